What follows belongs to an exercise in optimizing a design on an open flow for small area; a production flow would make more cautious choices.
Where RTL was checked, it was by simulation tests only, not by an equivalence proof against the original.
Order is by start time. A run may have started before the one above it ended, and the first run may already hold edits.
Not every run is shown, and edits may drop behaviour that the tests do not exercise.
Only the layout flow was run in runs 3, 19 to 22 and 27; the RTL was not checked for function there.
In runs 11 to 15 and 17 to 31 the design's own scripts or RTL, not TritonCTS, make the clock network.
The clock input has no modelled driver; a real chip could not lean on it and would need a root buffer or a full tree.
No activity file was given, so power comes from the tool's default toggle rates.

--- design/flow/config.mk ---
export PLATFORM = sky130hd
export DESIGN_NAME = MISR_golden_sign
export DESIGN_NICKNAME = MISR_golden_sign
export VERILOG_FILES = /design/flow/design.v
export SDC_FILE = /design/flow/constraint.sdc
export NUM_CORES = 4
export LEC_CHECK = 0
export CAP_MARGIN = 20
export CORE_MARGIN = 2
export CORE_UTILIZATION = 40
export SLEW_MARGIN = 20
--- design/flow/constraint.sdc ---
create_clock -name core_clock -period 5.5 [get_ports {clk}]
set_input_delay 1.1000 -clock core_clock [delete_from_list [all_inputs] [get_ports {clk}]]
set_output_delay 1.1000 -clock core_clock [all_outputs]
set_load 0.01 [all_outputs]
--- design/flow/design.v ---
`timescale 1ns / 1ps
module LFSR_input(
    input wire clk,
	 input wire reset,
	 output reg [7:0] q
	 );
	 always@(posedge clk)begin
	 if(reset)
	    q<=8'd1;
	 else begin
	 q[0]<=q[7];
	 q[1]<=q[0]^q[7];
	 q[2]<=q[1];
	 q[3]<=q[2];
	 q[4]<=q[3]^q[7];
	 q[5]<=q[4]^q[7];
	 q[6]<=q[5];
	 q[7]<=q[6];
	 end
	 end
endmodule
`timescale 1ns / 1ps
module CUT_ALU(
    input wire clk,
	 input wire reset,
	 output reg [7:0]sum,
	 output reg cout,
	 output reg [7:0]sub,
	 output reg borrow,
	 output reg [15:0] mul,
	 output reg [7:0] out_xor,
	 output reg [7:0] out_xnor,
	 output reg [7:0] out_NAND,
	 output reg [7:0] out_LL,
	 output reg [7:0] out_LR
    );
	  wire [7:0] w;
	 LFSR_input a0(.clk(clk),.reset(reset),.q(w));
	 reg [7:0] q,q_past;
	 always@(posedge clk)begin
	      if(reset)begin
	         sum<=8'd0;
				cout<=1'd0;
				sub<=8'd0;
				borrow<=1'd0;
				mul<=16'd0;
				out_xor<=8'd0;
				out_xnor<=8'd0;
				out_NAND<=8'd0;
				out_LL<=8'd0;
				out_LR<=8'd0;
				q<=8'd0;
				q_past<=8'd0;
			end
			else begin
			     q<=w;
			    {cout,sum}<=q+q_past;
				 {borrow,sub}<=q-q_past;
				 mul<=q*q_past;
				 out_xor<=q^q_past;
				 out_xnor<=~(q^q_past);
				 out_NAND<=~(q&q_past);
				 out_LL<=q<<2;
				 out_LR<=q>>2;
				 q_past<=q;
			end
	end
endmodule
`timescale 1ns / 1ps
module MISR_golden_sign(
    input clk,
	 input reset,
	 output reg[73:0] MISR
    );
	wire [7:0]sum;
   wire cout;
	wire [7:0]sub;
	wire borrow;
	wire [15:0] mul;
	wire [7:0] out_xor;
	wire [7:0] out_xnor;
	wire [7:0] out_NAND;
	wire [7:0] out_LL;
	wire [7:0] out_LR;
	CUT_ALU misr_in(.clk(clk),.reset(reset),
	         .sum(sum),
				.cout(cout),
				.sub(sub),
				.borrow(borrow),				
				.mul(mul),
				.out_xor(out_xor),
				.out_xnor(out_xnor),
				.out_NAND(out_NAND),
				.out_LL(out_LL),
				.out_LR(out_LR)
				);
				wire [73:0] MISR_in;
				assign MISR_in={sum,cout,sub,borrow,mul,out_xor,out_xnor,out_NAND,out_LL,out_LR};
	  wire [73:0] w1;
	  shifter_2 s0(.a(MISR_in[0]),.b(w1[73]),.c(w1[0]),.clk(clk),.reset(reset));
	  genvar i;
	  generate
	  for(i=1;i<=73;i=i+1) begin: gen_loop
	          if(i==69||i==70||i==73) begin:fb_loop
				 shifter_3 s3(.a(MISR_in[i]),.b(w1[i-1]),.fb(w1[73]),.c(w1[i]),.clk(clk),.reset(reset));
				 end
	         else begin:norm_loop
	           shifter_2 s1(.a(MISR_in[i]),.b(w1[i-1]),.c(w1[i]),.clk(clk),.reset(reset));
				  end
	  end
	  endgenerate
	  always@(posedge clk)begin
			  if(reset)
			  MISR<=74'd0;
			  else 
			  MISR<=w1;
			end
endmodule
module shifter_2(
    input a,
	 input b,
	 input clk,
	 input reset,
	 output reg c
	 );
	 always@(posedge clk)begin
	 if(reset)
	    c<=1'b0;
		 else
	 c<=a^b;
	 end
endmodule
module shifter_3(
    input a,
	 input b,
	 input fb,
	 input reset,
	 input clk,
	 output reg c
	 );
	 always@(posedge clk)begin
	 if(reset)
	    c<=1'b0;
		 else
	 c<=a^b^fb;
	 end
endmodule
--- design/flow/run.sh ---
#!/bin/bash
# synth_recipe.tcl (not shown) runs the flow's synth.tcl, then flattens the netlist and writes it again
# the make line also repeats each setting of config.mk as NAME=value (left out here)
make -C /OpenROAD-flow-scripts/flow DESIGN_CONFIG=/design/flow/config.mk WORK_HOME=/design/flow/orfs CLKGATE_MAP_FILE= SYNTH_SCRIPT=/design/flow/synth_recipe.tcl finish
==> results of run 1 <==
## final cells by class
class	instances	area [um^2]
Timing Repair Buffer	80	790
Inverter	73	274
Tap cell	280	350
Multi-Input combinational cell	538	4110
Sequential cell	216	4320
Clock inverter	5	41.3
Clock buffer	34	697
Fill cell	2069	11200
## sequential cells by signal (all words and copies together), names as in the netlist
signal                   cells
s0.c                         1
misr_in.sub                  7
misr_in.q                    2
misr_in.a0.q                 7
gen_loop.norm_loop.s1.c     66
misr_in.sum                  7
MISR                        74
misr_in.cout                 1
misr_in.out_LL               1
misr_in.out_LR               6
misr_in.out_NAND             8
misr_in.borrow               1
gen_loop.fb_loop.s3.c        3
misr_in.out_xnor             8
misr_in.mul                 16
misr_in.out_xor              8
## kinds of logic after synthesis
| logic type | after synthesis | share of synthesized area (%) |
|---|---|---|
| multiplexers | 7 | 0.944 |
| buffers and inverters | 107 | 4.97 |
| adder cells (fa/ha/maj) | 90 | 15.8 |
| AND/OR/NAND/NOR | 297 | 16.6 |
| flip-flops | 216 | 48.7 |
| XOR/XNOR | 82 | 8.09 |
| AO/OA/AOI/OAI | 62 | 4.88 |
## per-layer routing
| metal | track usage [%] | wire, um | vias up |
|---|---|---|---|
| li1 | - | - | 2812 |
| met1 | 19.4 | 7570 | 2587 |
| met2 | 23.0 | 7590 | 95 |
| met3 | 2.15 | 632 | 34 |
| met4 | 4.41 | 397 | 0 |
| met5 | 0 | 0 | - |
## worst max-delay path, cell delays in order, from the launching register on
cell      delay (ps)
dfxtp_1          630
inv_1            270
nor2_1           300
fa_1             490
fa_1             550
inv_1             50
fa_1             510
fa_1             540
inv_1             40
ha_1             370
a211oi_2          90
nor2_1           290
nor3_1            80
a21boi_1         140
mux2_1           320
## path summary, 6_finish.rpt
kind	startpoint	endpoint	slack, ps	cells past startpoint
max	misr_in.out_LR[0]	misr_in.mul[13]	680	14
min	misr_in.a0.q[1]	misr_in.a0.q[2]	440	1
max reg2reg	misr_in.out_LR[0]	misr_in.mul[13]	680	14
min reg2reg	misr_in.a0.q[1]	misr_in.a0.q[2]	440	1
## cell usage in the layout, fill, tap and decap left out, drive strengths merged, types with 2 or more instances in the layout
master	n
dfxtp	216
nor2	141
nor2b	98
xnor2	76
clkdlybuf4s50	74
inv	74
ha	53
fa	37
clkbuf	34
and2	19
o21ai	18
nand2	17
a21oi	14
nor3	9
o21a	6
xor2	6
nor4	6
buf	6
a211oi	6
mux2	5
o21bai	4
o31a	3
clkinv	2
nand2b	2
or2	2
nand4	2
mux2i	2
o31ai	2
clkinvlp	2
a21o	2
## power breakdown
part	leakage [nW]	switching, mW	internal, mW
Clock	0.358	0.594	0.877
Sequential	1.76	0.0340	1.63
Combinational	2.25	0.0819	0.0886
==> reports/summary.txt, run 1 <==
Max Fclk = 0.208 GHz
Vias in the first global route = 5444
Core Util, Final = 48.5%
FF+latch count, synth = 216
Post-synth EDFFs = 0
Clk buf depth = 3
P_leak = 4.37 nW
Endpoint class of the critical path = flop
Die Footprint = 23400 um^2
Max cap viols = 0
Primary FF master, synth = dfxtp_1
Wire per inst = 13.2 um
Peak supply drop = 131 uV
Overall Power = 3.30 mW
Worst-path clk slew = 60 ps
Tcrit/Tclk final = 87.5%
Core area = 21800 um^2
Least-Margin Pin Slew = 749 ps
Routed WL = 16200 um
Most instantiated cells after synthesis = dfxtp_1, nor2_1, nor2b_1, xnor2_1, inv_1
Ys Warns = 5
TritonCTS clock tree = done
Grt ovf = 0
Final setup fails = 0
Setup Buffers After CTS = 0
Area delta synth->final = 19.3%
CTS H-tree depth = 1
Post-DRT Antenna Nets = 0
CP required = 5880 ps
Non-filler instance count after layout = 1226
Initial cell density of the core = 40.7%
Clock sinks = 216
Die Span X = 153 um
Sequential element share of the synthesized area = 48.7%
TritonRoute pass-1 iters = 5
Most numerous cell in the Yosys netlist = dfxtp_1
Minimum clock period = 4820 ps
Detailed-route via count = 5528
I/O Buffers = 75
N_diodes = 0
Post-CTS Resized = 0
Count of different cell masters after synthesis = 49
Worst Path Max Fanout = 11
Synth area leader = dfxtp_1
Crit Path Category = reg -> reg
Row count = 54
Final hold violations = 0
Status = no timing/DRC/antenna violations
First-pass GRT wire length = 27300 um
Placed inst area = 9850 um^2
CTS root buffer = clkbuf_16
Final instance area = 10600 um^2
Post-Syn Area = 8880 um^2
Synth Area per Inst = 10.3 um^2
Largest cells by area after synthesis = dfxtp_1, fa_1, xnor2_1
RSZ-0062 raised after global routing = no
Via-to-Cell Ratio = 4.51
Max-slew violations = 0
Max-slew headroom = 50.1%
Clock latency on the worst-skew pair = 500 ps
Share of flip-flops with an asynchronous set or reset = 0%
CTS Buf Count = 23
DRC = 0
Hold WS = 436 ps
Pre-CTS setup slack = 738 ps
Share of cells above drive strength 1 = 6.03%
Detailed Place HPWL = 11500 um
Power Dens Cells = 312 nW/um^2
Crit path launch type = flop
Initial DRC count = 293
Inst Count DP = 1187
Fin worst setup slack = 685 ps
CP arrival = 5190 ps
Largest net degree at the start of global routing = 79
Final nets = 1024
Die Y-Extent = 153 um
Fin Clk Skew = 21.1 ps
GRT Resource Usage Total = 14.1%
Initial antenna violation count = 0
Cells after Synth = 861
Hold-fix buffers at CTS = 0
Yosys top cell area share = 48.7%
GP Congestion = 0.836
Fin Setup TNS = 0 ps
I/O Pins = 76
Worst hold path class = reg -> reg
==> inputs of run 2 (changes only) <==
==> design/flow/design.v (replaced) <==
module MISR_golden_sign(
    input clk,
    input reset,
    output reg [73:0] MISR
    );
    reg [7:0] x;
    reg [4:1] t;
    wire inj = t[2] & ~t[3];
    wire m = x[0] & t[4];
    wire [7:0] a = x;
    wire [7:0] b = {m, x[7], x[6], x[5] ^ m, x[4] ^ m, x[3], x[2], x[1] ^ m};
    wire [8:0] s = {1'b0, a} + {1'b0, b};    
    wire [8:0] d = {1'b0, a} - {1'b0, b};    
    wire [15:0] p = a * b;
    wire [7:0] xr = a ^ b;
    wire [7:0] xn = ~xr & {8{t[2]}};
    wire [7:0] nd = ~(a & b) & {8{t[2]}};
    wire [7:0] ll = a << 2;
    wire [7:0] lr = a >> 2;
    wire [73:0] r = {s[7:0], s[8], d[7:0], d[8], p, xr, xn, nd, ll, lr};
    wire fb = MISR[73];
    wire [73:0] nxt = {MISR[72:0], fb} ^ r ^ {fb, 2'b00, fb, fb, 69'd0};
    always @(posedge clk) begin
        if (reset) begin
            MISR <= 74'd0;
            x <= 8'd0;
            t <= 4'd0;
        end else begin
            MISR <= nxt;
            x <= {x[6], x[5], x[4] ^ x[7], x[3] ^ x[7], x[2], x[1], x[0] ^ x[7], x[7] | inj};
            t <= {t[3:1], 1'b1};
        end
    end
endmodule
==> run 2 against run 1 <==
  * Cell count fell by 28%
  * Routed wire length fell by 16%
  * Sequential power fell by 59%
  * Count of clock-buffer cells in the layout fell by 25
  * Largest cell class is now multi-input gates
  * Core utilization rose by 1.5 points
==> reports/summary.txt, run 2 <==
Status = no timing/DRC/antenna violations (unchanged)
Synth area leader = dfxtp_1 (unchanged)
Initial antenna violation count = 0 (unchanged)
Share of flip-flops with an asynchronous set or reset = 0% (unchanged)
Synth Area per Inst = 9.05 um^2 (was 10.3 um^2)
Crit path launch type = flop (unchanged)
Final nets = 800 (was 1024)
R2r endpoint = MISR[55] (was misr_in.mul[13])
FF+latch count, synth = 86 (was 216)
Max Fclk = 0.198 GHz (was 0.208 GHz)
Initial cell density of the core = 41.0% (was 40.7%)
Most numerous cell in the Yosys netlist = nor2_1 (was dfxtp_1)
Number of flip-flops in the largest register = 74 (unchanged)
Detailed Place HPWL = 10500 um (was 11500 um)
Worst-path clk slew = 70 ps (was 60 ps)
Largest net degree at the start of global routing = 68 (was 79)
Internal power = 1.10 mW (was 2.59 mW)
Most frequent cells in the layout = nor2_1, dfxtp_1, inv_1, clkdlybuf4s50_1, xnor2_1 (was dfxtp_1, nor2_1, nor2b_1, xnor2_1, clkdlybuf4s50_1)
Fin Setup TNS = 0 ps (unchanged)
Post-synth EDFFs = 0 (unchanged)
GP Congestion = 0.875 (was 0.836)
CTS Buf Count = 9 (was 23)
Crit Path Category = reg -> reg (unchanged)
RSZ-0062 raised after global routing = no (unchanged)
N_diodes = 0 (unchanged)
Core area = 13900 um^2 (was 21800 um^2)
Most common library cell in the layout ignoring fill and taps = nor2_1 (was dfxtp_1)
Grt ovf = 0 (unchanged)
Worst hold path class = reg -> reg (unchanged)
Fin Clk Skew = 6.61 ps (was 21.1 ps)
Tcrit/Tclk final = 92.0% (was 87.5%)
Inst Count DP = 870 (was 1187)
Hold-fix buffers at CTS = 0 (unchanged)
Non-filler instance count after layout = 886 (was 1226)
RR Startpoint = t[4] (was misr_in.out_LR[0])
Most instantiated cells after synthesis = nor2_1, dfxtp_1, inv_1, xnor2_1, ha_1 (was dfxtp_1, nor2_1, nor2b_1, xnor2_1, inv_1)
Minimum clock period = 5060 ps (was 4820 ps)
I/O Pins = 76 (unchanged)
Clock latency on the worst-skew pair = 350 ps (was 500 ps)
Ys Warns = 1 (was 5)
Clock network fraction of design power = 43.1% (was 44.5%)
Hold path endpoint = t[4] (was misr_in.a0.q[2])
TritonRoute pass-1 iters = 4 (was 5)
First-pass GRT wire length = 22300 um (was 27300 um)
P_leak = 3.10 nW (was 4.37 nW)
Max cap viols = 0 (unchanged)
Peak supply drop = 152 uV (was 131 uV)
CP required = 5790 ps (was 5880 ps)
Sequential element share of the synthesized area = 30.2% (was 48.7%)
Clk buf depth = 2 (was 3)
Power Dens Cells = 213 nW/um^2 (was 312 nW/um^2)
Worst hold start = t[3] (was misr_in.a0.q[1])
Post-Syn Area = 5690 um^2 (was 8880 um^2)
Worst Path Max Fanout = 6 (was 11)
Hold Path Depth = 2 (was 1)
CTS H-tree depth = 3 (was 1)
Max-slew headroom = 53.9% (was 50.1%)
Largest regs = MISR x74, x x8, t x4 (was MISR x74, gen_loop.norm_loop.s1.c x66, misr_in.mul x16)
Largest cells by area after synthesis = dfxtp_1, ha_1, fa_1 (was dfxtp_1, fa_1, xnor2_1)
Initial DRC count = 201 (was 293)
Endpoint class of the critical path = flop (unchanged)
Least-Margin Pin Slew = 691 ps (was 749 ps)
I/O Buffers = 75 (unchanged)
Final hold violations = 0 (unchanged)
Vias in the first global route = 4323 (was 5444)
CTS root buffer = clkbuf_16 (unchanged)
Share of cells above drive strength 1 = 4.67% (was 6.03%)
R2r setup slk = 440 ps (was 680 ps)
Row count = 43 (was 54)
CP arrival = 5350 ps (was 5190 ps)
Primary FF master, synth = dfxtp_1 (unchanged)
Area delta synth->final = 21.9% (was 19.3%)
Setup Buffers After CTS = 0 (unchanged)
Reg with most FFs = MISR (unchanged)
Final setup fails = 0 (unchanged)
Sw Pwr = 0.381 mW (was 0.710 mW)
Die Y-Extent = 123 um (was 153 um)
Post-CTS Resized = 0 (unchanged)
Wire per inst = 15.3 um (was 13.2 um)
Routed WL = 13600 um (was 16200 um)
DRC = 0 (unchanged)
Reg2Reg Depth = 16 (was 14)
Detailed-route via count = 4305 (was 5528)
Clock sinks = 86 (was 216)
Comb pwr share = 11.2% (was 5.2%)
Yosys top cell area share = 30.2% (was 48.7%)
GRT Resource Usage Total = 19.3% (was 14.1%)
Cells after Synth = 629 (was 861)
Die Footprint = 15200 um^2 (was 23400 um^2)
Max-slew violations = 0 (unchanged)
Switching share of power = 25.8% (was 21.5%)
Via-to-Cell Ratio = 4.86 (was 4.51)
Count of different cell masters after synthesis = 46 (was 49)
Die Span X = 123 um (was 153 um)
TritonCTS clock tree = done (unchanged)
Post-DRT Antenna Nets = 0 (unchanged)
Sequential share of power = 45.7% (was 50.3%)
[run 2: cell types whose count changed after synthesis, sizes merged, moves of 6 or more]
| cell | delta |
|---|---|
| buf | -10 |
| and2 | -11 |
| xnor2 | -11 |
| nor3 | -6 |
| nor2 | -45 |
| nor2b | -66 |
| inv | +6 |
| nand2 | +13 |
| ha | +7 |
| dfxtp | -130 |
| xor2 | +17 |
[run 2: layout make-up]
| cell class | count | area, um^2 |
|---|---|---|
| fill | 1320 | 6940 |
| sequential | 86 | 1720 |
| clock buffer | 9 | 225 |
| tap | 180 | 225 |
| clock inverter | 7 | 78.8 |
| timing repair buffer | 88 | 843 |
| multi-input combinational | 439 | 3560 |
| inverter | 77 | 289 |
[run 2: how the worst max path moves through the flow]
stage               from        to  slack [ps]  depth (start not counted)
floorplan           x[0]  MISR[55]         420                         19
global placement    t[4]  MISR[55]         620                         16
detailed placement  t[4]  MISR[55]         470                         16
CTS                 t[4]  MISR[55]         460                         16
global route        t[4]  MISR[55]         180                         16
finish              t[4]  MISR[55]         440                         16
[run 2: power groups by stage]
stage	Combinational [mW]	Sequential, mW	Clock (mW)
global route	0.182	0.679	0.680
floorplan	0.0835	0.697	0
global placement	0.166	0.689	0
detailed placement	0.166	0.690	0
CTS	0.167	0.676	0.651
finish	0.165	0.676	0.638
[run 2: kinds of logic (layout without fill, tap and decap cells)]
| kind of cell | count (synthesis) | count (layout) | synth area share [%] |
|---|---|---|---|
| AO/OA/AOI/OAI | 66 | 66 | 7.56 |
| XOR/XNOR | 88 | 88 | 13.5 |
| adder cells (fa/ha/maj) | 97 | 97 | 26.2 |
| buffers and inverters | 104 | 181 | 7.25 |
| flip-flops | 86 | 86 | 30.2 |
| multiplexers | 1 | 1 | 0.198 |
| AND/OR/NAND/NOR | 187 | 187 | 15.0 |
[run 2: layer usage]
metal  up-vias  GRT usage (%)  part of all wire [%]
met3        11           2.68                   3.4
met2        78           29.7                    46
met5         -              0                     0
li1       2121              -                     -
met4         0           6.82                   1.6
met1      2095           27.8                    48
[run 2: critical path: stages, from the launching register on]
cell      delay, ps
dfxtp_1         350
nand2_1         130
ha_1            430
inv_1           110
ha_1            280
fa_1            520
fa_1            450
fa_1            540
inv_1            50
fa_1            530
inv_1            40
ha_1            380
and3_4          220
a211oi_2        250
a21oi_1         130
or4_1           510
o21ai_1          80
[run 2: through the flow]
stage / setup WS (ps) / total power [mW] / hold WS, ps / utilization, % / instance area, um^2
4_1_cts: 462 / 1.49 / 439 / 50.0 / 6940
5_1_grt: 179 / 1.54 / 454 / 50.0 / 6940
6_report: 441 / 1.48 / 438 / 50.0 / 6940
3_5_place_dp: 466 / 0.856 / 427 / 47.8 / 6640
3_3_place_gp: 619 / 0.855 / 421 / 47.8 / 6640
2_1_floorplan: 425 / 0.780 / 414 / - / 5690
==> inputs of run 3 (changes only) <==
==> design/flow/design.v (replaced) <==
module bist_fa(input x, input y, input z, output s, output c);
    assign {c, s} = {1'b0, x} + {1'b0, y} + {1'b0, z};
endmodule
module bist_ha(input x, input y, output s, output c);
    assign {c, s} = {1'b0, x} + {1'b0, y};
endmodule
module MISR_golden_sign(
    input clk,
    input reset,
    output reg [73:0] MISR
    );
    reg [7:0] x;
    reg [4:1] t;
    wire inj = t[2] & ~t[3];
    wire m = x[0] & t[4];
    wire [7:0] a = x;
    wire [7:0] b = {m, x[7], x[6], x[5] ^ m, x[4] ^ m, x[3], x[2], x[1] ^ m};
    wire [8:0] cs;
    wire [7:0] s;
    assign cs[0] = 1'b0;
    wire [8:0] cd;
    wire [7:0] d;
    assign cd[0] = 1'b1;
    genvar i;
    generate
        for (i = 0; i < 8; i = i + 1) begin : rc
            assign s[i] = a[i] ^ b[i] ^ cs[i];
            assign cs[i+1] = (a[i] & b[i]) | (a[i] & cs[i]) | (b[i] & cs[i]);
            assign d[i] = a[i] ^ ~b[i] ^ cd[i];
            assign cd[i+1] = (a[i] & ~b[i]) | (a[i] & cd[i]) | (~b[i] & cd[i]);
        end
    endgenerate
    wire pp1 = a[0] & b[0];
    wire pp2 = a[0] & b[3];
    wire pp3 = a[0] & b[4];
    wire pp4 = a[0] & b[7];
    wire pp5 = a[1] & b[0];
    wire pp6 = a[1] & b[3];
    wire pp7 = a[1] & b[4];
    wire pp8 = a[1] & b[7];
    wire pp9 = a[2] & b[0];
    wire pp10 = a[2] & b[3];
    wire pp11 = a[2] & b[4];
    wire pp12 = a[2] & b[7];
    wire pp13 = a[3] & b[0];
    wire pp14 = a[3] & b[3];
    wire pp15 = a[3] & b[4];
    wire pp16 = a[3] & b[7];
    wire pp17 = a[4] & b[0];
    wire pp18 = a[4] & b[3];
    wire pp19 = a[4] & b[4];
    wire pp20 = a[4] & b[7];
    wire pp21 = a[5] & b[0];
    wire pp22 = a[5] & b[3];
    wire pp23 = a[5] & b[4];
    wire pp24 = a[5] & b[7];
    wire pp25 = a[6] & b[0];
    wire pp26 = a[6] & b[3];
    wire pp27 = a[6] & b[4];
    wire pp28 = a[6] & b[7];
    wire pp29 = a[7] & b[0];
    wire pp30 = a[7] & b[3];
    wire pp31 = a[7] & b[4];
    wire pp32 = a[7] & b[7];
    wire pp33 = a[0] & a[2];
    wire pp34 = a[0] & a[3];
    wire pp35 = a[0] & a[6];
    wire pp36 = a[0] & a[7];
    wire pp37 = a[1] & a[2];
    wire pp38 = a[1] & a[3];
    wire pp39 = a[1] & a[6];
    wire pp40 = a[1] & a[7];
    wire pp41 = a[2];
    wire pp42 = a[2] & a[3];
    wire pp43 = a[2] & a[6];
    wire pp44 = a[2] & a[7];
    wire pp45 = a[3];
    wire pp46 = a[3] & a[6];
    wire pp47 = a[3] & a[7];
    wire pp48 = a[2] & a[4];
    wire pp49 = a[3] & a[4];
    wire pp50 = a[4] & a[6];
    wire pp51 = a[4] & a[7];
    wire pp52 = a[2] & a[5];
    wire pp53 = a[3] & a[5];
    wire pp54 = a[5] & a[6];
    wire pp55 = a[5] & a[7];
    wire pp56 = a[6];
    wire pp57 = a[6] & a[7];
    wire pp58 = a[7];
    wire s59, c60;
    bist_ha us59 (.x(pp33), .y(pp5), .s(s59), .c(c60));
    wire s61, c62;
    bist_fa us61 (.x(pp34), .y(pp37), .z(pp9), .s(s61), .c(c62));
    wire s63, c64;
    bist_ha us63 (.x(c60), .y(s61), .s(s63), .c(c64));
    wire s65, c66;
    bist_fa us65 (.x(pp41), .y(pp38), .z(pp13), .s(s65), .c(c66));
    wire s67, c68;
    bist_fa us67 (.x(pp2), .y(c62), .z(s65), .s(s67), .c(c68));
    wire s69, c70;
    bist_ha us69 (.x(c64), .y(s67), .s(s69), .c(c70));
    wire s71, c72;
    bist_fa us71 (.x(pp17), .y(pp3), .z(pp6), .s(s71), .c(c72));
    wire s73, c74;
    bist_fa us73 (.x(c66), .y(s71), .z(c68), .s(s73), .c(c74));
    wire s75, c76;
    bist_ha us75 (.x(c70), .y(s73), .s(s75), .c(c76));
    wire s77, c78;
    bist_fa us77 (.x(pp45), .y(pp35), .z(pp42), .s(s77), .c(c78));
    wire s79, c80;
    bist_fa us79 (.x(pp48), .y(pp10), .z(pp21), .s(s79), .c(c80));
    wire s81, c82;
    bist_fa us81 (.x(pp7), .y(s77), .z(c72), .s(s81), .c(c82));
    wire s83, c84;
    bist_fa us83 (.x(s79), .y(s81), .z(c74), .s(s83), .c(c84));
    wire s85, c86;
    bist_ha us85 (.x(c76), .y(s83), .s(s85), .c(c86));
    wire s87, c88;
    bist_fa us87 (.x(pp36), .y(pp39), .z(pp49), .s(s87), .c(c88));
    wire s89, c90;
    bist_fa us89 (.x(pp52), .y(pp11), .z(pp14), .s(s89), .c(c90));
    wire s91, c92;
    bist_fa us91 (.x(pp25), .y(c78), .z(s87), .s(s91), .c(c92));
    wire s93, c94;
    bist_fa us93 (.x(c80), .y(s89), .z(s91), .s(s93), .c(c94));
    wire s95, c96;
    bist_fa us95 (.x(c82), .y(s93), .z(c84), .s(s95), .c(c96));
    wire s97, c98;
    bist_ha us97 (.x(c86), .y(s95), .s(s97), .c(c98));
    wire s99, c100;
    bist_fa us99 (.x(pp40), .y(pp53), .z(pp15), .s(s99), .c(c100));
    wire s101, c102;
    bist_fa us101 (.x(pp18), .y(pp29), .z(pp4), .s(s101), .c(c102));
    wire s103, c104;
    bist_fa us103 (.x(c88), .y(c90), .z(s101), .s(s103), .c(c104));
    wire s105, c106;
    bist_fa us105 (.x(s99), .y(c92), .z(s103), .s(s105), .c(c106));
    wire s107, c108;
    bist_fa us107 (.x(c94), .y(s105), .z(c96), .s(s107), .c(c108));
    wire s109, c110;
    bist_ha us109 (.x(c98), .y(s107), .s(s109), .c(c110));
    wire s111, c112;
    bist_fa us111 (.x(pp43), .y(pp19), .z(pp22), .s(s111), .c(c112));
    wire s113, c114;
    bist_fa us113 (.x(pp8), .y(c100), .z(c102), .s(s113), .c(c114));
    wire s115, c116;
    bist_fa us115 (.x(s111), .y(c104), .z(s113), .s(s115), .c(c116));
    wire s117, c118;
    bist_fa us117 (.x(c106), .y(s115), .z(c108), .s(s117), .c(c118));
    wire s119, c120;
    bist_ha us119 (.x(c110), .y(s117), .s(s119), .c(c120));
    wire s121, c122;
    bist_fa us121 (.x(pp44), .y(pp46), .z(pp50), .s(s121), .c(c122));
    wire s123, c124;
    bist_fa us123 (.x(pp12), .y(pp23), .z(pp26), .s(s123), .c(c124));
    wire s125, c126;
    bist_fa us125 (.x(s121), .y(c112), .z(s123), .s(s125), .c(c126));
    wire s127, c128;
    bist_fa us127 (.x(c114), .y(s125), .z(c116), .s(s127), .c(c128));
    wire s129, c130;
    bist_fa us129 (.x(s127), .y(c118), .z(c120), .s(s129), .c(c130));
    wire s131, c132;
    bist_fa us131 (.x(pp47), .y(pp51), .z(pp54), .s(s131), .c(c132));
    wire s133, c134;
    bist_fa us133 (.x(pp16), .y(pp27), .z(pp30), .s(s133), .c(c134));
    wire s135, c136;
    bist_fa us135 (.x(c122), .y(s131), .z(c124), .s(s135), .c(c136));
    wire s137, c138;
    bist_fa us137 (.x(s133), .y(c126), .z(s135), .s(s137), .c(c138));
    wire s139, c140;
    bist_fa us139 (.x(s137), .y(c128), .z(c130), .s(s139), .c(c140));
    wire s141, c142;
    bist_fa us141 (.x(pp56), .y(pp55), .z(pp20), .s(s141), .c(c142));
    wire s143, c144;
    bist_fa us143 (.x(pp31), .y(c132), .z(c134), .s(s143), .c(c144));
    wire s145, c146;
    bist_fa us145 (.x(s141), .y(c136), .z(s143), .s(s145), .c(c146));
    wire s147, c148;
    bist_fa us147 (.x(c138), .y(s145), .z(c140), .s(s147), .c(c148));
    wire s149, c150;
    bist_fa us149 (.x(pp24), .y(c142), .z(c144), .s(s149), .c(c150));
    wire s151, c152;
    bist_fa us151 (.x(c146), .y(s149), .z(c148), .s(s151), .c(c152));
    wire s153, c154;
    bist_fa us153 (.x(pp58), .y(pp57), .z(pp28), .s(s153), .c(c154));
    wire s155, c156;
    bist_fa us155 (.x(s153), .y(c150), .z(c152), .s(s155), .c(c156));
    wire s157, c158;
    bist_fa us157 (.x(pp32), .y(c154), .z(c156), .s(s157), .c(c158));
    wire [15:0] p = {c158, s157, s155, s151, s147, s139, s129, s119, s109, s97, s85, s75, s69, s63, s59, pp1};
    wire [7:0] xr = a ^ b;
    wire [7:0] xn = ~xr & {8{t[2]}};
    wire [7:0] nd = ~(a & b) & {8{t[2]}};
    wire [7:0] ll = a << 2;
    wire [7:0] lr = a >> 2;
    wire [73:0] r = {s, cs[8], d, ~cd[8], p, xr, xn, nd, ll, lr};
    wire fb = MISR[73];
    wire [73:0] nxt = {MISR[72:0], fb} ^ r ^ {fb, 2'b00, fb, fb, 69'd0};
    always @(posedge clk) begin
        if (reset) begin
            MISR <= 74'd0;
            x <= 8'd0;
            t <= 4'd0;
        end else begin
            MISR <= nxt;
            x <= {x[6], x[5], x[4] ^ x[7], x[3] ^ x[7], x[2], x[1], x[0] ^ x[7], x[7] | inj};
            t <= {t[3:1], 1'b1};
        end
    end
endmodule
--- a/design/flow/config.mk
+++ b/design/flow/config.mk
@@ -9,3 +9,4 @@
 export CORE_MARGIN = 2
 export CORE_UTILIZATION = 40
 export SLEW_MARGIN = 20
+export SYNTH_HIERARCHICAL = 1
==> run 3 against run 2 <==
  * Now fails the layout checks on negative setup slack
  * Cell count decreased by 25%
  * Sequential share of layout area increased by 3.6 points
  * Synthesized area decreased by 19%
  * Sequential power about the same
  * Design area decreased by 12%
  * Critical path depth increased by 3
  * Largest power group unchanged
==> reports/summary.txt, run 3 <==
Sequential element share of the synthesized area = 37.2% (was 30.2%)
Worst Path Max Fanout = 3 (was 6)
Share of flip-flops with an asynchronous set or reset = 0% (unchanged)
Most instantiated cells after synthesis = nor2_1, dfxtp_1, xnor2_1, fa_1, ha_1 (was nor2_1, dfxtp_1, inv_1, xnor2_1, ha_1)
Vias in the first global route = 3290 (was 4323)
Max incr delay on CP = 510 ps (was 540 ps)
GRT Resource Usage Total = 17.8% (was 19.3%)
First-pass GRT wire length = 17100 um (was 22300 um)
Grt ovf = 0 (unchanged)
Hold path endpoint = t[2] (was t[4])
Tcrit/Tclk final = 112% (was 92.0%)
Count of different cell masters after synthesis = 18 (was 46)
Post-synth EDFFs = 0 (unchanged)
Least-Margin Pin Slew = 870 ps (was 691 ps)
DRC = 0 (unchanged)
Detailed Place HPWL = 7640 um (was 10500 um)
Setup Buffers After CTS = 0 (unchanged)
Layout Check Fails = negative setup slack
Worst hold path class = reg -> reg (unchanged)
Most numerous cell in the Yosys netlist = nor2_1 (unchanged)
N_diodes = 0 (unchanged)
Final nets = 607 (was 800)
Ys Warns = 7 (was 1)
Cells after Synth = 416 (was 629)
Max cap viols = 0 (unchanged)
Fin Clk Skew = 3.76 ps (was 6.61 ps)
Worst-path clk slew = 60 ps (was 70 ps)
Clock sinks = 86 (unchanged)
CTS Buf Count = 9 (unchanged)
Wire per inst = 15.3 um (about the same)
Share of cells above drive strength 1 = 13.4% (was 4.67%)
RSZ-0062 raised after global routing = yes (was no)
Largest net degree at the start of global routing = 87 (was 68)
I/O Buffers = 75 (unchanged)
Worst hold start = t[1] (was t[3])
Largest cells by area after synthesis = dfxtp_1, fa_1, xnor2_1 (was dfxtp_1, ha_1, fa_1)
Status = finished with violations (was no timing/DRC/antenna violations)
TritonRoute pass-1 iters = 4 (unchanged)
Slowest cell on the critical path = fa_1 (unchanged)
Row count = 39 (was 43)
Hold Path Depth = 1 (was 2)
Most frequent CP cell = fa_2 (was fa_1)
CP arrival = 6330 ps (was 5350 ps)
Endpoint class of the critical path = flop (unchanged)
Crit path launch type = flop (unchanged)
Die Span X = 112 um (was 123 um)
Die Footprint = 12500 um^2 (was 15200 um^2)
P_leak = 2.67 nW (was 3.10 nW)
CTS root buffer = clkbuf_16 (unchanged)
Most frequent cells in the layout = nor2_1, dfxtp_1, clkdlybuf4s50_1, xnor2_1, fa_1 (was nor2_1, dfxtp_1, inv_1, clkdlybuf4s50_1, xnor2_1)
FF+latch count, synth = 86 (unchanged)
Routed WL = 10200 um (was 13600 um)
Post-Syn Area = 4630 um^2 (was 5690 um^2)
Max-slew headroom = 42.0% (was 53.9%)
CTS H-tree depth = 3 (unchanged)
Max Fclk = 0.163 GHz (was 0.198 GHz)
Final setup fails = 3 (was 0)
Final hold violations = 0 (unchanged)
Detailed-route via count = 2969 (was 4305)
Synth Area per Inst = 11.1 um^2 (was 9.05 um^2)
CP required = 5700 ps (was 5790 ps)
Max-slew violations = 0 (unchanged)
Primary FF master, synth = dfxtp_1 (unchanged)
CP Cell Sequence = nand2_4, ha_4, nor2_4, fa_1, fa_2, fa_2, fa_2, fa_2, fa_2, fa_1, ha_2, fa_2, fa_2, fa_2, fa_2, fa_2, fa_1, xnor2_1, nor2_1 (was nand2_1, ha_1, inv_1, ha_1, fa_1, fa_1, fa_1, inv_1, fa_1, inv_1, ha_1, and3_4, a211oi_2, a21oi_1, or4_1, o21ai_1)
Hold WS = 437 ps (was 438 ps)
R2r endpoint = MISR[54] (was MISR[55])
Crit Path Category = reg -> reg (unchanged)
Yosys top cell area share = 37.2% (was 30.2%)
Peak supply drop = 190 uV (was 152 uV)
Initial cell density of the core = 40.7% (was 41.0%)
R2r setup slk = -630 ps (was 440 ps)
Clock latency on the worst-skew pair = 340 ps (was 350 ps)
Reg with most FFs = MISR (unchanged)
Initial DRC count = 132 (was 201)
Inst Count DP = 652 (was 870)
Power Dens Cells = 241 nW/um^2 (was 213 nW/um^2)
Hold-fix buffers at CTS = 0 (unchanged)
I/O Pins = 76 (unchanged)
Number of flip-flops in the largest register = 74 (unchanged)
GP Congestion = 0.851 (was 0.875)
Non-filler instance count after layout = 667 (was 886)
Clk buf depth = 2 (unchanged)
TritonCTS clock tree = done (unchanged)
Reg2Reg Depth = 19 (was 16)
FILL cells = 1033 (was 1320)
Minimum clock period = 6130 ps (was 5060 ps)
Core area = 11400 um^2 (was 13900 um^2)
Synth area leader = dfxtp_1 (unchanged)
Fin worst setup slack = -635 ps (was 441 ps)
Initial antenna violation count = 0 (unchanged)
Most common library cell in the layout ignoring fill and taps = nor2_1 (unchanged)
Largest regs = MISR x74, x x8, t x4 (unchanged)
Post-DRT Antenna Nets = 0 (unchanged)
Area delta synth->final = 31.5% (was 21.9%)
RR Startpoint = x[0] (was t[4])
Die Y-Extent = 112 um (was 123 um)
Via-to-Cell Ratio = 4.45 (was 4.86)
run 3: cell count changes in the layout (fill, tap and decap cells not counted), moves of 9 or more:
cell / before / now
inv_1: 76 / 11
o21ai_1: 10 / 0
buf_4: 13 / 34
nand2_1: 30 / 5
fa_2: 0 / 12
a21oi_1: 17 / 2
ha_1: 60 / 28
nor2b_1: 32 / 22
xnor2_1: 65 / 56
run 3: how the worst max path moves through the flow:
stage / depth (start not counted) / end / from / slack [ps]
after floorplan: 19 / MISR[54] / x[0] / -620
after global placement: 19 / MISR[54] / t[4] / -650
after detailed placement: 19 / MISR[54] / t[4] / -720
after CTS: 19 / MISR[54] / x[0] / -690
after global routing: 18 / MISR[54] / x[0] / -830
final: 19 / MISR[54] / x[0] / -630
run 3: through the flow:
step	util, %	TNS, ps	instance area, um^2	power (mW)	worst slack, ps
finish	53.6	-1470	6090	1.47	-635
global route	53.6	-2220	6090	1.53	-834
CTS	53.6	-1620	6090	1.49	-687
detailed placement	50.7	-1810	5760	0.834	-716
global placement	50.7	-1560	5760	0.833	-654
floorplan	-	-1460	4690	0.765	-621
run 3: layout make-up:
class                           count  area [um^2]  share of cell area, %
Clock buffer                       12          268                   4.40
Multi-Input combinational cell    301         2820                   46.3
Sequential cell                    86         1730                   28.4
Tap cell                          143          179                   2.94
Timing Repair Buffer              109         1000                   16.4
Inverter                           13         48.8                  0.801
Clock inverter                      3         47.5                  0.780
run 3: routing by layer:
| metal | track usage, % | vias up | wire (um) | share of wire (%) |
|---|---|---|---|---|
| met3 | 4.63 | 13 | 636 | 6.2 |
| met1 | 23.2 | 1419 | 4520 | 44 |
| met2 | 28.7 | 75 | 4880 | 48 |
| met4 | 6.42 | 0 | 160 | 1.6 |
| li1 | - | 1462 | - | - |
| met5 | 0 | - | 0 | 0 |
run 3: report_power, final:
group | total, mW | switching [mW] | internal, mW
combinational | 0.146 | 0.0652 | 0.0812
clock | 0.646 | 0.253 | 0.393
sequential | 0.673 | 0.0232 | 0.650
run 3: worst max-delay path, delay by kind of cell (launching register included):
| family | cells | cell delay [ps] |
|---|---|---|
| AND/OR/NAND/NOR | 3 | 150 |
| XOR/XNOR | 1 | 120 |
| adder cells (fa/ha/maj) | 15 | 5370 |
| flip-flops | 1 | 350 |
run 3: logic make-up (layout without fill, tap and decap cells):
kind of cell | after synthesis | in the layout | share of synthesized area (%)
adder cells (fa/ha/maj) | 85 | 85 | 31.9
buffers and inverters | 29 | 137 | 3.32
flip-flops | 86 | 86 | 37.2
AO/OA/AOI/OAI | 2 | 2 | 0.216
AND/OR/NAND/NOR | 140 | 140 | 13.4
XOR/XNOR | 74 | 74 | 14.0
run 3: repair_timing:
| action | CTS | global route |
|---|---|---|
| resized for setup | 5 | 0 |
| setup endpoints to repair | 4 | 4 |
| pin swaps | 4 | 1 |
run 3: modules after synthesis (local to each module, per instance):
module / flip-flops and latches / cell area (um^2)
MISR_golden_sign: 86 / 3690
bist_fa: 0 / 20.0
bist_ha: 0 / 12.5
==> inputs of run 4 (changes only) <==
==> design/flow/design.v (replaced) <==
module MISR_golden_sign(
    input clk,
    input reset,
    output reg [73:0] MISR
    );
    reg [7:0] x;
    reg [4:1] t;
    wire inj = t[2] & ~t[3];
    wire m = x[0] & t[4];
    wire [7:0] a = x;
    wire [7:0] b = {m, x[7], x[6], x[5] ^ m, x[4] ^ m, x[3], x[2], x[1] ^ m};
    wire [8:0] s = {1'b0, a} + {1'b0, b};    
    wire [8:0] d = {1'b0, a} - {1'b0, b};    
    wire [15:0] p = a * b;
    wire [7:0] xr = a ^ b;
    wire [7:0] xn = ~xr & {8{t[2]}};
    wire [7:0] nd = ~(a & b) & {8{t[2]}};
    wire [7:0] ll = a << 2;
    wire [7:0] lr = a >> 2;
    wire [73:0] r = {s[7:0], s[8], d[7:0], d[8], p, xr, xn, nd, ll, lr};
    wire fb = MISR[73];
    wire [73:0] nxt = {MISR[72:0], fb} ^ r ^ {fb, 2'b00, fb, fb, 69'd0};
    always @(posedge clk) begin
        if (reset) begin
            MISR <= 74'd0;
            x <= 8'd0;
            t <= 4'd0;
        end else begin
            MISR <= nxt;
            x <= {x[6], x[5], x[4] ^ x[7], x[3] ^ x[7], x[2], x[1], x[0] ^ x[7], x[7] | inj};
            t <= {t[3:1], 1'b1};
        end
    end
endmodule
==> design/flow/flow/run.sh (new file) <==
#!/bin/bash
# Standard ORFS layout with smaller port buffers and no CTS dummy loads.
set -uo pipefail
bash standard.sh \
  "BUFFER_PORTS_ARGS=-buffer_cell sky130_fd_sc_hd__buf_1" \
  "CTS_ARGS=-sink_clustering_enable -repair_clock_nets -dont_use_dummy_load" \
  finish > standard.log 2>&1
==> design/flow/standard.sh (new file) <==
#!/bin/bash
# synth_recipe.tcl (not shown) runs the flow's synth.tcl, then flattens the netlist and writes it again
# the make line also repeats each setting of config.mk as NAME=value (left out here)
make -C /OpenROAD-flow-scripts/flow DESIGN_CONFIG=/design/flow/config.mk WORK_HOME=/design/flow/orfs CLKGATE_MAP_FILE= SYNTH_SCRIPT=/design/flow/synth_recipe.tcl "${@:-finish}"
--- a/design/flow/config.mk
+++ b/design/flow/config.mk
@@ -9,4 +9,3 @@
 export CORE_MARGIN = 2
 export CORE_UTILIZATION = 40
 export SLEW_MARGIN = 20
-export SYNTH_HIERARCHICAL = 1
removed: design/flow/run.sh
==> run 4 against run 3 <==
  * Now clean on timing, DRC and antenna
  * Fmax grew 19%
  * Sequential share of layout area shrank 1.3 points
  * Routed wire length grew 33%
  * Count of clock-buffer cells in the layout shrank 3
  * Highest routed layer unchanged
==> reports/summary.txt, run 4 <==
Row count = 43 (was 39)
Via-to-Cell Ratio = 4.92 (was 4.45)
Most instantiated cells after synthesis = nor2_1, dfxtp_1, inv_1, xnor2_1, ha_1 (was nor2_1, dfxtp_1, xnor2_1, fa_1, ha_1)
Setup Buffers After CTS = 0 (unchanged)
I/O Buffers = 75 (unchanged)
Final setup fails = 0 (was 3)
Detailed-route via count = 4296 (was 2969)
Count of different cell masters after synthesis = 46 (was 18)
Clock sinks = 86 (unchanged)
Max cap viols = 0 (unchanged)
Worst-path clk slew = 60 ps (about the same)
Post-synth EDFFs = 0 (unchanged)
Fin Setup TNS = 0 ps (was -1470 ps)
Max Fclk = 0.194 GHz (was 0.163 GHz)
CP Cell Sequence = nand2_1, ha_1, inv_1, ha_1, inv_1, fa_1, fa_1, inv_1, fa_1, inv_1, fa_1, inv_1, ha_1, and3_4, a211oi_2, a21oi_1, or4_1, o21ai_1 (was nand2_4, ha_4, nor2_4, fa_1, fa_2, fa_2, fa_2, fa_2, fa_2, fa_1, ha_2, fa_2, fa_2, fa_2, fa_2, fa_2, fa_1, xnor2_1, nor2_1)
Share of cells above drive strength 1 = 3.03% (was 13.4%)
Most frequent cells in the layout = nor2_1, dfxtp_1, inv_1, buf_1, xnor2_1 (was nor2_1, dfxtp_1, clkdlybuf4s50_1, xnor2_1, fa_1)
DRC = 0 (unchanged)
Least-Margin Pin Slew = 686 ps (was 870 ps)
Number of flip-flops in the largest register = 74 (unchanged)
Reg with most FFs = MISR (unchanged)
Die Span X = 123 um (was 112 um)
FILL cells = 1380 (was 1033)
Post-Syn Area = 5690 um^2 (was 4630 um^2)
Fin Clk Skew = 12.9 ps (was 3.76 ps)
Endpoint class of the critical path = flop (unchanged)
FF/Latch Area = 1720 um^2 (was 1730 um^2)
Tcrit/Tclk final = 93.6% (was 112%)
CP arrival = 5420 ps (was 6330 ps)
Yosys top cell area share = 30.2% (was 37.2%)
CTS root buffer = clkbuf_16 (unchanged)
Max-slew violations = 0 (unchanged)
Post-DRT Antenna Nets = 0 (unchanged)
RSZ-0062 raised after global routing = no (was yes)
Sequential element share of the synthesized area = 30.2% (was 37.2%)
Area delta synth->final = 11.8% (was 31.5%)
Crit Path Category = reg -> reg (unchanged)
Core area = 13900 um^2 (was 11400 um^2)
Initial DRC count = 204 (was 132)
N_diodes = 0 (unchanged)
Die Y-Extent = 123 um (was 112 um)
R2r setup slk = 350 ps (was -630 ps)
Cells after Synth = 629 (was 416)
Ys Warns = 1 (was 7)
Clk buf depth = 2 (unchanged)
Synth Area per Inst = 9.05 um^2 (was 11.1 um^2)
FF+latch count, synth = 86 (unchanged)
P_leak = 2.87 nW (was 2.67 nW)
Share of flip-flops with an asynchronous set or reset = 0% (unchanged)
Initial antenna violation count = 0 (unchanged)
Most frequent CP cell = inv_1 (was fa_2)
Primary FF master, synth = dfxtp_1 (unchanged)
Detailed Place HPWL = 10400 um (was 7640 um)
Hold-fix buffers at CTS = 0 (unchanged)
Multi-input logic area = 3560 um^2 (was 2820 um^2)
Largest regs = MISR x74, x x8, t x4 (unchanged)
Clock latency on the worst-skew pair = 350 ps (was 340 ps)
Final instance area = 6360 um^2 (was 6090 um^2)
Die Footprint = 15200 um^2 (was 12500 um^2)
Grt ovf = 0 (unchanged)
Initial cell density of the core = 41.0% (was 40.7%)
Post-CTS Resized = 0 (was 5)
CTS H-tree depth = 3 (unchanged)
TritonCTS clock tree = done (unchanged)
GP Congestion = 0.901 (was 0.851)
I/O Pins = 76 (unchanged)
Synth area leader = dfxtp_1 (unchanged)
CP required = 5770 ps (was 5700 ps)
Routed WL = 13600 um (was 10200 um)
Wire per inst = 15.5 um (was 15.3 um)
TritonRoute pass-1 iters = 4 (unchanged)
Crit path launch type = flop (unchanged)
Most numerous cell in the Yosys netlist = nor2_1 (unchanged)
Vias in the first global route = 4266 (was 3290)
Final hold violations = 0 (unchanged)
CTS Buf Count = 9 (unchanged)
Status = no timing/DRC/antenna violations (was finished with violations)
Largest cells by area after synthesis = dfxtp_1, ha_1, fa_1 (was dfxtp_1, fa_1, xnor2_1)
Slowest cell on the critical path = fa_1 (unchanged)
Power Dens Cells = 209 nW/um^2 (was 241 nW/um^2)
GRT Resource Usage Total = 18.8% (was 17.8%)
Largest net degree at the start of global routing = 67 (was 87)
Placed inst area = 6140 um^2 (was 5760 um^2)
Peak supply drop = 138 uV (was 190 uV)
Worst Path Max Fanout = 8 (was 3)
Max incr delay on CP = 530 ps (was 510 ps)
Most common library cell in the layout ignoring fill and taps = nor2_1 (unchanged)
Max-slew headroom = 54.2% (was 42.0%)
Minimum clock period = 5150 ps (was 6130 ps)
Final nets = 795 (was 607)
Worst hold path class = reg -> reg (unchanged)
First-pass GRT wire length = 21600 um (was 17100 um)
==> run 4: metrics by stage <==
stage | hold WS [ps] | worst slack, ps | instances | power [mW] | util, %
floorplan | 414 | 425 | 629 | 0.780 | -
finish | 435 | 352 | 874 | 1.33 | 45.8
CTS | 435 | 335 | 874 | 1.35 | 45.8
detailed placement | 420 | 370 | 865 | 0.823 | 44.2
global route | 470 | 29.4 | 874 | 1.39 | 45.8
global placement | 417 | 526 | 865 | 0.822 | 44.2
==> run 4: path summary, 6_finish.rpt <==
kind,start,end,cells past startpoint
hold reg to reg,t[1],t[2],1
setup / recovery,x[0],MISR[55],18
setup reg to reg,x[0],MISR[55],18
hold / removal,t[1],t[2],1
==> run 4: layer usage <==
metal	track usage, %	up-vias	wire length, um
met5	0	-	0
met2	30.4	86	6510
met4	5.54	0	81
met3	3.14	6	509
met1	26.0	2098	6490
li1	-	2106	-
==> run 4: power by group <==
group	leakage, nW	switching (mW)	internal (mW)
Sequential	0.700	0.0239	0.652
Combinational	2.06	0.0770	0.0561
Clock	0.111	0.230	0.288
Total	2.87	0.331	0.996
==> run 4: layout make-up <==
class,instances,area share (%)
flip-flops and latches,86,27.1
repair buffers,83,5.39
multi-input cells,439,55.9
clock buffers,9,3.54
inverters,77,4.54
well taps,180,3.54
==> run 4: cells by family after synthesis <==
| logic type | share of synthesized area, % |
|---|---|
| DFF | 30.2 |
| xor gates and xnor gates | 13.5 |
| AOI/OAI and AO/OA | 7.56 |
| muxes | 0.198 |
| and+or+nand+nor | 15.0 |
| buffers and inverters | 7.25 |
| adders and majority gates | 26.2 |
==> run 4: worst max-delay path: cells and delay by family, from the launching register on <==
family | cells | cell delay (ps)
buf+inv | 5 | 340
fa+ha+maj | 7 | 3020
simple gates | 3 | 890
compound gates | 3 | 480
flops | 1 | 320
==> inputs of run 5 (changes only) <==
==> design/flow/flow/run.sh (replaced) <==
#!/bin/bash
# Standard ORFS layout with smaller port buffers, a lighter clock tree and no CTS dummy loads.
set -uo pipefail
bash standard.sh \
  "BUFFER_PORTS_ARGS=-buffer_cell sky130_fd_sc_hd__buf_1" \
  "CTS_ARGS=-sink_clustering_enable -repair_clock_nets -dont_use_dummy_load -buf_list sky130_fd_sc_hd__clkbuf_8 -root_buf sky130_fd_sc_hd__clkbuf_8" \
  finish > standard.log 2>&1
--- a/design/flow/config.mk
+++ b/design/flow/config.mk
@@ -7,5 +7,5 @@
 export LEC_CHECK = 0
 export CAP_MARGIN = 20
 export CORE_MARGIN = 2
-export CORE_UTILIZATION = 40
+export CORE_UTILIZATION = 70
 export SLEW_MARGIN = 20
==> run 5 against run 4 <==
  * Critical path depth stayed put
  * First-iteration DRC count grew 7.4%
  * Core utilization up 33 points
  * Global-route usage is 11 points higher
  * Total power down 13%
  * Synthesized cell count stayed put
  * Non-clock buffer count is 2 higher
  * Combinational power is essentially flat
  * Critical endpoint unchanged
  * Worst hold slack gained 2.6 ps
  * Clock power down 32%
  * Fmax is 0.46% higher
  * Via count up 2.5%
==> reports/summary.txt, run 5 <==
Reg2Reg Depth = 18 (unchanged)
Status = no timing/DRC/antenna violations (unchanged)
First-pass GRT wire length = 20700 um (was 21600 um)
Worst-path clk slew = 80 ps (was 60 ps)
XOR/XNOR share of the synthesized area = 13.5% (unchanged)
P_leak = 2.84 nW (was 2.87 nW)
Minimum clock period = 5120 ps (was 5150 ps)
Initial DRC count = 219 (was 204)
GP Congestion = 0.989 (was 0.901)
Ys Warns = 1 (unchanged)
Power Dens Cells = 187 nW/um^2 (was 209 nW/um^2)
Least-Margin Pin Slew = 653 ps (was 686 ps)
Routed WL = 12600 um (was 13600 um)
Die Span X = 94.2 um (was 123 um)
Largest regs = MISR x74, x x8, t x4 (unchanged)
Post-Syn Area = 5690 um^2 (unchanged)
FF+latch count, synth = 86 (unchanged)
Setup Buffers After CTS = 0 (unchanged)
Yosys top cell area share = 30.2% (unchanged)
Peak supply drop = 149 uV (was 138 uV)
Synth area leader = dfxtp_1 (unchanged)
Area delta synth->final = 8.53% (was 11.8%)
Crit path launch type = flop (unchanged)
Detailed Place HPWL = 9590 um (was 10400 um)
R2r endpoint = MISR[55] (unchanged)
Hold path endpoint = t[2] (unchanged)
Clock latency on the worst-skew pair = 360 ps (was 350 ps)
I/O Pins = 76 (unchanged)
Cells after Synth = 629 (unchanged)
Clock sinks = 86 (unchanged)
DRC = 0 (unchanged)
Wire per inst = 15.7 um (was 15.5 um)
Max Fclk = 0.195 GHz (was 0.194 GHz)
Hold-fix buffers at CTS = 0 (unchanged)
Synth Area in Simple Gates = 15.0% (unchanged)
Pre-CTS setup slack = 427 ps (was 370 ps)
Overall Power = 1.16 mW (was 1.33 mW)
Final setup fails = 0 (unchanged)
Grt ovf = 0 (unchanged)
Row count = 32 (was 43)
CTS root buffer = clkbuf_8 (was clkbuf_16)
Initial cell density of the core = 72.9% (was 41.0%)
CTS H-tree depth = 3 (unchanged)
Fin Clk Skew = 29.2 ps (was 12.9 ps)
Most instantiated cells after synthesis = nor2_1, dfxtp_1, inv_1, xnor2_1, ha_1 (unchanged)
Hold Path Depth = 1 (unchanged)
R2r setup slk = 380 ps (was 350 ps)
Die Y-Extent = 94.2 um (was 123 um)
Die Footprint = 8870 um^2 (was 15200 um^2)
Max-slew violations = 0 (unchanged)
Final hold violations = 0 (unchanged)
CP required = 5770 ps (about the same)
CTS Buf Count = 9 (unchanged)
Share of cells above drive strength 1 = 3.30% (was 3.03%)
Reg with most FFs = MISR (unchanged)
Count of different cell masters after synthesis = 46 (unchanged)
Synth Area in Compound Gates = 7.56% (unchanged)
Clk buf depth = 2 (unchanged)
Final instance area = 6180 um^2 (was 6360 um^2)
Max-slew headroom = 56.4% (was 54.2%)
Number of flip-flops in the largest register = 74 (unchanged)
Main combinational cell family by area after synthesis = adder cells (unchanged)
Most numerous cell in the Yosys netlist = nor2_1 (unchanged)
TritonCTS clock tree = done (unchanged)
Largest net degree at the start of global routing = 66 (was 67)
Post-DRT Antenna Nets = 0 (unchanged)
Worst hold start = t[1] (unchanged)
Synth Area per Inst = 9.05 um^2 (unchanged)
Most frequent cells in the layout = nor2_1, dfxtp_1, inv_1, buf_1, xnor2_1 (unchanged)
Adder-cell area share of the yosys netlist = 26.2% (unchanged)
GRT Resource Usage Total = 30.3% (was 18.8%)
Fin worst setup slack = 375 ps (was 352 ps)
Initial antenna violation count = 0 (unchanged)
Fin Setup TNS = 0 ps (unchanged)
Post-synth EDFFs = 0 (unchanged)
Crit Path Category = reg -> reg (unchanged)
RSZ-0062 raised after global routing = no (unchanged)
RR Startpoint = t[4] (was x[0])
Max cap viols = 0 (unchanged)
Share of flip-flops with an asynchronous set or reset = 0% (unchanged)
Tcrit/Tclk final = 93.2% (was 93.6%)
Primary FF master, synth = dfxtp_1 (unchanged)
CP arrival = 5400 ps (was 5420 ps)
Placed inst area = 6060 um^2 (was 6140 um^2)
Vias in the first global route = 4363 (was 4266)
Sequential element share of the synthesized area = 30.2% (unchanged)
TritonRoute pass-1 iters = 5 (was 4)
Post-CTS Resized = 0 (unchanged)
Mux contribution to synthesized area = 0.198% (unchanged)
Largest cells by area after synthesis = dfxtp_1, ha_1, fa_1 (unchanged)
Core area = 7810 um^2 (was 13900 um^2)
Endpoint class of the critical path = flop (unchanged)
Worst Path Max Fanout = 8 (unchanged)
Detailed-route via count = 4404 (was 4296)
Most common library cell in the layout ignoring fill and taps = nor2_1 (unchanged)
Final nets = 797 (was 795)
I/O Buffers = 75 (unchanged)
N_diodes = 0 (unchanged)
Worst hold path class = reg -> reg (unchanged)
Via-to-Cell Ratio = 5.52 (was 4.92)
==> run 5: cell counts after synthesis <==
Identical to the previous run, type by type.
==> run 5: layout make-up <==
cell class / count / area, um^2
repair buffers: 85 / 358
fillers: 560 / 1630
well taps: 102 / 128
inverters: 77 / 289
clock buffers: 9 / 124
multi-input cells: 439 / 3560
flip-flops and latches: 86 / 1720
==> run 5: critical path: stages (launching register included) <==
cell      delay, ps
dfxtp_1         350
nand2_1         130
ha_1            420
inv_1           110
ha_1            230
inv_1           110
fa_1            450
fa_1            510
inv_1            50
fa_1            480
inv_1            60
fa_1            520
inv_1            40
ha_1            350
and3_4          210
a211oi_2        300
a21oi_1         140
or4_1           520
o21ai_1          80
==> run 5: layer usage <==
metal | GRT usage, % | wire length, um | vias to the layer above
met1 | 41.1 | 5590 | 2094
met5 | 0 | 0 | -
met2 | 49.4 | 5920 | 188
met4 | 7.61 | 150 | 0
met3 | 6.42 | 896 | 19
li1 | - | - | 2103
==> run 5: through the flow <==
stage / hold slack [ps] / cells / utilization [%]
after detailed placement: 433 / 789 / 77.6
after global routing: 453 / 798 / 79.2
after floorplan: 414 / 629 / -
after CTS: 445 / 798 / 79.2
after global placement: 423 / 789 / 77.6
final: 438 / 798 / 79.2
==> run 5: worst max path at each step <==
stage / to / start / cells after the start
after floorplan: MISR[55] / x[0] / 19
after global placement: MISR[55] / t[4] / 18
after detailed placement: MISR[55] / t[4] / 18
after CTS: MISR[55] / t[4] / 16
after global routing: MISR[55] / t[4] / 18
final: MISR[55] / t[4] / 18
==> run 5: power breakdown <==
part / switching, mW / internal [mW]
Sequential: 0.0237 / 0.651
Combinational: 0.0763 / 0.0564
Clock: 0.204 / 0.147
==> run 5: cells by family after synthesis <==
group,after synthesis
AND/OR/NAND/NOR,187
buffers and inverters,104
adder cells (fa/ha/maj),97
XOR/XNOR,88
flip-flops,86
AO/OA/AOI/OAI,66
multiplexers,1
==> inputs of run 6 (changes only) <==
==> design/flow/design.v (replaced) <==
module bist_fa(input x, input y, input z, output s, output c);
    assign {c, s} = {1'b0, x} + {1'b0, y} + {1'b0, z};
endmodule
module bist_ha(input x, input y, output s, output c);
    assign {c, s} = {1'b0, x} + {1'b0, y};
endmodule
module MISR_golden_sign(
    input clk,
    input reset,
    output reg [73:0] MISR
    );
    reg [7:0] x;
    reg [4:1] t;
    wire inj = t[2] & ~t[3];
    wire m = x[0] & t[4];
    wire [7:0] a = x;
    wire [7:0] b = {m, x[7], x[6], x[5] ^ m, x[4] ^ m, x[3], x[2], x[1] ^ m};
    wire [8:0] cs, cd;
    wire [7:0] s, d;
    bist_ha u_add0 (.x(a[0]), .y(b[0]), .s(s[0]), .c(cs[1]));
    assign d[0] = a[0] ^ b[0];
    assign cd[1] = a[0] | ~b[0];
    genvar i;
    generate
        for (i = 1; i < 8; i = i + 1) begin : rc
            bist_fa u_add (.x(a[i]), .y(b[i]), .z(cs[i]), .s(s[i]), .c(cs[i+1]));
            bist_fa u_sub (.x(a[i]), .y(~b[i]), .z(cd[i]), .s(d[i]), .c(cd[i+1]));
        end
    endgenerate
    wire pp1 = a[0] & b[0];
    wire pp2 = a[0] & b[3];
    wire pp3 = a[0] & b[4];
    wire pp4 = a[0] & b[7];
    wire pp5 = a[1] & b[0];
    wire pp6 = a[1] & b[3];
    wire pp7 = a[1] & b[4];
    wire pp8 = a[1] & b[7];
    wire pp9 = a[2] & b[0];
    wire pp10 = a[2] & b[3];
    wire pp11 = a[2] & b[4];
    wire pp12 = a[2] & b[7];
    wire pp13 = a[3] & b[0];
    wire pp14 = a[3] & b[3];
    wire pp15 = a[3] & b[4];
    wire pp16 = a[3] & b[7];
    wire pp17 = a[4] & b[0];
    wire pp18 = a[4] & b[3];
    wire pp19 = a[4] & b[4];
    wire pp20 = a[4] & b[7];
    wire pp21 = a[5] & b[0];
    wire pp22 = a[5] & b[3];
    wire pp23 = a[5] & b[4];
    wire pp24 = a[5] & b[7];
    wire pp25 = a[6] & b[0];
    wire pp26 = a[6] & b[3];
    wire pp27 = a[6] & b[4];
    wire pp28 = a[6] & b[7];
    wire pp29 = a[7] & b[0];
    wire pp30 = a[7] & b[3];
    wire pp31 = a[7] & b[4];
    wire pp32 = a[7] & b[7];
    wire pp33 = a[0] & a[2];
    wire pp34 = a[0] & a[3];
    wire pp35 = a[1] & a[2];
    wire pp36 = a[1] & a[3];
    wire pp37 = a[2];
    wire pp38 = a[2] & a[3];
    wire pp39 = a[0] & a[6];
    wire pp40 = a[2] & a[4];
    wire pp41 = a[3];
    wire pp42 = a[0] & a[7];
    wire pp43 = a[1] & a[6];
    wire pp44 = a[2] & a[5];
    wire pp45 = a[3] & a[4];
    wire pp46 = a[1] & a[7];
    wire pp47 = a[2] & a[6];
    wire pp48 = a[3] & a[5];
    wire pp49 = a[2] & a[7];
    wire pp50 = a[3] & a[6];
    wire pp51 = a[3] & a[7];
    wire pp52 = a[4] & a[6];
    wire pp53 = a[4] & a[7];
    wire pp54 = a[5] & a[6];
    wire pp55 = a[5] & a[7];
    wire pp56 = a[6];
    wire pp57 = a[6] & a[7];
    wire pp58 = a[7];
    wire s59, c60;
    bist_fa u_s59 (.x(pp34), .y(pp35), .z(pp9), .s(s59), .c(c60));
    wire s61, c62;
    bist_fa u_s61 (.x(pp37), .y(pp36), .z(pp13), .s(s61), .c(c62));
    wire s63, c64;
    bist_fa u_s63 (.x(pp2), .y(c60), .z(s61), .s(s63), .c(c64));
    wire s65, c66;
    bist_fa u_s65 (.x(pp17), .y(pp3), .z(pp6), .s(s65), .c(c66));
    wire s67, c68;
    bist_fa u_s67 (.x(c62), .y(s65), .z(c64), .s(s67), .c(c68));
    wire s69, c70;
    bist_fa u_s69 (.x(pp41), .y(pp38), .z(pp39), .s(s69), .c(c70));
    wire s71, c72;
    bist_fa u_s71 (.x(pp40), .y(pp10), .z(pp21), .s(s71), .c(c72));
    wire s73, c74;
    bist_fa u_s73 (.x(pp7), .y(s69), .z(c66), .s(s73), .c(c74));
    wire s75, c76;
    bist_fa u_s75 (.x(s71), .y(s73), .z(c68), .s(s75), .c(c76));
    wire s77, c78;
    bist_fa u_s77 (.x(pp42), .y(pp43), .z(pp44), .s(s77), .c(c78));
    wire s79, c80;
    bist_fa u_s79 (.x(pp45), .y(pp11), .z(pp14), .s(s79), .c(c80));
    wire s81, c82;
    bist_fa u_s81 (.x(pp25), .y(c70), .z(s77), .s(s81), .c(c82));
    wire s83, c84;
    bist_fa u_s83 (.x(c72), .y(s79), .z(s81), .s(s83), .c(c84));
    wire s85, c86;
    bist_fa u_s85 (.x(c74), .y(s83), .z(c76), .s(s85), .c(c86));
    wire s87, c88;
    bist_fa u_s87 (.x(pp46), .y(pp48), .z(pp15), .s(s87), .c(c88));
    wire s89, c90;
    bist_fa u_s89 (.x(pp18), .y(pp29), .z(pp4), .s(s89), .c(c90));
    wire s91, c92;
    bist_fa u_s91 (.x(c78), .y(c80), .z(s87), .s(s91), .c(c92));
    wire s93, c94;
    bist_fa u_s93 (.x(s89), .y(c82), .z(s91), .s(s93), .c(c94));
    wire s95, c96;
    bist_fa u_s95 (.x(c84), .y(s93), .z(c86), .s(s95), .c(c96));
    wire s97, c98;
    bist_fa u_s97 (.x(pp47), .y(pp19), .z(pp22), .s(s97), .c(c98));
    wire s99, c100;
    bist_fa u_s99 (.x(pp8), .y(c88), .z(c90), .s(s99), .c(c100));
    wire s101, c102;
    bist_fa u_s101 (.x(s97), .y(c92), .z(s99), .s(s101), .c(c102));
    wire s103, c104;
    bist_fa u_s103 (.x(c94), .y(s101), .z(c96), .s(s103), .c(c104));
    wire s105, c106;
    bist_fa u_s105 (.x(pp49), .y(pp50), .z(pp52), .s(s105), .c(c106));
    wire s107, c108;
    bist_fa u_s107 (.x(pp12), .y(pp23), .z(pp26), .s(s107), .c(c108));
    wire s109, c110;
    bist_fa u_s109 (.x(s105), .y(c98), .z(s107), .s(s109), .c(c110));
    wire s111, c112;
    bist_fa u_s111 (.x(c100), .y(s109), .z(c102), .s(s111), .c(c112));
    wire s113, c114;
    bist_fa u_s113 (.x(pp51), .y(pp53), .z(pp54), .s(s113), .c(c114));
    wire s115, c116;
    bist_fa u_s115 (.x(pp16), .y(pp27), .z(pp30), .s(s115), .c(c116));
    wire s117, c118;
    bist_fa u_s117 (.x(c106), .y(s113), .z(c108), .s(s117), .c(c118));
    wire s119, c120;
    bist_fa u_s119 (.x(s115), .y(s117), .z(c110), .s(s119), .c(c120));
    wire s121, c122;
    bist_fa u_s121 (.x(pp56), .y(pp55), .z(pp20), .s(s121), .c(c122));
    wire s123, c124;
    bist_fa u_s123 (.x(pp31), .y(c114), .z(c116), .s(s123), .c(c124));
    wire s125, c126;
    bist_fa u_s125 (.x(s121), .y(c118), .z(s123), .s(s125), .c(c126));
    wire s127, c128;
    bist_fa u_s127 (.x(pp24), .y(c122), .z(c124), .s(s127), .c(c128));
    wire s129, c130;
    bist_fa u_s129 (.x(pp58), .y(pp57), .z(pp28), .s(s129), .c(c130));
    wire s131, c132;
    bist_ha u_s131 (.x(pp33), .y(pp5), .s(s131), .c(c132));
    wire s133, c134;
    bist_ha u_s133 (.x(c132), .y(s59), .s(s133), .c(c134));
    wire s135, c136;
    bist_ha u_s135 (.x(c134), .y(s63), .s(s135), .c(c136));
    wire s137, c138;
    bist_ha u_s137 (.x(c136), .y(s67), .s(s137), .c(c138));
    wire s139, c140;
    bist_ha u_s139 (.x(c138), .y(s75), .s(s139), .c(c140));
    wire s141, c142;
    bist_ha u_s141 (.x(c140), .y(s85), .s(s141), .c(c142));
    wire s143, c144;
    bist_ha u_s143 (.x(c142), .y(s95), .s(s143), .c(c144));
    wire s145, c146;
    bist_ha u_s145 (.x(c144), .y(s103), .s(s145), .c(c146));
    wire s147, c148;
    bist_fa u_s147 (.x(s111), .y(c104), .z(c146), .s(s147), .c(c148));
    wire s149, c150;
    bist_ha u_s149 (.x(s119), .y(c112), .s(s149), .c(c150));
    wire s151 = s149 ^ c148;
    wire s152, c153;
    bist_ha u_s152 (.x(c120), .y(s125), .s(s152), .c(c153));
    wire cy154 = c150 | (s149 & c148);
    wire s155 = s152 ^ cy154;
    wire G156 = c153 | (s152 & c150);
    wire P157 = s152 & s149;
    wire s158, c159;
    bist_ha u_s158 (.x(c126), .y(s127), .s(s158), .c(c159));
    wire cy160 = G156 | (P157 & c148);
    wire s161 = s158 ^ cy160;
    wire G162 = c159 | (s158 & G156);
    wire P163 = s158 & P157;
    wire s164, c165;
    bist_ha u_s164 (.x(s129), .y(c128), .s(s164), .c(c165));
    wire cy166 = G162 | (P163 & c148);
    wire s167 = s164 ^ cy166;
    wire G168 = c165 | (s164 & G162);
    wire P169 = s164 & P163;
    wire s170, c171;
    bist_ha u_s170 (.x(pp32), .y(c130), .s(s170), .c(c171));
    wire cy172 = G168 | (P169 & c148);
    wire s173 = s170 ^ cy172;
    wire G174 = c171 | (s170 & G168);
    wire P175 = s170 & P169;
    wire cy176 = G174 | (P175 & c148);
    wire s177 = cy176;
    wire [15:0] p = {s177, s173, s167, s161, s155, s151, s147, s145, s143, s141, s139, s137, s135, s133, s131, pp1};
    wire [7:0] xr = a ^ b;
    wire [7:0] xn = ~xr & {8{t[2]}};
    wire [7:0] nd = ~(a & b) & {8{t[2]}};
    wire [7:0] ll = a << 2;
    wire [7:0] lr = a >> 2;
    wire [73:0] r = {s, cs[8], d, ~cd[8], p, xr, xn, nd, ll, lr};
    wire fb = MISR[73];
    wire [73:0] nxt = {MISR[72:0], fb} ^ r ^ {fb, 2'b00, fb, fb, 69'd0};
    always @(posedge clk) begin
        if (reset) begin
            MISR <= 74'd0;
            x <= 8'd0;
            t <= 4'd0;
        end else begin
            MISR <= nxt;
            x <= {x[6], x[5], x[4] ^ x[7], x[3] ^ x[7], x[2], x[1], x[0] ^ x[7], x[7] | inj};
            t <= {t[3:1], 1'b1};
        end
    end
endmodule
==> design/flow/flow/run.sh (replaced) <==
#!/bin/bash
# Standard ORFS layout with smaller port buffers and no CTS dummy loads.
set -uo pipefail
bash standard.sh \
  "BUFFER_PORTS_ARGS=-buffer_cell sky130_fd_sc_hd__buf_1" \
  "CTS_ARGS=-sink_clustering_enable -repair_clock_nets -dont_use_dummy_load" \
  finish > standard.log 2>&1
--- a/design/flow/config.mk
+++ b/design/flow/config.mk
@@ -7,5 +7,6 @@
 export LEC_CHECK = 0
 export CAP_MARGIN = 20
 export CORE_MARGIN = 2
-export CORE_UTILIZATION = 70
+export CORE_UTILIZATION = 40
 export SLEW_MARGIN = 20
+export SYNTH_HIERARCHICAL = 1
==> run 6 against run 5 <==
  * Cell count down 18%
  * Critical path depth shrank 2
  * Critical path type unchanged
  * Largest cell class unchanged
  * Count of clock-buffer cells in the layout unchanged
==> reports/summary.txt, run 6 <==
Status = no timing/DRC/antenna violations (unchanged)
Worst Path Max Fanout = 7 (was 8)
Crit path launch type = flop (unchanged)
Die Footprint = 12700 um^2 (was 8870 um^2)
Most instantiated cells after synthesis = nor2_1, dfxtp_1, xnor2_1, fa_1, ha_1 (was nor2_1, dfxtp_1, inv_1, xnor2_1, ha_1)
Fin Clk Skew = 12.7 ps (was 29.2 ps)
Core Util, Final = 47.9% (was 79.2%)
Ys Warns = 7 (was 1)
I/O Buffers = 75 (unchanged)
CTS root buffer = clkbuf_16 (was clkbuf_8)
Grt ovf = 0 (unchanged)
Max cap viols = 0 (unchanged)
Final setup fails = 0 (unchanged)
CP arrival = 5430 ps (was 5400 ps)
Final hold violations = 0 (unchanged)
Max Fclk = 0.192 GHz (was 0.195 GHz)
Hold Path Depth = 1 (unchanged)
Synth area leader = dfxtp_1 (unchanged)
Clock latency on the worst-skew pair = 350 ps (was 360 ps)
Primary FF master, synth = dfxtp_1 (unchanged)
GP Congestion = 0.856 (was 0.989)
Clock sinks = 86 (unchanged)
TritonRoute pass-1 iters = 4 (was 5)
Yosys top cell area share = 36.5% (was 30.2%)
Post-CTS Resized = 0 (unchanged)
Clk buf depth = 2 (unchanged)
Detailed Place HPWL = 7750 um (was 9590 um)
Tcrit/Tclk final = 94.6% (was 93.2%)
Vias in the first global route = 3274 (was 4363)
Setup Buffers After CTS = 0 (unchanged)
Post-synth EDFFs = 0 (unchanged)
Initial DRC count = 106 (was 219)
Area delta synth->final = 16.6% (was 8.53%)
N_diodes = 0 (unchanged)
I/O Pins = 76 (unchanged)
Hold-fix buffers at CTS = 0 (unchanged)
TritonCTS clock tree = done (unchanged)
Post-Syn Area = 4710 um^2 (was 5690 um^2)
Worst hold start = t[1] (unchanged)
Reg2Reg Depth = 16 (was 18)
Worst-path clk slew = 60 ps (was 80 ps)
Hold WS = 449 ps (was 438 ps)
Overall Power = 1.30 mW (was 1.16 mW)
Initial antenna violation count = 0 (unchanged)
Die Y-Extent = 113 um (was 94.2 um)
First-pass GRT wire length = 16800 um (was 20700 um)
RSZ-0062 raised after global routing = no (unchanged)
Share of cells above drive strength 1 = 9.02% (was 3.30%)
Largest net degree at the start of global routing = 70 (was 66)
Wire per inst = 15.6 um (was 15.7 um)
Cells after Synth = 426 (was 629)
Hold path endpoint = t[2] (unchanged)
Endpoint class of the critical path = flop (unchanged)
Detailed-route via count = 3080 (was 4404)
FILL cells = 1098 (was 560)
R2r setup slk = 300 ps (was 380 ps)
Largest cells by area after synthesis = dfxtp_1, fa_1, xnor2_1 (was dfxtp_1, ha_1, fa_1)
Power Dens Cells = 237 nW/um^2 (was 187 nW/um^2)
Initial cell density of the core = 41.1% (was 72.9%)
Via-to-Cell Ratio = 4.72 (was 5.52)
Most numerous cell in the Yosys netlist = nor2_1 (unchanged)
Sequential element share of the synthesized area = 36.5% (was 30.2%)
CP required = 5730 ps (was 5770 ps)
RR Startpoint = x[0] (was t[4])
Share of flip-flops with an asynchronous set or reset = 0% (unchanged)
Most common library cell in the layout ignoring fill and taps = nor2_1 (unchanged)
Least-Margin Pin Slew = 682 ps (was 653 ps)
Max-slew headroom = 54.5% (was 56.4%)
Worst hold path class = reg -> reg (unchanged)
Max-slew violations = 0 (unchanged)
Die Span X = 113 um (was 94.2 um)
Number of flip-flops in the largest register = 74 (unchanged)
CTS H-tree depth = 3 (unchanged)
Peak supply drop = 174 uV (was 149 uV)
Row count = 39 (was 32)
R2r endpoint = MISR[55] (unchanged)
Final nets = 597 (was 797)
P_leak = 2.41 nW (was 2.84 nW)
Largest regs = MISR x74, x x8, t x4 (unchanged)
Most frequent cells in the layout = nor2_1, dfxtp_1, buf_1, xnor2_1, fa_1 (was nor2_1, dfxtp_1, inv_1, buf_1, xnor2_1)
FF+latch count, synth = 86 (unchanged)
GRT Resource Usage Total = 17.4% (was 30.3%)
Core area = 11500 um^2 (was 7810 um^2)
CTS Buf Count = 9 (unchanged)
Post-DRT Antenna Nets = 0 (unchanged)
Minimum clock period = 5200 ps (was 5120 ps)
Reg with most FFs = MISR (unchanged)
Fin Setup TNS = 0 ps (unchanged)
Count of different cell masters after synthesis = 30 (was 46)
Crit Path Category = reg -> reg (unchanged)
Routed WL = 10200 um (was 12600 um)
Synth Area per Inst = 11.1 um^2 (was 9.05 um^2)
DRC = 0 (unchanged)
## run 6: changes by cell type after synthesis, moves of 5 or more
cell,before,now
a21oi_1,17,2
and2b_1,0,8
clkbuf_1,19,5
fa_1,37,51
ha_1,60,32
inv_1,76,7
nand2_1,30,2
nor2_1,96,88
o211ai_1,6,1
o21ai_1,10,0
xor2_1,23,5
## run 6: report_power, final
group,leakage [nW],switching (mW),internal [mW]
sequential,0.701,0.0224,0.651
clock,0.111,0.225,0.288
combinational,1.60,0.0640,0.0533
## run 6: layout make-up
class | instances | area, um^2 | share of cell area (%)
clock buffers | 9 | 225 | 4.10
inverters | 9 | 33.8 | 0.615
multi-input cells | 314 | 2920 | 53.2
flip-flops and latches | 86 | 1720 | 31.4
well taps | 143 | 179 | 3.26
repair buffers | 92 | 410 | 7.47
## run 6: metrics by stage
stage | setup slack (ps) | instances | cell area, um^2
3_3_place_gp | 112 | 644 | 5230
2_1_floorplan | 45.2 | 426 | 4730
6_report | 299 | 653 | 5490
4_1_cts | 31.7 | 653 | 5450
3_5_place_dp | 56.2 | 644 | 5230
5_1_grt | 34.9 | 653 | 5490
## run 6: how the worst max path moves through the flow
stage                to  start  slack, ps
6_report       MISR[55]   x[0]        300
5_1_grt        MISR[55]   t[4]         30
4_1_cts        MISR[55]   x[0]         30
3_5_place_dp   MISR[55]   x[0]         60
3_3_place_gp   MISR[55]   t[4]        110
2_1_floorplan  MISR[55]   x[1]         50
## run 6: kinds of logic (layout without fill, tap and decap cells)
family | Yosys count | count (layout) | share of synthesized area (%)
xor gates and xnor gates | 74 | 74 | 13.8
and+or+nand+nor | 147 | 147 | 15.0
muxes | 1 | 1 | 0.319
DFF | 86 | 86 | 36.5
adders and majority gates | 83 | 83 | 30.2
buffers and inverters | 26 | 110 | 2.66
AOI/OAI and AO/OA | 9 | 9 | 1.54
## run 6: routing by layer
metal	up-vias	track usage, %	wire length [um]
met2	68	27.5	4750
met1	1511	22.7	4720
li1	1488	-	-
met4	0	4.96	142
met5	-	0	0
met3	13	6.16	567
## run 6: worst max-delay path, stage by stage (launching register included)
cell and delay (ps):
dfxtp_2 330, nand2_2 70, ha_4 310, nor2_2 50, fa_1 480, fa_2 380, fa_2 370, fa_2 370
fa_1 420, fa_1 420, fa_1 470, ha_2 210, fa_2 370, nand3_2 100, a21boi_2 90, o41ai_2 330
mux2_4 330
## run 6: modules after synthesis, one instance, submodules excluded
module / area (um^2) / flops+latches / cells
bist_fa: 20.0 / 0 / 1
MISR_golden_sign: 3510 / 86 / 361
bist_ha: 12.5 / 0 / 1
==> inputs of run 7 (changes only) <==
==> design/flow/flow/run.sh (replaced) <==
#!/bin/bash
set -uo pipefail
bash standard.sh \
  "BUFFER_PORTS_ARGS=-buffer_cell sky130_fd_sc_hd__buf_1" \
  "CTS_ARGS=-sink_clustering_enable -repair_clock_nets -dont_use_dummy_load -buf_list sky130_fd_sc_hd__clkbuf_8 -root_buf sky130_fd_sc_hd__clkbuf_8 -sink_clustering_size 30 -sink_clustering_max_diameter 200" \
  finish > standard.log 2>&1
--- a/design/flow/config.mk
+++ b/design/flow/config.mk
@@ -7,6 +7,6 @@
 export LEC_CHECK = 0
 export CAP_MARGIN = 20
 export CORE_MARGIN = 2
-export CORE_UTILIZATION = 40
+export CORE_UTILIZATION = 70
 export SLEW_MARGIN = 20
 export SYNTH_HIERARCHICAL = 1
==> run 7 against run 6 <==
  * Total power shrank 14%
  * Sequential share of layout area grew 1.2 points
  * Routed wire length shrank 6.4%
  * Combinational power is essentially flat
  * Via count grew 0.81%
  * Largest power group unchanged
==> reports/summary.txt, run 7 <==
Detailed-route via count = 3105 (was 3080)
Number of flip-flops in the largest register = 74 (unchanged)
Most common library cell in the layout ignoring fill and taps = nor2_1 (unchanged)
FILL cells = 402 (was 1098)
Largest cells by area after synthesis = dfxtp_1, fa_1, xnor2_1 (unchanged)
Clock sinks = 86 (unchanged)
Most instantiated cells after synthesis = nor2_1, dfxtp_1, xnor2_1, fa_1, ha_1 (unchanged)
Max Fclk = 0.189 GHz (was 0.192 GHz)
N_diodes = 0 (unchanged)
Endpoint class of the critical path = flop (unchanged)
Worst-path clk slew = 80 ps (was 60 ps)
Switching share of power = 24.6% (was 23.9%)
Setup Buffers After CTS = 0 (unchanged)
Non-filler instance count after layout = 587 (was 653)
Vias in the first global route = 3301 (was 3274)
Worst Setup SP = x[0] (unchanged)
Detailed Place HPWL = 7240 um (was 7750 um)
CP required = 5740 ps (was 5730 ps)
Via-to-Cell Ratio = 5.29 (was 4.72)
Most numerous cell in the Yosys netlist = nor2_1 (unchanged)
Status = no timing/DRC/antenna violations (unchanged)
CP arrival = 5540 ps (was 5430 ps)
Share of flip-flops with an asynchronous set or reset = 0% (unchanged)
Area delta synth->final = 12.4% (was 16.6%)
Largest regs = MISR x74, x x8, t x4 (unchanged)
TritonRoute pass-1 iters = 4 (unchanged)
I/O Buffers = 75 (unchanged)
Post-DRT Antenna Nets = 0 (unchanged)
Wire per inst = 16.2 um (was 15.6 um)
Yosys top cell area share = 36.5% (unchanged)
RSZ-0062 raised after global routing = no (unchanged)
Die Y-Extent = 86.0 um (was 113 um)
Worst hold start = t[1] (unchanged)
CTS H-tree depth = 3 (unchanged)
Largest net degree at the start of global routing = 72 (was 70)
Minimum clock period = 5300 ps (was 5200 ps)
Post-Syn Area = 4710 um^2 (unchanged)
Initial cell density of the core = 73.3% (was 41.1%)
Reg2Reg Depth = 16 (unchanged)
Cells after Synth = 426 (unchanged)
GP Congestion = 0.859 (was 0.856)
Tcrit/Tclk final = 96.4% (was 94.6%)
Primary FF master, synth = dfxtp_1 (unchanged)
FF/Latch Area = 1720 um^2 (unchanged)
Die Footprint = 7400 um^2 (was 12700 um^2)
Mux contribution to synthesized area = 0.319% (unchanged)
First-pass GRT wire length = 16500 um (was 16800 um)
Synth area leader = dfxtp_1 (unchanged)
TritonCTS clock tree = done (unchanged)
P_leak = 2.37 nW (was 2.41 nW)
Ys Warns = 7 (unchanged)
Share of cells above drive strength 1 = 8.04% (was 9.02%)
Sw Pwr = 0.276 mW (was 0.311 mW)
Clock network fraction of design power = 29.9% (was 39.3%)
Adder-cell area share of the yosys netlist = 30.2% (unchanged)
Die Span X = 86.0 um (was 113 um)
DRC = 0 (unchanged)
Synth Area in Compound Gates = 1.54% (unchanged)
Synth Area in Simple Gates = 15.0% (unchanged)
Worst hold path class = reg -> reg (unchanged)
Initial DRC count = 136 (was 106)
I/O Pins = 76 (unchanged)
Hold WS = 453 ps (was 449 ps)
CTS Buf Count = 9 (unchanged)
Crit path launch type = flop (unchanged)
XOR/XNOR share of the synthesized area = 13.8% (unchanged)
Main combinational cell family by area after synthesis = adder cells (unchanged)
Multi-input logic area = 2900 um^2 (was 2920 um^2)
CTS root buffer = clkbuf_8 (was clkbuf_16)
Most frequent cells in the layout = nor2_1, dfxtp_1, buf_1, xnor2_1, fa_1 (unchanged)
Clock latency on the worst-skew pair = 360 ps (was 350 ps)
Least-Margin Pin Slew = 680 ps (was 682 ps)
Comb pwr share = 10.4% (was 9.0%)
Reg with most FFs = MISR (unchanged)
Internal power = 0.850 mW (was 0.991 mW)
Fin Clk Skew = 35.8 ps (was 12.7 ps)
Peak supply drop = 221 uV (was 174 uV)
Worst Path Max Fanout = 5 (was 7)
Pre-CTS setup slack = -25.9 ps (was 56.2 ps)
Count of different cell masters after synthesis = 30 (unchanged)
Crit Path Category = reg -> reg (unchanged)
Initial antenna violation count = 0 (unchanged)
Synth Area per Inst = 11.1 um^2 (unchanged)
Fin worst setup slack = 198 ps (was 299 ps)
Post-synth EDFFs = 0 (unchanged)
Final nets = 597 (unchanged)
Routed WL = 9530 um (was 10200 um)
Max cap viols = 0 (unchanged)
Sequential share of power = 59.7% (was 51.7%)
Grt ovf = 0 (unchanged)
Sequential element share of the synthesized area = 36.5% (unchanged)
FF+latch count, synth = 86 (unchanged)
RR Startpoint = x[0] (unchanged)
GRT Resource Usage Total = 29.5% (was 17.4%)
Final hold violations = 0 (unchanged)
Max-slew headroom = 54.6% (was 54.5%)
Max-slew violations = 0 (unchanged)
Power Dens Cells = 213 nW/um^2 (was 237 nW/um^2)
Clk buf depth = 2 (unchanged)
Hold Path Depth = 1 (unchanged)
Final setup fails = 0 (unchanged)
Core area = 6420 um^2 (was 11500 um^2)
Inst Count DP = 578 (was 644)
Overall Power = 1.13 mW (was 1.30 mW)
Row count = 29 (was 39)
[run 7: cells by family (layout without fill, tap and decap cells)]
group | Yosys count | count (layout)
mux | 1 | 1
buf+inv | 26 | 110
flops | 86 | 86
simple gates | 147 | 147
compound gates | 9 | 9
fa+ha+maj | 83 | 83
xor+xnor | 74 | 74
[run 7: worst paths after layout]
check	end	slack, ps
min reg2reg	t[2]	450
max	MISR[55]	200
max reg2reg	MISR[55]	200
min	t[2]	450
[run 7: what timing repair did]
item | 4_1_cts | 5_1_grt
endpoints found under the hold margin | 0 | 0
gates resized for setup | 1 | 7
hold buffers | 0 | 0
setup endpoints to repair | 1 | 2
pin swaps | 0 | 2
[run 7: layout make-up]
class	count	area share, %
repair buffers	92	7.75
inverters	9	0.638
multi-input cells	314	54.9
flip-flops and latches	86	32.6
well taps	77	1.82
clock buffers	9	2.34
[run 7: worst max-delay path, cell delays in order, from the launching register on]
cell	delay, ps
dfxtp_2	330
nand2_2	80
ha_4	290
nor2_1	50
fa_1	510
fa_2	390
fa_1	420
fa_1	430
fa_2	380
fa_2	370
fa_1	470
ha_1	250
fa_2	380
nand3_1	120
a21boi_2	100
o41ai_2	320
mux2_4	330
[run 7: stage by stage]
stage	utilization [%]	setup TNS (ps)	cell area, um^2
after CTS	82.0	0	5270
final	82.4	0	5290
after global placement	80.1	0	5140
after detailed placement	80.1	-25.9	5140
after global routing	82.4	0	5290
after floorplan	-	0	4730
[run 7: layer usage]
metal | wire (um) | GRT usage, % | up-vias
li1 | - | - | 1480
met1 | 4220 | 40.2 | 1509
met2 | 4660 | 47.5 | 102
met3 | 522 | 8.18 | 14
met4 | 136 | 6.49 | 0
met5 | 0 | 0 | -
[run 7: power groups by stage]
stage | Combinational (mW) | Clock, mW | Sequential, mW
floorplan | 0.0710 | 0 | 0.694
global placement | 0.114 | 0 | 0.685
detailed placement | 0.116 | 0 | 0.686
CTS | 0.118 | 0.345 | 0.672
global route | 0.131 | 0.371 | 0.675
finish | 0.117 | 0.337 | 0.672
[run 7: Yosys stat by module, one instance, submodules excluded]
module / flops+latches / cells / copies in the design
MISR_golden_sign: 86 / 361 / 1
bist_fa: 0 / 1 / 51
bist_ha: 0 / 1 / 14
==> inputs of run 8 (changes only) <==
==> design/flow/flow/run.sh (replaced) <==
#!/bin/bash
set -uo pipefail
bash standard.sh \
  "BUFFER_PORTS_ARGS=-buffer_cell sky130_fd_sc_hd__buf_1" \
  "CTS_ARGS=-repair_clock_nets -dont_use_dummy_load -buf_list sky130_fd_sc_hd__clkbuf_16 -root_buf sky130_fd_sc_hd__clkbuf_16" \
  finish > standard.log 2>&1
==> run 8 against run 7 <==
  * Core utilization is 1.5 points higher
  * Flip-flop and latch count stayed put
  * Die area stayed put
  * Worst setup slack better by 2.6 ps
  * Register-to-register slack hardly changed
  * Fmax hardly changed
  * Via count is 0.58% higher
  * Clock skew is 11 ps lower
  * Design area is 1.8% higher
  * Synthesized cell count stayed put
==> reports/summary.txt, run 8 <==
Status = no timing/DRC/antenna violations (unchanged)
Count of different cell masters after synthesis = 30 (unchanged)
Synth Area per Inst = 11.1 um^2 (unchanged)
TritonRoute pass-1 iters = 4 (unchanged)
Share of cells above drive strength 1 = 7.65% (was 8.04%)
Crit Path Category = reg -> reg (unchanged)
Hold path endpoint = t[2] (unchanged)
Core area = 6420 um^2 (unchanged)
Wire per inst = 16.8 um (was 16.2 um)
Die Y-Extent = 86.0 um (unchanged)
First-pass GRT wire length = 16800 um (was 16500 um)
R2r setup slk = 200 ps (about the same)
Ys Warns = 7 (unchanged)
GP Congestion = 0.859 (unchanged)
P_leak = 2.42 nW (was 2.37 nW)
Pre-CTS setup slack = -25.9 ps (unchanged)
CTS Buf Count = 9 (unchanged)
Minimum clock period = 5300 ps (about the same)
TritonCTS clock tree = done (unchanged)
Number of flip-flops in the largest register = 74 (unchanged)
Worst hold start = t[1] (unchanged)
Detailed-route via count = 3123 (was 3105)
Detailed Place HPWL = 7240 um (unchanged)
Reg with most FFs = MISR (unchanged)
Initial antenna violation count = 0 (unchanged)
Area delta synth->final = 14.4% (was 12.4%)
Peak supply drop = 224 uV (was 221 uV)
CP arrival = 5520 ps (was 5540 ps)
Endpoint class of the critical path = flop (unchanged)
CTS H-tree depth = 3 (unchanged)
Worst-path clk slew = 60 ps (was 80 ps)
Post-DRT Antenna Nets = 0 (unchanged)
Hold Path Depth = 1 (unchanged)
Grt ovf = 0 (unchanged)
Reg2Reg Depth = 16 (unchanged)
Setup Buffers After CTS = 0 (unchanged)
Most frequent cells in the layout = nor2_1, dfxtp_1, buf_1, xnor2_1, fa_1 (unchanged)
Primary FF master, synth = dfxtp_1 (unchanged)
R2r endpoint = MISR[55] (unchanged)
Crit path launch type = flop (unchanged)
Routed WL = 9840 um (was 9530 um)
GRT Resource Usage Total = 30.0% (was 29.5%)
Fin Setup TNS = 0 ps (unchanged)
Via-to-Cell Ratio = 5.32 (was 5.29)
Worst hold path class = reg -> reg (unchanged)
Die Footprint = 7400 um^2 (unchanged)
Share of flip-flops with an asynchronous set or reset = 0% (unchanged)
Hold WS = 449 ps (was 453 ps)
Fin worst setup slack = 201 ps (was 198 ps)
Most common library cell in the layout ignoring fill and taps = nor2_1 (unchanged)
Initial cell density of the core = 73.3% (unchanged)
Fin Clk Skew = 24.6 ps (was 35.8 ps)
Post-synth EDFFs = 0 (unchanged)
Least-Margin Pin Slew = 684 ps (was 680 ps)
Vias in the first global route = 3352 (was 3301)
Largest net degree at the start of global routing = 72 (unchanged)
Tcrit/Tclk final = 96.3% (was 96.4%)
Initial DRC count = 128 (was 136)
RR Startpoint = t[4] (was x[0])
Max Fclk = 0.189 GHz (about the same)
FF+latch count, synth = 86 (unchanged)
Overall Power = 1.29 mW (was 1.13 mW)
Most numerous cell in the Yosys netlist = nor2_1 (unchanged)
Yosys top cell area share = 36.5% (unchanged)
Core Util, Final = 83.9% (was 82.4%)
Most instantiated cells after synthesis = nor2_1, dfxtp_1, xnor2_1, fa_1, ha_1 (unchanged)
Max cap viols = 0 (unchanged)
Clock sinks = 86 (unchanged)
Die Span X = 86.0 um (unchanged)
CP required = 5720 ps (was 5740 ps)
Synth area leader = dfxtp_1 (unchanged)
I/O Buffers = 75 (unchanged)
Max-slew headroom = 54.4% (was 54.6%)
Final nets = 597 (unchanged)
I/O Pins = 76 (unchanged)
DRC = 0 (unchanged)
Clk buf depth = 2 (unchanged)
Worst Path Max Fanout = 5 (unchanged)
Post-Syn Area = 4710 um^2 (unchanged)
Cells after Synth = 426 (unchanged)
N_diodes = 0 (unchanged)
CTS root buffer = clkbuf_16 (was clkbuf_8)
Sequential element share of the synthesized area = 36.5% (unchanged)
Power Dens Cells = 239 nW/um^2 (was 213 nW/um^2)
Largest cells by area after synthesis = dfxtp_1, fa_1, xnor2_1 (unchanged)
Final setup fails = 0 (unchanged)
Final hold violations = 0 (unchanged)
Row count = 29 (unchanged)
Clock latency on the worst-skew pair = 340 ps (was 360 ps)
Max-slew violations = 0 (unchanged)
RSZ-0062 raised after global routing = no (unchanged)
Largest regs = MISR x74, x x8, t x4 (unchanged)
==> run 8: cell counts after synthesis <==
No cell type changed its count.
==> run 8: through the flow <==
step,std cells,instance area [um^2]
after floorplan,426,4730
after global placement,578,5140
after detailed placement,578,5140
after CTS,587,5380
after global routing,587,5390
final,587,5390
==> run 8: area by class of cell <==
cell class                      instances  area [um^2]
Fill cell                             368         1030
Tap cell                               77         96.3
Inverter                                9         33.8
Clock buffer                            9          225
Timing Repair Buffer                   92          410
Multi-Input combinational cell        314         2900
Sequential cell                        86         1720
==> run 8: where the power goes <==
part / internal [mW] / switching, mW / leakage, nW / total (mW)
clock: 0.287 / 0.209 / 0.111 / 0.496
sequential: 0.651 / 0.0229 / 0.701 / 0.674
combinational: 0.0533 / 0.0646 / 1.61 / 0.118
==> run 8: worst max-delay path by stage <==
stage | slack, ps | startpoint | endpoint
CTS | 50 | t[4] | MISR[55]
floorplan | 50 | x[1] | MISR[55]
detailed placement | -30 | x[1] | MISR[55]
finish | 200 | t[4] | MISR[55]
global route | 9 | t[4] | MISR[55]
global placement | 100 | x[1] | MISR[55]
==> run 8: cells by family (layout without fill, tap and decap cells) <==
logic type | count (synthesis) | count (layout) | share of synthesized area [%]
fa+ha+maj | 83 | 83 | 30.2
buf+inv | 26 | 110 | 2.66
flops | 86 | 86 | 36.5
mux | 1 | 1 | 0.319
xor+xnor | 74 | 74 | 13.8
compound gates | 9 | 9 | 1.54
simple gates | 147 | 147 | 15.0
==> run 8: worst max-delay path: stages (launching register included) <==
cell and delay (ps):
dfxtp_1 330, nand2_2 100, ha_4 290, nor2_1 50, fa_1 500, fa_2 390
fa_1 420, fa_1 430, fa_1 430, fa_2 380, fa_1 460, ha_1 250
fa_2 380, nand3_1 120, a21boi_2 100, o41ai_2 250, mux2_4 330
==> run 8: per-layer routing <==
metal | share of wire, % | wire length (um) | vias up | global-route usage, %
met3 | 6.4 | 632 | 15 | 8.47
met1 | 43 | 4270 | 1516 | 40.4
met2 | 48 | 4750 | 108 | 48.0
met5 | 0 | 0 | - | 0
met4 | 1.8 | 179 | 0 | 8.51
li1 | - | - | 1484 | -
==> run 8: what timing repair did <==
| item | in CTS | in global routing |
|---|---|---|
| endpoints found under the setup margin | 1 | 1 |
| hold buffers | 0 | 0 |
| gates resized for setup | 4 | 2 |
| pin swaps | 1 | 2 |
==> run 8: Yosys stat by module (local to each module, per instance) <==
module            cells inside  copies in the design
bist_ha                      1                    14
bist_fa                      1                    51
MISR_golden_sign           361                     1
==> inputs of run 9 (changes only) <==
==> design/flow/flow/run.sh (replaced) <==
#!/bin/bash
# Standard ORFS layout with buf_1 port buffers and a one-buffer clock tree
# (flow/cts_manual.tcl). Logs: standard.log.
set -uo pipefail
bash standard.sh \
  "BUFFER_PORTS_ARGS=-buffer_cell sky130_fd_sc_hd__buf_1" \
  "PRE_CTS_TCL=$PWD/flow/cts_manual.tcl" \
  "MANUAL_CTS_BUF=sky130_fd_sc_hd__clkbuf_16" \
  finish > standard.log 2>&1
==> design/flow/flow/cts_manual.tcl (new file) <==
# Sourced by ORFS's cts.tcl before its clock tree synthesis (PRE_CTS_TCL).
# Replaces clock_tree_synthesis with a one-level clock tree: a single clock
# buffer, placed at the centroid of the flip-flops, drives every clock pin.
# The clock port then drives only that buffer.
rename clock_tree_synthesis orfs_clock_tree_synthesis
proc clock_tree_synthesis {args} {
  set block [ord::get_db_block]
  set net [$block findNet clk]
  set sx 0.0
  set sy 0.0
  set n 0
  foreach it [$net getITerms] {
    set box [[$it getInst] getBBox]
    set sx [expr {$sx + ([$box xMin] + [$box xMax]) / 2.0}]
    set sy [expr {$sy + ([$box yMin] + [$box yMax]) / 2.0}]
    incr n
  }
  set dbu [$block getDbUnitsPerMicron]
  set cx [expr {$sx / $n / $dbu}]
  set cy [expr {$sy / $n / $dbu}]
  puts "manual CTS: $n clock pins, buffer at ($cx, $cy)"
  insert_buffer -net clk -buffer_cell $::env(MANUAL_CTS_BUF) \
    -location [list $cx $cy] -buffer_name clkbuf_root -net_name clknet_root
  [$block findNet clknet_root] setSigType CLOCK
  set_propagated_clock [all_clocks]
}
==> run 9 against run 8 <==
  * The flow now stops in 4_1_cts
  * Synthesized cell count is the same
  * Synthesized area is the same
==> reports/summary.txt, run 9 <==
Ys Warns = 7 (unchanged)
Inst Count DP = 578 (unchanged)
Synth Area per Inst = 11.1 um^2 (unchanged)
GP Congestion = 0.859 (unchanged)
Pre-CTS setup slack = -25.9 ps (unchanged)
Count of different cell masters after synthesis = 30 (unchanged)
Row count = 29 (unchanged)
Tool Error = Error: cts.tcl, 36 invalid command name "NULL"
Status = aborted with a tool error (was no timing/DRC/antenna violations)
Most instantiated cells after synthesis = nor2_1, dfxtp_1, xnor2_1, fa_1, ha_1 (unchanged)
I/O Buffers = 75 (unchanged)
Stop stage = 4_1_cts
Post-synth EDFFs = 0 (unchanged)
Yosys top cell area share = 36.5% (unchanged)
Detailed Place HPWL = 7240 um (unchanged)
Sequential element share of the synthesized area = 36.5% (unchanged)
Post-Syn Area = 4710 um^2 (unchanged)
Die Y-Extent = 86.0 um (unchanged)
Cells after Synth = 426 (unchanged)
I/O Pins = 76 (unchanged)
Largest cells by area after synthesis = dfxtp_1, fa_1, xnor2_1 (unchanged)
FF+latch count, synth = 86 (unchanged)
Die Span X = 86.0 um (unchanged)
Share of flip-flops with an asynchronous set or reset = 0% (unchanged)
Primary FF master, synth = dfxtp_1 (unchanged)
Most numerous cell in the Yosys netlist = nor2_1 (unchanged)
Synth area leader = dfxtp_1 (unchanged)
Initial cell density of the core = 73.3% (unchanged)
run 9: cells by family after synthesis:
group / Yosys count / synth area share (%)
simple gates: 147 / 15.0
flops: 86 / 36.5
fa+ha+maj: 83 / 30.2
xor+xnor: 74 / 13.8
buf+inv: 26 / 2.66
compound gates: 9 / 1.54
mux: 1 / 0.319
run 9: how the worst min path moves through the flow:
stage                       to  slack (ps)
after detailed placement  t[2]         440
after global placement    t[2]         430
after floorplan           t[2]         410
run 9: power by group through the flow:
stage               clock [mW]  combinational [mW]  sequential [mW]
global placement             0               0.114            0.685
floorplan                    0              0.0710            0.694
detailed placement           0               0.116            0.686
run 9: per-stage QoR:
step / hold slack, ps / instance area (um^2)
after global placement: 425 / 5140
after detailed placement: 435 / 5140
after floorplan: 414 / 4730
run 9: Yosys stat by module, one instance, submodules excluded:
module,copies in the design,flip-flops and latches,cells inside,cell area [um^2]
bist_ha,14,0,1,12.5
bist_fa,51,0,1,20.0
MISR_golden_sign,1,86,361,3510
==> inputs of run 10 (changes only) <==
==> design/flow/flow/run.sh (replaced) <==
#!/bin/bash
set -uo pipefail
bash standard.sh \
  "BUFFER_PORTS_ARGS=-buffer_cell sky130_fd_sc_hd__buf_1" \
  "CTS_ARGS=-sink_clustering_enable -repair_clock_nets -dont_use_dummy_load -buf_list sky130_fd_sc_hd__clkbuf_8 -root_buf sky130_fd_sc_hd__clkbuf_8 -sink_clustering_size 30 -sink_clustering_max_diameter 200" \
  finish > standard.log 2>&1
--- a/design/flow/config.mk
+++ b/design/flow/config.mk
@@ -8,5 +8,6 @@
 export CAP_MARGIN = 20
 export CORE_MARGIN = 2
 export CORE_UTILIZATION = 70
+export GPL_TIMING_DRIVEN = 0
 export SLEW_MARGIN = 20
 export SYNTH_HIERARCHICAL = 1
removed: design/flow/flow/cts_manual.tcl
==> run 10 against run 9 <==
  * The run now finishes clean
  * Synthesized cell count unchanged
  * Synthesized area stayed put
==> reports/summary.txt, run 10 <==
Status = no timing/DRC/antenna violations (was aborted with a tool error)
TritonCTS clock tree = done
CP arrival = 5520 ps
Synth Area per Inst = 11.1 um^2 (unchanged)
Vias in the first global route = 3469
Crit path launch type = flop
I/O Buffers = 75 (unchanged)
Synth area leader = dfxtp_1 (unchanged)
Peak supply drop = 238 uV
Detailed-route via count = 3257
Internal power = 0.849 mW
Grt ovf = 0
Worst-path clk slew = 80 ps
Sw Pwr = 0.288 mW
Comb pwr share = 10.5%
CTS Buf Count = 9
Minimum clock period = 5270 ps
Core area = 6420 um^2
Clk buf depth = 2
Ys Warns = 7 (unchanged)
Initial DRC count = 150
Met2 Usage GRT = 51.0%
FILL cells = 415
Primary FF master, synth = dfxtp_1 (unchanged)
Max-slew violations = 0
Largest cells by area after synthesis = dfxtp_1, fa_1, xnor2_1 (unchanged)
Fin Setup TNS = 0 ps
Hold-fix buffers at CTS = 0
Row count = 29 (unchanged)
Fin Clk Skew = 27.9 ps
Via-to-Cell Ratio = 5.54
Worst hold path class = reg -> reg
Clock sinks = 86
CTS root buffer = clkbuf_8
Post-DRT Antenna Nets = 0
Final setup fails = 0
P_leak = 2.36 nW
Sequential element share of the synthesized area = 36.5% (unchanged)
Initial cell density of the core = 73.3% (unchanged)
Least-Margin Pin Slew = 641 ps
Most frequent cells in the layout = nor2_1, dfxtp_1, buf_1, xnor2_1, fa_1
Clock network fraction of design power = 30.4%
Most numerous cell in the Yosys netlist = nor2_1 (unchanged)
Detailed Place HPWL = 7510 um (was 7240 um)
Post-Syn Area = 4710 um^2 (unchanged)
Endpoint class of the critical path = flop
Met3 Use GR = 7.70%
Most Crowded Layer GR = met2
Number of flip-flops in the largest register = 74
First-pass GRT wire length = 16800 um
DRC = 0
Die Footprint = 7400 um^2
TritonRoute pass-1 iters = 4
Reg with most FFs = MISR
Max cap viols = 0
Final hold violations = 0
Yosys top cell area share = 36.5% (unchanged)
Initial antenna violation count = 0
Power Dens Cells = 215 nW/um^2
GRT met1 Usage = 38.2%
Area delta synth->final = 12.0%
Max-slew headroom = 57.2%
RSZ-0062 raised after global routing = no
Cells after Synth = 426 (unchanged)
GP Congestion = 0.820 (was 0.859)
Share of cells above drive strength 1 = 8.22%
Max Fclk = 0.190 GHz
Core Util, Final = 82.2%
Routed WL = 10200 um
CTS H-tree depth = 3
Final nets = 598
Tcrit/Tclk final = 95.9%
Count of different cell masters after synthesis = 30 (unchanged)
Wire per inst = 17.3 um
Clock latency on the worst-skew pair = 370 ps
Largest net degree at the start of global routing = 17
Most common library cell in the layout ignoring fill and taps = nor2_1
GRT Resource Usage Total = 30.2%
Share of flip-flops with an asynchronous set or reset = 0% (unchanged)
CP required = 5750 ps
N_diodes = 0
Sequential share of power = 59.1%
Largest regs = MISR x74, x x8, t x4
Die Y-Extent = 86.0 um (unchanged)
Crit Path Category = reg -> reg
FF+latch count, synth = 86 (unchanged)
Die Span X = 86.0 um (unchanged)
Post-synth EDFFs = 0 (unchanged)
Most instantiated cells after synthesis = nor2_1, dfxtp_1, xnor2_1, fa_1, ha_1 (unchanged)
Switching share of power = 25.4%
I/O Pins = 76 (unchanged)
Worst Path Max Fanout = 8
==> run 10: worst paths after layout <==
path,start,endpoint,slack [ps],cells past startpoint
setup / recovery,t[4],MISR[55],230,16
hold / removal,t[1],t[2],440,1
setup reg to reg,t[4],MISR[55],230,16
hold reg to reg,t[1],t[2],440,1
==> run 10: power by group through the flow <==
stage	logic (mW)	registers (mW)	clock network, mW
after detailed placement	0.116	0.687	0
after global routing	0.132	0.674	0.371
after CTS	0.119	0.671	0.354
after global placement	0.113	0.686	0
after floorplan	0.0710	0.694	0
final	0.119	0.672	0.346
==> run 10: stage by stage <==
stage | setup slack [ps] | cells | cell area [um^2] | hold slack (ps) | power (mW)
3_5_place_dp | -587 | 578 | 5100 | 427 | 0.803
3_3_place_gp | -411 | 578 | 5100 | 425 | 0.799
2_1_floorplan | 45.2 | 426 | 4730 | 414 | 0.765
4_1_cts | 53.9 | 588 | 5270 | 447 | 1.14
5_1_grt | 7.52 | 588 | 5280 | 460 | 1.18
6_report | 225 | 588 | 5280 | 441 | 1.14
==> run 10: metal layers <==
layer	vias up	share of wire, %	wire (um)
met1	1622	40	4100
met3	22	7.2	738
li1	1489	-	-
met4	0	2.2	225
met5	-	0	0
met2	124	50	5130
==> run 10: worst max-delay path, stage by stage, from the launching register on <==
cell and delay, ps:
dfxtp_1 360, nand2_4 120, ha_4 320, nor2_1 60, fa_1 530, fa_2 400, fa_2 380, fa_2 370
fa_2 380, fa_2 380, fa_1 470, ha_1 240, fa_2 390, nand3_2 110, a21boi_2 90, o41ai_2 260
mux2_4 330
==> run 10: cells by family (layout without fill, tap and decap cells) <==
group	Yosys count	after routing	share of synthesized area (%)
simple gates	147	147	15.0
fa+ha+maj	83	83	30.2
compound gates	9	9	1.54
buf+inv	26	111	2.66
xor+xnor	74	74	13.8
flops	86	86	36.5
mux	1	1	0.319
==> run 10: modules after synthesis, one instance, submodules excluded <==
module,times used,flip-flops and latches,area (um^2)
bist_ha,14,0,12.5
bist_fa,51,0,20.0
MISR_golden_sign,1,86,3510
==> run 10: layout make-up <==
class / instances / area [um^2] / area share [%]
sequential: 86 / 1740 / 32.9
multi-input combinational: 314 / 2900 / 55.0
clock buffer: 9 / 124 / 2.35
timing repair buffer: 76 / 289 / 5.48
inverter: 9 / 33.8 / 0.640
buffer: 17 / 92.6 / 1.75
tap: 77 / 96.3 / 1.83
==> run 10: what timing repair did <==
action,4_1_cts,5_1_grt
endpoints found under the setup margin,7,1
gates resized for setup,14,3
setup buffers,1,0
pin swaps,1,2
==> inputs of run 11 (changes only) <==
--- a/design/flow/design.v
+++ b/design/flow/design.v
@@ -206,20 +206,24 @@
     wire s177 = cy176;
     wire [15:0] p = {s177, s173, s167, s161, s155, s151, s147, s145, s143, s141, s139, s137, s135, s133, s131, pp1};
     wire [7:0] xr = a ^ b;
-    wire [7:0] xn = ~xr & {8{t[2]}};
-    wire [7:0] nd = ~(a & b) & {8{t[2]}};
+    wire [7:0] xn = ~xr;
+    wire [7:0] nd = ~(a & b);
     wire [7:0] ll = a << 2;
     wire [7:0] lr = a >> 2;
     wire [73:0] r = {s, cs[8], d, ~cd[8], p, xr, xn, nd, ll, lr};
     wire fb = MISR[73];
     wire [73:0] nxt = {MISR[72:0], fb} ^ r ^ {fb, 2'b00, fb, fb, 69'd0};
     always @(posedge clk) begin
+        if (reset | ~t[2])
+            MISR <= 74'd0;
+        else
+            MISR <= nxt;
+    end
+    always @(posedge clk) begin
         if (reset) begin
-            MISR <= 74'd0;
             x <= 8'd0;
             t <= 4'd0;
         end else begin
-            MISR <= nxt;
             x <= {x[6], x[5], x[4] ^ x[7], x[3] ^ x[7], x[2], x[1], x[0] ^ x[7], x[7] | inj};
             t <= {t[3:1], 1'b1};
         end
==> design/flow/flow/run.sh (replaced) <==
#!/bin/bash
# Standard ORFS layout with buf_1 port buffers and a one-buffer clock tree
# (flow/cts_manual.tcl). Logs: standard.log.
set -uo pipefail
bash standard.sh \
  "BUFFER_PORTS_ARGS=-buffer_cell sky130_fd_sc_hd__buf_1" \
  "PRE_CTS_TCL=$PWD/flow/cts_manual.tcl" \
  "MANUAL_CTS_BUF=sky130_fd_sc_hd__clkbuf_16" "MANUAL_CTS_N=4" \
  finish > standard.log 2>&1
==> design/flow/flow/cts_manual.tcl (new file) <==
# Sourced by ORFS's cts.tcl before its clock tree synthesis (PRE_CTS_TCL).
# Replaces clock_tree_synthesis with a one-level clock tree: the flip-flops
# are split into MANUAL_CTS_N balanced groups by position (halves by x, then
# halves by y), and one clock buffer at each group's centroid drives that
# group's clock pins. The clock port drives only these buffers.
rename clock_tree_synthesis orfs_clock_tree_synthesis

proc cts_split {pins axis} {
  set keyed {}
  foreach p $pins {
    lappend keyed [list [lindex $p $axis] $p]
  }
  set sorted [lsort -real -index 0 $keyed]
  set half [expr {[llength $sorted] / 2}]
  set a {}
  set b {}
  set i 0
  foreach kp $sorted {
    if {$i < $half} { lappend a [lindex $kp 1] } else { lappend b [lindex $kp 1] }
    incr i
  }
  return [list $a $b]
}

proc clock_tree_synthesis {args} {
  set block [ord::get_db_block]
  set dbu [$block getDbUnitsPerMicron]
  set net [$block findNet clk]
  # each pin: {x y iterm}
  set pins {}
  foreach it [$net getITerms] {
    set box [[$it getInst] getBBox]
    lappend pins [list [expr {([$box xMin] + [$box xMax]) / 2.0 / $dbu}] \
                      [expr {([$box yMin] + [$box yMax]) / 2.0 / $dbu}] $it]
  }
  set groups [list $pins]
  set axis 0
  while {[llength $groups] < $::env(MANUAL_CTS_N)} {
    set next {}
    foreach g $groups {
      foreach h [cts_split $g $axis] { lappend next $h }
    }
    set groups $next
    set axis [expr {1 - $axis}]
  }
  set k 0
  foreach g $groups {
    set sx 0.0
    set sy 0.0
    set loads {}
    foreach p $g {
      set sx [expr {$sx + [lindex $p 0]}]
      set sy [expr {$sy + [lindex $p 1]}]
      set it [lindex $p 2]
      lappend loads [get_pins "[[$it getInst] getName]/[[$it getMTerm] getName]"]
    }
    set n [llength $g]
    set cx [expr {$sx / $n}]
    set cy [expr {$sy / $n}]
    puts "manual CTS: group $k, $n clock pins, buffer at ($cx, $cy)"
    insert_buffer -net clk -load_pins $loads -buffer_cell $::env(MANUAL_CTS_BUF) \
      -location [list $cx $cy] -buffer_name clkbuf_m$k -net_name clknet_m$k
    incr k
  }
  foreach it [[$block findNet clk] getITerms] {
    set buf [$it getInst]
    set out [[$buf findITerm X] getNet]
    $out setSigType CLOCK
    puts "manual CTS: [$buf getName] drives [$out getName] ([llength [$out getITerms]] pins)"
  }
  set_propagated_clock [all_clocks]
}
--- a/design/flow/config.mk
+++ b/design/flow/config.mk
@@ -8,6 +8,5 @@
 export CAP_MARGIN = 20
 export CORE_MARGIN = 2
 export CORE_UTILIZATION = 70
-export GPL_TIMING_DRIVEN = 0
 export SLEW_MARGIN = 20
 export SYNTH_HIERARCHICAL = 1
==> run 11 against run 10 <==
  * Combinational power shrank about 50%
  * Still clean
  * Cell count shrank 3.6%
  * Clock skew shrank 17 ps
  * Fmax grew 0.77%
  * Largest cell class unchanged
==> reports/summary.txt, run 11 <==
Detailed Place HPWL = 7090 um (was 7510 um)
Endpoint class of the critical path = flop (unchanged)
Number of flip-flops in the largest register = 74 (unchanged)
Via-to-Cell Ratio = 5.23 (was 5.54)
I/O Pins = 76 (unchanged)
Fin worst setup slack = 265 ps (was 225 ps)
Sequential element share of the synthesized area = 37.4% (was 36.5%)
Core Util, Final = 81.1% (was 82.2%)
Slowest cell on the critical path = fa_1 (unchanged)
RSZ-0062 raised after global routing = no (unchanged)
Detailed-route via count = 2967 (was 3257)
Die Span X = 85.1 um (was 86.0 um)
Final setup fails = 0 (unchanged)
Max incr delay on CP = 580 ps (was 530 ps)
Power Dens Cells = 191 nW/um^2 (was 215 nW/um^2)
Post-synth EDFFs = 0 (unchanged)
First-pass GRT wire length = 15300 um (was 16800 um)
Worst-path clk slew = 90 ps (was 80 ps)
Crit path launch type = flop (unchanged)
Share of cells above drive strength 1 = 6.94% (was 8.22%)
Max Fclk = 0.191 GHz (was 0.190 GHz)
Least-Margin Pin Slew = 731 ps (was 641 ps)
Area delta synth->final = 11.9% (was 12.0%)
Peak supply drop = 247 uV (was 238 uV)
Final instance area = 5150 um^2 (was 5280 um^2)
Synth Area in Compound Gates = 0.979% (was 1.54%)
CP arrival = 5310 ps (was 5520 ps)
Initial antenna violation count = 0 (unchanged)
Routed WL = 9250 um (was 10200 um)
Grt ovf = 0 (unchanged)
Ys Warns = 7 (unchanged)
CP required = 5570 ps (was 5750 ps)
N_diodes = 0 (unchanged)
Final nets = 577 (was 598)
Placed inst area = 5010 um^2 (was 5100 um^2)
CP Cell Sequence = nand2_2, buf_4, ha_2, inv_1, ha_1, fa_1, fa_1, fa_1, fa_1, fa_1, ha_1, fa_1, nand3_1, a21boi_1, or3_1, a21oi_1 (was nand2_4, ha_4, nor2_1, fa_1, fa_2, fa_2, fa_2, fa_2, fa_2, fa_1, ha_1, fa_2, nand3_2, a21boi_2, o41ai_2, mux2_4)
Initial DRC count = 156 (was 150)
Clock latency on the worst-skew pair = 150 ps (was 370 ps)
Most common library cell in the layout ignoring fill and taps = nor2_1 (unchanged)
Worst hold path class = reg -> reg (unchanged)
Most numerous cell in the Yosys netlist = nor2_1 (unchanged)
Post-DRT Antenna Nets = 0 (unchanged)
FILL cells = 405 (was 415)
Core area = 6350 um^2 (was 6420 um^2)
Hold-fix buffers at CTS = 0 (unchanged)
Post-Syn Area = 4600 um^2 (was 4710 um^2)
Synth Area per Inst = 11.2 um^2 (was 11.1 um^2)
GRT Resource Usage Total = 26.6% (was 30.2%)
TritonRoute pass-1 iters = 4 (unchanged)
Max-slew violations = 0 (unchanged)
Crit Path Category = reg -> reg (unchanged)
Tcrit/Tclk final = 95.2% (was 95.9%)
Die Y-Extent = 85.1 um (was 86.0 um)
FF/Latch Area = 1720 um^2 (was 1740 um^2)
Mux contribution to synthesized area = 0.435% (was 0.319%)
Die Footprint = 7240 um^2 (was 7400 um^2)
Largest net degree at the start of global routing = 72 (was 17)
CP Buf/Inv Count = 2 (was 0)
Most instantiated cells after synthesis = nor2_1, dfxtp_1, xnor2_1, fa_1, ha_1 (unchanged)
Pre-CTS setup slack = 7.87 ps (was -587 ps)
P_leak = 2.33 nW (was 2.36 nW)
Minimum clock period = 5230 ps (was 5270 ps)
Max cap viols = 0 (unchanged)
Primary FF master, synth = dfxtp_1 (unchanged)
Main combinational cell family by area after synthesis = adder cells (unchanged)
Largest regs = MISR x74, x x8, t x4 (unchanged)
Max-slew headroom = 51.2% (was 57.2%)
Worst Path Max Fanout = 7 (was 8)
Final hold violations = 0 (unchanged)
Largest cells by area after synthesis = dfxtp_1, fa_1, xnor2_1 (unchanged)
R2r setup slk = 270 ps (was 230 ps)
Adder-cell area share of the yosys netlist = 30.9% (was 30.2%)
Most frequent cells in the layout = nor2_1, dfxtp_1, buf_1, xnor2_1, fa_1 (unchanged)
CP top delay family = adder cells (unchanged)
Most frequent CP cell = fa_1 (was fa_2)
GP Congestion = 0.851 (was 0.820)
Synth area leader = dfxtp_1 (unchanged)
Synth Area in Simple Gates = 13.4% (was 15.0%)
Share of flip-flops with an asynchronous set or reset = 0% (unchanged)
Wire per inst = 16.3 um (was 17.3 um)
Fin Clk Skew = 10.7 ps (was 27.9 ps)
Fin Setup TNS = 0 ps (unchanged)
FF+latch count, synth = 86 (unchanged)
I/O Buffers = 75 (unchanged)
Initial cell density of the core = 72.4% (was 73.3%)
Multi-input logic area = 2790 um^2 (was 2900 um^2)
Count of different cell masters after synthesis = 31 (was 30)
Yosys top cell area share = 37.4% (was 36.5%)
Cells after Synth = 411 (was 426)
Row count = 29 (unchanged)
Reg with most FFs = MISR (unchanged)
Setup Buffers After CTS = 0 (was 1)
Status = no timing/DRC/antenna violations (unchanged)
Vias in the first global route = 3076 (was 3469)
XOR/XNOR share of the synthesized area = 14.1% (was 13.8%)
DRC = 0 (unchanged)
run 11: timing repair:
action / CTS / global route
pin swaps: 0 / 0
endpoints found under the setup margin: 1 / 5
cloned: 0 / 0
resized for setup: 2 / 8
run 11: layout make-up, clock buffers not listed:
| type | count | share of cell area [%] |
|---|---|---|
| Inverter | 10 | 0.729 |
| Multi-Input combinational cell | 299 | 54.2 |
| Sequential cell | 86 | 33.5 |
| Tap cell | 77 | 1.87 |
| Timing Repair Buffer | 91 | 7.80 |
run 11: worst paths after layout:
path,cells after the start,from,endpoint
setup / recovery,16,t[4],MISR[53]
hold / removal,1,t[1],t[2]
setup reg to reg,16,t[4],MISR[53]
hold reg to reg,1,t[1],t[2]
run 11: modules after synthesis, one instance, submodules excluded:
module | times used | cells | cell area, um^2
bist_ha | 14 | 1 | 12.5
MISR_golden_sign | 1 | 346 | 3400
bist_fa | 51 | 1 | 20.0
run 11: worst register-to-register path, stage by stage, from the launching register on:
cell and delay [ps]:
dfxtp_1 340, nand2_2 80, buf_4 170, ha_2 400, inv_1 120, ha_1 270, fa_1 440, fa_1 580
fa_1 450, fa_1 450, fa_1 460, ha_1 230, fa_1 420, nand3_1 120, a21boi_1 120, or3_1 360
a21oi_1 130
run 11: cell families after synthesis:
kind of cell,count (synthesis)
compound gates,7
xor+xnor,74
fa+ha+maj,83
buf+inv,26
flops,86
mux,2
simple gates,133
run 11: where the power goes:
group / switching (mW) / internal [mW]
Combinational: 0.0343 / 0.0253
Sequential: 0.00669 / 0.632
Clock: 0.155 / 0.133
run 11: routing by layer:
layer,track usage [%],part of all wire [%]
met3,2.04,5.2
met1,37.2,43
met2,47.4,51
met4,2.89,1.3
met5,0,0
run 11: through the flow:
step	total power, mW	hold WS, ps	instances
5_1_grt	1.01	467	567
4_1_cts	0.990	451	567
3_5_place_dp	0.712	431	563
2_1_floorplan	0.695	414	411
3_3_place_gp	0.710	419	563
6_report	0.986	451	567
==> inputs of run 12 (changes only) <==
==> design/flow/flow/run.sh (replaced) <==
#!/bin/bash
# The standard ORFS layout (standard.sh) with two changes:
#  - port buffers are buf_1 cells (BUFFER_PORTS_ARGS); every port is still buffered;
#  - the clock tree is one level of MANUAL_CTS_N clock buffers, each driving a
#    balanced group of flip-flops (flow/cts_manual.tcl, sourced as PRE_CTS_TCL).
# ORFS's own logs stay under orfs/logs/; make's output goes to standard.log.
set -uo pipefail
bash standard.sh \
  "BUFFER_PORTS_ARGS=-buffer_cell sky130_fd_sc_hd__buf_1" \
  "PRE_CTS_TCL=$PWD/flow/cts_manual.tcl" \
  "MANUAL_CTS_BUF=sky130_fd_sc_hd__clkbuf_16" \
  "MANUAL_CTS_N=4" \
  finish > standard.log 2>&1
==> run 12 against run 11 <==
  * Register-to-register slack barely moved
  * Combinational power barely moved
  * Worst setup slack did not move
  * Sequential power barely moved
  * Critical endpoint unchanged
  * Largest cell class unchanged
==> reports/summary.txt, run 12 <==
GP Congestion = 0.851 (unchanged)
Initial DRC count = 156 (unchanged)
Power Dens Cells = 191 nW/um^2 (unchanged)
Crit Path Category = reg -> reg (unchanged)
Hold-fix buffers at CTS = 0 (unchanged)
Count of different cell masters after synthesis = 31 (unchanged)
Fin Setup TNS = 0 ps (unchanged)
Non-filler instance count after layout = 567 (unchanged)
Number of flip-flops in the largest register = 74 (unchanged)
Via-to-Cell Ratio = 5.23 (unchanged)
N_diodes = 0 (unchanged)
I/O Pins = 76 (unchanged)
Crit path launch type = flop (unchanged)
Core area = 6350 um^2 (unchanged)
Inst Count DP = 563 (unchanged)
Die Footprint = 7240 um^2 (unchanged)
Post-DRT Antenna Nets = 0 (unchanged)
R2r setup slk = 270 ps (about the same)
Post-synth EDFFs = 0 (unchanged)
Synth Area per Inst = 11.2 um^2 (unchanged)
Synth area leader = dfxtp_1 (unchanged)
R2r endpoint = MISR[53] (unchanged)
Sequential element share of the synthesized area = 37.4% (unchanged)
GRT Resource Usage Total = 26.6% (unchanged)
Share of cells above drive strength 1 = 6.94% (unchanged)
Final setup fails = 0 (unchanged)
Vias in the first global route = 3076 (unchanged)
Share of flip-flops with an asynchronous set or reset = 0% (unchanged)
Most common library cell in the layout ignoring fill and taps = nor2_1 (unchanged)
Status = no timing/DRC/antenna violations (unchanged)
Worst Setup SP = t[4] (unchanged)
Cells after Synth = 411 (unchanged)
Largest net degree at the start of global routing = 72 (unchanged)
Reg2Reg Depth = 16 (unchanged)
CP required = 5570 ps (about the same)
Largest cells by area after synthesis = dfxtp_1, fa_1, xnor2_1 (unchanged)
I/O Buffers = 75 (unchanged)
DRC = 0 (unchanged)
Largest regs = MISR x74, x x8, t x4 (unchanged)
Worst Path Max Fanout = 7 (unchanged)
Least-Margin Pin Slew = 731 ps (unchanged)
Final nets = 577 (unchanged)
Final hold violations = 0 (unchanged)
Row count = 29 (unchanged)
Primary FF master, synth = dfxtp_1 (unchanged)
Max Fclk = 0.191 GHz (unchanged)
Worst setup path endpoint = MISR[53] (unchanged)
Overall Power = 0.986 mW (unchanged)
Reg with most FFs = MISR (unchanged)
First-pass GRT wire length = 15300 um (unchanged)
RSZ-0062 raised after global routing = no (unchanged)
Minimum clock period = 5230 ps (unchanged)
RR Startpoint = t[4] (unchanged)
Wire per inst = 16.3 um (unchanged)
Detailed-route via count = 2967 (unchanged)
Worst-path clk slew = 90 ps (about the same)
Grt ovf = 0 (unchanged)
TritonRoute pass-1 iters = 4 (unchanged)
Worst hold path class = reg -> reg (unchanged)
Detailed Place HPWL = 7090 um (unchanged)
Placed inst area = 5010 um^2 (unchanged)
Peak supply drop = 247 uV (unchanged)
Yosys top cell area share = 37.4% (unchanged)
Initial cell density of the core = 72.4% (unchanged)
Max-slew violations = 0 (unchanged)
Fin Clk Skew = 10.7 ps (unchanged)
Die Span X = 85.1 um (unchanged)
Initial antenna violation count = 0 (unchanged)
Die Y-Extent = 85.1 um (unchanged)
Tcrit/Tclk final = 95.2% (unchanged)
P_leak = 2.33 nW (unchanged)
Post-Syn Area = 4600 um^2 (unchanged)
Max-slew headroom = 51.2% (unchanged)
Most instantiated cells after synthesis = nor2_1, dfxtp_1, xnor2_1, fa_1, ha_1 (unchanged)
Most frequent cells in the layout = nor2_1, dfxtp_1, buf_1, xnor2_1, fa_1 (unchanged)
Clock latency on the worst-skew pair = 150 ps (about the same)
Routed WL = 9250 um (unchanged)
Max cap viols = 0 (unchanged)
Area delta synth->final = 11.9% (unchanged)
Final instance area = 5150 um^2 (unchanged)
Endpoint class of the critical path = flop (unchanged)
Most numerous cell in the Yosys netlist = nor2_1 (unchanged)
Ys Warns = 7 (unchanged)
FF+latch count, synth = 86 (unchanged)
CP arrival = 5310 ps (about the same)
## run 12: cell counts after synthesis
Identical to the previous run, type by type.
## run 12: worst max-delay path: stages, from the launching register on
cell	delay, ps
dfxtp_1	340
nand2_2	80
buf_4	170
ha_2	400
inv_1	120
ha_1	270
fa_1	440
fa_1	580
fa_1	450
fa_1	450
fa_1	460
ha_1	230
fa_1	420
nand3_1	120
a21boi_1	120
or3_1	360
a21oi_1	130
## run 12: modules after synthesis, one instance, submodules excluded
module	area (um^2)	times used	flip-flops and latches
bist_fa	20.0	51	0
bist_ha	12.5	14	0
MISR_golden_sign	3400	1	86
## run 12: metrics by stage
stage / setup WS, ps / util, % / hold WS (ps)
after floorplan: 56.5 / - / 414
after global placement: 106 / 78.9 / 419
after detailed placement: 7.87 / 78.9 / 431
after CTS: 34.0 / 80.7 / 451
after global routing: 21.4 / 81.1 / 467
final: 265 / 81.1 / 451
## run 12: layout make-up, clock buffers not listed
| class | instances | area, um^2 |
|---|---|---|
| fillers | 405 | 1200 |
| inverters | 10 | 37.5 |
| multi-input cells | 299 | 2790 |
| flip-flops and latches | 86 | 1720 |
| well taps | 77 | 96.3 |
| repair buffers | 91 | 402 |
## run 12: report_power, final
group / leakage, nW / switching, mW / internal [mW] / total [mW]
clock: 0.0493 / 0.155 / 0.133 / 0.288
combinational: 1.58 / 0.0343 / 0.0253 / 0.0596
sequential: 0.697 / 0.00669 / 0.632 / 0.638
## run 12: worst min path at each step
| stage | startpoint | to | slack [ps] | depth (start not counted) |
|---|---|---|---|---|
| floorplan | t[1] | t[2] | 410 | 1 |
| global placement | t[1] | t[2] | 420 | 1 |
| detailed placement | t[1] | t[2] | 430 | 1 |
| CTS | t[1] | t[2] | 450 | 1 |
| global route | t[1] | t[2] | 470 | 1 |
| finish | t[1] | t[2] | 450 | 1 |
## run 12: kinds of logic after synthesis
| family | synth area share [%] |
|---|---|
| adders and majority gates | 30.9 |
| xor gates and xnor gates | 14.1 |
| AOI/OAI and AO/OA | 0.979 |
| DFF | 37.4 |
| muxes | 0.435 |
| and+or+nand+nor | 13.4 |
| buffers and inverters | 2.77 |
## run 12: per-layer routing
| metal | track usage (%) | wire [um] | vias to the layer above |
|---|---|---|---|
| met5 | 0 | 0 | - |
| met4 | 2.89 | 123 | 0 |
| met3 | 2.04 | 482 | 13 |
| met2 | 47.4 | 4710 | 77 |
| met1 | 37.2 | 3930 | 1445 |
| li1 | - | - | 1432 |
## run 12: repair_timing
| action | in CTS | in global routing |
|---|---|---|
| endpoints found under the hold margin | 0 | 0 |
| endpoints found under the setup margin | 1 | 5 |
| setup buffers | 0 | 0 |
| resized for setup | 2 | 8 |
==> inputs of run 13 (changes only) <==
--- a/design/flow/flow/run.sh
+++ b/design/flow/flow/run.sh
@@ -9,5 +9,5 @@
   "BUFFER_PORTS_ARGS=-buffer_cell sky130_fd_sc_hd__buf_1" \
   "PRE_CTS_TCL=$PWD/flow/cts_manual.tcl" \
   "MANUAL_CTS_BUF=sky130_fd_sc_hd__clkbuf_16" \
-  "MANUAL_CTS_N=4" \
+  "MANUAL_CTS_N=4" "REMOVE_ABC_BUFFERS=1" \
   finish > standard.log 2>&1
--- a/design/flow/config.mk
+++ b/design/flow/config.mk
@@ -8,5 +8,6 @@
 export CAP_MARGIN = 20
 export CORE_MARGIN = 2
 export CORE_UTILIZATION = 70
+export GPL_TIMING_DRIVEN = 0
 export SLEW_MARGIN = 20
 export SYNTH_HIERARCHICAL = 1
==> run 13 against run 12 <==
  * First-iteration DRC count shrank 47%
  * Fmax fell by 0.29%
  * Via count is 1.5% lower
  * Critical path depth did not move
  * Still clean
  * Design area is 1.1% lower
  * Synthesized cell count did not move
  * Largest cell class unchanged
  * Sequential power about the same
  * Clock power is essentially flat
  * Highest routed layer unchanged
==> reports/summary.txt, run 13 <==
Yosys top cell area share = 37.4% (unchanged)
Max-slew violations = 0 (unchanged)
Final instance area = 5090 um^2 (was 5150 um^2)
Core Util, Final = 80.2% (was 81.1%)
Final setup fails = 0 (unchanged)
Clock network fraction of design power = 29.1% (was 29.2%)
Power Dens Cells = 193 nW/um^2 (was 191 nW/um^2)
I/O Pins = 76 (unchanged)
Least-Margin Pin Slew = 746 ps (was 731 ps)
Worst Path Max Fanout = 8 (was 7)
Non-filler instance count after layout = 556 (was 567)
Max-slew headroom = 50.3% (was 51.2%)
Met2 WL = 4350 um (was 4710 um)
GP Congestion = 0.825 (was 0.851)
FF+latch count, synth = 86 (unchanged)
Clock latency on the worst-skew pair = 150 ps (about the same)
Tcrit/Tclk final = 95.4% (was 95.2%)
Sw Pwr = 0.193 mW (was 0.196 mW)
Die Footprint = 7240 um^2 (unchanged)
Wire per inst = 15.3 um (was 16.3 um)
Reg with most FFs = MISR (unchanged)
Placed inst area = 4890 um^2 (was 5010 um^2)
Crit path launch type = flop (unchanged)
Die Y-Extent = 85.1 um (unchanged)
Area delta synth->final = 10.7% (was 11.9%)
Post-Syn Area = 4600 um^2 (unchanged)
Max incr delay on CP = 520 ps (was 580 ps)
Largest net degree at the start of global routing = 72 (unchanged)
Row count = 29 (unchanged)
Post-synth EDFFs = 0 (unchanged)
Max Fclk = 0.190 GHz (was 0.191 GHz)
Slowest cell on the critical path = fa_1 (unchanged)
Internal power = 0.787 mW (was 0.789 mW)
GRT Resource Usage Total = 24.7% (was 26.6%)
First-pass GRT wire length = 14400 um (was 15300 um)
Switching share of power = 19.7% (was 19.9%)
Hold path endpoint = t[2] (unchanged)
Synth Area per Inst = 11.2 um^2 (unchanged)
CP arrival = 5330 ps (was 5310 ps)
N_diodes = 0 (unchanged)
Inst Count DP = 547 (was 563)
Hold-fix buffers at CTS = 0 (unchanged)
Reg2Reg Depth = 16 (unchanged)
Count of different cell masters after synthesis = 31 (unchanged)
CP Cell Sequence = nand2_4, ha_4, nor2_1, fa_1, fa_1, fa_2, fa_1, fa_2, fa_2, fa_1, ha_1, fa_2, nand3_2, a21boi_2, o41ai_2, mux2i_1 (was nand2_2, buf_4, ha_2, inv_1, ha_1, fa_1, fa_1, fa_1, fa_1, fa_1, ha_1, fa_1, nand3_1, a21boi_1, or3_1, a21oi_1)
P_leak = 2.29 nW (was 2.33 nW)
Cells after Synth = 411 (unchanged)
Most common library cell in the layout ignoring fill and taps = nor2_1 (unchanged)
Most instantiated cells after synthesis = nor2_1, dfxtp_1, xnor2_1, fa_1, ha_1 (unchanged)
Detailed Place HPWL = 6390 um (was 7090 um)
Sequential element share of the synthesized area = 37.4% (unchanged)
Max cap viols = 0 (unchanged)
Most frequent cells in the layout = nor2_1, dfxtp_1, buf_1, xnor2_1, fa_1 (unchanged)
Initial antenna violation count = 0 (unchanged)
Core area = 6350 um^2 (unchanged)
RR Startpoint = x[0] (was t[4])
Hold Path Depth = 1 (unchanged)
M1 WL = 3640 um (was 3930 um)
Worst-path clk slew = 80 ps (was 90 ps)
Routed wl met3 = 372 um (was 482 um)
Primary FF master, synth = dfxtp_1 (unchanged)
Ys Warns = 7 (unchanged)
Via-to-Cell Ratio = 5.26 (was 5.23)
Endpoint class of the critical path = flop (unchanged)
Share of flip-flops with an asynchronous set or reset = 0% (unchanged)
Comb pwr share = 5.7% (was 6.0%)
R2r endpoint = MISR[55] (was MISR[53])
Share of cells above drive strength 1 = 6.05% (was 6.94%)
Detailed-route via count = 2922 (was 2967)
Sequential share of power = 65.2% (was 64.7%)
R2r setup slk = 250 ps (was 270 ps)
Routed WL = 8510 um (was 9250 um)
Grt ovf = 0 (unchanged)
Worst hold path class = reg -> reg (unchanged)
Number of flip-flops in the largest register = 74 (unchanged)
Worst hold start = t[1] (unchanged)
Post-DRT Antenna Nets = 0 (unchanged)
Vias in the first global route = 2961 (was 3076)
Final hold violations = 0 (unchanged)
Minimum clock period = 5250 ps (was 5230 ps)
Peak supply drop = 197 uV (was 247 uV)
I/O Buffers = 75 (unchanged)
CP required = 5580 ps (was 5570 ps)
Die Span X = 85.1 um (unchanged)
Synth area leader = dfxtp_1 (unchanged)
Initial DRC count = 82 (was 156)
Most numerous cell in the Yosys netlist = nor2_1 (unchanged)
Largest cells by area after synthesis = dfxtp_1, fa_1, xnor2_1 (unchanged)
Largest regs = MISR x74, x x8, t x4 (unchanged)
Fin Clk Skew = 7.69 ps (was 10.7 ps)
Final nets = 566 (was 577)
DRC = 0 (unchanged)
TritonRoute pass-1 iters = 4 (unchanged)
Status = no timing/DRC/antenna violations (unchanged)
Top layer in use = met4 (unchanged)
Crit Path Category = reg -> reg (unchanged)
Initial cell density of the core = 72.4% (unchanged)
## run 13: power by group through the flow
stage	registers [mW]	logic, mW	clock network, mW
2_1_floorplan	0.657	0.0351	0
3_3_place_gp	0.655	0.0518	0
3_5_place_dp	0.655	0.0531	0
4_1_cts	0.639	0.0556	0.293
5_1_grt	0.641	0.0630	0.316
6_report	0.639	0.0561	0.285
## run 13: worst max-delay path by stage
stage | depth (start not counted) | start | end | slack, ps
CTS | 16 | t[4] | MISR[53] | 60
detailed placement | 16 | x[0] | MISR[55] | -760
global placement | 16 | x[0] | MISR[55] | -660
finish | 16 | x[0] | MISR[55] | 250
floorplan | 16 | x[0] | MISR[55] | -120
global route | 16 | x[0] | MISR[55] | -1
## run 13: per-layer routing
metal  track usage [%]  vias up
met5                 0        -
met4              3.90        0
met3              2.04       13
met2              43.0       72
met1              34.8     1432
li1                  -     1405
## run 13: critical path: cells and delay by family, from the launching register on
| kind | cells | cell delay (ps) |
|---|---|---|
| AOI/OAI and AO/OA | 2 | 410 |
| adders and majority gates | 10 | 3920 |
| and+or+nand+nor | 3 | 270 |
| muxes | 1 | 220 |
| DFF | 1 | 360 |
## run 13: timing repair
item	CTS	global route
pin swaps	0	3
buffers inserted	1	4
endpoints found under the setup margin	7	4
resized for setup	14	8
## run 13: metrics by stage
step | setup slack (ps) | power (mW) | setup TNS [ps] | hold WS [ps]
after floorplan | -120 | 0.692 | -209 | 414
after global placement | -665 | 0.707 | -3070 | 418
after detailed placement | -759 | 0.709 | -3630 | 440
after CTS | 56.1 | 0.988 | 0 | 462
after global routing | -1.27 | 1.02 | -1.27 | 481
final | 250 | 0.981 | 0 | 457
## run 13: area by class of cell, clock buffers not listed
type | count | area (um^2)
timing repair buffer | 80 | 319
sequential | 86 | 1740
tap | 77 | 96.3
fill | 423 | 1260
inverter | 10 | 41.3
multi-input combinational | 299 | 2800
## run 13: kinds of logic (layout without fill, tap and decap cells)
logic type	count (synthesis)	after routing	share of synthesized area (%)
AO/OA/AOI/OAI	7	7	0.979
XOR/XNOR	74	74	14.1
AND/OR/NAND/NOR	133	133	13.4
flip-flops	86	86	37.4
adder cells (fa/ha/maj)	83	83	30.9
buffers and inverters	26	94	2.77
multiplexers	2	2	0.435
## run 13: Yosys stat by module, one instance, submodules excluded
module | flops+latches | times used
MISR_golden_sign | 86 | 1
bist_fa | 0 | 51
bist_ha | 0 | 14
==> inputs of run 14 (changes only) <==
--- a/design/flow/flow/run.sh
+++ b/design/flow/flow/run.sh
@@ -9,5 +9,5 @@
   "BUFFER_PORTS_ARGS=-buffer_cell sky130_fd_sc_hd__buf_1" \
   "PRE_CTS_TCL=$PWD/flow/cts_manual.tcl" \
   "MANUAL_CTS_BUF=sky130_fd_sc_hd__clkbuf_16" \
-  "MANUAL_CTS_N=4" "REMOVE_ABC_BUFFERS=1" \
+  "MANUAL_CTS_N=4" \
   finish > standard.log 2>&1
==> run 14 against run 13 <==
  * Still clean
  * Sequential share of layout area decreased by 0.61 points
  * First-iteration DRC count rose by 140%
  * Core utilization rose by 1.4 points
  * Combinational power rose by 9.3%
  * Die area unchanged
  * Synthesized area is the same
  * Routed wire length rose by 9.1%
  * Worst setup slack lost 48 ps
  * Total power is 0.49% higher
  * Synthesized cell count unchanged
  * Clock skew is essentially flat
  * Register-to-register slack worse by 50 ps
  * Critical endpoint is now MISR[53]
  * Largest power group unchanged
==> reports/summary.txt, run 14 <==
Slowest cell on the critical path = fa_1 (unchanged)
Row count = 29 (unchanged)
Crit Path Category = reg -> reg (unchanged)
P_leak = 2.35 nW (was 2.29 nW)
Grt ovf = 0 (unchanged)
Wire per inst = 16.2 um (was 15.3 um)
Detailed-route via count = 3066 (was 2922)
Vias in the first global route = 3142 (was 2961)
Most Crowded Layer GR = met2 (unchanged)
Crit path launch type = flop (unchanged)
FF+latch count, synth = 86 (unchanged)
RSZ-0062 raised after global routing = no
CP arrival = 5380 ps (was 5330 ps)
Max-slew violations = 0 (unchanged)
Core Util, Final = 81.6% (was 80.2%)
I/O Pins = 76 (unchanged)
Fin Setup TNS = 0 ps (unchanged)
Most numerous cell in the Yosys netlist = nor2_1 (unchanged)
Final nets = 583 (was 566)
Core area = 6350 um^2 (unchanged)
Least-Margin Pin Slew = 588 ps (was 746 ps)
Pre-CTS setup slack = -472 ps (was -759 ps)
Hold-fix buffers at CTS = 0 (unchanged)
Area delta synth->final = 12.6% (was 10.7%)
Initial cell density of the core = 72.4% (unchanged)
Max incr delay on CP = 510 ps (was 520 ps)
CP top delay family = adder cells (unchanged)
Die Footprint = 7240 um^2 (unchanged)
N_diodes = 0 (unchanged)
Worst Path Max Fanout = 8 (unchanged)
Count of different cell masters after synthesis = 31 (unchanged)
GP Congestion = 0.852 (was 0.825)
Most instantiated cells after synthesis = nor2_1, dfxtp_1, xnor2_1, fa_1, ha_1 (unchanged)
Final hold violations = 0 (unchanged)
Worst hold path class = reg -> reg (unchanged)
Share of cells above drive strength 1 = 7.46% (was 6.05%)
Primary FF master, synth = dfxtp_1 (unchanged)
Minimum clock period = 5300 ps (was 5250 ps)
GRT Resource Usage Total = 26.3% (was 24.7%)
Reg with most FFs = MISR (unchanged)
DRC = 0 (unchanged)
I/O Buffers = 75 (unchanged)
Die Span X = 85.1 um (unchanged)
Most common library cell in the layout ignoring fill and taps = nor2_1 (unchanged)
Post-DRT Antenna Nets = 0 (unchanged)
Synth area leader = dfxtp_1 (unchanged)
Sequential element share of the synthesized area = 37.4% (unchanged)
Peak supply drop = 238 uV (was 197 uV)
Max-slew headroom = 60.8% (was 50.3%)
Most frequent cells in the layout = nor2_1, dfxtp_1, buf_1, xnor2_1, fa_1 (unchanged)
Clock latency on the worst-skew pair = 150 ps (about the same)
Synth Area per Inst = 11.2 um^2 (unchanged)
Met2 Usage GRT = 45.2% (was 43.0%)
Endpoint class of the critical path = flop (unchanged)
First-pass GRT wire length = 15300 um (was 14400 um)
Die Y-Extent = 85.1 um (unchanged)
Via-to-Cell Ratio = 5.35 (was 5.26)
Fin Clk Skew = 7.37 ps (was 7.69 ps)
Share of flip-flops with an asynchronous set or reset = 0% (unchanged)
Ys Warns = 7 (unchanged)
Post-Syn Area = 4600 um^2 (unchanged)
Status = no timing/DRC/antenna violations (unchanged)
Max Fclk = 0.189 GHz (was 0.190 GHz)
Yosys top cell area share = 37.4% (unchanged)
Largest cells by area after synthesis = dfxtp_1, fa_1, xnor2_1 (unchanged)
Initial DRC count = 199 (was 82)
Tcrit/Tclk final = 96.3% (was 95.4%)
Final instance area = 5180 um^2 (was 5090 um^2)
CP required = 5580 ps (about the same)
Most frequent CP cell = fa_1
FILL cells = 431 (was 423)
Worst-path clk slew = 80 ps (about the same)
Fin worst setup slack = 202 ps (was 250 ps)
Initial antenna violation count = 0 (unchanged)
CP Cell Sequence = nand2_4, ha_4, nor2_2, fa_1, fa_2, fa_1, fa_1, fa_2, fa_2, fa_1, ha_1, fa_1, nand3_1, a21boi_1, or3_1, a21oi_2 (was nand2_4, ha_4, nor2_1, fa_1, fa_1, fa_2, fa_1, fa_2, fa_2, fa_1, ha_1, fa_2, nand3_2, a21boi_2, o41ai_2, mux2i_1)
GRT met1 Usage = 37.3% (was 34.8%)
Placed inst area = 4980 um^2 (was 4890 um^2)
Cells after Synth = 411 (unchanged)
Largest regs = MISR x74, x x8, t x4 (unchanged)
CP Buf/Inv Count = 0 (unchanged)
Post-synth EDFFs = 0 (unchanged)
Met3 Use GR = 2.92% (was 2.04%)
Detailed Place HPWL = 7020 um (was 6390 um)
Max cap viols = 0 (unchanged)
Power Dens Cells = 190 nW/um^2 (was 193 nW/um^2)
Routed WL = 9280 um (was 8510 um)
Number of flip-flops in the largest register = 74 (unchanged)
Final setup fails = 0 (unchanged)
Largest net degree at the start of global routing = 23 (was 72)
TritonRoute pass-1 iters = 4 (unchanged)
-- run 14: cell counts after synthesis --
Identical to the previous run, type by type.
-- run 14: area by class of cell, clock buffers not listed --
class,instances,area (um^2),area share [%]
buffer,16,91.3,1.76
inverter,10,37.5,0.725
multi-input combinational,299,2790,53.9
sequential,86,1740,33.5
tap,77,96.3,1.86
timing repair buffer,81,327,6.30
-- run 14: worst paths after layout --
kind | from | end | slack, ps | depth (start not counted)
worst max register to register | t[4] | MISR[53] | 200 | 16
worst max-delay path | t[4] | MISR[53] | 200 | 16
worst min register to register | t[1] | t[2] | 440 | 1
worst min-delay path | t[1] | t[2] | 440 | 1
-- run 14: stage by stage --
step	total power [mW]	instances	hold WS, ps
final	0.986	573	444
after global routing	1.02	573	456
after CTS	0.990	568	450
after detailed placement	0.712	563	430
after global placement	0.710	563	418
after floorplan	0.695	411	414
-- run 14: timing repair --
item,4_1_cts,5_1_grt
pin swaps,0,2
hold endpoints to repair,0,0
setup buffers,1,5
gates resized for setup,11,8
endpoints found under the setup margin,6,3
-- run 14: modules after synthesis (local to each module, per instance) --
module            flip-flops and latches  cells  times used
MISR_golden_sign                      86    346           1
bist_fa                                0      1          51
bist_ha                                0      1          14
-- run 14: layer usage --
metal / part of all wire [%] / vias to the layer above
met4: 1.4 / 0
met1: 43 / 1516
li1: - / 1443
met2: 49 / 94
met5: 0 / -
met3: 5.8 / 13
-- run 14: worst reg2reg max path, cell delays in order, from the launching register on --
cell	delay, ps
dfxtp_1	370
nand2_4	120
ha_4	330
nor2_2	60
fa_1	510
fa_2	380
fa_1	420
fa_1	430
fa_2	380
fa_2	370
fa_1	480
ha_1	230
fa_1	420
nand3_1	110
a21boi_1	120
or3_1	380
a21oi_2	150
-- run 14: cells by family after synthesis --
group / after synthesis / synth area share, %
adder cells (fa/ha/maj): 83 / 30.9
multiplexers: 2 / 0.435
AO/OA/AOI/OAI: 7 / 0.979
flip-flops: 86 / 37.4
buffers and inverters: 26 / 2.77
XOR/XNOR: 74 / 14.1
AND/OR/NAND/NOR: 133 / 13.4
-- run 14: where the power goes --
group	switching, mW	internal [mW]
Combinational	0.0346	0.0267
Sequential	0.00809	0.630
Clock	0.153	0.133
Total	0.196	0.790
==> inputs of run 15 (changes only) <==
==> design/flow/flow/run.sh (replaced) <==
#!/bin/bash
# The standard ORFS layout (standard.sh) with these changes:
#  - port buffers are buf_1 cells (BUFFER_PORTS_ARGS); every port is still buffered;
#  - the clock tree is one level of MANUAL_CTS_N clock buffers, each driving a
#    balanced group of flip-flops (flow/cts_manual.tcl, sourced as PRE_CTS_TCL).
# ORFS's own logs stay under orfs/logs/; make's output goes to standard.log.
set -uo pipefail
bash standard.sh \
  "BUFFER_PORTS_ARGS=-buffer_cell sky130_fd_sc_hd__buf_1" \
  "REMOVE_ABC_BUFFERS=1" \
  "PRE_CTS_TCL=$PWD/flow/cts_manual.tcl" \
  "MANUAL_CTS_BUF=sky130_fd_sc_hd__clkbuf_16" \
  "MANUAL_CTS_N=4" \
  finish > standard.log 2>&1
==> run 15 against run 14 <==
  * Still clean
  * Global-route usage down 1.6 points
  * Total power down 0.49%
  * Design area is 1.7% lower
  * Flip-flop and latch count did not move
  * Core utilization is 1.4 points lower
  * Sequential power about the same
  * Clock power about the same
  * Fmax increased by 0.92%
  * Die area unchanged
  * Critical endpoint is now MISR[55]
  * Largest cell class unchanged
  * Largest power group unchanged
  * Highest routed layer unchanged
==> reports/summary.txt, run 15 <==
Final nets = 566 (was 583)
Synth Area per Inst = 11.2 um^2 (unchanged)
Initial antenna violation count = 0 (unchanged)
Status = no timing/DRC/antenna violations (unchanged)
Die Footprint = 7240 um^2 (unchanged)
Number of flip-flops in the largest register = 74 (unchanged)
Most frequent cells in the layout = nor2_1, dfxtp_1, buf_1, xnor2_1, fa_1 (unchanged)
Via-to-Cell Ratio = 5.26 (was 5.35)
Grt ovf = 0 (unchanged)
Most common library cell in the layout ignoring fill and taps = nor2_1 (unchanged)
Max-slew violations = 0 (unchanged)
Largest net degree at the start of global routing = 72 (was 23)
Core area = 6350 um^2 (unchanged)
Max Fclk = 0.190 GHz (was 0.189 GHz)
GP Congestion = 0.825 (was 0.852)
TritonRoute pass-1 iters = 4 (unchanged)
Count of different cell masters after synthesis = 31 (unchanged)
Reg2Reg Depth = 16 (unchanged)
P_leak = 2.29 nW (was 2.35 nW)
FF+latch count, synth = 86 (unchanged)
Share of cells above drive strength 1 = 6.05% (was 7.46%)
Die Span X = 85.1 um (unchanged)
Hold WS = 457 ps (was 444 ps)
Row count = 29 (unchanged)
Fin Clk Skew = 7.69 ps (was 7.37 ps)
Die Y-Extent = 85.1 um (unchanged)
CP arrival = 5330 ps (was 5380 ps)
Most instantiated cells after synthesis = nor2_1, dfxtp_1, xnor2_1, fa_1, ha_1 (unchanged)
Yosys top cell area share = 37.4% (unchanged)
Hold path endpoint = t[2] (unchanged)
Tcrit/Tclk final = 95.4% (was 96.3%)
Hold-fix buffers at CTS = 0 (unchanged)
Final setup fails = 0 (unchanged)
Power Dens Cells = 193 nW/um^2 (was 190 nW/um^2)
Clock latency on the worst-skew pair = 150 ps (about the same)
Wire per inst = 15.3 um (was 16.2 um)
Minimum clock period = 5250 ps (was 5300 ps)
Least-Margin Pin Slew = 746 ps (was 588 ps)
Worst Path Max Fanout = 8 (unchanged)
Peak supply drop = 197 uV (was 238 uV)
I/O Buffers = 75 (unchanged)
Final hold violations = 0 (unchanged)
Worst hold start = t[1] (unchanged)
R2r endpoint = MISR[55] (was MISR[53])
Worst-path clk slew = 80 ps (about the same)
Initial DRC count = 82 (was 199)
Detailed-route via count = 2922 (was 3066)
Post-synth EDFFs = 0 (unchanged)
DRC = 0 (unchanged)
N_diodes = 0 (unchanged)
First-pass GRT wire length = 14400 um (was 15300 um)
CP required = 5580 ps (about the same)
Ys Warns = 7 (unchanged)
Area delta synth->final = 10.7% (was 12.6%)
Share of flip-flops with an asynchronous set or reset = 0% (unchanged)
I/O Pins = 76 (unchanged)
RR Startpoint = x[0] (was t[4])
Crit path launch type = flop (unchanged)
Hold Path Depth = 1 (unchanged)
Largest cells by area after synthesis = dfxtp_1, fa_1, xnor2_1 (unchanged)
Post-Syn Area = 4600 um^2 (unchanged)
Detailed Place HPWL = 6390 um (was 7020 um)
R2r setup slk = 250 ps (was 200 ps)
Primary FF master, synth = dfxtp_1 (unchanged)
Endpoint class of the critical path = flop (unchanged)
Cells after Synth = 411 (unchanged)
Overall Power = 0.981 mW (was 0.986 mW)
Initial cell density of the core = 72.4% (unchanged)
GRT Resource Usage Total = 24.7% (was 26.3%)
Reg with most FFs = MISR (unchanged)
Largest regs = MISR x74, x x8, t x4 (unchanged)
Max cap viols = 0 (unchanged)
Sequential element share of the synthesized area = 37.4% (unchanged)
Post-DRT Antenna Nets = 0 (unchanged)
Vias in the first global route = 2961 (was 3142)
Crit Path Category = reg -> reg (unchanged)
Synth area leader = dfxtp_1 (unchanged)
Routed WL = 8510 um (was 9280 um)
Worst hold path class = reg -> reg (unchanged)
Most numerous cell in the Yosys netlist = nor2_1 (unchanged)
Max-slew headroom = 50.3% (was 60.8%)
==> run 15: cell types whose count changed in the layout (fill, tap and decap cells not counted), sizes merged <==
cell,delta
buf,-11
clkinv,-1
clkbuf,-6
clkinvlp,+1
==> run 15: worst max-delay path by stage <==
stage	from	slack, ps	to
2_1_floorplan	x[0]	-120	MISR[55]
3_3_place_gp	x[0]	-660	MISR[55]
3_5_place_dp	x[0]	-760	MISR[55]
4_1_cts	t[4]	60	MISR[53]
5_1_grt	x[0]	-1	MISR[55]
6_report	x[0]	250	MISR[55]
==> run 15: kinds of logic (layout without fill, tap and decap cells) <==
logic type / Yosys count / after routing / synth area share [%]
buf+inv: 26 / 94 / 2.77
flops: 86 / 86 / 37.4
mux: 2 / 2 / 0.435
simple gates: 133 / 133 / 13.4
xor+xnor: 74 / 74 / 14.1
compound gates: 7 / 7 / 0.979
fa+ha+maj: 83 / 83 / 30.9
==> run 15: timing repair <==
| action | in CTS | in global routing |
|---|---|---|
| pin swaps | 0 | 3 |
| endpoints found under the setup margin | 7 | 4 |
| cloned | 0 | 0 |
| hold endpoints to repair | 0 | 0 |
| setup buffers | 1 | 4 |
| gates resized for setup | 14 | 8 |
==> run 15: report_power, final <==
| group | leakage (nW) | internal, mW | switching [mW] |
|---|---|---|---|
| sequential | 0.701 | 0.630 | 0.00879 |
| combinational | 1.54 | 0.0243 | 0.0319 |
| clock | 0.0493 | 0.133 | 0.153 |
| total | 2.29 | 0.787 | 0.193 |
==> run 15: final cells by class, clock buffers not listed <==
cell class,instances,area [um^2]
fill,423,1260
timing repair buffer,80,319
inverter,10,41.3
multi-input combinational,299,2800
sequential,86,1740
tap,77,96.3
==> run 15: through the flow <==
step           instances  util, %  area (um^2)  setup slack (ps)  setup TNS [ps]
2_1_floorplan        395        -         4510              -120            -209
3_3_place_gp         547     77.0         4890              -665           -3070
3_5_place_dp         547     77.0         4890              -759           -3630
4_1_cts              552     79.3         5040              56.1               0
5_1_grt              556     80.2         5090             -1.27           -1.27
6_report             556     80.2         5090               250               0
==> run 15: per-module statistics from Yosys, one instance, submodules excluded <==
module            flops+latches  copies in the design  cell area (um^2)
MISR_golden_sign             86                     1              3400
bist_fa                       0                    51              20.0
bist_ha                       0                    14              12.5
==> run 15: per-layer routing <==
metal / vias up / track usage (%) / part of all wire (%)
li1: 1405 / - / -
met1: 1432 / 34.8 / 43
met2: 72 / 43.0 / 51
met3: 13 / 2.04 / 4.4
met4: 0 / 3.90 / 1.7
met5: - / 0 / 0
==> run 15: critical path: stages (launching register included) <==
cell and delay (ps):
dfxtp_4 360, nand2_4 100, ha_4 320, nor2_1 70, fa_1 520, fa_1 430, fa_2 390, fa_1 430
fa_2 380, fa_2 370, fa_1 460, ha_1 240, fa_2 380, nand3_2 100, a21boi_2 80, o41ai_2 330
mux2i_1 220
==> inputs of run 16 (changes only) <==
--- a/design/flow/config.mk
+++ b/design/flow/config.mk
@@ -7,7 +7,7 @@
 export LEC_CHECK = 0
 export CAP_MARGIN = 20
 export CORE_MARGIN = 2
-export CORE_UTILIZATION = 70
+export CORE_UTILIZATION = 85
 export GPL_TIMING_DRIVEN = 0
 export SLEW_MARGIN = 20
 export SYNTH_HIERARCHICAL = 1
==> run 16 against run 15 <==
  * The flow now stops in 4_1_cts
  * Synthesized area unchanged
  * Synthesized cell count unchanged
==> reports/summary.txt, run 16 <==
Status = aborted with a tool error (was no timing/DRC/antenna violations)
Stop stage = 4_1_cts
Tool Error = [ERROR DPL-0033] detailed placement checks failed during check placement.
Primary FF master, synth = dfxtp_1 (unchanged)
Post-synth EDFFs = 0 (unchanged)
Setup Buffers After CTS = 1 (unchanged)
Hold-fix buffers at CTS = 0 (unchanged)
Share of flip-flops with an asynchronous set or reset = 0% (unchanged)
Synth Area per Inst = 11.2 um^2 (unchanged)
Post-Syn Area = 4600 um^2 (unchanged)
Sequential element share of the synthesized area = 37.4% (unchanged)
Mux contribution to synthesized area = 0.435% (unchanged)
Placed inst area = 4880 um^2 (was 4890 um^2)
Die Span X = 77.6 um (was 85.1 um)
I/O Buffers = 75 (unchanged)
Initial cell density of the core = 88.9% (was 72.4%)
Adder-cell area share of the yosys netlist = 30.9% (unchanged)
Detailed Place HPWL = 8610 um (was 6390 um)
Most numerous cell in the Yosys netlist = nor2_1 (unchanged)
I/O Pins = 76 (unchanged)
Die Y-Extent = 77.6 um (was 85.1 um)
Ys Warns = 7 (unchanged)
Pre-CTS setup slack = -966 ps (was -759 ps)
Post-CTS Resized = 22 (was 14)
FF+latch count, synth = 86 (unchanged)
Cells after Synth = 411 (unchanged)
GP Congestion = 0.891 (was 0.825)
Synth Area in Compound Gates = 0.979% (unchanged)
Yosys top cell area share = 37.4% (unchanged)
Largest cells by area after synthesis = dfxtp_1, fa_1, xnor2_1 (unchanged)
Inst Count DP = 540 (was 547)
Most instantiated cells after synthesis = nor2_1, dfxtp_1, xnor2_1, fa_1, ha_1 (unchanged)
XOR/XNOR share of the synthesized area = 14.1% (unchanged)
Synth Area in Simple Gates = 13.4% (unchanged)
Row count = 26 (was 29)
Main combinational cell family by area after synthesis = adder cells (unchanged)
Synth area leader = dfxtp_1 (unchanged)
Count of different cell masters after synthesis = 31 (unchanged)
## run 16: per-stage QoR
stage | hold WS, ps | util, %
2_1_floorplan | 414 | -
3_3_place_gp | 419 | 94.3
3_5_place_dp | 456 | 94.3
## run 16: cells by family after synthesis
family          count (synthesis)
simple gates                  133
mux                             2
buf+inv                        26
flops                          86
fa+ha+maj                      83
xor+xnor                       74
compound gates                  7
## run 16: Yosys stat by module, one instance, submodules excluded
| module | cells inside | flip-flops and latches |
|---|---|---|
| bist_ha | 1 | 0 |
| MISR_golden_sign | 346 | 86 |
| bist_fa | 1 | 0 |
## run 16: worst min path at each step
stage             from      end  depth (start not counted)
3_5_place_dp   MISR[6]  MISR[7]                          1
3_3_place_gp      t[1]     t[2]                          1
2_1_floorplan     t[1]     t[2]                          1
## run 16: power groups by stage
stage | clock, mW | combinational, mW | sequential, mW
after floorplan | 0 | 0.0351 | 0.657
after global placement | 0 | 0.0509 | 0.655
after detailed placement | 0 | 0.0564 | 0.656
==> inputs of run 17 (changes only) <==
--- a/design/flow/flow/run.sh
+++ b/design/flow/flow/run.sh
@@ -7,7 +7,7 @@
 set -uo pipefail
 bash standard.sh \
   "BUFFER_PORTS_ARGS=-buffer_cell sky130_fd_sc_hd__buf_1" \
-  "REMOVE_ABC_BUFFERS=1" \
+  "REMOVE_ABC_BUFFERS=1" "RECOVER_POWER=100" \
   "PRE_CTS_TCL=$PWD/flow/cts_manual.tcl" \
   "MANUAL_CTS_BUF=sky130_fd_sc_hd__clkbuf_16" \
   "MANUAL_CTS_N=4" \
--- a/design/flow/config.mk
+++ b/design/flow/config.mk
@@ -7,7 +7,7 @@
 export LEC_CHECK = 0
 export CAP_MARGIN = 20
 export CORE_MARGIN = 2
-export CORE_UTILIZATION = 85
+export CORE_UTILIZATION = 70
 export GPL_TIMING_DRIVEN = 0
 export SLEW_MARGIN = 20
 export SYNTH_HIERARCHICAL = 1
==> run 17 against run 16 <==
  * Now fails the layout checks on max-capacitance violations, max-slew violations
  * Synthesized cell count unchanged
  * Synthesized area stayed put
==> reports/summary.txt, run 17 <==
Clock latency on the worst-skew pair = 150 ps
Max cap viols = 1
Hold-fix buffers at CTS = 0 (unchanged)
Placed inst area = 4890 um^2 (was 4880 um^2)
Minimum clock period = 5250 ps
GRT Resource Usage Total = 24.7%
Vias in the first global route = 2961
Area delta synth->final = 10.4%
FILL cells = 428
TritonRoute pass-1 iters = 4
FF+latch count, synth = 86 (unchanged)
Post-synth EDFFs = 0 (unchanged)
P_leak = 2.28 nW
Initial DRC count = 82
Core Util, Final = 80.0%
Most instantiated cells after synthesis = nor2_1, dfxtp_1, xnor2_1, fa_1, ha_1 (unchanged)
Largest net degree at the start of global routing = 72
Layout Check Fails = max-capacitance violations, max-slew violations
Tcrit/Tclk final = 95.5%
CP required = 5580 ps
I/O Pins = 76 (unchanged)
Wire per inst = 15.2 um
Die Y-Extent = 85.1 um (was 77.6 um)
Endpoint class of the critical path = flop
Initial antenna violation count = 0
Share of flip-flops with an asynchronous set or reset = 0% (unchanged)
Overall Power = 0.979 mW
Status = finished with violations (was aborted with a tool error)
Synth area leader = dfxtp_1 (unchanged)
Max Fclk = 0.190 GHz
DRC = 0
Final setup fails = 0
Die Span X = 85.1 um (was 77.6 um)
Sequential element share of the synthesized area = 37.4% (unchanged)
Initial cell density of the core = 72.4% (was 88.9%)
Most numerous cell in the Yosys netlist = nor2_1 (unchanged)
Largest cells by area after synthesis = dfxtp_1, fa_1, xnor2_1 (unchanged)
Share of cells above drive strength 1 = 5.43%
Synth Area per Inst = 11.2 um^2 (unchanged)
Row count = 29 (was 26)
I/O Buffers = 75 (unchanged)
Most common library cell in the layout ignoring fill and taps = nor2_1
Via-to-Cell Ratio = 5.24
Ys Warns = 7 (unchanged)
Worst-path clk slew = 80 ps
Met2 WL = 4340 um
Number of flip-flops in the largest register = 74
Largest regs = MISR x74, x x8, t x4
M1 WL = 3630 um
Power Dens Cells = 193 nW/um^2
Worst hold path class = reg -> reg
Yosys top cell area share = 37.4% (unchanged)
Grt ovf = 0
Worst Path Max Fanout = 8
First-pass GRT wire length = 14400 um
Post-Syn Area = 4600 um^2 (unchanged)
Max-slew headroom = -70.4%
Final instance area = 5080 um^2
Fin worst setup slack = 249 ps
Routed WL = 8470 um
Routed wl met3 = 359 um
Reg with most FFs = MISR
Crit path launch type = flop
Least-Margin Pin Slew = 2560 ps
Most frequent cells in the layout = nor2_1, dfxtp_1, buf_1, xnor2_1, fa_1
Detailed Place HPWL = 6390 um (was 8610 um)
Top layer in use = met4
Fin Setup TNS = 0 ps
Max-slew violations = 72
Count of different cell masters after synthesis = 31 (unchanged)
Primary FF master, synth = dfxtp_1 (unchanged)
Final hold violations = 0
Core area = 6350 um^2
Pre-CTS setup slack = -759 ps (was -966 ps)
N_diodes = 0
Final nets = 566
Crit Path Category = reg -> reg
CP arrival = 5330 ps
Peak supply drop = 197 uV
GP Congestion = 0.825 (was 0.891)
Detailed-route via count = 2913
Post-DRT Antenna Nets = 0
Die Footprint = 7240 um^2
Fin Clk Skew = 7.73 ps
Cells after Synth = 411 (unchanged)
run 17: cell counts after synthesis:
No cell type changed its count.
run 17: cell families (layout without fill, tap and decap cells):
family	after synthesis	after routing	synth area share, %
buf+inv	26	94	2.77
flops	86	86	37.4
mux	2	2	0.435
simple gates	133	133	13.4
xor+xnor	74	74	14.1
fa+ha+maj	83	83	30.9
compound gates	7	7	0.979
run 17: cell type report, clock buffers not listed:
class,instances,area [um^2],area share (%)
sequential,86,1740,34.2
inverter,10,38.8,0.764
tap,77,96.3,1.90
timing repair buffer,80,315,6.21
multi-input combinational,299,2790,54.9
run 17: report_power, final:
group	internal, mW	total [mW]	switching [mW]
Combinational	0.0243	0.0560	0.0317
Clock	0.132	0.284	0.151
Sequential	0.630	0.639	0.00851
run 17: layer usage:
layer,up-vias,track usage [%]
li1,1407,-
met5,-,0
met3,13,2.04
met1,1425,34.8
met2,68,43.0
met4,0,3.90
run 17: path summary, 6_finish.rpt:
kind | start | end | cells after the start | slack [ps]
min | t[1] | t[2] | 1 | 460
max reg2reg | x[0] | MISR[55] | 16 | 250
min reg2reg | t[1] | t[2] | 1 | 460
max | x[0] | MISR[55] | 16 | 250
run 17: Yosys stat by module, one instance, submodules excluded:
module,cells inside,flip-flops and latches,copies in the design,cell area [um^2]
MISR_golden_sign,346,86,1,3400
bist_fa,1,0,51,20.0
bist_ha,1,0,14,12.5
run 17: through the flow:
step	std cells	hold slack (ps)
after floorplan	395	414
after CTS	552	462
after global routing	556	481
after detailed placement	547	440
final	556	457
after global placement	547	418
run 17: what timing repair did:
item,in CTS,in global routing
setup buffers,1,4
setup endpoints to repair,7,4
pin swaps,0,3
gates resized for setup,14,8
run 17: critical path: stages (launching register included):
cell and delay (ps):
dfxtp_4 360, nand2_4 100, ha_4 320, nor2_1 70, fa_1 520, fa_1 430, fa_2 390, fa_1 430
fa_2 380, fa_2 370, fa_1 460, ha_1 240, fa_2 380, nand3_2 100, a21boi_2 80, o41ai_2 330
mux2i_1 220
==> inputs of run 18 (changes only) <==
--- a/design/flow/design.v
+++ b/design/flow/design.v
@@ -9,24 +9,31 @@
     input reset,
     output reg [73:0] MISR
     );
-    reg [7:0] x;
+    reg [7:0] xn;
     reg [4:1] t;
+    wire [7:0] x = ~xn;
     wire inj = t[2] & ~t[3];
     wire m = x[0] & t[4];
     wire [7:0] a = x;
     wire [7:0] b = {m, x[7], x[6], x[5] ^ m, x[4] ^ m, x[3], x[2], x[1] ^ m};
-    wire [8:0] cs, cd;
+    wire [8:1] csn, cdn;
+    wire [7:1] sn, dn;
     wire [7:0] s, d;
-    bist_ha u_add0 (.x(a[0]), .y(b[0]), .s(s[0]), .c(cs[1]));
+    assign s[0] = a[0] ^ b[0];
+    assign csn[1] = ~(a[0] & b[0]);
     assign d[0] = a[0] ^ b[0];
-    assign cd[1] = a[0] | ~b[0];
+    assign cdn[1] = ~a[0] & b[0];
     genvar i;
     generate
         for (i = 1; i < 8; i = i + 1) begin : rc
-            bist_fa u_add (.x(a[i]), .y(b[i]), .z(cs[i]), .s(s[i]), .c(cs[i+1]));
-            bist_fa u_sub (.x(a[i]), .y(~b[i]), .z(cd[i]), .s(d[i]), .c(cd[i+1]));
+            bist_fa u_add (.x(xn[i]), .y(~b[i]), .z(csn[i]), .s(sn[i]), .c(csn[i+1]));
+            bist_fa u_sub (.x(xn[i]), .y(b[i]), .z(cdn[i]), .s(dn[i]), .c(cdn[i+1]));
         end
     endgenerate
+    assign s[7:1] = ~sn;
+    assign d[7:1] = ~dn;
+    wire [8:0] cs = {~csn[8], 8'd0};
+    wire [8:0] cd = {~cdn[8], 8'd0};
     wire pp1 = a[0] & b[0];
     wire pp2 = a[0] & b[3];
     wire pp3 = a[0] & b[4];
@@ -206,11 +213,11 @@
     wire s177 = cy176;
     wire [15:0] p = {s177, s173, s167, s161, s155, s151, s147, s145, s143, s141, s139, s137, s135, s133, s131, pp1};
     wire [7:0] xr = a ^ b;
-    wire [7:0] xn = ~xr;
+    wire [7:0] xnr = ~xr;
     wire [7:0] nd = ~(a & b);
     wire [7:0] ll = a << 2;
     wire [7:0] lr = a >> 2;
-    wire [73:0] r = {s, cs[8], d, ~cd[8], p, xr, xn, nd, ll, lr};
+    wire [73:0] r = {s, cs[8], d, ~cd[8], p, xr, xnr, nd, ll, lr};
     wire fb = MISR[73];
     wire [73:0] nxt = {MISR[72:0], fb} ^ r ^ {fb, 2'b00, fb, fb, 69'd0};
     always @(posedge clk) begin
@@ -221,10 +228,10 @@
     end
     always @(posedge clk) begin
         if (reset) begin
-            x <= 8'd0;
+            xn <= 8'hff;
             t <= 4'd0;
         end else begin
-            x <= {x[6], x[5], x[4] ^ x[7], x[3] ^ x[7], x[2], x[1], x[0] ^ x[7], x[7] | inj};
+            xn <= ~{x[6], x[5], x[4] ^ x[7], x[3] ^ x[7], x[2], x[1], x[0] ^ x[7], x[7] | inj};
             t <= {t[3:1], 1'b1};
         end
     end
--- a/design/flow/flow/run.sh
+++ b/design/flow/flow/run.sh
@@ -7,7 +7,7 @@
 set -uo pipefail
 bash standard.sh \
   "BUFFER_PORTS_ARGS=-buffer_cell sky130_fd_sc_hd__buf_1" \
-  "REMOVE_ABC_BUFFERS=1" "RECOVER_POWER=100" \
+  "REMOVE_ABC_BUFFERS=1" \
   "PRE_CTS_TCL=$PWD/flow/cts_manual.tcl" \
   "MANUAL_CTS_BUF=sky130_fd_sc_hd__clkbuf_16" \
   "MANUAL_CTS_N=4" \
==> run 18 against run 17 <==
  * The run now finishes clean
  * Synthesized area down 0.79%
  * Cell count rose by 0.54%
  * Global-route usage up 0.88 points
  * Combinational power shrank 3.7%
  * Core utilization rose by 0.063 points
  * Largest cell class unchanged
  * Flip-flop and latch count did not move
  * Critical path depth rose by 1
  * Worst setup slack worse by 75 ps
  * Register-to-register slack got worse by 70 ps
  * Design area down 0.49%
  * Largest power group unchanged
  * Clock skew down 1.0 ps
  * Critical endpoint is now MISR[53]
==> reports/summary.txt, run 18 <==
Core area = 6310 um^2 (was 6350 um^2)
Ys Warns = 7 (unchanged)
Largest regs = MISR x74, xn x8, t x4 (was MISR x74, x x8, t x4)
Hold-fix buffers at CTS = 0 (unchanged)
Initial cell density of the core = 72.3% (was 72.4%)
FF+latch count, synth = 86 (unchanged)
CP arrival = 5400 ps (was 5330 ps)
First-pass GRT wire length = 14800 um (was 14400 um)
Sw Pwr = 0.200 mW (was 0.192 mW)
Post-synth EDFFs = 0 (unchanged)
Largest cells by area after synthesis = dfxtp_1, fa_1, nor2_1 (was dfxtp_1, fa_1, xnor2_1)
Final hold violations = 0 (unchanged)
Comb pwr share = 5.5% (was 5.7%)
Routed WL = 8960 um (was 8470 um)
Placed inst area = 4830 um^2 (was 4890 um^2)
Sequential element share of the synthesized area = 37.7% (was 37.4%)
GRT Resource Usage Total = 25.6% (was 24.7%)
Post-DRT Antenna Nets = 0 (unchanged)
Number of flip-flops in the largest register = 74 (unchanged)
Final setup fails = 0 (unchanged)
Slowest cell on the critical path = fa_1 (unchanged)
Worst hold path class = reg -> reg (unchanged)
Tcrit/Tclk final = 96.8% (was 95.5%)
Area delta synth->final = 10.7% (was 10.4%)
Cells after Synth = 421 (was 411)
Primary FF master, synth = dfxtp_1 (unchanged)
Most instantiated cells after synthesis = nor2_1, dfxtp_1, fa_1, xor2_1, xnor2_1 (was nor2_1, dfxtp_1, xnor2_1, fa_1, ha_1)
Most common library cell in the layout ignoring fill and taps = nor2_1 (unchanged)
Max cap viols = 0 (was 1)
Most frequent cells in the layout = nor2_1, dfxtp_1, buf_1, fa_1, xor2_1 (was nor2_1, dfxtp_1, buf_1, xnor2_1, fa_1)
CP Cell Sequence = inv_6, nand2_8, ha_4, nor2_2, fa_1, fa_2, fa_2, fa_2, fa_1, fa_1, fa_1, ha_1, fa_2, nand3_1, a21boi_2, or3_1, a21oi_1 (was nand2_4, ha_4, nor2_1, fa_1, fa_1, fa_2, fa_1, fa_2, fa_2, fa_1, ha_1, fa_2, nand3_2, a21boi_2, o41ai_2, mux2i_1)
Wire per inst = 16.0 um (was 15.2 um)
Non-filler instance count after layout = 559 (was 556)
Max-slew violations = 0 (was 72)
Count of different cell masters after synthesis = 31 (unchanged)
Max-slew headroom = 50.6% (was -70.4%)
Peak supply drop = 252 uV (was 197 uV)
Worst-path clk slew = 90 ps (was 80 ps)
Share of cells above drive strength 1 = 6.02% (was 5.43%)
Pre-CTS setup slack = -683 ps (was -759 ps)
Vias in the first global route = 3040 (was 2961)
Grt ovf = 0 (unchanged)
Fin Clk Skew = 6.68 ps (was 7.73 ps)
Initial antenna violation count = 0 (unchanged)
CP Buf/Inv Count = 1 (was 0)
Minimum clock period = 5330 ps (was 5250 ps)
Endpoint class of the critical path = flop (unchanged)
GP Congestion = 0.826 (was 0.825)
Fin worst setup slack = 174 ps (was 249 ps)
Switching share of power = 20.3% (was 19.6%)
Sequential share of power = 64.9% (was 65.3%)
Final nets = 568 (was 566)
FILL cells = 410 (was 428)
Detailed-route via count = 2994 (was 2913)
Worst Path Max Fanout = 8 (unchanged)
DRC = 0 (unchanged)
Most numerous cell in the Yosys netlist = nor2_1 (unchanged)
Reg with most FFs = MISR (unchanged)
P_leak = 2.25 nW (was 2.28 nW)
Synth Area per Inst = 10.8 um^2 (was 11.2 um^2)
Multi-input logic area = 2740 um^2 (was 2790 um^2)
Share of flip-flops with an asynchronous set or reset = 0% (unchanged)
Least-Margin Pin Slew = 742 ps (was 2560 ps)
Status = no timing/DRC/antenna violations (was finished with violations)
TritonRoute pass-1 iters = 5 (was 4)
Detailed Place HPWL = 6550 um (was 6390 um)
I/O Buffers = 75 (unchanged)
Crit path launch type = flop (unchanged)
Clock network fraction of design power = 29.6% (was 29.0%)
Clock latency on the worst-skew pair = 150 ps (about the same)
Max Fclk = 0.188 GHz (was 0.190 GHz)
Synth area leader = dfxtp_1 (unchanged)
I/O Pins = 76 (unchanged)
Post-Syn Area = 4560 um^2 (was 4600 um^2)
Internal power = 0.784 mW (was 0.787 mW)
Die Footprint = 7180 um^2 (was 7240 um^2)
Crit Path Category = reg -> reg (unchanged)
Row count = 29 (unchanged)
Final instance area = 5050 um^2 (was 5080 um^2)
Power Dens Cells = 195 nW/um^2 (was 193 nW/um^2)
N_diodes = 0 (unchanged)
Die Span X = 84.7 um (was 85.1 um)
Inst Count DP = 551 (was 547)
Initial DRC count = 153 (was 82)
Die Y-Extent = 84.7 um (was 85.1 um)
Largest net degree at the start of global routing = 72 (unchanged)
Overall Power = 0.984 mW (was 0.979 mW)
FF/Latch Area = 1740 um^2 (about the same)
CP top delay family = adder cells (unchanged)
CP required = 5570 ps (was 5580 ps)
Max incr delay on CP = 510 ps (was 520 ps)
Yosys top cell area share = 37.7% (was 37.4%)
Via-to-Cell Ratio = 5.36 (was 5.24)
[run 18: power groups by stage]
| stage | Combinational, mW | Sequential, mW | Clock [mW] |
|---|---|---|---|
| 2_1_floorplan | 0.0331 | 0.656 | 0 |
| 3_3_place_gp | 0.0495 | 0.654 | 0 |
| 3_5_place_dp | 0.0510 | 0.654 | 0 |
| 4_1_cts | 0.0524 | 0.639 | 0.293 |
| 5_1_grt | 0.0606 | 0.639 | 0.313 |
| 6_report | 0.0539 | 0.638 | 0.292 |
[run 18: kinds of logic after synthesis]
| logic type | count (synthesis) | synth area share, % |
|---|---|---|
| and+or+nand+nor | 133 | 12.1 |
| DFF | 86 | 37.7 |
| muxes | 2 | 0.439 |
| buffers and inverters | 37 | 3.70 |
| AOI/OAI and AO/OA | 7 | 0.905 |
| xor gates and xnor gates | 74 | 14.2 |
| adders and majority gates | 82 | 30.9 |
[run 18: metal layers]
layer / global-route usage [%] / share of wire, % / vias up
li1: - / - / 1415
met1: 35.6 / 43 / 1486
met3: 1.47 / 3.2 / 14
met5: 0 / 0 / -
met2: 44.6 / 52 / 79
met4: 5.63 / 1.9 / 0
[run 18: worst paths after layout]
path / to / startpoint / slack, ps / depth (start not counted)
setup reg to reg: MISR[53] / xn[0] / 170 / 17
setup / recovery: MISR[53] / xn[0] / 170 / 17
hold / removal: t[2] / t[1] / 440 / 1
hold reg to reg: t[2] / t[1] / 440 / 1
[run 18: area by class of cell, clock buffers not listed]
class | instances | area share, %
multi-input cells | 298 | 54.2
well taps | 77 | 1.91
flip-flops and latches | 86 | 34.5
repair buffers | 79 | 6.17
inverters | 15 | 1.21
[run 18: metrics by stage]
step,setup TNS [ps],hold WS [ps],utilization (%)
final,0,443,80.0
after global placement,-3020,414,76.5
after detailed placement,-3300,430,76.5
after CTS,0,448,79.1
after floorplan,-208,411,-
after global routing,-1.64,473,80.0
[run 18: per-module statistics from Yosys (local to each module, per instance)]
module	times used	flops+latches
bist_fa	51	0
MISR_golden_sign	1	86
bist_ha	13	0
[run 18: what timing repair did]
item                                    4_1_cts  5_1_grt
cloned                                        0        0
hold endpoints to repair                      0        0
buffers inserted                              1        3
pin swaps                                     1        1
resized for setup                            22        8
endpoints found under the setup margin        7        6
[run 18: worst register-to-register path, stage by stage, from the launching register on]
cell	delay, ps
dfxtp_4	400
inv_6	100
nand2_8	100
ha_4	310
nor2_2	50
fa_1	510
fa_2	380
fa_2	370
fa_2	370
fa_1	420
fa_1	430
fa_1	470
ha_1	250
fa_2	380
nand3_1	120
a21boi_2	90
or3_1	360
a21oi_1	140
==> inputs of run 19 (changes only) <==
--- a/design/flow/design.v
+++ b/design/flow/design.v
@@ -3,6 +3,9 @@
 endmodule
 module bist_ha(input x, input y, output s, output c);
     assign {c, s} = {1'b0, x} + {1'b0, y};
+endmodule
+module bist_xor(input p, input q, output y);
+    assign y = p ^ q;
 endmodule
 module MISR_golden_sign(
     input clk,
@@ -15,7 +18,14 @@
     wire inj = t[2] & ~t[3];
     wire m = x[0] & t[4];
     wire [7:0] a = x;
-    wire [7:0] b = {m, x[7], x[6], x[5] ^ m, x[4] ^ m, x[3], x[2], x[1] ^ m};
+    wire [7:0] bn;
+    assign bn[7] = ~m;
+    assign bn[6:5] = xn[7:6];
+    assign bn[2:1] = xn[3:2];
+    bist_xor u_b0 (.p(xn[1]), .q(m), .y(bn[0]));
+    bist_xor u_b3 (.p(xn[4]), .q(m), .y(bn[3]));
+    bist_xor u_b4 (.p(xn[5]), .q(m), .y(bn[4]));
+    wire [7:0] b = ~bn;
     wire [8:1] csn, cdn;
     wire [7:1] sn, dn;
     wire [7:0] s, d;
@@ -212,7 +222,8 @@
     wire cy176 = G174 | (P175 & c148);
     wire s177 = cy176;
     wire [15:0] p = {s177, s173, s167, s161, s155, s151, s147, s145, s143, s141, s139, s137, s135, s133, s131, pp1};
-    wire [7:0] xr = a ^ b;
+    wire [7:0] xr;
+    bist_xor u_xr [7:0] (.p(xn), .q(bn), .y(xr));
     wire [7:0] xnr = ~xr;
     wire [7:0] nd = ~(a & b);
     wire [7:0] ll = a << 2;
==> run 19 against run 18 <==
  * Sequential power barely moved
  * Synthesized cell count increased by 2.9%
  * Critical path depth rose by 1
  * Still clean
  * First-iteration DRC count fell by 8.5%
  * Register-to-register slack improved by 30 ps
  * Sequential share of layout area decreased by 0.67 points
  * Global-route usage up 0.48 points
  * Flip-flop and latch count unchanged
  * Fmax up 0.52%
==> reports/summary.txt, run 19 <==
Detailed Place HPWL = 6150 um (was 6550 um)
Peak supply drop = 268 uV (was 252 uV)
CP arrival = 5360 ps (was 5400 ps)
Core Util, Final = 81.4% (was 80.0%)
Max cap viols = 0 (unchanged)
Minimum clock period = 5300 ps (was 5330 ps)
Initial DRC count = 140 (was 153)
Synth Area per Inst = 10.5 um^2 (was 10.8 um^2)
CP Buf/Inv Count = 3 (was 1)
Synth area leader = dfxtp_1 (unchanged)
Post-Syn Area = 4570 um^2 (was 4560 um^2)
FF+latch count, synth = 86 (unchanged)
Endpoint class of the critical path = flop (unchanged)
Top layer in use = met4 (unchanged)
Row count = 29 (unchanged)
Primary FF master, synth = dfxtp_1 (unchanged)
Fin Setup TNS = 0 ps (unchanged)
Tcrit/Tclk final = 96.3% (was 96.8%)
Yosys top cell area share = 37.7% (about the same)
Hold-fix buffers at CTS = 0 (unchanged)
Detailed-route via count = 3072 (was 2994)
Vias in the first global route = 3232 (was 3040)
I/O Buffers = 75 (unchanged)
Number of flip-flops in the largest register = 74 (unchanged)
Final setup fails = 0 (unchanged)
Routed WL = 9150 um (was 8960 um)
CP Cell Sequence = nand2b_4, clkinvlp_4, buf_4, buf_4, xor2_4, nor2_2, fa_1, fa_1, fa_1, fa_2, fa_2, fa_1, ha_1, fa_1, nand3_1, a21boi_2, or3_1, a21oi_1 (was inv_6, nand2_8, ha_4, nor2_2, fa_1, fa_2, fa_2, fa_2, fa_1, fa_1, fa_1, ha_1, fa_2, nand3_1, a21boi_2, or3_1, a21oi_1)
Post-synth EDFFs = 0 (unchanged)
Clock latency on the worst-skew pair = 150 ps (about the same)
Worst Path Max Fanout = 4 (was 8)
Hold WS = 438 ps (was 443 ps)
Most instantiated cells after synthesis = nor2_1, dfxtp_1, fa_1, xor2_1, xnor2_1 (unchanged)
Max-slew headroom = 42.5% (was 50.6%)
Area delta synth->final = 12.5% (was 10.7%)
N_diodes = 0 (unchanged)
Status = no timing/DRC/antenna violations (unchanged)
Crit path launch type = flop (unchanged)
Ys Warns = 7 (unchanged)
Wire per inst = 15.9 um (was 16.0 um)
Share of flip-flops with an asynchronous set or reset = 0% (unchanged)
CP top delay family = adder cells (unchanged)
Grt ovf = 0 (unchanged)
Routed wl met3 = 561 um (was 291 um)
Initial antenna violation count = 0 (unchanged)
CP required = 5560 ps (was 5570 ps)
I/O Pins = 76 (unchanged)
Fin Clk Skew = 12.2 ps (was 6.68 ps)
Die Y-Extent = 84.8 um (was 84.7 um)
Most frequent cells in the layout = nor2_1, dfxtp_1, buf_1, xor2_1, fa_1 (was nor2_1, dfxtp_1, buf_1, fa_1, xor2_1)
P_leak = 2.18 nW (was 2.25 nW)
Final nets = 573 (was 568)
Worst-path clk slew = 80 ps (was 90 ps)
Crit Path Category = reg -> reg (unchanged)
Count of different cell masters after synthesis = 30 (was 31)
Max Fclk = 0.189 GHz (was 0.188 GHz)
Initial cell density of the core = 72.4% (was 72.3%)
Overall Power = 0.987 mW (was 0.984 mW)
Cells after Synth = 433 (was 421)
M1 WL = 3730 um (was 3860 um)
Die Span X = 84.8 um (was 84.7 um)
Largest regs = MISR x74, xn x8, t x4 (unchanged)
DRC = 0 (unchanged)
Most common library cell in the layout ignoring fill and taps = nor2_1 (unchanged)
GP Congestion = 0.779 (was 0.826)
Sequential element share of the synthesized area = 37.7% (about the same)
First-pass GRT wire length = 15200 um (was 14800 um)
Max-slew violations = 0 (unchanged)
Share of cells above drive strength 1 = 8.42% (was 6.02%)
GRT Resource Usage Total = 26.0% (was 25.6%)
Final hold violations = 0 (unchanged)
Most frequent CP cell = fa_1
Inst Count DP = 560 (was 551)
TritonRoute pass-1 iters = 4 (was 5)
Via-to-Cell Ratio = 5.33 (was 5.36)
Die Footprint = 7190 um^2 (was 7180 um^2)
Largest cells by area after synthesis = dfxtp_1, fa_1, xor2_1 (was dfxtp_1, fa_1, nor2_1)
Slowest cell on the critical path = fa_1 (unchanged)
Core area = 6310 um^2 (unchanged)
Reg with most FFs = MISR (unchanged)
Least-Margin Pin Slew = 861 ps (was 742 ps)
Largest net degree at the start of global routing = 72 (unchanged)
Met2 WL = 4700 um (was 4630 um)
Max incr delay on CP = 500 ps (was 510 ps)
Power Dens Cells = 192 nW/um^2 (was 195 nW/um^2)
Worst hold path class = reg -> reg (unchanged)
Post-DRT Antenna Nets = 0 (unchanged)
Non-filler instance count after layout = 576 (was 559)
Most numerous cell in the Yosys netlist = nor2_1 (unchanged)
-- run 19: cell types whose count changed after synthesis, moves of 2 or more --
cell and change:
nand2_1 -3, xor2_1 +11, nor2_1 +12, clkbuf_1 +2
buf_2 +2, ha_1 -12, or2_2 +2
-- run 19: cells by family (layout without fill, tap and decap cells) --
logic type,after synthesis,count (layout),share of synthesized area [%]
AND/OR/NAND/NOR,145,145,13.3
flip-flops,86,86,37.7
XOR/XNOR,85,85,16.3
adder cells (fa/ha/maj),70,70,27.6
buffers and inverters,38,104,3.83
AO/OA/AOI/OAI,7,7,0.904
multiplexers,2,2,0.438
-- run 19: power breakdown --
| group | internal (mW) | switching [mW] | total, mW |
|---|---|---|---|
| sequential | 0.630 | 0.00952 | 0.640 |
| combinational | 0.0229 | 0.0331 | 0.0559 |
| clock | 0.133 | 0.158 | 0.291 |
| total | 0.786 | 0.201 | 0.987 |
-- run 19: timing repair --
action	CTS	global route
gates resized for setup	21	7
setup endpoints to repair	14	4
hold endpoints to repair	0	0
pin swaps	1	1
buffers inserted	12	0
-- run 19: Yosys stat by module (local to each module, per instance) --
| module | flops+latches | cells inside | copies in the design |
|---|---|---|---|
| MISR_golden_sign | 86 | 358 | 1 |
| bist_fa | 0 | 1 | 51 |
| bist_ha | 0 | 1 | 13 |
| bist_xor | 0 | 1 | 11 |
-- run 19: path summary, 6_finish.rpt --
path / cells after the start / endpoint / start / slack (ps)
worst max-delay path: 18 / MISR[53] / xn[0] / 200
worst min-delay path: 1 / t[2] / t[1] / 440
worst max register to register: 18 / MISR[53] / xn[0] / 200
worst min register to register: 1 / t[2] / t[1] / 440
-- run 19: layer usage --
layer | vias up | global-route usage (%)
met2 | 99 | 46.5
met1 | 1510 | 35.1
met4 | 0 | 3.75
li1 | 1447 | -
met3 | 16 | 3.24
met5 | - | 0
-- run 19: cell type report, clock buffers not listed --
type | instances | area (um^2)
fill | 407 | 1180
sequential | 86 | 1740
multi-input combinational | 309 | 2770
timing repair buffer | 87 | 384
tap | 77 | 96.3
inverter | 13 | 52.6
-- run 19: per-stage QoR --
step,area [um^2],setup WS [ps]
final,5140,202
after global routing,5140,-11.1
after CTS,5120,30.5
after detailed placement,4830,-1570
after global placement,4820,-1540
after floorplan,4440,-576
-- run 19: worst reg2reg max path, delay by kind of cell (launching register included) --
family	cells	cell delay, ps
DFF	1	350
AOI/OAI and AO/OA	2	250
buffers and inverters	3	450
xor gates and xnor gates	1	210
adders and majority gates	8	3270
and+or+nand+nor	4	690
==> inputs of run 20 (changes only) <==
--- a/design/flow/design.v
+++ b/design/flow/design.v
@@ -3,9 +3,6 @@
 endmodule
 module bist_ha(input x, input y, output s, output c);
     assign {c, s} = {1'b0, x} + {1'b0, y};
-endmodule
-module bist_xor(input p, input q, output y);
-    assign y = p ^ q;
 endmodule
 module MISR_golden_sign(
     input clk,
@@ -13,19 +10,12 @@
     output reg [73:0] MISR
     );
     reg [7:0] xn;
-    reg [4:1] t;
+    reg [3:1] t;
+    reg m;
     wire [7:0] x = ~xn;
     wire inj = t[2] & ~t[3];
-    wire m = x[0] & t[4];
     wire [7:0] a = x;
-    wire [7:0] bn;
-    assign bn[7] = ~m;
-    assign bn[6:5] = xn[7:6];
-    assign bn[2:1] = xn[3:2];
-    bist_xor u_b0 (.p(xn[1]), .q(m), .y(bn[0]));
-    bist_xor u_b3 (.p(xn[4]), .q(m), .y(bn[3]));
-    bist_xor u_b4 (.p(xn[5]), .q(m), .y(bn[4]));
-    wire [7:0] b = ~bn;
+    wire [7:0] b = {m, x[7], x[6], x[5] ^ m, x[4] ^ m, x[3], x[2], x[1] ^ m};
     wire [8:1] csn, cdn;
     wire [7:1] sn, dn;
     wire [7:0] s, d;
@@ -222,8 +212,7 @@
     wire cy176 = G174 | (P175 & c148);
     wire s177 = cy176;
     wire [15:0] p = {s177, s173, s167, s161, s155, s151, s147, s145, s143, s141, s139, s137, s135, s133, s131, pp1};
-    wire [7:0] xr;
-    bist_xor u_xr [7:0] (.p(xn), .q(bn), .y(xr));
+    wire [7:0] xr = a ^ b;
     wire [7:0] xnr = ~xr;
     wire [7:0] nd = ~(a & b);
     wire [7:0] ll = a << 2;
@@ -240,10 +229,12 @@
     always @(posedge clk) begin
         if (reset) begin
             xn <= 8'hff;
-            t <= 4'd0;
+            t <= 3'd0;
+            m <= 1'b0;
         end else begin
             xn <= ~{x[6], x[5], x[4] ^ x[7], x[3] ^ x[7], x[2], x[1], x[0] ^ x[7], x[7] | inj};
-            t <= {t[3:1], 1'b1};
+            t <= {t[2:1], 1'b1};
+            m <= x[7] & t[3];
         end
     end
 endmodule
==> run 20 against run 19 <==
  * Cell count shrank 2.4%
  * Combinational power shrank about 10%
  * Largest cell class unchanged
  * Critical endpoint unchanged
  * Worst setup slack gained 66 ps
  * Sequential power shrank 0.6%
  * Sequential share of layout area grew 0.49 points
  * Clock skew is essentially flat
  * Via count shrank 4.4%
  * Synthesized cell count shrank 2.8%
  * Die area grew 0.13%
  * Routed wire length shrank 1.6%
  * Global-route usage grew 0.12 points
  * Core utilization shrank 1.4 points
==> reports/summary.txt, run 20 <==
Worst-path clk slew = 80 ps (about the same)
Non-filler instance count after layout = 562 (was 576)
Primary FF master, synth = dfxtp_1 (unchanged)
Minimum clock period = 5230 ps (was 5300 ps)
Row count = 29 (unchanged)
Hold WS = 461 ps (was 438 ps)
DRC = 0 (unchanged)
Initial DRC count = 129 (was 140)
Die Y-Extent = 84.8 um (about the same)
Power Dens Cells = 192 nW/um^2 (about the same)
Synth area leader = dfxtp_1 (unchanged)
Initial cell density of the core = 72.0% (was 72.4%)
Most numerous cell in the Yosys netlist = nor2_1 (unchanged)
CP arrival = 5300 ps (was 5360 ps)
Final hold violations = 0 (unchanged)
Detailed-route via count = 2936 (was 3072)
Largest regs = MISR x74, xn x8, t x3 (was MISR x74, xn x8, t x4)
Inst Count DP = 551 (was 560)
Vias in the first global route = 3203 (was 3232)
Number of flip-flops in the largest register = 74 (unchanged)
Final nets = 572 (was 573)
Max cap viols = 0 (unchanged)
Routed WL = 9000 um (was 9150 um)
Pre-CTS setup slack = -626 ps (was -1570 ps)
Synth Area per Inst = 10.9 um^2 (was 10.5 um^2)
Yosys top cell area share = 37.6% (was 37.7%)
Max Fclk = 0.191 GHz (was 0.189 GHz)
Share of flip-flops with an asynchronous set or reset = 0% (unchanged)
Die Footprint = 7200 um^2 (was 7190 um^2)
I/O Pins = 76 (unchanged)
Wire per inst = 16.0 um (was 15.9 um)
Status = no timing/DRC/antenna violations (unchanged)
Post-Syn Area = 4570 um^2 (about the same)
RSZ-0062 raised after global routing = no
Most common library cell in the layout ignoring fill and taps = nor2_1 (unchanged)
Most frequent cells in the layout = nor2_1, dfxtp_1, buf_1, fa_1, xor2_1 (was nor2_1, dfxtp_1, buf_1, xor2_1, fa_1)
Reg with most FFs = MISR (unchanged)
Fin worst setup slack = 268 ps (was 202 ps)
Clock latency on the worst-skew pair = 150 ps (about the same)
Largest cells by area after synthesis = dfxtp_1, fa_1, ha_1 (was dfxtp_1, fa_1, xor2_1)
Final setup fails = 0 (unchanged)
TritonRoute pass-1 iters = 4 (unchanged)
Cells after Synth = 421 (was 433)
FILL cells = 423 (was 407)
Fin Clk Skew = 12.2 ps (about the same)
Most instantiated cells after synthesis = nor2_1, dfxtp_1, fa_1, xor2_1, xnor2_1 (unchanged)
Tcrit/Tclk final = 95.1% (was 96.3%)
N_diodes = 0 (unchanged)
Largest net degree at the start of global routing = 72 (unchanged)
First-pass GRT wire length = 15200 um (about the same)
Crit Path Category = reg -> reg (unchanged)
Peak supply drop = 255 uV (was 268 uV)
GRT Resource Usage Total = 26.1% (was 26.0%)
CP required = 5570 ps (was 5560 ps)
P_leak = 2.26 nW (was 2.18 nW)
Worst hold path class = reg -> reg (unchanged)
Crit path launch type = flop (unchanged)
Count of different cell masters after synthesis = 31 (was 30)
Sequential element share of the synthesized area = 37.6% (was 37.7%)
Die Span X = 84.8 um (about the same)
Share of cells above drive strength 1 = 6.60% (was 8.42%)
Core area = 6350 um^2 (was 6310 um^2)
Least-Margin Pin Slew = 747 ps (was 861 ps)
Worst Path Max Fanout = 4 (unchanged)
Endpoint class of the critical path = flop (unchanged)
Ys Warns = 7 (unchanged)
Detailed Place HPWL = 6360 um (was 6150 um)
Fin Setup TNS = 0 ps (unchanged)
Via-to-Cell Ratio = 5.22 (was 5.33)
Initial antenna violation count = 0 (unchanged)
Grt ovf = 0 (unchanged)
FF+latch count, synth = 86 (unchanged)
Max-slew headroom = 50.2% (was 42.5%)
GP Congestion = 0.780 (was 0.779)
Overall Power = 0.976 mW (was 0.987 mW)
I/O Buffers = 75 (unchanged)
Post-synth EDFFs = 0 (unchanged)
Max-slew violations = 0 (unchanged)
Post-DRT Antenna Nets = 0 (unchanged)
Area delta synth->final = 11.0% (was 12.5%)
run 20: changes by cell type in the layout (fill, tap and decap cells not counted), moves of 3 or more:
cell / delta
xor2_4: -3
nor2_1: -10
xor2_1: -8
ha_1: +10
buf_4: -4
ha_4: +3
run 20: path summary, 6_finish.rpt:
kind                            depth (start not counted)       end  slack, ps     from
worst max-delay path                                   16  MISR[53]        270        m
worst min-delay path                                    1   MISR[8]        460  MISR[7]
worst min register to register                          1   MISR[8]        460  MISR[7]
worst max register to register                         16  MISR[53]        270        m
run 20: cells by family after synthesis:
group / synth area share (%)
fa+ha+maj: 31.1
mux: 0.438
simple gates: 12.0
buf+inv: 3.69
flops: 37.6
xor+xnor: 14.2
compound gates: 0.985
run 20: where the power goes:
part | total (mW) | switching [mW] | internal [mW]
sequential | 0.636 | 0.00748 | 0.629
combinational | 0.0501 | 0.0306 | 0.0195
clock | 0.290 | 0.157 | 0.133
total | 0.976 | 0.196 | 0.781
run 20: worst max-delay path, cell delays in order, from the launching register on:
cell and delay (ps):
dfxtp_4 370, clkinvlp_4 150, ha_4 320, nor2_1 60, fa_1 440, fa_2 410
fa_1 420, fa_1 440, fa_2 380, fa_2 370, fa_1 460, ha_1 230
fa_2 380, nand3_1 120, a21boi_2 110, or3_1 350, a21oi_1 140
run 20: modules after synthesis (local to each module, per instance):
module	copies in the design	cell area (um^2)	cells	flip-flops and latches
MISR_golden_sign	1	3390	357	86
bist_fa	51	20.0	1	0
bist_ha	13	12.5	1	0
run 20: area by class of cell, clock buffers not listed:
| cell class | count | area, um^2 | area share (%) |
|---|---|---|---|
| well taps | 77 | 96.3 | 1.90 |
| repair buffers | 82 | 334 | 6.58 |
| multi-input cells | 298 | 2750 | 54.1 |
| flip-flops and latches | 86 | 1740 | 34.3 |
| inverters | 15 | 60.1 | 1.18 |
run 20: what timing repair did:
action                                  4_1_cts  5_1_grt
buffers inserted                              6        1
endpoints found under the setup margin        7        3
hold endpoints to repair                      0        0
pin swaps                                     2        2
gates resized for setup                      22        4
gates cloned                                  0        0
hold buffers                                  0        0
run 20: stage by stage:
step           area, um^2  util, %
6_report             5080     80.0
5_1_grt              5080     80.0
4_1_cts              5060     79.7
3_5_place_dp         4840     76.2
3_3_place_gp         4840     76.2
2_1_floorplan        4460        -
run 20: per-layer routing:
metal / track usage [%] / part of all wire, % / vias to the layer above
met5: 0 / 0 / -
met4: 4.62 / 1.3 / 0
met3: 1.65 / 5.2 / 9
met2: 48.1 / 53 / 88
met1: 34.8 / 41 / 1428
li1: - / - / 1411
==> inputs of run 21 (changes only) <==
--- a/design/flow/design.v
+++ b/design/flow/design.v
@@ -183,35 +183,31 @@
     wire s147, c148;
     bist_fa u_s147 (.x(s111), .y(c104), .z(c146), .s(s147), .c(c148));
     wire s149, c150;
-    bist_ha u_s149 (.x(s119), .y(c112), .s(s149), .c(c150));
-    wire s151 = s149 ^ c148;
-    wire s152, c153;
-    bist_ha u_s152 (.x(c120), .y(s125), .s(s152), .c(c153));
-    wire cy154 = c150 | (s149 & c148);
-    wire s155 = s152 ^ cy154;
-    wire G156 = c153 | (s152 & c150);
-    wire P157 = s152 & s149;
-    wire s158, c159;
-    bist_ha u_s158 (.x(c126), .y(s127), .s(s158), .c(c159));
-    wire cy160 = G156 | (P157 & c148);
-    wire s161 = s158 ^ cy160;
-    wire G162 = c159 | (s158 & G156);
-    wire P163 = s158 & P157;
-    wire s164, c165;
-    bist_ha u_s164 (.x(s129), .y(c128), .s(s164), .c(c165));
-    wire cy166 = G162 | (P163 & c148);
-    wire s167 = s164 ^ cy166;
-    wire G168 = c165 | (s164 & G162);
-    wire P169 = s164 & P163;
-    wire s170, c171;
-    bist_ha u_s170 (.x(pp32), .y(c130), .s(s170), .c(c171));
-    wire cy172 = G168 | (P169 & c148);
-    wire s173 = s170 ^ cy172;
-    wire G174 = c171 | (s170 & G168);
-    wire P175 = s170 & P169;
-    wire cy176 = G174 | (P175 & c148);
-    wire s177 = cy176;
-    wire [15:0] p = {s177, s173, s167, s161, s155, s151, s147, s145, s143, s141, s139, s137, s135, s133, s131, pp1};
+    bist_fa u_s149 (.x(s119), .y(c112), .z(c148), .s(s149), .c(c150));
+    wire s151, c152;
+    bist_ha u_s151 (.x(c120), .y(s125), .s(s151), .c(c152));
+    wire s153 = s151 ^ c150;
+    wire s154, c155;
+    bist_ha u_s154 (.x(c126), .y(s127), .s(s154), .c(c155));
+    wire cy156 = c152 | (s151 & c150);
+    wire s157 = s154 ^ cy156;
+    wire G158 = c155 | (s154 & c152);
+    wire P159 = s154 & s151;
+    wire s160, c161;
+    bist_ha u_s160 (.x(s129), .y(c128), .s(s160), .c(c161));
+    wire cy162 = G158 | (P159 & c150);
+    wire s163 = s160 ^ cy162;
+    wire G164 = c161 | (s160 & G158);
+    wire P165 = s160 & P159;
+    wire s166, c167;
+    bist_ha u_s166 (.x(pp32), .y(c130), .s(s166), .c(c167));
+    wire cy168 = G164 | (P165 & c150);
+    wire s169 = s166 ^ cy168;
+    wire G170 = c167 | (s166 & G164);
+    wire P171 = s166 & P165;
+    wire cy172 = G170 | (P171 & c150);
+    wire s173 = cy172;
+    wire [15:0] p = {s173, s169, s163, s157, s153, s149, s147, s145, s143, s141, s139, s137, s135, s133, s131, pp1};
     wire [7:0] xr = a ^ b;
     wire [7:0] xnr = ~xr;
     wire [7:0] nd = ~(a & b);
==> run 21 against run 20 <==
  * Via count rose by 0.92%
  * Sequential share of layout area fell by 0.33 points
  * Global-route usage decreased by 0.50 points
  * Cell count grew 1.1%
  * Clock skew fell by 6.9 ps
  * Routed wire length is 1.9% lower
  * Sequential power hardly changed
  * Flip-flop and latch count did not move
  * Critical endpoint is now MISR[54]
  * Largest cell class unchanged
  * Largest power group unchanged
  * Highest routed layer unchanged
==> reports/summary.txt, run 21 <==
Detailed-route via count = 2963 (was 2936)
CP Buf/Inv Count = 1 (unchanged)
Largest net degree at the start of global routing = 74 (was 72)
Worst-path clk slew = 80 ps (about the same)
Slowest cell on the critical path = fa_1 (unchanged)
Die Footprint = 7170 um^2 (was 7200 um^2)
Worst Path Max Fanout = 8 (was 4)
Endpoint class of the critical path = flop (unchanged)
Fin Setup TNS = 0 ps (unchanged)
Number of flip-flops in the largest register = 74 (unchanged)
Routed wl met3 = 419 um (was 464 um)
Max incr delay on CP = 510 ps (was 460 ps)
Clock latency on the worst-skew pair = 150 ps (about the same)
Via-to-Cell Ratio = 5.22 (about the same)
Switching share of power = 19.7% (was 20.0%)
Initial DRC count = 84 (was 129)
Least-Margin Pin Slew = 775 ps (was 747 ps)
Routed WL = 8830 um (was 9000 um)
Inst Count DP = 549 (was 551)
Most common library cell in the layout ignoring fill and taps = nor2_1 (unchanged)
Worst setup path endpoint = MISR[54] (was MISR[53])
RR Startpoint = m (unchanged)
Largest regs = MISR x74, xn x8, t x3 (unchanged)
Grt ovf = 0 (unchanged)
Ys Warns = 7 (unchanged)
CP top delay family = adder cells (unchanged)
Synth Area per Inst = 10.9 um^2 (about the same)
Sequential element share of the synthesized area = 37.8% (was 37.6%)
Detailed Place HPWL = 6270 um (was 6360 um)
Most frequent CP cell = fa_2
Final nets = 578 (was 572)
Worst Setup SP = m (unchanged)
R2r endpoint = MISR[54] (was MISR[53])
Max Fclk = 0.188 GHz (was 0.191 GHz)
Vias in the first global route = 3185 (was 3203)
Reg2Reg Depth = 17 (was 16)
R2r setup slk = 170 ps (was 270 ps)
Sequential share of power = 65.3% (was 65.2%)
Primary FF master, synth = dfxtp_1 (unchanged)
Share of cells above drive strength 1 = 10.4% (was 6.60%)
Row count = 29 (unchanged)
Most instantiated cells after synthesis = nor2_1, dfxtp_1, fa_1, xor2_1, xnor2_1 (unchanged)
CP Cell Sequence = inv_8, ha_4, nor2_2, fa_1, fa_2, fa_2, fa_2, fa_2, fa_2, fa_1, ha_2, fa_2, fa_2, a211oi_2, nor2_2, or3_1, a21oi_2 (was clkinvlp_4, ha_4, nor2_1, fa_1, fa_2, fa_1, fa_1, fa_2, fa_2, fa_1, ha_1, fa_2, nand3_1, a21boi_2, or3_1, a21oi_1)
Final hold violations = 0 (unchanged)
Power Dens Cells = 189 nW/um^2 (was 192 nW/um^2)
Yosys top cell area share = 37.8% (was 37.6%)
Initial cell density of the core = 72.2% (was 72.0%)
Max-slew violations = 0 (unchanged)
FILL cells = 414 (was 423)
Peak supply drop = 251 uV (was 255 uV)
RSZ-0062 raised after global routing = no (unchanged)
Die Y-Extent = 84.7 um (was 84.8 um)
CP arrival = 5400 ps (was 5300 ps)
Crit path launch type = flop (unchanged)
Cells after Synth = 419 (was 421)
CP required = 5570 ps (about the same)
P_leak = 2.25 nW (was 2.26 nW)
Multi-input logic area = 2740 um^2 (was 2750 um^2)
Wire per inst = 15.5 um (was 16.0 um)
Initial antenna violation count = 0 (unchanged)
Largest cells by area after synthesis = dfxtp_1, fa_1, nor2_1 (was dfxtp_1, fa_1, ha_1)
Crit Path Category = reg -> reg (unchanged)
Clock network fraction of design power = 29.4% (was 29.7%)
I/O Buffers = 75 (unchanged)
Reg with most FFs = MISR (unchanged)
Minimum clock period = 5330 ps (was 5230 ps)
Max-slew headroom = 48.3% (was 50.2%)
Core area = 6310 um^2 (was 6350 um^2)
TritonRoute pass-1 iters = 4 (unchanged)
GRT Resource Usage Total = 25.6% (was 26.1%)
Post-Syn Area = 4560 um^2 (was 4570 um^2)
Max cap viols = 0 (unchanged)
Internal power = 0.781 mW (about the same)
M1 WL = 3840 um (was 3660 um)
Post-DRT Antenna Nets = 0 (unchanged)
Post-synth EDFFs = 0 (unchanged)
N_diodes = 0 (unchanged)
Final setup fails = 0 (unchanged)
Synth area leader = dfxtp_1 (unchanged)
Top layer in use = met4 (unchanged)
Non-filler instance count after layout = 568 (was 562)
Hold WS = 452 ps (was 461 ps)
Status = no timing/DRC/antenna violations (unchanged)
FF+latch count, synth = 86 (unchanged)
Stages on worst setup path = 17 (was 16)
FF/Latch Area = 1750 um^2 (was 1740 um^2)
Sw Pwr = 0.192 mW (was 0.196 mW)
Tcrit/Tclk final = 96.8% (was 95.1%)
I/O Pins = 76 (unchanged)
GP Congestion = 0.815 (was 0.780)
Worst hold path class = reg -> reg (unchanged)
Most frequent cells in the layout = nor2_1, dfxtp_1, buf_1, fa_1, xor2_1 (unchanged)
Share of flip-flops with an asynchronous set or reset = 0% (unchanged)
Die Span X = 84.7 um (was 84.8 um)
Overall Power = 0.972 mW (was 0.976 mW)
Met2 WL = 4410 um (was 4750 um)
Comb pwr share = 5.3% (was 5.1%)
Count of different cell masters after synthesis = 31 (unchanged)
DRC = 0 (unchanged)
Final instance area = 5150 um^2 (was 5080 um^2)
Most numerous cell in the Yosys netlist = nor2_1 (unchanged)
First-pass GRT wire length = 15000 um (was 15200 um)
Fin Clk Skew = 5.30 ps (was 12.2 ps)
Area delta synth->final = 13.0% (was 11.0%)
Placed inst area = 4830 um^2 (was 4840 um^2)
-- run 21: area by class of cell, clock buffers not listed --
type                       count  area share (%)
inverter                      15            1.31
multi-input combinational    296            53.2
sequential                    86            34.0
tap                           77            1.87
timing repair buffer          90            7.65
-- run 21: cells by family (layout without fill, tap and decap cells) --
family          after synthesis  after routing  synth area share, %
xor+xnor                     74             74                 14.2
buf+inv                      37            109                 3.73
flops                        86             86                 37.8
fa+ha+maj                    83             83                 31.4
compound gates                9              9                 1.43
simple gates                130            130                 11.5
-- run 21: power groups by stage --
| stage | clock (mW) | combinational (mW) | sequential (mW) |
|---|---|---|---|
| floorplan | 0 | 0.0303 | 0.655 |
| global placement | 0 | 0.0458 | 0.654 |
| detailed placement | 0 | 0.0469 | 0.654 |
| CTS | 0.290 | 0.0511 | 0.635 |
| global route | 0.309 | 0.0575 | 0.636 |
| finish | 0.286 | 0.0513 | 0.635 |
-- run 21: how the worst min path moves through the flow --
stage | startpoint | to | slack, ps | depth (start not counted)
2_1_floorplan | t[1] | t[2] | 410 | 1
3_3_place_gp | t[1] | t[2] | 420 | 1
3_5_place_dp | t[1] | t[2] | 430 | 1
4_1_cts | t[1] | t[2] | 450 | 1
5_1_grt | MISR[7] | MISR[8] | 480 | 1
6_report | t[1] | t[2] | 450 | 1
-- run 21: per-stage QoR --
| step | util (%) | setup slack [ps] |
|---|---|---|
| 2_1_floorplan | - | -573 |
| 3_3_place_gp | 76.4 | -1120 |
| 3_5_place_dp | 76.5 | -1090 |
| 5_1_grt | 81.6 | 28.7 |
| 6_report | 81.6 | 175 |
| 4_1_cts | 81.2 | 3.26 |
-- run 21: metal layers --
metal	GRT usage (%)	up-vias
met5	0	-
met3	2.46	16
li1	-	1429
met4	4.76	0
met2	45.4	86
met1	34.9	1432
-- run 21: repair_timing --
action,4_1_cts,5_1_grt
gates cloned,0,0
buffers inserted,13,2
setup endpoints to repair,7,4
gates resized for setup,37,3
hold buffers,0,0
pin swaps,5,14
-- run 21: modules after synthesis (local to each module, per instance) --
module	cells	copies in the design
bist_ha	1	12
bist_fa	1	52
MISR_golden_sign	355	1
==> inputs of run 22 (changes only) <==
--- a/design/flow/design.v
+++ b/design/flow/design.v
@@ -185,29 +185,25 @@
     wire s149, c150;
     bist_fa u_s149 (.x(s119), .y(c112), .z(c148), .s(s149), .c(c150));
     wire s151, c152;
-    bist_ha u_s151 (.x(c120), .y(s125), .s(s151), .c(c152));
-    wire s153 = s151 ^ c150;
-    wire s154, c155;
-    bist_ha u_s154 (.x(c126), .y(s127), .s(s154), .c(c155));
-    wire cy156 = c152 | (s151 & c150);
-    wire s157 = s154 ^ cy156;
-    wire G158 = c155 | (s154 & c152);
-    wire P159 = s154 & s151;
-    wire s160, c161;
-    bist_ha u_s160 (.x(s129), .y(c128), .s(s160), .c(c161));
-    wire cy162 = G158 | (P159 & c150);
-    wire s163 = s160 ^ cy162;
-    wire G164 = c161 | (s160 & G158);
-    wire P165 = s160 & P159;
-    wire s166, c167;
-    bist_ha u_s166 (.x(pp32), .y(c130), .s(s166), .c(c167));
-    wire cy168 = G164 | (P165 & c150);
-    wire s169 = s166 ^ cy168;
-    wire G170 = c167 | (s166 & G164);
-    wire P171 = s166 & P165;
-    wire cy172 = G170 | (P171 & c150);
-    wire s173 = cy172;
-    wire [15:0] p = {s173, s169, s163, s157, s153, s149, s147, s145, s143, s141, s139, s137, s135, s133, s131, pp1};
+    bist_fa u_s151 (.x(c120), .y(s125), .z(c150), .s(s151), .c(c152));
+    wire s153, c154;
+    bist_ha u_s153 (.x(c126), .y(s127), .s(s153), .c(c154));
+    wire s155 = s153 ^ c152;
+    wire s156, c157;
+    bist_ha u_s156 (.x(s129), .y(c128), .s(s156), .c(c157));
+    wire cy158 = c154 | (s153 & c152);
+    wire s159 = s156 ^ cy158;
+    wire G160 = c157 | (s156 & c154);
+    wire P161 = s156 & s153;
+    wire s162, c163;
+    bist_ha u_s162 (.x(pp32), .y(c130), .s(s162), .c(c163));
+    wire cy164 = G160 | (P161 & c152);
+    wire s165 = s162 ^ cy164;
+    wire G166 = c163 | (s162 & G160);
+    wire P167 = s162 & P161;
+    wire cy168 = G166 | (P167 & c152);
+    wire s169 = cy168;
+    wire [15:0] p = {s169, s165, s159, s155, s151, s149, s147, s145, s143, s141, s139, s137, s135, s133, s131, pp1};
     wire [7:0] xr = a ^ b;
     wire [7:0] xnr = ~xr;
     wire [7:0] nd = ~(a & b);
==> run 22 against run 21 <==
  * The layout now fails its checks (negative setup slack)
  * Via count shrank 3.5%
  * Routed wire length shrank 1.4%
  * Die area shrank 0.27%
  * Synthesized cell count shrank 1.9%
  * Cell count shrank 2.1%
  * Design area shrank 0.95%
  * Sequential power is essentially flat
  * Flip-flop and latch count is the same
  * Core utilization shrank 0.77 points
  * Worst setup slack lost 200 ps
  * Largest cell class unchanged
  * Largest power group unchanged
==> reports/summary.txt, run 22 <==
Fin worst setup slack = -25.5 ps (was 175 ps)
Non-filler instance count after layout = 556 (was 568)
Overall Power = 0.975 mW (was 0.972 mW)
Area delta synth->final = 12.3% (was 13.0%)
Post-DRT Antenna Nets = 0 (unchanged)
Endpoint class of the critical path = flop (unchanged)
Max-slew violations = 0 (unchanged)
Detailed Place HPWL = 6110 um (was 6270 um)
Primary FF master, synth = dfxtp_1 (unchanged)
Cells after Synth = 411 (was 419)
Fin Setup TNS = -25.5 ps (was 0 ps)
Reg with most FFs = MISR (unchanged)
Detailed-route via count = 2858 (was 2963)
Post-synth EDFFs = 0 (unchanged)
Routed WL = 8700 um (was 8830 um)
Most numerous cell in the Yosys netlist = nor2_1 (unchanged)
FF+latch count, synth = 86 (unchanged)
Vias in the first global route = 2976 (was 3185)
Crit Path Category = reg -> reg (unchanged)
Worst hold path class = reg -> reg (unchanged)
Fin Clk Skew = 9.12 ps (was 5.30 ps)
I/O Pins = 76 (unchanged)
Die Y-Extent = 84.6 um (was 84.7 um)
Clock latency on the worst-skew pair = 150 ps (about the same)
Largest cells by area after synthesis = dfxtp_1, fa_1, nor2_1 (unchanged)
Largest net degree at the start of global routing = 71 (was 74)
Worst Path Max Fanout = 4 (was 8)
Least-Margin Pin Slew = 733 ps (was 775 ps)
Core Util, Final = 80.8% (was 81.6%)
DRC = 0 (unchanged)
Minimum clock period = 5530 ps (was 5330 ps)
R2r setup slk = -30 ps (was 170 ps)
Layout Check Fails = negative setup slack
Number of flip-flops in the largest register = 74 (unchanged)
CP required = 5590 ps (was 5570 ps)
Status = finished with violations (was no timing/DRC/antenna violations)
GP Congestion = 0.809 (was 0.815)
Grt ovf = 0 (unchanged)
Max cap viols = 0 (unchanged)
Most common library cell in the layout ignoring fill and taps = nor2_1 (unchanged)
GRT Resource Usage Total = 25.1% (was 25.6%)
Multi-input logic area = 2720 um^2 (was 2740 um^2)
N_diodes = 0 (unchanged)
Yosys top cell area share = 37.9% (was 37.8%)
Tcrit/Tclk final = 100% (was 96.8%)
First-pass GRT wire length = 14500 um (was 15000 um)
Core area = 6310 um^2 (unchanged)
Synth area leader = dfxtp_1 (unchanged)
Peak supply drop = 232 uV (was 251 uV)
Final setup fails = 1 (was 0)
Max Fclk = 0.181 GHz (was 0.188 GHz)
Sequential element share of the synthesized area = 37.9% (was 37.8%)
Row count = 29 (unchanged)
CP arrival = 5610 ps (was 5400 ps)
Initial antenna violation count = 0 (unchanged)
Pre-CTS setup slack = -1350 ps (was -1090 ps)
Max-slew headroom = 51.1% (was 48.3%)
FILL cells = 393 (was 414)
Ys Warns = 7 (unchanged)
Largest regs = MISR x74, xn x8, t x3 (unchanged)
Most frequent cells in the layout = nor2_1, dfxtp_1, buf_1, fa_1, xor2_1 (unchanged)
Post-Syn Area = 4540 um^2 (was 4560 um^2)
Initial cell density of the core = 72.0% (was 72.2%)
Final hold violations = 0 (unchanged)
Power Dens Cells = 191 nW/um^2 (was 189 nW/um^2)
Via-to-Cell Ratio = 5.14 (was 5.22)
P_leak = 2.23 nW (was 2.25 nW)
TritonRoute pass-1 iters = 4 (unchanged)
Final nets = 566 (was 578)
Crit path launch type = flop (unchanged)
Inst Count DP = 541 (was 549)
Share of cells above drive strength 1 = 10.2% (was 10.4%)
Wire per inst = 15.6 um (was 15.5 um)
Die Footprint = 7150 um^2 (was 7170 um^2)
Share of flip-flops with an asynchronous set or reset = 0% (unchanged)
I/O Buffers = 75 (unchanged)
Worst-path clk slew = 80 ps (about the same)
RSZ-0062 raised after global routing = yes (was no)
Count of different cell masters after synthesis = 26 (was 31)
Synth Area per Inst = 11.1 um^2 (was 10.9 um^2)
Most instantiated cells after synthesis = nor2_1, dfxtp_1, fa_1, xor2_1, xnor2_1 (unchanged)
Initial DRC count = 138 (was 84)
Die Span X = 84.6 um (was 84.7 um)
FF/Latch Area = 1750 um^2 (unchanged)
-- run 22: worst max-delay path, stage by stage, from the launching register on --
cell and delay, ps:
dfxtp_4 370, clkinvlp_4 120, ha_4 320, nor2_4 40, fa_1 480, fa_2 380
fa_2 350, fa_2 360, fa_2 350, fa_2 340, fa_1 460, ha_2 210
fa_2 340, fa_2 350, fa_2 370, a21o_1 190, a2111o_1 380, o21ai_2 60
-- run 22: area by class of cell, clock buffers not listed --
class                           instances  area share (%)
Inverter                               15            1.32
Multi-Input combinational cell        288            53.3
Sequential cell                        86            34.3
Tap cell                               77            1.89
Timing Repair Buffer                   86            7.21
-- run 22: metrics by stage --
stage	cell area, um^2	hold WS, ps
2_1_floorplan	4400	414
3_3_place_gp	4780	425
3_5_place_dp	4790	445
4_1_cts	5080	464
5_1_grt	5100	475
6_report	5100	464
-- run 22: Yosys stat by module, one instance, submodules excluded --
module / times used / area [um^2]
MISR_golden_sign: 1 / 3350
bist_fa: 53 / 20.0
bist_ha: 11 / 12.5
-- run 22: where the power goes --
part	internal (mW)	switching, mW	total [mW]
combinational	0.0197	0.0304	0.0501
clock	0.133	0.157	0.290
sequential	0.628	0.00723	0.635
-- run 22: path summary, 6_finish.rpt --
check                           startpoint        to  cells after the start
worst min register to register        t[1]      t[2]                      1
worst max-delay path                     m  MISR[54]                     17
worst max register to register           m  MISR[54]                     17
worst min-delay path                  t[1]      t[2]                      1
-- run 22: cell families after synthesis --
kind of cell | after synthesis | synth area share, %
muxes | 1 | 0.220
xor gates and xnor gates | 73 | 14.1
adders and majority gates | 83 | 31.6
and+or+nand+nor | 124 | 10.7
AOI/OAI and AO/OA | 7 | 1.16
buffers and inverters | 37 | 4.32
DFF | 86 | 37.9
-- run 22: timing repair --
| item | CTS | global route |
|---|---|---|
| hold buffers | 0 | 0 |
| gates resized for setup | 39 | 4 |
| setup endpoints to repair | 7 | 5 |
| setup buffers | 11 | 0 |
| pin swaps | 18 | 5 |
-- run 22: metal layers --
| layer | routed length (um) | global-route usage, % | part of all wire (%) |
|---|---|---|---|
| met1 | 3760 | 35.9 | 43 |
| met2 | 4400 | 43.5 | 51 |
| met3 | 373 | 1.67 | 4.3 |
| met4 | 166 | 4.18 | 1.9 |
| met5 | 0 | 0 | 0 |
==> inputs of run 23 (changes only) <==
==> design/flow/design.v: back to that of run 18 <==
--- a/design/flow/flow/run.sh
+++ b/design/flow/flow/run.sh
@@ -10,5 +10,5 @@
   "REMOVE_ABC_BUFFERS=1" \
   "PRE_CTS_TCL=$PWD/flow/cts_manual.tcl" \
   "MANUAL_CTS_BUF=sky130_fd_sc_hd__clkbuf_16" \
-  "MANUAL_CTS_N=4" \
+  "MANUAL_CTS_N=3" \
   finish > standard.log 2>&1
--- a/design/flow/flow/cts_manual.tcl
+++ b/design/flow/flow/cts_manual.tcl
@@ -1,25 +1,29 @@
 # Sourced by ORFS's cts.tcl before its clock tree synthesis (PRE_CTS_TCL).
 # Replaces clock_tree_synthesis with a one-level clock tree: the flip-flops
-# are split into MANUAL_CTS_N balanced groups by position (halves by x, then
-# halves by y), and one clock buffer at each group's centroid drives that
+# are split into MANUAL_CTS_N balanced groups by position (cut recursively
+# across the longer side), and one clock buffer at each group's centroid drives that
 # group's clock pins. The clock port drives only these buffers.
 rename clock_tree_synthesis orfs_clock_tree_synthesis
 
-proc cts_split {pins axis} {
-  set keyed {}
+# Split pins ({x y iterm} each) into n groups of near-equal size: cut across
+# the longer side of the group's bounding box, in proportion, and recurse.
+proc cts_split {pins n} {
+  if {$n <= 1} { return [list $pins] }
+  set xs {}
+  set ys {}
   foreach p $pins {
-    lappend keyed [list [lindex $p $axis] $p]
+    lappend xs [lindex $p 0]
+    lappend ys [lindex $p 1]
   }
-  set sorted [lsort -real -index 0 $keyed]
-  set half [expr {[llength $sorted] / 2}]
-  set a {}
-  set b {}
-  set i 0
-  foreach kp $sorted {
-    if {$i < $half} { lappend a [lindex $kp 1] } else { lappend b [lindex $kp 1] }
-    incr i
-  }
-  return [list $a $b]
+  set xs [lsort -real $xs]
+  set ys [lsort -real $ys]
+  set axis [expr {([lindex $xs end] - [lindex $xs 0]) >= ([lindex $ys end] - [lindex $ys 0]) ? 0 : 1}]
+  set sorted [lsort -real -index $axis $pins]
+  set n1 [expr {$n / 2}]
+  set cut [expr {([llength $sorted] * $n1 + $n / 2) / $n}]
+  set a [lrange $sorted 0 [expr {$cut - 1}]]
+  set b [lrange $sorted $cut end]
+  return [concat [cts_split $a $n1] [cts_split $b [expr {$n - $n1}]]]
 }
 
 proc clock_tree_synthesis {args} {
@@ -33,16 +37,7 @@
     lappend pins [list [expr {([$box xMin] + [$box xMax]) / 2.0 / $dbu}] \
                       [expr {([$box yMin] + [$box yMax]) / 2.0 / $dbu}] $it]
   }
-  set groups [list $pins]
-  set axis 0
-  while {[llength $groups] < $::env(MANUAL_CTS_N)} {
-    set next {}
-    foreach g $groups {
-      foreach h [cts_split $g $axis] { lappend next $h }
-    }
-    set groups $next
-    set axis [expr {1 - $axis}]
-  }
+  set groups [cts_split $pins $::env(MANUAL_CTS_N)]
   set k 0
   foreach g $groups {
     set sx 0.0
==> run 23 against run 22 <==
  * Synthesized area rose by 0.41%
  * Core utilization is 1.5 points lower
  * Worst setup slack better by 200 ps
  * Largest power group unchanged
  * Fmax rose by 3.8%
  * Total power decreased by 3.2%
  * Highest routed layer unchanged
  * Routed wire length is 0.80% higher
  * Cell count increased by 0.36%
  * Worst hold slack got worse by 10 ps
  * Now clean on timing, DRC and antenna
  * Critical path depth down 3
  * Die area increased by 0.40%
==> reports/summary.txt, run 23 <==
Die Footprint = 7180 um^2 (was 7150 um^2)
CP Cell Sequence = inv_1, ha_1, fa_1, fa_1, fa_1, fa_1, fa_1, fa_1, ha_1, fa_2, nand3_1, a21boi_2, or3_1, a21oi_1 (was clkinvlp_4, ha_4, nor2_4, fa_1, fa_2, fa_2, fa_2, fa_2, fa_2, fa_1, ha_2, fa_2, fa_2, fa_2, a21o_1, a2111o_1, o21ai_2)
Grt ovf = 0 (unchanged)
Clock latency on the worst-skew pair = 160 ps (was 150 ps)
Row count = 29 (unchanged)
FF/Latch Area = 1740 um^2 (was 1750 um^2)
N_diodes = 0 (unchanged)
Vias in the first global route = 2987 (was 2976)
Most frequent cells in the layout = nor2_1, dfxtp_1, buf_1, fa_1, xor2_1 (unchanged)
Max incr delay on CP = 540 ps (was 480 ps)
Final setup fails = 0 (was 1)
Wire per inst = 15.7 um (was 15.6 um)
Max Fclk = 0.188 GHz (was 0.181 GHz)
FF+latch count, synth = 86 (unchanged)
Crit path launch type = flop (unchanged)
Most frequent CP cell = fa_1 (was fa_2)
Reg with most FFs = MISR (unchanged)
GP Congestion = 0.826 (was 0.809)
Overall Power = 0.944 mW (was 0.975 mW)
Largest cells by area after synthesis = dfxtp_1, fa_1, nor2_1 (unchanged)
Slowest cell on the critical path = dfxtp_2 (was fa_1)
Post-synth EDFFs = 0 (unchanged)
Multi-input logic area = 2720 um^2 (about the same)
CP Buf/Inv Count = 1 (unchanged)
Yosys top cell area share = 37.7% (was 37.9%)
Core area = 6310 um^2 (unchanged)
Detailed Place HPWL = 6550 um (was 6110 um)
Pre-CTS setup slack = -683 ps (was -1350 ps)
CP top delay family = adder cells (unchanged)
Hold-fix buffers at CTS = 0 (unchanged)
Sequential share of power = 67.6% (was 65.2%)
Ys Warns = 7 (unchanged)
Power Dens Cells = 189 nW/um^2 (was 191 nW/um^2)
Internal power = 0.753 mW (was 0.780 mW)
Most common library cell in the layout ignoring fill and taps = nor2_1 (unchanged)
Via-to-Cell Ratio = 5.37 (was 5.14)
Primary FF master, synth = dfxtp_1 (unchanged)
Most numerous cell in the Yosys netlist = nor2_1 (unchanged)
Clock network fraction of design power = 26.7% (was 29.7%)
Initial DRC count = 100 (was 138)
Worst Path Max Fanout = 11 (was 4)
Final nets = 567 (was 566)
Fin Setup TNS = 0 ps (was -25.5 ps)
Tcrit/Tclk final = 96.8% (was 100%)
Cells after Synth = 421 (was 411)
Sequential element share of the synthesized area = 37.7% (was 37.9%)
Max cap viols = 0 (unchanged)
Share of cells above drive strength 1 = 5.82% (was 10.2%)
Max-slew violations = 0 (unchanged)
Endpoint class of the critical path = flop (unchanged)
Post-DRT Antenna Nets = 0 (unchanged)
CP arrival = 5420 ps (was 5610 ps)
GRT Resource Usage Total = 25.0% (was 25.1%)
Max-slew headroom = 51.1% (about the same)
Post-Syn Area = 4560 um^2 (was 4540 um^2)
Fin Clk Skew = 6.18 ps (was 9.12 ps)
Die Span X = 84.7 um (was 84.6 um)
RSZ-0062 raised after global routing = no (was yes)
Hold WS = 453 ps (was 464 ps)
P_leak = 2.25 nW (was 2.23 nW)
CP required = 5590 ps (about the same)
Largest net degree at the start of global routing = 72 (was 71)
Worst-path clk slew = 100 ps (was 80 ps)
FILL cells = 412 (was 393)
Largest regs = MISR x74, xn x8, t x4 (was MISR x74, xn x8, t x3)
I/O Buffers = 75 (unchanged)
TritonRoute pass-1 iters = 4 (unchanged)
Switching share of power = 20.3% (was 20.0%)
Share of flip-flops with an asynchronous set or reset = 0% (unchanged)
Minimum clock period = 5330 ps (was 5530 ps)
Count of different cell masters after synthesis = 31 (was 26)
Crit Path Category = reg -> reg (unchanged)
Most instantiated cells after synthesis = nor2_1, dfxtp_1, fa_1, xor2_1, xnor2_1 (unchanged)
Fin worst setup slack = 174 ps (was -25.5 ps)
Detailed-route via count = 2994 (was 2858)
First-pass GRT wire length = 14600 um (was 14500 um)
I/O Pins = 76 (unchanged)
Least-Margin Pin Slew = 734 ps (was 733 ps)
Initial antenna violation count = 0 (unchanged)
Sw Pwr = 0.191 mW (was 0.194 mW)
Status = no timing/DRC/antenna violations (was finished with violations)
Final hold violations = 0 (unchanged)
Area delta synth->final = 9.71% (was 12.3%)
Peak supply drop = 280 uV (was 232 uV)
Die Y-Extent = 84.7 um (was 84.6 um)
Worst hold path class = reg -> reg (unchanged)
Comb pwr share = 5.7% (was 5.1%)
Synth Area per Inst = 10.8 um^2 (was 11.1 um^2)
Number of flip-flops in the largest register = 74 (unchanged)
DRC = 0 (unchanged)
Synth area leader = dfxtp_1 (unchanged)
Initial cell density of the core = 72.3% (was 72.0%)
Routed WL = 8770 um (was 8700 um)
==> run 23: modules after synthesis (local to each module, per instance) <==
module / times used / flip-flops and latches / cell area (um^2) / cells
MISR_golden_sign: 1 / 86 / 3380 / 357
bist_fa: 51 / 0 / 20.0 / 1
bist_ha: 13 / 0 / 12.5 / 1
==> run 23: cells by family (layout without fill, tap and decap cells) <==
family | count (synthesis) | after routing | synth area share [%]
flops | 86 | 86 | 37.7
xor+xnor | 74 | 74 | 14.2
buf+inv | 37 | 97 | 3.70
compound gates | 7 | 7 | 0.905
fa+ha+maj | 82 | 82 | 30.9
mux | 2 | 2 | 0.439
simple gates | 133 | 133 | 12.1
==> run 23: cell type report, clock buffers not listed <==
type                       count  area share (%)
sequential                    86            34.8
tap                           77            1.92
multi-input combinational    298            54.4
inverter                      15            1.17
timing repair buffer          79            6.22
==> run 23: final timing paths <==
| check | startpoint | endpoint | slack (ps) | cells after the start |
|---|---|---|---|---|
| max | xn[7] | MISR[53] | 170 | 14 |
| min | t[1] | t[2] | 450 | 1 |
| max reg2reg | xn[7] | MISR[53] | 170 | 14 |
| min reg2reg | t[1] | t[2] | 450 | 1 |
==> run 23: power by group through the flow <==
stage          logic [mW]  registers, mW  clock network, mW
2_1_floorplan      0.0331          0.656                  0
3_3_place_gp       0.0495          0.654                  0
3_5_place_dp       0.0510          0.654                  0
4_1_cts            0.0526          0.640              0.260
5_1_grt            0.0604          0.640              0.275
6_report           0.0537          0.638              0.252
==> run 23: repair_timing <==
| item | CTS | global route |
|---|---|---|
| setup buffers | 1 | 3 |
| resized for setup | 22 | 5 |
| pin swaps | 1 | 1 |
| endpoints found under the setup margin | 7 | 6 |
==> run 23: metal layers <==
metal  share of wire [%]  vias to the layer above  global-route usage, %
met5                   0                        -                      0
met1                  41                     1472                   34.6
met2                  52                       87                   44.2
met3                 5.1                       20                   1.38
li1                    -                     1415                      -
met4                 2.5                        0                   5.48
==> run 23: metrics by stage <==
stage,cells,utilization [%],area [um^2]
floorplan,399,-,4450
global placement,551,76.5,4830
detailed placement,551,76.5,4830
CTS,555,78.7,4970
global route,558,79.3,5010
finish,558,79.3,5010
==> inputs of run 24 (changes only) <==
--- a/design/flow/flow/run.sh
+++ b/design/flow/flow/run.sh
@@ -9,6 +9,6 @@
   "BUFFER_PORTS_ARGS=-buffer_cell sky130_fd_sc_hd__buf_1" \
   "REMOVE_ABC_BUFFERS=1" \
   "PRE_CTS_TCL=$PWD/flow/cts_manual.tcl" \
-  "MANUAL_CTS_BUF=sky130_fd_sc_hd__clkbuf_16" \
-  "MANUAL_CTS_N=3" \
+  "MANUAL_CTS_BUF=sky130_fd_sc_hd__buf_12" \
+  "MANUAL_CTS_N=4" \
   finish > standard.log 2>&1
==> run 24 against run 23 <==
  * Total power rose by 2.0%
  * Critical endpoint unchanged
  * Design area rose by 0.52%
  * Fmax fell by 0.48%
  * Worst setup slack got worse by 25 ps
  * Largest power group unchanged
==> reports/summary.txt, run 24 <==
GRT Resource Usage Total = 25.3% (was 25.0%)
CP arrival = 5400 ps (was 5420 ps)
Pre-CTS setup slack = -683 ps (unchanged)
Most common library cell in the layout ignoring fill and taps = nor2_1 (unchanged)
I/O Buffers = 75 (unchanged)
Detailed Place HPWL = 6550 um (unchanged)
GP Congestion = 0.826 (unchanged)
Endpoint class of the critical path = flop (unchanged)
Core area = 6310 um^2 (unchanged)
Max incr delay on CP = 520 ps (was 540 ps)
Largest regs = MISR x74, xn x8, t x4 (unchanged)
Sw Pwr = 0.192 mW (was 0.191 mW)
Number of flip-flops in the largest register = 74 (unchanged)
Final instance area = 5030 um^2 (was 5010 um^2)
TritonRoute pass-1 iters = 4 (unchanged)
Primary FF master, synth = dfxtp_1 (unchanged)
I/O Pins = 76 (unchanged)
Clock latency on the worst-skew pair = 130 ps (was 160 ps)
Die Span X = 84.7 um (unchanged)
DRC = 0 (unchanged)
Vias in the first global route = 2995 (was 2987)
Crit Path Category = reg -> reg (unchanged)
Count of different cell masters after synthesis = 31 (unchanged)
Final setup fails = 0 (unchanged)
CP required = 5550 ps (was 5590 ps)
Post-Syn Area = 4560 um^2 (unchanged)
Clock network fraction of design power = 28.0% (was 26.7%)
Sequential share of power = 66.4% (was 67.6%)
Grt ovf = 0 (unchanged)
Yosys top cell area share = 37.7% (unchanged)
Final nets = 568 (was 567)
Most numerous cell in the Yosys netlist = nor2_1 (unchanged)
Fin worst setup slack = 149 ps (was 174 ps)
Crit path launch type = flop (unchanged)
Switching share of power = 20.0% (was 20.3%)
Worst hold path class = reg -> reg (unchanged)
Most instantiated cells after synthesis = nor2_1, dfxtp_1, fa_1, xor2_1, xnor2_1 (unchanged)
Sequential element share of the synthesized area = 37.7% (unchanged)
CP top delay family = adder cells (unchanged)
Hold-fix buffers at CTS = 0 (unchanged)
Die Footprint = 7180 um^2 (unchanged)
Cells after Synth = 421 (unchanged)
Share of cells above drive strength 1 = 6.02% (was 5.82%)
Max Fclk = 0.187 GHz (was 0.188 GHz)
Final hold violations = 0 (unchanged)
Initial antenna violation count = 0 (unchanged)
P_leak = 2.24 nW (was 2.25 nW)
Synth Area per Inst = 10.8 um^2 (unchanged)
Comb pwr share = 5.6% (was 5.7%)
Max cap viols = 0 (unchanged)
Detailed-route via count = 2969 (was 2994)
Initial DRC count = 154 (was 100)
N_diodes = 0 (unchanged)
Synth area leader = dfxtp_1 (unchanged)
Worst Path Max Fanout = 8 (was 11)
Tcrit/Tclk final = 97.3% (was 96.8%)
Slowest cell on the critical path = fa_1 (was dfxtp_2)
Largest cells by area after synthesis = dfxtp_1, fa_1, nor2_1 (unchanged)
Most frequent cells in the layout = nor2_1, dfxtp_1, buf_1, fa_1, xor2_1 (unchanged)
Post-synth EDFFs = 0 (unchanged)
Worst-path clk slew = 90 ps (was 100 ps)
Power Dens Cells = 191 nW/um^2 (was 189 nW/um^2)
FILL cells = 411 (was 412)
Share of flip-flops with an asynchronous set or reset = 0% (unchanged)
FF/Latch Area = 1740 um^2 (unchanged)
Largest net degree at the start of global routing = 72 (unchanged)
Fin Setup TNS = 0 ps (unchanged)
Least-Margin Pin Slew = 733 ps (was 734 ps)
Via-to-Cell Ratio = 5.31 (was 5.37)
Max-slew violations = 0 (unchanged)
Wire per inst = 15.8 um (was 15.7 um)
Overall Power = 0.963 mW (was 0.944 mW)
FF+latch count, synth = 86 (unchanged)
Die Y-Extent = 84.7 um (unchanged)
CP Buf/Inv Count = 1 (unchanged)
Post-DRT Antenna Nets = 0 (unchanged)
First-pass GRT wire length = 14700 um (was 14600 um)
Area delta synth->final = 10.3% (was 9.71%)
Minimum clock period = 5350 ps (was 5330 ps)
Placed inst area = 4830 um^2 (unchanged)
Peak supply drop = 262 uV (was 280 uV)
Max-slew headroom = 51.1% (about the same)
Initial cell density of the core = 72.3% (unchanged)
Ys Warns = 7 (unchanged)
Reg with most FFs = MISR (unchanged)
Row count = 29 (unchanged)
Fin Clk Skew = 7.26 ps (was 6.18 ps)
Internal power = 0.770 mW (was 0.753 mW)
CP Cell Sequence = inv_6, nand2_8, ha_4, nor2_2, fa_1, fa_2, fa_2, fa_2, fa_1, fa_1, fa_1, ha_1, fa_2, nand3_1, a21boi_2, or3_1, a21oi_1 (was inv_1, ha_1, fa_1, fa_1, fa_1, fa_1, fa_1, fa_1, ha_1, fa_2, nand3_1, a21boi_2, or3_1, a21oi_1)
Routed WL = 8860 um (was 8770 um)
Status = no timing/DRC/antenna violations (unchanged)
Multi-input logic area = 2740 um^2 (was 2720 um^2)
run 24: cell counts after synthesis:
No cell type changed its count.
run 24: per-module statistics from Yosys (local to each module, per instance):
module / flip-flops and latches / cells / cell area, um^2
MISR_golden_sign: 86 / 357 / 3380
bist_fa: 0 / 1 / 20.0
bist_ha: 0 / 1 / 12.5
run 24: final timing paths:
check	startpoint	end	slack, ps	cells past startpoint
setup / recovery	xn[0]	MISR[53]	150	17
hold / removal	t[1]	t[2]	450	1
setup reg to reg	xn[0]	MISR[53]	150	17
hold reg to reg	t[1]	t[2]	450	1
run 24: cell families (layout without fill, tap and decap cells):
logic type	after synthesis	after routing	share of synthesized area [%]
flops	86	86	37.7
compound gates	7	7	0.905
buf+inv	37	98	3.70
xor+xnor	74	74	14.2
simple gates	133	133	12.1
mux	2	2	0.439
fa+ha+maj	82	82	30.9
run 24: metrics by stage:
| step | util [%] | instances | hold WS [ps] |
|---|---|---|---|
| 2_1_floorplan | - | 399 | 411 |
| 3_3_place_gp | 76.5 | 551 | 414 |
| 3_5_place_dp | 76.5 | 551 | 430 |
| 4_1_cts | 78.8 | 556 | 451 |
| 5_1_grt | 79.7 | 559 | 478 |
| 6_report | 79.7 | 559 | 446 |
run 24: power by group through the flow:
stage          clock network (mW)  registers [mW]  logic (mW)
2_1_floorplan                   0           0.656      0.0331
3_3_place_gp                    0           0.654      0.0495
3_5_place_dp                    0           0.654      0.0510
4_1_cts                     0.278           0.640      0.0524
5_1_grt                     0.297           0.639      0.0605
6_report                    0.270           0.639      0.0539
run 24: per-layer routing:
layer,global-route usage [%],part of all wire (%)
met1,35.6,42
met2,43.8,51
met3,1.87,5.1
met4,4.76,1.7
met5,0,0
run 24: final cells by class, clock buffers not listed:
type	count	share of cell area, %
Inverter	15	1.22
Tap cell	77	1.91
Multi-Input combinational cell	298	54.5
Timing Repair Buffer	79	6.19
Sequential cell	86	34.6
run 24: repair_timing:
action | in CTS | in global routing
pin swaps | 1 | 1
resized for setup | 22 | 8
endpoints found under the setup margin | 7 | 6
setup buffers | 1 | 3
==> inputs of run 25 (changes only) <==
--- a/design/flow/flow/run.sh
+++ b/design/flow/flow/run.sh
@@ -10,5 +10,5 @@
   "REMOVE_ABC_BUFFERS=1" \
   "PRE_CTS_TCL=$PWD/flow/cts_manual.tcl" \
   "MANUAL_CTS_BUF=sky130_fd_sc_hd__buf_12" \
-  "MANUAL_CTS_N=4" \
+  "MANUAL_CTS_N=3" \
   finish > standard.log 2>&1
==> run 25 against run 24 <==
  * Total power down 3.2%
  * Flip-flop and latch count unchanged
  * Sequential power barely moved
  * Fmax grew 0.56%
  * Combinational power is essentially flat
  * Global-route usage down 0.27 points
  * Clock power down 11%
  * Routed wire length is 1.1% lower
  * Synthesized area unchanged
  * Worst setup slack better by 30 ps
  * Cell count down 0.18%
  * Critical path depth is 3 lower
  * Largest cell class unchanged
  * Highest routed layer unchanged
==> reports/summary.txt, run 25 <==
Tcrit/Tclk final = 96.7% (was 97.3%)
Ys Warns = 7 (unchanged)
Overall Power = 0.932 mW (was 0.963 mW)
Most frequent cells in the layout = nor2_1, dfxtp_1, buf_1, fa_1, xor2_1 (unchanged)
Grt ovf = 0 (unchanged)
Synth area leader = dfxtp_1 (unchanged)
Non-filler instance count after layout = 558 (was 559)
Post-synth EDFFs = 0 (unchanged)
Max-slew violations = 0 (unchanged)
Peak supply drop = 261 uV (was 262 uV)
Share of flip-flops with an asynchronous set or reset = 0% (unchanged)
Wire per inst = 15.7 um (was 15.8 um)
Initial DRC count = 137 (was 154)
DRC = 0 (unchanged)
Final setup fails = 0 (unchanged)
Placed inst area = 4830 um^2 (unchanged)
Share of cells above drive strength 1 = 5.82% (was 6.02%)
Stages on worst setup path = 14 (was 17)
I/O Buffers = 75 (unchanged)
Largest cells by area after synthesis = dfxtp_1, fa_1, nor2_1 (unchanged)
Routed WL = 8760 um (was 8860 um)
Initial antenna violation count = 0 (unchanged)
P_leak = 2.24 nW (about the same)
Reg with most FFs = MISR (unchanged)
Worst-path clk slew = 110 ps (was 90 ps)
Most numerous cell in the Yosys netlist = nor2_1 (unchanged)
CP Buf/Inv Count = 1 (unchanged)
GRT Resource Usage Total = 25.0% (was 25.3%)
Detailed-route via count = 2978 (was 2969)
Primary FF master, synth = dfxtp_1 (unchanged)
Max incr delay on CP = 540 ps (was 520 ps)
CP required = 5570 ps (was 5550 ps)
Worst Path Max Fanout = 11 (was 8)
First-pass GRT wire length = 14600 um (was 14700 um)
Yosys top cell area share = 37.7% (unchanged)
Area delta synth->final = 9.38% (was 10.3%)
Final instance area = 4990 um^2 (was 5030 um^2)
Count of different cell masters after synthesis = 31 (unchanged)
TritonRoute pass-1 iters = 4 (unchanged)
Largest regs = MISR x74, xn x8, t x4 (unchanged)
Clock latency on the worst-skew pair = 140 ps (was 130 ps)
Via-to-Cell Ratio = 5.34 (was 5.31)
Worst Setup SP = xn[7] (was xn[0])
Detailed Place HPWL = 6550 um (unchanged)
Worst hold start = t[1] (unchanged)
Row count = 29 (unchanged)
Die Y-Extent = 84.7 um (unchanged)
Largest net degree at the start of global routing = 72 (unchanged)
I/O Pins = 76 (unchanged)
Power Dens Cells = 187 nW/um^2 (was 191 nW/um^2)
Inst Count DP = 551 (unchanged)
Slowest cell on the critical path = dfxtp_2 (was fa_1)
Max Fclk = 0.188 GHz (was 0.187 GHz)
GP Congestion = 0.826 (unchanged)
N_diodes = 0 (unchanged)
Worst hold path class = reg -> reg (unchanged)
CP top delay family = adder cells (unchanged)
Reg2Reg Depth = 14 (was 17)
Hold Path Depth = 1 (unchanged)
Fin worst setup slack = 179 ps (was 149 ps)
Fin Clk Skew = 4.12 ps (was 7.26 ps)
Max cap viols = 0 (unchanged)
Die Span X = 84.7 um (unchanged)
Most common library cell in the layout ignoring fill and taps = nor2_1 (unchanged)
Status = no timing/DRC/antenna violations (unchanged)
Max-slew headroom = 51.0% (was 51.1%)
Top layer in use = met4 (unchanged)
CP Cell Sequence = inv_1, ha_1, fa_1, fa_1, fa_1, fa_1, fa_1, fa_1, ha_1, fa_2, nand3_1, a21boi_2, or3_1, a21oi_1 (was inv_6, nand2_8, ha_4, nor2_2, fa_1, fa_2, fa_2, fa_2, fa_1, fa_1, fa_1, ha_1, fa_2, nand3_1, a21boi_2, or3_1, a21oi_1)
M1 WL = 3560 um (was 3700 um)
Crit Path Category = reg -> reg (unchanged)
Vias in the first global route = 2988 (was 2995)
Synth Area per Inst = 10.8 um^2 (unchanged)
RR Startpoint = xn[7] (was xn[0])
FF+latch count, synth = 86 (unchanged)
Final nets = 567 (was 568)
Least-Margin Pin Slew = 736 ps (was 733 ps)
Core Util, Final = 79.1% (was 79.7%)
Final hold violations = 0 (unchanged)
Number of flip-flops in the largest register = 74 (unchanged)
Minimum clock period = 5320 ps (was 5350 ps)
Die Footprint = 7180 um^2 (unchanged)
Endpoint class of the critical path = flop (unchanged)
Initial cell density of the core = 72.3% (unchanged)
Most instantiated cells after synthesis = nor2_1, dfxtp_1, fa_1, xor2_1, xnor2_1 (unchanged)
Sequential element share of the synthesized area = 37.7% (unchanged)
Routed wl met3 = 482 um (was 456 um)
Hold-fix buffers at CTS = 0 (unchanged)
Core area = 6310 um^2 (unchanged)
Pre-CTS setup slack = -683 ps (unchanged)
Most frequent CP cell = fa_1
Crit path launch type = flop (unchanged)
Post-DRT Antenna Nets = 0 (unchanged)
CP arrival = 5390 ps (was 5400 ps)
Met2 WL = 4500 um (was 4550 um)
Post-Syn Area = 4560 um^2 (unchanged)
Cells after Synth = 421 (unchanged)
==> run 25: cell counts after synthesis <==
Identical to the previous run, type by type.
==> run 25: Yosys stat by module, one instance, submodules excluded <==
module	flip-flops and latches	cell area [um^2]
bist_fa	0	20.0
bist_ha	0	12.5
MISR_golden_sign	86	3380
==> run 25: cell type report, clock buffers not listed <==
cell class	count	area, um^2
well taps	77	96.3
fillers	416	1320
inverters	15	58.8
multi-input cells	298	2720
repair buffers	79	312
flip-flops and latches	86	1740
==> run 25: cells by family after synthesis <==
family                     count (synthesis)  share of synthesized area, %
muxes                                      2                         0.439
adders and majority gates                 82                          30.9
and+or+nand+nor                          133                          12.1
AOI/OAI and AO/OA                          7                         0.905
buffers and inverters                     37                          3.70
xor gates and xnor gates                  74                          14.2
DFF                                       86                          37.7
==> run 25: where the power goes <==
part	total, mW	internal, mW	switching, mW
Clock	0.240	0.0891	0.151
Combinational	0.0538	0.0219	0.0319
Sequential	0.638	0.629	0.00870
Total	0.932	0.741	0.191
==> run 25: timing repair <==
item                       4_1_cts  5_1_grt
buffers inserted                 1        3
gates resized for setup         22        5
hold endpoints to repair         0        0
setup endpoints to repair        7        6
pin swaps                        1        1
==> run 25: final timing paths <==
path,to,slack [ps]
setup / recovery,MISR[53],180
hold / removal,t[2],450
setup reg to reg,MISR[53],180
hold reg to reg,t[2],450
==> run 25: metrics by stage <==
stage	hold WS [ps]	TNS [ps]
CTS	457	0
global placement	414	-3020
finish	453	0
floorplan	411	-208
global route	485	-2.41
detailed placement	430	-3300
==> run 25: routing by layer <==
metal | global-route usage, % | up-vias
met1 | 34.4 | 1457
met4 | 4.91 | 0
met3 | 2.06 | 19
li1 | - | 1412
met2 | 44.0 | 90
met5 | 0 | -
==> inputs of run 26 (changes only) <==
--- a/design/flow/flow/run.sh
+++ b/design/flow/flow/run.sh
@@ -1,7 +1,7 @@
 #!/bin/bash
 # The standard ORFS layout (standard.sh) with these changes:
 #  - port buffers are buf_1 cells (BUFFER_PORTS_ARGS); every port is still buffered;
-#  - the clock tree is one level of MANUAL_CTS_N clock buffers, each driving a
+#  - the clock tree is one level of MANUAL_CTS_N buffers (MANUAL_CTS_BUF), each driving a
 #    balanced group of flip-flops (flow/cts_manual.tcl, sourced as PRE_CTS_TCL).
 # ORFS's own logs stay under orfs/logs/; make's output goes to standard.log.
 set -uo pipefail
==> run 26 against run 25 <==
  * First-iteration DRC count unchanged
  * Cell count did not move
  * Synthesized area unchanged
  * Combinational power about the same
  * Sequential power is essentially flat
  * Routed wire length unchanged
  * Clock skew stayed put
  * Register-to-register slack about the same
  * Highest routed layer unchanged
==> reports/summary.txt, run 26 <==
Status = no timing/DRC/antenna violations (unchanged)
Yosys top cell area share = 37.7% (unchanged)
Post-Syn Area = 4560 um^2 (unchanged)
Final setup fails = 0 (unchanged)
Worst hold path class = reg -> reg (unchanged)
Most frequent cells in the layout = nor2_1, dfxtp_1, buf_1, fa_1, xor2_1 (unchanged)
TritonRoute pass-1 iters = 4 (unchanged)
Detailed-route via count = 2978 (unchanged)
Synth area leader = dfxtp_1 (unchanged)
Max-slew violations = 0 (unchanged)
Most numerous cell in the Yosys netlist = nor2_1 (unchanged)
Reg with most FFs = MISR (unchanged)
I/O Buffers = 75 (unchanged)
DRC = 0 (unchanged)
Number of flip-flops in the largest register = 74 (unchanged)
Most instantiated cells after synthesis = nor2_1, dfxtp_1, fa_1, xor2_1, xnor2_1 (unchanged)
Largest regs = MISR x74, xn x8, t x4 (unchanged)
Synth Area per Inst = 10.8 um^2 (unchanged)
Grt ovf = 0 (unchanged)
Most common library cell in the layout ignoring fill and taps = nor2_1 (unchanged)
Max cap viols = 0 (unchanged)
Hold-fix buffers at CTS = 0 (unchanged)
Non-filler instance count after layout = 558 (unchanged)
Max Fclk = 0.188 GHz (unchanged)
FF+latch count, synth = 86 (unchanged)
RR Startpoint = xn[7] (unchanged)
CP Buf/Inv Count = 1 (unchanged)
Final hold violations = 0 (unchanged)
Post-synth EDFFs = 0 (unchanged)
Multi-input logic area = 2720 um^2 (unchanged)
P_leak = 2.24 nW (unchanged)
Minimum clock period = 5320 ps (unchanged)
Initial cell density of the core = 72.3% (unchanged)
I/O Pins = 76 (unchanged)
Clock network fraction of design power = 25.8% (about the same)
Most frequent CP cell = fa_1 (unchanged)
Overall Power = 0.932 mW (unchanged)
Fin Setup TNS = 0 ps (unchanged)
Max-slew headroom = 51.0% (unchanged)
Pre-CTS setup slack = -683 ps (unchanged)
CP arrival = 5390 ps (about the same)
Share of flip-flops with an asynchronous set or reset = 0% (unchanged)
Worst-path clk slew = 110 ps (about the same)
Hold Path Depth = 1 (unchanged)
Die Footprint = 7180 um^2 (unchanged)
Hold path endpoint = t[2] (unchanged)
Row count = 29 (unchanged)
First-pass GRT wire length = 14600 um (unchanged)
Least-Margin Pin Slew = 736 ps (unchanged)
Worst Path Max Fanout = 11 (unchanged)
R2r endpoint = MISR[53] (unchanged)
Fin worst setup slack = 179 ps (unchanged)
Worst hold start = t[1] (unchanged)
Largest cells by area after synthesis = dfxtp_1, fa_1, nor2_1 (unchanged)
Final nets = 567 (unchanged)
Switching share of power = 20.5% (unchanged)
Internal power = 0.741 mW (unchanged)
Tcrit/Tclk final = 96.7% (unchanged)
Sequential share of power = 68.5% (about the same)
Clock latency on the worst-skew pair = 140 ps (about the same)
CP Cell Sequence = inv_1, ha_1, fa_1, fa_1, fa_1, fa_1, fa_1, fa_1, ha_1, fa_2, nand3_1, a21boi_2, or3_1, a21oi_1 (unchanged)
Crit path launch type = flop (unchanged)
Power Dens Cells = 187 nW/um^2 (unchanged)
Inst Count DP = 551 (unchanged)
Fin Clk Skew = 4.12 ps (unchanged)
Routed WL = 8760 um (unchanged)
CP top delay family = adder cells (unchanged)
Slowest cell on the critical path = dfxtp_2 (unchanged)
Via-to-Cell Ratio = 5.34 (unchanged)
Hold WS = 453 ps (unchanged)
Wire per inst = 15.7 um (unchanged)
Reg2Reg Depth = 14 (unchanged)
Detailed Place HPWL = 6550 um (unchanged)
Initial antenna violation count = 0 (unchanged)
Cells after Synth = 421 (unchanged)
Share of cells above drive strength 1 = 5.82% (unchanged)
Count of different cell masters after synthesis = 31 (unchanged)
Vias in the first global route = 2988 (unchanged)
R2r setup slk = 180 ps (about the same)
Max incr delay on CP = 540 ps (about the same)
GRT Resource Usage Total = 25.0% (unchanged)
Core area = 6310 um^2 (unchanged)
Sw Pwr = 0.191 mW (unchanged)
CP required = 5570 ps (about the same)
Die Y-Extent = 84.7 um (unchanged)
Endpoint class of the critical path = flop (unchanged)
Crit Path Category = reg -> reg (unchanged)
GP Congestion = 0.826 (unchanged)
Area delta synth->final = 9.38% (unchanged)
FF/Latch Area = 1740 um^2 (unchanged)
Die Span X = 84.7 um (unchanged)
Peak supply drop = 261 uV (unchanged)
Comb pwr share = 5.8% (about the same)
Post-DRT Antenna Nets = 0 (unchanged)
FILL cells = 416 (unchanged)
Primary FF master, synth = dfxtp_1 (unchanged)
N_diodes = 0 (unchanged)
Initial DRC count = 137 (unchanged)
Ys Warns = 7 (unchanged)
Sequential element share of the synthesized area = 37.7% (unchanged)
Largest net degree at the start of global routing = 72 (unchanged)
[run 26: metrics by stage]
stage / cell area [um^2] / util, %
2_1_floorplan: 4450 / -
3_3_place_gp: 4830 / 76.5
3_5_place_dp: 4830 / 76.5
4_1_cts: 4960 / 78.5
5_1_grt: 4990 / 79.1
6_report: 4990 / 79.1
[run 26: area by class of cell, clock buffers not listed]
cell class                 instances  area share (%)
sequential                        86            34.9
multi-input combinational        298            54.5
timing repair buffer              79            6.24
tap                               77            1.93
inverter                          15            1.18
[run 26: worst reg2reg max path: stages, from the launching register on]
cell	delay, ps
dfxtp_2	540
inv_1	280
ha_1	280
fa_1	460
fa_1	500
fa_1	510
fa_1	460
fa_1	430
fa_1	470
ha_1	240
fa_2	370
nand3_1	120
a21boi_2	100
or3_1	360
a21oi_1	140
[run 26: repair_timing]
action                     in CTS  in global routing
buffers inserted                1                  3
setup endpoints to repair       7                  6
pin swaps                       1                  1
resized for setup              22                  5
[run 26: cells by family (layout without fill, tap and decap cells)]
| group | Yosys count | count (layout) | synth area share [%] |
|---|---|---|---|
| AO/OA/AOI/OAI | 7 | 7 | 0.905 |
| multiplexers | 2 | 2 | 0.439 |
| adder cells (fa/ha/maj) | 82 | 82 | 30.9 |
| buffers and inverters | 37 | 97 | 3.70 |
| AND/OR/NAND/NOR | 133 | 133 | 12.1 |
| flip-flops | 86 | 86 | 37.7 |
| XOR/XNOR | 74 | 74 | 14.2 |
[run 26: how the worst max path moves through the flow]
stage | from | end | depth (start not counted)
after floorplan | xn[0] | MISR[55] | 17
after global placement | xn[0] | MISR[55] | 17
after detailed placement | xn[0] | MISR[55] | 17
after CTS | xn[0] | MISR[53] | 17
after global routing | xn[4] | MISR[53] | 15
final | xn[7] | MISR[53] | 14
[run 26: power by group through the flow]
stage                     combinational, mW  sequential, mW  clock, mW
after CTS                            0.0526           0.639      0.248
after floorplan                      0.0331           0.656          0
final                                0.0538           0.638      0.240
after detailed placement             0.0510           0.654          0
after global routing                 0.0603           0.639      0.264
after global placement               0.0495           0.654          0
[run 26: layer usage]
layer | GRT usage, % | wire, um | vias to the layer above
met3 | 2.06 | 482 | 19
met4 | 4.91 | 212 | 0
met1 | 34.4 | 3560 | 1457
met2 | 44.0 | 4500 | 90
li1 | - | - | 1412
met5 | 0 | 0 | -
[run 26: per-module statistics from Yosys, one instance, submodules excluded]
| module | area (um^2) | cells inside | flops+latches |
|---|---|---|---|
| bist_ha | 12.5 | 1 | 0 |
| MISR_golden_sign | 3380 | 357 | 86 |
| bist_fa | 20.0 | 1 | 0 |
==> inputs of run 27 (changes only) <==
--- a/design/flow/design.v
+++ b/design/flow/design.v
@@ -3,6 +3,14 @@
 endmodule
 module bist_ha(input x, input y, output s, output c);
     assign {c, s} = {1'b0, x} + {1'b0, y};
+endmodule
+module bist_cy(input p, input x, input y, output s, output on);
+    assign s = p ^ x;
+    assign on = ~(p ? x : y);
+endmodule
+module bist_bw(input p, input w, input bb, output d, output on);
+    assign d = p ^ w;
+    assign on = ~(p ? bb : w);
 endmodule
 module MISR_golden_sign(
     input clk,
@@ -10,30 +18,34 @@
     output reg [73:0] MISR
     );
     reg [7:0] xn;
-    reg [4:1] t;
+    reg [3:1] t;
+    reg m;
     wire [7:0] x = ~xn;
     wire inj = t[2] & ~t[3];
-    wire m = x[0] & t[4];
     wire [7:0] a = x;
     wire [7:0] b = {m, x[7], x[6], x[5] ^ m, x[4] ^ m, x[3], x[2], x[1] ^ m};
-    wire [8:1] csn, cdn;
-    wire [7:1] sn, dn;
-    wire [7:0] s, d;
-    assign s[0] = a[0] ^ b[0];
-    assign csn[1] = ~(a[0] & b[0]);
-    assign d[0] = a[0] ^ b[0];
-    assign cdn[1] = ~a[0] & b[0];
+    wire [7:0] bn = ~b;
+    wire [7:0] xr = a ^ b;
+    wire [8:1] cy, bw;
+    wire [7:1] sv, dv;
+    assign cy[1] = a[0] & b[0];
+    assign bw[1] = ~a[0] & b[0];
     genvar i;
     generate
         for (i = 1; i < 8; i = i + 1) begin : rc
-            bist_fa u_add (.x(xn[i]), .y(~b[i]), .z(csn[i]), .s(sn[i]), .c(csn[i+1]));
-            bist_fa u_sub (.x(xn[i]), .y(b[i]), .z(cdn[i]), .s(dn[i]), .c(cdn[i+1]));
+            if (i % 2) begin : odd
+                bist_cy u_add (.p(xr[i]), .x(cy[i]), .y(a[i]), .s(sv[i]), .on(cy[i+1]));
+                bist_bw u_sub (.p(xr[i]), .w(bw[i]), .bb(b[i]), .d(dv[i]), .on(bw[i+1]));
+            end else begin : even
+                bist_cy u_add (.p(xr[i]), .x(cy[i]), .y(xn[i]), .s(sv[i]), .on(cy[i+1]));
+                bist_bw u_sub (.p(xr[i]), .w(bw[i]), .bb(bn[i]), .d(dv[i]), .on(bw[i+1]));
+            end
         end
     endgenerate
-    assign s[7:1] = ~sn;
-    assign d[7:1] = ~dn;
-    wire [8:0] cs = {~csn[8], 8'd0};
-    wire [8:0] cd = {~cdn[8], 8'd0};
+    wire [7:0] s = {sv[7], ~sv[6], sv[5], ~sv[4], sv[3], ~sv[2], sv[1], xr[0]};
+    wire [7:0] d = {dv[7], ~dv[6], dv[5], ~dv[4], dv[3], ~dv[2], dv[1], xr[0]};
+    wire cout = ~cy[8];
+    wire borrow = ~bw[8];
     wire pp1 = a[0] & b[0];
     wire pp2 = a[0] & b[3];
     wire pp3 = a[0] & b[4];
@@ -212,12 +224,11 @@
     wire cy176 = G174 | (P175 & c148);
     wire s177 = cy176;
     wire [15:0] p = {s177, s173, s167, s161, s155, s151, s147, s145, s143, s141, s139, s137, s135, s133, s131, pp1};
-    wire [7:0] xr = a ^ b;
     wire [7:0] xnr = ~xr;
     wire [7:0] nd = ~(a & b);
     wire [7:0] ll = a << 2;
     wire [7:0] lr = a >> 2;
-    wire [73:0] r = {s, cs[8], d, ~cd[8], p, xr, xnr, nd, ll, lr};
+    wire [73:0] r = {s, cout, d, borrow, p, xr, xnr, nd, ll, lr};
     wire fb = MISR[73];
     wire [73:0] nxt = {MISR[72:0], fb} ^ r ^ {fb, 2'b00, fb, fb, 69'd0};
     always @(posedge clk) begin
@@ -229,10 +240,12 @@
     always @(posedge clk) begin
         if (reset) begin
             xn <= 8'hff;
-            t <= 4'd0;
+            t <= 3'd0;
+            m <= 1'b0;
         end else begin
             xn <= ~{x[6], x[5], x[4] ^ x[7], x[3] ^ x[7], x[2], x[1], x[0] ^ x[7], x[7] | inj};
-            t <= {t[3:1], 1'b1};
+            t <= {t[2:1], 1'b1};
+            m <= x[7];
         end
     end
 endmodule
==> run 27 against run 26 <==
  * Clock power rose by 2%
  * Critical path depth rose by 2
  * Worst setup slack improved by 83 ps
  * Design area rose by 0.43%
  * Register-to-register slack improved by 80 ps
  * Fmax rose by 1.6%
  * Via count rose by 1.6%
  * Sequential power barely moved
  * Routed wire length rose by 0.21%
  * Cell count rose by 3.0%
  * Combinational power fell by 7.4%
  * First-iteration DRC count fell by 40%
  * Critical path type unchanged
  * Largest cell class unchanged
  * Largest power group unchanged
  * Highest routed layer unchanged
==> reports/summary.txt, run 27 <==
Fin Setup TNS = 0 ps (unchanged)
Share of flip-flops with an asynchronous set or reset = 0% (unchanged)
Routed WL = 8780 um (was 8760 um)
Overall Power = 0.930 mW (was 0.932 mW)
Non-filler instance count after layout = 575 (was 558)
Reg with most FFs = MISR (unchanged)
Most instantiated cells after synthesis = nor2_1, dfxtp_1, xor2_1, fa_1, xnor2_1 (was nor2_1, dfxtp_1, fa_1, xor2_1, xnor2_1)
Via-to-Cell Ratio = 5.26 (was 5.34)
Minimum clock period = 5240 ps (was 5320 ps)
Most Crowded Layer GR = met2 (unchanged)
Worst hold path class = reg -> reg (unchanged)
Vias in the first global route = 2951 (was 2988)
Yosys top cell area share = 37.9% (was 37.7%)
First-pass GRT wire length = 14400 um (was 14600 um)
Worst-path clk slew = 110 ps (about the same)
FF+latch count, synth = 86 (unchanged)
Inst Count DP = 564 (was 551)
Post-DRT Antenna Nets = 0 (unchanged)
Count of different cell masters after synthesis = 29 (was 31)
Die Span X = 84.5 um (was 84.7 um)
Detailed-route via count = 3025 (was 2978)
Share of cells above drive strength 1 = 6.63% (was 5.82%)
Final hold violations = 0 (unchanged)
Met2 Usage GRT = 41.9% (was 44.0%)
Max cap viols = 0 (unchanged)
Most numerous cell in the Yosys netlist = nor2_1 (unchanged)
Peak supply drop = 300 uV (was 261 uV)
Wire per inst = 15.3 um (was 15.7 um)
Largest net degree at the start of global routing = 73 (was 72)
Initial cell density of the core = 71.9% (was 72.3%)
CP Cell Sequence = inv_4, ha_4, nor2_2, fa_1, fa_2, fa_2, fa_2, fa_1, fa_1, fa_1, ha_1, fa_2, nand3_1, a21boi_2, o41ai_2, mux2i_1 (was inv_1, ha_1, fa_1, fa_1, fa_1, fa_1, fa_1, fa_1, ha_1, fa_2, nand3_1, a21boi_2, or3_1, a21oi_1)
CP arrival = 5320 ps (was 5390 ps)
Internal power = 0.737 mW (was 0.741 mW)
Most frequent cells in the layout = nor2_1, dfxtp_1, buf_1, xor2_1, xnor2_1 (was nor2_1, dfxtp_1, buf_1, fa_1, xor2_1)
Synth area leader = dfxtp_1 (unchanged)
Initial DRC count = 82 (was 137)
GP Congestion = 0.783 (was 0.826)
Fin Clk Skew = 14.1 ps (was 4.12 ps)
Power Dens Cells = 186 nW/um^2 (was 187 nW/um^2)
I/O Buffers = 75 (unchanged)
Core area = 6310 um^2 (unchanged)
Met3 Use GR = 1.18% (was 2.06%)
Slowest cell on the critical path = fa_1 (was dfxtp_2)
Least-Margin Pin Slew = 734 ps (was 736 ps)
Cells after Synth = 433 (was 421)
Final nets = 571 (was 567)
Initial antenna violation count = 0 (unchanged)
Max incr delay on CP = 490 ps (was 540 ps)
Clock network fraction of design power = 26.4% (was 25.8%)
Area delta synth->final = 10.4% (was 9.38%)
Endpoint class of the critical path = flop (unchanged)
Max-slew violations = 0 (unchanged)
Largest regs = MISR x74, xn x8, t x3 (was MISR x74, xn x8, t x4)
Crit Path Category = reg -> reg (unchanged)
Primary FF master, synth = dfxtp_1 (unchanged)
Switching share of power = 20.8% (was 20.5%)
Synth Area per Inst = 10.5 um^2 (was 10.8 um^2)
N_diodes = 0 (unchanged)
DRC = 0 (unchanged)
Max Fclk = 0.191 GHz (was 0.188 GHz)
I/O Pins = 76 (unchanged)
Crit path launch type = flop (unchanged)
Tcrit/Tclk final = 95.2% (was 96.7%)
Sequential element share of the synthesized area = 37.9% (was 37.7%)
Clock latency on the worst-skew pair = 150 ps (was 140 ps)
Grt ovf = 0 (unchanged)
Pre-CTS setup slack = -400 ps (was -683 ps)
Die Footprint = 7140 um^2 (was 7180 um^2)
RSZ-0062 raised after global routing = no
Most common library cell in the layout ignoring fill and taps = nor2_1 (unchanged)
Die Y-Extent = 84.5 um (was 84.7 um)
Status = no timing/DRC/antenna violations (unchanged)
Post-Syn Area = 4540 um^2 (was 4560 um^2)
Largest cells by area after synthesis = dfxtp_1, fa_1, xor2_1 (was dfxtp_1, fa_1, nor2_1)
Sw Pwr = 0.194 mW (was 0.191 mW)
Number of flip-flops in the largest register = 74 (unchanged)
Worst Path Max Fanout = 7 (was 11)
Row count = 29 (unchanged)
Fin worst setup slack = 262 ps (was 179 ps)
Detailed Place HPWL = 6510 um (was 6550 um)
GRT met1 Usage = 35.8% (was 34.4%)
Sequential share of power = 68.3% (was 68.5%)
Final setup fails = 0 (unchanged)
GRT Resource Usage Total = 24.4% (was 25.0%)
CP required = 5580 ps (was 5570 ps)
Comb pwr share = 5.4% (was 5.8%)
Ys Warns = 7 (unchanged)
P_leak = 2.27 nW (was 2.24 nW)
Hold Path Depth = 1 (unchanged)
Max-slew headroom = 51.0% (about the same)
Reg2Reg Depth = 16 (was 14)
Post-synth EDFFs = 0 (unchanged)
TritonRoute pass-1 iters = 4 (unchanged)
[run 27: through the flow]
step | hold WS (ps) | area [um^2] | util (%)
floorplan | 414 | 4430 | -
global placement | 422 | 4810 | 76.2
detailed placement | 432 | 4810 | 76.2
CTS | 466 | 4910 | 77.7
global route | 481 | 5010 | 79.4
finish | 465 | 5010 | 79.4
[run 27: logic make-up (layout without fill, tap and decap cells)]
| kind of cell | count (synthesis) | count (layout) | synth area share [%] |
|---|---|---|---|
| adders and majority gates | 69 | 69 | 25.1 |
| muxes | 16 | 16 | 3.53 |
| DFF | 86 | 86 | 37.9 |
| xor gates and xnor gates | 88 | 88 | 17.0 |
| buffers and inverters | 35 | 100 | 3.53 |
| AOI/OAI and AO/OA | 6 | 6 | 0.800 |
| and+or+nand+nor | 133 | 133 | 12.1 |
[run 27: path summary, 6_finish.rpt]
check          start  endpoint  slack [ps]
max                m  MISR[55]         260
min          MISR[7]   MISR[8]         470
max reg2reg        m  MISR[55]         260
min reg2reg  MISR[7]   MISR[8]         470
[run 27: modules after synthesis, one instance, submodules excluded]
| module | times used | cells | flip-flops and latches | cell area, um^2 |
|---|---|---|---|---|
| bist_ha | 13 | 1 | 0 | 12.5 |
| bist_bw | 7 | 2 | 0 | 18.8 |
| bist_cy | 7 | 2 | 0 | 18.8 |
| bist_fa | 37 | 1 | 0 | 20.0 |
| MISR_golden_sign | 1 | 355 | 86 | 3370 |
[run 27: critical path: cells and delay by family, from the launching register on]
family / cells / cell delay [ps]
flops: 1 / 400
buf+inv: 1 / 70
simple gates: 2 / 170
compound gates: 2 / 450
fa+ha+maj: 10 / 3890
mux: 1 / 210
[run 27: final cells by class, clock buffers not listed]
type / count / area (um^2)
fill: 425 / 1300
inverter: 14 / 57.6
multi-input combinational: 312 / 2710
sequential: 86 / 1750
tap: 77 / 96.3
timing repair buffer: 83 / 342
[run 27: per-layer routing]
layer / vias to the layer above / share of wire (%)
met5: - / 0
met4: 0 / 0.93
met3: 8 / 3.3
met2: 59 / 51
met1: 1483 / 45
li1: 1475 / -
[run 27: timing repair]
item | in CTS | in global routing
pin swaps | 0 | 1
endpoints found under the hold margin | 0 | 0
hold buffers | 0 | 0
setup endpoints to repair | 6 | 4
resized for setup | 16 | 15
setup buffers | 0 | 8
[run 27: power groups by stage]
stage | registers (mW) | clock network, mW | logic (mW)
detailed placement | 0.654 | 0 | 0.0471
global route | 0.636 | 0.270 | 0.0554
CTS | 0.638 | 0.254 | 0.0478
floorplan | 0.655 | 0 | 0.0313
finish | 0.635 | 0.245 | 0.0498
global placement | 0.653 | 0 | 0.0461
==> inputs of run 28 (changes only) <==
--- a/design/flow/design.v
+++ b/design/flow/design.v
@@ -20,10 +20,11 @@
     reg [7:0] xn;
     reg [3:1] t;
     reg m;
+    reg [2:0] bq;
     wire [7:0] x = ~xn;
     wire inj = t[2] & ~t[3];
     wire [7:0] a = x;
-    wire [7:0] b = {m, x[7], x[6], x[5] ^ m, x[4] ^ m, x[3], x[2], x[1] ^ m};
+    wire [7:0] b = {m, x[7], x[6], bq[2], bq[1], x[3], x[2], bq[0]};
     wire [7:0] bn = ~b;
     wire [7:0] xr = a ^ b;
     wire [8:1] cy, bw;
@@ -107,35 +108,35 @@
     wire s59, c60;
     bist_fa u_s59 (.x(pp34), .y(pp35), .z(pp9), .s(s59), .c(c60));
     wire s61, c62;
-    bist_fa u_s61 (.x(pp37), .y(pp36), .z(pp13), .s(s61), .c(c62));
+    bist_fa u_s61 (.x(pp37), .y(pp13), .z(pp2), .s(s61), .c(c62));
     wire s63, c64;
-    bist_fa u_s63 (.x(pp2), .y(c60), .z(s61), .s(s63), .c(c64));
+    bist_fa u_s63 (.x(pp36), .y(c60), .z(s61), .s(s63), .c(c64));
     wire s65, c66;
     bist_fa u_s65 (.x(pp17), .y(pp3), .z(pp6), .s(s65), .c(c66));
     wire s67, c68;
     bist_fa u_s67 (.x(c62), .y(s65), .z(c64), .s(s67), .c(c68));
     wire s69, c70;
-    bist_fa u_s69 (.x(pp41), .y(pp38), .z(pp39), .s(s69), .c(c70));
+    bist_fa u_s69 (.x(pp41), .y(pp10), .z(pp21), .s(s69), .c(c70));
     wire s71, c72;
-    bist_fa u_s71 (.x(pp40), .y(pp10), .z(pp21), .s(s71), .c(c72));
+    bist_fa u_s71 (.x(pp38), .y(pp39), .z(pp40), .s(s71), .c(c72));
     wire s73, c74;
-    bist_fa u_s73 (.x(pp7), .y(s69), .z(c66), .s(s73), .c(c74));
+    bist_fa u_s73 (.x(pp7), .y(c66), .z(s69), .s(s73), .c(c74));
     wire s75, c76;
     bist_fa u_s75 (.x(s71), .y(s73), .z(c68), .s(s75), .c(c76));
     wire s77, c78;
-    bist_fa u_s77 (.x(pp42), .y(pp43), .z(pp44), .s(s77), .c(c78));
+    bist_fa u_s77 (.x(pp11), .y(pp14), .z(pp25), .s(s77), .c(c78));
     wire s79, c80;
-    bist_fa u_s79 (.x(pp45), .y(pp11), .z(pp14), .s(s79), .c(c80));
+    bist_fa u_s79 (.x(pp42), .y(pp43), .z(pp44), .s(s79), .c(c80));
     wire s81, c82;
-    bist_fa u_s81 (.x(pp25), .y(c70), .z(s77), .s(s81), .c(c82));
+    bist_fa u_s81 (.x(pp45), .y(c70), .z(c72), .s(s81), .c(c82));
     wire s83, c84;
-    bist_fa u_s83 (.x(c72), .y(s79), .z(s81), .s(s83), .c(c84));
+    bist_fa u_s83 (.x(s77), .y(s79), .z(c74), .s(s83), .c(c84));
     wire s85, c86;
-    bist_fa u_s85 (.x(c74), .y(s83), .z(c76), .s(s85), .c(c86));
+    bist_fa u_s85 (.x(s81), .y(s83), .z(c76), .s(s85), .c(c86));
     wire s87, c88;
-    bist_fa u_s87 (.x(pp46), .y(pp48), .z(pp15), .s(s87), .c(c88));
+    bist_fa u_s87 (.x(pp15), .y(pp18), .z(pp29), .s(s87), .c(c88));
     wire s89, c90;
-    bist_fa u_s89 (.x(pp18), .y(pp29), .z(pp4), .s(s89), .c(c90));
+    bist_fa u_s89 (.x(pp4), .y(pp46), .z(pp48), .s(s89), .c(c90));
     wire s91, c92;
     bist_fa u_s91 (.x(c78), .y(c80), .z(s87), .s(s91), .c(c92));
     wire s93, c94;
@@ -143,7 +144,7 @@
     wire s95, c96;
     bist_fa u_s95 (.x(c84), .y(s93), .z(c86), .s(s95), .c(c96));
     wire s97, c98;
-    bist_fa u_s97 (.x(pp47), .y(pp19), .z(pp22), .s(s97), .c(c98));
+    bist_fa u_s97 (.x(pp19), .y(pp22), .z(pp47), .s(s97), .c(c98));
     wire s99, c100;
     bist_fa u_s99 (.x(pp8), .y(c88), .z(c90), .s(s99), .c(c100));
     wire s101, c102;
@@ -151,31 +152,31 @@
     wire s103, c104;
     bist_fa u_s103 (.x(c94), .y(s101), .z(c96), .s(s103), .c(c104));
     wire s105, c106;
-    bist_fa u_s105 (.x(pp49), .y(pp50), .z(pp52), .s(s105), .c(c106));
+    bist_fa u_s105 (.x(pp12), .y(pp23), .z(pp26), .s(s105), .c(c106));
     wire s107, c108;
-    bist_fa u_s107 (.x(pp12), .y(pp23), .z(pp26), .s(s107), .c(c108));
+    bist_fa u_s107 (.x(pp49), .y(pp50), .z(pp52), .s(s107), .c(c108));
     wire s109, c110;
-    bist_fa u_s109 (.x(s105), .y(c98), .z(s107), .s(s109), .c(c110));
+    bist_fa u_s109 (.x(c98), .y(s105), .z(s107), .s(s109), .c(c110));
     wire s111, c112;
     bist_fa u_s111 (.x(c100), .y(s109), .z(c102), .s(s111), .c(c112));
     wire s113, c114;
-    bist_fa u_s113 (.x(pp51), .y(pp53), .z(pp54), .s(s113), .c(c114));
+    bist_fa u_s113 (.x(pp16), .y(pp27), .z(pp30), .s(s113), .c(c114));
     wire s115, c116;
-    bist_fa u_s115 (.x(pp16), .y(pp27), .z(pp30), .s(s115), .c(c116));
+    bist_fa u_s115 (.x(pp51), .y(pp53), .z(pp54), .s(s115), .c(c116));
     wire s117, c118;
-    bist_fa u_s117 (.x(c106), .y(s113), .z(c108), .s(s117), .c(c118));
+    bist_fa u_s117 (.x(c106), .y(c108), .z(s113), .s(s117), .c(c118));
     wire s119, c120;
-    bist_fa u_s119 (.x(s115), .y(s117), .z(c110), .s(s119), .c(c120));
+    bist_fa u_s119 (.x(s115), .y(c110), .z(s117), .s(s119), .c(c120));
     wire s121, c122;
-    bist_fa u_s121 (.x(pp56), .y(pp55), .z(pp20), .s(s121), .c(c122));
+    bist_fa u_s121 (.x(pp56), .y(pp20), .z(pp31), .s(s121), .c(c122));
     wire s123, c124;
-    bist_fa u_s123 (.x(pp31), .y(c114), .z(c116), .s(s123), .c(c124));
+    bist_fa u_s123 (.x(pp55), .y(c114), .z(c116), .s(s123), .c(c124));
     wire s125, c126;
     bist_fa u_s125 (.x(s121), .y(c118), .z(s123), .s(s125), .c(c126));
     wire s127, c128;
     bist_fa u_s127 (.x(pp24), .y(c122), .z(c124), .s(s127), .c(c128));
     wire s129, c130;
-    bist_fa u_s129 (.x(pp58), .y(pp57), .z(pp28), .s(s129), .c(c130));
+    bist_fa u_s129 (.x(pp58), .y(pp28), .z(pp57), .s(s129), .c(c130));
     wire s131, c132;
     bist_ha u_s131 (.x(pp33), .y(pp5), .s(s131), .c(c132));
     wire s133, c134;
@@ -204,7 +205,7 @@
     wire G156 = c153 | (s152 & c150);
     wire P157 = s152 & s149;
     wire s158, c159;
-    bist_ha u_s158 (.x(c126), .y(s127), .s(s158), .c(c159));
+    bist_ha u_s158 (.x(s127), .y(c126), .s(s158), .c(c159));
     wire cy160 = G156 | (P157 & c148);
     wire s161 = s158 ^ cy160;
     wire G162 = c159 | (s158 & G156);
@@ -242,10 +243,12 @@
             xn <= 8'hff;
             t <= 3'd0;
             m <= 1'b0;
+            bq <= 3'd0;
         end else begin
             xn <= ~{x[6], x[5], x[4] ^ x[7], x[3] ^ x[7], x[2], x[1], x[0] ^ x[7], x[7] | inj};
             t <= {t[2:1], 1'b1};
             m <= x[7];
+            bq <= {x[4], x[3], x[0]};
         end
     end
 endmodule
==> run 28 against run 27 <==
  * Highest routed layer unchanged
  * First-iteration DRC count grew 72%
  * Still clean on timing, DRC and antenna
  * Critical endpoint is now MISR[53]
  * Synthesized cell count grew 0.69%
  * Cell count shrank 0.52%
==> reports/summary.txt, run 28 <==
Status = no timing/DRC/antenna violations (unchanged)
Worst-path clk slew = 120 ps (was 110 ps)
Final nets = 562 (was 571)
Endpoint class of the critical path = flop (unchanged)
Clock network fraction of design power = 26.2% (was 26.4%)
Routed WL = 8580 um (was 8780 um)
Share of cells above drive strength 1 = 3.23% (was 6.63%)
Post-Syn Area = 4590 um^2 (was 4540 um^2)
Minimum clock period = 5290 ps (was 5240 ps)
TritonRoute pass-1 iters = 4 (unchanged)
Max Fclk = 0.189 GHz (was 0.191 GHz)
I/O Buffers = 75 (unchanged)
Largest regs = MISR x74, xn x8 (was MISR x74, xn x8, t x3)
Max-slew violations = 0 (unchanged)
Most numerous cell in the Yosys netlist = nor2_1 (unchanged)
Sequential element share of the synthesized area = 38.8% (was 37.9%)
Hold WS = 457 ps (was 465 ps)
Crit path launch type = flop (unchanged)
Worst Path Max Fanout = 5 (was 7)
Sequential share of power = 68.8% (was 68.3%)
Largest net degree at the start of global routing = 73 (unchanged)
P_leak = 2.21 nW (was 2.27 nW)
Row count = 29 (unchanged)
CP Buf/Inv Count = 1 (unchanged)
Final setup fails = 0 (unchanged)
FF+latch count, synth = 89 (was 86)
Clock latency on the worst-skew pair = 150 ps (about the same)
Max-slew headroom = 48.7% (was 51.0%)
Most frequent CP cell = fa_1
Switching share of power = 20.8% (about the same)
FILL cells = 461 (was 425)
Detailed Place HPWL = 6370 um (was 6510 um)
Post-synth EDFFs = 0 (unchanged)
Max incr delay on CP = 480 ps (was 490 ps)
Max cap viols = 0 (unchanged)
CP top delay family = adder cells (unchanged)
Post-DRT Antenna Nets = 0 (unchanged)
CP Cell Sequence = inv_1, ha_2, fa_1, fa_1, fa_1, fa_1, fa_1, fa_1, fa_1, ha_1, fa_1, nand3_1, a21boi_2, or3_1, a21oi_1 (was inv_4, ha_4, nor2_2, fa_1, fa_2, fa_2, fa_2, fa_1, fa_1, fa_1, ha_1, fa_2, nand3_1, a21boi_2, o41ai_2, mux2i_1)
Worst hold path class = reg -> reg (unchanged)
Cells after Synth = 436 (was 433)
First-pass GRT wire length = 14500 um (was 14400 um)
FF/Latch Area = 1800 um^2 (was 1750 um^2)
Share of flip-flops with an asynchronous set or reset = 0% (unchanged)
Comb pwr share = 4.9% (was 5.4%)
N_diodes = 0 (unchanged)
Die Y-Extent = 85.0 um (was 84.5 um)
Primary FF master, synth = dfxtp_1 (unchanged)
Most common library cell in the layout ignoring fill and taps = nor2_1 (unchanged)
Most frequent cells in the layout = nor2_1, dfxtp_1, buf_1, xor2_1 (was nor2_1, dfxtp_1, buf_1, xor2_1, xnor2_1)
Wire per inst = 15.0 um (was 15.3 um)
Vias in the first global route = 3046 (was 2951)
Detailed-route via count = 3020 (was 3025)
Die Footprint = 7220 um^2 (was 7140 um^2)
Most instantiated cells after synthesis = nor2_1, dfxtp_1, xor2_1, fa_1, xnor2_1 (unchanged)
RR Startpoint = xn[2] (was m)
Worst hold start = t[3] (was MISR[7])
Crit Path Category = reg -> reg (unchanged)
Internal power = 0.759 mW (was 0.737 mW)
Overall Power = 0.958 mW (was 0.930 mW)
Initial cell density of the core = 72.3% (was 71.9%)
Largest cells by area after synthesis = dfxtp_1, fa_1, xor2_1 (unchanged)
Peak supply drop = 217 uV (was 300 uV)
CP required = 5570 ps (was 5580 ps)
Initial DRC count = 141 (was 82)
I/O Pins = 76 (unchanged)
Reg with most FFs = MISR (unchanged)
Fin Clk Skew = 8.81 ps (was 14.1 ps)
Fin Setup TNS = 0 ps (unchanged)
Synth area leader = dfxtp_1 (unchanged)
Grt ovf = 0 (unchanged)
RSZ-0062 raised after global routing = no (unchanged)
Ys Warns = 7 (unchanged)
Sw Pwr = 0.199 mW (was 0.194 mW)
Die Span X = 85.0 um (was 84.5 um)
Core area = 6350 um^2 (was 6310 um^2)
CP arrival = 5370 ps (was 5320 ps)
Number of flip-flops in the largest register = 74 (unchanged)
Worst Setup SP = xn[2] (was m)
Yosys top cell area share = 38.8% (was 37.9%)
Least-Margin Pin Slew = 770 ps (was 734 ps)
DRC = 0 (unchanged)
Final hold violations = 0 (unchanged)
Core Util, Final = 78.3% (was 79.4%)
GRT Resource Usage Total = 24.3% (was 24.4%)
Power Dens Cells = 193 nW/um^2 (was 186 nW/um^2)
Multi-input logic area = 2680 um^2 (was 2710 um^2)
Slowest cell on the critical path = fa_1 (unchanged)
Count of different cell masters after synthesis = 28 (was 29)
GP Congestion = 0.782 (was 0.783)
Area delta synth->final = 8.31% (was 10.4%)
Synth Area per Inst = 10.5 um^2 (about the same)
Tcrit/Tclk final = 96.2% (was 95.2%)
Via-to-Cell Ratio = 5.28 (was 5.26)
Initial antenna violation count = 0 (unchanged)
run 28: cell count changes after synthesis, sizes merged:
| cell | before | now |
|---|---|---|
| ha | 32 | 26 |
| nor2b | 1 | 22 |
| clkinv | 1 | 2 |
| nor2 | 108 | 96 |
| inv | 13 | 9 |
| dfxtp | 86 | 89 |
run 28: cell type report, clock buffers not listed:
type,instances,share of cell area (%)
timing repair buffer,77,5.96
tap,77,1.94
multi-input combinational,315,53.9
inverter,11,0.830
sequential,89,36.1
run 28: power by group through the flow:
stage / clock [mW] / sequential [mW] / combinational [mW]
floorplan: 0 / 0.677 / 0.0297
global placement: 0 / 0.676 / 0.0450
detailed placement: 0 / 0.676 / 0.0461
CTS: 0.256 / 0.660 / 0.0471
global route: 0.272 / 0.661 / 0.0526
finish: 0.251 / 0.660 / 0.0473
run 28: final timing paths:
check,endpoint,slack (ps),cells after the start
hold reg to reg,xn[0],460,2
setup reg to reg,MISR[53],210,15
hold / removal,xn[0],460,2
setup / recovery,MISR[53],210,15
run 28: layer usage:
layer | GRT usage (%) | vias to the layer above | share of wire (%)
li1 | - | 1471 | -
met1 | 35.2 | 1465 | 45
met2 | 42.4 | 78 | 50
met3 | 1.17 | 6 | 4.3
met4 | 2.60 | 0 | 1.0
met5 | 0 | - | 0
run 28: modules after synthesis (local to each module, per instance):
module,cells inside,copies in the design,area (um^2),flops+latches
MISR_golden_sign,358,1,3420,89
bist_fa,1,37,20.0,0
bist_cy,2,7,18.8,0
bist_bw,2,7,18.8,0
bist_ha,1,13,12.5,0
run 28: cell families (layout without fill, tap and decap cells):
kind of cell,Yosys count,count (layout),synth area share (%)
AO/OA/AOI/OAI,6,6,0.791
buffers and inverters,32,91,3.24
adder cells (fa/ha/maj),63,63,23.2
XOR/XNOR,88,88,16.8
flip-flops,89,89,38.8
multiplexers,16,16,3.49
AND/OR/NAND/NOR,142,142,13.7
run 28: through the flow:
step / setup slack [ps] / instance area (um^2) / std cells
4_1_cts: 49.0 / 4950 / 571
3_5_place_dp: -417 / 4870 / 567
6_report: 208 / 4970 / 572
5_1_grt: 7.00 / 4970 / 572
3_3_place_gp: -392 / 4860 / 567
2_1_floorplan: 155 / 4480 / 415
run 28: worst register-to-register path: cells and delay by family, from the launching register on:
| kind | cells | cell delay (ps) |
|---|---|---|
| DFF | 1 | 360 |
| AOI/OAI and AO/OA | 2 | 240 |
| and+or+nand+nor | 2 | 480 |
| buffers and inverters | 1 | 110 |
| adders and majority gates | 10 | 4030 |
run 28: repair_timing:
action / 4_1_cts / 5_1_grt
setup buffers: 1 / 1
hold buffers: 0 / 0
setup endpoints to repair: 6 / 3
gates resized for setup: 6 / 6
==> inputs of run 29 (changes only) <==
--- a/design/flow/design.v
+++ b/design/flow/design.v
@@ -19,11 +19,13 @@
     );
     reg [7:0] xn;
     reg [3:1] t;
-    reg m;
-    reg [2:0] bq;
+    reg mn;
+    reg [2:0] bqn;
     wire [7:0] x = ~xn;
     wire inj = t[2] & ~t[3];
     wire [7:0] a = x;
+    wire m = ~mn;
+    wire [2:0] bq = ~bqn;
     wire [7:0] b = {m, x[7], x[6], bq[2], bq[1], x[3], x[2], bq[0]};
     wire [7:0] bn = ~b;
     wire [7:0] xr = a ^ b;
@@ -242,13 +244,13 @@
         if (reset) begin
             xn <= 8'hff;
             t <= 3'd0;
-            m <= 1'b0;
-            bq <= 3'd0;
         end else begin
             xn <= ~{x[6], x[5], x[4] ^ x[7], x[3] ^ x[7], x[2], x[1], x[0] ^ x[7], x[7] | inj};
             t <= {t[2:1], 1'b1};
-            m <= x[7];
-            bq <= {x[4], x[3], x[0]};
         end
     end
-endmodule
+    always @(posedge clk) begin
+        mn <= xn[7];
+        bqn <= {xn[4], xn[3], xn[0]};
+    end
+endmodule
==> run 29 against run 28 <==
  * First-iteration DRC count is 16% higher
  * Critical path depth stayed put
  * Core utilization is 0.46 points lower
  * Critical path type unchanged
  * Largest cell class unchanged
  * Largest power group unchanged
==> reports/summary.txt, run 29 <==
R2r setup slk = 250 ps (was 210 ps)
Worst-path clk slew = 110 ps (was 120 ps)
Most instantiated cells after synthesis = nor2_1, dfxtp_1, xor2_1, fa_1, xnor2_1 (unchanged)
Post-synth EDFFs = 0 (unchanged)
Max Fclk = 0.190 GHz (was 0.189 GHz)
Largest regs = MISR x74, xn x8 (unchanged)
Overall Power = 0.962 mW (was 0.958 mW)
Detailed-route via count = 3040 (was 3020)
Yosys top cell area share = 39.0% (was 38.8%)
Final nets = 561 (was 562)
RSZ-0062 raised after global routing = no (unchanged)
R2r endpoint = MISR[53] (unchanged)
CP required = 5570 ps (about the same)
Routed WL = 8680 um (was 8580 um)
Max-slew headroom = 50.2% (was 48.7%)
M1 WL = 3900 um (was 3840 um)
Placed inst area = 4820 um^2 (was 4870 um^2)
Pre-CTS setup slack = -392 ps (was -417 ps)
Initial antenna violation count = 0 (unchanged)
Power Dens Cells = 196 nW/um^2 (was 193 nW/um^2)
Tcrit/Tclk final = 95.5% (was 96.2%)
Most common library cell in the layout ignoring fill and taps = nor2_1 (unchanged)
Largest net degree at the start of global routing = 72 (was 73)
Most frequent cells in the layout = nor2_1, dfxtp_1, buf_1, xor2_1, xnor2_1 (was nor2_1, dfxtp_1, buf_1, xor2_1)
Endpoint class of the critical path = flop (unchanged)
Wire per inst = 15.2 um (was 15.0 um)
Most numerous cell in the Yosys netlist = nor2_1 (unchanged)
Max cap viols = 0 (unchanged)
Peak supply drop = 214 uV (was 217 uV)
Reg with most FFs = MISR (unchanged)
I/O Pins = 76 (unchanged)
FF+latch count, synth = 89 (unchanged)
Initial DRC count = 163 (was 141)
First-pass GRT wire length = 14400 um (was 14500 um)
P_leak = 2.24 nW (was 2.21 nW)
Number of flip-flops in the largest register = 74 (unchanged)
Primary FF master, synth = dfxtp_1 (unchanged)
GRT Resource Usage Total = 24.3% (about the same)
Post-DRT Antenna Nets = 0 (unchanged)
Initial cell density of the core = 72.3% (about the same)
Synth Area per Inst = 10.4 um^2 (was 10.5 um^2)
Reg2Reg Depth = 15 (unchanged)
Worst hold path class = reg -> reg (unchanged)
Ys Warns = 7 (unchanged)
Detailed Place HPWL = 6370 um (about the same)
Die Span X = 84.8 um (was 85.0 um)
Crit Path Category = reg -> reg (unchanged)
N_diodes = 0 (unchanged)
Final hold violations = 0 (unchanged)
Area delta synth->final = 7.65% (was 8.31%)
Share of cells above drive strength 1 = 2.83% (was 3.23%)
RR Startpoint = xn[2] (unchanged)
Top layer in use = met4 (unchanged)
Routed wl met3 = 341 um (was 370 um)
Crit path launch type = flop (unchanged)
Vias in the first global route = 3080 (was 3046)
DRC = 0 (unchanged)
Count of different cell masters after synthesis = 30 (was 28)
Fin Clk Skew = 8.59 ps (was 8.81 ps)
TritonRoute pass-1 iters = 4 (unchanged)
Share of flip-flops with an asynchronous set or reset = 0% (unchanged)
Post-Syn Area = 4570 um^2 (was 4590 um^2)
Final instance area = 4910 um^2 (was 4970 um^2)
Met2 WL = 4370 um (was 4280 um)
Hold-fix buffers at CTS = 0 (unchanged)
I/O Buffers = 75 (unchanged)
Sequential element share of the synthesized area = 39.0% (was 38.8%)
Worst Path Max Fanout = 5 (unchanged)
CP arrival = 5330 ps (was 5370 ps)
Hold WS = 452 ps (was 457 ps)
Grt ovf = 0 (unchanged)
Minimum clock period = 5250 ps (was 5290 ps)
Cells after Synth = 439 (was 436)
Max-slew violations = 0 (unchanged)
Worst hold start = t[1] (was t[3])
Via-to-Cell Ratio = 5.32 (was 5.28)
Largest cells by area after synthesis = dfxtp_1, fa_1, xor2_1 (unchanged)
Die Footprint = 7180 um^2 (was 7220 um^2)
Synth area leader = dfxtp_1 (unchanged)
Status = no timing/DRC/antenna violations (unchanged)
Fin worst setup slack = 246 ps (was 208 ps)
Fin Setup TNS = 0 ps (unchanged)
Core area = 6310 um^2 (was 6350 um^2)
Least-Margin Pin Slew = 746 ps (was 770 ps)
Row count = 29 (unchanged)
Hold Path Depth = 1 (was 2)
Hold path endpoint = t[2] (was xn[0])
GP Congestion = 0.827 (was 0.782)
Die Y-Extent = 84.8 um (was 85.0 um)
Clock latency on the worst-skew pair = 150 ps (about the same)
Final setup fails = 0 (unchanged)
-- run 29: cell count changes in the layout (fill, tap and decap cells not counted), sizes merged --
| cell | previous run | this run |
|---|---|---|
| nor2b | 22 | 2 |
| o21ai | 2 | 3 |
| nor2 | 96 | 111 |
| inv | 9 | 13 |
| clkinv | 2 | 1 |
-- run 29: layout make-up, clock buffers not listed --
| class | instances | area [um^2] |
|---|---|---|
| Multi-Input combinational cell | 311 | 2620 |
| Sequential cell | 89 | 1790 |
| Fill cell | 436 | 1400 |
| Timing Repair Buffer | 77 | 297 |
| Tap cell | 77 | 96.3 |
| Inverter | 14 | 52.6 |
-- run 29: cell families after synthesis --
kind of cell             share of synthesized area, %
AND/OR/NAND/NOR                                  12.4
flip-flops                                       39.0
XOR/XNOR                                         16.9
adder cells (fa/ha/maj)                          23.3
buffers and inverters                            3.86
multiplexers                                     3.51
AO/OA/AOI/OAI                                   0.987
-- run 29: timing repair --
action | 4_1_cts | 5_1_grt
setup buffers | 1 | 1
gates resized for setup | 4 | 4
setup endpoints to repair | 6 | 5
-- run 29: metal layers --
| layer | vias to the layer above | track usage [%] |
|---|---|---|
| met5 | - | 0 |
| met4 | 0 | 2.74 |
| met3 | 9 | 1.08 |
| met2 | 83 | 44.4 |
| met1 | 1487 | 33.4 |
| li1 | 1461 | - |
-- run 29: critical path, cell delays in order, from the launching register on --
cell      delay, ps
dfxtp_4         360
inv_1           100
ha_1            250
fa_1            470
fa_1            460
fa_1            450
fa_2            380
fa_1            420
fa_1            420
fa_1            460
ha_1            230
fa_1            440
nand3_1         120
a21boi_1        120
or3_1           360
a21oi_1         150
-- run 29: through the flow --
step	util, %	instances
floorplan	-	414
CTS	77.6	570
global route	77.8	571
finish	77.8	571
global placement	76.3	566
detailed placement	76.3	566
-- run 29: where the power goes --
| part | switching, mW | total (mW) | internal, mW |
|---|---|---|---|
| Combinational | 0.0308 | 0.0506 | 0.0198 |
| Sequential | 0.00902 | 0.662 | 0.653 |
| Clock | 0.160 | 0.249 | 0.0892 |
| Total | 0.200 | 0.962 | 0.762 |
-- run 29: per-module statistics from Yosys, one instance, submodules excluded --
module,times used,cell area [um^2],flops+latches,cells inside
MISR_golden_sign,1,3400,89,361
bist_fa,37,20.0,0,1
bist_bw,7,18.8,0,2
bist_cy,7,18.8,0,2
bist_ha,13,12.5,0,1
-- run 29: how the worst max path moves through the flow --
stage | slack, ps | from | endpoint
floorplan | 150 | xn[2] | MISR[55]
finish | 250 | xn[2] | MISR[53]
global route | 3 | xn[1] | MISR[53]
detailed placement | -390 | xn[2] | MISR[55]
CTS | 20 | xn[3] | MISR[53]
global placement | -330 | xn[2] | MISR[55]
==> inputs of run 30 (changes only) <==
--- a/design/flow/config.mk
+++ b/design/flow/config.mk
@@ -7,7 +7,7 @@
 export LEC_CHECK = 0
 export CAP_MARGIN = 20
 export CORE_MARGIN = 2
-export CORE_UTILIZATION = 70
+export CORE_UTILIZATION = 60
 export GPL_TIMING_DRIVEN = 0
 export SLEW_MARGIN = 20
 export SYNTH_HIERARCHICAL = 1
==> run 30 against run 29 <==
  * Worst hold slack worse by 13 ps
  * Synthesized cell count unchanged
  * Clock skew increased by 4.7 ps
  * Critical endpoint unchanged
  * Total power barely moved
  * Synthesized area unchanged
  * Via count shrank 3.1%
  * Highest routed layer unchanged
  * Sequential share of layout area fell by 0.23 points
  * Combinational power is essentially flat
  * Register-to-register slack about the same
  * Worst setup slack better by 1.6 ps
==> reports/summary.txt, run 30 <==
Status = no timing/DRC/antenna violations (unchanged)
Share of flip-flops with an asynchronous set or reset = 0% (unchanged)
Most common library cell in the layout ignoring fill and taps = nor2_1 (unchanged)
TritonRoute pass-1 iters = 4 (unchanged)
Met2 Usage GRT = 38.0% (was 44.4%)
Sequential share of power = 68.8% (about the same)
Initial cell density of the core = 62.6% (was 72.3%)
Clock network fraction of design power = 25.9% (about the same)
Die Span X = 91.2 um (was 84.8 um)
CP required = 5570 ps (about the same)
Worst Path Max Fanout = 5 (unchanged)
First-pass GRT wire length = 15100 um (was 14400 um)
Most numerous cell in the Yosys netlist = nor2_1 (unchanged)
Reg with most FFs = MISR (unchanged)
Least-Margin Pin Slew = 739 ps (was 746 ps)
Initial antenna violation count = 0 (unchanged)
Crit Path Category = reg -> reg (unchanged)
Tcrit/Tclk final = 95.5% (about the same)
Fin Clk Skew = 13.2 ps (was 8.59 ps)
Area delta synth->final = 8.33% (was 7.65%)
Largest net degree at the start of global routing = 72 (unchanged)
Hold-fix buffers at CTS = 0 (unchanged)
Initial DRC count = 112 (was 163)
I/O Pins = 76 (unchanged)
Final setup fails = 0 (unchanged)
Adder-cell area share of the yosys netlist = 23.3% (unchanged)
Routed WL = 8590 um (was 8680 um)
Post-synth EDFFs = 0 (unchanged)
Max-slew headroom = 50.7% (was 50.2%)
Comb pwr share = 5.3% (about the same)
Most frequent cells in the layout = nor2_1, dfxtp_1, buf_1, xor2_1 (was nor2_1, dfxtp_1, buf_1, xor2_1, xnor2_1)
Crit path launch type = flop (unchanged)
Worst hold path class = reg -> reg (unchanged)
Mux contribution to synthesized area = 3.51% (unchanged)
GP Congestion = 0.823 (was 0.827)
I/O Buffers = 75 (unchanged)
Final nets = 561 (unchanged)
Minimum clock period = 5250 ps (about the same)
Grt ovf = 0 (unchanged)
Max cap viols = 0 (unchanged)
Yosys top cell area share = 39.0% (unchanged)
Overall Power = 0.962 mW (about the same)
FF+latch count, synth = 89 (unchanged)
Die Y-Extent = 91.2 um (was 84.8 um)
GRT met1 Usage = 31.4% (was 33.4%)
P_leak = 2.24 nW (about the same)
Count of different cell masters after synthesis = 30 (unchanged)
Slowest cell on the critical path = fa_1 (unchanged)
Endpoint class of the critical path = flop (unchanged)
Largest regs = MISR x74, xn x8 (unchanged)
Worst-path clk slew = 120 ps (was 110 ps)
Power Dens Cells = 194 nW/um^2 (was 196 nW/um^2)
Synth area leader = dfxtp_1 (unchanged)
RSZ-0062 raised after global routing = no (unchanged)
Sw Pwr = 0.200 mW (about the same)
CP Cell Sequence = inv_1, ha_2, fa_1, fa_1, fa_1, fa_1, fa_1, fa_1, fa_1, ha_1, fa_1, nand3_1, a21boi_2, or3_1, a21oi_1 (was inv_1, ha_1, fa_1, fa_1, fa_1, fa_2, fa_1, fa_1, fa_1, ha_1, fa_1, nand3_1, a21boi_1, or3_1, a21oi_1)
Wire per inst = 14.5 um (was 15.2 um)
Detailed Place HPWL = 6420 um (was 6370 um)
Synth Area per Inst = 10.4 um^2 (unchanged)
Clock latency on the worst-skew pair = 150 ps (about the same)
Via-to-Cell Ratio = 4.97 (was 5.32)
Max incr delay on CP = 470 ps (about the same)
Most frequent CP cell = fa_1 (unchanged)
Vias in the first global route = 3085 (was 3080)
Fin Setup TNS = 0 ps (unchanged)
Pre-CTS setup slack = -373 ps (was -392 ps)
GRT Resource Usage Total = 21.8% (was 24.3%)
Fin worst setup slack = 247 ps (was 246 ps)
Switching share of power = 20.8% (about the same)
CP arrival = 5330 ps (about the same)
Synth Area in Compound Gates = 0.987% (unchanged)
Number of flip-flops in the largest register = 74 (unchanged)
Post-DRT Antenna Nets = 0 (unchanged)
Max-slew violations = 0 (unchanged)
Ys Warns = 7 (unchanged)
Primary FF master, synth = dfxtp_1 (unchanged)
Die Footprint = 8320 um^2 (was 7180 um^2)
Sequential element share of the synthesized area = 39.0% (unchanged)
Most Crowded Layer GR = met2 (unchanged)
Max Fclk = 0.190 GHz (about the same)
Final hold violations = 0 (unchanged)
Share of cells above drive strength 1 = 3.04% (was 2.83%)
Main combinational cell family by area after synthesis = adder cells (unchanged)
DRC = 0 (unchanged)
Cells after Synth = 439 (unchanged)
Synth Area in Simple Gates = 12.4% (unchanged)
Met3 Use GR = 1.08% (about the same)
Core area = 7290 um^2 (was 6310 um^2)
FILL cells = 595 (was 436)
Most instantiated cells after synthesis = nor2_1, dfxtp_1, xor2_1, fa_1, xnor2_1 (unchanged)
Peak supply drop = 201 uV (was 214 uV)
Post-Syn Area = 4570 um^2 (unchanged)
Detailed-route via count = 2947 (was 3040)
Largest cells by area after synthesis = dfxtp_1, fa_1, xor2_1 (unchanged)
XOR/XNOR share of the synthesized area = 16.9% (unchanged)
Internal power = 0.762 mW (about the same)
Row count = 31 (was 29)
N_diodes = 0 (unchanged)
[run 30: cell types whose count changed in the layout (fill, tap and decap cells not counted)]
cell,delta
ha_2,+1
fa_2,-1
fa_1,+1
ha_1,-1
a21boi_1,-1
a21boi_2,+1
[run 30: modules after synthesis, one instance, submodules excluded]
module | cells | area, um^2 | flops+latches
bist_fa | 1 | 20.0 | 0
bist_ha | 1 | 12.5 | 0
bist_cy | 2 | 18.8 | 0
bist_bw | 2 | 18.8 | 0
MISR_golden_sign | 361 | 3400 | 89
[run 30: cell families (layout without fill, tap and decap cells)]
logic type      count (synthesis)  in the layout
simple gates                  137            137
flops                          89             89
xor+xnor                       88             88
fa+ha+maj                      63             63
buf+inv                        39             94
mux                            16             16
compound gates                  7              7
[run 30: metal layers]
metal / vias up / wire length [um]
met5: - / 0
met3: 4 / 269
li1: 1461 / -
met1: 1426 / 4100
met4: 0 / 65
met2: 56 / 4160
[run 30: worst max-delay path, delay by kind of cell (launching register included)]
kind	cells	cell delay, ps
adder cells (fa/ha/maj)	10	3990
AND/OR/NAND/NOR	2	480
flip-flops	1	360
AO/OA/AOI/OAI	2	250
buffers and inverters	1	100
[run 30: worst paths after layout]
| kind | cells past startpoint | start | slack, ps | to |
|---|---|---|---|---|
| max reg2reg | 15 | xn[2] | 250 | MISR[53] |
| max | 15 | xn[2] | 250 | MISR[53] |
| min | 1 | t[1] | 440 | t[2] |
| min reg2reg | 1 | t[1] | 440 | t[2] |
[run 30: metrics by stage]
stage	std cells	cell area, um^2	hold WS [ps]	utilization, %
after floorplan	414	4440	414	-
final	593	4950	439	67.8
after detailed placement	588	4850	433	66.5
after CTS	592	4930	441	67.6
after global routing	593	4950	453	67.8
after global placement	588	4850	420	66.5
[run 30: power groups by stage]
stage	clock (mW)	combinational [mW]	sequential (mW)
after floorplan	0	0.0330	0.679
after global placement	0	0.0486	0.678
after detailed placement	0	0.0494	0.678
after CTS	0.260	0.0504	0.662
after global routing	0.273	0.0570	0.663
final	0.249	0.0507	0.662
[run 30: final cells by class, clock buffers not listed]
| class | count | area (um^2) | area share, % |
|---|---|---|---|
| inverter | 14 | 52.6 | 1.06 |
| multi-input combinational | 311 | 2620 | 53.0 |
| sequential | 89 | 1790 | 36.2 |
| tap | 99 | 124 | 2.50 |
| timing repair buffer | 77 | 297 | 6.00 |
[run 30: what timing repair did]
item                                    in CTS  in global routing
setup buffers                                1                  1
gates resized for setup                      5                  4
endpoints found under the setup margin       6                  3
==> inputs of run 31 (changes only) <==
--- a/design/flow/config.mk
+++ b/design/flow/config.mk
@@ -7,7 +7,7 @@
 export LEC_CHECK = 0
 export CAP_MARGIN = 20
 export CORE_MARGIN = 2
-export CORE_UTILIZATION = 60
+export CORE_UTILIZATION = 78
 export GPL_TIMING_DRIVEN = 0
 export SLEW_MARGIN = 20
 export SYNTH_HIERARCHICAL = 1
==> run 31 against run 30 <==
  * Cell count shrank 4.2%
  * Worst setup slack lost 51 ps
  * Design area shrank 0.25%
  * Worst hold slack gained 14 ps
  * Synthesized cell count is the same
  * Register-to-register slack lost 50 ps
  * Total power grew 0.61%
  * Fmax shrank 0.96%
  * Largest cell class unchanged
  * Largest power group unchanged
==> reports/summary.txt, run 31 <==
Status = no timing/DRC/antenna violations (unchanged)
Number of flip-flops in the largest register = 74 (unchanged)
Overall Power = 0.967 mW (was 0.962 mW)
Inst Count DP = 561 (was 588)
Initial cell density of the core = 81.9% (was 62.6%)
Fin Clk Skew = 12.2 ps (was 13.2 ps)
TritonRoute pass-1 iters = 4 (unchanged)
GRT Resource Usage Total = 28.2% (was 21.8%)
Synth Area per Inst = 10.4 um^2 (unchanged)
Synth area leader = dfxtp_1 (unchanged)
Post-synth EDFFs = 0 (unchanged)
Clock latency on the worst-skew pair = 150 ps (about the same)
Initial antenna violation count = 0 (unchanged)
Reg with most FFs = MISR (unchanged)
Ys Warns = 7 (unchanged)
Primary FF master, synth = dfxtp_1 (unchanged)
Hold-fix buffers at CTS = 0 (unchanged)
Largest regs = MISR x74, xn x8 (unchanged)
First-pass GRT wire length = 14300 um (was 15100 um)
Hold WS = 453 ps (was 439 ps)
Max-slew violations = 0 (unchanged)
N_diodes = 0 (unchanged)
Cells after Synth = 439 (unchanged)
Routed WL = 9470 um (was 8590 um)
Worst hold path class = reg -> reg (unchanged)
Crit path launch type = flop (unchanged)
Grt ovf = 0 (unchanged)
Initial DRC count = 202 (was 112)
Post-DRT Antenna Nets = 0 (unchanged)
Yosys top cell area share = 39.0% (unchanged)
Most common library cell in the layout ignoring fill and taps = nor2_1 (unchanged)
Max Fclk = 0.189 GHz (was 0.190 GHz)
Share of cells above drive strength 1 = 3.83% (was 3.04%)
Endpoint class of the critical path = flop (unchanged)
Tcrit/Tclk final = 96.4% (was 95.5%)
Peak supply drop = 195 uV (was 201 uV)
Max-slew headroom = 50.0% (was 50.7%)
Least-Margin Pin Slew = 750 ps (was 739 ps)
Max cap viols = 0 (unchanged)
Core area = 5570 um^2 (was 7290 um^2)
FF+latch count, synth = 89 (unchanged)
Most instantiated cells after synthesis = nor2_1, dfxtp_1, xor2_1, fa_1, xnor2_1 (unchanged)
GP Congestion = 0.802 (was 0.823)
Row count = 27 (was 31)
Via-to-Cell Ratio = 5.52 (was 4.97)
Vias in the first global route = 3063 (was 3085)
Final instance area = 4930 um^2 (was 4950 um^2)
Largest net degree at the start of global routing = 72 (unchanged)
Most frequent cells in the layout = nor2_1, dfxtp_1, buf_1, xor2_1, xnor2_1 (was nor2_1, dfxtp_1, buf_1, xor2_1)
Final nets = 563 (was 561)
Die Footprint = 6480 um^2 (was 8320 um^2)
DRC = 0 (unchanged)
Detailed Place HPWL = 6800 um (was 6420 um)
Placed inst area = 4810 um^2 (was 4850 um^2)
Die Span X = 80.5 um (was 91.2 um)
Worst Path Max Fanout = 6 (was 5)
CP arrival = 5380 ps (was 5330 ps)
Post-Syn Area = 4570 um^2 (unchanged)
Largest cells by area after synthesis = dfxtp_1, fa_1, xor2_1 (unchanged)
Die Y-Extent = 80.5 um (was 91.2 um)
Final hold violations = 0 (unchanged)
Count of different cell masters after synthesis = 30 (unchanged)
I/O Buffers = 75 (unchanged)
Most numerous cell in the Yosys netlist = nor2_1 (unchanged)
P_leak = 2.24 nW (about the same)
Core Util, Final = 88.5% (was 67.8%)
Wire per inst = 16.7 um (was 14.5 um)
Non-filler instance count after layout = 568 (was 593)
RSZ-0062 raised after global routing = no (unchanged)
Minimum clock period = 5300 ps (was 5250 ps)
Power Dens Cells = 196 nW/um^2 (was 194 nW/um^2)
Detailed-route via count = 3135 (was 2947)
Sequential element share of the synthesized area = 39.0% (unchanged)
Final setup fails = 0 (unchanged)
I/O Pins = 76 (unchanged)
Crit Path Category = reg -> reg (unchanged)
Share of flip-flops with an asynchronous set or reset = 0% (unchanged)
CP required = 5580 ps (was 5570 ps)
Area delta synth->final = 8.06% (was 8.33%)
Worst-path clk slew = 120 ps (about the same)
==> run 31: modules after synthesis (local to each module, per instance) <==
module / times used / flip-flops and latches / cell area (um^2)
bist_fa: 37 / 0 / 20.0
bist_bw: 7 / 0 / 18.8
bist_cy: 7 / 0 / 18.8
bist_ha: 13 / 0 / 12.5
MISR_golden_sign: 1 / 89 / 3400
==> run 31: layout make-up, clock buffers not listed <==
| type | instances | area (um^2) |
|---|---|---|
| fillers | 280 | 641 |
| inverters | 14 | 52.6 |
| multi-input cells | 311 | 2630 |
| flip-flops and latches | 89 | 1790 |
| well taps | 72 | 90.1 |
| repair buffers | 79 | 312 |
==> run 31: metal layers <==
metal	GRT usage, %	wire [um]	up-vias
met4	4.07	224	0
met5	0	0	-
li1	-	-	1460
met1	36.2	3830	1550
met2	53.2	4960	103
met3	2.13	460	22
==> run 31: logic make-up (layout without fill, tap and decap cells) <==
family | after synthesis | in the layout | share of synthesized area (%)
DFF | 89 | 89 | 39.0
muxes | 16 | 16 | 3.51
xor gates and xnor gates | 88 | 88 | 16.9
and+or+nand+nor | 137 | 137 | 12.4
buffers and inverters | 39 | 96 | 3.86
AOI/OAI and AO/OA | 7 | 7 | 0.987
adders and majority gates | 63 | 63 | 23.3
==> run 31: critical path: stages (launching register included) <==
cell and delay, ps:
dfxtp_4 400, inv_1 110, ha_2 220, fa_1 450, fa_1 460, fa_2 390
fa_1 420, fa_1 420, fa_1 420, fa_1 460, ha_1 230, fa_1 440
nand3_1 160, a21boi_2 110, or3_1 390, a21oi_2 150
==> run 31: report_power, final <==
part	leakage [nW]	total (mW)	switching, mW	internal (mW)
logic	1.49	0.0525	0.0321	0.0203
clock network	0.0282	0.253	0.163	0.0893
registers	0.720	0.662	0.00962	0.653
total	2.24	0.967	0.205	0.762
==> run 31: worst paths after layout <==
| check | from | endpoint | slack (ps) | depth (start not counted) |
|---|---|---|---|---|
| hold reg to reg | t[1] | t[2] | 450 | 1 |
| setup / recovery | xn[2] | MISR[53] | 200 | 15 |
| setup reg to reg | xn[2] | MISR[53] | 200 | 15 |
| hold / removal | t[1] | t[2] | 450 | 1 |
==> run 31: metrics by stage <==
stage / worst slack (ps) / setup TNS (ps)
after floorplan: 153 / 0
after global placement: -294 / -781
after detailed placement: -325 / -961
after CTS: 22.0 / 0
after global routing: 2.00 / 0
final: 196 / 0
==> run 31: what timing repair did <==
item                                    CTS  global route
endpoints found under the setup margin    6             5
cloned                                    0             0
gates resized for setup                   4             7
buffers inserted                          0             4

[port drivers added, routing unchanged]
How much do the figures lean on ideal ports? The routed layouts below were timed once more, with nothing changed but the port constraints.
Step 1 assumes that a clkbuf_16 drives the clock port and a buf_2 every other input.
Step 2 also shifts input and output timing later by t, the mid clock arrival at the registers, as if the neighbouring blocks saw the same clock.
a / b / c = ideal / step 1 / step 2; a / b = the first two.
| run | t (ns) | slack for setup (ns) | hold slack, ns |
|---|---|---|---|
| run 1 | 0.536 | 0.685 / 0.685 / 0.685 | 0.436 / 0.436 / 0.436 |
| run 2 | 0.391 | 0.441 / 0.441 / 0.441 | 0.438 / 0.438 / 0.438 |
| run 3 | 0.377 | -0.635 / -0.635 / -0.635 | 0.437 / 0.437 / 0.437 |
| run 4 | 0.379 | 0.352 / 0.352 / 0.352 | 0.435 / 0.435 / 0.435 |
| run 5 | 0.380 | 0.375 / 0.375 / 0.375 | 0.438 / 0.438 / 0.438 |
| run 6 | 0.377 | 0.299 / 0.299 / 0.299 | 0.449 / 0.449 / 0.449 |
| run 7 | 0.372 | 0.198 / 0.198 / 0.198 | 0.453 / 0.453 / 0.453 |
| run 8 | 0.359 | 0.201 / 0.201 / 0.201 | 0.449 / 0.449 / 0.449 |
| run 10 | 0.383 | 0.225 / 0.225 / 0.225 | 0.441 / 0.441 / 0.441 |
| run 11 | 0.226 | 0.265 / 0.265 / 0.265 | 0.451 / 0.451 / 0.451 |
| run 12 | 0.226 | 0.265 / 0.265 / 0.265 | 0.451 / 0.451 / 0.451 |
| run 13 | 0.223 | 0.250 / 0.250 / 0.250 | 0.457 / 0.457 / 0.457 |
| run 14 | 0.225 | 0.202 / 0.202 / 0.202 | 0.444 / 0.444 / 0.444 |
| run 15 | 0.223 | 0.250 / 0.250 / 0.250 | 0.457 / 0.457 / 0.457 |
| run 17 | 0.223 | 0.249 / 0.249 / 0.249 | 0.457 / 0.457 / 0.457 |
| run 18 | 0.227 | 0.174 / 0.174 / 0.174 | 0.443 / 0.444 / 0.444 |
| run 19 | 0.222 | 0.202 / 0.202 / 0.202 | 0.438 / 0.438 / 0.438 |
| run 20 | 0.228 | 0.268 / 0.268 / 0.268 | 0.461 / 0.461 / 0.461 |
| run 21 | 0.222 | 0.175 / 0.175 / 0.175 | 0.452 / 0.452 / 0.452 |
| run 22 | 0.226 | -0.026 / -0.026 / -0.026 | 0.464 / 0.464 / 0.464 |
| run 23 | 0.225 | 0.174 / 0.174 / 0.174 | 0.453 / 0.454 / 0.454 |
| run 24 | 0.205 | 0.149 / 0.149 / 0.149 | 0.446 / 0.446 / 0.446 |
| run 25 | 0.204 | 0.179 / 0.179 / 0.179 | 0.453 / 0.453 / 0.453 |
| run 26 | 0.204 | 0.179 / 0.179 / 0.179 | 0.453 / 0.453 / 0.453 |
| run 27 | 0.207 | 0.262 / 0.262 / 0.262 | 0.465 / 0.465 / 0.465 |
| run 28 | 0.210 | 0.208 / 0.208 / 0.208 | 0.457 / 0.457 / 0.457 |
| run 29 | 0.209 | 0.246 / 0.246 / 0.246 | 0.452 / 0.452 / 0.452 |
| run 30 | 0.211 | 0.247 / 0.247 / 0.247 | 0.439 / 0.439 / 0.439 |
| run 31 | 0.209 | 0.196 / 0.196 / 0.196 | 0.453 / 0.453 / 0.453 |
